Source: an optimization exercise on an open RTL-to-GDS flow (aim: small area). Production flows keep margins and buffers that such runs may drop. RTL that was checked went through simulation tests only; none was proved equivalent to the original. Runs are listed by start time; runs that overlapped did not see each other's results, and the first one shown may already differ from the original design. Some runs may be left out. An edit can pass the tests and still lose a function that they never use. The RTL of runs 1, 2, 6, 11 to 14, 17, 18 and 21 was laid out without a check of its function. Power is estimated from default activity; no workload was simulated. The clock port is modelled as an ideal driver; clocking choices that lean on that would not hold on a real chip.

[flow/constraint.sdc]
create_clock -name core_clock -period 4.0 [get_ports {clk}]
set_input_delay 0.8000 -clock core_clock [delete_from_list [all_inputs] [get_ports {clk}]]
set_output_delay 0.8000 -clock core_clock [all_outputs]
set_load 0.01 [all_outputs]
[flow/design.v]
module odd_even_sort #(parameter n = 8, parameter k = 8, parameter ODD_PHASE = 1)
(
  input  clk, 
  input  rstn,
  input  [n * k - 1 : 0] in,
  output [n * k - 1 : 0] out
);
reg [n * k - 1 : 0] out_reg;
genvar i;
generate
  if (ODD_PHASE) begin : odd
    for (i = 1; i < n/2; i = i + 1) begin
      always @(posedge clk or negedge rstn) begin
        if (rstn == 1'b0) begin
          out_reg[((2*i + 1)*k - 1)-: 2*k] <= 0;
        end else begin
          if (in[((2*i + 0)*k - 1)-: k] >= in[((2*i + 1)*k - 1)-: k]) begin
            out_reg[((2*i + 0)*k - 1)-: k] <= in[((2*i + 1)*k - 1)-: k];
            out_reg[((2*i + 1)*k - 1)-: k] <= in[((2*i + 0)*k - 1)-: k];
          end else begin
            out_reg[((2*i + 1)*k -1)-: 2*k] <= in[((2*i + 1)*k -1)-: 2*k];
          end 
        end 
      end
    end
    always @(posedge clk or negedge rstn) begin
      if (rstn == 1'b0) begin
        out_reg[k - 1 : 0] <= 0;
        out_reg[((n*k) - 1)-: k] <= 0;
      end else begin
        out_reg[k - 1 : 0]  <= in[k - 1 : 0];
        out_reg[((n*k) - 1)-: k] <= in[((n*k) - 1)-: k];
      end 
    end 
  end else begin : even
    for (i = 0; i < n/2; i = i + 1) begin
      always @(posedge clk or negedge rstn) begin
        if (rstn == 1'b0)
          out_reg[((2*i + 2)*k -1)-: 2*k] <= 0; 
        else begin
          if (in[((2*i + 1)*k - 1)-: k] >= in[((2*i + 2)*k - 1)-: k]) begin
            out_reg[((2*i + 1)*k - 1)-: k] <= in[((2*i + 2)*k - 1)-: k];
            out_reg[((2*i + 2)*k - 1)-: k] <= in[((2*i + 1)*k - 1)-: k];
          end else begin
            out_reg[((2*i + 2)*k -1)-: 2*k] <= in[((2*i + 2)*k -1)-: 2*k];
          end
        end 
      end
    end
  end
endgenerate
assign out = out_reg;
endmodule
module top #(parameter n = 16, parameter k = 8)
(
  input clk, 
  input rstn,
  input  [n * k - 1 : 0] in,
  output [n * k - 1 : 0] out
);
reg [n * k - 1 : 0] inp_reg;
always @(posedge clk or negedge rstn) begin
  if (!rstn)
    inp_reg <= 0;
  else 
    inp_reg <= in;
end
wire [(n*k -1) : 0] stage[n:0];
assign stage[0] = inp_reg;
genvar i;
generate 
  for (i = 0; i < n; i = i + 1) begin
    odd_even_sort #(.n(n), .k(k), .ODD_PHASE(i & 1'b1)) u_odd_even_sort
    (
      .clk  (clk),
      .rstn (rstn),
      .in (stage[i]),
      .out (stage[i + 1])
    );
  end
endgenerate
assign out = stage[n];
endmodule
[flow/run.sh]
#!/bin/bash
# synth_recipe.tcl (not shown) runs the flow's synth.tcl, then flattens the netlist and writes it again
# the make line also repeats each setting of config.mk as NAME=value (left out here)
make -C /OpenROAD-flow-scripts/flow DESIGN_CONFIG=/design/flow/config.mk WORK_HOME=/design/flow/orfs CLKGATE_MAP_FILE= SYNTH_SCRIPT=/design/flow/synth_recipe.tcl finish
[flow/config.mk]
export PLATFORM = sky130hd
export DESIGN_NAME = top
export DESIGN_NICKNAME = top
export VERILOG_FILES = /design/flow/design.v
export SDC_FILE = /design/flow/constraint.sdc
export NUM_CORES = 4
export LEC_CHECK = 0
export CAP_MARGIN = 20
export CORE_MARGIN = 2
export CORE_UTILIZATION = 40
export SLEW_MARGIN = 20
==> impl_metrics.csv, run 1 <==
group,metric,value,unit
status,status,"no timing/DRC/antenna violations",
sta,maxSlewHeadroom,34.75,%
clocking,clk_path_buf_depth,4,
clocking,postCtsResizedCells,0,
critical_path,critPathArrivalTime,3.46,ns
synth,synth_fa_ha_area_share,11.09,%
synth,yosys-mux-area-fraction,24.11,%
synth,synth_top_family_by_area,"multiplexers",
clocking,h-tree-depth,4,
clocking,clk_pin_slew,0.07,ns
die,die_h,524.5,um
synth,synth_compound_area_share,5.958,%
synth,synth_area,0.1084,sq mm
die,die-area,0.2751,sq mm
synth,yosys.area_share.simple,2.633,%
sta,slew_viol_final,0,
clocking,cts_root_buf,"clkbuf_16",
finish,area_delta_synth_final,12.61,%
finish,nFillCells,23800,
route,detail_route.wl_per_cell,15.62,um
critical_path,crit_type,"reg -> reg",
finish,drive_gt1_share,32.73,%
clocking,post_cts_buffers,0,
sta,finalHoldViolCount,0,
place,io_buffers,257,
sta,worst_pin_slew,0.9756,ns
die,ios,258,
critical_path,crit_required,4.75,ns
sta,finalSetupViolations,0,
clocking,numClockSinks,2176,
synth,seq_area_frac_synth,50.25,%
route,ant_nets,0,
route,num_vias,54820,
die,core,0.2700,sq mm
die,start_util,40.12,%
synth,syn-num-nets,8426,
clocking,tritoncts,"yes",
place,place_area,0.1137,sq mm
flow_run,cap_violations,0,
finish,nNetsFinal,8856,
hold_path,hp-class,"reg -> reg",
critical_path,crit_fanout,16,
finish,largest_reg_flops,2048,
global_route,antenna_found_initial,1,
global_route,grt_max_degree,125,
synth,netlist_instances,7336,
clocking,clk_latency,0.88,ns
synth,avgSynthCellArea,14.77,sq um
route,drt-total-wl,180.0,mm
sta,min_period_over_period,67.73,%
synth,synth-seq-cells,2176,
synth,synthXorXnorAreaFrac,0,%
die,rows,191,
sta,clock_skew,0.04349,ns
global_route,grt_usage,13.23,%
sta,rsz0062_at_grt,"false",
route,viasPerCell,4.758,
route,post-route-drc-count,0,
global_route,overflow,0,
synth,synth.distinct_cells,14,
finish,design_area,0.1220,sq mm
global_route,grt_pass1_wl,308.0,mm
sta,finalCriticalPeriod,2.709,ns
die,die_x,524.5,um
place,gp_congestion,0.8025,
route,drtIter0Drc,1704,
synth,ys_warn_count,3,
place,dp.final_hpwl,136.2,mm
route,drtPass1Iterations,5,
critical_path,end_kind,"flop",
global_route,grt_pass1_vias,60480,
critical_path,critPathLaunchType,"flop",
clocking,cts_inserted_buffers,238,
sta,fin_setup_tns,0,ns
sta,fmax,369.1,MHz
per-layer routing:
layer  part of all wire, %  up-vias  track usage (%)
met3                   2.9      330            1.973
met4                   2.6        0            3.833
met5                     0        -                0
met1                    45    27630            16.97
met2                    49      597            23.06
li1                      -    26270                -
per-stage QoR:
stage	worst slack, ns	util, %	std cells	hold slack, ns
2_1_floorplan	1.793	-	7336	0.3312
3_3_place_gp	1.336	42.10	11100	0.3332
3_5_place_dp	1.287	42.10	11100	0.3347
4_1_cts	1.280	45.18	11520	0.2648
5_1_grt	1.158	45.18	11520	0.2942
6_report	1.291	45.18	11520	0.3429
cells by family (layout without fill, tap and decap cells):
kind of cell,count (synthesis),after routing
flops,2176,2176
compound gates,720,720
other cells,0,1
fa+ha+maj,960,960
simple gates,360,360
buf+inv,1200,1814
mux,1920,1920
cells in the mapped netlist:
cell type | instances | area share, %
mux2_2 | 720 | 7.5
a2111o_1 | 120 | 1.2
ha_1 | 960 | 11
inv_1 | 1080 | 3.7
nor2_1 | 120 | 0.42
dfrtp_1 | 2176 | 50
nand2b_4 | 120 | 1.5
nand4_1 | 120 | 0.69
a21oi_1 | 120 | 0.55
a211oi_4 | 120 | 2.2
mux2_4 | 1200 | 17
buf_12 | 120 | 2.2
a211oi_1 | 120 | 0.83
o21ai_0 | 240 | 1.1
area by class of cell:
cell class / instances / area (sq um) / share of cell area (%)
antenna: 1 / 2.502 / 0.002051
tap: 3570 / 4467 / 3.661
clock inverter: 106 / 1564 / 1.282
timing repair buffer: 310 / 3291 / 2.697
sequential: 2176 / 54450 / 44.63
multi-input combinational: 3960 / 47450 / 38.88
clock buffer: 318 / 6740 / 5.524
inverter: 1080 / 4054 / 3.322
timing repair:
item                                   CTS  global route
hold buffers                             1             0
setup endpoints to repair                0             0
endpoints found under the hold margin   55             0
final timing paths:
kind	start	to	slack, ns	cells past startpoint
min reg2reg	genblk1[4].u_odd_even_sort.out_reg[0]	genblk1[5].u_odd_even_sort.out_reg[0]	0.34	0
max in group asynchronous	rstn	genblk1[7].u_odd_even_sort.out_reg[74]	2.16	3
max	genblk1[14].u_odd_even_sort.out_reg[8]	genblk1[15].u_odd_even_sort.out_reg[10]	1.29	6
min	genblk1[4].u_odd_even_sort.out_reg[0]	genblk1[5].u_odd_even_sort.out_reg[0]	0.34	0
max reg2reg	genblk1[14].u_odd_even_sort.out_reg[8]	genblk1[15].u_odd_even_sort.out_reg[10]	1.29	6
min in group asynchronous	rstn	genblk1[15].u_odd_even_sort.out_reg[33]	0.52	2
worst max-delay path: stages (launching register included):
cell and delay, ns:
dfrtp_1 0.39, inv_1 0.06, ha_1 0.29, nand2b_4 0.13, a2111o_1 0.46, a211oi_4 0.84, mux2_2 0.43
placed cells by master, fill, tap and decap left out:
| cell type | netlist | layout |
|---|---|---|
| mux2_2 | 720 | 720 |
| buf_16 | 0 | 1 |
| diode_2 | 0 | 1 |
| nand4_1 | 120 | 120 |
| clkbuf_1 | 0 | 35 |
| bufinv_16 | 0 | 35 |
| a21oi_1 | 120 | 120 |
| clkinv_2 | 0 | 33 |
| buf_4 | 0 | 28 |
| inv_6 | 0 | 7 |
| nand2b_4 | 120 | 120 |
| nor2_1 | 120 | 120 |
| clkbuf_16 | 0 | 241 |
| dlygate4sd3_1 | 0 | 1 |
| a211oi_4 | 120 | 120 |
| o21ai_0 | 240 | 240 |
| clkinv_8 | 0 | 1 |
| mux2_4 | 1200 | 1200 |
| clkbuf_8 | 0 | 42 |
| buf_12 | 120 | 24 |
| dfrtp_1 | 2176 | 2176 |
| clkinvlp_4 | 0 | 12 |
| a2111o_1 | 120 | 120 |
| clkinv_4 | 0 | 16 |
| clkdlybuf4s50_1 | 0 | 256 |
| a211oi_1 | 120 | 120 |
| ha_1 | 960 | 960 |
| inv_16 | 0 | 2 |
| inv_1 | 1080 | 1080 |
Power of run 1 is not shown: the default activity estimate is doubtful for this run.
==> run 2, diff against run 1 <==
==> flow/design.v (replaced) <==
module cas (
  input  [7:0] a,
  input  [7:0] b,
  output [7:0] lo,
  output [7:0] hi
);
wire swap = a > b;
assign lo = swap ? b : a;
assign hi = swap ? a : b;
endmodule
module top #(parameter n = 16, parameter k = 8)
(
  input clk,
  input rstn,
  input  [n * k - 1 : 0] in,
  output [n * k - 1 : 0] out
);
reg [4:0] age;
always @(posedge clk or negedge rstn) begin
  if (!rstn)
    age <= 5'd0;
  else if (age != 5'd17)
    age <= age + 5'd1;
end
wire valid = (age == 5'd17);
wire [7:0] c0_lo, c0_hi;
cas u_cas0 (.a(in[7:0]), .b(in[111:104]), .lo(c0_lo), .hi(c0_hi));
wire [7:0] c1_lo, c1_hi;
cas u_cas1 (.a(in[15:8]), .b(in[103:96]), .lo(c1_lo), .hi(c1_hi));
wire [7:0] c2_lo, c2_hi;
cas u_cas2 (.a(in[23:16]), .b(in[127:120]), .lo(c2_lo), .hi(c2_hi));
wire [7:0] c3_lo, c3_hi;
cas u_cas3 (.a(in[31:24]), .b(in[119:112]), .lo(c3_lo), .hi(c3_hi));
wire [7:0] c4_lo, c4_hi;
cas u_cas4 (.a(in[39:32]), .b(in[71:64]), .lo(c4_lo), .hi(c4_hi));
wire [7:0] c5_lo, c5_hi;
cas u_cas5 (.a(in[47:40]), .b(in[55:48]), .lo(c5_lo), .hi(c5_hi));
wire [7:0] c6_lo, c6_hi;
cas u_cas6 (.a(in[63:56]), .b(in[95:88]), .lo(c6_lo), .hi(c6_hi));
wire [7:0] c7_lo, c7_hi;
cas u_cas7 (.a(in[79:72]), .b(in[87:80]), .lo(c7_lo), .hi(c7_hi));
reg [127:0] s0;
always @(posedge clk) s0 <= {c2_hi, c3_hi, c0_hi, c1_hi, c6_hi, c7_hi, c7_lo, c4_hi, c6_lo, c5_hi, c5_lo, c4_lo, c3_lo, c2_lo, c1_lo, c0_lo};
wire [7:0] c8_lo, c8_hi;
cas u_cas8 (.a(s0[7:0]), .b(s0[47:40]), .lo(c8_lo), .hi(c8_hi));
wire [7:0] c9_lo, c9_hi;
cas u_cas9 (.a(s0[15:8]), .b(s0[63:56]), .lo(c9_lo), .hi(c9_hi));
wire [7:0] c10_lo, c10_hi;
cas u_cas10 (.a(s0[23:16]), .b(s0[79:72]), .lo(c10_lo), .hi(c10_hi));
wire [7:0] c11_lo, c11_hi;
cas u_cas11 (.a(s0[31:24]), .b(s0[39:32]), .lo(c11_lo), .hi(c11_hi));
wire [7:0] c12_lo, c12_hi;
cas u_cas12 (.a(s0[55:48]), .b(s0[111:104]), .lo(c12_lo), .hi(c12_hi));
wire [7:0] c13_lo, c13_hi;
cas u_cas13 (.a(s0[71:64]), .b(s0[119:112]), .lo(c13_lo), .hi(c13_hi));
wire [7:0] c14_lo, c14_hi;
cas u_cas14 (.a(s0[87:80]), .b(s0[127:120]), .lo(c14_lo), .hi(c14_hi));
wire [7:0] c15_lo, c15_hi;
cas u_cas15 (.a(s0[95:88]), .b(s0[103:96]), .lo(c15_lo), .hi(c15_hi));
wire [7:0] c16_lo, c16_hi;
cas u_cas16 (.a(c8_lo), .b(c9_lo), .lo(c16_lo), .hi(c16_hi));
wire [7:0] c17_lo, c17_hi;
cas u_cas17 (.a(c10_lo), .b(c11_lo), .lo(c17_lo), .hi(c17_hi));
wire [7:0] c18_lo, c18_hi;
cas u_cas18 (.a(c11_hi), .b(c8_hi), .lo(c18_lo), .hi(c18_hi));
wire [7:0] c19_lo, c19_hi;
cas u_cas19 (.a(c12_lo), .b(c13_lo), .lo(c19_lo), .hi(c19_hi));
wire [7:0] c20_lo, c20_hi;
cas u_cas20 (.a(c9_hi), .b(c10_hi), .lo(c20_lo), .hi(c20_hi));
wire [7:0] c21_lo, c21_hi;
cas u_cas21 (.a(c14_lo), .b(c15_lo), .lo(c21_lo), .hi(c21_hi));
wire [7:0] c22_lo, c22_hi;
cas u_cas22 (.a(c15_hi), .b(c12_hi), .lo(c22_lo), .hi(c22_hi));
wire [7:0] c23_lo, c23_hi;
cas u_cas23 (.a(c13_hi), .b(c14_hi), .lo(c23_lo), .hi(c23_hi));
reg [127:0] s1;
always @(posedge clk) s1 <= {c23_hi, c23_lo, c22_hi, c22_lo, c21_hi, c21_lo, c20_hi, c19_hi, c20_lo, c19_lo, c18_hi, c18_lo, c17_hi, c17_lo, c16_hi, c16_lo};
wire [7:0] c24_lo, c24_hi;
cas u_cas24 (.a(s1[7:0]), .b(s1[23:16]), .lo(c24_lo), .hi(c24_hi));
wire [7:0] c25_lo, c25_hi;
cas u_cas25 (.a(s1[15:8]), .b(s1[31:24]), .lo(c25_lo), .hi(c25_hi));
wire [7:0] c26_lo, c26_hi;
cas u_cas26 (.a(s1[39:32]), .b(s1[87:80]), .lo(c26_lo), .hi(c26_hi));
wire [7:0] c27_lo, c27_hi;
cas u_cas27 (.a(s1[47:40]), .b(s1[95:88]), .lo(c27_lo), .hi(c27_hi));
wire [7:0] c28_lo, c28_hi;
cas u_cas28 (.a(s1[55:48]), .b(s1[63:56]), .lo(c28_lo), .hi(c28_hi));
wire [7:0] c29_lo, c29_hi;
cas u_cas29 (.a(s1[71:64]), .b(s1[79:72]), .lo(c29_lo), .hi(c29_hi));
wire [7:0] c30_lo, c30_hi;
cas u_cas30 (.a(s1[103:96]), .b(s1[119:112]), .lo(c30_lo), .hi(c30_hi));
wire [7:0] c31_lo, c31_hi;
cas u_cas31 (.a(s1[111:104]), .b(s1[127:120]), .lo(c31_lo), .hi(c31_hi));
wire [7:0] c32_lo, c32_hi;
cas u_cas32 (.a(c25_lo), .b(c24_hi), .lo(c32_lo), .hi(c32_hi));
wire [7:0] c33_lo, c33_hi;
cas u_cas33 (.a(c25_hi), .b(c30_lo), .lo(c33_lo), .hi(c33_hi));
wire [7:0] c34_lo, c34_hi;
cas u_cas34 (.a(c26_lo), .b(c28_lo), .lo(c34_lo), .hi(c34_hi));
wire [7:0] c35_lo, c35_hi;
cas u_cas35 (.a(c27_lo), .b(c28_hi), .lo(c35_lo), .hi(c35_hi));
wire [7:0] c36_lo, c36_hi;
cas u_cas36 (.a(c29_lo), .b(c26_hi), .lo(c36_lo), .hi(c36_hi));
wire [7:0] c37_lo, c37_hi;
cas u_cas37 (.a(c29_hi), .b(c27_hi), .lo(c37_lo), .hi(c37_hi));
wire [7:0] c38_lo, c38_hi;
cas u_cas38 (.a(c31_lo), .b(c30_hi), .lo(c38_lo), .hi(c38_hi));
reg [127:0] s2;
always @(posedge clk) s2 <= {c31_hi, c38_hi, c38_lo, c33_hi, c37_hi, c36_hi, c37_lo, c36_lo, c35_hi, c34_hi, c35_lo, c34_lo, c33_lo, c32_hi, c32_lo, c24_lo};
wire [7:0] c39_lo, c39_hi;
cas u_cas39 (.a(s2[15:8]), .b(s2[39:32]), .lo(c39_lo), .hi(c39_hi));
wire [7:0] c40_lo, c40_hi;
cas u_cas40 (.a(s2[23:16]), .b(s2[55:48]), .lo(c40_lo), .hi(c40_hi));
wire [7:0] c41_lo, c41_hi;
cas u_cas41 (.a(s2[47:40]), .b(s2[71:64]), .lo(c41_lo), .hi(c41_hi));
wire [7:0] c42_lo, c42_hi;
cas u_cas42 (.a(s2[63:56]), .b(s2[87:80]), .lo(c42_lo), .hi(c42_hi));
wire [7:0] c43_lo, c43_hi;
cas u_cas43 (.a(s2[79:72]), .b(s2[111:104]), .lo(c43_lo), .hi(c43_hi));
wire [7:0] c44_lo, c44_hi;
cas u_cas44 (.a(s2[95:88]), .b(s2[119:112]), .lo(c44_lo), .hi(c44_hi));
wire [7:0] c45_lo, c45_hi;
cas u_cas45 (.a(c40_lo), .b(c39_hi), .lo(c45_lo), .hi(c45_hi));
wire [7:0] c46_lo, c46_hi;
cas u_cas46 (.a(s2[31:24]), .b(c40_hi), .lo(c46_lo), .hi(c46_hi));
wire [7:0] c47_lo, c47_hi;
cas u_cas47 (.a(c43_lo), .b(s2[103:96]), .lo(c47_lo), .hi(c47_hi));
wire [7:0] c48_lo, c48_hi;
cas u_cas48 (.a(c44_lo), .b(c43_hi), .lo(c48_lo), .hi(c48_hi));
reg [127:0] s3;
always @(posedge clk) s3 <= {s2[127:120], c44_hi, c48_hi, c47_hi, c48_lo, c42_hi, c47_lo, c41_hi, c42_lo, c46_hi, c41_lo, c45_hi, c46_lo, c45_lo, c39_lo, s2[7:0]};
wire [7:0] c49_lo, c49_hi;
cas u_cas49 (.a(s3[31:24]), .b(s3[47:40]), .lo(c49_lo), .hi(c49_hi));
wire [7:0] c50_lo, c50_hi;
cas u_cas50 (.a(s3[55:48]), .b(s3[71:64]), .lo(c50_lo), .hi(c50_hi));
wire [7:0] c51_lo, c51_hi;
cas u_cas51 (.a(s3[63:56]), .b(s3[79:72]), .lo(c51_lo), .hi(c51_hi));
wire [7:0] c52_lo, c52_hi;
cas u_cas52 (.a(s3[87:80]), .b(s3[103:96]), .lo(c52_lo), .hi(c52_hi));
wire [7:0] c53_lo, c53_hi;
cas u_cas53 (.a(c49_lo), .b(s3[39:32]), .lo(c53_lo), .hi(c53_hi));
wire [7:0] c54_lo, c54_hi;
cas u_cas54 (.a(c49_hi), .b(c50_lo), .lo(c54_lo), .hi(c54_hi));
wire [7:0] c55_lo, c55_hi;
cas u_cas55 (.a(c51_lo), .b(c50_hi), .lo(c55_lo), .hi(c55_hi));
wire [7:0] c56_lo, c56_hi;
cas u_cas56 (.a(c51_hi), .b(c52_lo), .lo(c56_lo), .hi(c56_hi));
wire [7:0] c57_lo, c57_hi;
cas u_cas57 (.a(s3[95:88]), .b(c52_hi), .lo(c57_lo), .hi(c57_hi));
reg [127:0] s4;
always @(posedge clk) s4 <= {s3[127:120], s3[119:112], s3[111:104], c57_hi, c57_lo, c56_hi, c56_lo, c55_hi, c55_lo, c54_hi, c54_lo, c53_hi, c53_lo, s3[23:16], s3[15:8], s3[7:0]};
wire [7:0] c58_lo, c58_hi;
cas u_cas58 (.a(s4[55:48]), .b(s4[63:56]), .lo(c58_lo), .hi(c58_hi));
wire [7:0] c59_lo, c59_hi;
cas u_cas59 (.a(s4[71:64]), .b(s4[79:72]), .lo(c59_lo), .hi(c59_hi));
wire [127:0] srt = {s4[127:120], s4[119:112], s4[111:104], s4[103:96], s4[95:88], s4[87:80], c59_hi, c59_lo, c58_hi, c58_lo, s4[47:40], s4[39:32], s4[31:24], s4[23:16], s4[15:8], s4[7:0]};
wire [95:0] low;
wire [15:0] z1, z2, z3;
genvar g;
generate
  for (g = 0; g < 16; g = g + 1) begin : split
    assign low[6*g+5 -: 6] = srt[8*g+5 -: 6];
    assign z1[g] = ~srt[8*g+7] & ~srt[8*g+6];
    assign z2[g] = ~srt[8*g+7];
    assign z3[g] = ~(srt[8*g+7] & srt[8*g+6]);
  end
endgenerate
reg [110:0] e5;
always @(posedge clk) e5 <= {therm2bin(z3), therm2bin(z2), therm2bin(z1), low};
reg [110:0] e6;
always @(posedge clk) e6 <= e5;
reg [110:0] e7;
always @(posedge clk) e7 <= e6;
reg [110:0] e8;
always @(posedge clk) e8 <= e7;
reg [110:0] e9;
always @(posedge clk) e9 <= e8;
reg [110:0] e10;
always @(posedge clk) e10 <= e9;
reg [110:0] e11;
always @(posedge clk) e11 <= e10;
reg [110:0] e12;
always @(posedge clk) e12 <= e11;
reg [110:0] e13;
always @(posedge clk) e13 <= e12;
reg [110:0] e14;
always @(posedge clk) e14 <= e13;
reg [110:0] e15;
always @(posedge clk) e15 <= e14;
reg [110:0] e16;
always @(posedge clk) e16 <= e15;
wire [4:0] cnt1 = e16[100:96];
wire [4:0] cnt2 = e16[105:101];
wire [4:0] cnt3 = e16[110:106];
genvar h;
generate
  for (h = 0; h < 16; h = h + 1) begin : expand
    wire b7 = (h >= cnt2);
    wire b6 = ((h >= cnt1) && (h < cnt2)) || (h >= cnt3);
    assign out[8*h+7 -: 8] = valid ? {b7, b6, e16[6*h+5 -: 6]} : 8'd0;
  end
endgenerate
function [4:0] therm2bin;
  input [15:0] z;
  begin
    therm2bin[4] = z[15];
    therm2bin[3] = z[7] & ~z[15];
    therm2bin[2] = (z[3] & ~z[7]) | (z[11] & ~z[15]);
    therm2bin[1] = (z[1] & ~z[3]) | (z[5] & ~z[7]) | (z[9] & ~z[11]) | (z[13] & ~z[15]);
    therm2bin[0] = (z[0] & ~z[1]) | (z[2] & ~z[3]) | (z[4] & ~z[5]) | (z[6] & ~z[7]) |
                   (z[8] & ~z[9]) | (z[10] & ~z[11]) | (z[12] & ~z[13]) | (z[14] & ~z[15]);
  end
endfunction
endmodule
==> run 2 against run 1 <==
Effect of this change: synthesized cell count shrank 31%; worst setup slack lost 1.1 ns; worst hold slack lost 0.14 ns; register-to-register slack lost 1.1 ns; first-iteration DRC count shrank 0.76%; fmax shrank 29%.
==> impl_metrics.csv, run 2 <==
group,metric,value,unit
status,status,"no timing/DRC/antenna violations",
sta,fmax,263.5,MHz
sta,holdWs,0.1992,ns
synth,ys_warn_count,1,
flow_run,cap_violations,0,
finish,nFillCells,14050,
critical_path,critPathArrivalTime,2.99,ns
synth,synth-main-ff-cell,"dfxtp_1",
critical_path,crit_required,3.20,ns
route,drtIter0Drc,1691,
global_route,antenna_found_initial,3,
sta,min_period_over_period,94.87,%
critical_path,cp_num_buf_inv,2,
finish,area_delta_synth_final,21.40,%
critical_path,end_kind,"primary output",
sta,clock_skew,0.05515,ns
route,drt-total-wl,128.6,mm
route,ant_nets,0,
finish,seqCellArea,0.03960,sq mm
synth,netlist_instances,5072,
die,die-area,0.1634,sq mm
global_route,grt_pass1_vias,35980,
critical_path,slowest_stage,"clkdlybuf4s50_1",
clocking,clk_latency,0.82,ns
synth,synth.top_cell.area_share,61.62,%
finish,multi_input_area,0.02221,sq mm
critical_path,path_delay_family,"buffers and inverters",
global_route,grt_pass1_wl,198.0,mm
synth,synth-edff-count,0,
place,preCtsSetupSlack,-0.2021,ns
route,drtPass1Iterations,5,
global_route,grt_max_degree,58,
clocking,tritoncts,"yes",
finish,layout_commonest_cell,"dfxtp_1",
route,detail_route.wl_per_cell,16.23,um
critical_path,critPathLaunchType,"flop",
die,rows,146,
synth,seq_area_frac_synth,61.81,%
route,num_vias,36300,
place,dp.final_hpwl,100.5,mm
synth,synth_area,0.06407,sq mm
sta,finalSetupViolations,0,
synth,synth.distinct_cells,71,
place,gp_congestion,0.9157,
finish,drive_gt1_share,14.61,%
global_route,grt_usage,15.62,%
clocking,cts_root_buf,"clkbuf_16",
route,viasPerCell,4.584,
critical_path,crit_type,"reg -> out",
route,post-route-drc-count,0,
die,start_util,40.36,%
synth,netlist.top_cell.by_area,"dfxtp_1",
hold_path,hp-class,"in -> async",
sta,worst_pin_slew,0.8346,ns
synth,syn-num-nets,5684,
finish,final_cell_mix,"1,972 x dfxtp_1, 688 x mux2i_1, 495 x inv_1, 482 x ha_1, 270 x buf_4",
synth,synthArstFlopShare,0.2529,%
global_route,overflow,0,
die,die_x,404.2,um
synth,avgSynthCellArea,12.63,sq um
die,die_h,404.2,um
place,io_buffers,257,
clocking,clk_path_buf_depth,3,
critical_path,crit_fanout,6,
finish,nNetsFinal,6309,
die,core,0.1587,sq mm
clocking,cts_inserted_buffers,185,
critical_path,slowest_delay,0.56,ns
sta,slew_viol_final,0,
synth,synth_commonest_cells,"1,972 x dfxtp_1, 696 x mux2i_1, 495 x inv_1",
synth,synth.area.top_cells,"dfxtp_1 62%, mux2i_1 11%, ha_1 9.4%, mux2_2 3.4%, inv_1 2.9%",
clocking,hold_buffers,0,
critical_path,cp_cell_sequence,"inv_1 -> ha_1 -> and4bb_4 -> nand2b_1 -> a21oi_1 -> a21boi_0 -> clkdlybuf4s50_1",
clocking,clk_pin_slew,0.06,ns
sta,timing.final.ws_setup,0.2053,ns
clocking,numClockSinks,1977,
sta,finalCriticalPeriod,3.795,ns
sta,finalHoldViolCount,0,
synth,synth-seq-cells,1977,
synth,yosysMostFrequentCell,"dfxtp_1",
die,ios,258,
sta,maxSlewHeadroom,44.25,%
clocking,h-tree-depth,4,
## run 2: changes by cell type after synthesis, sizes merged, moves of 218 or more
cell and delta:
dfrtp -2171, dfxtp +1972, mux2 -1680, mux2i +696, inv -585, ha -478, a211oi -218
## run 2: per-stage QoR
step                      setup TNS, ns  std cells  instance area [sq um]  util (%)
final                                 0       7919                  77780     49.00
after global routing            -0.8844       7918                  77770     48.99
after CTS                      -0.01138       7893                  77410     48.77
after detailed placement         -1.405       7557                  70770     44.58
after global placement          -0.2805       7557                  70770     44.58
after floorplan                       0       5072                  64070         -
## run 2: what timing repair did
action / in CTS / in global routing
pin swaps: 0 / 9
setup buffers: 0 / 25
resized for setup: 10 / 21
endpoints found under the setup margin: 46 / 231
gates cloned: 0 / 0
## run 2: worst paths after layout
path	from	end	slack [ns]	depth (start not counted)
hold / removal	rstn	age[4]	0.20	1
min in group core_clock	e14[17]	e15[17]	0.29	0
hold reg to reg	e14[17]	e15[17]	0.29	0
setup / recovery	age[1]	out[71]	0.21	7
setup reg to reg	s0[57]	s1[2]	0.22	18
max in group asynchronous	rstn	age[1]	3.61	1
## run 2: cells by family (layout without fill, tap and decap cells)
logic type,Yosys count,count (layout),synth area share (%)
adder cells (fa/ha/maj),482,482,9.413
other,0,1,0
multiplexers,936,936,15.10
buffers and inverters,600,1374,3.752
AO/OA/AOI/OAI,501,501,5.021
AND/OR/NAND/NOR,572,572,4.847
XOR/XNOR,4,4,0.05468
flip-flops,1977,1977,61.81
## run 2: area by class of cell
cell class                      count  share of cell area, %
Timing Repair Buffer              543                  6.319
Multi-Input combinational cell   2495                  28.56
Inverter                          495                  2.389
Sequential cell                  1977                  50.92
Tap cell                         2072                  3.333
Clock buffer                      248                  6.720
Antenna cell                        1               0.003217
Clock inverter                     88                  1.762
## run 2: metal layers
metal | global-route usage [%] | part of all wire [%] | up-vias | wire [um]
li1 | - | - | 18550 | -
met1 | 19.14 | 45 | 16870 | 57320
met2 | 26.53 | 48 | 644 | 61170
met3 | 2.774 | 3.7 | 237 | 4701
met4 | 7.417 | 4.2 | 0 | 5360
met5 | 0 | 0 | - | 0
## run 2: worst reg2reg max path, delay by kind of cell, from the launching register on
kind	cells	cell delay (ns)
buf+inv	5	0.79
mux	2	0.35
flops	1	0.35
compound gates	5	1.14
simple gates	4	0.44
fa+ha+maj	2	0.56
Power of run 2 is left out: the tool's default activity adds up to more than one toggle a clock period on the data nets, which glitch-free logic cannot reach.
==> run 3, diff against run 2 <==
==> flow/design.v (replaced) <==
module cas (
  input  [7:0] a,
  input  [7:0] b,
  output [7:0] lo,
  output [7:0] hi
);
wire [8:0] gt;
assign gt[0] = 1'b0;
genvar i;
generate
  for (i = 0; i < 8; i = i + 1) begin : rip
    assign gt[i+1] = (a[i] & ~b[i]) | (gt[i] & (a[i] | ~b[i]));
  end
endgenerate
wire swap = gt[8];
assign lo = swap ? b : a;
assign hi = swap ? a : b;
endmodule
module top #(parameter n = 16, parameter k = 8)
(
  input clk,
  input rstn,
  input  [n * k - 1 : 0] in,
  output [n * k - 1 : 0] out
);
reg [4:0] age;
always @(posedge clk or negedge rstn) begin
  if (!rstn)
    age <= 5'd0;
  else if (age != 5'd17)
    age <= age + 5'd1;
end
wire valid = (age == 5'd17);
wire [7:0] x_0 = in[7:0];
wire [7:0] x_1 = in[15:8];
wire [7:0] x_2 = in[23:16];
wire [7:0] x_3 = in[31:24];
wire [7:0] x_4 = in[39:32];
wire [7:0] x_5 = in[47:40];
wire [7:0] x_6 = in[55:48];
wire [7:0] x_7 = in[63:56];
wire [7:0] x_8 = in[71:64];
wire [7:0] x_9 = in[79:72];
wire [7:0] x_10 = in[87:80];
wire [7:0] x_11 = in[95:88];
wire [7:0] x_12 = in[103:96];
wire [7:0] x_13 = in[111:104];
wire [7:0] x_14 = in[119:112];
wire [7:0] x_15 = in[127:120];
wire [7:0] c0_lo, c0_hi;
cas u_cas0 (.a(x_0), .b(x_13), .lo(c0_lo), .hi(c0_hi));
wire [7:0] c1_lo, c1_hi;
cas u_cas1 (.a(x_1), .b(x_12), .lo(c1_lo), .hi(c1_hi));
wire [7:0] c2_lo, c2_hi;
cas u_cas2 (.a(x_2), .b(x_15), .lo(c2_lo), .hi(c2_hi));
wire [7:0] c3_lo, c3_hi;
cas u_cas3 (.a(x_3), .b(x_14), .lo(c3_lo), .hi(c3_hi));
wire [7:0] c4_lo, c4_hi;
cas u_cas4 (.a(x_4), .b(x_8), .lo(c4_lo), .hi(c4_hi));
wire [7:0] c5_lo, c5_hi;
cas u_cas5 (.a(x_5), .b(x_6), .lo(c5_lo), .hi(c5_hi));
wire [7:0] c6_lo, c6_hi;
cas u_cas6 (.a(x_7), .b(x_11), .lo(c6_lo), .hi(c6_hi));
wire [7:0] c7_lo, c7_hi;
cas u_cas7 (.a(x_9), .b(x_10), .lo(c7_lo), .hi(c7_hi));
reg [127:0] s0;
always @(posedge clk) s0 <= {c2_hi, c3_hi, c0_hi, c1_hi, c6_hi, c7_hi, c7_lo, c4_hi, c6_lo, c5_hi, c5_lo, c4_lo, c3_lo, c2_lo, c1_lo, c0_lo};
wire [7:0] s0_0 = s0[7:0];
wire [7:0] s0_1 = s0[15:8];
wire [7:0] s0_2 = s0[23:16];
wire [7:0] s0_3 = s0[31:24];
wire [7:0] s0_4 = s0[39:32];
wire [7:0] s0_5 = s0[47:40];
wire [7:0] s0_6 = s0[55:48];
wire [7:0] s0_7 = s0[63:56];
wire [7:0] s0_8 = s0[71:64];
wire [7:0] s0_9 = s0[79:72];
wire [7:0] s0_10 = s0[87:80];
wire [7:0] s0_11 = s0[95:88];
wire [7:0] s0_12 = s0[103:96];
wire [7:0] s0_13 = s0[111:104];
wire [7:0] s0_14 = s0[119:112];
wire [7:0] s0_15 = s0[127:120];
wire [7:0] c8_lo, c8_hi;
cas u_cas8 (.a(s0_0), .b(s0_5), .lo(c8_lo), .hi(c8_hi));
wire [7:0] c9_lo, c9_hi;
cas u_cas9 (.a(s0_1), .b(s0_7), .lo(c9_lo), .hi(c9_hi));
wire [7:0] c10_lo, c10_hi;
cas u_cas10 (.a(s0_2), .b(s0_9), .lo(c10_lo), .hi(c10_hi));
wire [7:0] c11_lo, c11_hi;
cas u_cas11 (.a(s0_3), .b(s0_4), .lo(c11_lo), .hi(c11_hi));
wire [7:0] c12_lo, c12_hi;
cas u_cas12 (.a(s0_6), .b(s0_13), .lo(c12_lo), .hi(c12_hi));
wire [7:0] c13_lo, c13_hi;
cas u_cas13 (.a(s0_8), .b(s0_14), .lo(c13_lo), .hi(c13_hi));
wire [7:0] c14_lo, c14_hi;
cas u_cas14 (.a(s0_10), .b(s0_15), .lo(c14_lo), .hi(c14_hi));
wire [7:0] c15_lo, c15_hi;
cas u_cas15 (.a(s0_11), .b(s0_12), .lo(c15_lo), .hi(c15_hi));
reg [127:0] s1;
always @(posedge clk) s1 <= {c14_hi, c13_hi, c12_hi, c15_hi, c15_lo, c14_lo, c10_hi, c13_lo, c9_hi, c12_lo, c8_hi, c11_hi, c11_lo, c10_lo, c9_lo, c8_lo};
wire [7:0] s1_0 = s1[7:0];
wire [7:0] s1_1 = s1[15:8];
wire [7:0] s1_2 = s1[23:16];
wire [7:0] s1_3 = s1[31:24];
wire [7:0] s1_4 = s1[39:32];
wire [7:0] s1_5 = s1[47:40];
wire [7:0] s1_6 = s1[55:48];
wire [7:0] s1_7 = s1[63:56];
wire [7:0] s1_8 = s1[71:64];
wire [7:0] s1_9 = s1[79:72];
wire [7:0] s1_10 = s1[87:80];
wire [7:0] s1_11 = s1[95:88];
wire [7:0] s1_12 = s1[103:96];
wire [7:0] s1_13 = s1[111:104];
wire [7:0] s1_14 = s1[119:112];
wire [7:0] s1_15 = s1[127:120];
wire [7:0] c16_lo, c16_hi;
cas u_cas16 (.a(s1_0), .b(s1_1), .lo(c16_lo), .hi(c16_hi));
wire [7:0] c17_lo, c17_hi;
cas u_cas17 (.a(s1_2), .b(s1_3), .lo(c17_lo), .hi(c17_hi));
wire [7:0] c18_lo, c18_hi;
cas u_cas18 (.a(s1_4), .b(s1_5), .lo(c18_lo), .hi(c18_hi));
wire [7:0] c19_lo, c19_hi;
cas u_cas19 (.a(s1_6), .b(s1_8), .lo(c19_lo), .hi(c19_hi));
wire [7:0] c20_lo, c20_hi;
cas u_cas20 (.a(s1_7), .b(s1_9), .lo(c20_lo), .hi(c20_hi));
wire [7:0] c21_lo, c21_hi;
cas u_cas21 (.a(s1_10), .b(s1_11), .lo(c21_lo), .hi(c21_hi));
wire [7:0] c22_lo, c22_hi;
cas u_cas22 (.a(s1_12), .b(s1_13), .lo(c22_lo), .hi(c22_hi));
wire [7:0] c23_lo, c23_hi;
cas u_cas23 (.a(s1_14), .b(s1_15), .lo(c23_lo), .hi(c23_hi));
reg [127:0] s2;
always @(posedge clk) s2 <= {c23_hi, c23_lo, c22_hi, c22_lo, c21_hi, c21_lo, c20_hi, c19_hi, c20_lo, c19_lo, c18_hi, c18_lo, c17_hi, c17_lo, c16_hi, c16_lo};
wire [7:0] s2_0 = s2[7:0];
wire [7:0] s2_1 = s2[15:8];
wire [7:0] s2_2 = s2[23:16];
wire [7:0] s2_3 = s2[31:24];
wire [7:0] s2_4 = s2[39:32];
wire [7:0] s2_5 = s2[47:40];
wire [7:0] s2_6 = s2[55:48];
wire [7:0] s2_7 = s2[63:56];
wire [7:0] s2_8 = s2[71:64];
wire [7:0] s2_9 = s2[79:72];
wire [7:0] s2_10 = s2[87:80];
wire [7:0] s2_11 = s2[95:88];
wire [7:0] s2_12 = s2[103:96];
wire [7:0] s2_13 = s2[111:104];
wire [7:0] s2_14 = s2[119:112];
wire [7:0] s2_15 = s2[127:120];
wire [7:0] c24_lo, c24_hi;
cas u_cas24 (.a(s2_0), .b(s2_2), .lo(c24_lo), .hi(c24_hi));
wire [7:0] c25_lo, c25_hi;
cas u_cas25 (.a(s2_1), .b(s2_3), .lo(c25_lo), .hi(c25_hi));
wire [7:0] c26_lo, c26_hi;
cas u_cas26 (.a(s2_4), .b(s2_10), .lo(c26_lo), .hi(c26_hi));
wire [7:0] c27_lo, c27_hi;
cas u_cas27 (.a(s2_5), .b(s2_11), .lo(c27_lo), .hi(c27_hi));
wire [7:0] c28_lo, c28_hi;
cas u_cas28 (.a(s2_6), .b(s2_7), .lo(c28_lo), .hi(c28_hi));
wire [7:0] c29_lo, c29_hi;
cas u_cas29 (.a(s2_8), .b(s2_9), .lo(c29_lo), .hi(c29_hi));
wire [7:0] c30_lo, c30_hi;
cas u_cas30 (.a(s2_12), .b(s2_14), .lo(c30_lo), .hi(c30_hi));
wire [7:0] c31_lo, c31_hi;
cas u_cas31 (.a(s2_13), .b(s2_15), .lo(c31_lo), .hi(c31_hi));
reg [127:0] s3;
always @(posedge clk) s3 <= {c31_hi, c30_hi, c31_lo, c30_lo, c27_hi, c26_hi, c29_hi, c29_lo, c28_hi, c28_lo, c27_lo, c26_lo, c25_hi, c24_hi, c25_lo, c24_lo};
wire [7:0] s3_0 = s3[7:0];
wire [7:0] s3_1 = s3[15:8];
wire [7:0] s3_2 = s3[23:16];
wire [7:0] s3_3 = s3[31:24];
wire [7:0] s3_4 = s3[39:32];
wire [7:0] s3_5 = s3[47:40];
wire [7:0] s3_6 = s3[55:48];
wire [7:0] s3_7 = s3[63:56];
wire [7:0] s3_8 = s3[71:64];
wire [7:0] s3_9 = s3[79:72];
wire [7:0] s3_10 = s3[87:80];
wire [7:0] s3_11 = s3[95:88];
wire [7:0] s3_12 = s3[103:96];
wire [7:0] s3_13 = s3[111:104];
wire [7:0] s3_14 = s3[119:112];
wire [7:0] s3_15 = s3[127:120];
wire [7:0] c32_lo, c32_hi;
cas u_cas32 (.a(s3_1), .b(s3_2), .lo(c32_lo), .hi(c32_hi));
wire [7:0] c33_lo, c33_hi;
cas u_cas33 (.a(s3_3), .b(s3_12), .lo(c33_lo), .hi(c33_hi));
wire [7:0] c34_lo, c34_hi;
cas u_cas34 (.a(s3_4), .b(s3_6), .lo(c34_lo), .hi(c34_hi));
wire [7:0] c35_lo, c35_hi;
cas u_cas35 (.a(s3_5), .b(s3_7), .lo(c35_lo), .hi(c35_hi));
wire [7:0] c36_lo, c36_hi;
cas u_cas36 (.a(s3_8), .b(s3_10), .lo(c36_lo), .hi(c36_hi));
wire [7:0] c37_lo, c37_hi;
cas u_cas37 (.a(s3_9), .b(s3_11), .lo(c37_lo), .hi(c37_hi));
wire [7:0] c38_lo, c38_hi;
cas u_cas38 (.a(s3_13), .b(s3_14), .lo(c38_lo), .hi(c38_hi));
reg [127:0] s4;
always @(posedge clk) s4 <= {s3_15, c38_hi, c38_lo, c33_hi, c37_hi, c36_hi, c37_lo, c36_lo, c35_hi, c34_hi, c35_lo, c34_lo, c33_lo, c32_hi, c32_lo, s3_0};
wire [7:0] s4_0 = s4[7:0];
wire [7:0] s4_1 = s4[15:8];
wire [7:0] s4_2 = s4[23:16];
wire [7:0] s4_3 = s4[31:24];
wire [7:0] s4_4 = s4[39:32];
wire [7:0] s4_5 = s4[47:40];
wire [7:0] s4_6 = s4[55:48];
wire [7:0] s4_7 = s4[63:56];
wire [7:0] s4_8 = s4[71:64];
wire [7:0] s4_9 = s4[79:72];
wire [7:0] s4_10 = s4[87:80];
wire [7:0] s4_11 = s4[95:88];
wire [7:0] s4_12 = s4[103:96];
wire [7:0] s4_13 = s4[111:104];
wire [7:0] s4_14 = s4[119:112];
wire [7:0] s4_15 = s4[127:120];
wire [7:0] c39_lo, c39_hi;
cas u_cas39 (.a(s4_1), .b(s4_4), .lo(c39_lo), .hi(c39_hi));
wire [7:0] c40_lo, c40_hi;
cas u_cas40 (.a(s4_2), .b(s4_6), .lo(c40_lo), .hi(c40_hi));
wire [7:0] c41_lo, c41_hi;
cas u_cas41 (.a(s4_5), .b(s4_8), .lo(c41_lo), .hi(c41_hi));
wire [7:0] c42_lo, c42_hi;
cas u_cas42 (.a(s4_7), .b(s4_10), .lo(c42_lo), .hi(c42_hi));
wire [7:0] c43_lo, c43_hi;
cas u_cas43 (.a(s4_9), .b(s4_13), .lo(c43_lo), .hi(c43_hi));
wire [7:0] c44_lo, c44_hi;
cas u_cas44 (.a(s4_11), .b(s4_14), .lo(c44_lo), .hi(c44_hi));
reg [127:0] s5;
always @(posedge clk) s5 <= {s4_15, c44_hi, c43_hi, s4_12, c44_lo, c42_hi, c43_lo, c41_hi, c42_lo, c40_hi, c41_lo, c39_hi, s4_3, c40_lo, c39_lo, s4_0};
wire [7:0] s5_0 = s5[7:0];
wire [7:0] s5_1 = s5[15:8];
wire [7:0] s5_2 = s5[23:16];
wire [7:0] s5_3 = s5[31:24];
wire [7:0] s5_4 = s5[39:32];
wire [7:0] s5_5 = s5[47:40];
wire [7:0] s5_6 = s5[55:48];
wire [7:0] s5_7 = s5[63:56];
wire [7:0] s5_8 = s5[71:64];
wire [7:0] s5_9 = s5[79:72];
wire [7:0] s5_10 = s5[87:80];
wire [7:0] s5_11 = s5[95:88];
wire [7:0] s5_12 = s5[103:96];
wire [7:0] s5_13 = s5[111:104];
wire [7:0] s5_14 = s5[119:112];
wire [7:0] s5_15 = s5[127:120];
wire [7:0] c45_lo, c45_hi;
cas u_cas45 (.a(s5_2), .b(s5_4), .lo(c45_lo), .hi(c45_hi));
wire [7:0] c46_lo, c46_hi;
cas u_cas46 (.a(s5_3), .b(s5_6), .lo(c46_lo), .hi(c46_hi));
wire [7:0] c47_lo, c47_hi;
cas u_cas47 (.a(s5_9), .b(s5_12), .lo(c47_lo), .hi(c47_hi));
wire [7:0] c48_lo, c48_hi;
cas u_cas48 (.a(s5_11), .b(s5_13), .lo(c48_lo), .hi(c48_hi));
reg [127:0] s6;
always @(posedge clk) s6 <= {s5_15, s5_14, c48_hi, c47_hi, c48_lo, s5_10, c47_lo, s5_8, s5_7, c46_hi, s5_5, c45_hi, c46_lo, c45_lo, s5_1, s5_0};
wire [7:0] s6_0 = s6[7:0];
wire [7:0] s6_1 = s6[15:8];
wire [7:0] s6_2 = s6[23:16];
wire [7:0] s6_3 = s6[31:24];
wire [7:0] s6_4 = s6[39:32];
wire [7:0] s6_5 = s6[47:40];
wire [7:0] s6_6 = s6[55:48];
wire [7:0] s6_7 = s6[63:56];
wire [7:0] s6_8 = s6[71:64];
wire [7:0] s6_9 = s6[79:72];
wire [7:0] s6_10 = s6[87:80];
wire [7:0] s6_11 = s6[95:88];
wire [7:0] s6_12 = s6[103:96];
wire [7:0] s6_13 = s6[111:104];
wire [7:0] s6_14 = s6[119:112];
wire [7:0] s6_15 = s6[127:120];
wire [7:0] c49_lo, c49_hi;
cas u_cas49 (.a(s6_3), .b(s6_5), .lo(c49_lo), .hi(c49_hi));
wire [7:0] c50_lo, c50_hi;
cas u_cas50 (.a(s6_6), .b(s6_8), .lo(c50_lo), .hi(c50_hi));
wire [7:0] c51_lo, c51_hi;
cas u_cas51 (.a(s6_7), .b(s6_9), .lo(c51_lo), .hi(c51_hi));
wire [7:0] c52_lo, c52_hi;
cas u_cas52 (.a(s6_10), .b(s6_12), .lo(c52_lo), .hi(c52_hi));
reg [127:0] s7;
always @(posedge clk) s7 <= {s6_15, s6_14, s6_13, c52_hi, s6_11, c52_lo, c51_hi, c50_hi, c51_lo, c50_lo, c49_hi, s6_4, c49_lo, s6_2, s6_1, s6_0};
wire [7:0] s7_0 = s7[7:0];
wire [7:0] s7_1 = s7[15:8];
wire [7:0] s7_2 = s7[23:16];
wire [7:0] s7_3 = s7[31:24];
wire [7:0] s7_4 = s7[39:32];
wire [7:0] s7_5 = s7[47:40];
wire [7:0] s7_6 = s7[55:48];
wire [7:0] s7_7 = s7[63:56];
wire [7:0] s7_8 = s7[71:64];
wire [7:0] s7_9 = s7[79:72];
wire [7:0] s7_10 = s7[87:80];
wire [7:0] s7_11 = s7[95:88];
wire [7:0] s7_12 = s7[103:96];
wire [7:0] s7_13 = s7[111:104];
wire [7:0] s7_14 = s7[119:112];
wire [7:0] s7_15 = s7[127:120];
wire [7:0] c53_lo, c53_hi;
cas u_cas53 (.a(s7_3), .b(s7_4), .lo(c53_lo), .hi(c53_hi));
wire [7:0] c54_lo, c54_hi;
cas u_cas54 (.a(s7_5), .b(s7_6), .lo(c54_lo), .hi(c54_hi));
wire [7:0] c55_lo, c55_hi;
cas u_cas55 (.a(s7_7), .b(s7_8), .lo(c55_lo), .hi(c55_hi));
wire [7:0] c56_lo, c56_hi;
cas u_cas56 (.a(s7_9), .b(s7_10), .lo(c56_lo), .hi(c56_hi));
wire [7:0] c57_lo, c57_hi;
cas u_cas57 (.a(s7_11), .b(s7_12), .lo(c57_lo), .hi(c57_hi));
reg [127:0] s8;
always @(posedge clk) s8 <= {s7_15, s7_14, s7_13, c57_hi, c57_lo, c56_hi, c56_lo, c55_hi, c55_lo, c54_hi, c54_lo, c53_hi, c53_lo, s7_2, s7_1, s7_0};
wire [7:0] s8_0 = s8[7:0];
wire [7:0] s8_1 = s8[15:8];
wire [7:0] s8_2 = s8[23:16];
wire [7:0] s8_3 = s8[31:24];
wire [7:0] s8_4 = s8[39:32];
wire [7:0] s8_5 = s8[47:40];
wire [7:0] s8_6 = s8[55:48];
wire [7:0] s8_7 = s8[63:56];
wire [7:0] s8_8 = s8[71:64];
wire [7:0] s8_9 = s8[79:72];
wire [7:0] s8_10 = s8[87:80];
wire [7:0] s8_11 = s8[95:88];
wire [7:0] s8_12 = s8[103:96];
wire [7:0] s8_13 = s8[111:104];
wire [7:0] s8_14 = s8[119:112];
wire [7:0] s8_15 = s8[127:120];
wire [7:0] c58_lo, c58_hi;
cas u_cas58 (.a(s8_6), .b(s8_7), .lo(c58_lo), .hi(c58_hi));
wire [7:0] c59_lo, c59_hi;
cas u_cas59 (.a(s8_8), .b(s8_9), .lo(c59_lo), .hi(c59_hi));
wire [95:0] low = {s8_15[5:0], s8_14[5:0], s8_13[5:0], s8_12[5:0], s8_11[5:0], s8_10[5:0], c59_hi[5:0], c59_lo[5:0], c58_hi[5:0], c58_lo[5:0], s8_5[5:0], s8_4[5:0], s8_3[5:0], s8_2[5:0], s8_1[5:0], s8_0[5:0]};
wire [15:0] z1;
assign z1[0] = (~s8_0[7] & ~s8_0[6]);
assign z1[1] = (~s8_1[7] & ~s8_1[6]);
assign z1[2] = (~s8_2[7] & ~s8_2[6]);
assign z1[3] = (~s8_3[7] & ~s8_3[6]);
assign z1[4] = (~s8_4[7] & ~s8_4[6]);
assign z1[5] = (~s8_5[7] & ~s8_5[6]);
assign z1[6] = ((~s8_6[7] & ~s8_6[6]) | (~s8_7[7] & ~s8_7[6]));
assign z1[7] = ((~s8_6[7] & ~s8_6[6]) & (~s8_7[7] & ~s8_7[6]));
assign z1[8] = ((~s8_8[7] & ~s8_8[6]) | (~s8_9[7] & ~s8_9[6]));
assign z1[9] = ((~s8_8[7] & ~s8_8[6]) & (~s8_9[7] & ~s8_9[6]));
assign z1[10] = (~s8_10[7] & ~s8_10[6]);
assign z1[11] = (~s8_11[7] & ~s8_11[6]);
assign z1[12] = (~s8_12[7] & ~s8_12[6]);
assign z1[13] = (~s8_13[7] & ~s8_13[6]);
assign z1[14] = (~s8_14[7] & ~s8_14[6]);
assign z1[15] = (~s8_15[7] & ~s8_15[6]);
wire [15:0] z2;
assign z2[0] = (~s8_0[7]);
assign z2[1] = (~s8_1[7]);
assign z2[2] = (~s8_2[7]);
assign z2[3] = (~s8_3[7]);
assign z2[4] = (~s8_4[7]);
assign z2[5] = (~s8_5[7]);
assign z2[6] = ((~s8_6[7]) | (~s8_7[7]));
assign z2[7] = ((~s8_6[7]) & (~s8_7[7]));
assign z2[8] = ((~s8_8[7]) | (~s8_9[7]));
assign z2[9] = ((~s8_8[7]) & (~s8_9[7]));
assign z2[10] = (~s8_10[7]);
assign z2[11] = (~s8_11[7]);
assign z2[12] = (~s8_12[7]);
assign z2[13] = (~s8_13[7]);
assign z2[14] = (~s8_14[7]);
assign z2[15] = (~s8_15[7]);
wire [15:0] z3;
assign z3[0] = (~(s8_0[7] & s8_0[6]));
assign z3[1] = (~(s8_1[7] & s8_1[6]));
assign z3[2] = (~(s8_2[7] & s8_2[6]));
assign z3[3] = (~(s8_3[7] & s8_3[6]));
assign z3[4] = (~(s8_4[7] & s8_4[6]));
assign z3[5] = (~(s8_5[7] & s8_5[6]));
assign z3[6] = ((~(s8_6[7] & s8_6[6])) | (~(s8_7[7] & s8_7[6])));
assign z3[7] = ((~(s8_6[7] & s8_6[6])) & (~(s8_7[7] & s8_7[6])));
assign z3[8] = ((~(s8_8[7] & s8_8[6])) | (~(s8_9[7] & s8_9[6])));
assign z3[9] = ((~(s8_8[7] & s8_8[6])) & (~(s8_9[7] & s8_9[6])));
assign z3[10] = (~(s8_10[7] & s8_10[6]));
assign z3[11] = (~(s8_11[7] & s8_11[6]));
assign z3[12] = (~(s8_12[7] & s8_12[6]));
assign z3[13] = (~(s8_13[7] & s8_13[6]));
assign z3[14] = (~(s8_14[7] & s8_14[6]));
assign z3[15] = (~(s8_15[7] & s8_15[6]));
reg [110:0] e9;
always @(posedge clk) e9 <= {therm2bin(z3), therm2bin(z2), therm2bin(z1), low};
reg [110:0] e10;
always @(posedge clk) e10 <= e9;
reg [110:0] e11;
always @(posedge clk) e11 <= e10;
reg [110:0] e12;
always @(posedge clk) e12 <= e11;
reg [110:0] e13;
always @(posedge clk) e13 <= e12;
reg [110:0] e14;
always @(posedge clk) e14 <= e13;
reg [110:0] e15;
always @(posedge clk) e15 <= e14;
reg [110:0] e16;
always @(posedge clk) e16 <= e15;
wire [4:0] cnt1 = e16[100:96];
wire [4:0] cnt2 = e16[105:101];
wire [4:0] cnt3 = e16[110:106];
genvar h;
generate
  for (h = 0; h < 16; h = h + 1) begin : expand
    wire b7 = (h >= cnt2);
    wire b6 = ((h >= cnt1) && (h < cnt2)) || (h >= cnt3);
    assign out[8*h+7 -: 8] = valid ? {b7, b6, e16[6*h+5 -: 6]} : 8'd0;
  end
endgenerate
function [4:0] therm2bin;
  input [15:0] z;
  begin
    therm2bin[4] = z[15];
    therm2bin[3] = z[7] & ~z[15];
    therm2bin[2] = (z[3] & ~z[7]) | (z[11] & ~z[15]);
    therm2bin[1] = (z[1] & ~z[3]) | (z[5] & ~z[7]) | (z[9] & ~z[11]) | (z[13] & ~z[15]);
    therm2bin[0] = (z[0] & ~z[1]) | (z[2] & ~z[3]) | (z[4] & ~z[5]) | (z[6] & ~z[7]) |
                   (z[8] & ~z[9]) | (z[10] & ~z[11]) | (z[12] & ~z[13]) | (z[14] & ~z[15]);
  end
endfunction
endmodule
==> run 3 against run 2 <==
Effect of this change: still clean on timing, DRC and antenna; utilization is 1.0 points lower; worst hold slack better by 0.0010 ns; die area is 3.9% lower; critical path depth stayed put; critical path type unchanged.
==> impl_metrics.csv, run 3 <==
group,metric,value,unit
critical_path,slowest_delay,0.56,ns
critical_path,critPathArrivalTime,2.95,ns
critical_path,crit_type,"reg -> out",
route,drt-total-wl,110.5,mm
critical_path,crit_required,3.20,ns
finish,nNetsFinal,5186,
critical_path,r2r_cells,6,
place,place_area,0.06605,sq mm
global_route,overflow,0,
finish,diodes,0,
synth,netlist.top_cell.by_area,"dfxtp_1",
global_route,grt_max_degree,61,
die,ios,258,
place,gp_congestion,0.8361,
status,status,"no timing/DRC/antenna violations",
synth,synth.top_cell.area_share,66.36,%
clocking,clk_latency,0.83,ns
critical_path,slowest_stage,"clkdlybuf4s50_1",
synth,synthArstFlopShare,0.2445,%
finish,design_area,0.07310,sq mm
critical_path,cp_num_buf_inv,3,
finish,drive_gt1_share,20.02,%
die,die_x,396.3,um
global_route,grt_usage,13.87,%
clocking,clk_pin_slew,0.06,ns
synth,synth_commonest_cells,"2,040 x dfxtp_1, 488 x inv_1, 363 x mux2_2",
hold_path,hp-class,"in -> async",
clocking,clk_path_buf_depth,3,
synth,avgSynthCellArea,13.18,sq um
die,die_h,396.3,um
sta,slew_viol_final,0,
synth,synth.area.top_cells,"dfxtp_1 66%, mux2_2 6.6%, mux2_4 4.5%, inv_1 3.0%, mux2i_1 2.2%",
clocking,tritoncts,"yes",
route,post-route-drc-count,0,
die,rows,143,
critical_path,r2r-end,"s2[57]",
route,ant_nets,0,
route,drtIter0Drc,1713,
sta,min_period_over_period,93.69,%
global_route,antenna_found_initial,1,
critical_path,critPathLaunchType,"flop",
place,io_buffers,257,
sta,maxSlewHeadroom,28.24,%
critical_path,end_kind,"primary output",
die,die-area,0.1570,sq mm
die,core,0.1524,sq mm
power,powerDensity,962.2,mW/mm^2
synth,ys_warn_count,1,
sta,rsz0062_at_grt,"false",
finish,area_delta_synth_final,18.78,%
synth,netlist_instances,4671,
sta,finalCriticalPeriod,3.747,ns
critical_path,crit_fanout,26,
finish,fin_cells,7240,
sta,clock_skew,0.05141,ns
sta,finalHoldViolCount,0,
critical_path,cp_cell_sequence,"inv_1 -> ha_1 -> nand4bb_1 -> buf_6 -> or2_2 -> nor3_1 -> clkdlybuf4s50_1",
global_route,grt_pass1_wl,172.2,mm
critical_path,path_delay_family,"buffers and inverters",
synth,synth-edff-count,0,
synth,yosysMostFrequentCell,"dfxtp_1",
sta,fmax,266.9,MHz
synth,synth-seq-cells,2045,
finish,layout_commonest_cell,"dfxtp_1",
synth,synth-main-ff-cell,"dfxtp_1",
critical_path,cp_num_cells,7,
synth,syn-num-nets,4813,
finish,final_cell_mix,"2,040 x dfxtp_1, 488 x inv_1, 363 x mux2_2, 257 x clkdlybuf4s50_1, 196 x clkbuf_16",
clocking,h-tree-depth,4,
clocking,cts_root_buf,"clkbuf_16",
power,ir_worst_vdd,0.5259,mV
route,detail_route.wl_per_cell,15.26,um
critical_path,rr_startpoint,"s1[76]",
synth,seq_area_frac_synth,66.56,%
route,num_vias,32540,
finish,final_util,47.95,%
place,dp.final_hpwl,81.84,mm
clocking,cts_inserted_buffers,196,
route,viasPerCell,4.494,
sta,fin_setup_tns,0,ns
synth,synth_area,0.06155,sq mm
clocking,numClockSinks,2045,
critical_path,r2r_slack,1.66,ns
die,start_util,40.37,%
power,leakage,31.17,nW
sta,worst_pin_slew,1.070,ns
global_route,grt_pass1_vias,31860,
place,dp_cells,6876,
route,drtPass1Iterations,6,
sta,finalSetupViolations,0,
flow_run,cap_violations,0,
synth,synth.distinct_cells,70,
## run 3: cell count changes after synthesis, moves of 73 or more
cell / delta
a21oi_1: -159
ha_1: -470
mux2_2: +171
mux2_4: +185
mux2i_1: -558
nand2b_1: +88
nand4_1: -117
o22ai_1: +73
## run 3: what timing repair did
action	in CTS	in global routing
endpoints found under the setup margin	0	1
buffers inserted	0	0
gates resized for setup	0	1
hold buffers	0	0
## run 3: per-stage QoR
| step | power, mW | setup WS, ns | hold WS, ns |
|---|---|---|---|
| floorplan | 46.66 | 1.721 | 0.3096 |
| global placement | 51.81 | 1.089 | 0.3097 |
| detailed placement | 52.03 | 1.062 | 0.3121 |
| CTS | 71.33 | 0.1306 | 0.1169 |
| global route | 74.40 | 0.01044 | 0.1571 |
| finish | 70.34 | 0.2526 | 0.2002 |
## run 3: where the power goes
part	total [mW]	switching, mW	internal (mW)
clock	19.0	7.76	11.2
combinational	17.3	7.40	9.90
sequential	34.0	4.26	29.8
## run 3: per-layer routing
layer	share of wire (%)	track usage (%)	wire (um)	vias up
met4	2.9	5.425	3233	0
met2	48	23.63	52750	640
met5	0	0	0	-
met3	4.2	2.883	4638	184
li1	-	-	-	16570
met1	45	17.14	49850	15140
## run 3: area by class of cell
type                            count  area (sq um)
Sequential cell                  2045         40960
Timing Repair Buffer              263          2621
Multi-Input combinational cell   2048         18140
Clock inverter                    102          1450
Fill cell                       13370         79340
Clock buffer                      262          5543
Tap cell                         2030          2540
Inverter                          490          1839
## run 3: worst max-delay path by stage
stage                      start       end  slack [ns]
final                     age[1]    out[7]        0.25
after detailed placement  age[1]    out[7]        1.06
after floorplan           age[1]  out[116]        1.72
after global placement    age[1]    out[7]        1.09
after CTS                 age[1]    out[7]        0.13
after global routing      age[1]   out[23]        0.01
## run 3: cell families (layout without fill, tap and decap cells)
logic type / Yosys count / in the layout / synth area share, %
fa+ha+maj: 107 / 107 / 1.854
mux: 786 / 786 / 15.24
compound gates: 568 / 568 / 7.191
flops: 2045 / 2045 / 66.56
xor+xnor: 4 / 4 / 0.05692
simple gates: 583 / 583 / 5.007
buf+inv: 578 / 1117 / 4.096
==> run 4, diff against run 3 <==
==> flow/flow/run.sh (new file) <==
#!/bin/bash
# Standard synthesis and layout, with three changes to how the layout is made:
# the ports are buffered with the smallest buffer, clock tree synthesis adds
# no dummy loads, and global routing downsizes gates that have timing slack.
set -euo pipefail
export BUFFER_PORTS_ARGS="-buffer_cell sky130_fd_sc_hd__buf_1"
export CTS_ARGS="-sink_clustering_enable -repair_clock_nets -dont_use_dummy_load"
export RECOVER_POWER=100
bash standard.sh finish > flow_make.log 2>&1
==> flow/standard.sh (new file) <==
#!/bin/bash
# synth_recipe.tcl (not shown) runs the flow's synth.tcl, then flattens the netlist and writes it again
# the make line also repeats each setting of config.mk as NAME=value (left out here)
make -C /OpenROAD-flow-scripts/flow DESIGN_CONFIG=/design/flow/config.mk WORK_HOME=/design/flow/orfs CLKGATE_MAP_FILE= SYNTH_SCRIPT=/design/flow/synth_recipe.tcl "${@:-finish}"
removed: flow/run.sh
==> run 4 against run 3 <==
Effect of this change: die area unchanged; largest cell class unchanged; sequential power is essentially flat; critical path type unchanged; flip-flop and latch count unchanged; highest routed layer unchanged; now fails the layout checks on max-capacitance violations, max-slew violations; first-iteration DRC count is 7.2% lower; clock skew rose by 0.028 ns.
==> impl_metrics.csv, run 4 <==
group,metric,value,unit
synth,synth_commonest_cells,"2,040 x dfxtp_1, 488 x inv_1, 363 x mux2_2",
synth,synth-seq-cells,2045,
clocking,postCtsResizedCells,0,
sta,slew_viol_final,68,
hold_path,hp-class,"reg -> reg",
place,io_buffers,257,
synth,syn-num-nets,4813,
synth,yosysMostFrequentCell,"dfxtp_1",
die,ios,258,
finish,drive_gt1_share,10.16,%
finish,layout_commonest_cell,"dfxtp_1",
sta,maxSlewHeadroom,-32.82,%
synth,seq_area_frac_synth,66.56,%
clocking,post_cts_buffers,0,
synth,avgSynthCellArea,13.18,sq um
synth,ys_warn_count,1,
die,start_util,40.37,%
sta,timing.final.ws_setup,0.6053,ns
clocking,numClockSinks,2045,
status,status,"failed layout checks",
route,num_vias,32100,
route,viasPerCell,4.539,
die,rows,143,
global_route,antenna_found_initial,1,
die,die_h,396.3,um
synth,synth_area,0.06155,sq mm
critical_path,r2r_cells,6,
critical_path,crit_required,3.20,ns
power,internal-power,45.52,mW
sta,clock_skew,0.07926,ns
sta,min_period_over_period,84.87,%
die,die_x,396.3,um
power,p_switching,17.85,mW
power,clkPwrFrac,23.7,%
hold_path,min_path_cells,0,
power,netSwitchingFraction,28.17,%
clocking,tritoncts,"yes",
clocking,h-tree-depth,4,
finish,nFillCells,14110,
critical_path,cp_cell_sequence,"inv_1 -> ha_1 -> nor4bb_1 -> buf_4 -> and2_0 -> buf_1",
place,place_area,0.06443,sq mm
power,powerDensity,929.7,mW/mm^2
finish,design_area,0.06816,sq mm
synth,synthArstFlopShare,0.2445,%
synth,synth.top_cell.area_share,66.36,%
flow_run,cap_violations,6,
power,p_seq_share,53.6,%
critical_path,critPathArrivalTime,2.59,ns
status,so_faults,"max-capacitance violations, max-slew violations",
place,dp.final_hpwl,81.93,mm
finish,nNetsFinal,5185,
critical_path,end_kind,"primary output",
power,leakage,28.52,nW
global_route,overflow,0,
power,comb_power_share,22.7,%
critical_path,slowest_stage,"buf_4",
clocking,clk_path_buf_depth,3,
route,drtIter0Drc,1590,
sta,finalSetupViolations,0,
die,core,0.1524,sq mm
route,post-route-drc-count,0,
clocking,cts_root_buf,"clkbuf_16",
synth,synth.area.top_cells,"dfxtp_1 66%, mux2_2 6.6%, mux2_4 4.5%, inv_1 3.0%, mux2i_1 2.2%",
synth,synth.distinct_cells,70,
critical_path,slowest_delay,0.46,ns
route,drt-total-wl,111.3,mm
sta,fin_setup_tns,0,ns
route,drtPass1Iterations,6,
clocking,clk_pin_slew,0.06,ns
place,preCtsSetupSlack,1.384,ns
global_route,grt_pass1_vias,31460,
die,die-area,0.1570,sq mm
route,detail_route.wl_per_cell,15.74,um
critical_path,crit_type,"reg -> out",
sta,worst_pin_slew,1.986,ns
finish,area_delta_synth_final,10.74,%
finish,final_cell_mix,"2,040 x dfxtp_1, 489 x inv_1, 383 x mux2_1, 265 x mux2_2, 254 x buf_1",
synth,netlist.top_cell.by_area,"dfxtp_1",
critical_path,critPathLaunchType,"flop",
power,ir_worst_vdd,0.4196,mV
synth,synth-main-ff-cell,"dfxtp_1",
route,ant_nets,0,
synth,synth-edff-count,0,
clocking,clk_latency,0.84,ns
sta,rsz0062_at_grt,"false",
place,gp_congestion,0.8593,
global_route,grt_usage,13.81,%
sta,finalCriticalPeriod,3.395,ns
clocking,hold_buffers,1,
clocking,cts_inserted_buffers,194,
sta,finalHoldViolCount,0,
global_route,grt_pass1_wl,170.8,mm
global_route,grt_max_degree,61,
sta,fmax,294.6,MHz
synth,netlist_instances,4671,
critical_path,crit_fanout,60,
[run 4: cell counts after synthesis]
Identical to the previous run, type by type.
[run 4: worst paths after layout]
kind                       startpoint       end  slack (ns)
max in group asynchronous        rstn    age[0]        3.37
max reg2reg                    s3[80]    s4[80]        1.03
min                            s8[21]    e9[17]        0.25
min in group asynchronous        rstn    age[4]        0.39
max                            age[1]  out[115]        0.61
min reg2reg                    s8[21]    e9[17]        0.25
[run 4: layer usage]
metal,track usage (%),wire length [um],vias to the layer above
met5,0,0,-
met2,23.49,52160,629
met1,17.02,50650,14870
met3,2.883,4854,213
met4,5.629,3668,0
li1,-,-,16400
[run 4: final cells by class]
type                    instances  area [sq um]  area share (%)
flip-flops and latches       2045         40960           60.10
diodes                          2         5.005        0.007343
repair buffers                264          1008           1.480
well taps                    2030          2540           3.727
clock buffers                 194          4855           7.123
multi-input cells            2048         16940           24.86
inverters                     490          1839           2.699
[run 4: power groups by stage]
| stage | clock, mW | combinational, mW | sequential, mW |
|---|---|---|---|
| CTS | 15.6 | 16.6 | 34.2 |
| detailed placement | 0 | 16.5 | 34.6 |
| global placement | 0 | 16.4 | 34.5 |
| floorplan | 0 | 14.1 | 32.6 |
| global route | 16.3 | 15.9 | 35.0 |
| finish | 15.0 | 14.4 | 34.0 |
[run 4: cells by family (layout without fill, tap and decap cells)]
kind of cell	Yosys count	after routing	share of synthesized area, %
XOR/XNOR	4	4	0.05692
flip-flops	2045	2045	66.56
other	0	2	0
AO/OA/AOI/OAI	568	568	7.191
multiplexers	786	786	15.24
adder cells (fa/ha/maj)	107	107	1.854
buffers and inverters	578	948	4.096
AND/OR/NAND/NOR	583	583	5.007
[run 4: worst max-delay path, delay by kind of cell (launching register included)]
family / cells / cell delay [ns]
and+or+nand+nor: 2 / 0.51
adders and majority gates: 1 / 0.14
DFF: 1 / 0.41
buffers and inverters: 3 / 0.68
[run 4: per-stage QoR]
stage               hold slack [ns]  cells  util [%]  total power, mW
global route                 0.2315   7071     44.71            67.30
detailed placement           0.3121   6876     42.27            51.08
floorplan                    0.3096   4671         -            46.66
CTS                          0.1869   7071     45.46            66.33
finish                       0.2513   7073     44.71            63.36
global placement             0.3102   6876     42.26            50.87
==> run 5, diff against run 4 <==
==> flow/flow/run.sh (replaced) <==
#!/bin/bash
# Standard synthesis and layout, with these changes to how the layout is made:
#  - after synthesis, 2:1 mux cells that share a select are rewritten as
#    o22a/o22ai cells with one inverter per select (muxrw.py);
#  - the ports are buffered with the smallest buffer;
#  - clock tree synthesis adds no dummy loads;
#  - after placement repair, gates with slack are downsized, then slew and
#    capacitance are repaired again (post_resize.tcl).
set -euo pipefail
F=$(pwd)/flow
R=orfs/results/sky130hd/top/base
export BUFFER_PORTS_ARGS="-buffer_cell sky130_fd_sc_hd__buf_1"
export CTS_ARGS="-sink_clustering_enable -repair_clock_nets -dont_use_dummy_load"
export POST_RESIZE_TCL=$F/post_resize.tcl
bash standard.sh synth > synth.log 2>&1
cp $R/1_2_yosys.v $R/1_2_yosys.std.v
python3 $F/muxrw.py $R/1_2_yosys.std.v $R/1_2_yosys.v > muxrw.log 2>&1
rm -f $R/1_synth.odb
bash standard.sh synth > synth_odb.log 2>&1
bash standard.sh finish > layout.log 2>&1
==> flow/flow/muxrw.py (new file) <==
#!/usr/bin/env python3
"""Rewrite 2:1 multiplexer cells of a Yosys netlist as OR-AND gates.

A select net that drives several mux2/mux2i cells gets one inverter, and each
of those cells becomes an o22a (mux2) or o22ai (mux2i) cell, which is
smaller:  S ? A1 : A0  ==  (S | A0) & (~S | A1).
Usage: muxrw.py IN.v OUT.v
"""
import re, sys, collections

src = open(sys.argv[1]).read()
inst_re = re.compile(r'(\n\s*)(sky130_fd_sc_hd__(mux2i?)_\d+)\s+(\S+)\s*\((.*?)\);', re.S)
pin_re = re.compile(r'\.(\w+)\(\s*(.*?)\s*\)\s*(?:,|$)', re.S)

def pins(body):
    # escaped identifiers keep the space that ends them
    return {m.group(1): (m.group(2) + ' ' if m.group(2).startswith('\\') else m.group(2))
            for m in pin_re.finditer(body.strip())}

muxes = []
count = None
for m in inst_re.finditer(src):
    muxes.append((m, pins(m.group(5))))


# existing inverters of a select net
inv_re = re.compile(r'sky130_fd_sc_hd__(?:inv|clkinv)_\d+\s+\S+\s*\((.*?)\);', re.S)
have_inv = {}
for m in inv_re.finditer(src):
    p = pins(m.group(1))
    if 'A' in p and 'Y' in p:
        have_inv.setdefault(p['A'], p['Y'])

# buffers: a select net is inverted at the root of its buffer tree
buf_re = re.compile(r'sky130_fd_sc_hd__(?:buf|clkbuf)_\d+\s+\S+\s*\((.*?)\);', re.S)
buf_in = {}
for m in buf_re.finditer(src):
    p = pins(m.group(1))
    if 'A' in p and 'X' in p:
        buf_in[p['X']] = p['A']
def root(s):
    while s in buf_in:
        s = buf_in[s]
    return s

count = collections.Counter(root(p['S']) for _, p in muxes)
new_inv = {}
def sel_n(s):
    r = root(s)
    if r in have_inv:
        return have_inv[r]
    if r not in new_inv:
        new_inv[r] = '\\muxrw_sn%d ' % len(new_inv)
    return new_inv[r]

out = []
pos = 0
nrw = 0
for m, p in muxes:
    s = p['S']
    if count[root(s)] < 2 and root(s) not in have_inv:
        continue
    sn = sel_n(s)
    if m.group(3) == 'mux2i':
        cell, o = 'sky130_fd_sc_hd__o22ai_1', '.Y(%s)' % p['Y']
    else:
        cell, o = 'sky130_fd_sc_hd__o22a_1', '.X(%s)' % p['X']
    out.append(src[pos:m.start()])
    out.append('%s%s %s (.A1(%s), .A2(%s), .B1(%s), .B2(%s), %s);' %
               (m.group(1), cell, m.group(4), s, p['A0'], sn, p['A1'], o))
    pos = m.end()
    nrw += 1
out.append(src[pos:])
res = ''.join(out)
decl = []
for i, (s, sn) in enumerate(new_inv.items()):
    decl.append(' wire %s;' % sn)
    decl.append(' sky130_fd_sc_hd__inv_1 \\muxrw_inv%d  (.A(%s), .Y(%s));' % (i, s, sn))
k = res.rindex('endmodule')
res = res[:k] + '\n'.join(decl) + '\n' + res[k:]
open(sys.argv[2], 'w').write(res)
print('muxrw: %d muxes rewritten, %d inverters added, %d reused' %
      (nrw, len(new_inv), len([s for s in count if s in have_inv])))
==> flow/flow/post_resize.tcl (new file) <==
# After placement-based repair: downsize gates whose paths have slack, then
# repair max slew / capacitance / fanout again.
repair_timing -recover_power 100 -verbose
repair_design_helper
==> run 5 against run 4 <==
Effect of this change: now clean on timing, DRC and antenna; clock-buffer cell count unchanged; flip-flop and latch count unchanged; non-clock buffer count increased by 5; sequential power decreased by 4%; via count increased by 6.5%; highest routed layer unchanged.
==> impl_metrics.csv, run 5 <==
group,metric,value,unit
status,status,"no timing/DRC/antenna violations",
clocking,h-tree-depth,4,
power,leakage,27.16,nW
critical_path,slowest_delay,0.40,ns
synth,avgSynthCellArea,12.46,sq um
finish,drive_gt1_share,4.681,%
place,gp_congestion,0.8744,
route,drtPass1Iterations,7,
clocking,tritoncts,"yes",
finish,multi_input_area,0.01479,sq mm
sta,maxSlewHeadroom,32.39,%
synth,syn-num-nets,4873,
critical_path,critPathArrivalTime,2.74,ns
critical_path,cp_num_buf_inv,4,
finish,layout_commonest_cell,"dfxtp_1",
power,powerDensity,939.4,mW/mm^2
critical_path,r2r-end,"s4[90]",
sta,worst_pin_slew,1.009,ns
finish,seqCellArea,0.04096,sq mm
clocking,post_cts_buffers,0,
clocking,clk_latency,0.81,ns
hold_path,hp-class,"reg -> reg",
critical_path,path_delay_family,"buffers and inverters",
critical_path,r2r_slack,1.34,ns
clocking,cts_inserted_buffers,194,
die,die_h,387.8,um
critical_path,end_kind,"primary output",
sta,finalHoldViolCount,0,
hold_path,min_path_cells,0,
clocking,clk_pin_slew,0.06,ns
die,rows,140,
sta,finalCriticalPeriod,3.536,ns
die,die-area,0.1504,sq mm
sta,timing.final.ws_setup,0.4642,ns
finish,nNetsFinal,5250,
place,preCtsSetupSlack,0.9038,ns
critical_path,rr_startpoint,"s3[88]",
sta,rsz0062_at_grt,"false",
clocking,numClockSinks,2045,
sta,fin_setup_tns,0,ns
sta,holdWs,0.2470,ns
route,detail_route.wl_per_cell,16.21,um
finish,final_cell_mix,"2,040 x dfxtp_1, 648 x o22a_1, 550 x inv_1, 257 x buf_1, 230 x o22ai_1",
hold_path,whs_endpoint,"e16[26]",
critical_path,cp_cell_sequence,"inv_1 -> ha_1 -> nor4bb_2 -> buf_6 -> buf_12 -> and2_1 -> buf_1",
sta,slew_viol_final,0,
die,ios,258,
route,ant_nets,0,
global_route,grt_usage,14.77,%
critical_path,slowest_stage,"dfrtp_1",
flow_run,cap_violations,0,
synth,ys_warn_count,1,
power,ir_worst_vdd,0.3808,mV
route,viasPerCell,4.867,
sta,clock_skew,0.07243,ns
critical_path,crit_fanout,52,
clocking,cts_root_buf,"clkbuf_16",
finish,diodes,0,
synth,synth_area,0.05893,sq mm
critical_path,r2r_cells,7,
finish,area_delta_synth_final,12.19,%
global_route,grt_pass1_wl,176.1,mm
sta,min_period_over_period,88.40,%
die,start_util,40.39,%
sta,finalSetupViolations,0,
critical_path,critPathLaunchType,"flop",
synth,netlist_instances,4731,
die,core,0.1459,sq mm
global_route,grt_pass1_vias,32360,
route,drt-total-wl,113.9,mm
global_route,grt_max_degree,53,
global_route,antenna_found_initial,1,
die,die_x,387.8,um
hold_path,hold_start,"e15[26]",
critical_path,crit_required,3.20,ns
sta,fmax,282.8,MHz
finish,nFillCells,13230,
route,post-route-drc-count,0,
global_route,overflow,0,
route,num_vias,34180,
route,drtIter0Drc,2128,
place,io_buffers,257,
place,dp.final_hpwl,83.31,mm
critical_path,crit_type,"reg -> out",
clocking,clk_path_buf_depth,3,
## run 5: per-layer routing
layer,wire length [um],GRT usage [%],up-vias,part of all wire [%]
li1,-,-,17290,-
met1,51450,18.44,15900,45
met2,53320,24.89,757,47
met3,5374,3.133,235,4.7
met4,3700,5.767,0,3.2
met5,0,0,-,0
## run 5: stage by stage
stage          instances  total power [mW]  util, %  cell area (sq um)
2_1_floorplan       4731             43.65        -              58930
3_3_place_gp        6826             47.96    42.28              61700
3_5_place_dp        6828             47.50    41.97              61230
4_1_cts             7023             62.78    45.30              66100
5_1_grt             7023             65.84    45.31              66110
6_report            7023             62.11    45.31              66110
## run 5: timing repair
item                                    4_1_cts  5_1_grt
endpoints found under the hold margin         5        0
hold buffers                                  1        0
endpoints found under the setup margin        0       52
gates resized for setup                       0        3
## run 5: area by class of cell
class	count	area share [%]
inverter	550	3.123
clock buffer	194	7.343
tap	1917	3.628
timing repair buffer	269	1.576
multi-input combinational	2048	22.37
sequential	2045	61.96
## run 5: power breakdown
group,internal (mW),total [mW],leakage [nW],switching [mW]
logic,6.51,14.4,7.63,7.93
registers,28.5,32.7,17.1,4.13
clock network,8.44,15.0,2.39,6.56
total,43.5,62.1,27.2,18.6
## run 5: how the worst max path moves through the flow
| stage | from | endpoint | slack [ns] | cells past startpoint |
|---|---|---|---|---|
| detailed placement | in[98] | s0[10] | 0.90 | 8 |
| global route | age[1] | out[12] | 0.21 | 7 |
| global placement | in[96] | s0[10] | 1.07 | 8 |
| CTS | age[1] | out[20] | 0.07 | 7 |
| finish | age[1] | out[20] | 0.46 | 7 |
| floorplan | age[1] | out[116] | 1.72 | 6 |
==> run 6, diff against run 5 <==
--- a/flow/design.v
+++ b/flow/design.v
@@ -65,21 +65,21 @@
 cas u_cas7 (.a(x_9), .b(x_10), .lo(c7_lo), .hi(c7_hi));
 reg [127:0] s0;
-always @(posedge clk) s0 <= {c2_hi, c3_hi, c0_hi, c1_hi, c6_hi, c7_hi, c7_lo, c4_hi, c6_lo, c5_hi, c5_lo, c4_lo, c3_lo, c2_lo, c1_lo, c0_lo};
-wire [7:0] s0_0 = s0[7:0];
-wire [7:0] s0_1 = s0[15:8];
-wire [7:0] s0_2 = s0[23:16];
-wire [7:0] s0_3 = s0[31:24];
-wire [7:0] s0_4 = s0[39:32];
-wire [7:0] s0_5 = s0[47:40];
-wire [7:0] s0_6 = s0[55:48];
-wire [7:0] s0_7 = s0[63:56];
-wire [7:0] s0_8 = s0[71:64];
-wire [7:0] s0_9 = s0[79:72];
-wire [7:0] s0_10 = s0[87:80];
-wire [7:0] s0_11 = s0[95:88];
-wire [7:0] s0_12 = s0[103:96];
-wire [7:0] s0_13 = s0[111:104];
-wire [7:0] s0_14 = s0[119:112];
-wire [7:0] s0_15 = s0[127:120];
+always @(posedge clk) s0 <= {~c2_hi, ~c3_hi, ~c0_hi, ~c1_hi, ~c6_hi, ~c7_hi, ~c7_lo, ~c4_hi, ~c6_lo, ~c5_hi, ~c5_lo, ~c4_lo, ~c3_lo, ~c2_lo, ~c1_lo, ~c0_lo};
+wire [7:0] s0_0 = ~s0[7:0];
+wire [7:0] s0_1 = ~s0[15:8];
+wire [7:0] s0_2 = ~s0[23:16];
+wire [7:0] s0_3 = ~s0[31:24];
+wire [7:0] s0_4 = ~s0[39:32];
+wire [7:0] s0_5 = ~s0[47:40];
+wire [7:0] s0_6 = ~s0[55:48];
+wire [7:0] s0_7 = ~s0[63:56];
+wire [7:0] s0_8 = ~s0[71:64];
+wire [7:0] s0_9 = ~s0[79:72];
+wire [7:0] s0_10 = ~s0[87:80];
+wire [7:0] s0_11 = ~s0[95:88];
+wire [7:0] s0_12 = ~s0[103:96];
+wire [7:0] s0_13 = ~s0[111:104];
+wire [7:0] s0_14 = ~s0[119:112];
+wire [7:0] s0_15 = ~s0[127:120];
 wire [7:0] c8_lo, c8_hi;
 cas u_cas8 (.a(s0_0), .b(s0_5), .lo(c8_lo), .hi(c8_hi));
@@ -133,21 +133,21 @@
 cas u_cas23 (.a(s1_14), .b(s1_15), .lo(c23_lo), .hi(c23_hi));
 reg [127:0] s2;
-always @(posedge clk) s2 <= {c23_hi, c23_lo, c22_hi, c22_lo, c21_hi, c21_lo, c20_hi, c19_hi, c20_lo, c19_lo, c18_hi, c18_lo, c17_hi, c17_lo, c16_hi, c16_lo};
-wire [7:0] s2_0 = s2[7:0];
-wire [7:0] s2_1 = s2[15:8];
-wire [7:0] s2_2 = s2[23:16];
-wire [7:0] s2_3 = s2[31:24];
-wire [7:0] s2_4 = s2[39:32];
-wire [7:0] s2_5 = s2[47:40];
-wire [7:0] s2_6 = s2[55:48];
-wire [7:0] s2_7 = s2[63:56];
-wire [7:0] s2_8 = s2[71:64];
-wire [7:0] s2_9 = s2[79:72];
-wire [7:0] s2_10 = s2[87:80];
-wire [7:0] s2_11 = s2[95:88];
-wire [7:0] s2_12 = s2[103:96];
-wire [7:0] s2_13 = s2[111:104];
-wire [7:0] s2_14 = s2[119:112];
-wire [7:0] s2_15 = s2[127:120];
+always @(posedge clk) s2 <= {~c23_hi, ~c23_lo, ~c22_hi, ~c22_lo, ~c21_hi, ~c21_lo, ~c20_hi, ~c19_hi, ~c20_lo, ~c19_lo, ~c18_hi, ~c18_lo, ~c17_hi, ~c17_lo, ~c16_hi, ~c16_lo};
+wire [7:0] s2_0 = ~s2[7:0];
+wire [7:0] s2_1 = ~s2[15:8];
+wire [7:0] s2_2 = ~s2[23:16];
+wire [7:0] s2_3 = ~s2[31:24];
+wire [7:0] s2_4 = ~s2[39:32];
+wire [7:0] s2_5 = ~s2[47:40];
+wire [7:0] s2_6 = ~s2[55:48];
+wire [7:0] s2_7 = ~s2[63:56];
+wire [7:0] s2_8 = ~s2[71:64];
+wire [7:0] s2_9 = ~s2[79:72];
+wire [7:0] s2_10 = ~s2[87:80];
+wire [7:0] s2_11 = ~s2[95:88];
+wire [7:0] s2_12 = ~s2[103:96];
+wire [7:0] s2_13 = ~s2[111:104];
+wire [7:0] s2_14 = ~s2[119:112];
+wire [7:0] s2_15 = ~s2[127:120];
 wire [7:0] c24_lo, c24_hi;
 cas u_cas24 (.a(s2_0), .b(s2_2), .lo(c24_lo), .hi(c24_hi));
@@ -199,20 +199,20 @@
 cas u_cas38 (.a(s3_13), .b(s3_14), .lo(c38_lo), .hi(c38_hi));
 reg [127:0] s4;
-always @(posedge clk) s4 <= {s3_15, c38_hi, c38_lo, c33_hi, c37_hi, c36_hi, c37_lo, c36_lo, c35_hi, c34_hi, c35_lo, c34_lo, c33_lo, c32_hi, c32_lo, s3_0};
+always @(posedge clk) s4 <= {s3_15, ~c38_hi, ~c38_lo, ~c33_hi, ~c37_hi, ~c36_hi, ~c37_lo, ~c36_lo, ~c35_hi, ~c34_hi, ~c35_lo, ~c34_lo, ~c33_lo, ~c32_hi, ~c32_lo, s3_0};
 wire [7:0] s4_0 = s4[7:0];
-wire [7:0] s4_1 = s4[15:8];
-wire [7:0] s4_2 = s4[23:16];
-wire [7:0] s4_3 = s4[31:24];
-wire [7:0] s4_4 = s4[39:32];
-wire [7:0] s4_5 = s4[47:40];
-wire [7:0] s4_6 = s4[55:48];
-wire [7:0] s4_7 = s4[63:56];
-wire [7:0] s4_8 = s4[71:64];
-wire [7:0] s4_9 = s4[79:72];
-wire [7:0] s4_10 = s4[87:80];
-wire [7:0] s4_11 = s4[95:88];
-wire [7:0] s4_12 = s4[103:96];
-wire [7:0] s4_13 = s4[111:104];
-wire [7:0] s4_14 = s4[119:112];
+wire [7:0] s4_1 = ~s4[15:8];
+wire [7:0] s4_2 = ~s4[23:16];
+wire [7:0] s4_3 = ~s4[31:24];
+wire [7:0] s4_4 = ~s4[39:32];
+wire [7:0] s4_5 = ~s4[47:40];
+wire [7:0] s4_6 = ~s4[55:48];
+wire [7:0] s4_7 = ~s4[63:56];
+wire [7:0] s4_8 = ~s4[71:64];
+wire [7:0] s4_9 = ~s4[79:72];
+wire [7:0] s4_10 = ~s4[87:80];
+wire [7:0] s4_11 = ~s4[95:88];
+wire [7:0] s4_12 = ~s4[103:96];
+wire [7:0] s4_13 = ~s4[111:104];
+wire [7:0] s4_14 = ~s4[119:112];
 wire [7:0] s4_15 = s4[127:120];
 wire [7:0] c39_lo, c39_hi;
@@ -229,9 +229,9 @@
 cas u_cas44 (.a(s4_11), .b(s4_14), .lo(c44_lo), .hi(c44_hi));
 reg [127:0] s5;
-always @(posedge clk) s5 <= {s4_15, c44_hi, c43_hi, s4_12, c44_lo, c42_hi, c43_lo, c41_hi, c42_lo, c40_hi, c41_lo, c39_hi, s4_3, c40_lo, c39_lo, s4_0};
+always @(posedge clk) s5 <= {s4_15, c44_hi, c43_hi, ~s4_12, c44_lo, c42_hi, c43_lo, c41_hi, c42_lo, c40_hi, c41_lo, c39_hi, ~s4_3, c40_lo, c39_lo, s4_0};
 wire [7:0] s5_0 = s5[7:0];
 wire [7:0] s5_1 = s5[15:8];
 wire [7:0] s5_2 = s5[23:16];
-wire [7:0] s5_3 = s5[31:24];
+wire [7:0] s5_3 = ~s5[31:24];
 wire [7:0] s5_4 = s5[39:32];
 wire [7:0] s5_5 = s5[47:40];
@@ -242,5 +242,5 @@
 wire [7:0] s5_10 = s5[87:80];
 wire [7:0] s5_11 = s5[95:88];
-wire [7:0] s5_12 = s5[103:96];
+wire [7:0] s5_12 = ~s5[103:96];
 wire [7:0] s5_13 = s5[111:104];
 wire [7:0] s5_14 = s5[119:112];
@@ -255,19 +255,19 @@
 cas u_cas48 (.a(s5_11), .b(s5_13), .lo(c48_lo), .hi(c48_hi));
 reg [127:0] s6;
-always @(posedge clk) s6 <= {s5_15, s5_14, c48_hi, c47_hi, c48_lo, s5_10, c47_lo, s5_8, s5_7, c46_hi, s5_5, c45_hi, c46_lo, c45_lo, s5_1, s5_0};
+always @(posedge clk) s6 <= {s5_15, s5_14, ~c48_hi, ~c47_hi, ~c48_lo, s5_10, ~c47_lo, s5_8, s5_7, c46_hi, s5_5, ~c45_hi, c46_lo, ~c45_lo, s5_1, s5_0};
 wire [7:0] s6_0 = s6[7:0];
 wire [7:0] s6_1 = s6[15:8];
-wire [7:0] s6_2 = s6[23:16];
+wire [7:0] s6_2 = ~s6[23:16];
 wire [7:0] s6_3 = s6[31:24];
-wire [7:0] s6_4 = s6[39:32];
+wire [7:0] s6_4 = ~s6[39:32];
 wire [7:0] s6_5 = s6[47:40];
 wire [7:0] s6_6 = s6[55:48];
 wire [7:0] s6_7 = s6[63:56];
 wire [7:0] s6_8 = s6[71:64];
-wire [7:0] s6_9 = s6[79:72];
+wire [7:0] s6_9 = ~s6[79:72];
 wire [7:0] s6_10 = s6[87:80];
-wire [7:0] s6_11 = s6[95:88];
-wire [7:0] s6_12 = s6[103:96];
-wire [7:0] s6_13 = s6[111:104];
+wire [7:0] s6_11 = ~s6[95:88];
+wire [7:0] s6_12 = ~s6[103:96];
+wire [7:0] s6_13 = ~s6[111:104];
 wire [7:0] s6_14 = s6[119:112];
 wire [7:0] s6_15 = s6[127:120];
@@ -281,19 +281,19 @@
 cas u_cas52 (.a(s6_10), .b(s6_12), .lo(c52_lo), .hi(c52_hi));
 reg [127:0] s7;
-always @(posedge clk) s7 <= {s6_15, s6_14, s6_13, c52_hi, s6_11, c52_lo, c51_hi, c50_hi, c51_lo, c50_lo, c49_hi, s6_4, c49_lo, s6_2, s6_1, s6_0};
+always @(posedge clk) s7 <= {s6_15, s6_14, ~s6_13, ~c52_hi, ~s6_11, ~c52_lo, ~c51_hi, ~c50_hi, ~c51_lo, ~c50_lo, ~c49_hi, ~s6_4, ~c49_lo, ~s6_2, s6_1, s6_0};
 wire [7:0] s7_0 = s7[7:0];
 wire [7:0] s7_1 = s7[15:8];
-wire [7:0] s7_2 = s7[23:16];
-wire [7:0] s7_3 = s7[31:24];
-wire [7:0] s7_4 = s7[39:32];
-wire [7:0] s7_5 = s7[47:40];
-wire [7:0] s7_6 = s7[55:48];
-wire [7:0] s7_7 = s7[63:56];
-wire [7:0] s7_8 = s7[71:64];
-wire [7:0] s7_9 = s7[79:72];
-wire [7:0] s7_10 = s7[87:80];
-wire [7:0] s7_11 = s7[95:88];
-wire [7:0] s7_12 = s7[103:96];
-wire [7:0] s7_13 = s7[111:104];
+wire [7:0] s7_2 = ~s7[23:16];
+wire [7:0] s7_3 = ~s7[31:24];
+wire [7:0] s7_4 = ~s7[39:32];
+wire [7:0] s7_5 = ~s7[47:40];
+wire [7:0] s7_6 = ~s7[55:48];
+wire [7:0] s7_7 = ~s7[63:56];
+wire [7:0] s7_8 = ~s7[71:64];
+wire [7:0] s7_9 = ~s7[79:72];
+wire [7:0] s7_10 = ~s7[87:80];
+wire [7:0] s7_11 = ~s7[95:88];
+wire [7:0] s7_12 = ~s7[103:96];
+wire [7:0] s7_13 = ~s7[111:104];
 wire [7:0] s7_14 = s7[119:112];
 wire [7:0] s7_15 = s7[127:120];
@@ -309,8 +309,8 @@
 cas u_cas57 (.a(s7_11), .b(s7_12), .lo(c57_lo), .hi(c57_hi));
 reg [127:0] s8;
-always @(posedge clk) s8 <= {s7_15, s7_14, s7_13, c57_hi, c57_lo, c56_hi, c56_lo, c55_hi, c55_lo, c54_hi, c54_lo, c53_hi, c53_lo, s7_2, s7_1, s7_0};
+always @(posedge clk) s8 <= {s7_15, s7_14, ~s7_13, c57_hi, c57_lo, c56_hi, c56_lo, c55_hi, c55_lo, c54_hi, c54_lo, c53_hi, c53_lo, ~s7_2, s7_1, s7_0};
 wire [7:0] s8_0 = s8[7:0];
 wire [7:0] s8_1 = s8[15:8];
-wire [7:0] s8_2 = s8[23:16];
+wire [7:0] s8_2 = ~s8[23:16];
 wire [7:0] s8_3 = s8[31:24];
 wire [7:0] s8_4 = s8[39:32];
@@ -323,5 +323,5 @@
 wire [7:0] s8_11 = s8[95:88];
 wire [7:0] s8_12 = s8[103:96];
-wire [7:0] s8_13 = s8[111:104];
+wire [7:0] s8_13 = ~s8[111:104];
 wire [7:0] s8_14 = s8[119:112];
 wire [7:0] s8_15 = s8[127:120];
@@ -330,5 +330,5 @@
 wire [7:0] c59_lo, c59_hi;
 cas u_cas59 (.a(s8_8), .b(s8_9), .lo(c59_lo), .hi(c59_hi));
-wire [95:0] low = {s8_15[5:0], s8_14[5:0], s8_13[5:0], s8_12[5:0], s8_11[5:0], s8_10[5:0], c59_hi[5:0], c59_lo[5:0], c58_hi[5:0], c58_lo[5:0], s8_5[5:0], s8_4[5:0], s8_3[5:0], s8_2[5:0], s8_1[5:0], s8_0[5:0]};
+wire [95:0] low = {s8_15[5:0], s8_14[5:0], ~s8_13[5:0], s8_12[5:0], s8_11[5:0], s8_10[5:0], ~c59_hi[5:0], ~c59_lo[5:0], ~c58_hi[5:0], ~c58_lo[5:0], s8_5[5:0], s8_4[5:0], s8_3[5:0], ~s8_2[5:0], s8_1[5:0], s8_0[5:0]};
 wire [15:0] z1;
 assign z1[0] = (~s8_0[7] & ~s8_0[6]);
@@ -382,23 +382,27 @@
 assign z3[14] = (~(s8_14[7] & s8_14[6]));
 assign z3[15] = (~(s8_15[7] & s8_15[6]));
-reg [110:0] e9;
-always @(posedge clk) e9 <= {therm2bin(z3), therm2bin(z2), therm2bin(z1), low};
-reg [110:0] e10;
+wire [4:0] n1 = therm2bin(z1), n2 = therm2bin(z2), n3 = therm2bin(z3);
+wire [1:0] full = {n2[4], n3[4] & ~n2[4] | n1[4]};
+reg [109:0] e9;
+always @(posedge clk) e9 <= {full, n3[3:0], n2[3:0], n1[3:0], low};
+reg [109:0] e10;
 always @(posedge clk) e10 <= e9;
-reg [110:0] e11;
+reg [109:0] e11;
 always @(posedge clk) e11 <= e10;
-reg [110:0] e12;
+reg [109:0] e12;
 always @(posedge clk) e12 <= e11;
-reg [110:0] e13;
+reg [109:0] e13;
 always @(posedge clk) e13 <= e12;
-reg [110:0] e14;
+reg [109:0] e14;
 always @(posedge clk) e14 <= e13;
-reg [110:0] e15;
+reg [109:0] e15;
 always @(posedge clk) e15 <= e14;
-reg [110:0] e16;
+reg [109:0] e16;
 always @(posedge clk) e16 <= e15;
-wire [4:0] cnt1 = e16[100:96];
-wire [4:0] cnt2 = e16[105:101];
-wire [4:0] cnt3 = e16[110:106];
+wire [1:0] nfull = e16[109:108];
+localparam [15:0] lowpol = 16'b0010001111000100;
+wire [4:0] cnt1 = {nfull == 2'd3, e16[99:96]};
+wire [4:0] cnt2 = {nfull[1], e16[103:100]};
+wire [4:0] cnt3 = {nfull != 2'd0, e16[107:104]};
 genvar h;
 generate
@@ -406,5 +410,5 @@
     wire b7 = (h >= cnt2);
     wire b6 = ((h >= cnt1) && (h < cnt2)) || (h >= cnt3);
-    assign out[8*h+7 -: 8] = valid ? {b7, b6, e16[6*h+5 -: 6]} : 8'd0;
+    assign out[8*h+7 -: 8] = valid ? {b7, b6, e16[6*h+5 -: 6] ^ {6{lowpol[h]}}} : 8'd0;
   end
 endgenerate
==> run 6 against run 5 <==
Effect of this change: design area grew 0.67%; register-to-register slack lost 0.60 ns; critical path depth unchanged; via count up 5.6%; die area down 0.12%; routed wire length increased by 2.9%; cell count is 5.5% higher; largest power group unchanged.
==> impl_metrics.csv, run 6 <==
group,metric,value,unit
critical_path,crit_path_end,"out[89]",
route,post-route-drc-count,0,
sta,slew_viol_final,0,
critical_path,crit_required,3.20,ns
power,p_switching,19.40,mW
die,die_h,387.6,um
route,drtPass1Iterations,5,
sta,fmax,276.6,MHz
finish,final_cell_mix,"2,032 x dfxtp_1, 554 x o22ai_1, 428 x inv_1, 347 x a21oi_1, 256 x buf_1",
critical_path,critPathArrivalTime,2.82,ns
critical_path,path_delay_family,"buffers and inverters",
die,start_util,40.34,%
clocking,cts_root_buf,"clkbuf_16",
global_route,grt_max_degree,35,
route,num_vias,36090,
clocking,tritoncts,"yes",
synth,synth_area,0.05886,sq mm
place,io_buffers,257,
die,die-area,0.1502,sq mm
critical_path,r2r_slack,0.74,ns
global_route,grt_pass1_vias,34580,
finish,layout_commonest_cell,"dfxtp_1",
synth,syn-num-nets,5237,
clocking,clk_pin_slew,0.06,ns
finish,drive_gt1_share,4.042,%
sta,fin_setup_tns,0,ns
power,leakage,27.21,nW
power,netSwitchingFraction,30.55,%
finish,area_delta_synth_final,13.07,%
critical_path,end_kind,"primary output",
critical_path,r2r_cells,8,
critical_path,slowest_delay,0.41,ns
synth,ys_warn_count,1,
global_route,overflow,0,
power,internal-power,44.10,mW
sta,clock_skew,0.08210,ns
global_route,grt_pass1_wl,183.9,mm
sta,maxSlewHeadroom,26.98,%
critical_path,slowest_stage,"dfrtp_1",
critical_path,crit_fanout,34,
finish,nFillCells,13340,
critical_path,cp_num_cells,7,
critical_path,cp_common_cell,"buf_4",
route,drt-total-wl,117.1,mm
sta,finalHoldViolCount,0,
clocking,numClockSinks,2037,
power,clkPwrFrac,23.3,%
die,ios,258,
clocking,clk_latency,0.81,ns
place,dp.final_hpwl,86.70,mm
power,comb_power_share,22.5,%
power,ir_worst_vdd,0.3977,mV
finish,fin_cells,7411,
critical_path,cp_num_buf_inv,4,
status,status,"no timing/DRC/antenna violations",
synth,avgSynthCellArea,11.55,sq um
finish,nNetsFinal,5637,
critical_path,crit_type,"reg -> out",
sta,rsz0062_at_grt,"false",
flow_run,cap_violations,0,
critical_path,setup.worst_path.start,"age[1]",
sta,finalSetupViolations,0,
route,viasPerCell,4.870,
critical_path,rr_startpoint,"s1[112]",
hold_path,hp-class,"in -> reg",
die,core,0.1459,sq mm
clocking,clk_path_buf_depth,3,
critical_path,critPathLaunchType,"flop",
place,gp_congestion,0.8784,
die,die_x,387.6,um
die,rows,140,
critical_path,cp_cell_sequence,"inv_1 -> ha_1 -> nor4bb_4 -> buf_4 -> buf_4 -> and2_1 -> buf_1",
global_route,grt_usage,15.22,%
place,dp_cells,7218,
route,drtIter0Drc,2044,
clocking,cts_inserted_buffers,191,
synth,netlist_instances,5095,
power,p_seq_share,54.2,%
route,detail_route.wl_per_cell,15.80,um
power,powerDensity,954.2,mW/mm^2
sta,worst_pin_slew,1.089,ns
global_route,antenna_found_initial,1,
sta,min_period_over_period,90.38,%
clocking,h-tree-depth,4,
route,ant_nets,0,
sta,finalCriticalPeriod,3.615,ns
critical_path,r2r-end,"s2[113]",
-- run 6: changes by cell type in the layout (fill, tap and decap cells not counted), sizes merged, moves of 51 or more --
cell	before	now
o22a	648	2
inv	550	428
nand2	105	180
a21oi	95	347
a22oi	2	53
maj3	95	169
o21a	8	193
and2	122	69
o22ai	230	554
a222oi	62	6
nor2	115	240
nor2b	51	139
-- run 6: through the flow --
step	cell area, sq um	total power, mW	hold slack (ns)	worst slack (ns)	util [%]
2_1_floorplan	58860	44.25	0.3096	1.281	-
3_3_place_gp	62030	49.09	0.3108	0.9931	42.51
3_5_place_dp	61750	49.15	0.3121	0.3540	42.32
4_1_cts	66540	64.16	0.1286	0.08273	45.60
5_1_grt	66550	67.55	0.1697	0.06244	45.61
6_report	66560	63.50	0.2054	0.3847	45.61
-- run 6: how the worst min path moves through the flow --
stage                    end      from  cells past startpoint  slack, ns
floorplan             e10[0]     e9[0]                      0       0.31
global placement    e16[103]  e15[103]                      0       0.31
finish                s0[69]    in[69]                      2       0.21
global route          s0[55]    in[55]                      2       0.17
detailed placement   e10[13]    e9[13]                      0       0.31
CTS                   s0[69]    in[69]                      2       0.13
-- run 6: what timing repair did --
| action | CTS | global route |
|---|---|---|
| endpoints found under the setup margin | 0 | 4 |
| buffers inserted | 0 | 0 |
| hold buffers | 1 | 0 |
| gates resized for setup | 0 | 1 |
| endpoints found under the hold margin | 5 | 0 |
-- run 6: worst register-to-register path, delay by kind of cell (launching register included) --
family / cells / cell delay (ns)
adders and majority gates: 4 / 1.40
AOI/OAI and AO/OA: 2 / 0.92
buffers and inverters: 1 / 0.38
DFF: 1 / 0.32
and+or+nand+nor: 1 / 0.13
-- run 6: cell type report --
cell class,count,area (sq um),share of cell area [%]
clock buffer,191,4780,7.181
timing repair buffer,278,1061,1.594
inverter,428,1607,2.414
tap,1917,2399,3.604
multi-input combinational,2559,15900,23.89
sequential,2037,40800,61.31
antenna,1,2.502,0.003760
-- run 6: power groups by stage --
stage / registers [mW] / clock network, mW / logic [mW]
after floorplan: 32.7 / 0 / 11.6
after global placement: 34.8 / 0 / 14.3
after detailed placement: 34.9 / 0 / 14.2
after CTS: 34.5 / 15.3 / 14.3
after global routing: 35.4 / 16.1 / 16.0
final: 34.4 / 14.8 / 14.3
-- run 6: layer usage --
layer	wire length, um	part of all wire, %	vias up	global-route usage (%)
li1	-	-	18470	-
met1	51700	44	16460	18.62
met2	55030	47	875	25.72
met3	5441	4.6	283	3.056
met4	4947	4.2	0	7.138
met5	0	0	-	0
==> run 7, diff against run 6 <==
==> flow/design.v: back to that of run 3 <==
--- a/flow/flow/run.sh
+++ b/flow/flow/run.sh
@@ -11,5 +11,5 @@
 R=orfs/results/sky130hd/top/base
 export BUFFER_PORTS_ARGS="-buffer_cell sky130_fd_sc_hd__buf_1"
-export CTS_ARGS="-sink_clustering_enable -repair_clock_nets -dont_use_dummy_load"
+export CTS_ARGS="-sink_clustering_enable -repair_clock_nets -dont_use_dummy_load -buf_list {sky130_fd_sc_hd__clkbuf_4 sky130_fd_sc_hd__clkbuf_8}"
 export POST_RESIZE_TCL=$F/post_resize.tcl
 bash standard.sh synth > synth.log 2>&1
==> run 7 against run 6 <==
Effect of this change: via count shrank 3.7%; combinational power is essentially flat; non-clock buffer count shrank 9; worst setup slack lost 0.11 ns; highest routed layer unchanged; power shrank 4.2%; clock-buffer cell count grew 137.
==> impl_metrics.csv, run 7 <==
group,metric,value,unit
status,status,"no timing/DRC/antenna violations",
die,start_util,40.39,%
clocking,clk_latency,1.01,ns
sta,clock_skew,0.08670,ns
route,ant_nets,0,
critical_path,critPathArrivalTime,2.93,ns
clocking,clk_path_buf_depth,4,
place,gp_congestion,0.8744,
synth,netlist_instances,4731,
clocking,cts_inserted_buffers,328,
route,drt-total-wl,114.6,mm
global_route,grt_usage,14.85,%
die,rows,140,
synth,synth_area,0.05893,sq mm
critical_path,end_kind,"primary output",
synth,ys_warn_count,1,
critical_path,crit_required,3.20,ns
clocking,clk_pin_slew,0.06,ns
clocking,h-tree-depth,5,
flow_run,cap_violations,0,
finish,drive_gt1_share,7.118,%
die,die-area,0.1504,sq mm
place,dp_cells,6828,
die,die_x,387.8,um
power,leakage,27.13,nW
finish,area_delta_synth_final,11.63,%
power,netSwitchingFraction,30.54,%
sta,slew_viol_final,0,
sta,worst_pin_slew,0.9928,ns
finish,final_cell_mix,"2,040 x dfxtp_1, 648 x o22a_1, 550 x inv_1, 329 x clkbuf_8, 257 x buf_1",
place,io_buffers,257,
synth,avgSynthCellArea,12.46,sq um
route,num_vias,34770,
global_route,antenna_found_initial,5,
clocking,cts_root_buf,"clkbuf_8",
critical_path,crit_fanout,52,
die,ios,258,
route,drtIter0Drc,2000,
clocking,tritoncts,"yes",
global_route,grt_max_degree,53,
global_route,grt_pass1_wl,177.5,mm
route,drtPass1Iterations,8,
power,powerDensity,925.2,mW/mm^2
sta,finalHoldViolCount,0,
sta,fin_setup_tns,0,ns
route,detail_route.wl_per_cell,16.00,um
sta,maxSlewHeadroom,33.51,%
sta,finalCriticalPeriod,3.726,ns
finish,nFillCells,13400,
global_route,overflow,0,
finish,nNetsFinal,5384,
power,p_seq_share,53.7,%
route,viasPerCell,4.855,
sta,finalSetupViolations,0,
global_route,grt_pass1_vias,33400,
route,post-route-drc-count,0,
finish,seqCellArea,0.04096,sq mm
power,p_switching,18.59,mW
hold_path,hp-class,"in -> reg",
sta,min_period_over_period,93.14,%
power,ir_worst_vdd,0.3394,mV
sta,holdWs,0.1104,ns
synth,syn-num-nets,4873,
clocking,post_cts_buffers,0,
power,clkPwrFrac,22.6,%
clocking,numClockSinks,2045,
place,dp.final_hpwl,83.31,mm
critical_path,critPathLaunchType,"flop",
die,core,0.1459,sq mm
critical_path,crit_type,"reg -> out",
finish,multi_input_area,0.01479,sq mm
power,comb_power_share,23.7,%
die,die_h,387.8,um
finish,fin_cells,7162,
sta,fmax,268.4,MHz
finish,final_util,45.09,%
power,power.total,60.87,mW
finish,layout_commonest_cell,"dfxtp_1",
power,internal-power,42.27,mW
==> run 7: area by class of cell <==
cell class | count | share of cell area (%)
Sequential cell | 2045 | 62.27
Multi-Input combinational cell | 2048 | 22.48
Clock buffer | 328 | 6.862
Tap cell | 1917 | 3.646
Inverter | 550 | 3.138
Timing Repair Buffer | 269 | 1.588
Antenna cell | 5 | 0.01902
==> run 7: per-layer routing <==
| metal | wire length, um | global-route usage, % | vias to the layer above |
|---|---|---|---|
| met5 | 0 | 0 | - |
| met3 | 5037 | 3.265 | 300 |
| met2 | 53370 | 24.67 | 864 |
| met1 | 51470 | 18.12 | 16080 |
| met4 | 4691 | 7.507 | 0 |
| li1 | - | - | 17530 |
==> run 7: power groups by stage <==
stage               Clock [mW]  Sequential, mW  Combinational [mW]
floorplan                    0            31.3                12.4
global placement             0            33.0                14.9
detailed placement           0            33.1                14.4
CTS                       14.4            32.7                14.5
global route              15.2            33.5                16.0
finish                    13.8            32.7                14.4
==> run 7: timing repair <==
item,in CTS,in global routing
endpoints found under the setup margin,52,0
gates resized for setup,2,0
hold buffers,1,0
hold endpoints to repair,5,0
==> run 7: through the flow <==
| stage | setup slack, ns | cell area (sq um) |
|---|---|---|
| after floorplan | 1.721 | 58930 |
| after global placement | 1.066 | 61700 |
| after detailed placement | 0.9038 | 61230 |
| after CTS | 0.03968 | 65770 |
| after global routing | -0.009255 | 65790 |
| final | 0.2743 | 65790 |
==> run 7: worst max-delay path, stage by stage, from the launching register on <==
cell      delay, ns
dfrtp_1        0.41
inv_1          0.07
ha_1           0.16
nor4bb_2       0.37
clkbuf_8       0.37
buf_12         0.22
and2_1         0.16
buf_1          0.16
==> run 7: final timing paths <==
check / end / cells after the start / slack, ns / from
worst min register to register: s7[33] / 0 / 0.26 / s6[33]
worst min-delay path: s0[119] / 3 / 0.11 / in[31]
max in group asynchronous: age[2] / 2 / 3.54 / rstn
worst max-delay path: out[20] / 7 / 0.27 / age[1]
worst max register to register: s4[89] / 7 / 1.33 / s3[88]
min in group asynchronous: age[0] / 2 / 0.23 / rstn
==> run 8, diff against run 7 <==
--- a/flow/flow/run.sh
+++ b/flow/flow/run.sh
@@ -11,5 +11,5 @@
 R=orfs/results/sky130hd/top/base
 export BUFFER_PORTS_ARGS="-buffer_cell sky130_fd_sc_hd__buf_1"
-export CTS_ARGS="-sink_clustering_enable -repair_clock_nets -dont_use_dummy_load -buf_list {sky130_fd_sc_hd__clkbuf_4 sky130_fd_sc_hd__clkbuf_8}"
+export CTS_ARGS="-sink_clustering_enable -repair_clock_nets -dont_use_dummy_load -sink_clustering_size 30 -sink_clustering_max_diameter 80 -buf_list {sky130_fd_sc_hd__clkbuf_8 sky130_fd_sc_hd__clkbuf_16}"
 export POST_RESIZE_TCL=$F/post_resize.tcl
 bash standard.sh synth > synth.log 2>&1
==> run 8 against run 7 <==
Effect of this change: register-to-register slack got worse by 0.05 ns; critical endpoint unchanged; largest cell class unchanged; utilization fell by 1.6 points; via count fell by 4.0%.
==> impl_metrics.csv, run 8 <==
group,metric,value,unit
status,status,"no timing/DRC/antenna violations",
route,post-route-drc-count,0,
global_route,grt_pass1_wl,172.3,mm
route,num_vias,33390,
die,core,0.1459,sq mm
global_route,antenna_found_initial,3,
critical_path,end_kind,"primary output",
critical_path,critPathLaunchType,"flop",
die,die-area,0.1504,sq mm
critical_path,crit_required,3.20,ns
finish,area_delta_synth_final,7.669,%
place,place_area,0.06123,sq mm
clocking,post_cts_buffers,0,
power,netSwitchingFraction,31.25,%
finish,diodes,0,
sta,holdWs,0.2533,ns
power,leakage,25.85,nW
clocking,tritoncts,"yes",
sta,timing.final.ws_setup,0.3491,ns
sta,fin_setup_tns,0,ns
finish,drive_gt1_share,2.640,%
synth,netlist_instances,4731,
critical_path,critPathArrivalTime,2.85,ns
route,detail_route.wl_per_cell,16.17,um
critical_path,crit_fanout,52,
power,clkPwrFrac,17.0,%
power,powerDensity,892.3,mW/mm^2
clocking,cts_inserted_buffers,88,
finish,final_cell_mix,"2,040 x dfxtp_1, 648 x o22a_1, 550 x inv_1, 257 x buf_1, 230 x o22ai_1",
sta,rsz0062_at_grt,"false",
sta,finalHoldViolCount,0,
finish,nNetsFinal,5144,
power,internal-power,38.92,mW
finish,layout_commonest_cell,"dfxtp_1",
sta,worst_pin_slew,1.007,ns
clocking,h-tree-depth,3,
clocking,numClockSinks,2045,
route,drt-total-wl,111.8,mm
clocking,cts_root_buf,"clkbuf_16",
route,ant_nets,0,
power,comb_power_share,25.5,%
place,io_buffers,257,
global_route,grt_max_degree,53,
hold_path,hp-class,"reg -> reg",
die,die_x,387.8,um
sta,maxSlewHeadroom,32.55,%
route,viasPerCell,4.827,
route,drtPass1Iterations,8,
die,rows,140,
route,drtIter0Drc,2106,
power,p_seq_share,57.6,%
sta,clock_skew,0.06844,ns
die,start_util,40.39,%
synth,syn-num-nets,4873,
sta,fmax,273.9,MHz
die,ios,258,
power,ir_worst_vdd,0.3360,mV
global_route,grt_usage,14.38,%
die,die_h,387.8,um
synth,ys_warn_count,1,
synth,avgSynthCellArea,12.46,sq um
power,p_switching,17.69,mW
sta,finalSetupViolations,0,
place,gp_congestion,0.8744,
power,power.total,56.62,mW
global_route,overflow,0,
sta,min_period_over_period,91.27,%
place,dp.final_hpwl,83.31,mm
clocking,clk_path_buf_depth,3,
flow_run,cap_violations,0,
clocking,clk_pin_slew,0.10,ns
global_route,grt_pass1_vias,31340,
finish,nFillCells,13470,
sta,finalCriticalPeriod,3.651,ns
finish,design_area,0.06345,sq mm
synth,synth_area,0.05893,sq mm
critical_path,crit_type,"reg -> out",
clocking,clk_latency,0.72,ns
place,preCtsSetupSlack,0.9038,ns
sta,slew_viol_final,0,
-- run 8: power groups by stage --
stage	registers, mW	logic [mW]	clock network [mW]
2_1_floorplan	31.3	12.4	0
3_3_place_gp	33.0	14.9	0
3_5_place_dp	33.1	14.4	0
4_1_cts	32.6	14.5	10.1
5_1_grt	33.5	16.0	10.8
6_report	32.6	14.4	9.61
-- run 8: final timing paths --
kind	from	to	slack, ns	cells after the start
min in group asynchronous	rstn	age[2]	0.48	2
max in group asynchronous	rstn	age[3]	3.29	2
max	age[1]	out[20]	0.35	7
max reg2reg	s3[88]	s4[88]	1.28	7
min	s8[24]	e9[18]	0.25	0
min reg2reg	s8[24]	e9[18]	0.25	0
-- run 8: area by class of cell --
type	count	area, sq um	share of cell area (%)
clock buffers	88	2202	3.471
inverters	550	2064	3.254
well taps	1917	2399	3.780
flip-flops and latches	2045	40960	64.56
repair buffers	269	1039	1.637
multi-input cells	2048	14780	23.30
-- run 8: per-layer routing --
layer  share of wire [%]  global-route usage, %
met1                  46                  18.39
met2                  47                  24.44
met3                 4.1                  2.188
met4                 3.3                  5.490
met5                   0                      0
-- run 8: timing repair --
action / 4_1_cts / 5_1_grt
hold buffers: 1 / 0
endpoints found under the setup margin: 0 / 52
endpoints found under the hold margin: 5 / 0
gates resized for setup: 0 / 1
-- run 8: worst max-delay path, cell delays in order (launching register included) --
cell and delay, ns:
dfrtp_1 0.42, inv_1 0.07, ha_1 0.16, nor4bb_1 0.46, buf_4 0.45, buf_12 0.24
and2_1 0.16, buf_1 0.15
-- run 8: through the flow --
| stage | util (%) | std cells |
|---|---|---|
| final | 43.49 | 6917 |
| after global routing | 43.49 | 6917 |
| after CTS | 43.48 | 6917 |
| after detailed placement | 41.97 | 6828 |
| after global placement | 42.28 | 6826 |
| after floorplan | - | 4731 |
==> run 9, diff against run 8 <==
--- a/flow/flow/run.sh
+++ b/flow/flow/run.sh
@@ -11,5 +11,5 @@
 R=orfs/results/sky130hd/top/base
 export BUFFER_PORTS_ARGS="-buffer_cell sky130_fd_sc_hd__buf_1"
-export CTS_ARGS="-sink_clustering_enable -repair_clock_nets -dont_use_dummy_load -sink_clustering_size 30 -sink_clustering_max_diameter 80 -buf_list {sky130_fd_sc_hd__clkbuf_8 sky130_fd_sc_hd__clkbuf_16}"
+export CTS_ARGS="-sink_clustering_enable -repair_clock_nets -dont_use_dummy_load -sink_clustering_size 34 -sink_clustering_max_diameter 80 -buf_list {sky130_fd_sc_hd__clkbuf_16}"
 export POST_RESIZE_TCL=$F/post_resize.tcl
 bash standard.sh synth > synth.log 2>&1
==> run 9 against run 8 <==
Effect of this change: sequential share of layout area barely moved; global-route usage barely moved; first-iteration DRC count rose by 2.7%; combinational power barely moved; utilization barely moved; critical path depth did not move; power fell by 0.14%; worst setup slack improved by 0.029 ns; fmax rose by 0.81%.
==> impl_metrics.csv, run 9 <==
group,metric,value,unit
critical_path,crit_required,3.20,ns
clocking,clk_pin_slew,0.11,ns
critical_path,critPathArrivalTime,2.82,ns
sta,finalSetupViolations,0,
critical_path,crit_fanout,52,
sta,finalCriticalPeriod,3.622,ns
route,drtIter0Drc,2162,
finish,nNetsFinal,5143,
route,drt-total-wl,111.4,mm
clocking,tritoncts,"yes",
sta,worst_pin_slew,1.007,ns
route,drtPass1Iterations,6,
place,io_buffers,257,
sta,slew_viol_final,0,
global_route,grt_pass1_wl,172.0,mm
route,ant_nets,0,
global_route,grt_max_degree,53,
synth,netlist_instances,4731,
finish,layout_commonest_cell,"dfxtp_1",
power,powerDensity,891.4,mW/mm^2
sta,maxSlewHeadroom,32.56,%
global_route,grt_usage,14.35,%
critical_path,cp_cell_sequence,"inv_1 -> ha_1 -> nor4bb_1 -> buf_6 -> buf_12 -> and2_1 -> buf_1",
flow_run,cap_violations,0,
hold_path,min_path_cells,0,
route,post-route-drc-count,0,
sta,clock_skew,0.07966,ns
finish,diodes,0,
power,leakage,25.84,nW
place,dp.final_hpwl,83.31,mm
synth,synth_area,0.05893,sq mm
critical_path,slowest_delay,0.52,ns
clocking,clk_latency,0.73,ns
clocking,clk_path_buf_depth,3,
synth,ys_warn_count,1,
finish,drive_gt1_share,2.621,%
sta,fmax,276.1,MHz
power,ir_worst_vdd,0.3032,mV
die,core,0.1459,sq mm
critical_path,critPathLaunchType,"flop",
clocking,cts_root_buf,"clkbuf_16",
global_route,antenna_found_initial,3,
global_route,overflow,0,
place,gp_congestion,0.8744,
sta,holdWs,0.2585,ns
die,die_x,387.8,um
clocking,h-tree-depth,3,
die,die_h,387.8,um
finish,area_delta_synth_final,7.632,%
clocking,cts_inserted_buffers,87,
route,viasPerCell,4.843,
synth,syn-num-nets,4873,
die,ios,258,
clocking,numClockSinks,2045,
hold_path,hp-class,"reg -> reg",
die,rows,140,
die,start_util,40.39,%
status,status,"no timing/DRC/antenna violations",
critical_path,end_kind,"primary output",
global_route,grt_pass1_vias,31310,
critical_path,crit_type,"reg -> out",
route,num_vias,33500,
critical_path,slowest_stage,"nor4bb_1",
sta,fin_setup_tns,0,ns
critical_path,r2r_cells,7,
sta,finalHoldViolCount,0,
route,detail_route.wl_per_cell,16.11,um
sta,rsz0062_at_grt,"false",
die,die-area,0.1504,sq mm
finish,final_cell_mix,"2,040 x dfxtp_1, 648 x o22a_1, 550 x inv_1, 257 x buf_1, 230 x o22ai_1",
synth,avgSynthCellArea,12.46,sq um
sta,min_period_over_period,90.54,%
-- run 9: where the power goes --
group,leakage [nW],internal (mW),switching [mW],total (mW)
sequential,17.1,28.5,4.12,32.6
clock,1.07,3.90,5.62,9.52
combinational,7.63,6.51,7.92,14.4
total,25.8,38.9,17.7,56.5
-- run 9: metrics by stage --
stage	std cells	total power, mW	util, %	worst slack [ns]	instance area, sq um
after floorplan	4731	43.65	-	1.721	58930
after global placement	6826	47.96	42.28	1.066	61700
after detailed placement	6828	47.50	41.97	0.9038	61230
after CTS	6916	57.15	43.46	0.1243	63420
after global routing	6916	60.11	43.47	0.03901	63430
final	6916	56.54	43.47	0.3785	63430
-- run 9: final cells by class --
type	count	area, sq um
multi-input combinational	2048	14780
sequential	2045	40960
timing repair buffer	269	1042
inverter	550	2064
clock buffer	87	2177
fill	13480	82480
tap	1917	2399
-- run 9: routing by layer --
metal | track usage (%) | routed length, um
met2 | 24.38 | 52040
met1 | 18.44 | 51420
met3 | 2.098 | 4352
met4 | 5.362 | 3583
met5 | 0 | 0
-- run 9: final timing paths --
kind	start	endpoint	slack, ns
min in group asynchronous	rstn	age[2]	0.47
max reg2reg	s3[88]	s4[89]	1.26
min reg2reg	s6[38]	s7[38]	0.26
max in group asynchronous	rstn	age[3]	3.29
min	s6[38]	s7[38]	0.26
max	age[1]	out[20]	0.38
-- run 9: worst max-delay path, delay by kind of cell, from the launching register on --
family	cells	cell delay, ns
buffers and inverters	4	0.79
DFF	1	0.42
adders and majority gates	1	0.16
and+or+nand+nor	2	0.68
-- run 9: what timing repair did --
item,4_1_cts,5_1_grt
hold buffers,1,0
resized for setup,0,2
buffers inserted,0,0
endpoints found under the hold margin,5,0
setup endpoints to repair,0,52
==> run 10, diff against run 9 <==
--- a/flow/flow/run.sh
+++ b/flow/flow/run.sh
@@ -11,5 +11,5 @@
 R=orfs/results/sky130hd/top/base
 export BUFFER_PORTS_ARGS="-buffer_cell sky130_fd_sc_hd__buf_1"
-export CTS_ARGS="-sink_clustering_enable -repair_clock_nets -dont_use_dummy_load -sink_clustering_size 34 -sink_clustering_max_diameter 80 -buf_list {sky130_fd_sc_hd__clkbuf_16}"
+export CTS_ARGS="-sink_clustering_enable -repair_clock_nets -dont_use_dummy_load -sink_clustering_size 32 -sink_clustering_max_diameter 60 -buf_list {sky130_fd_sc_hd__clkbuf_16}"
 export POST_RESIZE_TCL=$F/post_resize.tcl
 bash standard.sh synth > synth.log 2>&1
==> run 10 against run 9 <==
Effect of this change: cell count increased by 0.64%; synthesized cell count unchanged; critical path depth unchanged; non-clock buffer count unchanged; design area increased by 1.7%; routed wire length increased by 1.1%; worst hold slack improved by 0.015 ns; via count increased by 0.76%; global-route usage increased by 0.22 points; clock power increased by 24%; largest power group unchanged; utilization increased by 0.75 points; clock-buffer cell count increased by 44.
==> impl_metrics.csv, run 10 <==
group,metric,value,unit
status,status,"no timing/DRC/antenna violations",
synth,synth_area,0.05893,sq mm
place,dp_cells,6828,
global_route,grt_max_degree,53,
finish,final_cell_mix,"2,040 x dfxtp_1, 648 x o22a_1, 550 x inv_1, 257 x buf_1, 230 x o22ai_1",
global_route,grt_pass1_wl,173.5,mm
finish,diodes,0,
route,detail_route.wl_per_cell,16.18,um
critical_path,crit_required,3.20,ns
clocking,clk_pin_slew,0.10,ns
die,die_x,387.8,um
route,ant_nets,0,
sta,clock_skew,0.06602,ns
sta,rsz0062_at_grt,"false",
place,io_buffers,257,
finish,nFillCells,13390,
sta,finalCriticalPeriod,3.666,ns
sta,slew_viol_final,0,
synth,avgSynthCellArea,12.46,sq um
clocking,numClockSinks,2045,
hold_path,hp-class,"reg -> reg",
critical_path,crit_type,"reg -> out",
route,num_vias,33750,
place,preCtsSetupSlack,0.9038,ns
critical_path,critPathLaunchType,"flop",
critical_path,r2r_slack,1.36,ns
die,die-area,0.1504,sq mm
sta,fin_setup_tns,0,ns
die,start_util,40.39,%
flow_run,cap_violations,0,
sta,finalSetupViolations,0,
route,drt-total-wl,112.6,mm
critical_path,crit_fanout,52,
sta,fmax,272.8,MHz
place,dp.final_hpwl,83.31,mm
finish,final_util,44.23,%
power,leakage,26.38,nW
global_route,overflow,0,
finish,drive_gt1_share,3.470,%
finish,area_delta_synth_final,9.501,%
die,rows,140,
die,ios,258,
sta,timing.final.ws_setup,0.3339,ns
route,drtPass1Iterations,6,
sta,finalHoldViolCount,0,
clocking,clk_path_buf_depth,3,
route,viasPerCell,4.849,
die,die_h,387.8,um
finish,design_area,0.06453,sq mm
finish,layout_commonest_cell,"dfxtp_1",
sta,holdWs,0.2738,ns
power,power.total,58.87,mW
clocking,cts_inserted_buffers,131,
sta,min_period_over_period,91.65,%
global_route,grt_usage,14.57,%
critical_path,critPathArrivalTime,2.87,ns
synth,ys_warn_count,1,
clocking,h-tree-depth,4,
global_route,grt_pass1_vias,31610,
synth,syn-num-nets,4873,
clocking,tritoncts,"yes",
synth,netlist_instances,4731,
route,post-route-drc-count,0,
place,gp_congestion,0.8744,
clocking,cts_root_buf,"clkbuf_16",
power,ir_worst_vdd,0.3578,mV
critical_path,end_kind,"primary output",
finish,nNetsFinal,5187,
route,drtIter0Drc,2146,
power,powerDensity,912.2,mW/mm^2
sta,worst_pin_slew,1.016,ns
die,core,0.1459,sq mm
place,place_area,0.06123,sq mm
sta,maxSlewHeadroom,31.96,%
clocking,clk_latency,0.78,ns
finish,fin_cells,6960,
clocking,post_cts_buffers,0,
global_route,antenna_found_initial,4,
## run 10: final timing paths
kind / from / to / cells past startpoint
max: age[1] / out[20] / 7
max in group asynchronous: rstn / age[1] / 2
max reg2reg: s0[112] / s1[113] / 7
min in group asynchronous: rstn / age[3] / 2
min reg2reg: e11[97] / e12[97] / 0
min: e11[97] / e12[97] / 0
## run 10: area by class of cell
type | count | area [sq um] | share of cell area (%)
clock buffers | 131 | 3278 | 5.080
multi-input cells | 2048 | 14780 | 22.91
well taps | 1917 | 2399 | 3.717
inverters | 550 | 2064 | 3.199
repair buffers | 269 | 1042 | 1.615
flip-flops and latches | 2045 | 40960 | 63.48
## run 10: timing repair
action,4_1_cts,5_1_grt
endpoints found under the hold margin,5,0
hold buffers,1,0
resized for setup,0,2
setup endpoints to repair,0,52
## run 10: worst max-delay path, cell delays in order, from the launching register on
cell and delay, ns:
dfrtp_1 0.41, inv_1 0.07, ha_1 0.16, nor4bb_1 0.53
buf_6 0.35, buf_12 0.22, and2_1 0.16, buf_1 0.16
## run 10: routing by layer
layer  GRT usage [%]  vias up  wire, um
li1                -    17150         -
met1           18.39    15690     51340
met2           24.57      717     52660
met3           2.863      196      4928
met4           5.469        0      3694
met5               0        -         0
## run 10: report_power, final
part	internal [mW]	switching [mW]	total, mW	leakage [nW]
Clock	5.79	6.03	11.8	1.61
Combinational	6.51	7.91	14.4	7.63
Sequential	28.5	4.12	32.6	17.1
==> run 11, diff against run 10 <==
--- a/flow/design.v
+++ b/flow/design.v
@@ -382,23 +382,26 @@
 assign z3[14] = (~(s8_14[7] & s8_14[6]));
 assign z3[15] = (~(s8_15[7] & s8_15[6]));
-reg [110:0] e9;
-always @(posedge clk) e9 <= {therm2bin(z3), therm2bin(z2), therm2bin(z1), low};
-reg [110:0] e10;
+wire [4:0] n1 = therm2bin(z1), n2 = therm2bin(z2), n3 = therm2bin(z3);
+wire [1:0] full = {n2[4], n3[4] & ~n2[4] | n1[4]};
+reg [109:0] e9;
+always @(posedge clk) e9 <= {full, n3[3:0], n2[3:0], n1[3:0], ~low};
+reg [109:0] e10;
 always @(posedge clk) e10 <= e9;
-reg [110:0] e11;
+reg [109:0] e11;
 always @(posedge clk) e11 <= e10;
-reg [110:0] e12;
+reg [109:0] e12;
 always @(posedge clk) e12 <= e11;
-reg [110:0] e13;
+reg [109:0] e13;
 always @(posedge clk) e13 <= e12;
-reg [110:0] e14;
+reg [109:0] e14;
 always @(posedge clk) e14 <= e13;
-reg [110:0] e15;
+reg [109:0] e15;
 always @(posedge clk) e15 <= e14;
-reg [110:0] e16;
+reg [109:0] e16;
 always @(posedge clk) e16 <= e15;
-wire [4:0] cnt1 = e16[100:96];
-wire [4:0] cnt2 = e16[105:101];
-wire [4:0] cnt3 = e16[110:106];
+wire [1:0] nfull = e16[109:108];
+wire [4:0] cnt1 = {nfull == 2'd3, e16[99:96]};
+wire [4:0] cnt2 = {nfull[1], e16[103:100]};
+wire [4:0] cnt3 = {nfull != 2'd0, e16[107:104]};
 genvar h;
 generate
@@ -406,5 +409,5 @@
     wire b7 = (h >= cnt2);
     wire b6 = ((h >= cnt1) && (h < cnt2)) || (h >= cnt3);
-    assign out[8*h+7 -: 8] = valid ? {b7, b6, e16[6*h+5 -: 6]} : 8'd0;
+    assign out[8*h+7 -: 8] = valid ? {b7, b6, ~e16[6*h+5 -: 6]} : 8'd0;
   end
 endgenerate
--- a/flow/flow/run.sh
+++ b/flow/flow/run.sh
@@ -11,5 +11,5 @@
 R=orfs/results/sky130hd/top/base
 export BUFFER_PORTS_ARGS="-buffer_cell sky130_fd_sc_hd__buf_1"
-export CTS_ARGS="-sink_clustering_enable -repair_clock_nets -dont_use_dummy_load -sink_clustering_size 32 -sink_clustering_max_diameter 60 -buf_list {sky130_fd_sc_hd__clkbuf_16}"
+export CTS_ARGS="-sink_clustering_enable -repair_clock_nets -dont_use_dummy_load -sink_clustering_size 30 -sink_clustering_max_diameter 80 -buf_list {sky130_fd_sc_hd__clkbuf_8 sky130_fd_sc_hd__clkbuf_16}"
 export POST_RESIZE_TCL=$F/post_resize.tcl
 bash standard.sh synth > synth.log 2>&1
--- a/flow/config.mk
+++ b/flow/config.mk
@@ -8,4 +8,4 @@
 export CAP_MARGIN = 20
 export CORE_MARGIN = 2
-export CORE_UTILIZATION = 40
+export CORE_UTILIZATION = 60
 export SLEW_MARGIN = 20
==> run 11 against run 10 <==
Effect of this change: largest cell class unchanged; combinational power barely moved; synthesized area fell by 1.5%; register-to-register slack improved by 0.08 ns; flip-flop and latch count fell by 8; still clean on timing, DRC and antenna; sequential power barely moved; non-clock buffer count rose by 5.
==> impl_metrics.csv, run 11 <==
group,metric,value,unit
sta,min_period_over_period,81.69,%
critical_path,path_delay_family,"buffers and inverters",
critical_path,crit_type,"reg -> out",
finish,design_area,0.06230,sq mm
clocking,clk_path_buf_depth,3,
sta,clock_skew,0.05508,ns
clocking,postCtsResizedCells,0,
hold_path,hp-class,"reg -> reg",
sta,finalSetupViolations,0,
die,core,0.09628,sq mm
global_route,grt_pass1_wl,166.6,mm
sta,holdWs,0.3217,ns
route,post-route-drc-count,0,
die,ios,258,
global_route,grt_max_degree,53,
sta,finalCriticalPeriod,3.268,ns
route,drtIter0Drc,2191,
sta,slew_viol_final,0,
critical_path,end_kind,"primary output",
critical_path,cp_cell_sequence,"inv_1 -> ha_1 -> nand4bb_4 -> clkbuf_2 -> buf_12 -> nor2_1 -> buf_1",
critical_path,slowest_stage,"dfrtp_1",
place,preCtsSetupSlack,0.8705,ns
clocking,cts_inserted_buffers,80,
clocking,numClockSinks,2037,
power,powerDensity,897.7,mW/mm^2
route,m1WireLength,48.38,mm
sta,fmax,306.0,MHz
route,viasPerCell,5.335,
sta,timing.final.ws_setup,0.7325,ns
critical_path,setup.worst_path.start,"age[1]",
critical_path,crit_required,3.20,ns
critical_path,slowest_delay,0.42,ns
finish,layout_commonest_cell,"dfxtp_1",
critical_path,rr_startpoint,"s0[22]",
route,met3WireLength,4.102,mm
power,leakage,26.11,nW
synth,netlist_instances,4809,
finish,final_cell_mix,"2,032 x dfxtp_1, 622 x o22a_1, 610 x inv_1, 259 x o22ai_1, 256 x buf_1",
route,ant_nets,0,
finish,drive_gt1_share,2.502,%
place,gp_congestion,0.8912,
finish,area_delta_synth_final,7.347,%
global_route,grt_pass1_vias,31290,
route,routed-wl-met2,51.67,mm
route,drtPass1Iterations,6,
sta,rsz0062_at_grt,"false",
clocking,h-tree-depth,3,
global_route,overflow,0,
die,rows,114,
place,io_buffers,257,
route,num_vias,33890,
flow_run,cap_violations,0,
global_route,grt_usage,21.16,%
sta,worst_pin_slew,0.9666,ns
power,power.total,55.93,mW
clocking,cts_root_buf,"clkbuf_16",
synth,ys_warn_count,1,
synth,synth_area,0.05804,sq mm
critical_path,cp_num_buf_inv,4,
critical_path,critPathLaunchType,"flop",
route,detail_route.wl_per_cell,16.89,um
sta,finalHoldViolCount,0,
die,die_h,315.0,um
die,start_util,60.28,%
hold_path,hold_start,"s6[114]",
finish,nNetsFinal,5220,
status,status,"no timing/DRC/antenna violations",
sta,maxSlewHeadroom,35.26,%
clocking,clk_latency,0.66,ns
critical_path,critPathArrivalTime,2.47,ns
power,ir_worst_vdd,0.5484,mV
synth,syn-num-nets,4951,
route,topRoutingLayerUsed,"met5",
clocking,clk_pin_slew,0.11,ns
global_route,antenna_found_initial,2,
route,drt-total-wl,107.3,mm
die,die-area,0.09923,sq mm
place,dp.final_hpwl,79.92,mm
synth,avgSynthCellArea,12.07,sq um
place,place_area,0.06028,sq mm
die,die_x,315.0,um
clocking,post_cts_buffers,0,
clocking,tritoncts,"yes",
sta,fin_setup_tns,0,ns
critical_path,crit_fanout,40,
## run 11: worst paths after layout
check                           endpoint  depth (start not counted)  slack (ns)
min in group asynchronous         age[2]                          2        0.53
worst min register to register   s7[114]                          0        0.32
worst max-delay path             out[19]                          7        0.73
max in group asynchronous         age[0]                          2        3.19
worst min-delay path             s7[114]                          0        0.32
worst max register to register    s1[16]                          5        1.44
## run 11: worst register-to-register path, stage by stage (launching register included)
cell and delay (ns):
dfxtp_1 0.40, a222oi_1 0.34, o21ai_0 0.20, a31oi_1 0.71, inv_1 0.40, o22a_1 0.39
## run 11: through the flow
step           util (%)  cells
2_1_floorplan         -   4809
3_3_place_gp      62.63   6269
3_5_place_dp      62.61   6271
4_1_cts           64.70   6352
5_1_grt           64.71   6352
6_report          64.71   6353
## run 11: routing by layer
layer / GRT usage (%) / vias up
met5: 0 / -
met4: 6.851 / 2
met3: 2.908 / 155
met2: 37.09 / 691
met1: 26.95 / 15830
li1: - / 17210
## run 11: cell type report
type	instances	area (sq um)
well taps	1276	1597
fillers	7530	33980
repair buffers	274	1060
multi-input cells	2061	14500
inverters	624	2342
flip-flops and latches	2037	40800
diodes	1	2.502
clock buffers	80	2002
## run 11: power breakdown
group	switching [mW]	internal (mW)
registers	4.07	28.4
clock network	5.44	3.61
logic	8.01	6.42
total	17.5	38.4
## run 11: what timing repair did
action | CTS | global route
hold buffers | 1 | 0
endpoints found under the hold margin | 5 | 0
endpoints found under the setup margin | 0 | 0
==> run 12, diff against run 11 <==
--- a/flow/config.mk
+++ b/flow/config.mk
@@ -8,4 +8,4 @@
 export CAP_MARGIN = 20
 export CORE_MARGIN = 2
-export CORE_UTILIZATION = 60
+export CORE_UTILIZATION = 40
 export SLEW_MARGIN = 20
==> run 12 against run 11 <==
Effect of this change: highest routed layer is now met4; register-to-register slack worse by 0.08 ns; largest power group unchanged; largest cell class unchanged; clock skew up 0.022 ns; global-route usage down 6.5 points; via count up 1.2%; worst hold slack worse by 0.040 ns; first-iteration DRC count down 2.0%; die area up 49%; cell count up 9.9%; clock-buffer cell count up 9; still clean.
==> impl_metrics.csv, run 12 <==
group,metric,value,unit
critical_path,end_kind,"primary output",
clocking,tritoncts,"yes",
global_route,grt_pass1_vias,32200,
sta,finalHoldViolCount,0,
synth,ys_warn_count,1,
critical_path,r2r_slack,1.36,ns
synth,netlist_instances,4809,
synth,syn-num-nets,4951,
clocking,h-tree-depth,3,
critical_path,crit_fanout,66,
synth,synth_area,0.05804,sq mm
sta,min_period_over_period,83.11,%
status,status,"no timing/DRC/antenna violations",
critical_path,critPathArrivalTime,2.52,ns
route,viasPerCell,4.909,
critical_path,critPathLaunchType,"flop",
route,ant_nets,0,
critical_path,setup.worst_path.start,"age[1]",
clocking,cts_inserted_buffers,89,
die,start_util,40.35,%
finish,nNetsFinal,5225,
die,die_x,384.9,um
finish,nFillCells,13350,
critical_path,crit_path_end,"out[94]",
sta,clock_skew,0.07659,ns
power,powerDensity,893.3,mW/mm^2
critical_path,crit_required,3.20,ns
critical_path,r2r-end,"s1[18]",
sta,slew_viol_final,0,
global_route,grt_usage,14.61,%
die,die-area,0.1482,sq mm
place,gp_congestion,0.8741,
route,num_vias,34280,
global_route,grt_pass1_wl,173.3,mm
die,rows,139,
sta,fin_setup_tns,0,ns
route,drtIter0Drc,2147,
flow_run,cap_violations,0,
route,drtPass1Iterations,6,
finish,layout_commonest_cell,"dfxtp_1",
finish,final_cell_mix,"2,032 x dfxtp_1, 622 x o22a_1, 610 x inv_1, 259 x o22ai_1, 257 x buf_1",
critical_path,rr_startpoint,"s0[77]",
die,ios,258,
finish,area_delta_synth_final,9.022,%
route,drt-total-wl,111.1,mm
critical_path,crit_type,"reg -> out",
sta,rsz0062_at_grt,"false",
sta,timing.final.ws_setup,0.6758,ns
clocking,clk_latency,0.72,ns
route,detail_route.wl_per_cell,15.90,um
global_route,grt_max_degree,67,
global_route,overflow,0,
clocking,clk_path_buf_depth,3,
clocking,numClockSinks,2037,
place,preCtsSetupSlack,0.8207,ns
place,dp.final_hpwl,82.40,mm
sta,worst_pin_slew,0.9995,ns
sta,maxSlewHeadroom,33.06,%
power,leakage,26.21,nW
hold_path,hp-class,"reg -> reg",
route,post-route-drc-count,0,
sta,finalCriticalPeriod,3.324,ns
sta,fmax,300.8,MHz
sta,finalSetupViolations,0,
die,core,0.1438,sq mm
synth,avgSynthCellArea,12.07,sq um
place,io_buffers,257,
finish,diodes,0,
clocking,clk_pin_slew,0.10,ns
power,ir_worst_vdd,0.4923,mV
clocking,cts_root_buf,"clkbuf_16",
finish,drive_gt1_share,2.637,%
critical_path,r2r_cells,6,
die,die_h,384.9,um
global_route,antenna_found_initial,1,
run 12: changes by cell type in the layout (fill, tap and decap cells not counted), moves of 2 or more:
cell	before	now
clkbuf_1	13	9
clkbuf_16	80	89
o21ai_0	90	88
o21ai_1	2	4
run 12: power by group:
part	internal [mW]	switching [mW]	leakage, nW	total (mW)
combinational	6.43	8.00	8.05	14.4
sequential	28.4	4.11	17.1	32.5
clock	3.99	5.62	1.10	9.61
total	38.8	17.7	26.2	56.5
run 12: what timing repair did:
action	CTS	global route
resized for setup	0	0
setup endpoints to repair	0	0
buffers inserted	0	0
hold endpoints to repair	5	0
hold buffers	1	0
run 12: cell type report:
| type | count | area (sq um) | area share, % |
|---|---|---|---|
| clock buffers | 89 | 2227 | 3.520 |
| inverters | 624 | 2342 | 3.702 |
| multi-input cells | 2061 | 14490 | 22.90 |
| flip-flops and latches | 2037 | 40800 | 64.49 |
| well taps | 1903 | 2381 | 3.763 |
| repair buffers | 270 | 1031 | 1.629 |
run 12: worst min-delay path by stage:
stage | cells after the start | endpoint | slack, ns | start
floorplan | 0 | e10[0] | 0.31 | e9[0]
global placement | 0 | e14[107] | 0.31 | e13[107]
detailed placement | 0 | e10[26] | 0.31 | e9[26]
CTS | 0 | s5[120] | 0.28 | s4[120]
global route | 0 | s4[123] | 0.28 | s3[123]
finish | 0 | s4[123] | 0.28 | s3[123]
run 12: metal layers:
metal | part of all wire (%) | global-route usage, % | up-vias
met4 | 3.7 | 6.351 | 0
met3 | 4.2 | 1.986 | 168
met5 | 0 | 0 | -
li1 | - | - | 17220
met2 | 46 | 24.43 | 772
met1 | 46 | 18.87 | 16130
run 12: critical path, stage by stage (launching register included):
cell and delay, ns:
dfrtp_1 0.42, inv_1 0.07, ha_1 0.22, nand4bb_4 0.13, clkbuf_4 0.43, a21oi_1 0.36
buf_1 0.19
run 12: per-stage QoR:
step                      power, mW  utilization (%)  std cells  hold slack, ns  cell area [sq um]
after floorplan               42.66                -       4809          0.3096              58040
after detailed placement      47.39            42.44       6894          0.3121              61040
after global routing          60.19            43.99       6984          0.2778              63270
after global placement        47.27            42.46       6893          0.3100              61070
after CTS                     57.15            43.99       6984          0.2783              63270
final                         56.52            43.99       6984          0.2818              63270
==> run 13, diff against run 12 <==
--- a/flow/design.v
+++ b/flow/design.v
@@ -17,4 +17,36 @@
 assign hi = swap ? a : b;
 endmodule
+module casg #(parameter INV = 0) (
+  input  [7:0] a,
+  input  [7:0] b,
+  output [7:0] lo,
+  output [7:0] hi
+);
+wire [7:0] x = INV ? b : a;
+wire [7:0] y = INV ? a : b;
+wire [7:0] yn;
+wire [8:1] c;
+sky130_fd_sc_hd__nor2b_1 u_c1 (.A(y[0]), .B_N(x[0]), .Y(c[1]));
+genvar i;
+generate
+  for (i = 1; i < 8; i = i + 1) begin : rip
+    sky130_fd_sc_hd__inv_1 u_yn (.A(y[i]), .Y(yn[i]));
+    sky130_fd_sc_hd__maj3_1 u_c (.A(x[i]), .B(yn[i]), .C(c[i]), .X(c[i+1]));
+  end
+endgenerate
+wire s = c[8];
+wire sn;
+sky130_fd_sc_hd__inv_1 u_sn (.A(s), .Y(sn));
+generate
+  for (i = 0; i < 8; i = i + 1) begin : mux
+    sky130_fd_sc_hd__o22ai_1 u_lo (.A1(s), .A2(a[i]), .B1(sn), .B2(b[i]), .Y(lo[i]));
+    sky130_fd_sc_hd__o22ai_1 u_hi (.A1(s), .A2(b[i]), .B1(sn), .B2(a[i]), .Y(hi[i]));
+  end
+endgenerate
+endmodule
+
+
+
+
 module top #(parameter n = 16, parameter k = 8)
 (
@@ -50,20 +82,28 @@
 wire [7:0] c0_lo, c0_hi;
 cas u_cas0 (.a(x_0), .b(x_13), .lo(c0_lo), .hi(c0_hi));
+wire [7:0] r0_lo = ~c0_lo, r0_hi = ~c0_hi;
 wire [7:0] c1_lo, c1_hi;
 cas u_cas1 (.a(x_1), .b(x_12), .lo(c1_lo), .hi(c1_hi));
+wire [7:0] r1_lo = ~c1_lo, r1_hi = ~c1_hi;
 wire [7:0] c2_lo, c2_hi;
 cas u_cas2 (.a(x_2), .b(x_15), .lo(c2_lo), .hi(c2_hi));
+wire [7:0] r2_lo = ~c2_lo, r2_hi = ~c2_hi;
 wire [7:0] c3_lo, c3_hi;
 cas u_cas3 (.a(x_3), .b(x_14), .lo(c3_lo), .hi(c3_hi));
+wire [7:0] r3_lo = ~c3_lo, r3_hi = ~c3_hi;
 wire [7:0] c4_lo, c4_hi;
 cas u_cas4 (.a(x_4), .b(x_8), .lo(c4_lo), .hi(c4_hi));
+wire [7:0] r4_lo = ~c4_lo, r4_hi = ~c4_hi;
 wire [7:0] c5_lo, c5_hi;
 cas u_cas5 (.a(x_5), .b(x_6), .lo(c5_lo), .hi(c5_hi));
+wire [7:0] r5_lo = ~c5_lo, r5_hi = ~c5_hi;
 wire [7:0] c6_lo, c6_hi;
 cas u_cas6 (.a(x_7), .b(x_11), .lo(c6_lo), .hi(c6_hi));
+wire [7:0] r6_lo = ~c6_lo, r6_hi = ~c6_hi;
 wire [7:0] c7_lo, c7_hi;
 cas u_cas7 (.a(x_9), .b(x_10), .lo(c7_lo), .hi(c7_hi));
+wire [7:0] r7_lo = ~c7_lo, r7_hi = ~c7_hi;
 reg [127:0] s0;
-always @(posedge clk) s0 <= {c2_hi, c3_hi, c0_hi, c1_hi, c6_hi, c7_hi, c7_lo, c4_hi, c6_lo, c5_hi, c5_lo, c4_lo, c3_lo, c2_lo, c1_lo, c0_lo};
+always @(posedge clk) s0 <= {r2_hi, r3_hi, r0_hi, r1_hi, r6_hi, r7_hi, r7_lo, r4_hi, r6_lo, r5_hi, r5_lo, r4_lo, r3_lo, r2_lo, r1_lo, r0_lo};
 wire [7:0] s0_0 = s0[7:0];
 wire [7:0] s0_1 = s0[15:8];
@@ -83,19 +123,19 @@
 wire [7:0] s0_15 = s0[127:120];
 wire [7:0] c8_lo, c8_hi;
-cas u_cas8 (.a(s0_0), .b(s0_5), .lo(c8_lo), .hi(c8_hi));
+casg #(.INV(1)) u_cas8 (.a(s0_0), .b(s0_5), .lo(c8_lo), .hi(c8_hi));
 wire [7:0] c9_lo, c9_hi;
-cas u_cas9 (.a(s0_1), .b(s0_7), .lo(c9_lo), .hi(c9_hi));
+casg #(.INV(1)) u_cas9 (.a(s0_1), .b(s0_7), .lo(c9_lo), .hi(c9_hi));
 wire [7:0] c10_lo, c10_hi;
-cas u_cas10 (.a(s0_2), .b(s0_9), .lo(c10_lo), .hi(c10_hi));
+casg #(.INV(1)) u_cas10 (.a(s0_2), .b(s0_9), .lo(c10_lo), .hi(c10_hi));
 wire [7:0] c11_lo, c11_hi;
-cas u_cas11 (.a(s0_3), .b(s0_4), .lo(c11_lo), .hi(c11_hi));
+casg #(.INV(1)) u_cas11 (.a(s0_3), .b(s0_4), .lo(c11_lo), .hi(c11_hi));
 wire [7:0] c12_lo, c12_hi;
-cas u_cas12 (.a(s0_6), .b(s0_13), .lo(c12_lo), .hi(c12_hi));
+casg #(.INV(1)) u_cas12 (.a(s0_6), .b(s0_13), .lo(c12_lo), .hi(c12_hi));
 wire [7:0] c13_lo, c13_hi;
-cas u_cas13 (.a(s0_8), .b(s0_14), .lo(c13_lo), .hi(c13_hi));
+casg #(.INV(1)) u_cas13 (.a(s0_8), .b(s0_14), .lo(c13_lo), .hi(c13_hi));
 wire [7:0] c14_lo, c14_hi;
-cas u_cas14 (.a(s0_10), .b(s0_15), .lo(c14_lo), .hi(c14_hi));
+casg #(.INV(1)) u_cas14 (.a(s0_10), .b(s0_15), .lo(c14_lo), .hi(c14_hi));
 wire [7:0] c15_lo, c15_hi;
-cas u_cas15 (.a(s0_11), .b(s0_12), .lo(c15_lo), .hi(c15_hi));
+casg #(.INV(1)) u_cas15 (.a(s0_11), .b(s0_12), .lo(c15_lo), .hi(c15_hi));
 reg [127:0] s1;
 always @(posedge clk) s1 <= {c14_hi, c13_hi, c12_hi, c15_hi, c15_lo, c14_lo, c10_hi, c13_lo, c9_hi, c12_lo, c8_hi, c11_hi, c11_lo, c10_lo, c9_lo, c8_lo};
@@ -117,19 +157,19 @@
 wire [7:0] s1_15 = s1[127:120];
 wire [7:0] c16_lo, c16_hi;
-cas u_cas16 (.a(s1_0), .b(s1_1), .lo(c16_lo), .hi(c16_hi));
+casg #(.INV(0)) u_cas16 (.a(s1_0), .b(s1_1), .lo(c16_lo), .hi(c16_hi));
 wire [7:0] c17_lo, c17_hi;
-cas u_cas17 (.a(s1_2), .b(s1_3), .lo(c17_lo), .hi(c17_hi));
+casg #(.INV(0)) u_cas17 (.a(s1_2), .b(s1_3), .lo(c17_lo), .hi(c17_hi));
 wire [7:0] c18_lo, c18_hi;
-cas u_cas18 (.a(s1_4), .b(s1_5), .lo(c18_lo), .hi(c18_hi));
+casg #(.INV(0)) u_cas18 (.a(s1_4), .b(s1_5), .lo(c18_lo), .hi(c18_hi));
 wire [7:0] c19_lo, c19_hi;
-cas u_cas19 (.a(s1_6), .b(s1_8), .lo(c19_lo), .hi(c19_hi));
+casg #(.INV(0)) u_cas19 (.a(s1_6), .b(s1_8), .lo(c19_lo), .hi(c19_hi));
 wire [7:0] c20_lo, c20_hi;
-cas u_cas20 (.a(s1_7), .b(s1_9), .lo(c20_lo), .hi(c20_hi));
+casg #(.INV(0)) u_cas20 (.a(s1_7), .b(s1_9), .lo(c20_lo), .hi(c20_hi));
 wire [7:0] c21_lo, c21_hi;
-cas u_cas21 (.a(s1_10), .b(s1_11), .lo(c21_lo), .hi(c21_hi));
+casg #(.INV(0)) u_cas21 (.a(s1_10), .b(s1_11), .lo(c21_lo), .hi(c21_hi));
 wire [7:0] c22_lo, c22_hi;
-cas u_cas22 (.a(s1_12), .b(s1_13), .lo(c22_lo), .hi(c22_hi));
+casg #(.INV(0)) u_cas22 (.a(s1_12), .b(s1_13), .lo(c22_lo), .hi(c22_hi));
 wire [7:0] c23_lo, c23_hi;
-cas u_cas23 (.a(s1_14), .b(s1_15), .lo(c23_lo), .hi(c23_hi));
+casg #(.INV(0)) u_cas23 (.a(s1_14), .b(s1_15), .lo(c23_lo), .hi(c23_hi));
 reg [127:0] s2;
 always @(posedge clk) s2 <= {c23_hi, c23_lo, c22_hi, c22_lo, c21_hi, c21_lo, c20_hi, c19_hi, c20_lo, c19_lo, c18_hi, c18_lo, c17_hi, c17_lo, c16_hi, c16_lo};
@@ -151,19 +191,19 @@
 wire [7:0] s2_15 = s2[127:120];
 wire [7:0] c24_lo, c24_hi;
-cas u_cas24 (.a(s2_0), .b(s2_2), .lo(c24_lo), .hi(c24_hi));
+casg #(.INV(1)) u_cas24 (.a(s2_0), .b(s2_2), .lo(c24_lo), .hi(c24_hi));
 wire [7:0] c25_lo, c25_hi;
-cas u_cas25 (.a(s2_1), .b(s2_3), .lo(c25_lo), .hi(c25_hi));
+casg #(.INV(1)) u_cas25 (.a(s2_1), .b(s2_3), .lo(c25_lo), .hi(c25_hi));
 wire [7:0] c26_lo, c26_hi;
-cas u_cas26 (.a(s2_4), .b(s2_10), .lo(c26_lo), .hi(c26_hi));
+casg #(.INV(1)) u_cas26 (.a(s2_4), .b(s2_10), .lo(c26_lo), .hi(c26_hi));
 wire [7:0] c27_lo, c27_hi;
-cas u_cas27 (.a(s2_5), .b(s2_11), .lo(c27_lo), .hi(c27_hi));
+casg #(.INV(1)) u_cas27 (.a(s2_5), .b(s2_11), .lo(c27_lo), .hi(c27_hi));
 wire [7:0] c28_lo, c28_hi;
-cas u_cas28 (.a(s2_6), .b(s2_7), .lo(c28_lo), .hi(c28_hi));
+casg #(.INV(1)) u_cas28 (.a(s2_6), .b(s2_7), .lo(c28_lo), .hi(c28_hi));
 wire [7:0] c29_lo, c29_hi;
-cas u_cas29 (.a(s2_8), .b(s2_9), .lo(c29_lo), .hi(c29_hi));
+casg #(.INV(1)) u_cas29 (.a(s2_8), .b(s2_9), .lo(c29_lo), .hi(c29_hi));
 wire [7:0] c30_lo, c30_hi;
-cas u_cas30 (.a(s2_12), .b(s2_14), .lo(c30_lo), .hi(c30_hi));
+casg #(.INV(1)) u_cas30 (.a(s2_12), .b(s2_14), .lo(c30_lo), .hi(c30_hi));
 wire [7:0] c31_lo, c31_hi;
-cas u_cas31 (.a(s2_13), .b(s2_15), .lo(c31_lo), .hi(c31_hi));
+casg #(.INV(1)) u_cas31 (.a(s2_13), .b(s2_15), .lo(c31_lo), .hi(c31_hi));
 reg [127:0] s3;
 always @(posedge clk) s3 <= {c31_hi, c30_hi, c31_lo, c30_lo, c27_hi, c26_hi, c29_hi, c29_lo, c28_hi, c28_lo, c27_lo, c26_lo, c25_hi, c24_hi, c25_lo, c24_lo};
@@ -185,17 +225,17 @@
 wire [7:0] s3_15 = s3[127:120];
 wire [7:0] c32_lo, c32_hi;
-cas u_cas32 (.a(s3_1), .b(s3_2), .lo(c32_lo), .hi(c32_hi));
+casg #(.INV(0)) u_cas32 (.a(s3_1), .b(s3_2), .lo(c32_lo), .hi(c32_hi));
 wire [7:0] c33_lo, c33_hi;
-cas u_cas33 (.a(s3_3), .b(s3_12), .lo(c33_lo), .hi(c33_hi));
+casg #(.INV(0)) u_cas33 (.a(s3_3), .b(s3_12), .lo(c33_lo), .hi(c33_hi));
 wire [7:0] c34_lo, c34_hi;
-cas u_cas34 (.a(s3_4), .b(s3_6), .lo(c34_lo), .hi(c34_hi));
+casg #(.INV(0)) u_cas34 (.a(s3_4), .b(s3_6), .lo(c34_lo), .hi(c34_hi));
 wire [7:0] c35_lo, c35_hi;
-cas u_cas35 (.a(s3_5), .b(s3_7), .lo(c35_lo), .hi(c35_hi));
+casg #(.INV(0)) u_cas35 (.a(s3_5), .b(s3_7), .lo(c35_lo), .hi(c35_hi));
 wire [7:0] c36_lo, c36_hi;
-cas u_cas36 (.a(s3_8), .b(s3_10), .lo(c36_lo), .hi(c36_hi));
+casg #(.INV(0)) u_cas36 (.a(s3_8), .b(s3_10), .lo(c36_lo), .hi(c36_hi));
 wire [7:0] c37_lo, c37_hi;
-cas u_cas37 (.a(s3_9), .b(s3_11), .lo(c37_lo), .hi(c37_hi));
+casg #(.INV(0)) u_cas37 (.a(s3_9), .b(s3_11), .lo(c37_lo), .hi(c37_hi));
 wire [7:0] c38_lo, c38_hi;
-cas u_cas38 (.a(s3_13), .b(s3_14), .lo(c38_lo), .hi(c38_hi));
+casg #(.INV(0)) u_cas38 (.a(s3_13), .b(s3_14), .lo(c38_lo), .hi(c38_hi));
 reg [127:0] s4;
 always @(posedge clk) s4 <= {s3_15, c38_hi, c38_lo, c33_hi, c37_hi, c36_hi, c37_lo, c36_lo, c35_hi, c34_hi, c35_lo, c34_lo, c33_lo, c32_hi, c32_lo, s3_0};
@@ -217,15 +257,15 @@
 wire [7:0] s4_15 = s4[127:120];
 wire [7:0] c39_lo, c39_hi;
-cas u_cas39 (.a(s4_1), .b(s4_4), .lo(c39_lo), .hi(c39_hi));
+casg #(.INV(1)) u_cas39 (.a(s4_1), .b(s4_4), .lo(c39_lo), .hi(c39_hi));
 wire [7:0] c40_lo, c40_hi;
-cas u_cas40 (.a(s4_2), .b(s4_6), .lo(c40_lo), .hi(c40_hi));
+casg #(.INV(1)) u_cas40 (.a(s4_2), .b(s4_6), .lo(c40_lo), .hi(c40_hi));
 wire [7:0] c41_lo, c41_hi;
-cas u_cas41 (.a(s4_5), .b(s4_8), .lo(c41_lo), .hi(c41_hi));
+casg #(.INV(1)) u_cas41 (.a(s4_5), .b(s4_8), .lo(c41_lo), .hi(c41_hi));
 wire [7:0] c42_lo, c42_hi;
-cas u_cas42 (.a(s4_7), .b(s4_10), .lo(c42_lo), .hi(c42_hi));
+casg #(.INV(1)) u_cas42 (.a(s4_7), .b(s4_10), .lo(c42_lo), .hi(c42_hi));
 wire [7:0] c43_lo, c43_hi;
-cas u_cas43 (.a(s4_9), .b(s4_13), .lo(c43_lo), .hi(c43_hi));
+casg #(.INV(1)) u_cas43 (.a(s4_9), .b(s4_13), .lo(c43_lo), .hi(c43_hi));
 wire [7:0] c44_lo, c44_hi;
-cas u_cas44 (.a(s4_11), .b(s4_14), .lo(c44_lo), .hi(c44_hi));
+casg #(.INV(1)) u_cas44 (.a(s4_11), .b(s4_14), .lo(c44_lo), .hi(c44_hi));
 reg [127:0] s5;
 always @(posedge clk) s5 <= {s4_15, c44_hi, c43_hi, s4_12, c44_lo, c42_hi, c43_lo, c41_hi, c42_lo, c40_hi, c41_lo, c39_hi, s4_3, c40_lo, c39_lo, s4_0};
@@ -247,13 +287,16 @@
 wire [7:0] s5_15 = s5[127:120];
 wire [7:0] c45_lo, c45_hi;
-cas u_cas45 (.a(s5_2), .b(s5_4), .lo(c45_lo), .hi(c45_hi));
+casg #(.INV(0)) u_cas45 (.a(s5_2), .b(s5_4), .lo(c45_lo), .hi(c45_hi));
 wire [7:0] c46_lo, c46_hi;
-cas u_cas46 (.a(s5_3), .b(s5_6), .lo(c46_lo), .hi(c46_hi));
+wire [7:0] t1 = ~s5_3;
+cas u_cas46 (.a(t1), .b(s5_6), .lo(c46_lo), .hi(c46_hi));
 wire [7:0] c47_lo, c47_hi;
-cas u_cas47 (.a(s5_9), .b(s5_12), .lo(c47_lo), .hi(c47_hi));
+wire [7:0] t2 = ~s5_12;
+cas u_cas47 (.a(s5_9), .b(t2), .lo(c47_lo), .hi(c47_hi));
+wire [7:0] r47_lo = ~c47_lo, r47_hi = ~c47_hi;
 wire [7:0] c48_lo, c48_hi;
-cas u_cas48 (.a(s5_11), .b(s5_13), .lo(c48_lo), .hi(c48_hi));
+casg #(.INV(0)) u_cas48 (.a(s5_11), .b(s5_13), .lo(c48_lo), .hi(c48_hi));
 reg [127:0] s6;
-always @(posedge clk) s6 <= {s5_15, s5_14, c48_hi, c47_hi, c48_lo, s5_10, c47_lo, s5_8, s5_7, c46_hi, s5_5, c45_hi, c46_lo, c45_lo, s5_1, s5_0};
+always @(posedge clk) s6 <= {s5_15, s5_14, c48_hi, r47_hi, c48_lo, s5_10, r47_lo, s5_8, s5_7, c46_hi, s5_5, c45_hi, c46_lo, c45_lo, s5_1, s5_0};
 wire [7:0] s6_0 = s6[7:0];
 wire [7:0] s6_1 = s6[15:8];
@@ -273,13 +316,17 @@
 wire [7:0] s6_15 = s6[127:120];
 wire [7:0] c49_lo, c49_hi;
-cas u_cas49 (.a(s6_3), .b(s6_5), .lo(c49_lo), .hi(c49_hi));
+casg #(.INV(0)) u_cas49 (.a(s6_3), .b(s6_5), .lo(c49_lo), .hi(c49_hi));
 wire [7:0] c50_lo, c50_hi;
-cas u_cas50 (.a(s6_6), .b(s6_8), .lo(c50_lo), .hi(c50_hi));
+casg #(.INV(0)) u_cas50 (.a(s6_6), .b(s6_8), .lo(c50_lo), .hi(c50_hi));
 wire [7:0] c51_lo, c51_hi;
-cas u_cas51 (.a(s6_7), .b(s6_9), .lo(c51_lo), .hi(c51_hi));
+wire [7:0] t3 = ~s6_9;
+cas u_cas51 (.a(s6_7), .b(t3), .lo(c51_lo), .hi(c51_hi));
+wire [7:0] r51_lo = ~c51_lo, r51_hi = ~c51_hi;
 wire [7:0] c52_lo, c52_hi;
-cas u_cas52 (.a(s6_10), .b(s6_12), .lo(c52_lo), .hi(c52_hi));
+wire [7:0] t4 = ~s6_12;
+cas u_cas52 (.a(s6_10), .b(t4), .lo(c52_lo), .hi(c52_hi));
+wire [7:0] r52_lo = ~c52_lo, r52_hi = ~c52_hi;
 reg [127:0] s7;
-always @(posedge clk) s7 <= {s6_15, s6_14, s6_13, c52_hi, s6_11, c52_lo, c51_hi, c50_hi, c51_lo, c50_lo, c49_hi, s6_4, c49_lo, s6_2, s6_1, s6_0};
+always @(posedge clk) s7 <= {s6_15, s6_14, s6_13, r52_hi, s6_11, r52_lo, r51_hi, c50_hi, r51_lo, c50_lo, c49_hi, s6_4, c49_lo, s6_2, s6_1, s6_0};
 wire [7:0] s7_0 = s7[7:0];
 wire [7:0] s7_1 = s7[15:8];
@@ -299,13 +346,13 @@
 wire [7:0] s7_15 = s7[127:120];
 wire [7:0] c53_lo, c53_hi;
-cas u_cas53 (.a(s7_3), .b(s7_4), .lo(c53_lo), .hi(c53_hi));
+casg #(.INV(1)) u_cas53 (.a(s7_3), .b(s7_4), .lo(c53_lo), .hi(c53_hi));
 wire [7:0] c54_lo, c54_hi;
-cas u_cas54 (.a(s7_5), .b(s7_6), .lo(c54_lo), .hi(c54_hi));
+casg #(.INV(1)) u_cas54 (.a(s7_5), .b(s7_6), .lo(c54_lo), .hi(c54_hi));
 wire [7:0] c55_lo, c55_hi;
-cas u_cas55 (.a(s7_7), .b(s7_8), .lo(c55_lo), .hi(c55_hi));
+casg #(.INV(1)) u_cas55 (.a(s7_7), .b(s7_8), .lo(c55_lo), .hi(c55_hi));
 wire [7:0] c56_lo, c56_hi;
-cas u_cas56 (.a(s7_9), .b(s7_10), .lo(c56_lo), .hi(c56_hi));
+casg #(.INV(1)) u_cas56 (.a(s7_9), .b(s7_10), .lo(c56_lo), .hi(c56_hi));
 wire [7:0] c57_lo, c57_hi;
-cas u_cas57 (.a(s7_11), .b(s7_12), .lo(c57_lo), .hi(c57_hi));
+casg #(.INV(1)) u_cas57 (.a(s7_11), .b(s7_12), .lo(c57_lo), .hi(c57_hi));
 reg [127:0] s8;
 always @(posedge clk) s8 <= {s7_15, s7_14, s7_13, c57_hi, c57_lo, c56_hi, c56_lo, c55_hi, c55_lo, c54_hi, c54_lo, c53_hi, c53_lo, s7_2, s7_1, s7_0};
@@ -326,13 +373,17 @@
 wire [7:0] s8_14 = s8[119:112];
 wire [7:0] s8_15 = s8[127:120];
+wire [7:0] t5 = ~s8_2;
+wire [7:0] t6 = ~s8_13;
 wire [7:0] c58_lo, c58_hi;
 cas u_cas58 (.a(s8_6), .b(s8_7), .lo(c58_lo), .hi(c58_hi));
+wire [7:0] r58_lo = ~c58_lo, r58_hi = ~c58_hi;
 wire [7:0] c59_lo, c59_hi;
 cas u_cas59 (.a(s8_8), .b(s8_9), .lo(c59_lo), .hi(c59_hi));
-wire [95:0] low = {s8_15[5:0], s8_14[5:0], s8_13[5:0], s8_12[5:0], s8_11[5:0], s8_10[5:0], c59_hi[5:0], c59_lo[5:0], c58_hi[5:0], c58_lo[5:0], s8_5[5:0], s8_4[5:0], s8_3[5:0], s8_2[5:0], s8_1[5:0], s8_0[5:0]};
+wire [7:0] r59_lo = ~c59_lo, r59_hi = ~c59_hi;
+wire [95:0] low = {s8_15[5:0], s8_14[5:0], s8_13[5:0], s8_12[5:0], s8_11[5:0], s8_10[5:0], r59_hi[5:0], r59_lo[5:0], r58_hi[5:0], r58_lo[5:0], s8_5[5:0], s8_4[5:0], s8_3[5:0], s8_2[5:0], s8_1[5:0], s8_0[5:0]};
 wire [15:0] z1;
 assign z1[0] = (~s8_0[7] & ~s8_0[6]);
 assign z1[1] = (~s8_1[7] & ~s8_1[6]);
-assign z1[2] = (~s8_2[7] & ~s8_2[6]);
+assign z1[2] = (~t5[7] & ~t5[6]);
 assign z1[3] = (~s8_3[7] & ~s8_3[6]);
 assign z1[4] = (~s8_4[7] & ~s8_4[6]);
@@ -345,5 +396,5 @@
 assign z1[11] = (~s8_11[7] & ~s8_11[6]);
 assign z1[12] = (~s8_12[7] & ~s8_12[6]);
-assign z1[13] = (~s8_13[7] & ~s8_13[6]);
+assign z1[13] = (~t6[7] & ~t6[6]);
 assign z1[14] = (~s8_14[7] & ~s8_14[6]);
 assign z1[15] = (~s8_15[7] & ~s8_15[6]);
@@ -351,5 +402,5 @@
 assign z2[0] = (~s8_0[7]);
 assign z2[1] = (~s8_1[7]);
-assign z2[2] = (~s8_2[7]);
+assign z2[2] = (~t5[7]);
 assign z2[3] = (~s8_3[7]);
 assign z2[4] = (~s8_4[7]);
@@ -362,5 +413,5 @@
 assign z2[11] = (~s8_11[7]);
 assign z2[12] = (~s8_12[7]);
-assign z2[13] = (~s8_13[7]);
+assign z2[13] = (~t6[7]);
 assign z2[14] = (~s8_14[7]);
 assign z2[15] = (~s8_15[7]);
@@ -368,5 +419,5 @@
 assign z3[0] = (~(s8_0[7] & s8_0[6]));
 assign z3[1] = (~(s8_1[7] & s8_1[6]));
-assign z3[2] = (~(s8_2[7] & s8_2[6]));
+assign z3[2] = (~(t5[7] & t5[6]));
 assign z3[3] = (~(s8_3[7] & s8_3[6]));
 assign z3[4] = (~(s8_4[7] & s8_4[6]));
@@ -379,5 +430,5 @@
 assign z3[11] = (~(s8_11[7] & s8_11[6]));
 assign z3[12] = (~(s8_12[7] & s8_12[6]));
-assign z3[13] = (~(s8_13[7] & s8_13[6]));
+assign z3[13] = (~(t6[7] & t6[6]));
 assign z3[14] = (~(s8_14[7] & s8_14[6]));
 assign z3[15] = (~(s8_15[7] & s8_15[6]));
@@ -385,5 +436,5 @@
 wire [1:0] full = {n2[4], n3[4] & ~n2[4] | n1[4]};
 reg [109:0] e9;
-always @(posedge clk) e9 <= {full, n3[3:0], n2[3:0], n1[3:0], ~low};
+always @(posedge clk) e9 <= {full, n3[3:0], n2[3:0], n1[3:0], low};
 reg [109:0] e10;
 always @(posedge clk) e10 <= e9;
@@ -401,4 +452,5 @@
 always @(posedge clk) e16 <= e15;
 wire [1:0] nfull = e16[109:108];
+localparam [15:0] lowpol = 16'b0010001111000100;
 wire [4:0] cnt1 = {nfull == 2'd3, e16[99:96]};
 wire [4:0] cnt2 = {nfull[1], e16[103:100]};
@@ -409,5 +461,5 @@
     wire b7 = (h >= cnt2);
     wire b6 = ((h >= cnt1) && (h < cnt2)) || (h >= cnt3);
-    assign out[8*h+7 -: 8] = valid ? {b7, b6, ~e16[6*h+5 -: 6]} : 8'd0;
+    assign out[8*h+7 -: 8] = valid ? {b7, b6, e16[6*h+5 -: 6] ^ {6{lowpol[h]}}} : 8'd0;
   end
 endgenerate
--- a/flow/flow/run.sh
+++ b/flow/flow/run.sh
@@ -1,8 +1,10 @@
 #!/bin/bash
 # Standard synthesis and layout, with these changes to how the layout is made:
+#  - the RTL's gate modules (sky_<cell>) are mapped to the sky130 cells of
+#    the same function before synthesis (cellmap.py), so synthesis keeps them;
 #  - after synthesis, 2:1 mux cells that share a select are rewritten as
 #    o22a/o22ai cells with one inverter per select (muxrw.py);
 #  - the ports are buffered with the smallest buffer;
-#  - clock tree synthesis adds no dummy loads;
+#  - clock tree synthesis adds no dummy loads and clusters up to 30 sinks;
 #  - after placement repair, gates with slack are downsized, then slew and
 #    capacitance are repaired again (post_resize.tcl).
@@ -13,4 +15,6 @@
 export CTS_ARGS="-sink_clustering_enable -repair_clock_nets -dont_use_dummy_load -sink_clustering_size 30 -sink_clustering_max_diameter 80 -buf_list {sky130_fd_sc_hd__clkbuf_8 sky130_fd_sc_hd__clkbuf_16}"
 export POST_RESIZE_TCL=$F/post_resize.tcl
+cp design.v design.rtl.v
+python3 $F/cellmap.py design.rtl.v design.v > cellmap.log 2>&1
 bash standard.sh synth > synth.log 2>&1
 cp $R/1_2_yosys.v $R/1_2_yosys.std.v
==> flow/flow/cellmap.py (new file) <==
#!/usr/bin/env python3
"""Map the design's gate modules (sky_<cell>) to the sky130_fd_sc_hd cells.

The RTL models a few gates as modules named sky_<cell>, with the cells'
functions and pin names.  This drops those module definitions and makes each
instance of sky_<cell> an instance of sky130_fd_sc_hd__<cell>, so that
synthesis keeps those gates as they are.
Usage: cellmap.py IN.v OUT.v
"""
import re, sys

src = open(sys.argv[1]).read()
src, n = re.subn(r'\bmodule\s+sky_\w+\s*\(.*?\bendmodule\b', '', src, flags=re.S)
src, m = re.subn(r'\bsky_(\w+)(\s+\w+\s*\()', r'sky130_fd_sc_hd__\1\2', src)
assert 'sky_' not in re.sub(r'sky130_fd_sc_hd__', '', src), 'unmapped sky_ name'
open(sys.argv[2], 'w').write(src)
print('cellmap: %d gate modules dropped, %d instances mapped' % (n, m))
==> run 13 against run 12 <==
Effect of this change: still clean on timing, DRC and antenna; non-clock buffer count grew 53; routed wire length grew 0.21%; die area shrank 3.5%; critical endpoint is now s2[41].
==> impl_metrics.csv, run 13 <==
group,metric,value,unit
global_route,grt_pass1_wl,169.6,mm
finish,final_cell_mix,"2,032 x dfxtp_1, 880 x o22ai_1, 479 x inv_1, 350 x maj3_1, 256 x buf_1",
route,num_vias,32310,
die,die_x,378.2,um
place,place_area,0.05955,sq mm
route,routed-wl-met2,53.26,mm
route,drt-total-wl,111.3,mm
place,io_buffers,257,
hold_path,hp-class,"reg -> reg",
route,topRoutingLayerUsed,"met5",
synth,synth_area,0.05600,sq mm
route,ant_nets,0,
die,ios,258,
critical_path,end_kind,"flop",
sta,fmax,256.2,MHz
place,gp_congestion,0.8925,
synth,ys_warn_count,1,
critical_path,crit_type,"reg -> reg",
critical_path,crit_fanout,16,
clocking,cts_inserted_buffers,85,
critical_path,critPathLaunchType,"flop",
critical_path,slowest_delay,0.37,ns
place,dp.final_hpwl,84.98,mm
sta,timing.final.ws_setup,0.09624,ns
die,core,0.1392,sq mm
route,drtPass1Iterations,5,
status,status,"no timing/DRC/antenna violations",
finish,design_area,0.06178,sq mm
finish,nNetsFinal,5013,
finish,layout_commonest_cell,"dfxtp_1",
sta,rsz0062_at_grt,"false",
finish,area_delta_synth_final,10.32,%
place,dp_cells,6659,
finish,drive_gt1_share,3.450,%
die,die_h,378.2,um
route,m1WireLength,50.83,mm
finish,diodes,0,
route,drtIter0Drc,1904,
die,die-area,0.1430,sq mm
critical_path,critPathArrivalTime,4.39,ns
critical_path,cp_common_cell,"maj3_1",
sta,slew_viol_final,0,
clocking,tritoncts,"yes",
critical_path,crit_required,4.49,ns
clocking,clk_latency,0.72,ns
die,rows,137,
sta,finalSetupViolations,0,
clocking,h-tree-depth,3,
synth,syn-num-nets,4645,
global_route,grt_max_degree,41,
synth,netlist_instances,4503,
clocking,clk_path_buf_depth,3,
place,preCtsSetupSlack,0.01364,ns
sta,maxSlewHeadroom,38.65,%
clocking,numClockSinks,2037,
route,met3WireLength,4.242,mm
clocking,clk_pin_slew,0.10,ns
route,viasPerCell,4.791,
finish,fin_cells,6745,
global_route,overflow,0,
sta,fin_setup_tns,0,ns
flow_run,cap_violations,0,
sta,finalHoldViolCount,0,
global_route,antenna_found_initial,2,
sta,min_period_over_period,97.59,%
finish,nFillCells,12890,
route,post-route-drc-count,0,
critical_path,slowest_stage,"maj3_1",
critical_path,cp_cell_sequence,"nor2b_1 -> maj3_1 -> maj3_1 -> maj3_1 -> maj3_1 -> maj3_1 -> maj3_1 -> maj3_1 -> inv_1 -> o22ai_1",
sta,worst_pin_slew,0.9160,ns
sta,finalCriticalPeriod,3.904,ns
global_route,grt_pass1_vias,30130,
synth,avgSynthCellArea,12.44,sq um
clocking,cts_root_buf,"clkbuf_16",
route,detail_route.wl_per_cell,16.50,um
sta,clock_skew,0.08263,ns
global_route,grt_usage,15.14,%
die,start_util,40.23,%
## run 13: changes by cell type in the layout (fill, tap and decap cells not counted), sizes merged, moves of 35 or more
cell | previous run | this run
o22ai | 259 | 889
o22a | 622 | 1
maj3 | 92 | 350
inv | 624 | 481
nand2b | 130 | 39
nor2 | 202 | 117
a222oi | 57 | 2
nand2 | 114 | 61
buf | 259 | 308
and2 | 27 | 69
o21ai | 92 | 57
## run 13: final timing paths
path / slack (ns) / to / cells after the start / start
max: 0.1 / s2[41] / 10 / s1[32]
min: 0.26 / e16[80] / 0 / e15[80]
max reg2reg: 0.1 / s2[41] / 10 / s1[32]
min reg2reg: 0.26 / e16[80] / 0 / e15[80]
max in group asynchronous: 3.32 / age[1] / 2 / rstn
min in group asynchronous: 0.46 / age[0] / 2 / rstn
## run 13: critical path, delay by kind of cell (launching register included)
family	cells	cell delay [ns]
buf+inv	1	0.33
simple gates	1	0.14
fa+ha+maj	7	2.55
compound gates	1	0.30
flops	1	0.34
## run 13: what timing repair did
action / CTS / global route
cloned: 0 / 0
hold buffers: 1 / 0
hold endpoints to repair: 5 / 0
setup buffers: 0 / 0
setup endpoints to repair: 7 / 51
resized for setup: 2 / 21
## run 13: cell type report
| type | count | area [sq um] | share of cell area [%] |
|---|---|---|---|
| timing repair buffer | 323 | 1420 | 2.299 |
| sequential | 2037 | 40800 | 66.05 |
| clock buffer | 85 | 2127 | 3.443 |
| inverter | 486 | 1843 | 2.983 |
| multi-input combinational | 1938 | 13240 | 21.43 |
| tap | 1876 | 2347 | 3.799 |
## run 13: layer usage
metal,global-route usage (%),vias to the layer above
met5,0,-
met4,4.811,2
met3,2.039,149
met2,26.36,673
met1,19.39,14950
li1,-,16540
## run 13: stage by stage
stage | hold WS, ns | utilization (%)
finish | 0.2587 | 44.39
global route | 0.2579 | 44.39
global placement | 0.3098 | 42.85
floorplan | 0.3096 | -
CTS | 0.2335 | 44.33
detailed placement | 0.3121 | 42.78
Power of run 13 is not shown: the default activity estimate is doubtful for this run.
==> run 14, diff against run 13 <==
--- a/flow/config.mk
+++ b/flow/config.mk
@@ -8,4 +8,4 @@
 export CAP_MARGIN = 20
 export CORE_MARGIN = 2
-export CORE_UTILIZATION = 40
+export CORE_UTILIZATION = 60
 export SLEW_MARGIN = 20
==> run 14 against run 13 <==
Effect of this change: die area shrank 33%; register-to-register slack is essentially flat; still clean; routed wire length shrank 4.6%.
==> impl_metrics.csv, run 14 <==
group,metric,value,unit
sta,slew_viol_final,0,
synth,ys_warn_count,1,
clocking,clk_latency,0.67,ns
clocking,h-tree-depth,3,
critical_path,critPathLaunchType,"flop",
clocking,post_cts_buffers,0,
synth,syn-num-nets,4645,
clocking,clk_path_buf_depth,3,
finish,final_util,65.44,%
synth,netlist_instances,4503,
route,drtPass1Iterations,6,
global_route,grt_max_degree,66,
sta,finalHoldViolCount,0,
sta,maxSlewHeadroom,38.53,%
finish,layout_commonest_cell,"dfxtp_1",
sta,worst_pin_slew,0.9178,ns
clocking,clk_pin_slew,0.10,ns
sta,holdWs,0.2876,ns
place,dp.final_hpwl,80.42,mm
clocking,cts_root_buf,"clkbuf_16",
status,status,"no timing/DRC/antenna violations",
die,rows,112,
hold_path,hp-class,"reg -> reg",
global_route,overflow,0,
die,die_h,309.5,um
synth,synth_area,0.05600,sq mm
sta,fin_setup_tns,0,ns
critical_path,critPathArrivalTime,4.37,ns
route,num_vias,32290,
finish,seqCellArea,0.04080,sq mm
die,core,0.09291,sq mm
die,ios,258,
sta,finalSetupViolations,0,
global_route,grt_usage,21.43,%
route,ant_nets,0,
sta,finalCriticalPeriod,3.911,ns
finish,drive_gt1_share,3.065,%
route,detail_route.wl_per_cell,17.36,um
route,viasPerCell,5.279,
sta,fmax,255.7,MHz
critical_path,crit_type,"reg -> reg",
finish,final_cell_mix,"2,032 x dfxtp_1, 887 x o22ai_1, 481 x inv_1, 350 x maj3_1, 256 x buf_1",
die,die_x,309.5,um
sta,clock_skew,0.04786,ns
route,drt-total-wl,106.2,mm
clocking,numClockSinks,2037,
clocking,cts_inserted_buffers,78,
global_route,grt_pass1_wl,159.3,mm
flow_run,cap_violations,0,
critical_path,crit_required,4.46,ns
sta,rsz0062_at_grt,"false",
finish,nFillCells,7192,
clocking,tritoncts,"yes",
die,start_util,60.28,%
finish,nNetsFinal,5005,
route,post-route-drc-count,0,
global_route,grt_pass1_vias,29270,
critical_path,crit_fanout,16,
global_route,antenna_found_initial,0,
sta,min_period_over_period,97.79,%
finish,area_delta_synth_final,8.564,%
finish,multi_input_area,0.01321,sq mm
critical_path,end_kind,"flop",
die,die-area,0.09580,sq mm
place,gp_congestion,0.9057,
route,drtIter0Drc,2065,
place,io_buffers,257,
synth,avgSynthCellArea,12.44,sq um
run 14: cell types whose count changed in the layout (fill, tap and decap cells not counted), sizes merged:
cell,before,now
inv,481,482
clkinvlp,5,4
buf,308,309
diode,0,2
clkbuf,99,90
run 14: area by class of cell:
class | instances | share of cell area [%]
Timing Repair Buffer | 322 | 2.334
Sequential cell | 2037 | 67.12
Multi-Input combinational cell | 1938 | 21.73
Inverter | 486 | 3.025
Tap cell | 1254 | 2.581
Antenna cell | 2 | 0.008232
Clock buffer | 78 | 3.210
run 14: what timing repair did:
item | in CTS | in global routing
hold endpoints to repair | 5 | 0
hold buffers | 1 | 0
setup endpoints to repair | 0 | 24
resized for setup | 0 | 6
run 14: worst max-delay path: stages (launching register included):
cell	delay (ns)
dfxtp_1	0.34
nor2b_1	0.13
maj3_1	0.36
maj3_1	0.37
maj3_1	0.37
maj3_1	0.36
maj3_1	0.36
maj3_1	0.36
maj3_1	0.41
buf_4	0.21
o22ai_1	0.45
run 14: per-layer routing:
layer | vias up | GRT usage, % | routed length [um]
met3 | 175 | 2.568 | 3980
met2 | 743 | 38.97 | 52810
met1 | 14850 | 26.08 | 45700
met5 | - | 0 | 0
met4 | 0 | 7.699 | 3729
li1 | 16520 | - | -
run 14: worst paths after layout:
path / cells after the start / slack (ns) / to / startpoint
min in group asynchronous: 2 / 0.53 / age[0] / rstn
worst min register to register: 0 / 0.29 / s6[71] / s5[71]
worst max-delay path: 10 / 0.09 / s1[40] / s0[40]
worst min-delay path: 0 / 0.29 / s6[71] / s5[71]
max in group asynchronous: 2 / 3.25 / age[4] / rstn
worst max register to register: 10 / 0.09 / s1[40] / s0[40]
run 14: stage by stage:
| step | setup slack (ns) | instances | cell area (sq um) |
|---|---|---|---|
| 2_1_floorplan | 0.3536 | 4503 | 56000 |
| 3_3_place_gp | 0.1009 | 6037 | 58870 |
| 3_5_place_dp | 0.08065 | 6037 | 58810 |
| 4_1_cts | 0.06711 | 6116 | 60770 |
| 5_1_grt | 0.001521 | 6115 | 60790 |
| 6_report | 0.08853 | 6117 | 60800 |
Power of run 14 is not shown: the default activity estimate is doubtful for this run.
==> run 15, diff against run 14 <==
--- a/flow/design.v
+++ b/flow/design.v
@@ -39,12 +39,21 @@
 sky130_fd_sc_hd__inv_1 u_sn (.A(s), .Y(sn));
 generate
-  for (i = 0; i < 8; i = i + 1) begin : mux
+  for (i = 0; i < 7; i = i + 1) begin : mux
     sky130_fd_sc_hd__o22ai_1 u_lo (.A1(s), .A2(a[i]), .B1(sn), .B2(b[i]), .Y(lo[i]));
     sky130_fd_sc_hd__o22ai_1 u_hi (.A1(s), .A2(b[i]), .B1(sn), .B2(a[i]), .Y(hi[i]));
   end
+  if (INV) begin : top_inv
+    sky130_fd_sc_hd__nor2_1 u_lo7 (.A(a[7]), .B(b[7]), .Y(lo[7]));
+    sky130_fd_sc_hd__nand2_1 u_hi7 (.A(a[7]), .B(b[7]), .Y(hi[7]));
+  end else begin : top_true
+    sky130_fd_sc_hd__nand2_1 u_lo7 (.A(a[7]), .B(b[7]), .Y(lo[7]));
+    sky130_fd_sc_hd__nor2_1 u_hi7 (.A(a[7]), .B(b[7]), .Y(hi[7]));
+  end
 endgenerate
 endmodule
 
 
+
+
 
 
==> run 15 against run 14 <==
Effect of this change: still clean on timing, DRC and antenna; routed wire length down 1.3%; register-to-register slack got worse by 0.03 ns; clock-buffer cell count stayed put; via count decreased by 1.9%; worst setup slack worse by 0.030 ns; non-clock buffer count stayed put; global-route usage barely moved; flip-flop and latch count is the same; worst hold slack lost 0.0051 ns; clock skew fell by 0.0058 ns; sequential share of layout area increased by 0.34 points; critical path type unchanged; largest cell class unchanged; highest routed layer unchanged.
==> impl_metrics.csv, run 15 <==
group,metric,value,unit
synth,syn-num-nets,4645,
flow_run,cap_violations,0,
critical_path,critPathLaunchType,"flop",
status,status,"no timing/DRC/antenna violations",
place,io_buffers,257,
global_route,grt_max_degree,37,
global_route,overflow,0,
critical_path,critPathArrivalTime,4.45,ns
sta,worst_pin_slew,1.030,ns
clocking,numClockSinks,2037,
die,ios,258,
finish,drive_gt1_share,2.983,%
critical_path,r2r_slack,0.06,ns
die,core,0.09194,sq mm
hold_path,min_path_cells,0,
critical_path,slowest_delay,0.53,ns
die,rows,111,
route,viasPerCell,5.186,
sta,slew_viol_final,0,
critical_path,r2r_cells,10,
finish,seqCellArea,0.04080,sq mm
clocking,clk_pin_slew,0.10,ns
place,dp.final_hpwl,79.91,mm
route,drt-total-wl,104.8,mm
global_route,grt_pass1_wl,158.2,mm
sta,finalCriticalPeriod,3.942,ns
power,power.total,57.66,mW
critical_path,cp_cell_sequence,"nor2b_1 -> maj3_1 -> maj3_1 -> maj3_1 -> maj3_1 -> maj3_1 -> maj3_1 -> maj3_1 -> clkbuf_2 -> o22ai_1",
sta,finalHoldViolCount,0,
sta,min_period_over_period,98.54,%
clocking,tritoncts,"yes",
finish,multi_input_area,0.01295,sq mm
finish,area_delta_synth_final,8.469,%
finish,final_cell_mix,"2,032 x dfxtp_1, 796 x o22ai_1, 485 x inv_1, 350 x maj3_1, 256 x buf_1",
clocking,clk_latency,0.67,ns
critical_path,crit_required,4.50,ns
route,num_vias,31660,
sta,maxSlewHeadroom,30.71,%
global_route,antenna_found_initial,0,
critical_path,crit_type,"reg -> reg",
route,detail_route.wl_per_cell,17.17,um
clocking,cts_inserted_buffers,78,
synth,netlist_instances,4503,
sta,finalSetupViolations,0,
synth,avgSynthCellArea,12.39,sq um
finish,nNetsFinal,5005,
sta,fmax,253.7,MHz
die,die_x,308.9,um
clocking,h-tree-depth,3,
critical_path,end_kind,"flop",
hold_path,hp-class,"reg -> reg",
clocking,post_cts_buffers,0,
route,post-route-drc-count,0,
power,leakage,24.70,nW
clocking,cts_root_buf,"clkbuf_16",
route,ant_nets,0,
critical_path,slowest_stage,"o22ai_1",
place,gp_congestion,0.9185,
sta,clock_skew,0.04209,ns
finish,final_util,65.80,%
die,die_h,308.9,um
route,drtIter0Drc,2179,
clocking,clk_path_buf_depth,3,
synth,synth_area,0.05577,sq mm
power,ir_worst_vdd,0.3885,mV
global_route,grt_usage,21.43,%
die,die-area,0.09541,sq mm
global_route,grt_pass1_vias,28880,
finish,nFillCells,7164,
finish,layout_commonest_cell,"dfxtp_1",
power,powerDensity,953.1,mW/mm^2
die,start_util,60.66,%
critical_path,cp_common_cell,"maj3_1",
sta,holdWs,0.2825,ns
route,drtPass1Iterations,7,
critical_path,crit_fanout,14,
synth,ys_warn_count,1,
[run 15: worst paths after layout]
check,startpoint,end
worst max register to register,s0[56],s1[9]
min in group asynchronous,rstn,age[1]
max in group asynchronous,rstn,age[2]
worst max-delay path,s0[56],s1[9]
worst min-delay path,e12[1],e13[1]
worst min register to register,e12[1],e13[1]
[run 15: stage by stage]
stage	setup WS, ns	std cells	TNS (ns)	area (sq um)
final	0.05839	6105	0	60490
after global routing	-0.008375	6104	-0.008375	60490
after detailed placement	0.08661	6026	0	58520
after CTS	0.03138	6105	0	60490
after global placement	0.1170	6025	0	58610
after floorplan	0.4126	4503	0	55770
[run 15: area by class of cell]
cell class              count  share of cell area, %
multi-input cells        1938                  21.40
flip-flops and latches   2037                  67.45
inverters                 486                  3.016
diodes                      1               0.004137
clock buffers              78                  3.227
well taps                1243                  2.571
repair buffers            322                  2.331
[run 15: where the power goes]
group          internal (mW)  switching, mW  total (mW)
clock network           3.53           5.39        8.91
logic                   6.31           7.59        13.9
registers               29.8           5.01        34.9
[run 15: critical path: cells and delay by family, from the launching register on]
| kind | cells | cell delay [ns] |
|---|---|---|
| simple gates | 1 | 0.13 |
| compound gates | 1 | 0.53 |
| fa+ha+maj | 7 | 2.58 |
| flops | 1 | 0.34 |
| buf+inv | 1 | 0.23 |
[run 15: routing by layer]
| layer | vias to the layer above | GRT usage, % | share of wire (%) |
|---|---|---|---|
| li1 | 16340 | - | - |
| met1 | 14480 | 25.97 | 43 |
| met2 | 684 | 38.61 | 49 |
| met3 | 166 | 2.638 | 3.7 |
| met4 | 0 | 8.817 | 4.1 |
| met5 | - | 0 | 0 |
[run 15: repair_timing]
action | in CTS | in global routing
resized for setup | 1 | 1
pin swaps | 0 | 0
hold buffers | 1 | 0
endpoints found under the setup margin | 1 | 2
hold endpoints to repair | 5 | 0
==> run 16, diff against run 15 <==
--- a/flow/config.mk
+++ b/flow/config.mk
@@ -9,3 +9,4 @@
 export CORE_MARGIN = 2
 export CORE_UTILIZATION = 60
+export SETUP_SLACK_MARGIN = 0.15
 export SLEW_MARGIN = 20
==> run 16 against run 15 <==
Effect of this change: synthesized cell count is the same; first-iteration DRC count shrank 2.2%; global-route usage hardly changed; non-clock buffer count stayed put; die area unchanged; critical endpoint is now s3[50]; register-to-register slack improved by 0.15 ns; utilization increased by 0.17 points; critical path depth unchanged; power rose by 0.30%.
==> impl_metrics.csv, run 16 <==
group,metric,value,unit
critical_path,end_kind,"flop",
die,die_x,308.9,um
die,die-area,0.09541,sq mm
route,viasPerCell,5.194,
power,clkPwrFrac,15.4,%
sta,finalHoldViolCount,0,
synth,avgSynthCellArea,12.39,sq um
place,dp.final_hpwl,79.91,mm
critical_path,cp_common_cell,"maj3_1",
critical_path,cp_cell_sequence,"nor2b_1 -> maj3_1 -> maj3_1 -> maj3_1 -> maj3_1 -> maj3_1 -> maj3_1 -> maj3_1 -> buf_4 -> o22ai_1",
critical_path,setup.worst_path.start,"s2[48]",
hold_path,hold_start,"e12[1]",
finish,nNetsFinal,5005,
finish,drive_gt1_share,3.518,%
place,gp_congestion,0.9185,
finish,layout_commonest_cell,"dfxtp_1",
power,internal-power,39.74,mW
critical_path,crit_required,4.52,ns
power,p_switching,18.09,mW
global_route,grt_usage,21.44,%
clocking,h-tree-depth,3,
place,io_buffers,257,
hold_path,hp-class,"reg -> reg",
sta,fin_setup_tns,0,ns
route,num_vias,31700,
sta,finalSetupViolations,0,
die,start_util,60.66,%
finish,diodes,0,
clocking,clk_latency,0.66,ns
route,drt-total-wl,105.0,mm
route,post-route-drc-count,0,
power,leakage,24.65,nW
clocking,cts_root_buf,"clkbuf_16",
clocking,post_cts_buffers,0,
critical_path,rr_startpoint,"s2[48]",
sta,min_period_over_period,94.91,%
route,drtIter0Drc,2131,
critical_path,critPathArrivalTime,4.31,ns
synth,netlist_instances,4503,
power,comb_power_share,24.3,%
critical_path,cp_num_buf_inv,1,
clocking,clk_pin_slew,0.10,ns
global_route,overflow,0,
sta,maxSlewHeadroom,31.71,%
clocking,cts_inserted_buffers,78,
die,core,0.09194,sq mm
place,preCtsSetupSlack,0.08661,ns
finish,final_util,65.97,%
flow_run,cap_violations,0,
status,status,"no timing/DRC/antenna violations",
critical_path,critPathLaunchType,"flop",
global_route,grt_pass1_vias,28910,
route,detail_route.wl_per_cell,17.20,um
sta,slew_viol_final,0,
power,p_seq_share,60.3,%
power,powerDensity,953.5,mW/mm^2
route,ant_nets,0,
power,power.total,57.83,mW
sta,rsz0062_at_grt,"true",
clocking,clk_path_buf_depth,3,
global_route,grt_max_degree,37,
die,die_h,308.9,um
global_route,grt_pass1_wl,158.3,mm
sta,worst_pin_slew,1.015,ns
critical_path,slowest_delay,0.44,ns
power,netSwitchingFraction,31.28,%
global_route,antenna_found_initial,0,
die,ios,258,
critical_path,slowest_stage,"dfxtp_1",
power,ir_worst_vdd,0.3885,mV
clocking,tritoncts,"yes",
synth,syn-num-nets,4645,
synth,synth_area,0.05577,sq mm
finish,area_delta_synth_final,8.756,%
route,drtPass1Iterations,7,
die,rows,111,
finish,final_cell_mix,"2,031 x dfxtp_1, 786 x o22ai_1, 471 x inv_1, 350 x maj3_1, 256 x buf_1",
critical_path,path_delay_family,"adder cells",
sta,clock_skew,0.04315,ns
sta,finalCriticalPeriod,3.796,ns
sta,timing.final.ws_setup,0.2035,ns
finish,nFillCells,7144,
critical_path,crit_fanout,14,
critical_path,crit_type,"reg -> reg",
sta,fmax,263.4,MHz
synth,ys_warn_count,1,
clocking,numClockSinks,2037,
[run 16: final timing paths]
path | endpoint | slack [ns] | cells past startpoint
hold reg to reg | e13[1] | 0.28 | 0
hold / removal | e13[1] | 0.28 | 0
setup / recovery | s3[50] | 0.20 | 10
setup reg to reg | s3[50] | 0.20 | 10
max in group asynchronous | age[2] | 3.23 | 2
min in group asynchronous | age[1] | 0.53 | 2
[run 16: timing repair]
action	in CTS	in global routing
cloned	0	0
resized for setup	8	29
setup endpoints to repair	43	105
hold endpoints to repair	5	0
hold buffers	1	0
[run 16: layout make-up]
class,count,area (sq um),share of cell area (%)
clock buffer,78,1952,3.218
inverter,486,1877,3.094
multi-input combinational,1938,13050,21.52
sequential,2037,40810,67.28
tap,1243,1555,2.564
timing repair buffer,322,1411,2.327
[run 16: power by group through the flow]
stage | clock network (mW) | logic (mW) | registers, mW
2_1_floorplan | 0 | 10.3 | 33.0
6_report | 8.92 | 14.0 | 34.9
3_5_place_dp | 0 | 13.8 | 35.4
4_1_cts | 9.22 | 13.9 | 34.9
5_1_grt | 9.93 | 15.6 | 35.8
3_3_place_gp | 0 | 13.6 | 35.2
[run 16: metal layers]
| metal | wire (um) | part of all wire [%] | track usage (%) | vias up |
|---|---|---|---|---|
| met5 | 0 | 0 | 0 | - |
| met4 | 4204 | 4.0 | 8.817 | 0 |
| met3 | 3788 | 3.6 | 2.638 | 168 |
| met2 | 52060 | 50 | 38.64 | 656 |
| met1 | 44930 | 43 | 25.96 | 14540 |
| li1 | - | - | - | 16340 |
[run 16: worst reg2reg max path: stages, from the launching register on]
cell	delay (ns)
dfxtp_1	0.44
nor2b_1	0.08
maj3_1	0.36
maj3_1	0.36
maj3_1	0.36
maj3_1	0.37
maj3_1	0.37
maj3_1	0.36
maj3_1	0.41
buf_4	0.20
o22ai_1	0.35
[run 16: metrics by stage]
step	cells	hold slack, ns	area (sq um)
floorplan	4503	0.3096	55770
global placement	6025	0.3095	58610
detailed placement	6026	0.3121	58520
CTS	6105	0.2815	60530
global route	6104	0.2764	60650
finish	6104	0.2821	60650
==> run 17, diff against run 16 <==
--- a/flow/design.v
+++ b/flow/design.v
@@ -90,29 +90,21 @@
 wire [7:0] x_15 = in[127:120];
 wire [7:0] c0_lo, c0_hi;
-cas u_cas0 (.a(x_0), .b(x_13), .lo(c0_lo), .hi(c0_hi));
-wire [7:0] r0_lo = ~c0_lo, r0_hi = ~c0_hi;
+casg #(.INV(0)) u_cas0 (.a(x_0), .b(x_13), .lo(c0_lo), .hi(c0_hi));
 wire [7:0] c1_lo, c1_hi;
-cas u_cas1 (.a(x_1), .b(x_12), .lo(c1_lo), .hi(c1_hi));
-wire [7:0] r1_lo = ~c1_lo, r1_hi = ~c1_hi;
+casg #(.INV(0)) u_cas1 (.a(x_1), .b(x_12), .lo(c1_lo), .hi(c1_hi));
 wire [7:0] c2_lo, c2_hi;
-cas u_cas2 (.a(x_2), .b(x_15), .lo(c2_lo), .hi(c2_hi));
-wire [7:0] r2_lo = ~c2_lo, r2_hi = ~c2_hi;
+casg #(.INV(0)) u_cas2 (.a(x_2), .b(x_15), .lo(c2_lo), .hi(c2_hi));
 wire [7:0] c3_lo, c3_hi;
-cas u_cas3 (.a(x_3), .b(x_14), .lo(c3_lo), .hi(c3_hi));
-wire [7:0] r3_lo = ~c3_lo, r3_hi = ~c3_hi;
+casg #(.INV(0)) u_cas3 (.a(x_3), .b(x_14), .lo(c3_lo), .hi(c3_hi));
 wire [7:0] c4_lo, c4_hi;
-cas u_cas4 (.a(x_4), .b(x_8), .lo(c4_lo), .hi(c4_hi));
-wire [7:0] r4_lo = ~c4_lo, r4_hi = ~c4_hi;
+casg #(.INV(0)) u_cas4 (.a(x_4), .b(x_8), .lo(c4_lo), .hi(c4_hi));
 wire [7:0] c5_lo, c5_hi;
-cas u_cas5 (.a(x_5), .b(x_6), .lo(c5_lo), .hi(c5_hi));
-wire [7:0] r5_lo = ~c5_lo, r5_hi = ~c5_hi;
+casg #(.INV(0)) u_cas5 (.a(x_5), .b(x_6), .lo(c5_lo), .hi(c5_hi));
 wire [7:0] c6_lo, c6_hi;
-cas u_cas6 (.a(x_7), .b(x_11), .lo(c6_lo), .hi(c6_hi));
-wire [7:0] r6_lo = ~c6_lo, r6_hi = ~c6_hi;
+casg #(.INV(0)) u_cas6 (.a(x_7), .b(x_11), .lo(c6_lo), .hi(c6_hi));
 wire [7:0] c7_lo, c7_hi;
-cas u_cas7 (.a(x_9), .b(x_10), .lo(c7_lo), .hi(c7_hi));
-wire [7:0] r7_lo = ~c7_lo, r7_hi = ~c7_hi;
+casg #(.INV(0)) u_cas7 (.a(x_9), .b(x_10), .lo(c7_lo), .hi(c7_hi));
 reg [127:0] s0;
-always @(posedge clk) s0 <= {r2_hi, r3_hi, r0_hi, r1_hi, r6_hi, r7_hi, r7_lo, r4_hi, r6_lo, r5_hi, r5_lo, r4_lo, r3_lo, r2_lo, r1_lo, r0_lo};
+always @(posedge clk) s0 <= {c2_hi, c3_hi, c0_hi, c1_hi, c6_hi, c7_hi, c7_lo, c4_hi, c6_lo, c5_hi, c5_lo, c4_lo, c3_lo, c2_lo, c1_lo, c0_lo};
 wire [7:0] s0_0 = s0[7:0];
 wire [7:0] s0_1 = s0[15:8];
==> run 17 against run 16 <==
Effect of this change: die area up 0.23%; design area is 0.25% higher; fmax up 0.66%; synthesized area up 0.24%; flip-flop and latch count is the same; utilization is 0.17 points higher; clock skew increased by 0.0057 ns; first-iteration DRC count is 6.7% higher; clock-buffer cell count stayed put; cell count fell by 0.44%; critical path type unchanged; largest cell class unchanged.
==> impl_metrics.csv, run 17 <==
group,metric,value,unit
die,rows,111,
die,die_h,309.2,um
route,drtPass1Iterations,6,
synth,synth_area,0.05590,sq mm
finish,area_delta_synth_final,8.774,%
critical_path,crit_required,4.54,ns
sta,slew_viol_final,0,
global_route,antenna_found_initial,1,
route,viasPerCell,5.233,
route,num_vias,31800,
route,detail_route.wl_per_cell,17.50,um
sta,rsz0062_at_grt,"true",
synth,netlist_instances,4458,
clocking,tritoncts,"yes",
critical_path,critPathArrivalTime,4.31,ns
sta,finalHoldViolCount,0,
clocking,cts_root_buf,"clkbuf_16",
finish,diodes,0,
die,die_x,309.2,um
die,core,0.09194,sq mm
clocking,post_cts_buffers,0,
critical_path,crit_type,"reg -> reg",
critical_path,critPathLaunchType,"flop",
clocking,clk_pin_slew,0.11,ns
place,gp_congestion,0.9063,
finish,final_util,66.14,%
clocking,numClockSinks,2037,
clocking,clk_latency,0.68,ns
finish,drive_gt1_share,4.923,%
synth,syn-num-nets,4600,
finish,final_cell_mix,"2,028 x dfxtp_1, 808 x o22ai_1, 462 x inv_1, 374 x maj3_1, 256 x buf_1",
sta,maxSlewHeadroom,36.92,%
die,start_util,60.80,%
sta,finalCriticalPeriod,3.771,ns
clocking,h-tree-depth,3,
sta,worst_pin_slew,0.9462,ns
die,die-area,0.09563,sq mm
synth,avgSynthCellArea,12.54,sq um
critical_path,crit_fanout,14,
hold_path,hp-class,"reg -> reg",
sta,finalSetupViolations,0,
place,preCtsSetupSlack,-0.05179,ns
global_route,grt_max_degree,43,
global_route,overflow,0,
route,drtIter0Drc,2274,
route,ant_nets,0,
clocking,cts_inserted_buffers,78,
synth,ys_warn_count,1,
critical_path,end_kind,"flop",
sta,fmax,265.2,MHz
clocking,clk_path_buf_depth,3,
status,status,"no timing/DRC/antenna violations",
place,io_buffers,257,
route,post-route-drc-count,0,
global_route,grt_pass1_wl,159.9,mm
global_route,grt_pass1_vias,28970,
sta,clock_skew,0.04888,ns
global_route,grt_usage,21.71,%
place,dp.final_hpwl,80.58,mm
sta,timing.final.ws_setup,0.2286,ns
finish,layout_commonest_cell,"dfxtp_1",
route,drt-total-wl,106.4,mm
sta,min_period_over_period,94.29,%
finish,nNetsFinal,4978,
die,ios,258,
flow_run,cap_violations,0,
run 17: cell count changes in the layout (fill, tap and decap cells not counted), moves of 21 or more:
cell / previous run / this run
nand4_1: 3 / 25
buf_4: 47 / 76
o22ai_1: 786 / 808
nand3_1: 13 / 34
a21oi_1: 69 / 32
maj3_1: 350 / 374
o21ai_0: 56 / 26
run 17: cell type report:
type	count	area, sq um
sequential	2037	40810
fill	7115	31130
multi-input combinational	1882	12980
clock buffer	78	1952
inverter	488	1877
timing repair buffer	349	1632
tap	1243	1555
run 17: critical path, stage by stage, from the launching register on:
cell	delay (ns)
dfxtp_1	0.34
nor2b_1	0.13
maj3_1	0.36
maj3_1	0.38
maj3_1	0.36
maj3_1	0.36
maj3_1	0.37
maj3_1	0.36
maj3_1	0.42
buf_4	0.21
o22ai_1	0.38
run 17: path summary, 6_finish.rpt:
path	startpoint	endpoint	slack [ns]	cells past startpoint
max	s2[120]	s3[124]	0.23	10
min	e9[108]	e10[108]	0.31	0
max reg2reg	s2[120]	s3[124]	0.23	10
min reg2reg	e9[108]	e10[108]	0.31	0
max in group asynchronous	rstn	age[2]	3.27	2
min in group asynchronous	rstn	age[1]	0.50	2
run 17: per-layer routing:
metal  wire length, um  part of all wire, %  vias up  GRT usage, %
met2             51890                   49      683         38.31
met4              5130                  4.8        0         10.39
met5                 0                    0        -             0
li1                  -                    -    16230             -
met3              3668                  3.4      184         2.452
met1             45660                   43    14700         26.56
run 17: what timing repair did:
action / CTS / global route
setup endpoints to repair: 53 / 115
gates resized for setup: 7 / 37
endpoints found under the hold margin: 5 / 0
gates cloned: 0 / 0
hold buffers: 1 / 0
run 17: metrics by stage:
| step | hold WS (ns) | cell area, sq um | cells | TNS (ns) |
|---|---|---|---|---|
| 2_1_floorplan | 0.3096 | 55910 | 4458 | 0 |
| 3_3_place_gp | 0.3095 | 58870 | 5997 | 0 |
| 3_5_place_dp | 0.3121 | 58730 | 5998 | -0.8718 |
| 4_1_cts | 0.2775 | 60710 | 6077 | 0 |
| 5_1_grt | 0.2972 | 60810 | 6077 | 0 |
| 6_report | 0.3062 | 60810 | 6077 | 0 |
Power of run 17 is not shown: the default activity estimate is doubtful for this run.
==> run 18, diff against run 17 <==
--- a/flow/design.v
+++ b/flow/design.v
@@ -52,4 +52,34 @@
 endgenerate
 endmodule
+module casgm (
+  input  [7:0] t,
+  input  [7:0] nr,
+  output [7:0] lo,
+  output [7:0] hi
+);
+wire [8:1] c;
+sky130_fd_sc_hd__and2_1 u_c1 (.A(t[0]), .B(nr[0]), .X(c[1]));
+genvar i;
+generate
+  for (i = 1; i < 8; i = i + 1) begin : rip
+    sky130_fd_sc_hd__maj3_1 u_c (.A(t[i]), .B(nr[i]), .C(c[i]), .X(c[i+1]));
+  end
+endgenerate
+wire g = c[8];
+wire gn;
+sky130_fd_sc_hd__inv_1 u_gn (.A(g), .Y(gn));
+wire [6:0] tn;
+generate
+  for (i = 0; i < 7; i = i + 1) begin : mux
+    sky130_fd_sc_hd__inv_1 u_tn (.A(t[i]), .Y(tn[i]));
+    sky130_fd_sc_hd__o22ai_1 u_lo (.A1(g), .A2(tn[i]), .B1(gn), .B2(nr[i]), .Y(lo[i]));
+    sky130_fd_sc_hd__o22ai_1 u_hi (.A1(g), .A2(nr[i]), .B1(gn), .B2(tn[i]), .Y(hi[i]));
+  end
+endgenerate
+sky130_fd_sc_hd__nor2b_1 u_lo7 (.A(nr[7]), .B_N(t[7]), .Y(lo[7]));
+sky130_fd_sc_hd__nand2b_1 u_hi7 (.A_N(t[7]), .B(nr[7]), .Y(hi[7]));
+endmodule
+
+
 
 
@@ -90,21 +120,29 @@
 wire [7:0] x_15 = in[127:120];
 wire [7:0] c0_lo, c0_hi;
-casg #(.INV(0)) u_cas0 (.a(x_0), .b(x_13), .lo(c0_lo), .hi(c0_hi));
+cas u_cas0 (.a(x_0), .b(x_13), .lo(c0_lo), .hi(c0_hi));
+wire [7:0] r0_lo = ~c0_lo, r0_hi = ~c0_hi;
 wire [7:0] c1_lo, c1_hi;
-casg #(.INV(0)) u_cas1 (.a(x_1), .b(x_12), .lo(c1_lo), .hi(c1_hi));
+cas u_cas1 (.a(x_1), .b(x_12), .lo(c1_lo), .hi(c1_hi));
+wire [7:0] r1_lo = ~c1_lo, r1_hi = ~c1_hi;
 wire [7:0] c2_lo, c2_hi;
-casg #(.INV(0)) u_cas2 (.a(x_2), .b(x_15), .lo(c2_lo), .hi(c2_hi));
+cas u_cas2 (.a(x_2), .b(x_15), .lo(c2_lo), .hi(c2_hi));
+wire [7:0] r2_lo = ~c2_lo, r2_hi = ~c2_hi;
 wire [7:0] c3_lo, c3_hi;
-casg #(.INV(0)) u_cas3 (.a(x_3), .b(x_14), .lo(c3_lo), .hi(c3_hi));
+cas u_cas3 (.a(x_3), .b(x_14), .lo(c3_lo), .hi(c3_hi));
+wire [7:0] r3_lo = ~c3_lo, r3_hi = ~c3_hi;
 wire [7:0] c4_lo, c4_hi;
-casg #(.INV(0)) u_cas4 (.a(x_4), .b(x_8), .lo(c4_lo), .hi(c4_hi));
+cas u_cas4 (.a(x_4), .b(x_8), .lo(c4_lo), .hi(c4_hi));
+wire [7:0] r4_lo = ~c4_lo, r4_hi = ~c4_hi;
 wire [7:0] c5_lo, c5_hi;
-casg #(.INV(0)) u_cas5 (.a(x_5), .b(x_6), .lo(c5_lo), .hi(c5_hi));
+cas u_cas5 (.a(x_5), .b(x_6), .lo(c5_lo), .hi(c5_hi));
+wire [7:0] r5_lo = ~c5_lo, r5_hi = ~c5_hi;
 wire [7:0] c6_lo, c6_hi;
-casg #(.INV(0)) u_cas6 (.a(x_7), .b(x_11), .lo(c6_lo), .hi(c6_hi));
+cas u_cas6 (.a(x_7), .b(x_11), .lo(c6_lo), .hi(c6_hi));
+wire [7:0] r6_lo = ~c6_lo, r6_hi = ~c6_hi;
 wire [7:0] c7_lo, c7_hi;
-casg #(.INV(0)) u_cas7 (.a(x_9), .b(x_10), .lo(c7_lo), .hi(c7_hi));
+cas u_cas7 (.a(x_9), .b(x_10), .lo(c7_lo), .hi(c7_hi));
+wire [7:0] r7_lo = ~c7_lo, r7_hi = ~c7_hi;
 reg [127:0] s0;
-always @(posedge clk) s0 <= {c2_hi, c3_hi, c0_hi, c1_hi, c6_hi, c7_hi, c7_lo, c4_hi, c6_lo, c5_hi, c5_lo, c4_lo, c3_lo, c2_lo, c1_lo, c0_lo};
+always @(posedge clk) s0 <= {r2_hi, r3_hi, r0_hi, r1_hi, r6_hi, r7_hi, r7_lo, r4_hi, r6_lo, r5_hi, r5_lo, r4_lo, r3_lo, r2_lo, r1_lo, r0_lo};
 wire [7:0] s0_0 = s0[7:0];
 wire [7:0] s0_1 = s0[15:8];
@@ -290,14 +328,11 @@
 casg #(.INV(0)) u_cas45 (.a(s5_2), .b(s5_4), .lo(c45_lo), .hi(c45_hi));
 wire [7:0] c46_lo, c46_hi;
-wire [7:0] t1 = ~s5_3;
-cas u_cas46 (.a(t1), .b(s5_6), .lo(c46_lo), .hi(c46_hi));
+casgm u_cas46 (.t(s5_6), .nr(s5_3), .lo(c46_lo), .hi(c46_hi));
 wire [7:0] c47_lo, c47_hi;
-wire [7:0] t2 = ~s5_12;
-cas u_cas47 (.a(s5_9), .b(t2), .lo(c47_lo), .hi(c47_hi));
-wire [7:0] r47_lo = ~c47_lo, r47_hi = ~c47_hi;
+casgm u_cas47 (.t(s5_9), .nr(s5_12), .lo(c47_lo), .hi(c47_hi));
 wire [7:0] c48_lo, c48_hi;
 casg #(.INV(0)) u_cas48 (.a(s5_11), .b(s5_13), .lo(c48_lo), .hi(c48_hi));
 reg [127:0] s6;
-always @(posedge clk) s6 <= {s5_15, s5_14, c48_hi, r47_hi, c48_lo, s5_10, r47_lo, s5_8, s5_7, c46_hi, s5_5, c45_hi, c46_lo, c45_lo, s5_1, s5_0};
+always @(posedge clk) s6 <= {s5_15, s5_14, c48_hi, c47_hi, c48_lo, s5_10, c47_lo, s5_8, s5_7, c46_hi, s5_5, c45_hi, c46_lo, c45_lo, s5_1, s5_0};
 wire [7:0] s6_0 = s6[7:0];
 wire [7:0] s6_1 = s6[15:8];
@@ -321,13 +356,9 @@
 casg #(.INV(0)) u_cas50 (.a(s6_6), .b(s6_8), .lo(c50_lo), .hi(c50_hi));
 wire [7:0] c51_lo, c51_hi;
-wire [7:0] t3 = ~s6_9;
-cas u_cas51 (.a(s6_7), .b(t3), .lo(c51_lo), .hi(c51_hi));
-wire [7:0] r51_lo = ~c51_lo, r51_hi = ~c51_hi;
+casg #(.INV(0)) u_cas51 (.a(s6_7), .b(s6_9), .lo(c51_lo), .hi(c51_hi));
 wire [7:0] c52_lo, c52_hi;
-wire [7:0] t4 = ~s6_12;
-cas u_cas52 (.a(s6_10), .b(t4), .lo(c52_lo), .hi(c52_hi));
-wire [7:0] r52_lo = ~c52_lo, r52_hi = ~c52_hi;
+casg #(.INV(0)) u_cas52 (.a(s6_10), .b(s6_12), .lo(c52_lo), .hi(c52_hi));
 reg [127:0] s7;
-always @(posedge clk) s7 <= {s6_15, s6_14, s6_13, r52_hi, s6_11, r52_lo, r51_hi, c50_hi, r51_lo, c50_lo, c49_hi, s6_4, c49_lo, s6_2, s6_1, s6_0};
+always @(posedge clk) s7 <= {s6_15, s6_14, s6_13, c52_hi, s6_11, c52_lo, c51_hi, c50_hi, c51_lo, c50_lo, c49_hi, s6_4, c49_lo, s6_2, s6_1, s6_0};
 wire [7:0] s7_0 = s7[7:0];
 wire [7:0] s7_1 = s7[15:8];
@@ -374,6 +405,6 @@
 wire [7:0] s8_14 = s8[119:112];
 wire [7:0] s8_15 = s8[127:120];
-wire [7:0] t5 = ~s8_2;
-wire [7:0] t6 = ~s8_13;
+wire [7:0] t1 = ~s8_2;
+wire [7:0] t2 = ~s8_13;
 wire [7:0] c58_lo, c58_hi;
 cas u_cas58 (.a(s8_6), .b(s8_7), .lo(c58_lo), .hi(c58_hi));
@@ -386,5 +417,5 @@
 assign z1[0] = (~s8_0[7] & ~s8_0[6]);
 assign z1[1] = (~s8_1[7] & ~s8_1[6]);
-assign z1[2] = (~t5[7] & ~t5[6]);
+assign z1[2] = (~t1[7] & ~t1[6]);
 assign z1[3] = (~s8_3[7] & ~s8_3[6]);
 assign z1[4] = (~s8_4[7] & ~s8_4[6]);
@@ -397,5 +428,5 @@
 assign z1[11] = (~s8_11[7] & ~s8_11[6]);
 assign z1[12] = (~s8_12[7] & ~s8_12[6]);
-assign z1[13] = (~t6[7] & ~t6[6]);
+assign z1[13] = (~t2[7] & ~t2[6]);
 assign z1[14] = (~s8_14[7] & ~s8_14[6]);
 assign z1[15] = (~s8_15[7] & ~s8_15[6]);
@@ -403,5 +434,5 @@
 assign z2[0] = (~s8_0[7]);
 assign z2[1] = (~s8_1[7]);
-assign z2[2] = (~t5[7]);
+assign z2[2] = (~t1[7]);
 assign z2[3] = (~s8_3[7]);
 assign z2[4] = (~s8_4[7]);
@@ -414,5 +445,5 @@
 assign z2[11] = (~s8_11[7]);
 assign z2[12] = (~s8_12[7]);
-assign z2[13] = (~t6[7]);
+assign z2[13] = (~t2[7]);
 assign z2[14] = (~s8_14[7]);
 assign z2[15] = (~s8_15[7]);
@@ -420,5 +451,5 @@
 assign z3[0] = (~(s8_0[7] & s8_0[6]));
 assign z3[1] = (~(s8_1[7] & s8_1[6]));
-assign z3[2] = (~(t5[7] & t5[6]));
+assign z3[2] = (~(t1[7] & t1[6]));
 assign z3[3] = (~(s8_3[7] & s8_3[6]));
 assign z3[4] = (~(s8_4[7] & s8_4[6]));
@@ -431,5 +462,5 @@
 assign z3[11] = (~(s8_11[7] & s8_11[6]));
 assign z3[12] = (~(s8_12[7] & s8_12[6]));
-assign z3[13] = (~(t6[7] & t6[6]));
+assign z3[13] = (~(t2[7] & t2[6]));
 assign z3[14] = (~(s8_14[7] & s8_14[6]));
 assign z3[15] = (~(s8_15[7] & s8_15[6]));
==> run 18 against run 17 <==
Effect of this change: clock-buffer cell count increased by 1; design area increased by 5.0%; synthesized cell count increased by 13%.
==> impl_metrics.csv, run 18 <==
group,metric,value,unit
status,status,"no timing/DRC/antenna violations",
place,place_area,0.06170,sq mm
global_route,grt_usage,22.38,%
route,detail_route.wl_per_cell,17.65,um
sta,worst_pin_slew,1.118,ns
power,p_switching,19.04,mW
die,die-area,0.1009,sq mm
route,drtIter0Drc,2568,
critical_path,critPathArrivalTime,4.31,ns
flow_run,cap_violations,0,
route,ant_nets,0,
place,dp.final_hpwl,86.85,mm
finish,design_area,0.06387,sq mm
clocking,post_cts_buffers,0,
global_route,overflow,0,
finish,nFillCells,7712,
place,dp_cells,6536,
sta,min_period_over_period,94.43,%
global_route,antenna_found_initial,2,
finish,fin_cells,6620,
power,clkPwrFrac,15.1,%
die,core,0.09799,sq mm
critical_path,critPathLaunchType,"flop",
clocking,h-tree-depth,3,
route,post-route-drc-count,0,
critical_path,crit_required,4.54,ns
hold_path,min_path_cells,0,
die,ios,258,
critical_path,path_delay_family,"adder cells",
sta,holdWs,0.2873,ns
critical_path,crit_type,"reg -> reg",
clocking,numClockSinks,2037,
global_route,grt_pass1_wl,179.6,mm
power,comb_power_share,25.6,%
sta,fmax,264.8,MHz
synth,synth_area,0.05901,sq mm
critical_path,cp_cell_sequence,"nor2b_1 -> maj3_1 -> maj3_1 -> maj3_1 -> maj3_1 -> maj3_1 -> maj3_1 -> maj3_1 -> buf_2 -> o22ai_4",
finish,area_delta_synth_final,8.242,%
finish,layout_commonest_cell,"dfxtp_1",
sta,clock_skew,0.04956,ns
sta,slew_viol_final,0,
critical_path,r2r_cells,10,
power,internal-power,40.53,mW
hold_path,hold_start,"s6[4]",
finish,nNetsFinal,5474,
place,io_buffers,257,
route,viasPerCell,5.459,
clocking,tritoncts,"yes",
finish,drive_gt1_share,4.221,%
synth,avgSynthCellArea,11.72,sq um
critical_path,cp_num_buf_inv,1,
power,powerDensity,932.5,mW/mm^2
synth,syn-num-nets,5177,
power,leakage,25.54,nW
clocking,clk_path_buf_depth,3,
finish,final_cell_mix,"2,032 x dfxtp_1, 708 x o22ai_1, 455 x inv_1, 369 x maj3_1, 305 x nand2_1",
power,ir_worst_vdd,0.3926,mV
sta,finalSetupViolations,0,
critical_path,slowest_stage,"dfxtp_1",
place,gp_congestion,0.9416,
critical_path,rr_startpoint,"s2[40]",
sta,finalHoldViolCount,0,
sta,rsz0062_at_grt,"true",
route,drt-total-wl,116.9,mm
critical_path,crit_fanout,14,
critical_path,slowest_delay,0.46,ns
clocking,cts_inserted_buffers,79,
critical_path,cp_common_cell,"maj3_1",
synth,ys_warn_count,1,
critical_path,setup.worst_path.start,"s2[40]",
clocking,clk_latency,0.66,ns
die,start_util,60.22,%
critical_path,end_kind,"flop",
global_route,grt_max_degree,46,
route,num_vias,36140,
global_route,grt_pass1_vias,32770,
clocking,cts_root_buf,"clkbuf_16",
die,rows,115,
sta,maxSlewHeadroom,25.46,%
die,die_x,317.6,um
hold_path,hp-class,"reg -> reg",
sta,finalCriticalPeriod,3.777,ns
synth,netlist_instances,5035,
power,netSwitchingFraction,31.96,%
die,die_h,317.6,um
power,p_seq_share,59.3,%
critical_path,cp_num_cells,10,
route,drtPass1Iterations,6,
clocking,clk_pin_slew,0.11,ns
finish,final_util,65.19,%
==> run 18: layer usage <==
metal | up-vias | share of wire, % | wire length (um) | GRT usage [%]
met3 | 184 | 3.6 | 4228 | 2.401
met1 | 16800 | 42 | 49310 | 27.49
met5 | - | 0 | 0 | 0
li1 | 18300 | - | - | -
met4 | 0 | 4.9 | 5784 | 11.15
met2 | 855 | 49 | 57540 | 39.25
==> run 18: final timing paths <==
path / endpoint / slack (ns)
max: s3[88] / 0.22
min: s7[4] / 0.29
max reg2reg: s3[88] / 0.22
min reg2reg: s7[4] / 0.29
max in group asynchronous: age[4] / 3.26
min in group asynchronous: age[1] / 0.51
==> run 18: cell type report <==
cell class | count | area [sq um] | share of cell area (%)
antenna | 3 | 7.507 | 0.01175
multi-input combinational | 2393 | 16020 | 25.09
sequential | 2037 | 40800 | 63.88
clock buffer | 79 | 1977 | 3.095
timing repair buffer | 341 | 1597 | 2.500
tap | 1287 | 1610 | 2.521
inverter | 480 | 1854 | 2.903
==> run 18: power by group through the flow <==
| stage | clock network [mW] | registers, mW | logic [mW] |
|---|---|---|---|
| floorplan | 0 | 33.2 | 11.3 |
| global placement | 0 | 35.6 | 14.8 |
| detailed placement | 0 | 35.9 | 15.0 |
| CTS | 9.28 | 35.4 | 15.1 |
| global route | 10.0 | 36.2 | 16.8 |
| finish | 8.98 | 35.3 | 15.2 |
==> run 18: repair_timing <==
item	4_1_cts	5_1_grt
hold endpoints to repair	5	0
endpoints found under the setup margin	54	105
gates cloned	0	1
resized for setup	10	35
pin swaps	0	1
hold buffers	1	0
==> run 18: worst register-to-register path, delay by kind of cell, from the launching register on <==
| family | cells | cell delay, ns |
|---|---|---|
| DFF | 1 | 0.46 |
| and+or+nand+nor | 1 | 0.08 |
| AOI/OAI and AO/OA | 1 | 0.29 |
| adders and majority gates | 7 | 2.59 |
| buffers and inverters | 1 | 0.23 |
==> run 18: metrics by stage <==
stage | total power [mW] | TNS [ns] | setup WS [ns]
global route | 63.12 | 0 | 0.1234
floorplan | 44.52 | 0 | 0.3870
finish | 59.56 | 0 | 0.2230
CTS | 59.75 | 0 | 0.1621
detailed placement | 50.83 | -0.08406 | -0.04288
global placement | 50.37 | -0.03282 | -0.03282
==> run 19, diff against run 18 <==
--- a/flow/design.v
+++ b/flow/design.v
@@ -120,29 +120,21 @@
 wire [7:0] x_15 = in[127:120];
 wire [7:0] c0_lo, c0_hi;
-cas u_cas0 (.a(x_0), .b(x_13), .lo(c0_lo), .hi(c0_hi));
-wire [7:0] r0_lo = ~c0_lo, r0_hi = ~c0_hi;
+casg #(.INV(0)) u_cas0 (.a(x_0), .b(x_13), .lo(c0_lo), .hi(c0_hi));
 wire [7:0] c1_lo, c1_hi;
-cas u_cas1 (.a(x_1), .b(x_12), .lo(c1_lo), .hi(c1_hi));
-wire [7:0] r1_lo = ~c1_lo, r1_hi = ~c1_hi;
+casg #(.INV(0)) u_cas1 (.a(x_1), .b(x_12), .lo(c1_lo), .hi(c1_hi));
 wire [7:0] c2_lo, c2_hi;
-cas u_cas2 (.a(x_2), .b(x_15), .lo(c2_lo), .hi(c2_hi));
-wire [7:0] r2_lo = ~c2_lo, r2_hi = ~c2_hi;
+casg #(.INV(0)) u_cas2 (.a(x_2), .b(x_15), .lo(c2_lo), .hi(c2_hi));
 wire [7:0] c3_lo, c3_hi;
-cas u_cas3 (.a(x_3), .b(x_14), .lo(c3_lo), .hi(c3_hi));
-wire [7:0] r3_lo = ~c3_lo, r3_hi = ~c3_hi;
+casg #(.INV(0)) u_cas3 (.a(x_3), .b(x_14), .lo(c3_lo), .hi(c3_hi));
 wire [7:0] c4_lo, c4_hi;
-cas u_cas4 (.a(x_4), .b(x_8), .lo(c4_lo), .hi(c4_hi));
-wire [7:0] r4_lo = ~c4_lo, r4_hi = ~c4_hi;
+casg #(.INV(0)) u_cas4 (.a(x_4), .b(x_8), .lo(c4_lo), .hi(c4_hi));
 wire [7:0] c5_lo, c5_hi;
-cas u_cas5 (.a(x_5), .b(x_6), .lo(c5_lo), .hi(c5_hi));
-wire [7:0] r5_lo = ~c5_lo, r5_hi = ~c5_hi;
+casg #(.INV(0)) u_cas5 (.a(x_5), .b(x_6), .lo(c5_lo), .hi(c5_hi));
 wire [7:0] c6_lo, c6_hi;
-cas u_cas6 (.a(x_7), .b(x_11), .lo(c6_lo), .hi(c6_hi));
-wire [7:0] r6_lo = ~c6_lo, r6_hi = ~c6_hi;
+casg #(.INV(0)) u_cas6 (.a(x_7), .b(x_11), .lo(c6_lo), .hi(c6_hi));
 wire [7:0] c7_lo, c7_hi;
-cas u_cas7 (.a(x_9), .b(x_10), .lo(c7_lo), .hi(c7_hi));
-wire [7:0] r7_lo = ~c7_lo, r7_hi = ~c7_hi;
+casg #(.INV(0)) u_cas7 (.a(x_9), .b(x_10), .lo(c7_lo), .hi(c7_hi));
 reg [127:0] s0;
-always @(posedge clk) s0 <= {r2_hi, r3_hi, r0_hi, r1_hi, r6_hi, r7_hi, r7_lo, r4_hi, r6_lo, r5_hi, r5_lo, r4_lo, r3_lo, r2_lo, r1_lo, r0_lo};
+always @(posedge clk) s0 <= {c2_hi, c3_hi, c0_hi, c1_hi, c6_hi, c7_hi, c7_lo, c4_hi, c6_lo, c5_hi, c5_lo, c4_lo, c3_lo, c2_lo, c1_lo, c0_lo};
 wire [7:0] s0_0 = s0[7:0];
 wire [7:0] s0_1 = s0[15:8];
==> run 19 against run 18 <==
Effect of this change: flip-flop and latch count is the same; design area shrank 5.8%; die area shrank 6.4%; sequential share of layout area grew 3.9 points; global-route usage shrank 2.0 points; fmax shrank 0.93%; register-to-register slack lost 0.04 ns; clock power shrank 0.6%; first-iteration DRC count shrank 18%; power shrank 3.3%; critical endpoint is now s3[98]; largest cell class unchanged.
==> impl_metrics.csv, run 19 <==
group,metric,value,unit
critical_path,critPathLaunchType,"flop",
clocking,h-tree-depth,3,
finish,layout_commonest_cell,"dfxtp_1",
route,viasPerCell,5.202,
place,io_buffers,257,
hold_path,hold_start,"e9[102]",
power,p_seq_share,59.7,%
synth,syn-num-nets,4498,
finish,nNetsFinal,4883,
power,leakage,24.40,nW
route,detail_route.wl_per_cell,16.52,um
synth,avgSynthCellArea,12.66,sq um
clocking,clk_path_buf_depth,3,
critical_path,crit_fanout,14,
place,place_area,0.05810,sq mm
critical_path,end_kind,"flop",
route,drtPass1Iterations,5,
power,netSwitchingFraction,30.82,%
die,die_h,307.2,um
critical_path,crit_type,"reg -> reg",
sta,worst_pin_slew,1.011,ns
critical_path,critPathArrivalTime,4.33,ns
critical_path,r2r-end,"s3[98]",
power,internal-power,39.83,mW
status,status,"no timing/DRC/antenna violations",
power,comb_power_share,24.8,%
sta,clock_skew,0.05574,ns
die,core,0.09139,sq mm
finish,area_delta_synth_final,9.121,%
power,p_switching,17.74,mW
finish,design_area,0.06019,sq mm
die,rows,111,
hold_path,hp-class,"reg -> reg",
die,ios,258,
clocking,cts_root_buf,"clkbuf_16",
critical_path,r2r_cells,10,
die,die_x,307.2,um
die,start_util,60.36,%
hold_path,min_path_cells,0,
sta,finalSetupViolations,0,
clocking,cts_inserted_buffers,78,
synth,ys_warn_count,1,
finish,multi_input_area,0.01239,sq mm
route,drt-total-wl,97.89,mm
route,post-route-drc-count,0,
sta,finalHoldViolCount,0,
clocking,clk_pin_slew,0.11,ns
clocking,tritoncts,"yes",
clocking,clk_latency,0.66,ns
sta,slew_viol_final,0,
power,powerDensity,956.5,mW/mm^2
sta,min_period_over_period,95.31,%
sta,fmax,262.3,MHz
finish,drive_gt1_share,4.389,%
power,clkPwrFrac,15.5,%
global_route,grt_pass1_vias,28740,
global_route,grt_max_degree,37,
place,dp.final_hpwl,73.15,mm
sta,maxSlewHeadroom,32.57,%
hold_path,whs_endpoint,"e10[102]",
critical_path,rr_startpoint,"s2[112]",
power,power.total,57.57,mW
sta,rsz0062_at_grt,"true",
place,gp_congestion,0.9307,
finish,nFillCells,6929,
critical_path,r2r_slack,0.19,ns
critical_path,crit_required,4.51,ns
power,ir_worst_vdd,0.5342,mV
global_route,grt_pass1_wl,152.2,mm
clocking,numClockSinks,2037,
global_route,grt_usage,20.37,%
route,ant_nets,0,
finish,seqCellArea,0.04080,sq mm
finish,final_cell_mix,"2,032 x dfxtp_1, 826 x o22ai_1, 464 x inv_1, 403 x maj3_1, 256 x buf_1",
sta,finalCriticalPeriod,3.812,ns
synth,synth_area,0.05516,sq mm
route,drtIter0Drc,2108,
finish,final_util,65.87,%
route,num_vias,30830,
global_route,overflow,0,
flow_run,cap_violations,0,
sta,holdWs,0.2747,ns
synth,netlist_instances,4356,
global_route,antenna_found_initial,1,
die,die-area,0.09437,sq mm
run 19: metal layers:
layer  share of wire, %  global-route usage, %  vias up  wire, um
met5                  0                      0        -         0
met4                3.4                  7.623        0      3319
met3                3.9                  2.567      146      3811
met2                 48                  35.16      678     46560
met1                 45                  26.26    14180     44200
li1                   -                      -    15820         -
run 19: through the flow:
step                      setup slack, ns  TNS [ns]  std cells
final                              0.1875         0       5926
after global routing               0.1235         0       5925
after CTS                          0.1629         0       5925
after detailed placement         -0.03393   -0.4353       5846
after global placement            0.03469         0       5844
after floorplan                    0.1578         0       4356
run 19: power groups by stage:
stage	sequential, mW	combinational [mW]	clock (mW)
after detailed placement	34.9	14.1	0
final	34.3	14.3	8.93
after CTS	34.4	14.2	9.23
after global placement	34.6	14.0	0
after global routing	35.3	15.9	9.95
after floorplan	32.9	10.5	0
run 19: how the worst max path moves through the flow:
stage / from / end / slack, ns / depth (start not counted)
after floorplan: in[0] / s0[0] / 0.16 / 10
after global placement: s0[104] / s1[104] / 0.03 / 10
after detailed placement: in[8] / s0[96] / -0.03 / 11
after CTS: s2[24] / s3[24] / 0.16 / 10
after global routing: s0[48] / s1[104] / 0.12 / 10
final: s2[112] / s3[98] / 0.19 / 10
run 19: repair_timing:
| item | CTS | global route |
|---|---|---|
| endpoints found under the hold margin | 5 | 0 |
| hold buffers | 1 | 0 |
| setup buffers | 0 | 0 |
| resized for setup | 5 | 27 |
| endpoints found under the setup margin | 17 | 81 |
| gates cloned | 0 | 0 |
run 19: worst max-delay path, cell delays in order, from the launching register on:
cell	delay, ns
dfxtp_1	0.37
nor2b_1	0.15
maj3_1	0.37
maj3_1	0.37
maj3_1	0.36
maj3_1	0.36
maj3_1	0.36
maj3_1	0.37
maj3_1	0.41
buf_4	0.21
o22ai_1	0.35
run 19: cell type report:
class                   instances  share of cell area, %
diodes                          1               0.004157
clock buffers                  78                  3.243
inverters                     494                  3.218
multi-input cells            1786                  20.59
flip-flops and latches       2037                  67.79
well taps                    1186                  2.465
repair buffers                344                  2.688
==> run 20, diff against run 19 <==
--- a/flow/design.v
+++ b/flow/design.v
@@ -80,4 +80,88 @@
 sky130_fd_sc_hd__nand2b_1 u_hi7 (.A_N(t[7]), .B(nr[7]), .Y(hi[7]));
 endmodule
+module casf #(parameter INV = 0) (
+  input  [7:0] a,
+  input  [7:0] b,
+  output [7:0] lo,
+  output [7:0] hi
+);
+wire [7:0] x = INV ? b : a;
+wire [7:0] y = INV ? a : b;
+wire [8:1] c;   
+sky130_fd_sc_hd__nor2b_1 u_c1 (.A(y[0]), .B_N(x[0]), .Y(c[1]));
+genvar i;
+generate
+  for (i = 1; i < 8; i = i + 1) begin : rip
+    if (i % 2) begin : even_out
+      wire g, p;
+      sky130_fd_sc_hd__nor2b_1 u_g (.A(y[i]), .B_N(x[i]), .Y(g));
+      sky130_fd_sc_hd__nand2b_1 u_p (.A_N(x[i]), .B(y[i]), .Y(p));
+      sky130_fd_sc_hd__a21oi_1 u_c (.A1(p), .A2(c[i]), .B1(g), .Y(c[i+1]));
+    end else begin : odd_out
+      wire gn, pn;
+      sky130_fd_sc_hd__nand2b_1 u_gn (.A_N(y[i]), .B(x[i]), .Y(gn));
+      sky130_fd_sc_hd__nor2b_1 u_pn (.A(x[i]), .B_N(y[i]), .Y(pn));
+      sky130_fd_sc_hd__o21ai_0 u_c (.A1(pn), .A2(c[i]), .B1(gn), .Y(c[i+1]));
+    end
+  end
+endgenerate
+wire sn = c[8];
+wire s;
+sky130_fd_sc_hd__inv_1 u_s (.A(sn), .Y(s));
+generate
+  for (i = 0; i < 7; i = i + 1) begin : mux
+    sky130_fd_sc_hd__o22ai_1 u_lo (.A1(s), .A2(a[i]), .B1(sn), .B2(b[i]), .Y(lo[i]));
+    sky130_fd_sc_hd__o22ai_1 u_hi (.A1(s), .A2(b[i]), .B1(sn), .B2(a[i]), .Y(hi[i]));
+  end
+  if (INV) begin : top_inv
+    sky130_fd_sc_hd__nor2_1 u_lo7 (.A(a[7]), .B(b[7]), .Y(lo[7]));
+    sky130_fd_sc_hd__nand2_1 u_hi7 (.A(a[7]), .B(b[7]), .Y(hi[7]));
+  end else begin : top_true
+    sky130_fd_sc_hd__nand2_1 u_lo7 (.A(a[7]), .B(b[7]), .Y(lo[7]));
+    sky130_fd_sc_hd__nor2_1 u_hi7 (.A(a[7]), .B(b[7]), .Y(hi[7]));
+  end
+endgenerate
+endmodule
+module casfm (
+  input  [7:0] t,
+  input  [7:0] nr,
+  output [7:0] lo,
+  output [7:0] hi
+);
+wire [8:1] c;   
+sky130_fd_sc_hd__and2_1 u_c1 (.A(t[0]), .B(nr[0]), .X(c[1]));
+genvar i;
+generate
+  for (i = 1; i < 8; i = i + 1) begin : rip
+    if (i % 2) begin : even_out
+      wire g, p;
+      sky130_fd_sc_hd__and2_1 u_g (.A(t[i]), .B(nr[i]), .X(g));
+      sky130_fd_sc_hd__or2_1 u_p (.A(t[i]), .B(nr[i]), .X(p));
+      sky130_fd_sc_hd__a21oi_1 u_c (.A1(p), .A2(c[i]), .B1(g), .Y(c[i+1]));
+    end else begin : odd_out
+      wire gn, pn;
+      sky130_fd_sc_hd__nand2_1 u_gn (.A(t[i]), .B(nr[i]), .Y(gn));
+      sky130_fd_sc_hd__nor2_1 u_pn (.A(t[i]), .B(nr[i]), .Y(pn));
+      sky130_fd_sc_hd__o21ai_0 u_c (.A1(pn), .A2(c[i]), .B1(gn), .Y(c[i+1]));
+    end
+  end
+endgenerate
+wire gn = c[8];
+wire g;
+sky130_fd_sc_hd__inv_1 u_g (.A(gn), .Y(g));
+wire [6:0] tn;
+generate
+  for (i = 0; i < 7; i = i + 1) begin : mux
+    sky130_fd_sc_hd__inv_1 u_tn (.A(t[i]), .Y(tn[i]));
+    sky130_fd_sc_hd__o22ai_1 u_lo (.A1(g), .A2(tn[i]), .B1(gn), .B2(nr[i]), .Y(lo[i]));
+    sky130_fd_sc_hd__o22ai_1 u_hi (.A1(g), .A2(nr[i]), .B1(gn), .B2(tn[i]), .Y(hi[i]));
+  end
+endgenerate
+sky130_fd_sc_hd__nor2b_1 u_lo7 (.A(nr[7]), .B_N(t[7]), .Y(lo[7]));
+sky130_fd_sc_hd__nand2b_1 u_hi7 (.A_N(t[7]), .B(nr[7]), .Y(hi[7]));
+endmodule
+
+
+
 
 
@@ -318,13 +402,21 @@
 wire [7:0] s5_15 = s5[127:120];
 wire [7:0] c45_lo, c45_hi;
-casg #(.INV(0)) u_cas45 (.a(s5_2), .b(s5_4), .lo(c45_lo), .hi(c45_hi));
+casf #(.INV(0)) u_cas45 (.a(s5_2), .b(s5_4), .lo(c45_lo), .hi(c45_hi));
 wire [7:0] c46_lo, c46_hi;
-casgm u_cas46 (.t(s5_6), .nr(s5_3), .lo(c46_lo), .hi(c46_hi));
+casfm u_cas46 (.t(s5_6), .nr(s5_3), .lo(c46_lo), .hi(c46_hi));
 wire [7:0] c47_lo, c47_hi;
-casgm u_cas47 (.t(s5_9), .nr(s5_12), .lo(c47_lo), .hi(c47_hi));
+casfm u_cas47 (.t(s5_9), .nr(s5_12), .lo(c47_lo), .hi(c47_hi));
 wire [7:0] c48_lo, c48_hi;
-casg #(.INV(0)) u_cas48 (.a(s5_11), .b(s5_13), .lo(c48_lo), .hi(c48_hi));
+casf #(.INV(0)) u_cas48 (.a(s5_11), .b(s5_13), .lo(c48_lo), .hi(c48_hi));
+wire [7:0] c49_lo, c49_hi;
+casf #(.INV(0)) u_cas49 (.a(c46_lo), .b(s5_5), .lo(c49_lo), .hi(c49_hi));
+wire [7:0] c50_lo, c50_hi;
+casf #(.INV(0)) u_cas50 (.a(c46_hi), .b(s5_8), .lo(c50_lo), .hi(c50_hi));
+wire [7:0] c51_lo, c51_hi;
+casf #(.INV(0)) u_cas51 (.a(s5_7), .b(c47_lo), .lo(c51_lo), .hi(c51_hi));
+wire [7:0] c52_lo, c52_hi;
+casf #(.INV(0)) u_cas52 (.a(s5_10), .b(c47_hi), .lo(c52_lo), .hi(c52_hi));
 reg [127:0] s6;
-always @(posedge clk) s6 <= {s5_15, s5_14, c48_hi, c47_hi, c48_lo, s5_10, c47_lo, s5_8, s5_7, c46_hi, s5_5, c45_hi, c46_lo, c45_lo, s5_1, s5_0};
+always @(posedge clk) s6 <= {s5_15, s5_14, c48_hi, c52_hi, c48_lo, c52_lo, c51_hi, c50_hi, c51_lo, c50_lo, c49_hi, c45_hi, c49_lo, c45_lo, s5_1, s5_0};
 wire [7:0] s6_0 = s6[7:0];
 wire [7:0] s6_1 = s6[15:8];
@@ -343,122 +435,90 @@
 wire [7:0] s6_14 = s6[119:112];
 wire [7:0] s6_15 = s6[127:120];
-wire [7:0] c49_lo, c49_hi;
-casg #(.INV(0)) u_cas49 (.a(s6_3), .b(s6_5), .lo(c49_lo), .hi(c49_hi));
-wire [7:0] c50_lo, c50_hi;
-casg #(.INV(0)) u_cas50 (.a(s6_6), .b(s6_8), .lo(c50_lo), .hi(c50_hi));
-wire [7:0] c51_lo, c51_hi;
-casg #(.INV(0)) u_cas51 (.a(s6_7), .b(s6_9), .lo(c51_lo), .hi(c51_hi));
-wire [7:0] c52_lo, c52_hi;
-casg #(.INV(0)) u_cas52 (.a(s6_10), .b(s6_12), .lo(c52_lo), .hi(c52_hi));
-reg [127:0] s7;
-always @(posedge clk) s7 <= {s6_15, s6_14, s6_13, c52_hi, s6_11, c52_lo, c51_hi, c50_hi, c51_lo, c50_lo, c49_hi, s6_4, c49_lo, s6_2, s6_1, s6_0};
-wire [7:0] s7_0 = s7[7:0];
-wire [7:0] s7_1 = s7[15:8];
-wire [7:0] s7_2 = s7[23:16];
-wire [7:0] s7_3 = s7[31:24];
-wire [7:0] s7_4 = s7[39:32];
-wire [7:0] s7_5 = s7[47:40];
-wire [7:0] s7_6 = s7[55:48];
-wire [7:0] s7_7 = s7[63:56];
-wire [7:0] s7_8 = s7[71:64];
-wire [7:0] s7_9 = s7[79:72];
-wire [7:0] s7_10 = s7[87:80];
-wire [7:0] s7_11 = s7[95:88];
-wire [7:0] s7_12 = s7[103:96];
-wire [7:0] s7_13 = s7[111:104];
-wire [7:0] s7_14 = s7[119:112];
-wire [7:0] s7_15 = s7[127:120];
+wire [7:0] t1 = ~s6_2;
+wire [7:0] t2 = ~s6_3;
+wire [7:0] t3 = ~s6_4;
+wire [7:0] t4 = ~s6_5;
+wire [7:0] t5 = ~s6_6;
+wire [7:0] t6 = ~s6_7;
+wire [7:0] t7 = ~s6_8;
+wire [7:0] t8 = ~s6_9;
+wire [7:0] t9 = ~s6_10;
+wire [7:0] t10 = ~s6_11;
+wire [7:0] t11 = ~s6_12;
+wire [7:0] t12 = ~s6_13;
 wire [7:0] c53_lo, c53_hi;
-casg #(.INV(1)) u_cas53 (.a(s7_3), .b(s7_4), .lo(c53_lo), .hi(c53_hi));
+casf #(.INV(1)) u_cas53 (.a(s6_3), .b(s6_4), .lo(c53_lo), .hi(c53_hi));
 wire [7:0] c54_lo, c54_hi;
-casg #(.INV(1)) u_cas54 (.a(s7_5), .b(s7_6), .lo(c54_lo), .hi(c54_hi));
+casf #(.INV(1)) u_cas54 (.a(s6_5), .b(s6_6), .lo(c54_lo), .hi(c54_hi));
 wire [7:0] c55_lo, c55_hi;
-casg #(.INV(1)) u_cas55 (.a(s7_7), .b(s7_8), .lo(c55_lo), .hi(c55_hi));
+casf #(.INV(1)) u_cas55 (.a(s6_7), .b(s6_8), .lo(c55_lo), .hi(c55_hi));
 wire [7:0] c56_lo, c56_hi;
-casg #(.INV(1)) u_cas56 (.a(s7_9), .b(s7_10), .lo(c56_lo), .hi(c56_hi));
+casf #(.INV(1)) u_cas56 (.a(s6_9), .b(s6_10), .lo(c56_lo), .hi(c56_hi));
 wire [7:0] c57_lo, c57_hi;
-casg #(.INV(1)) u_cas57 (.a(s7_11), .b(s7_12), .lo(c57_lo), .hi(c57_hi));
-reg [127:0] s8;
-always @(posedge clk) s8 <= {s7_15, s7_14, s7_13, c57_hi, c57_lo, c56_hi, c56_lo, c55_hi, c55_lo, c54_hi, c54_lo, c53_hi, c53_lo, s7_2, s7_1, s7_0};
-wire [7:0] s8_0 = s8[7:0];
-wire [7:0] s8_1 = s8[15:8];
-wire [7:0] s8_2 = s8[23:16];
-wire [7:0] s8_3 = s8[31:24];
-wire [7:0] s8_4 = s8[39:32];
-wire [7:0] s8_5 = s8[47:40];
-wire [7:0] s8_6 = s8[55:48];
-wire [7:0] s8_7 = s8[63:56];
-wire [7:0] s8_8 = s8[71:64];
-wire [7:0] s8_9 = s8[79:72];
-wire [7:0] s8_10 = s8[87:80];
-wire [7:0] s8_11 = s8[95:88];
-wire [7:0] s8_12 = s8[103:96];
-wire [7:0] s8_13 = s8[111:104];
-wire [7:0] s8_14 = s8[119:112];
-wire [7:0] s8_15 = s8[127:120];
-wire [7:0] t1 = ~s8_2;
-wire [7:0] t2 = ~s8_13;
+casf #(.INV(1)) u_cas57 (.a(s6_11), .b(s6_12), .lo(c57_lo), .hi(c57_hi));
 wire [7:0] c58_lo, c58_hi;
-cas u_cas58 (.a(s8_6), .b(s8_7), .lo(c58_lo), .hi(c58_hi));
-wire [7:0] r58_lo = ~c58_lo, r58_hi = ~c58_hi;
+casf #(.INV(0)) u_cas58 (.a(c54_hi), .b(c55_lo), .lo(c58_lo), .hi(c58_hi));
 wire [7:0] c59_lo, c59_hi;
-cas u_cas59 (.a(s8_8), .b(s8_9), .lo(c59_lo), .hi(c59_hi));
-wire [7:0] r59_lo = ~c59_lo, r59_hi = ~c59_hi;
-wire [95:0] low = {s8_15[5:0], s8_14[5:0], s8_13[5:0], s8_12[5:0], s8_11[5:0], s8_10[5:0], r59_hi[5:0], r59_lo[5:0], r58_hi[5:0], r58_lo[5:0], s8_5[5:0], s8_4[5:0], s8_3[5:0], s8_2[5:0], s8_1[5:0], s8_0[5:0]};
+casf #(.INV(0)) u_cas59 (.a(c55_hi), .b(c56_lo), .lo(c59_lo), .hi(c59_hi));
+wire [95:0] low = {s6_15[5:0], s6_14[5:0], s6_13[5:0], c57_hi[5:0], c57_lo[5:0], c56_hi[5:0], c59_hi[5:0], c59_lo[5:0], c58_hi[5:0], c58_lo[5:0], c54_lo[5:0], c53_hi[5:0], c53_lo[5:0], s6_2[5:0], s6_1[5:0], s6_0[5:0]};
 wire [15:0] z1;
-assign z1[0] = (~s8_0[7] & ~s8_0[6]);
-assign z1[1] = (~s8_1[7] & ~s8_1[6]);
+assign z1[0] = (~s6_0[7] & ~s6_0[6]);
+assign z1[1] = (~s6_1[7] & ~s6_1[6]);
 assign z1[2] = (~t1[7] & ~t1[6]);
-assign z1[3] = (~s8_3[7] & ~s8_3[6]);
-assign z1[4] = (~s8_4[7] & ~s8_4[6]);
-assign z1[5] = (~s8_5[7] & ~s8_5[6]);
-assign z1[6] = ((~s8_6[7] & ~s8_6[6]) | (~s8_7[7] & ~s8_7[6]));
-assign z1[7] = ((~s8_6[7] & ~s8_6[6]) & (~s8_7[7] & ~s8_7[6]));
-assign z1[8] = ((~s8_8[7] & ~s8_8[6]) | (~s8_9[7] & ~s8_9[6]));
-assign z1[9] = ((~s8_8[7] & ~s8_8[6]) & (~s8_9[7] & ~s8_9[6]));
-assign z1[10] = (~s8_10[7] & ~s8_10[6]);
-assign z1[11] = (~s8_11[7] & ~s8_11[6]);
-assign z1[12] = (~s8_12[7] & ~s8_12[6]);
-assign z1[13] = (~t2[7] & ~t2[6]);
-assign z1[14] = (~s8_14[7] & ~s8_14[6]);
-assign z1[15] = (~s8_15[7] & ~s8_15[6]);
+assign z1[3] = ((~t2[7] & ~t2[6]) | (~t3[7] & ~t3[6]));
+assign z1[4] = ((~t2[7] & ~t2[6]) & (~t3[7] & ~t3[6]));
+assign z1[5] = ((~t4[7] & ~t4[6]) | (~t5[7] & ~t5[6]));
+assign z1[6] = (((~t4[7] & ~t4[6]) & (~t5[7] & ~t5[6])) | ((~t6[7] & ~t6[6]) | (~t7[7] & ~t7[6])));
+assign z1[7] = (((~t4[7] & ~t4[6]) & (~t5[7] & ~t5[6])) & ((~t6[7] & ~t6[6]) | (~t7[7] & ~t7[6])));
+assign z1[8] = (((~t6[7] & ~t6[6]) & (~t7[7] & ~t7[6])) | ((~t8[7] & ~t8[6]) | (~t9[7] & ~t9[6])));
+assign z1[9] = (((~t6[7] & ~t6[6]) & (~t7[7] & ~t7[6])) & ((~t8[7] & ~t8[6]) | (~t9[7] & ~t9[6])));
+assign z1[10] = ((~t8[7] & ~t8[6]) & (~t9[7] & ~t9[6]));
+assign z1[11] = ((~t10[7] & ~t10[6]) | (~t11[7] & ~t11[6]));
+assign z1[12] = ((~t10[7] & ~t10[6]) & (~t11[7] & ~t11[6]));
+assign z1[13] = (~t12[7] & ~t12[6]);
+assign z1[14] = (~s6_14[7] & ~s6_14[6]);
+assign z1[15] = (~s6_15[7] & ~s6_15[6]);
 wire [15:0] z2;
-assign z2[0] = (~s8_0[7]);
-assign z2[1] = (~s8_1[7]);
+assign z2[0] = (~s6_0[7]);
+assign z2[1] = (~s6_1[7]);
 assign z2[2] = (~t1[7]);
-assign z2[3] = (~s8_3[7]);
-assign z2[4] = (~s8_4[7]);
-assign z2[5] = (~s8_5[7]);
-assign z2[6] = ((~s8_6[7]) | (~s8_7[7]));
-assign z2[7] = ((~s8_6[7]) & (~s8_7[7]));
-assign z2[8] = ((~s8_8[7]) | (~s8_9[7]));
-assign z2[9] = ((~s8_8[7]) & (~s8_9[7]));
-assign z2[10] = (~s8_10[7]);
-assign z2[11] = (~s8_11[7]);
-assign z2[12] = (~s8_12[7]);
-assign z2[13] = (~t2[7]);
-assign z2[14] = (~s8_14[7]);
-assign z2[15] = (~s8_15[7]);
+assign z2[3] = ((~t2[7]) | (~t3[7]));
+assign z2[4] = ((~t2[7]) & (~t3[7]));
+assign z2[5] = ((~t4[7]) | (~t5[7]));
+assign z2[6] = (((~t4[7]) & (~t5[7])) | ((~t6[7]) | (~t7[7])));
+assign z2[7] = (((~t4[7]) & (~t5[7])) & ((~t6[7]) | (~t7[7])));
+assign z2[8] = (((~t6[7]) & (~t7[7])) | ((~t8[7]) | (~t9[7])));
+assign z2[9] = (((~t6[7]) & (~t7[7])) & ((~t8[7]) | (~t9[7])));
+assign z2[10] = ((~t8[7]) & (~t9[7]));
+assign z2[11] = ((~t10[7]) | (~t11[7]));
+assign z2[12] = ((~t10[7]) & (~t11[7]));
+assign z2[13] = (~t12[7]);
+assign z2[14] = (~s6_14[7]);
+assign z2[15] = (~s6_15[7]);
 wire [15:0] z3;
-assign z3[0] = (~(s8_0[7] & s8_0[6]));
-assign z3[1] = (~(s8_1[7] & s8_1[6]));
+assign z3[0] = (~(s6_0[7] & s6_0[6]));
+assign z3[1] = (~(s6_1[7] & s6_1[6]));
 assign z3[2] = (~(t1[7] & t1[6]));
-assign z3[3] = (~(s8_3[7] & s8_3[6]));
-assign z3[4] = (~(s8_4[7] & s8_4[6]));
-assign z3[5] = (~(s8_5[7] & s8_5[6]));
-assign z3[6] = ((~(s8_6[7] & s8_6[6])) | (~(s8_7[7] & s8_7[6])));
-assign z3[7] = ((~(s8_6[7] & s8_6[6])) & (~(s8_7[7] & s8_7[6])));
-assign z3[8] = ((~(s8_8[7] & s8_8[6])) | (~(s8_9[7] & s8_9[6])));
-assign z3[9] = ((~(s8_8[7] & s8_8[6])) & (~(s8_9[7] & s8_9[6])));
-assign z3[10] = (~(s8_10[7] & s8_10[6]));
-assign z3[11] = (~(s8_11[7] & s8_11[6]));
-assign z3[12] = (~(s8_12[7] & s8_12[6]));
-assign z3[13] = (~(t2[7] & t2[6]));
-assign z3[14] = (~(s8_14[7] & s8_14[6]));
-assign z3[15] = (~(s8_15[7] & s8_15[6]));
+assign z3[3] = ((~(t2[7] & t2[6])) | (~(t3[7] & t3[6])));
+assign z3[4] = ((~(t2[7] & t2[6])) & (~(t3[7] & t3[6])));
+assign z3[5] = ((~(t4[7] & t4[6])) | (~(t5[7] & t5[6])));
+assign z3[6] = (((~(t4[7] & t4[6])) & (~(t5[7] & t5[6]))) | ((~(t6[7] & t6[6])) | (~(t7[7] & t7[6]))));
+assign z3[7] = (((~(t4[7] & t4[6])) & (~(t5[7] & t5[6]))) & ((~(t6[7] & t6[6])) | (~(t7[7] & t7[6]))));
+assign z3[8] = (((~(t6[7] & t6[6])) & (~(t7[7] & t7[6]))) | ((~(t8[7] & t8[6])) | (~(t9[7] & t9[6]))));
+assign z3[9] = (((~(t6[7] & t6[6])) & (~(t7[7] & t7[6]))) & ((~(t8[7] & t8[6])) | (~(t9[7] & t9[6]))));
+assign z3[10] = ((~(t8[7] & t8[6])) & (~(t9[7] & t9[6])));
+assign z3[11] = ((~(t10[7] & t10[6])) | (~(t11[7] & t11[6])));
+assign z3[12] = ((~(t10[7] & t10[6])) & (~(t11[7] & t11[6])));
+assign z3[13] = (~(t12[7] & t12[6]));
+assign z3[14] = (~(s6_14[7] & s6_14[6]));
+assign z3[15] = (~(s6_15[7] & s6_15[6]));
 wire [4:0] n1 = therm2bin(z1), n2 = therm2bin(z2), n3 = therm2bin(z3);
 wire [1:0] full = {n2[4], n3[4] & ~n2[4] | n1[4]};
+reg [109:0] e7;
+always @(posedge clk) e7 <= {full, n3[3:0], n2[3:0], n1[3:0], low};
+reg [109:0] e8;
+always @(posedge clk) e8 <= e7;
 reg [109:0] e9;
-always @(posedge clk) e9 <= {full, n3[3:0], n2[3:0], n1[3:0], low};
+always @(posedge clk) e9 <= e8;
 reg [109:0] e10;
 always @(posedge clk) e10 <= e9;
==> run 20 against run 19 <==
Effect of this change: global-route usage up 0.37 points; sequential share of layout area down 0.83 points; critical endpoint is now s3[72]; critical path type unchanged; still clean; die area down 1.3%.
==> impl_metrics.csv, run 20 <==
group,metric,value,unit
synth,yosysMostFrequentCell,"dfxtp_1",
global_route,antenna_found_initial,1,
place,place_area,0.05731,sq mm
critical_path,crit_type,"reg -> reg",
finish,nNetsFinal,4896,
die,die_x,305.2,um
sta,finalSetupViolations,0,
finish,nFillCells,6877,
synth,synth.distinct_cells,60,
hold_path,hold_start,"e12[59]",
finish,drive_gt1_share,5.845,%
route,ant_nets,0,
global_route,grt_usage,20.74,%
die,rows,110,
route,post-route-drc-count,0,
synth,synth.top_cell.area_share,73.40,%
flow_run,cap_violations,0,
route,drt-total-wl,99.85,mm
route,detail_route.wl_per_cell,16.82,um
synth,netlist_instances,4345,
global_route,grt_pass1_wl,152.8,mm
global_route,grt_max_degree,33,
clocking,h-tree-depth,3,
route,drtIter0Drc,1877,
sta,min_period_over_period,95.66,%
synth,synth-main-ff-cell,"dfxtp_1",
sta,slew_viol_final,0,
route,viasPerCell,5.216,
place,io_buffers,257,
critical_path,crit_required,4.50,ns
sta,clock_skew,0.04992,ns
die,die-area,0.09316,sq mm
synth,synth_commonest_cells,"1,996 x dfxtp_1, 833 x o22ai_1, 397 x inv_1",
sta,finalHoldViolCount,0,
critical_path,rr_startpoint,"s2[64]",
synth,avgSynthCellArea,12.53,sq um
synth,synthArstFlopShare,0.2499,%
synth,seq_area_frac_synth,73.63,%
route,num_vias,30960,
synth,syn-num-nets,4483,
status,status,"no timing/DRC/antenna violations",
route,drtPass1Iterations,5,
clocking,cts_root_buf,"clkbuf_16",
clocking,cts_inserted_buffers,78,
finish,design_area,0.05986,sq mm
clocking,clk_latency,0.66,ns
clocking,numClockSinks,2001,
synth,ys_warn_count,1,
synth,synth.area.top_cells,"dfxtp_1 73%, o22ai_1 9.6%, maj3_1 5.8%, inv_1 2.7%, nor2b_1 1.8%",
critical_path,setup.worst_path.start,"s2[64]",
finish,area_delta_synth_final,9.963,%
sta,finalCriticalPeriod,3.826,ns
clocking,tritoncts,"yes",
place,gp_congestion,0.9286,
synth,netlist.top_cell.by_area,"dfxtp_1",
finish,layout_commonest_cell,"dfxtp_1",
synth,synth_area,0.05444,sq mm
synth,synth-seq-cells,2001,
critical_path,end_kind,"flop",
synth,synth-edff-count,0,
sta,rsz0062_at_grt,"true",
die,ios,258,
global_route,overflow,0,
sta,fmax,261.4,MHz
hold_path,min_path_cells,0,
critical_path,r2r_cells,10,
hold_path,hp-class,"reg -> reg",
critical_path,crit_fanout,14,
die,die_h,305.2,um
sta,worst_pin_slew,1.005,ns
critical_path,critPathLaunchType,"flop",
die,start_util,60.48,%
place,dp.final_hpwl,74.17,mm
critical_path,critPathArrivalTime,4.32,ns
finish,final_cell_mix,"1,995 x dfxtp_1, 795 x o22ai_1, 363 x inv_1, 309 x maj3_1, 256 x buf_1",
die,core,0.09001,sq mm
clocking,clk_path_buf_depth,3,
global_route,grt_pass1_vias,28750,
clocking,clk_pin_slew,0.11,ns
sta,maxSlewHeadroom,33.01,%
==> run 20: logic make-up (layout without fill, tap and decap cells) <==
| kind of cell | count (synthesis) | in the layout | share of synthesized area (%) |
|---|---|---|---|
| DFF | 2001 | 2001 | 73.63 |
| AOI/OAI and AO/OA | 1015 | 1016 | 11.56 |
| and+or+nand+nor | 574 | 574 | 5.732 |
| buffers and inverters | 428 | 838 | 3.036 |
| adders and majority gates | 323 | 323 | 5.976 |
| xor gates and xnor gates | 4 | 4 | 0.06435 |
| other | 0 | 4 | 0 |
==> run 20: final cells by class <==
class | instances | area (sq um) | share of cell area (%)
multi-input combinational | 1917 | 13040 | 21.79
sequential | 2001 | 40080 | 66.96
antenna | 4 | 10.01 | 0.01672
inverter | 400 | 1583 | 2.644
tap | 1176 | 1471 | 2.458
clock buffer | 78 | 1952 | 3.261
timing repair buffer | 357 | 1697 | 2.834
timing repair inverter | 3 | 22.52 | 0.03762
==> run 20: critical path: stages (launching register included) <==
cell and delay, ns:
dfxtp_1 0.41, nor2b_1 0.07, maj3_1 0.36, maj3_1 0.37, maj3_1 0.36, maj3_1 0.36
maj3_1 0.37, maj3_1 0.36, maj3_1 0.42, buf_4 0.21, o22ai_1 0.40
==> run 20: metal layers <==
layer  track usage [%]  vias up  wire (um)
li1                  -    15910          -
met1             26.00    14190      44180
met2             36.10      691      47780
met3             2.357      174       3545
met4             9.428        0       4340
met5                 0        -          0
==> run 20: per-stage QoR <==
step / hold WS, ns / setup TNS (ns) / instances / utilization, % / worst slack [ns]
after CTS: 0.2978 / 0 / 5914 / 65.96 / 0.1508
after floorplan: 0.3096 / 0 / 4345 / - / 0.1568
after global routing: 0.3063 / 0 / 5935 / 66.50 / 0.08666
final: 0.3016 / 0 / 5936 / 66.51 / 0.1738
after detailed placement: 0.3121 / -2.561 / 5830 / 63.67 / -0.1084
after global placement: 0.3095 / -0.04162 / 5830 / 63.75 / -0.02890
==> run 20: worst paths after layout <==
| kind | endpoint | slack (ns) |
|---|---|---|
| worst max-delay path | s3[72] | 0.17 |
| min in group asynchronous | age[2] | 0.53 |
| worst min-delay path | e13[59] | 0.30 |
| worst max register to register | s3[72] | 0.17 |
| worst min register to register | e13[59] | 0.30 |
| max in group asynchronous | age[1] | 3.25 |
==> run 20: repair_timing <==
action	in CTS	in global routing
gates cloned	0	4
hold buffers	1	0
endpoints found under the setup margin	74	144
buffers inserted	5	14
endpoints found under the hold margin	5	0
gates resized for setup	13	85
pin swaps	0	5
Power of run 20 is not shown: the default activity estimate is doubtful for this run.
==> run 21, diff against run 20 <==
--- a/flow/design.v
+++ b/flow/design.v
@@ -340,19 +340,31 @@
 wire [7:0] s3_15 = s3[127:120];
 wire [7:0] c32_lo, c32_hi;
-casg #(.INV(0)) u_cas32 (.a(s3_1), .b(s3_2), .lo(c32_lo), .hi(c32_hi));
+casf #(.INV(0)) u_cas32 (.a(s3_1), .b(s3_2), .lo(c32_lo), .hi(c32_hi));
 wire [7:0] c33_lo, c33_hi;
-casg #(.INV(0)) u_cas33 (.a(s3_3), .b(s3_12), .lo(c33_lo), .hi(c33_hi));
+casf #(.INV(0)) u_cas33 (.a(s3_3), .b(s3_12), .lo(c33_lo), .hi(c33_hi));
 wire [7:0] c34_lo, c34_hi;
-casg #(.INV(0)) u_cas34 (.a(s3_4), .b(s3_6), .lo(c34_lo), .hi(c34_hi));
+casf #(.INV(0)) u_cas34 (.a(s3_4), .b(s3_6), .lo(c34_lo), .hi(c34_hi));
 wire [7:0] c35_lo, c35_hi;
-casg #(.INV(0)) u_cas35 (.a(s3_5), .b(s3_7), .lo(c35_lo), .hi(c35_hi));
+casf #(.INV(0)) u_cas35 (.a(s3_5), .b(s3_7), .lo(c35_lo), .hi(c35_hi));
 wire [7:0] c36_lo, c36_hi;
-casg #(.INV(0)) u_cas36 (.a(s3_8), .b(s3_10), .lo(c36_lo), .hi(c36_hi));
+casf #(.INV(0)) u_cas36 (.a(s3_8), .b(s3_10), .lo(c36_lo), .hi(c36_hi));
 wire [7:0] c37_lo, c37_hi;
-casg #(.INV(0)) u_cas37 (.a(s3_9), .b(s3_11), .lo(c37_lo), .hi(c37_hi));
+casf #(.INV(0)) u_cas37 (.a(s3_9), .b(s3_11), .lo(c37_lo), .hi(c37_hi));
 wire [7:0] c38_lo, c38_hi;
-casg #(.INV(0)) u_cas38 (.a(s3_13), .b(s3_14), .lo(c38_lo), .hi(c38_hi));
+casf #(.INV(0)) u_cas38 (.a(s3_13), .b(s3_14), .lo(c38_lo), .hi(c38_hi));
+wire [7:0] c39_lo, c39_hi;
+casf #(.INV(1)) u_cas39 (.a(c32_lo), .b(c34_lo), .lo(c39_lo), .hi(c39_hi));
+wire [7:0] c40_lo, c40_hi;
+casf #(.INV(1)) u_cas40 (.a(c32_hi), .b(c34_hi), .lo(c40_lo), .hi(c40_hi));
+wire [7:0] c41_lo, c41_hi;
+casf #(.INV(1)) u_cas41 (.a(c35_lo), .b(c36_lo), .lo(c41_lo), .hi(c41_hi));
+wire [7:0] c42_lo, c42_hi;
+casf #(.INV(1)) u_cas42 (.a(c35_hi), .b(c36_hi), .lo(c42_lo), .hi(c42_hi));
+wire [7:0] c43_lo, c43_hi;
+casf #(.INV(1)) u_cas43 (.a(c37_lo), .b(c38_lo), .lo(c43_lo), .hi(c43_hi));
+wire [7:0] c44_lo, c44_hi;
+casf #(.INV(1)) u_cas44 (.a(c37_hi), .b(c38_hi), .lo(c44_lo), .hi(c44_hi));
 reg [127:0] s4;
-always @(posedge clk) s4 <= {s3_15, c38_hi, c38_lo, c33_hi, c37_hi, c36_hi, c37_lo, c36_lo, c35_hi, c34_hi, c35_lo, c34_lo, c33_lo, c32_hi, c32_lo, s3_0};
+always @(posedge clk) s4 <= {s3_15, c44_hi, c43_hi, c33_hi, c44_lo, c42_hi, c43_lo, c41_hi, c42_lo, c40_hi, c41_lo, c39_hi, c33_lo, c40_lo, c39_lo, s3_0};
 wire [7:0] s4_0 = s4[7:0];
 wire [7:0] s4_1 = s4[15:8];
@@ -371,18 +383,22 @@
 wire [7:0] s4_14 = s4[119:112];
 wire [7:0] s4_15 = s4[127:120];
-wire [7:0] c39_lo, c39_hi;
-casg #(.INV(1)) u_cas39 (.a(s4_1), .b(s4_4), .lo(c39_lo), .hi(c39_hi));
-wire [7:0] c40_lo, c40_hi;
-casg #(.INV(1)) u_cas40 (.a(s4_2), .b(s4_6), .lo(c40_lo), .hi(c40_hi));
-wire [7:0] c41_lo, c41_hi;
-casg #(.INV(1)) u_cas41 (.a(s4_5), .b(s4_8), .lo(c41_lo), .hi(c41_hi));
-wire [7:0] c42_lo, c42_hi;
-casg #(.INV(1)) u_cas42 (.a(s4_7), .b(s4_10), .lo(c42_lo), .hi(c42_hi));
-wire [7:0] c43_lo, c43_hi;
-casg #(.INV(1)) u_cas43 (.a(s4_9), .b(s4_13), .lo(c43_lo), .hi(c43_hi));
-wire [7:0] c44_lo, c44_hi;
-casg #(.INV(1)) u_cas44 (.a(s4_11), .b(s4_14), .lo(c44_lo), .hi(c44_hi));
+wire [7:0] c45_lo, c45_hi;
+casf #(.INV(0)) u_cas45 (.a(s4_2), .b(s4_4), .lo(c45_lo), .hi(c45_hi));
+wire [7:0] c46_lo, c46_hi;
+casfm u_cas46 (.t(s4_6), .nr(s4_3), .lo(c46_lo), .hi(c46_hi));
+wire [7:0] c47_lo, c47_hi;
+casfm u_cas47 (.t(s4_9), .nr(s4_12), .lo(c47_lo), .hi(c47_hi));
+wire [7:0] c48_lo, c48_hi;
+casf #(.INV(0)) u_cas48 (.a(s4_11), .b(s4_13), .lo(c48_lo), .hi(c48_hi));
+wire [7:0] c49_lo, c49_hi;
+casf #(.INV(0)) u_cas49 (.a(c46_lo), .b(s4_5), .lo(c49_lo), .hi(c49_hi));
+wire [7:0] c50_lo, c50_hi;
+casf #(.INV(0)) u_cas50 (.a(c46_hi), .b(s4_8), .lo(c50_lo), .hi(c50_hi));
+wire [7:0] c51_lo, c51_hi;
+casf #(.INV(0)) u_cas51 (.a(s4_7), .b(c47_lo), .lo(c51_lo), .hi(c51_hi));
+wire [7:0] c52_lo, c52_hi;
+casf #(.INV(0)) u_cas52 (.a(s4_10), .b(c47_hi), .lo(c52_lo), .hi(c52_hi));
 reg [127:0] s5;
-always @(posedge clk) s5 <= {s4_15, c44_hi, c43_hi, s4_12, c44_lo, c42_hi, c43_lo, c41_hi, c42_lo, c40_hi, c41_lo, c39_hi, s4_3, c40_lo, c39_lo, s4_0};
+always @(posedge clk) s5 <= {s4_15, s4_14, c48_hi, c52_hi, c48_lo, c52_lo, c51_hi, c50_hi, c51_lo, c50_lo, c49_hi, c45_hi, c49_lo, c45_lo, s4_1, s4_0};
 wire [7:0] s5_0 = s5[7:0];
 wire [7:0] s5_1 = s5[15:8];
@@ -401,68 +417,34 @@
 wire [7:0] s5_14 = s5[119:112];
 wire [7:0] s5_15 = s5[127:120];
-wire [7:0] c45_lo, c45_hi;
-casf #(.INV(0)) u_cas45 (.a(s5_2), .b(s5_4), .lo(c45_lo), .hi(c45_hi));
-wire [7:0] c46_lo, c46_hi;
-casfm u_cas46 (.t(s5_6), .nr(s5_3), .lo(c46_lo), .hi(c46_hi));
-wire [7:0] c47_lo, c47_hi;
-casfm u_cas47 (.t(s5_9), .nr(s5_12), .lo(c47_lo), .hi(c47_hi));
-wire [7:0] c48_lo, c48_hi;
-casf #(.INV(0)) u_cas48 (.a(s5_11), .b(s5_13), .lo(c48_lo), .hi(c48_hi));
-wire [7:0] c49_lo, c49_hi;
-casf #(.INV(0)) u_cas49 (.a(c46_lo), .b(s5_5), .lo(c49_lo), .hi(c49_hi));
-wire [7:0] c50_lo, c50_hi;
-casf #(.INV(0)) u_cas50 (.a(c46_hi), .b(s5_8), .lo(c50_lo), .hi(c50_hi));
-wire [7:0] c51_lo, c51_hi;
-casf #(.INV(0)) u_cas51 (.a(s5_7), .b(c47_lo), .lo(c51_lo), .hi(c51_hi));
-wire [7:0] c52_lo, c52_hi;
-casf #(.INV(0)) u_cas52 (.a(s5_10), .b(c47_hi), .lo(c52_lo), .hi(c52_hi));
-reg [127:0] s6;
-always @(posedge clk) s6 <= {s5_15, s5_14, c48_hi, c52_hi, c48_lo, c52_lo, c51_hi, c50_hi, c51_lo, c50_lo, c49_hi, c45_hi, c49_lo, c45_lo, s5_1, s5_0};
-wire [7:0] s6_0 = s6[7:0];
-wire [7:0] s6_1 = s6[15:8];
-wire [7:0] s6_2 = s6[23:16];
-wire [7:0] s6_3 = s6[31:24];
-wire [7:0] s6_4 = s6[39:32];
-wire [7:0] s6_5 = s6[47:40];
-wire [7:0] s6_6 = s6[55:48];
-wire [7:0] s6_7 = s6[63:56];
-wire [7:0] s6_8 = s6[71:64];
-wire [7:0] s6_9 = s6[79:72];
-wire [7:0] s6_10 = s6[87:80];
-wire [7:0] s6_11 = s6[95:88];
-wire [7:0] s6_12 = s6[103:96];
-wire [7:0] s6_13 = s6[111:104];
-wire [7:0] s6_14 = s6[119:112];
-wire [7:0] s6_15 = s6[127:120];
-wire [7:0] t1 = ~s6_2;
-wire [7:0] t2 = ~s6_3;
-wire [7:0] t3 = ~s6_4;
-wire [7:0] t4 = ~s6_5;
-wire [7:0] t5 = ~s6_6;
-wire [7:0] t6 = ~s6_7;
-wire [7:0] t7 = ~s6_8;
-wire [7:0] t8 = ~s6_9;
-wire [7:0] t9 = ~s6_10;
-wire [7:0] t10 = ~s6_11;
-wire [7:0] t11 = ~s6_12;
-wire [7:0] t12 = ~s6_13;
+wire [7:0] t1 = ~s5_2;
+wire [7:0] t2 = ~s5_3;
+wire [7:0] t3 = ~s5_4;
+wire [7:0] t4 = ~s5_5;
+wire [7:0] t5 = ~s5_6;
+wire [7:0] t6 = ~s5_7;
+wire [7:0] t7 = ~s5_8;
+wire [7:0] t8 = ~s5_9;
+wire [7:0] t9 = ~s5_10;
+wire [7:0] t10 = ~s5_11;
+wire [7:0] t11 = ~s5_12;
+wire [7:0] t12 = ~s5_13;
 wire [7:0] c53_lo, c53_hi;
-casf #(.INV(1)) u_cas53 (.a(s6_3), .b(s6_4), .lo(c53_lo), .hi(c53_hi));
+casf #(.INV(1)) u_cas53 (.a(s5_3), .b(s5_4), .lo(c53_lo), .hi(c53_hi));
 wire [7:0] c54_lo, c54_hi;
-casf #(.INV(1)) u_cas54 (.a(s6_5), .b(s6_6), .lo(c54_lo), .hi(c54_hi));
+casf #(.INV(1)) u_cas54 (.a(s5_5), .b(s5_6), .lo(c54_lo), .hi(c54_hi));
 wire [7:0] c55_lo, c55_hi;
-casf #(.INV(1)) u_cas55 (.a(s6_7), .b(s6_8), .lo(c55_lo), .hi(c55_hi));
+casf #(.INV(1)) u_cas55 (.a(s5_7), .b(s5_8), .lo(c55_lo), .hi(c55_hi));
 wire [7:0] c56_lo, c56_hi;
-casf #(.INV(1)) u_cas56 (.a(s6_9), .b(s6_10), .lo(c56_lo), .hi(c56_hi));
+casf #(.INV(1)) u_cas56 (.a(s5_9), .b(s5_10), .lo(c56_lo), .hi(c56_hi));
 wire [7:0] c57_lo, c57_hi;
-casf #(.INV(1)) u_cas57 (.a(s6_11), .b(s6_12), .lo(c57_lo), .hi(c57_hi));
+casf #(.INV(1)) u_cas57 (.a(s5_11), .b(s5_12), .lo(c57_lo), .hi(c57_hi));
 wire [7:0] c58_lo, c58_hi;
 casf #(.INV(0)) u_cas58 (.a(c54_hi), .b(c55_lo), .lo(c58_lo), .hi(c58_hi));
 wire [7:0] c59_lo, c59_hi;
 casf #(.INV(0)) u_cas59 (.a(c55_hi), .b(c56_lo), .lo(c59_lo), .hi(c59_hi));
-wire [95:0] low = {s6_15[5:0], s6_14[5:0], s6_13[5:0], c57_hi[5:0], c57_lo[5:0], c56_hi[5:0], c59_hi[5:0], c59_lo[5:0], c58_hi[5:0], c58_lo[5:0], c54_lo[5:0], c53_hi[5:0], c53_lo[5:0], s6_2[5:0], s6_1[5:0], s6_0[5:0]};
+wire [95:0] low = {s5_15[5:0], s5_14[5:0], s5_13[5:0], c57_hi[5:0], c57_lo[5:0], c56_hi[5:0], c59_hi[5:0], c59_lo[5:0], c58_hi[5:0], c58_lo[5:0], c54_lo[5:0], c53_hi[5:0], c53_lo[5:0], s5_2[5:0], s5_1[5:0], s5_0[5:0]};
 wire [15:0] z1;
-assign z1[0] = (~s6_0[7] & ~s6_0[6]);
-assign z1[1] = (~s6_1[7] & ~s6_1[6]);
+assign z1[0] = (~s5_0[7] & ~s5_0[6]);
+assign z1[1] = (~s5_1[7] & ~s5_1[6]);
 assign z1[2] = (~t1[7] & ~t1[6]);
 assign z1[3] = ((~t2[7] & ~t2[6]) | (~t3[7] & ~t3[6]));
@@ -477,9 +459,9 @@
 assign z1[12] = ((~t10[7] & ~t10[6]) & (~t11[7] & ~t11[6]));
 assign z1[13] = (~t12[7] & ~t12[6]);
-assign z1[14] = (~s6_14[7] & ~s6_14[6]);
-assign z1[15] = (~s6_15[7] & ~s6_15[6]);
+assign z1[14] = (~s5_14[7] & ~s5_14[6]);
+assign z1[15] = (~s5_15[7] & ~s5_15[6]);
 wire [15:0] z2;
-assign z2[0] = (~s6_0[7]);
-assign z2[1] = (~s6_1[7]);
+assign z2[0] = (~s5_0[7]);
+assign z2[1] = (~s5_1[7]);
 assign z2[2] = (~t1[7]);
 assign z2[3] = ((~t2[7]) | (~t3[7]));
@@ -494,9 +476,9 @@
 assign z2[12] = ((~t10[7]) & (~t11[7]));
 assign z2[13] = (~t12[7]);
-assign z2[14] = (~s6_14[7]);
-assign z2[15] = (~s6_15[7]);
+assign z2[14] = (~s5_14[7]);
+assign z2[15] = (~s5_15[7]);
 wire [15:0] z3;
-assign z3[0] = (~(s6_0[7] & s6_0[6]));
-assign z3[1] = (~(s6_1[7] & s6_1[6]));
+assign z3[0] = (~(s5_0[7] & s5_0[6]));
+assign z3[1] = (~(s5_1[7] & s5_1[6]));
 assign z3[2] = (~(t1[7] & t1[6]));
 assign z3[3] = ((~(t2[7] & t2[6])) | (~(t3[7] & t3[6])));
@@ -511,10 +493,12 @@
 assign z3[12] = ((~(t10[7] & t10[6])) & (~(t11[7] & t11[6])));
 assign z3[13] = (~(t12[7] & t12[6]));
-assign z3[14] = (~(s6_14[7] & s6_14[6]));
-assign z3[15] = (~(s6_15[7] & s6_15[6]));
+assign z3[14] = (~(s5_14[7] & s5_14[6]));
+assign z3[15] = (~(s5_15[7] & s5_15[6]));
 wire [4:0] n1 = therm2bin(z1), n2 = therm2bin(z2), n3 = therm2bin(z3);
 wire [1:0] full = {n2[4], n3[4] & ~n2[4] | n1[4]};
+reg [109:0] e6;
+always @(posedge clk) e6 <= {full, n3[3:0], n2[3:0], n1[3:0], low};
 reg [109:0] e7;
-always @(posedge clk) e7 <= {full, n3[3:0], n2[3:0], n1[3:0], low};
+always @(posedge clk) e7 <= e6;
 reg [109:0] e8;
 always @(posedge clk) e8 <= e7;
==> run 21 against run 20 <==
Effect of this change: worst hold slack improved by 0.00092 ns; clock-buffer cell count did not move; still clean; utilization rose by 1.5 points; fmax rose by 1.0%; sequential share of layout area fell by 1.9 points; worst setup slack improved by 0.039 ns; die area fell by 0.15%; synthesized cell count rose by 1.8%; design area rose by 2.0%; first-iteration DRC count rose by 10%; critical path depth did not move.
==> impl_metrics.csv, run 21 <==
group,metric,value,unit
global_route,globalRouteMet3Util,2.183,%
status,status,"no timing/DRC/antenna violations",
die,rows,110,
synth,syn-num-nets,4560,
critical_path,critPathLaunchType,"flop",
critical_path,critPathArrivalTime,4.29,ns
finish,area_delta_synth_final,12.37,%
critical_path,cp_cell_sequence,"nor2b_1 -> maj3_1 -> maj3_1 -> maj3_1 -> maj3_1 -> maj3_1 -> maj3_1 -> maj3_1 -> buf_4 -> o22ai_1",
sta,finalHoldViolCount,0,
finish,nNetsFinal,5030,
die,die_x,305.0,um
critical_path,cp_num_buf_inv,1,
finish,drive_gt1_share,9.039,%
global_route,grt_use_met2,37.95,%
finish,multi_input_area,0.01448,sq mm
finish,final_cell_mix,"1,960 x dfxtp_1, 719 x o22ai_1, 264 x inv_1, 255 x buf_1, 244 x nor2b_1",
critical_path,setup.worst_path.start,"s2[80]",
synth,synth.area.top_cells,"dfxtp_1 73%, o22ai_1 9.6%, maj3_1 4.1%, nor2b_1 2.8%, nand2b_1 2.1%",
global_route,grt_max_degree,42,
synth,synth.top_cell.area_share,72.85,%
die,start_util,60.48,%
critical_path,end_kind,"flop",
sta,fmax,264.0,MHz
finish,design_area,0.06108,sq mm
finish,nFillCells,6738,
sta,clock_skew,0.09445,ns
route,drtIter0Drc,2069,
route,viasPerCell,5.295,
clocking,tritoncts,"yes",
synth,synth_area,0.05436,sq mm
synth,synth-main-ff-cell,"dfxtp_1",
route,drt-total-wl,105.0,mm
synth,ys_warn_count,1,
clocking,clk_pin_slew,0.11,ns
finish,layout_commonest_cell,"dfxtp_1",
place,place_area,0.05735,sq mm
synth,synthArstFlopShare,0.2521,%
sta,min_period_over_period,94.68,%
route,drtPass1Iterations,6,
die,core,0.08987,sq mm
synth,synth.distinct_cells,52,
critical_path,crit_required,4.50,ns
clocking,clk_path_buf_depth,3,
critical_path,path_delay_family,"adder cells",
clocking,h-tree-depth,3,
critical_path,rr_startpoint,"s2[80]",
route,num_vias,32130,
place,io_buffers,257,
clocking,clk_latency,0.68,ns
clocking,numClockSinks,1983,
route,ant_nets,0,
sta,finalCriticalPeriod,3.787,ns
die,die_h,305.0,um
clocking,cts_inserted_buffers,78,
critical_path,crit_type,"reg -> reg",
synth,synth-seq-cells,1983,
place,dp.final_hpwl,77.70,mm
synth,synth_commonest_cells,"1,978 x dfxtp_1, 833 x o22ai_1, 306 x inv_1",
sta,slew_viol_final,0,
synth,yosysMostFrequentCell,"dfxtp_1",
die,ios,258,
global_route,grt_pass1_wl,156.6,mm
flow_run,cap_violations,0,
global_route,grt_pass1_vias,28760,
sta,finalSetupViolations,0,
sta,maxSlewHeadroom,42.13,%
global_route,grt_use_met1,27.36,%
synth,avgSynthCellArea,12.29,sq um
global_route,overflow,0,
critical_path,slowest_stage,"maj3_1",
synth,synth-edff-count,0,
synth,seq_area_frac_synth,73.08,%
die,die-area,0.09302,sq mm
place,gp_congestion,0.9207,
critical_path,cp_common_cell,"maj3_1",
synth,netlist_instances,4422,
route,detail_route.wl_per_cell,17.30,um
route,post-route-drc-count,0,
hold_path,hold_start,"e13[69]",
hold_path,hp-class,"reg -> reg",
sta,rsz0062_at_grt,"true",
finish,seqCellArea,0.03975,sq mm
global_route,antenna_found_initial,0,
critical_path,crit_fanout,14,
global_route,grt-busiest-layer,"met2",
clocking,cts_root_buf,"clkbuf_16",
synth,netlist.top_cell.by_area,"dfxtp_1",
sta,worst_pin_slew,0.8680,ns
global_route,grt_usage,21.47,%
critical_path,slowest_delay,0.41,ns
[run 21: changes by cell type after synthesis, sizes merged, moves of 37 or more]
cell    before  now
maj3       315  224
o21ai       57   94
nor2b      153  244
inv        400  306
a21oi       76  139
nand2b      94  186
[run 21: cells by family (layout without fill, tap and decap cells)]
| family | count (synthesis) | after routing | share of synthesized area, % |
|---|---|---|---|
| AO/OA/AOI/OAI | 1096 | 1096 | 12.19 |
| XOR/XNOR | 4 | 4 | 0.06444 |
| adder cells (fa/ha/maj) | 232 | 232 | 4.309 |
| buffers and inverters | 329 | 797 | 2.366 |
| flip-flops | 1983 | 1983 | 73.08 |
| other | 0 | 2 | 0 |
| AND/OR/NAND/NOR | 778 | 778 | 7.996 |
[run 21: layout make-up]
cell class	count	share of cell area (%)
Inverter	306	2.022
Sequential cell	1983	65.08
Multi-Input combinational cell	2110	23.71
Tap cell	1176	2.409
Clock buffer	78	3.196
Timing Repair Buffer	404	3.462
Timing Repair inverter	9	0.1106
Antenna cell	2	0.008194
[run 21: metrics by stage]
stage / util [%] / cells / TNS, ns / hold WS, ns / setup slack, ns
floorplan: - / 4422 / 0 / 0.3096 / 0.1568
global placement: 63.88 / 5921 / 0 / 0.3095 / 0.01399
detailed placement: 63.81 / 5921 / -1.930 / 0.3121 / -0.06879
CTS: 66.09 / 6000 / 0 / 0.2983 / 0.1434
global route: 67.96 / 6066 / -0.007576 / 0.2951 / -0.004035
finish: 67.96 / 6068 / 0 / 0.3025 / 0.2127
[run 21: path summary, 6_finish.rpt]
kind                           end  slack (ns)  depth (start not counted)
setup / recovery            s3[34]        0.21                         10
setup reg to reg            s3[34]        0.21                         10
hold reg to reg            e14[69]        0.30                          0
hold / removal             e14[69]        0.30                          0
min in group asynchronous   age[0]        0.50                          2
max in group asynchronous   age[1]        3.25                          2
[run 21: routing by layer]
| metal | part of all wire (%) | routed length, um |
|---|---|---|
| met1 | 44 | 46040 |
| met2 | 49 | 51480 |
| met3 | 3.7 | 3899 |
| met4 | 3.4 | 3550 |
| met5 | 0 | 0 |
[run 21: what timing repair did]
action / 4_1_cts / 5_1_grt
setup endpoints to repair: 70 / 271
hold buffers: 1 / 0
hold endpoints to repair: 5 / 0
resized for setup: 17 / 247
cloned: 0 / 12
setup buffers: 0 / 54
pin swaps: 0 / 46
Power of run 21 is not shown: the default activity estimate is doubtful for this run.
==> run 22, diff against run 21 <==
==> flow/design.v: back to that of run 20 <==
--- a/flow/config.mk
+++ b/flow/config.mk
@@ -8,5 +8,5 @@
 export CAP_MARGIN = 20
 export CORE_MARGIN = 2
-export CORE_UTILIZATION = 60
+export CORE_UTILIZATION = 70
 export SETUP_SLACK_MARGIN = 0.15
 export SLEW_MARGIN = 20
==> run 22 against run 21 <==
Effect of this change: largest cell class unchanged; die area decreased by 14%; flip-flop and latch count rose by 18; design area decreased by 2.4%; via count shrank 0.84%; critical path type unchanged; clock skew fell by 0.026 ns; non-clock buffer count down 42; still clean on timing, DRC and antenna.
==> impl_metrics.csv, run 22 <==
group,metric,value,unit
status,status,"no timing/DRC/antenna violations",
sta,fin_setup_tns,0,ns
critical_path,r2r_slack,0.23,ns
global_route,grt_max_degree,42,
critical_path,cp_cell_sequence,"nor2b_1 -> maj3_1 -> maj3_1 -> maj3_1 -> maj3_1 -> maj3_1 -> maj3_1 -> maj3_1 -> inv_1 -> o22ai_1",
clocking,cts_root_buf,"clkbuf_16",
critical_path,cp_common_cell,"maj3_1",
critical_path,slowest_delay,0.43,ns
place,io_buffers,257,
route,viasPerCell,5.493,
sta,finalHoldViolCount,0,
critical_path,crit_type,"reg -> reg",
finish,nNetsFinal,4900,
clocking,clk_pin_slew,0.10,ns
critical_path,slowest_stage,"dfxtp_1",
route,drtPass1Iterations,7,
synth,synth.distinct_cells,60,
clocking,numClockSinks,2001,
synth,netlist_instances,4345,
sta,maxSlewHeadroom,33.81,%
die,start_util,70.51,%
die,ios,258,
synth,synth-edff-count,0,
place,preCtsSetupSlack,-0.1036,ns
die,die_h,282.9,um
sta,min_period_over_period,94.24,%
flow_run,cap_violations,0,
clocking,cts_inserted_buffers,77,
sta,finalSetupViolations,0,
sta,rsz0062_at_grt,"true",
sta,fmax,265.3,MHz
critical_path,crit_fanout,14,
critical_path,critPathLaunchType,"flop",
die,core,0.07721,sq mm
synth,synthArstFlopShare,0.2499,%
die,die_x,282.9,um
route,drtIter0Drc,1971,
place,gp_congestion,0.9427,
hold_path,hp-class,"reg -> reg",
synth,synth-main-ff-cell,"dfxtp_1",
clocking,clk_latency,0.67,ns
global_route,grt_pass1_vias,29570,
synth,ys_warn_count,1,
route,detail_route.wl_per_cell,17.88,um
synth,synth_area,0.05444,sq mm
finish,layout_commonest_cell,"dfxtp_1",
global_route,grt_pass1_wl,155.5,mm
sta,timing.final.ws_setup,0.2305,ns
sta,holdWs,0.2607,ns
place,dp.final_hpwl,73.28,mm
finish,final_cell_mix,"1,992 x dfxtp_1, 808 x o22ai_1, 366 x inv_1, 312 x maj3_1, 256 x buf_1",
clocking,h-tree-depth,3,
critical_path,end_kind,"flop",
die,rows,102,
synth,syn-num-nets,4483,
route,post-route-drc-count,0,
finish,area_delta_synth_final,9.515,%
synth,synth.top_cell.area_share,73.40,%
sta,slew_viol_final,0,
global_route,antenna_found_initial,1,
route,num_vias,31860,
sta,worst_pin_slew,0.9928,ns
finish,drive_gt1_share,5.588,%
synth,yosysMostFrequentCell,"dfxtp_1",
die,die-area,0.08002,sq mm
synth,netlist.top_cell.by_area,"dfxtp_1",
clocking,clk_path_buf_depth,3,
global_route,grt_usage,25.02,%
critical_path,crit_required,4.47,ns
synth,avgSynthCellArea,12.53,sq um
synth,synth_commonest_cells,"1,996 x dfxtp_1, 833 x o22ai_1, 397 x inv_1",
route,ant_nets,0,
sta,finalCriticalPeriod,3.770,ns
critical_path,critPathArrivalTime,4.24,ns
clocking,tritoncts,"yes",
global_route,overflow,0,
synth,seq_area_frac_synth,73.63,%
route,drt-total-wl,103.7,mm
finish,diodes,0,
synth,synth.area.top_cells,"dfxtp_1 73%, o22ai_1 9.6%, maj3_1 5.8%, inv_1 2.7%, nor2b_1 1.8%",
finish,final_util,77.22,%
sta,clock_skew,0.06848,ns
synth,synth-seq-cells,2001,
==> run 22: cell types whose count changed after synthesis, moves of 38 or more <==
cell,change
nand2b_1,-92
inv_1,+91
maj3_1,+91
nor2b_1,-91
a21oi_1,-63
o21ai_0,-38
==> run 22: critical path, delay by kind of cell, from the launching register on <==
kind            cells  cell delay (ns)
flops               1             0.43
simple gates        1             0.08
compound gates      1             0.20
fa+ha+maj           7             2.61
buf+inv             1             0.31
==> run 22: routing by layer <==
metal	track usage, %	vias up	wire (um)
li1	-	15900	-
met5	0	-	0
met1	29.84	14750	42520
met3	3.038	260	4232
met4	12.92	0	5493
met2	44.51	947	51480
==> run 22: final cells by class <==
cell class,instances,area [sq um]
timing repair buffer,362,1720
sequential,2001,40090
clock buffer,77,1927
fill,4833,17590
timing repair inverter,3,22.52
multi-input combinational,1917,12990
tap,1040,1301
inverter,400,1572
==> run 22: cells by family (layout without fill, tap and decap cells) <==
family | after synthesis | count (layout) | synth area share, %
flip-flops | 2001 | 2001 | 73.63
AND/OR/NAND/NOR | 574 | 574 | 5.732
XOR/XNOR | 4 | 4 | 0.06435
buffers and inverters | 428 | 842 | 3.036
adder cells (fa/ha/maj) | 323 | 323 | 5.976
AO/OA/AOI/OAI | 1015 | 1016 | 11.56
==> run 22: path summary, 6_finish.rpt <==
path | start | to | cells past startpoint
setup reg to reg | s0[88] | s1[89] | 10
hold reg to reg | s5[14] | s6[14] | 0
min in group asynchronous | rstn | age[0] | 2
hold / removal | s5[14] | s6[14] | 0
max in group asynchronous | rstn | age[1] | 2
setup / recovery | s0[88] | s1[89] | 10
==> run 22: per-stage QoR <==
stage	cell area, sq um	instances
floorplan	54480	4345
global placement	57220	5696
detailed placement	57140	5696
CTS	59110	5774
global route	59620	5800
finish	59620	5800
==> run 22: timing repair <==
item	4_1_cts	5_1_grt
hold buffers	1	0
endpoints found under the hold margin	5	0
pin swaps	0	13
buffers inserted	0	20
resized for setup	9	90
endpoints found under the setup margin	60	176
cloned	0	6
Power of run 22 is not shown: the default activity estimate is doubtful for this run.
==> run 23, diff against run 22 <==
--- a/flow/design.v
+++ b/flow/design.v
@@ -402,21 +402,13 @@
 wire [7:0] s5_15 = s5[127:120];
 wire [7:0] c45_lo, c45_hi;
-casf #(.INV(0)) u_cas45 (.a(s5_2), .b(s5_4), .lo(c45_lo), .hi(c45_hi));
+casg #(.INV(0)) u_cas45 (.a(s5_2), .b(s5_4), .lo(c45_lo), .hi(c45_hi));
 wire [7:0] c46_lo, c46_hi;
-casfm u_cas46 (.t(s5_6), .nr(s5_3), .lo(c46_lo), .hi(c46_hi));
+casgm u_cas46 (.t(s5_6), .nr(s5_3), .lo(c46_lo), .hi(c46_hi));
 wire [7:0] c47_lo, c47_hi;
-casfm u_cas47 (.t(s5_9), .nr(s5_12), .lo(c47_lo), .hi(c47_hi));
+casgm u_cas47 (.t(s5_9), .nr(s5_12), .lo(c47_lo), .hi(c47_hi));
 wire [7:0] c48_lo, c48_hi;
-casf #(.INV(0)) u_cas48 (.a(s5_11), .b(s5_13), .lo(c48_lo), .hi(c48_hi));
-wire [7:0] c49_lo, c49_hi;
-casf #(.INV(0)) u_cas49 (.a(c46_lo), .b(s5_5), .lo(c49_lo), .hi(c49_hi));
-wire [7:0] c50_lo, c50_hi;
-casf #(.INV(0)) u_cas50 (.a(c46_hi), .b(s5_8), .lo(c50_lo), .hi(c50_hi));
-wire [7:0] c51_lo, c51_hi;
-casf #(.INV(0)) u_cas51 (.a(s5_7), .b(c47_lo), .lo(c51_lo), .hi(c51_hi));
-wire [7:0] c52_lo, c52_hi;
-casf #(.INV(0)) u_cas52 (.a(s5_10), .b(c47_hi), .lo(c52_lo), .hi(c52_hi));
+casg #(.INV(0)) u_cas48 (.a(s5_11), .b(s5_13), .lo(c48_lo), .hi(c48_hi));
 reg [127:0] s6;
-always @(posedge clk) s6 <= {s5_15, s5_14, c48_hi, c52_hi, c48_lo, c52_lo, c51_hi, c50_hi, c51_lo, c50_lo, c49_hi, c45_hi, c49_lo, c45_lo, s5_1, s5_0};
+always @(posedge clk) s6 <= {s5_15, s5_14, c48_hi, c47_hi, c48_lo, s5_10, c47_lo, s5_8, s5_7, c46_hi, s5_5, c45_hi, c46_lo, c45_lo, s5_1, s5_0};
 wire [7:0] s6_0 = s6[7:0];
 wire [7:0] s6_1 = s6[15:8];
@@ -435,34 +427,60 @@
 wire [7:0] s6_14 = s6[119:112];
 wire [7:0] s6_15 = s6[127:120];
-wire [7:0] t1 = ~s6_2;
-wire [7:0] t2 = ~s6_3;
-wire [7:0] t3 = ~s6_4;
-wire [7:0] t4 = ~s6_5;
-wire [7:0] t5 = ~s6_6;
-wire [7:0] t6 = ~s6_7;
-wire [7:0] t7 = ~s6_8;
-wire [7:0] t8 = ~s6_9;
-wire [7:0] t9 = ~s6_10;
-wire [7:0] t10 = ~s6_11;
-wire [7:0] t11 = ~s6_12;
-wire [7:0] t12 = ~s6_13;
+wire [7:0] c49_lo, c49_hi;
+casg #(.INV(0)) u_cas49 (.a(s6_3), .b(s6_5), .lo(c49_lo), .hi(c49_hi));
+wire [7:0] c50_lo, c50_hi;
+casg #(.INV(0)) u_cas50 (.a(s6_6), .b(s6_8), .lo(c50_lo), .hi(c50_hi));
+wire [7:0] c51_lo, c51_hi;
+casg #(.INV(0)) u_cas51 (.a(s6_7), .b(s6_9), .lo(c51_lo), .hi(c51_hi));
+wire [7:0] c52_lo, c52_hi;
+casg #(.INV(0)) u_cas52 (.a(s6_10), .b(s6_12), .lo(c52_lo), .hi(c52_hi));
+reg [127:0] s7;
+always @(posedge clk) s7 <= {s6_15, s6_14, s6_13, c52_hi, s6_11, c52_lo, c51_hi, c50_hi, c51_lo, c50_lo, c49_hi, s6_4, c49_lo, s6_2, s6_1, s6_0};
+wire [7:0] s7_0 = s7[7:0];
+wire [7:0] s7_1 = s7[15:8];
+wire [7:0] s7_2 = s7[23:16];
+wire [7:0] s7_3 = s7[31:24];
+wire [7:0] s7_4 = s7[39:32];
+wire [7:0] s7_5 = s7[47:40];
+wire [7:0] s7_6 = s7[55:48];
+wire [7:0] s7_7 = s7[63:56];
+wire [7:0] s7_8 = s7[71:64];
+wire [7:0] s7_9 = s7[79:72];
+wire [7:0] s7_10 = s7[87:80];
+wire [7:0] s7_11 = s7[95:88];
+wire [7:0] s7_12 = s7[103:96];
+wire [7:0] s7_13 = s7[111:104];
+wire [7:0] s7_14 = s7[119:112];
+wire [7:0] s7_15 = s7[127:120];
+wire [7:0] t1 = ~s7_2;
+wire [7:0] t2 = ~s7_3;
+wire [7:0] t3 = ~s7_4;
+wire [7:0] t4 = ~s7_5;
+wire [7:0] t5 = ~s7_6;
+wire [7:0] t6 = ~s7_7;
+wire [7:0] t7 = ~s7_8;
+wire [7:0] t8 = ~s7_9;
+wire [7:0] t9 = ~s7_10;
+wire [7:0] t10 = ~s7_11;
+wire [7:0] t11 = ~s7_12;
+wire [7:0] t12 = ~s7_13;
 wire [7:0] c53_lo, c53_hi;
-casf #(.INV(1)) u_cas53 (.a(s6_3), .b(s6_4), .lo(c53_lo), .hi(c53_hi));
+casf #(.INV(1)) u_cas53 (.a(s7_3), .b(s7_4), .lo(c53_lo), .hi(c53_hi));
 wire [7:0] c54_lo, c54_hi;
-casf #(.INV(1)) u_cas54 (.a(s6_5), .b(s6_6), .lo(c54_lo), .hi(c54_hi));
+casf #(.INV(1)) u_cas54 (.a(s7_5), .b(s7_6), .lo(c54_lo), .hi(c54_hi));
 wire [7:0] c55_lo, c55_hi;
-casf #(.INV(1)) u_cas55 (.a(s6_7), .b(s6_8), .lo(c55_lo), .hi(c55_hi));
+casf #(.INV(1)) u_cas55 (.a(s7_7), .b(s7_8), .lo(c55_lo), .hi(c55_hi));
 wire [7:0] c56_lo, c56_hi;
-casf #(.INV(1)) u_cas56 (.a(s6_9), .b(s6_10), .lo(c56_lo), .hi(c56_hi));
+casf #(.INV(1)) u_cas56 (.a(s7_9), .b(s7_10), .lo(c56_lo), .hi(c56_hi));
 wire [7:0] c57_lo, c57_hi;
-casf #(.INV(1)) u_cas57 (.a(s6_11), .b(s6_12), .lo(c57_lo), .hi(c57_hi));
+casf #(.INV(1)) u_cas57 (.a(s7_11), .b(s7_12), .lo(c57_lo), .hi(c57_hi));
 wire [7:0] c58_lo, c58_hi;
 casf #(.INV(0)) u_cas58 (.a(c54_hi), .b(c55_lo), .lo(c58_lo), .hi(c58_hi));
 wire [7:0] c59_lo, c59_hi;
 casf #(.INV(0)) u_cas59 (.a(c55_hi), .b(c56_lo), .lo(c59_lo), .hi(c59_hi));
-wire [95:0] low = {s6_15[5:0], s6_14[5:0], s6_13[5:0], c57_hi[5:0], c57_lo[5:0], c56_hi[5:0], c59_hi[5:0], c59_lo[5:0], c58_hi[5:0], c58_lo[5:0], c54_lo[5:0], c53_hi[5:0], c53_lo[5:0], s6_2[5:0], s6_1[5:0], s6_0[5:0]};
+wire [95:0] low = {s7_15[5:0], s7_14[5:0], s7_13[5:0], c57_hi[5:0], c57_lo[5:0], c56_hi[5:0], c59_hi[5:0], c59_lo[5:0], c58_hi[5:0], c58_lo[5:0], c54_lo[5:0], c53_hi[5:0], c53_lo[5:0], s7_2[5:0], s7_1[5:0], s7_0[5:0]};
 wire [15:0] z1;
-assign z1[0] = (~s6_0[7] & ~s6_0[6]);
-assign z1[1] = (~s6_1[7] & ~s6_1[6]);
+assign z1[0] = (~s7_0[7] & ~s7_0[6]);
+assign z1[1] = (~s7_1[7] & ~s7_1[6]);
 assign z1[2] = (~t1[7] & ~t1[6]);
 assign z1[3] = ((~t2[7] & ~t2[6]) | (~t3[7] & ~t3[6]));
@@ -477,9 +495,9 @@
 assign z1[12] = ((~t10[7] & ~t10[6]) & (~t11[7] & ~t11[6]));
 assign z1[13] = (~t12[7] & ~t12[6]);
-assign z1[14] = (~s6_14[7] & ~s6_14[6]);
-assign z1[15] = (~s6_15[7] & ~s6_15[6]);
+assign z1[14] = (~s7_14[7] & ~s7_14[6]);
+assign z1[15] = (~s7_15[7] & ~s7_15[6]);
 wire [15:0] z2;
-assign z2[0] = (~s6_0[7]);
-assign z2[1] = (~s6_1[7]);
+assign z2[0] = (~s7_0[7]);
+assign z2[1] = (~s7_1[7]);
 assign z2[2] = (~t1[7]);
 assign z2[3] = ((~t2[7]) | (~t3[7]));
@@ -494,9 +512,9 @@
 assign z2[12] = ((~t10[7]) & (~t11[7]));
 assign z2[13] = (~t12[7]);
-assign z2[14] = (~s6_14[7]);
-assign z2[15] = (~s6_15[7]);
+assign z2[14] = (~s7_14[7]);
+assign z2[15] = (~s7_15[7]);
 wire [15:0] z3;
-assign z3[0] = (~(s6_0[7] & s6_0[6]));
-assign z3[1] = (~(s6_1[7] & s6_1[6]));
+assign z3[0] = (~(s7_0[7] & s7_0[6]));
+assign z3[1] = (~(s7_1[7] & s7_1[6]));
 assign z3[2] = (~(t1[7] & t1[6]));
 assign z3[3] = ((~(t2[7] & t2[6])) | (~(t3[7] & t3[6])));
@@ -511,12 +529,10 @@
 assign z3[12] = ((~(t10[7] & t10[6])) & (~(t11[7] & t11[6])));
 assign z3[13] = (~(t12[7] & t12[6]));
-assign z3[14] = (~(s6_14[7] & s6_14[6]));
-assign z3[15] = (~(s6_15[7] & s6_15[6]));
+assign z3[14] = (~(s7_14[7] & s7_14[6]));
+assign z3[15] = (~(s7_15[7] & s7_15[6]));
 wire [4:0] n1 = therm2bin(z1), n2 = therm2bin(z2), n3 = therm2bin(z3);
 wire [1:0] full = {n2[4], n3[4] & ~n2[4] | n1[4]};
-reg [109:0] e7;
-always @(posedge clk) e7 <= {full, n3[3:0], n2[3:0], n1[3:0], low};
 reg [109:0] e8;
-always @(posedge clk) e8 <= e7;
+always @(posedge clk) e8 <= {full, n3[3:0], n2[3:0], n1[3:0], low};
 reg [109:0] e9;
 always @(posedge clk) e9 <= e8;
==> run 23 against run 22 <==
Effect of this change: flip-flop and latch count is 18 higher; routed wire length fell by 0.81%; register-to-register slack lost 0.06 ns; worst hold slack better by 0.040 ns; clock-buffer cell count unchanged; non-clock buffer count decreased by 6; synthesized cell count down 1.2%; clock skew shrank 0.0097 ns.
==> impl_metrics.csv, run 23 <==
group,metric,value,unit
status,status,"no timing/DRC/antenna violations",
critical_path,cp_num_cells,10,
sta,timing.final.ws_setup,0.1693,ns
critical_path,critPathArrivalTime,4.37,ns
sta,finalHoldViolCount,0,
global_route,antenna_found_initial,0,
route,viasPerCell,5.430,
sta,fin_setup_tns,0,ns
finish,layout_commonest_cell,"dfxtp_1",
die,die_h,283.2,um
place,gp_congestion,0.9078,
clocking,tritoncts,"yes",
finish,diodes,0,
synth,netlist_instances,4293,
route,detail_route.wl_per_cell,17.93,um
finish,area_delta_synth_final,9.110,%
place,preCtsSetupSlack,-0.08550,ns
synth,synth_area,0.05457,sq mm
die,die_x,283.2,um
clocking,clk_pin_slew,0.10,ns
route,ant_nets,0,
clocking,numClockSinks,2019,
place,dp.final_hpwl,73.02,mm
sta,fmax,261.0,MHz
global_route,overflow,0,
global_route,grt_max_degree,44,
die,rows,102,
critical_path,cp_num_buf_inv,1,
clocking,h-tree-depth,3,
route,post-route-drc-count,0,
critical_path,cp_common_cell,"maj3_1",
sta,slew_viol_final,0,
clocking,clk_latency,0.67,ns
hold_path,whs_endpoint,"e16[22]",
die,start_util,70.56,%
sta,finalCriticalPeriod,3.831,ns
synth,avgSynthCellArea,12.71,sq um
critical_path,slowest_delay,0.42,ns
clocking,clk_path_buf_depth,3,
synth,seq_area_frac_synth,74.12,%
sta,finalSetupViolations,0,
finish,nNetsFinal,4839,
hold_path,hold_start,"e15[22]",
sta,maxSlewHeadroom,37.15,%
die,die-area,0.08020,sq mm
clocking,cts_inserted_buffers,77,
synth,netlist.top_cell.by_area,"dfxtp_1",
sta,min_period_over_period,95.77,%
die,core,0.07734,sq mm
place,io_buffers,257,
critical_path,r2r-end,"s3[98]",
sta,worst_pin_slew,0.9427,ns
critical_path,crit_fanout,14,
route,drt-total-wl,102.9,mm
finish,final_cell_mix,"2,013 x dfxtp_1, 817 x o22ai_1, 412 x inv_1, 369 x maj3_1, 256 x buf_1",
flow_run,cap_violations,0,
critical_path,path_delay_family,"adder cells",
route,drtPass1Iterations,7,
synth,synth.distinct_cells,60,
critical_path,rr_startpoint,"s2[112]",
global_route,grt_usage,24.68,%
sta,clock_skew,0.05880,ns
critical_path,critPathLaunchType,"flop",
critical_path,r2r_cells,10,
synth,synth_commonest_cells,"2,014 x dfxtp_1, 833 x o22ai_1, 439 x inv_1",
route,drtIter0Drc,2003,
synth,synth-edff-count,0,
finish,final_util,76.98,%
critical_path,crit_type,"reg -> reg",
critical_path,slowest_stage,"maj3_1",
synth,ys_warn_count,1,
synth,synth-main-ff-cell,"dfxtp_1",
synth,synthArstFlopShare,0.2476,%
route,num_vias,31170,
global_route,grt_pass1_vias,29690,
die,ios,258,
global_route,grt_pass1_wl,156.3,mm
synth,synth.top_cell.area_share,73.89,%
synth,synth.area.top_cells,"dfxtp_1 74%, o22ai_1 9.6%, maj3_1 6.8%, inv_1 3.0%, nor2b_1 1.3%",
critical_path,cp_cell_sequence,"nor2b_1 -> maj3_1 -> maj3_1 -> maj3_1 -> maj3_1 -> maj3_1 -> maj3_1 -> maj3_1 -> buf_4 -> o22ai_1",
hold_path,hp-class,"reg -> reg",
synth,synth-seq-cells,2019,
synth,syn-num-nets,4431,
finish,drive_gt1_share,5.086,%
clocking,cts_root_buf,"clkbuf_16",
hold_path,min_path_cells,0,
critical_path,end_kind,"flop",
critical_path,crit_required,4.53,ns
critical_path,r2r_slack,0.17,ns
synth,yosysMostFrequentCell,"dfxtp_1",
## run 23: worst max-delay path by stage
stage / start / slack, ns / to
2_1_floorplan: in[0] / 0.16 / s0[0]
3_3_place_gp: in[8] / 0.04 / s0[8]
3_5_place_dp: in[32] / -0.09 / s0[37]
4_1_cts: s0[64] / 0.16 / s1[112]
5_1_grt: s7[81] / -0.006 / e8[58]
6_report: s2[112] / 0.17 / s3[98]
## run 23: what timing repair did
item | in CTS | in global routing
cloned | 0 | 2
buffers inserted | 0 | 12
hold buffers | 1 | 0
pin swaps | 0 | 6
resized for setup | 6 | 56
endpoints found under the setup margin | 49 | 83
hold endpoints to repair | 5 | 0
## run 23: cell type report
class	instances	area, sq um
Tap cell	1040	1301
Inverter	442	1719
Timing Repair inverter	1	7.507
Multi-Input combinational cell	1804	12460
Clock buffer	77	1927
Fill cell	4883	17800
Sequential cell	2019	40450
Timing Repair Buffer	356	1682
## run 23: metal layers
| metal | routed length [um] | part of all wire (%) | track usage [%] | up-vias |
|---|---|---|---|---|
| li1 | - | - | - | 15690 |
| met1 | 42100 | 41 | 29.07 | 14410 |
| met2 | 51610 | 50 | 44.96 | 865 |
| met3 | 4069 | 4.0 | 2.923 | 209 |
| met4 | 5101 | 5.0 | 11.48 | 0 |
| met5 | 0 | 0 | 0 | - |
## run 23: cells by family (layout without fill, tap and decap cells)
logic type / count (synthesis) / after routing / synth area share [%]
fa+ha+maj: 379 / 379 / 6.989
xor+xnor: 4 / 4 / 0.06420
compound gates: 959 / 959 / 11.02
buf+inv: 470 / 876 / 3.318
flops: 2019 / 2019 / 74.12
simple gates: 462 / 462 / 4.490
## run 23: through the flow
stage          instance area, sq um  std cells  hold slack, ns
2_1_floorplan                 54580       4293          0.3096
3_3_place_gp                  57340       5647          0.3095
3_5_place_dp                  57280       5647          0.3121
4_1_cts                       59250       5725          0.2871
5_1_grt                       59540       5739          0.2981
6_report                      59540       5739          0.3004
Power of run 23 is not shown: the default activity estimate is doubtful for this run.
==> run 24, diff against run 23 <==
--- a/flow/config.mk
+++ b/flow/config.mk
@@ -8,5 +8,5 @@
 export CAP_MARGIN = 20
 export CORE_MARGIN = 2
-export CORE_UTILIZATION = 70
+export CORE_UTILIZATION = 60
 export SETUP_SLACK_MARGIN = 0.15
 export SLEW_MARGIN = 20
==> run 24 against run 23 <==
Effect of this change: still clean; worst setup slack gained 0.042 ns; cell count increased by 2.3%; register-to-register slack better by 0.04 ns; fmax increased by 1.1%; routed wire length shrank 3.5%; global-route usage down 3.7 points; die area grew 16%; design area up 0.32%; critical path type unchanged; critical endpoint is now s7[64].
==> impl_metrics.csv, run 24 <==
group,metric,value,unit
finish,nNetsFinal,4832,
die,ios,258,
finish,area_delta_synth_final,9.461,%
synth,synth_fa_ha_area_share,6.989,%
die,die-area,0.09337,sq mm
die,die_x,305.6,um
synth,synth_top_family_by_area,"compound AO/OA/AOI/OAI gates",
clocking,clk_path_buf_depth,3,
sta,finalCriticalPeriod,3.788,ns
sta,slew_viol_final,0,
critical_path,slowest_stage,"dfxtp_1",
sta,worst_pin_slew,0.9285,ns
synth,netlist_instances,4293,
synth,synth_commonest_cells,"2,014 x dfxtp_1, 833 x o22ai_1, 439 x inv_1",
synth,synth.top_cell.area_share,73.89,%
clocking,clk_latency,0.66,ns
global_route,grt_pass1_wl,153.7,mm
sta,finalSetupViolations,0,
clocking,numClockSinks,2019,
critical_path,cp_cell_sequence,"nor2b_1 -> maj3_1 -> maj3_1 -> maj3_1 -> maj3_1 -> maj3_1 -> maj3_1 -> maj3_1 -> buf_4 -> o22ai_2",
route,post-route-drc-count,0,
synth,ys_warn_count,1,
route,drt-total-wl,99.30,mm
die,rows,110,
critical_path,crit_required,4.53,ns
critical_path,cp_common_cell,"maj3_1",
flow_run,cap_violations,0,
clocking,h-tree-depth,3,
clocking,cts_inserted_buffers,78,
route,met3WireLength,3.498,mm
synth,netlist.top_cell.by_area,"dfxtp_1",
route,drtPass1Iterations,5,
finish,nFillCells,6868,
critical_path,crit_type,"reg -> reg",
clocking,clk_pin_slew,0.10,ns
status,status,"no timing/DRC/antenna violations",
sta,min_period_over_period,94.71,%
route,routed-wl-met2,47.58,mm
critical_path,critPathArrivalTime,4.32,ns
global_route,grt_max_degree,46,
global_route,grt_usage,20.95,%
sta,fmax,264.0,MHz
critical_path,end_kind,"flop",
place,dp.final_hpwl,74.59,mm
route,drtIter0Drc,1904,
synth,synth-seq-cells,2019,
synth,yosys-mux-area-fraction,0,%
route,m1WireLength,43.91,mm
synth,yosys.area_share.simple,4.490,%
clocking,tritoncts,"yes",
synth,yosysMostFrequentCell,"dfxtp_1",
hold_path,hp-class,"reg -> reg",
finish,drive_gt1_share,5.136,%
global_route,grt_pass1_vias,28850,
place,preCtsSetupSlack,-0.04542,ns
route,num_vias,30450,
sta,holdWs,0.2836,ns
critical_path,critPathLaunchType,"flop",
route,viasPerCell,5.186,
sta,timing.final.ws_setup,0.2116,ns
global_route,overflow,0,
clocking,cts_root_buf,"clkbuf_16",
die,start_util,60.62,%
die,die_h,305.6,um
route,ant_nets,0,
sta,finalHoldViolCount,0,
global_route,antenna_found_initial,2,
sta,maxSlewHeadroom,38.10,%
route,detail_route.wl_per_cell,16.91,um
finish,layout_commonest_cell,"dfxtp_1",
synth,synth-edff-count,0,
place,io_buffers,257,
place,gp_congestion,0.8942,
finish,final_cell_mix,"2,010 x dfxtp_1, 810 x o22ai_1, 414 x inv_1, 366 x maj3_1, 255 x buf_1",
synth,seq_area_frac_synth,74.12,%
route,topRoutingLayerUsed,"met4",
critical_path,crit_fanout,14,
synth,synthArstFlopShare,0.2476,%
die,core,0.09001,sq mm
synth,synth-main-ff-cell,"dfxtp_1",
synth,synth_compound_area_share,11.02,%
synth,avgSynthCellArea,12.71,sq um
synth,synth.distinct_cells,60,
synth,synth_area,0.05457,sq mm
synth,synthXorXnorAreaFrac,0.06420,%
synth,syn-num-nets,4431,
sta,clock_skew,0.06734,ns
synth,synth.area.top_cells,"dfxtp_1 74%, o22ai_1 9.6%, maj3_1 6.8%, inv_1 3.0%, nor2b_1 1.3%",
sta,rsz0062_at_grt,"true",
critical_path,slowest_delay,0.42,ns
## run 24: cell types whose count changed in the layout (fill, tap and decap cells not counted), sizes merged
cell,before,now
buf,344,332
clkbuf,88,93
clkinvlp,17,16
diode,0,4
inv,425,426
## run 24: final timing paths
kind                         from      to  slack (ns)  cells after the start
max in group asynchronous    rstn  age[3]        3.26                      2
max reg2reg                s6[64]  s7[64]        0.21                     10
min reg2reg                 s3[4]   s4[4]        0.28                      0
max                        s6[64]  s7[64]        0.21                     10
min in group asynchronous    rstn  age[2]        0.52                      2
min                         s3[4]   s4[4]        0.28                      0
## run 24: layer usage
layer	GRT usage, %	vias up
li1	-	15680
met1	26.16	13990
met2	36.52	634
met3	2.607	155
met4	9.245	0
met5	0	-
## run 24: critical path, delay by kind of cell (launching register included)
family,cells,cell delay (ns)
buffers and inverters,1,0.22
DFF,1,0.42
and+or+nand+nor,1,0.08
adders and majority gates,7,2.59
AOI/OAI and AO/OA,1,0.33
## run 24: layout make-up
class / count / area [sq um] / area share [%]
well taps: 1176 / 1471 / 2.463
repair inverters: 1 / 7.507 / 0.01257
repair buffers: 348 / 1628 / 2.725
diodes: 4 / 10.01 / 0.01676
multi-input cells: 1804 / 12500 / 20.92
inverters: 442 / 1715 / 2.872
clock buffers: 78 / 1952 / 3.268
flip-flops and latches: 2019 / 40450 / 67.72
## run 24: logic make-up (layout without fill, tap and decap cells)
logic type | after synthesis | count (layout)
AOI/OAI and AO/OA | 959 | 959
xor gates and xnor gates | 4 | 4
adders and majority gates | 379 | 379
buffers and inverters | 470 | 869
DFF | 2019 | 2019
other | 0 | 4
and+or+nand+nor | 462 | 462
## run 24: what timing repair did
item | in CTS | in global routing
cloned | 0 | 1
endpoints found under the setup margin | 59 | 129
endpoints found under the hold margin | 5 | 0
resized for setup | 6 | 59
setup buffers | 0 | 2
hold buffers | 1 | 0
pin swaps | 0 | 1
## run 24: per-stage QoR
step	area (sq um)	instances	setup TNS, ns	util (%)
2_1_floorplan	54580	4293	0	-
3_3_place_gp	57550	5786	0	63.93
3_5_place_dp	57480	5786	-0.7540	63.86
4_1_cts	59470	5865	0	66.07
5_1_grt	59730	5871	0	66.36
6_report	59730	5872	0	66.36
Power of run 24 is not shown: the default activity estimate is doubtful for this run.

-- port drivers added, routing unchanged --
Ports are ideal in the flow. The routed layouts listed here were re-timed in OpenROAD.
Step 1 sets driving cells, clkbuf_16 on the clock port and buf_2 on the other inputs (assumed; they add their load-dependent delay and slew).
Step 2, shift: input delay + t, output delay - t, t = (earliest + latest rising clock arrival at the registers) / 2. This alone moves slack from input paths to output paths.
a / b / c = no drivers / after step 1 / after step 2; a / b = the first two.
run | t (ns) | setup WS [ns] | hold slack, ns | worst setup path at the end | worst register clock-pin slew, ns
run 1 | 0.950 | 1.291 / 1.291 / 1.274 | 0.343 / 0.287 / 0.343 | input, reset recovery | 0.07 / 0.07
run 2 | 0.874 | 0.205 / 0.124 / 0.221 | 0.199 / 0.143 / 0.292 | register to register | 0.07 / 0.07
run 3 | 0.879 | 0.253 / 0.177 / 1.057 | 0.200 / 0.163 / 0.305 | register to output | 0.06 / 0.06
run 4 | 0.864 | 0.605 / 0.526 / 1.033 | 0.251 / 0.205 / 0.251 | register to register | 0.06 / 0.06
run 5 | 0.843 | 0.464 / 0.390 / 0.877 | 0.247 / 0.242 / 0.247 | input to register | 0.06 / 0.06
run 6 | 0.843 | 0.385 / 0.305 / 0.502 | 0.205 / 0.154 / 0.247 | input to register | 0.06 / 0.06
run 7 | 1.025 | 0.274 / 0.202 / 0.856 | 0.110 / 0.081 / 0.263 | input to register | 0.06 / 0.06
run 8 | 0.759 | 0.349 / 0.272 / 0.903 | 0.253 / 0.253 / 0.253 | input to register | 0.11 / 0.11
run 9 | 0.750 | 0.378 / 0.303 / 0.872 | 0.258 / 0.258 / 0.258 | input to register | 0.12 / 0.12
run 10 | 0.820 | 0.334 / 0.258 / 0.882 | 0.274 / 0.258 / 0.274 | input to register | 0.10 / 0.10
run 11 | 0.714 | 0.732 / 0.663 / 1.013 | 0.322 / 0.322 / 0.322 | input to register | 0.11 / 0.11
run 12 | 0.762 | 0.676 / 0.597 / 0.860 | 0.282 / 0.282 / 0.282 | input to register | 0.11 / 0.11
run 13 | 0.751 | 0.096 / 0.096 / 0.096 | 0.259 / 0.245 / 0.259 | register to register | 0.11 / 0.11
run 14 | 0.715 | 0.089 / 0.089 / 0.089 | 0.288 / 0.288 / 0.288 | register to register | 0.11 / 0.11
run 15 | 0.711 | 0.058 / 0.058 / 0.058 | 0.282 / 0.282 / 0.282 | register to register | 0.11 / 0.11
run 16 | 0.709 | 0.204 / 0.204 / 0.204 | 0.282 / 0.282 / 0.282 | register to register | 0.11 / 0.11
run 17 | 0.723 | 0.229 / 0.229 / -0.068 | 0.306 / 0.274 / 0.306 | input to register | 0.11 / 0.11
run 18 | 0.713 | 0.223 / 0.223 / 0.223 | 0.287 / 0.287 / 0.287 | register to register | 0.11 / 0.11
run 19 | 0.705 | 0.188 / 0.188 / -0.048 | 0.275 / 0.275 / 0.275 | input to register | 0.11 / 0.11
run 20 | 0.705 | 0.174 / 0.174 / -0.073 | 0.302 / 0.302 / 0.302 | input to register | 0.11 / 0.11
run 21 | 0.699 | 0.213 / 0.213 / -0.065 | 0.303 / 0.289 / 0.303 | input to register | 0.12 / 0.12
run 22 | 0.697 | 0.230 / 0.230 / -0.089 | 0.261 / 0.261 / 0.261 | input to register | 0.11 / 0.11
run 23 | 0.703 | 0.169 / 0.169 / -0.117 | 0.300 / 0.291 / 0.300 | input to register | 0.11 / 0.11
run 24 | 0.709 | 0.212 / 0.212 / -0.063 | 0.284 / 0.284 / 0.284 | input to register | 0.11 / 0.11
Met with ideal ports but missed after step 2: setup timing in 7 of these runs. The setup slack of run 22, which loses most, moves by 0.000 ns with the drivers and by -0.319 ns with both steps. Setup slack includes reset recovery checks.
